Context: an optimization exercise on an open-source flow, tuned for small area, a short achievable clock period and few clock cycles per item. The choices shown serve that exercise and are no tape-out recipe. Where RTL was checked, it was by simulation tests only, not by an equivalence proof against the original. Runs are listed by start time; runs that overlapped did not see each other's results, and the first one shown may already differ from the original design. Some runs may be left out. An edit can pass the tests and still lose a function that they never use. For runs 5 to 10, 14, 16, 17, 19 to 25, 27, 28, 30, 38, 40 and 42 to 52, only the layout was checked, not whether the RTL still works.

`run.sh`:
```
#!/bin/bash
# synth_recipe.tcl (not shown) runs the flow's synth.tcl, then flattens the netlist and writes it again
# the make line also repeats each setting of config.mk as NAME=value (left out here)
make -C /OpenROAD-flow-scripts/flow DESIGN_CONFIG=/design/flow/config.mk WORK_HOME=/design/flow/orfs CLKGATE_MAP_FILE= SYNTH_SCRIPT=/design/flow/synth_recipe.tcl finish
```
`config.mk`:
```
export PLATFORM = sky130hd
export DESIGN_NAME = mult32x32_fast
export DESIGN_NICKNAME = mult32x32_fast
export VERILOG_FILES = /design/flow/design.v
export SDC_FILE = /design/flow/constraint.sdc
export NUM_CORES = 4
export LEC_CHECK = 0
export CAP_MARGIN = 20
export CORE_MARGIN = 2
export CORE_UTILIZATION = 40
export SLEW_MARGIN = 20
```
`constraint.sdc`:
```
create_clock -name core_clock -period 10.0 [get_ports {clk}]
set_input_delay 2.0000 -clock core_clock [delete_from_list [all_inputs] [get_ports {clk}]]
set_output_delay 2.0000 -clock core_clock [all_outputs]
set_load 0.01 [all_outputs]
```
`design.v`:
```
module mult32x32_fast_fsm (
    input logic clk,               
    input logic reset,             
    input logic start,             
    input logic a_msb_is_0,        
    input logic b_msw_is_0,        
    output logic busy,             
    output logic [1:0] a_sel,      
    output logic b_sel,            
    output logic [2:0] shift_sel,  
    output logic upd_prod,         
    output logic clr_prod          
);
typedef enum { Idle, FirstByte1b, SecondByte1b, ThirdByte1b, FourthByte1b, FirstByte2b, SecondByte2b, ThirdByte2b, FourthByte2b } sm_type;
	sm_type current_state;
	sm_type next_state;
	always_ff @(posedge clk, posedge reset) begin
		if (reset == 1'b1) begin
			current_state <= Idle;  
		end
		else begin
			current_state <= next_state;
		end
	end
	always_comb begin
		next_state = current_state;
		busy = 1'b0;
		a_sel = 2'd0;
		b_sel = 1'b0;
		shift_sel = 3'd0;
		upd_prod = 1'b1;
		clr_prod = 1'b0;
		case (current_state)
			Idle: begin
				if (start == 1'b1) begin
					next_state = FirstByte1b;
					clr_prod = 1'b1;
				end
				else begin
					upd_prod = 0;
				end
			end
			FirstByte1b: begin
				next_state = SecondByte1b;
				busy = 1'b1;
			end
			SecondByte1b: begin
				next_state = ThirdByte1b;
				busy = 1'b1;
				a_sel= 2'd1;
				shift_sel = 3'd1;
			end
			ThirdByte1b: begin
				if (a_msb_is_0 == 1 && b_msw_is_0 == 1) begin
					next_state = Idle;
				end
				else if (a_msb_is_0 == 1) begin
					next_state = FirstByte2b;
				end
				else begin
					next_state = FourthByte1b;
				end
				busy = 1'b1;
				a_sel = 2'd2;
				shift_sel = 3'd2;
			end
			FourthByte1b: begin
				if (b_msw_is_0 == 1) begin
					next_state = Idle;
				end
				else begin
					next_state = FirstByte2b;
				end
				busy = 1'b1;
				a_sel = 2'd3;
				shift_sel = 3'd3;
			end
			FirstByte2b: begin
				next_state = SecondByte2b;
				busy = 1'b1;
				b_sel = 1'd1;
				shift_sel = 3'd2;
			end
			SecondByte2b: begin
				next_state = ThirdByte2b;
				busy = 1'b1;
				a_sel = 2'd1;
				b_sel = 1'b1;
				shift_sel = 3'd3;
			end
			ThirdByte2b: begin
				if (a_msb_is_0 == 1) begin
					next_state = Idle;
				end
				else begin
					next_state = FourthByte2b;
				end
				busy = 1'b1;
				a_sel = 2'd2;
				b_sel = 1'b1;
				shift_sel = 3'd4;
			end
			FourthByte2b: begin
				next_state = Idle;
				a_sel = 2'd3;
				b_sel = 1'b1;
				shift_sel = 3'd5;
				busy = 1'b1;
			end
		endcase
	end
endmodule
module mult32x32_fast_arith (
    input logic clk,              
    input logic reset,            
    input logic [31:0] a,         
    input logic [31:0] b,         
    input logic [1:0] a_sel,      
    input logic b_sel,            
    input logic [2:0] shift_sel,  
    input logic upd_prod,         
    input logic clr_prod,         
    output logic a_msb_is_0,      
    output logic b_msw_is_0,      
    output logic [63:0] product   
);
logic [7:0] mux4ToMult;
	logic [15:0] mux2ToMult;
	logic [23:0] multToShifter;
	logic [63:0] shifterToAdder;
	always_ff @(posedge clk, posedge reset) begin  
		if (reset == 1'b1) begin
			product <= 64'b0;
		end
		else begin 
			if (clr_prod == 1'b1) begin 
				product <= 64'b0;
			end
			else if (upd_prod == 1'b1) begin
				product <= product + shifterToAdder;  
			end
		end
	end
	always_comb begin  
		case (a_sel)
			2'd0: begin
				mux4ToMult = a[7:0];
			end
			2'd1: begin
				mux4ToMult = a[15:8];
			end
			2'd2: begin
				mux4ToMult = a[23:16];
			end
			2'd3: begin
				mux4ToMult = a[31:24];
			end
		endcase
	end
	always_comb begin  
		if (b_sel == 1'b0) begin
			mux2ToMult = b[15:0];
		end
		else begin
			mux2ToMult = b[31:16];
		end
	end
	assign multToShifter = mux2ToMult * mux4ToMult;  
	always_comb begin  
		case (shift_sel)
			3'd0: shifterToAdder = multToShifter << 0;
			3'd1: shifterToAdder = multToShifter << 8;
			3'd2: shifterToAdder = multToShifter << 16;
			3'd3: shifterToAdder = multToShifter << 24;
			3'd4: shifterToAdder = multToShifter << 32;
			3'd5: shifterToAdder = multToShifter << 40;
			default: shifterToAdder = 64'd0;
		endcase
	end
	always_comb begin
	a_msb_is_0 = (a[31:24] == 8'b0);
	b_msw_is_0 = (b[31:16] == 16'b0);
	end
endmodule
module mult32x32_fast (
    input logic clk,             
    input logic reset,           
    input logic start,           
    input logic [31:0] a,        
    input logic [31:0] b,        
    output logic busy,           
    output logic [63:0] product  
);
	logic [1:0] a_sel;
	logic b_sel;
	logic [2:0] shift_sel;
	logic upd_prod;
	logic clr_prod;
	logic a_msb_is_0;
	logic b_msw_is_0;
	mult32x32_fast_fsm fsm (
		.clk(clk),
		.reset(reset),
		.start(start),
		.busy(busy),
		.a_sel(a_sel),
		.b_sel(b_sel),
		.shift_sel(shift_sel),
		.upd_prod(upd_prod),
		.clr_prod(clr_prod),
		.a_msb_is_0(a_msb_is_0),
		.b_msw_is_0(b_msw_is_0)
	);
	mult32x32_fast_arith arithUnit (
		.clk(clk),
		.reset(reset),
		.a(a),
		.b(b),
		.a_sel(a_sel),
		.b_sel(b_sel),
		.shift_sel(shift_sel),
		.upd_prod(upd_prod),
		.clr_prod(clr_prod),
		.product(product),
		.a_msb_is_0(a_msb_is_0),
		.b_msw_is_0(b_msw_is_0)
	);
endmodule
```
==> impl_summary.log, run 1 <==
INFO  metric postRouteAntennaNets = 0
INFO  metric vias_in_the_first_global_route = 11400
INFO  metric synth_seq_area_share = 0.149
INFO  metric slowest_stage = sky130_fd_sc_hd__fa_1
INFO  metric hold_violations = 0
INFO  metric worstSetupStartpoint = a[22]
INFO  metric tritoncts.num_buffers = 9
INFO  metric final-seq-area = 1700 um2
INFO  metric avgRoutedWirePerCell = 17.2 um
INFO  metric maxSlewViolCount = 0
INFO  metric proportion_of_layout_cells_with_a_drive_suffix_above_1 = 0.202
INFO  metric diodes = 0
INFO  metric drc_violations_left = 0
INFO  metric synthesis.yosys.warnings = 2
INFO  metric yosys-top-cells-area = sky130_fd_sc_hd__dfrtp_1 (15%), sky130_fd_sc_hd__fa_1 (15%), sky130_fd_sc_hd__ha_1 (12%)
INFO  metric period_needed = 9.67 ns
INFO  metric maxCapViolations = 0
INFO  metric initial_core_util = 0.409
INFO  metric globalRouteMet2Util = 0.395
INFO  metric hp-start = arithUnit.product[33]
INFO  metric vias = 11502
INFO  metric globalRoute.busiestLayer = met2
INFO  metric clk_root_buffer_cell = sky130_fd_sc_hd__clkbuf_16
INFO  metric async_reset_ff_frac = 1.00
INFO  metric kind_of_path_behind_the_tightest_hold_check = reg2reg
INFO  metric synth_enable_flop_cells = 0
INFO  metric critical_path_peak_fanout = 9
INFO  metric timing.setup.tns = 0 ns
INFO  metric cts-root-to-sink-buffers = 2
INFO  metric crit_type = in2reg
INFO  metric timing.critical_path.slowest_cell_delay = 0.56 ns
INFO  metric start_kind = input port
INFO  metric antenna_found_initial = 0
INFO  metric min_period_over_period = 0.967
INFO  metric number_of_detailed_route_iterations_in_the_first_pass = 5
INFO  metric run_status = finished clean
INFO  metric fp.dieW = 173 um
INFO  metric crit-reg2reg-launch = fsm.current_state[0]
INFO  metric floorplan.rows = 61
INFO  metric worst_slew_pin_slew = 0.924 ns
INFO  metric mappedNetlistArea = 11400 um2
INFO  metric postCtsHoldBufs = 0
INFO  metric yosysTopAreaCellShare = 0.149
INFO  metric clk_sink_count = 68
INFO  metric core_region_area = 27900 um2
INFO  metric drt-vias-per-instance = 5.38
INFO  metric achievable-frequency = 103 MHz
INFO  metric cts.htree.levels = 3
INFO  metric synth_top_flop_cell = sky130_fd_sc_hd__dfrtp_1
INFO  metric worstSkewPairLatency = 0.36 ns
INFO  metric fp.dieH = 173 um
INFO  metric post_synth.cell_area_avg = 7.91 um2
INFO  metric grt_pass1_wl = 60000 um
INFO  metric critPathArrivalTime = 9.94 ns
INFO  metric post-dp-hpwl = 29500 um
INFO  metric synth_top_cell_by_area = sky130_fd_sc_hd__dfrtp_1
INFO  metric dieArea = 29900 um2
INFO  metric gr-usage-met3 = 0.0352
INFO  metric num-fill-cells = 2678
INFO  metric syn_inst = 1443
INFO  metric syn_to_final_growth = 35.2%
INFO  metric drc_marker_count_from_the_first_detailed_route_iteration = 651
INFO  metric globalRouteTotalUtil = 0.245
INFO  metric synth_seq_cells = 68
INFO  metric clk_pin_slew_worst_paths = 0.07 ns
INFO  metric grt_start_max_net_pins = 69
INFO  metric setup.worst_path.end_class = flop
INFO  metric tritoncts = yes
INFO  metric slew-limit-headroom = 0.384
INFO  metric timing.hold.ws = 0.552 ns
INFO  metric groute.layer.met1.usage = 0.349
INFO  metric setup_viol_count_final = 0
INFO  metric worst-endpoint-required = 10.27 ns
INFO  metric grt_remaining_overflow = 0
INFO  metric finalClockSkew = 0.0138 ns
INFO  metric multi_input_area = 9380 um2
INFO  metric synth_cell_types = 64
INFO  metric fin_nets = 2013
INFO  metric i_o_buffers = 131
INFO  metric wirelength = 36900 um
INFO  metric globalplace.congestion = 0.930
INFO  metric pin_count = 132
==> cells in the mapped netlist, types with 3 or more instances <==
cell                       instances
sky130_fd_sc_hd__a31oi_1          13
sky130_fd_sc_hd__o22ai_1           6
sky130_fd_sc_hd__nand4_1          13
sky130_fd_sc_hd__o21a_1            4
sky130_fd_sc_hd__o31ai_1           3
sky130_fd_sc_hd__a21oi_2           3
sky130_fd_sc_hd__mux2i_1          38
sky130_fd_sc_hd__o21bai_1         21
sky130_fd_sc_hd__clkbuf_1         58
sky130_fd_sc_hd__o211ai_1          5
sky130_fd_sc_hd__dfrtp_1          68
sky130_fd_sc_hd__nand2_1         117
sky130_fd_sc_hd__ha_1            107
sky130_fd_sc_hd__or3_1             4
sky130_fd_sc_hd__nand3b_1         61
sky130_fd_sc_hd__a21oi_1          97
sky130_fd_sc_hd__and2_1           13
sky130_fd_sc_hd__nor2_1          176
sky130_fd_sc_hd__nor3b_1           5
sky130_fd_sc_hd__o21ai_1           8
sky130_fd_sc_hd__a211oi_1         11
sky130_fd_sc_hd__nand2b_1         11
sky130_fd_sc_hd__nor4_1            7
sky130_fd_sc_hd__nor2b_1           8
sky130_fd_sc_hd__or2_2            15
sky130_fd_sc_hd__o21ai_0         127
sky130_fd_sc_hd__a21o_1           39
sky130_fd_sc_hd__xor2_1           36
sky130_fd_sc_hd__a22oi_1           8
sky130_fd_sc_hd__nor3_1           12
sky130_fd_sc_hd__buf_2             4
sky130_fd_sc_hd__and3_1           11
sky130_fd_sc_hd__buf_1             3
sky130_fd_sc_hd__fa_1             85
sky130_fd_sc_hd__and4_1            4
sky130_fd_sc_hd__o221ai_1         24
sky130_fd_sc_hd__inv_1           121
sky130_fd_sc_hd__xnor2_1          46
sky130_fd_sc_hd__nand3_1          18
==> layout make-up <==
cell class              count  area share
clock buffers              10      0.0155
clock inverters             6     0.00568
inverters                 121      0.0294
multi-input cells        1188       0.608
flip-flops and latches     68       0.110
well taps                 378      0.0306
repair buffers            366       0.201
==> metal layers <==
layer / up-vias / wire length, um
li1: 5659 / -
met1: 5524 / 17300
met2: 283 / 17300
met3: 36 / 1750
met4: 0 / 530
met5: - / 0
==> repair_timing <==
item,4_1_cts,5_1_grt
endpoints found under the hold margin,0,0
resized for setup,7,86
endpoints found under the setup margin,7,27
pin swaps,1,52
setup buffers,1,3
gates cloned,0,0
==> flip-flops by register name (all words and copies together) (netlist names) <==
name / flops
arithUnit.product: 64
fsm.current_state: 4
==> cells in the final DEF, fill, tap and decap left out, drive strengths merged, types with 5 or more instances in the layout <==
cell type,n
mux2i,38
a31oi,16
nand2,117
nand2b,11
and2,13
a211oi,11
dfrtp,68
and3,11
buf,236
xnor2,46
o221ai,24
nor3,12
inv,121
o21ai,135
or2,15
o211ai,6
fa,85
nor2b,8
nor3b,5
nor4,7
o22ai,6
ha,107
a21o,39
a221oi,5
nor2,176
a22oi,8
o21bai,22
xor2,36
nand3,19
nand3b,61
clkbuf,10
nand4,13
clkdlybuf4s50,130
a21oi,100
==> kinds of logic (layout without fill, tap and decap cells) <==
group,Yosys count,after routing,synth area share
and+or+nand+nor,478,478,0.203
DFF,68,68,0.149
buffers and inverters,187,503,0.0626
AOI/OAI and AO/OA,397,397,0.221
adders and majority gates,192,192,0.266
xor gates and xnor gates,82,82,0.0629
muxes,39,39,0.0343
==> metrics by stage <==
stage                     std cells  setup WS [ns]  cell area (um2)  utilization
after floorplan                1443          0.327            11400            -
after global placement         2116         -0.404            14700        0.526
after detailed placement       2116         -0.510            14700        0.526
after CTS                      2133        -0.0162            15000        0.539
after global routing           2137        -0.0282            15400        0.552
final                          2137          0.327            15400        0.552
==> path summary, 6_finish.rpt <==
check	to	slack, ns	depth (start not counted)
min in group asynchronous	arithUnit.product[7]	2.23	3
max in group asynchronous	arithUnit.product[44]	7.13	3
max reg2reg	arithUnit.product[61]	0.96	36
max	arithUnit.product[61]	0.33	37
min	arithUnit.product[33]	0.55	2
min reg2reg	arithUnit.product[33]	0.55	2
==> worst max-delay path: cells and delay by family <==
kind | cells | cell delay (ns)
fa+ha+maj | 6 | 2.84
simple gates | 7 | 1.41
compound gates | 13 | 2.14
xor+xnor | 1 | 0.16
buf+inv | 8 | 1.24
mux | 2 | 0.15
Testbench counts, summed over its fixed seeds: cycles 20,034, items 3,200.
Power of run 1 is not shown: the default activity estimate is doubtful for this run.
--- run 2: outline of the changes from run 1 ---
design.v: 228 -> 1192 lines; modules unchanged: 0
  mult32x32_fast: edited, 44 -> 1181 lines, shown in part
  mfa: new, 4 lines
  mha: new, 4 lines
  mbpp: new, 3 lines
  removed: mult32x32_fast_fsm, mult32x32_fast_arith
==> module mult32x32_fast, changes in run 2, first 19 of 1223 lines <==
@@ -1,44 +1,1181 @@
 module mult32x32_fast (
-    input logic clk,             
-    input logic reset,           
-    input logic start,           
-    input logic [31:0] a,        
-    input logic [31:0] b,        
-    output logic busy,           
-    output logic [63:0] product  
+    input logic clk,
+    input logic reset,
+    input logic start,
+    input logic [31:0] a,
+    input logic [31:0] b,
+    output logic busy,
+    output logic [63:0] product
 );
-	logic [1:0] a_sel;
-	logic b_sel;
==> module mfa as of run 2 <==
module mfa (input logic x, input logic y, input logic z, output logic s, output logic c);
	assign s = x ^ y ^ z;
	assign c = (x & y) | (x & z) | (y & z);
endmodule
==> module mha as of run 2 <==
module mha (input logic x, input logic y, output logic s, output logic c);
	assign s = x ^ y;
	assign c = x & y;
endmodule
==> module mbpp as of run 2 <==
module mbpp (input logic one, input logic two, input logic neg, input logic aj, input logic ajm, output logic p);
	assign p = ((one & aj) | (two & ajm)) ^ neg;
endmodule
--- a/config.mk
+++ b/config.mk
@@ -8,4 +8,7 @@
 export CAP_MARGIN = 20
 export CORE_MARGIN = 2
 export CORE_UTILIZATION = 40
+export SETUP_SLACK_MARGIN = 3
 export SLEW_MARGIN = 20
+export SYNTH_HIERARCHICAL = 1
+export SYNTH_MINIMUM_KEEP_SIZE = 0
==> run 2 against run 1 <==
Effect of this change: register-to-register slack better by 2.0 ns; cell area up 63%; first-iteration DRC count up 70%; synthesized area up 52%; clock skew up 0.0016 ns; final cell count up 17%; sequential cell count down 2; synthesized cell count up 2.8%; largest cell class unchanged; die area up 51%; worst setup slack better by 2.2 ns; sequential share of layout area down 3.1 points; via count up 30%.
==> impl_summary.log, run 2 <==
INFO  metric run_status = finished clean
INFO  metric postCtsHoldBufs = 0
INFO  metric setup_viol_count_final = 0
INFO  metric worst-endpoint-required = 10.07 ns
INFO  metric i_o_buffers = 131
INFO  metric grt_remaining_overflow = 0
INFO  metric synth_commonest_cells = sky130_fd_sc_hd__xnor2_1 (296), sky130_fd_sc_hd__a22oi_2 (264), sky130_fd_sc_hd__fa_1 (256)
INFO  metric cts-root-to-sink-buffers = 2
INFO  metric drc_violations_left = 0
INFO  metric fin_nets = 2313
INFO  metric syn_to_final_growth = 45.0%
INFO  metric drc_marker_count_from_the_first_detailed_route_iteration = 1108
INFO  metric grt_pass1_wl = 101000 um
INFO  metric vias = 14954
INFO  metric period_needed = 7.49 ns
INFO  metric synth_top_cell_by_area = sky130_fd_sc_hd__fa_1
INFO  metric yosys-top-cells-area = sky130_fd_sc_hd__fa_1 (30%), sky130_fd_sc_hd__a22oi_2 (19%), sky130_fd_sc_hd__xnor2_1 (15%)
INFO  metric largest_registers = H: 48 flops, L: 16 flops
INFO  metric dieArea = 45000 um2
INFO  metric worst_slew_pin_slew = 1.10 ns
INFO  metric finalClockSkew = 0.0154 ns
INFO  metric maxCapViolations = 0
INFO  metric clk_sink_count = 66
INFO  metric cts.htree.levels = 3
INFO  metric fp.dieH = 212 um
INFO  metric initial_core_util = 0.404
INFO  metric floorplan.rows = 76
INFO  metric synth_seq_area_share = 0.114
INFO  metric largest_register_ff_count = 48
INFO  metric tritoncts.num_buffers = 9
INFO  metric synth_cell_types = 67
INFO  metric number_of_detailed_route_iterations_in_the_first_pass = 7
INFO  metric setup.worst_path.end_class = flop
INFO  metric maxSlewViolCount = 0
INFO  metric pin_count = 132
INFO  metric critical_path_peak_fanout = 7
INFO  metric globalRouteTotalUtil = 0.304
INFO  metric timing.critical_path.slowest_cell_delay = 0.64 ns
INFO  metric kind_of_path_behind_the_tightest_hold_check = reg2reg
INFO  metric globalRoute.busiestLayer = met2
INFO  metric layout.cells.most_common = sky130_fd_sc_hd__a22oi_2
INFO  metric min_period_over_period = 0.749
INFO  metric slew-limit-headroom = 0.265
INFO  metric start_kind = input port
INFO  metric top_register = H
INFO  metric grt_setup_unrepaired = yes
INFO  metric worstSkewPairLatency = 0.34 ns
INFO  metric avgRoutedWirePerCell = 27.2 um
INFO  metric synthesis.yosys.warnings = 7
INFO  metric clk_pin_slew_worst_paths = 0.06 ns
INFO  metric grt_start_max_net_pins = 65
INFO  metric drt-vias-per-instance = 5.96
INFO  metric async_reset_ff_frac = 0.0152
INFO  metric core_region_area = 42900 um2
INFO  metric mappedNetlistArea = 17300 um2
INFO  metric achievable-frequency = 134 MHz
INFO  metric commonest_non_fill_non_tap_cells_in_the_layout = sky130_fd_sc_hd__a22oi_2 (265), sky130_fd_sc_hd__xnor2_1 (234), sky130_fd_sc_hd__fa_1 (198)
INFO  metric gr-usage-met3 = 0.0518
INFO  metric groute.layer.met1.usage = 0.376
INFO  metric clk_root_buffer_cell = sky130_fd_sc_hd__clkbuf_16
INFO  metric wirelength = 68200 um
INFO  metric yosys.cell_count.top_type = sky130_fd_sc_hd__xnor2_1
INFO  metric post-dp-hpwl = 44700 um
INFO  metric slowest_stage = sky130_fd_sc_hd__fa_2
INFO  metric post_synth.cell_area_avg = 11.7 um2
INFO  metric vias_in_the_first_global_route = 16094
INFO  metric syn_inst = 1484
INFO  metric tritoncts = yes
INFO  metric postRouteAntennaNets = 0
INFO  metric synth_top_flop_cell = sky130_fd_sc_hd__edfxtp_1
INFO  metric antenna_found_initial = 2
INFO  metric yosysTopAreaCellShare = 0.296
INFO  metric globalRouteMet2Util = 0.511
INFO  metric synth_seq_cells = 66
INFO  metric timing.setup.tns = 0 ns
INFO  metric hold_violations = 0
INFO  metric synth_enable_flop_cells = 65
INFO  metric globalplace.congestion = 0.879
INFO  metric crit_path_cell_trace = buf_6, mux2i_4, buf_4, buf_4, nand2_2, o21ai_4, buf_12, buf_4, a22oi_2, xnor2_2, fa_1, fa_2, fa_2, fa_1, ha_4, a21oi_4, o21bai_4, a211o_1, or4_4, o21ai_4, o21ai_4, buf_6, xor2_2
INFO  metric critPathArrivalTime = 7.55 ns
INFO  metric crit_type = in2reg
INFO  metric proportion_of_layout_cells_with_a_drive_suffix_above_1 = 0.488
INFO  metric fp.dieW = 212 um
[run 2: final timing paths]
path	to	slack, ns	from	cells after the start
worst min register to register	L[8]	0.48	H[8]	0
max in group asynchronous	busy	8.10	reset	2
worst max-delay path	H[36]	2.51	b[3]	23
min in group asynchronous	busy	1.80	reset	2
worst max register to register	H[36]	2.98	busy	21
worst min-delay path	L[8]	0.48	H[8]	0
[run 2: final cells by class]
| type | count | area, um2 |
|---|---|---|
| fillers | 3462 | 17800 |
| multi-input cells | 1398 | 17300 |
| repair buffers | 425 | 4660 |
| flip-flops and latches | 66 | 1980 |
| well taps | 585 | 732 |
| clock buffers | 9 | 225 |
| clock inverters | 7 | 100 |
| inverters | 19 | 97.6 |
| diodes | 1 | 2.50 |
[run 2: worst max-delay path, delay by kind of cell]
| kind | cells | cell delay (ns) |
|---|---|---|
| fa+ha+maj | 5 | 2.42 |
| compound gates | 7 | 1.25 |
| buf+inv | 6 | 0.81 |
| simple gates | 2 | 0.56 |
| xor+xnor | 2 | 0.31 |
| mux | 1 | 0.19 |
[run 2: logic make-up (layout without fill, tap and decap cells)]
logic type      after synthesis  after routing  share of synthesized area
simple gates                224            224                     0.0679
flops                        66             66                      0.114
other cells                   2             25                   0.000433
fa+ha+maj                   327            327                      0.347
buf+inv                      48            460                     0.0108
compound gates              439            443                      0.261
mux                          64             64                     0.0405
xor+xnor                    314            316                      0.159
[run 2: per-layer routing]
metal | routed length (um) | vias to the layer above
met5 | 0 | -
met4 | 4080 | 0
met3 | 4790 | 205
met2 | 33000 | 696
met1 | 26300 | 7682
li1 | - | 6371
[run 2: through the flow]
| step | util | std cells | hold slack (ns) | setup slack (ns) | area, um2 |
|---|---|---|---|---|---|
| global route | 0.586 | 2509 | 0.500 | 2.43 | 25100 |
| floorplan | - | 1506 | 0.440 | 1.55 | 18200 |
| global placement | 0.481 | 2260 | 0.456 | 0.821 | 20600 |
| finish | 0.586 | 2510 | 0.475 | 2.51 | 25100 |
| detailed placement | 0.481 | 2260 | 0.470 | 0.874 | 20600 |
| CTS | 0.571 | 2480 | 0.484 | 2.60 | 24500 |
[run 2: Yosys stat by module (local to each module, per instance)]
module / cells / flops+latches
mult32x32_fast: 677 / 66
mbpp: 2 / 0
mfa: 1 / 0
mha: 1 / 0
[run 2: timing repair]
action                     4_1_cts  5_1_grt
gates cloned                    21        1
setup buffers                  183       28
gates resized for setup        376       76
setup endpoints to repair       39       31
pin swaps                      152      104
Testbench counts for the RTL of run 2, summed over its fixed seeds: cycles 4,794, items 3,200.
Power of run 2 is left out: the tool's default activity adds up to more than one toggle a clock period on the data nets, which glitch-free logic cannot reach.
==> run 3: changes to the inputs <==
--- a/config.mk
+++ b/config.mk
@@ -8,7 +8,6 @@
 export CAP_MARGIN = 20
 export CORE_MARGIN = 2
 export CORE_UTILIZATION = 40
-export SETUP_SLACK_MARGIN = 3
 export SLEW_MARGIN = 20
 export SYNTH_HIERARCHICAL = 1
 export SYNTH_MINIMUM_KEEP_SIZE = 0
==> run 3 against run 2 <==
Effect of this change: non-clock buffer count fell by 209; cell area fell by 18%; sequential share of layout area rose by 1.7 points; wire length fell by 15%; still clean; first-iteration DRC count fell by 16%; largest cell class unchanged; clock-buffer cell count did not move; final cell count fell by 8.6%; worst setup slack got worse by 1.5 ns; critical path depth fell by 1; critical path type unchanged; hold slack got worse by 0.0040 ns; fmax fell by 16%.
==> impl_summary.log, run 3 <==
INFO  metric main_combinational_cell_family_by_area_after_synthesis = adder cells
INFO  metric critical_path_peak_fanout = 35
INFO  metric synth_cell_types = 67
INFO  metric cts-resized-gates = 0
INFO  metric crit_type = in2reg
INFO  metric synth_xor_xnor_area_share = 0.159
INFO  metric post_synth.cell_area_avg = 11.7 um2
INFO  metric wl_met2 = 29000 um
INFO  metric largest_registers = H: 48 flops, L: 16 flops
INFO  metric core_region_area = 42900 um2
INFO  metric crit_path_cell_trace = clkdlybuf4s50_1, mux2i_1, inv_2, buf_4, nand3_1, o21ai_4, buf_4, a22oi_2, xnor2_1, fa_1, fa_1, fa_1, fa_1, ha_1, a21oi_1, a21oi_1, a211o_1, or4_1, o21ai_1, o21ai_1, a41oi_1, xnor2_1
INFO  metric vias = 13387
INFO  metric synth.mux.area_fraction = 0.0405
INFO  metric globalRouteTotalUtil = 0.261
INFO  metric critPathArrivalTime = 9.03 ns
INFO  metric cts.htree.levels = 3
INFO  metric clk_root_buffer_cell = sky130_fd_sc_hd__clkbuf_16
INFO  metric synth_seq_cells = 66
INFO  metric grt_remaining_overflow = 0
INFO  metric post-dp-hpwl = 44900 um
INFO  metric globalplace.congestion = 0.891
INFO  metric syn_to_final_growth = 18.6%
INFO  metric postCtsSetupRepairBufs = 0
INFO  metric routedLengthMet1 = 23800 um
INFO  metric start_kind = input port
INFO  metric vias_in_the_first_global_route = 14363
INFO  metric pin_count = 132
INFO  metric clk_sink_count = 66
INFO  metric i_o_buffers = 131
INFO  metric diodes = 0
INFO  metric tritoncts = yes
INFO  metric synthesis.yosys.warnings = 7
INFO  metric final.setup.worst_slack = 1.05 ns
INFO  metric regToRegEndpoint = H[45]
INFO  metric crit_path_max_delay_family = adder cells
INFO  metric slew-limit-headroom = 0.232
INFO  metric drt-vias-per-instance = 5.84
INFO  metric floorplan.rows = 76
INFO  metric achievable-frequency = 112 MHz
INFO  metric commonest_non_fill_non_tap_cells_in_the_layout = sky130_fd_sc_hd__xnor2_1 (289), sky130_fd_sc_hd__a22oi_2 (264), sky130_fd_sc_hd__fa_1 (256)
INFO  metric post-place-ws = 0.763 ns
INFO  metric postRouteAntennaNets = 0
INFO  metric worst_reg2reg_setup_slack = 2.18 ns
INFO  metric synth_seq_area_share = 0.114
INFO  metric synthSimpleGateAreaFrac = 0.0679
INFO  metric final-seq-area = 1980 um2
INFO  metric synth-compound-area-share = 0.261
INFO  metric maxSlewViolCount = 0
INFO  metric placedInstanceArea = 20200 um2
INFO  metric clk_pin_slew_worst_paths = 0.06 ns
INFO  metric slowest_stage = sky130_fd_sc_hd__buf_4
INFO  metric antenna_found_initial = 2
INFO  metric synth_commonest_cells = sky130_fd_sc_hd__xnor2_1 (296), sky130_fd_sc_hd__a22oi_2 (264), sky130_fd_sc_hd__fa_1 (256)
INFO  metric fp.dieW = 212 um
INFO  metric worst-endpoint-required = 10.08 ns
INFO  metric layout.cells.most_common = sky130_fd_sc_hd__xnor2_1
INFO  metric drc_marker_count_from_the_first_detailed_route_iteration = 926
INFO  metric largest_register_ff_count = 48
INFO  metric syn_inst = 1484
INFO  metric multi_input_area = 15500 um2
INFO  metric avgRoutedWirePerCell = 25.2 um
INFO  metric setup.worst_path.end_class = flop
INFO  metric initial_core_util = 0.404
INFO  metric drc_violations_left = 0
INFO  metric maxUsedRoutingLayer = met4
INFO  metric met3_wirelength = 2740 um
INFO  metric crit-reg2reg-launch = busy
INFO  metric synth_top_flop_cell = sky130_fd_sc_hd__edfxtp_1
INFO  metric worst-path-buf-inv = 4
INFO  metric worstSkewPairLatency = 0.33 ns
INFO  metric run_status = finished clean
INFO  metric min_period_over_period = 0.895
INFO  metric tritoncts.num_buffers = 9
INFO  metric hold_violations = 0
INFO  metric postCtsHoldBufs = 0
INFO  metric yosys.cell_count.top_type = sky130_fd_sc_hd__xnor2_1
INFO  metric num-fill-cells = 3978
INFO  metric cts-root-to-sink-buffers = 2
INFO  metric finalClockSkew = 0.0114 ns
INFO  metric synth_enable_flop_cells = 65
INFO  metric maxCapViolations = 0
INFO  metric yosys-top-cells-area = sky130_fd_sc_hd__fa_1 (30%), sky130_fd_sc_hd__a22oi_2 (19%), sky130_fd_sc_hd__xnor2_1 (15%)
INFO  metric final_core_utilization = 0.479
INFO  metric grt_pass1_wl = 88400 um
INFO  metric async_reset_ff_frac = 0.0152
INFO  metric hold-path-endpoint = L[11]
INFO  metric synth_top_cell_by_area = sky130_fd_sc_hd__fa_1
INFO  metric worst_hold_path.num_cells = 0
INFO  metric kind_of_path_behind_the_tightest_hold_check = reg2reg
INFO  metric wirelength = 57700 um
INFO  metric fp.dieH = 212 um
INFO  metric timing.setup.tns = 0 ns
INFO  metric mappedNetlistArea = 17300 um2
INFO  metric timing.reg2reg.worst_path_depth = 19
INFO  metric top_register = H
INFO  metric yosys.area_share.adder = 0.347
INFO  metric worstSetupStartpoint = b[19]
INFO  metric finish.instance_area = 20600 um2
INFO  metric dieArea = 45000 um2
INFO  metric yosysTopAreaCellShare = 0.296
INFO  metric grt_setup_unrepaired = no
INFO  metric fin_nets = 2098
## run 3: logic make-up after synthesis
family | count (synthesis)
compound gates | 439
xor+xnor | 314
fa+ha+maj | 327
buf+inv | 48
flops | 66
mux | 64
other cells | 2
simple gates | 224
## run 3: layout make-up
| cell class | instances | area share |
|---|---|---|
| Multi-Input combinational cell | 1392 | 0.753 |
| Sequential cell | 66 | 0.0963 |
| Timing Repair Buffer | 216 | 0.0952 |
| Tap cell | 585 | 0.0356 |
| Clock buffer | 9 | 0.0110 |
| Clock inverter | 7 | 0.00524 |
| Inverter | 19 | 0.00347 |
## run 3: worst max path at each step
| stage | end | slack, ns | cells past startpoint |
|---|---|---|---|
| floorplan | H[42] | -0.02 | 20 |
| global placement | H[46] | 0.83 | 20 |
| detailed placement | H[42] | 0.76 | 20 |
| CTS | H[42] | 1.13 | 20 |
| global route | H[42] | 0.69 | 20 |
| finish | H[44] | 1.05 | 22 |
## run 3: modules after synthesis (local to each module, per instance)
module,copies in the design,cell area [um2],cells
mbpp,264,21.3,2
mfa,255,20.0,1
mha,24,12.5,1
mult32x32_fast,1,6310,677
## run 3: stage by stage
stage | std cells | hold WS (ns)
3_5_place_dp | 2278 | 0.460
2_1_floorplan | 1506 | 0.440
5_1_grt | 2294 | 0.485
3_3_place_gp | 2278 | 0.452
4_1_cts | 2294 | 0.477
6_report | 2294 | 0.471
## run 3: layer usage
| metal | vias to the layer above | global-route usage |
|---|---|---|
| met5 | - | 0 |
| met2 | 459 | 0.461 |
| met3 | 102 | 0.0285 |
| li1 | 5895 | - |
| met4 | 0 | 0.0884 |
| met1 | 6931 | 0.333 |
Power of run 3 is left out for the same reason.
==> run 4: changes to the inputs <==
--- a/config.mk
+++ b/config.mk
@@ -8,6 +8,8 @@
 export CAP_MARGIN = 20
 export CORE_MARGIN = 2
 export CORE_UTILIZATION = 40
+export SETUP_SLACK_MARGIN = 3
 export SLEW_MARGIN = 20
 export SYNTH_HIERARCHICAL = 1
 export SYNTH_MINIMUM_KEEP_SIZE = 0
+export TNS_END_PERCENT = 0
==> run 4 against run 3 <==
Effect of this change: still clean; sequential cell count stayed put; worst setup slack improved by 1.4 ns; synthesized area unchanged; clock-buffer cell count unchanged; critical path type unchanged; highest routed layer unchanged.
==> impl_summary.log, run 4 <==
INFO  metric post_synth.cell_area_avg = 11.7 um2
INFO  metric finish.instance_area = 24200 um2
INFO  metric drt-vias-per-instance = 5.95
INFO  metric finalClockSkew = 0.0140 ns
INFO  metric critical_path_peak_fanout = 6
INFO  metric grt_pass1_wl = 98100 um
INFO  metric crit_path_max_delay_family = adder cells
INFO  metric pin_count = 132
INFO  metric kind_of_path_behind_the_tightest_hold_check = reg2reg
INFO  metric maxCapViolations = 0
INFO  metric drc_marker_count_from_the_first_detailed_route_iteration = 1227
INFO  metric maxSlewViolCount = 0
INFO  metric number_of_detailed_route_iterations_in_the_first_pass = 5
INFO  metric commonest_non_fill_non_tap_cells_in_the_layout = sky130_fd_sc_hd__a22oi_2 (264), sky130_fd_sc_hd__xnor2_1 (258), sky130_fd_sc_hd__fa_1 (222)
INFO  metric crit_path_cell_trace = buf_2, mux2i_4, clkinvlp_4, buf_6, xnor2_4, buf_4, clkbuf_16, buf_4, a22oi_2, xnor2_1, fa_1, fa_1, fa_1, fa_1, ha_4, a21o_1, o21bai_4, a211o_1, or4_4, o21ai_4, o21ai_4, a21oi_2, xnor2_2
INFO  metric yosysTopAreaCellShare = 0.296
INFO  metric cp_common_cell = sky130_fd_sc_hd__fa_1
INFO  metric tritoncts.num_buffers = 9
INFO  metric synth_top_flop_cell = sky130_fd_sc_hd__edfxtp_1
INFO  metric critPathArrivalTime = 7.62 ns
INFO  metric worst-endpoint-required = 10.10 ns
INFO  metric antenna_found_initial = 0
INFO  metric avgRoutedWirePerCell = 27.0 um
INFO  metric globalplace.congestion = 0.883
INFO  metric core_region_area = 42900 um2
INFO  metric synth_seq_cells = 66
INFO  metric synth_top_cell_by_area = sky130_fd_sc_hd__fa_1
INFO  metric layout.cells.most_common = sky130_fd_sc_hd__a22oi_2
INFO  metric mappedNetlistArea = 17300 um2
INFO  metric vias_in_the_first_global_route = 15667
INFO  metric clk_root_buffer_cell = sky130_fd_sc_hd__clkbuf_16
INFO  metric synth_seq_area_share = 0.114
INFO  metric i_o_buffers = 131
INFO  metric timing.critical_path.slowest_cell_delay = 0.60 ns
INFO  metric postRouteAntennaNets = 0
INFO  metric worst-path-buf-inv = 6
INFO  metric tritoncts = yes
INFO  metric worst_reg2reg_setup_slack = 3.23 ns
INFO  metric min_period_over_period = 0.752
INFO  metric largest_register_ff_count = 48
INFO  metric fp.dieW = 212 um
INFO  metric proportion_of_layout_cells_with_a_drive_suffix_above_1 = 0.431
INFO  metric worst_slew_pin_slew = 1.08 ns
INFO  metric grt_remaining_overflow = 0
INFO  metric initial_core_util = 0.404
INFO  metric timing.setup.tns = 0 ns
INFO  metric period_needed = 7.52 ns
INFO  metric vias = 14826
INFO  metric synthesis.yosys.warnings = 7
INFO  metric synth_cell_types = 67
INFO  metric grt_setup_unrepaired = yes
INFO  metric synth_enable_flop_cells = 65
INFO  metric fp.dieH = 212 um
INFO  metric hold_violations = 0
INFO  metric clk_sink_count = 66
INFO  metric async_reset_ff_frac = 0.0152
INFO  metric slew-limit-headroom = 0.281
INFO  metric setup_viol_count_final = 0
INFO  metric yosys.cell_count.top_type = sky130_fd_sc_hd__xnor2_1
INFO  metric timing.hold.ws = 0.474 ns
INFO  metric start_kind = input port
INFO  metric drc_violations_left = 0
INFO  metric top_register = H
INFO  metric clk_pin_slew_worst_paths = 0.07 ns
INFO  metric run_status = finished clean
INFO  metric dieArea = 45000 um2
INFO  metric wirelength = 67100 um
INFO  metric slowest_stage = sky130_fd_sc_hd__fa_1
INFO  metric diodes = 0
INFO  metric worstSkewPairLatency = 0.35 ns
INFO  metric syn_inst = 1484
INFO  metric num-fill-cells = 3662
INFO  metric yosys-top-cells-area = sky130_fd_sc_hd__fa_1 (30%), sky130_fd_sc_hd__a22oi_2 (19%), sky130_fd_sc_hd__xnor2_1 (15%)
INFO  metric placedInstanceArea = 20400 um2
INFO  metric syn_to_final_growth = 39.7%
INFO  metric setup.worst_path.end_class = flop
INFO  metric post-dp-hpwl = 44300 um
INFO  metric achievable-frequency = 133 MHz
INFO  metric largest_registers = H: 48 flops, L: 16 flops
INFO  metric cts.htree.levels = 3
INFO  metric crit_type = in2reg
INFO  metric grt_start_max_net_pins = 65
INFO  metric globalRouteTotalUtil = 0.295
INFO  metric floorplan.rows = 76
INFO  metric synth_commonest_cells = sky130_fd_sc_hd__xnor2_1 (296), sky130_fd_sc_hd__a22oi_2 (264), sky130_fd_sc_hd__fa_1 (256)
INFO  metric cts-root-to-sink-buffers = 2
INFO  metric fin_nets = 2294
==> run 4: cell counts after synthesis <==
Identical to the previous run, type by type.
==> run 4: repair_timing <==
action	4_1_cts	5_1_grt
hold buffers	0	0
cloned	14	4
pin swaps	118	99
hold endpoints to repair	0	0
buffers inserted	159	35
resized for setup	255	105
setup endpoints to repair	40	34
==> run 4: path summary, 6_finish.rpt <==
path                            startpoint    end  depth (start not counted)
worst max register to register        busy  H[40]                         22
worst min-delay path                  H[3]   L[3]                          0
worst max-delay path                  b[1]  H[40]                         23
max in group asynchronous            reset   busy                          2
min in group asynchronous            reset   busy                          2
worst min register to register        H[3]   L[3]                          0
==> run 4: layer usage <==
layer	up-vias	global-route usage	wire length, um
li1	6310	-	-
met1	7670	0.376	27000
met2	672	0.490	32400
met3	174	0.0433	4310
met4	0	0.142	3420
met5	-	0	0
==> run 4: through the flow <==
stage / setup WS [ns] / cells / util
6_report: 2.48 / 2490 / 0.565
5_1_grt: 2.36 / 2490 / 0.565
4_1_cts: 2.55 / 2451 / 0.545
3_5_place_dp: 0.748 / 2262 / 0.476
3_3_place_gp: 0.654 / 2261 / 0.476
2_1_floorplan: 1.55 / 1506 / -
==> run 4: area by class of cell <==
class	instances	area, um2	share of cell area
multi-input cells	1396	16800	0.692
repair buffers	408	4360	0.180
flip-flops and latches	66	1980	0.0818
well taps	585	732	0.0302
clock buffers	9	225	0.00930
inverters	19	103	0.00424
clock inverters	7	53.8	0.00222
==> run 4: cells by family (layout without fill, tap and decap cells) <==
group | count (synthesis) | in the layout | share of synthesized area
flip-flops | 66 | 66 | 0.114
multiplexers | 64 | 64 | 0.0405
adder cells (fa/ha/maj) | 327 | 327 | 0.347
XOR/XNOR | 314 | 316 | 0.159
other | 2 | 24 | 0.000433
AO/OA/AOI/OAI | 439 | 441 | 0.261
AND/OR/NAND/NOR | 224 | 224 | 0.0679
buffers and inverters | 48 | 443 | 0.0108
==> run 4: modules after synthesis (local to each module, per instance) <==
module	cell area (um2)	times used
mbpp	21.3	264
mfa	20.0	255
mha	12.5	24
mult32x32_fast	6310	1
Power of run 4 is left out for the same reason.
## Run 5: large edit since run 4, in outline
design.v: 1192 -> 1597 lines; modules unchanged: 3
  mult32x32_fast: edited, 1181 -> 1586 lines, not shown
--- a/config.mk
+++ b/config.mk
@@ -8,8 +8,6 @@
 export CAP_MARGIN = 20
 export CORE_MARGIN = 2
 export CORE_UTILIZATION = 40
-export SETUP_SLACK_MARGIN = 3
 export SLEW_MARGIN = 20
 export SYNTH_HIERARCHICAL = 1
 export SYNTH_MINIMUM_KEEP_SIZE = 0
-export TNS_END_PERCENT = 0
==> run 5 against run 4 <==
Effect of this change: still clean; synthesized cell count is 2.0% lower; global-route usage is 4.0 points lower; critical path type unchanged; sequential share of layout area is 1.6 points higher; final cell count is 11% lower; critical endpoint is now H[46]; first-iteration DRC count is 26% lower; synthesized area is 0.98% lower.
==> impl_summary.log, run 5 <==
INFO  metric run_status = finished clean
INFO  metric grt_setup_unrepaired = no
INFO  metric i_o_buffers = 131
INFO  metric slew-limit-headroom = 0.224
INFO  metric synth_commonest_cells = sky130_fd_sc_hd__xnor2_1 (297), sky130_fd_sc_hd__a22oi_2 (264), sky130_fd_sc_hd__fa_1 (256)
INFO  metric synthesis.yosys.warnings = 7
INFO  metric drc_violations_left = 0
INFO  metric cp_num_cells = 22
INFO  metric num-fill-cells = 3910
INFO  metric critical_path_peak_fanout = 35
INFO  metric maxSlewViolCount = 0
INFO  metric syn_to_final_growth = 18.0%
INFO  metric clk_root_buffer_cell = sky130_fd_sc_hd__clkbuf_16
INFO  metric fp.dieH = 211 um
INFO  metric synth_top_cell_by_area = sky130_fd_sc_hd__fa_1
INFO  metric hold_violations = 0
INFO  metric nonClkBufAreaFrac = 0.0934
INFO  metric start_kind = input port
INFO  metric post_synth.cell_area_avg = 11.8 um2
INFO  metric timing.critical_path.slowest_cell_delay = 0.59 ns
INFO  metric yosys-top-cells-area = sky130_fd_sc_hd__fa_1 (30%), sky130_fd_sc_hd__a22oi_2 (19%), sky130_fd_sc_hd__xnor2_1 (15%)
INFO  metric min_period_over_period = 0.877
INFO  metric syn_inst = 1454
INFO  metric synth_seq_cells = 66
INFO  metric num-nonclk-inverters = 23
INFO  metric layout.cells.most_common = sky130_fd_sc_hd__xnor2_1
INFO  metric critPathArrivalTime = 8.85 ns
INFO  metric yosysTopAreaCellShare = 0.299
INFO  metric period_needed = 8.77 ns
INFO  metric worst_hold_path.num_cells = 0
INFO  metric slowest_stage = sky130_fd_sc_hd__buf_4
INFO  metric setup_viol_count_final = 0
INFO  metric antenna_found_initial = 2
INFO  metric async_reset_ff_frac = 0.0152
INFO  metric postCtsHoldBufs = 0
INFO  metric worst-path-buf-inv = 3
INFO  metric largest_register_ff_count = 48
INFO  metric yosys.cell_count.top_type = sky130_fd_sc_hd__xnor2_1
INFO  metric synth_top_flop_cell = sky130_fd_sc_hd__edfxtp_1
INFO  metric cts-resized-gates = 0
INFO  metric grt_remaining_overflow = 0
INFO  metric timing.hold.ws = 0.471 ns
INFO  metric crit_type = in2reg
INFO  metric cts-root-to-sink-buffers = 2
INFO  metric tritoncts = yes
INFO  metric final.setup.worst_slack = 1.23 ns
INFO  metric globalplace.congestion = 0.938
INFO  metric vias = 12959
INFO  metric commonest_non_fill_non_tap_cells_in_the_layout = sky130_fd_sc_hd__xnor2_1 (290), sky130_fd_sc_hd__a22oi_2 (264), sky130_fd_sc_hd__fa_1 (256)
INFO  metric worstSetupStartpoint = b[29]
INFO  metric final-clk-cell-share = 0.0157
INFO  metric synth_seq_area_share = 0.115
INFO  metric buffers = 209
INFO  metric crit_path_max_delay_family = adder cells
INFO  metric post-dp-hpwl = 43300 um
INFO  metric core_region_area = 42100 um2
INFO  metric cts.htree.levels = 3
INFO  metric postCtsSetupRepairBufs = 0
INFO  metric setup.worst_path.end_class = flop
INFO  metric final_core_utilization = 0.481
INFO  metric grt_start_max_net_pins = 56
INFO  metric pin_count = 132
INFO  metric number_of_detailed_route_iterations_in_the_first_pass = 5
INFO  metric tritoncts.num_buffers = 9
INFO  metric crit_path_cell_trace = clkdlybuf4s50_1, mux2i_1, inv_2, buf_4, nand3_1, o21ai_4, a22oi_2, xnor2_1, fa_1, fa_1, fa_1, fa_1, ha_1, a21oi_2, o21ai_1, a32o_1, or3_4, o2111ai_4, a21oi_2, nor3_4, o41ai_2, xor2_1
INFO  metric clk_sink_count = 66
INFO  metric maxCapViolations = 0
INFO  metric mappedNetlistArea = 17200 um2
INFO  metric postRouteAntennaNets = 0
INFO  metric fp.dieW = 211 um
INFO  metric timing.setup.tns = 0 ns
[run 5: routing by layer]
| metal | global-route usage | vias up | routed length [um] | share of wire |
|---|---|---|---|---|
| li1 | - | 5752 | - | - |
| met1 | 0.341 | 6791 | 23900 | 0.43 |
| met2 | 0.451 | 344 | 28100 | 0.51 |
| met3 | 0.0192 | 72 | 1960 | 0.036 |
| met4 | 0.0537 | 0 | 1150 | 0.021 |
| met5 | 0 | - | 0 | 0 |
[run 5: worst reg2reg max path: stages, from the launching register on]
cell and delay, ns:
sky130_fd_sc_hd__dfrtp_2 0.63, sky130_fd_sc_hd__buf_4 0.61, sky130_fd_sc_hd__mux2i_4 0.53, sky130_fd_sc_hd__nand2_1 0.16
sky130_fd_sc_hd__o21ai_4 0.60, sky130_fd_sc_hd__buf_4 0.47, sky130_fd_sc_hd__a22oi_2 0.11, sky130_fd_sc_hd__xnor2_1 0.25
sky130_fd_sc_hd__fa_1 0.47, sky130_fd_sc_hd__fa_1 0.44, sky130_fd_sc_hd__fa_1 0.49, sky130_fd_sc_hd__fa_1 0.52
sky130_fd_sc_hd__ha_1 0.41, sky130_fd_sc_hd__o21ai_0 0.25, sky130_fd_sc_hd__o211ai_1 0.12, sky130_fd_sc_hd__or3_4 0.37
sky130_fd_sc_hd__o2111ai_4 0.22, sky130_fd_sc_hd__a21oi_2 0.10, sky130_fd_sc_hd__nor3_4 0.26, sky130_fd_sc_hd__o41ai_2 0.10
sky130_fd_sc_hd__xor2_1 0.16
[run 5: per-module statistics from Yosys (local to each module, per instance)]
module,cells,flops+latches,copies in the design
mfa,1,0,255
mbpp,2,0,264
mult32x32_fast,647,66,1
mha,1,0,24
[run 5: kinds of logic after synthesis]
| kind of cell | share of synthesized area |
|---|---|
| muxes | 0.0409 |
| AOI/OAI and AO/OA | 0.252 |
| adders and majority gates | 0.350 |
| xor gates and xnor gates | 0.162 |
| and+or+nand+nor | 0.0673 |
| buffers and inverters | 0.0110 |
| DFF | 0.115 |
| other | 0.000438 |
[run 5: through the flow]
| step | area [um2] | std cells |
|---|---|---|
| after global routing | 20300 | 2215 |
| after floorplan | 17300 | 1476 |
| final | 20300 | 2215 |
| after detailed placement | 19900 | 2199 |
| after global placement | 19900 | 2199 |
| after CTS | 20300 | 2215 |
Power of run 5 is left out for the same reason.
## Run 6: large edit since run 5, in outline
design.v: 1597 -> 1450 lines; modules unchanged: 3
  mult32x32_fast: edited, 1586 -> 1439 lines, not shown
==> run 6 against run 5 <==
Effect of this change: via count down 6.5%; critical path type unchanged; synthesized area decreased by 3.4%; synthesized cell count decreased by 8.5%; first-iteration DRC count decreased by 22%; sequential cell count is the same; die area fell by 3.4%; clock skew up 0.0093 ns; critical path depth down 1.
==> impl_summary.log, run 6 <==
INFO  metric core_region_area = 40800 um2
INFO  metric post-place-ws = 0.771 ns
INFO  metric crit-reg2reg-launch = busy
INFO  metric proportion_of_layout_cells_with_a_drive_suffix_above_1 = 0.287
INFO  metric postCtsSetupRepairBufs = 0
INFO  metric worstSetupStartpoint = b[19]
INFO  metric maxSlewViolCount = 0
INFO  metric clk_pin_slew_worst_paths = 0.07 ns
INFO  metric worst_hold_path.num_cells = 0
INFO  metric yosysTopAreaCellShare = 0.315
INFO  metric async_reset_ff_frac = 0.0152
INFO  metric globalRouteMet2Util = 0.451
INFO  metric post-dp-hpwl = 40400 um
INFO  metric initial_core_util = 0.406
INFO  metric yosys.cell_count.top_type = sky130_fd_sc_hd__xnor2_1
INFO  metric final.setup.worst_slack = 1.12 ns
INFO  metric synth_top_cell_by_area = sky130_fd_sc_hd__fa_1
INFO  metric fin_nets = 1960
INFO  metric timing.setup.tns = 0 ns
INFO  metric syn_to_final_growth = 19.1%
INFO  metric hold-path-endpoint = L[2]
INFO  metric cts-root-to-sink-buffers = 2
INFO  metric kind_of_path_behind_the_tightest_hold_check = reg2reg
INFO  metric grt_pass1_wl = 82000 um
INFO  metric fp.dieW = 208 um
INFO  metric worst_slew_pin_slew = 1.17 ns
INFO  metric number_of_detailed_route_iterations_in_the_first_pass = 4
INFO  metric cell_count_post_placement = 2083
INFO  metric yosys-top-cells-area = sky130_fd_sc_hd__fa_1 (32%), sky130_fd_sc_hd__a22oi_2 (20%), sky130_fd_sc_hd__xnor2_1 (16%)
INFO  metric grt_remaining_overflow = 0
INFO  metric synth_enable_flop_cells = 65
INFO  metric i_o_buffers = 131
INFO  metric regToRegEndpoint = H[33]
INFO  metric drc_violations_left = 0
INFO  metric grt_start_max_net_pins = 62
INFO  metric fp.dieH = 208 um
INFO  metric largest_registers = H: 48 flops, L: 16 flops
INFO  metric min_period_over_period = 0.888
INFO  metric period_needed = 8.88 ns
INFO  metric mappedNetlistArea = 16600 um2
INFO  metric wirelength = 52200 um
INFO  metric pin_count = 132
INFO  metric achievable-frequency = 113 MHz
INFO  metric synthesis.yosys.warnings = 7
INFO  metric globalplace.congestion = 0.898
INFO  metric gr-usage-met3 = 0.0256
INFO  metric commonest_non_fill_non_tap_cells_in_the_layout = sky130_fd_sc_hd__xnor2_1 (288), sky130_fd_sc_hd__a22oi_2 (264), sky130_fd_sc_hd__fa_1 (261)
INFO  metric globalRouteTotalUtil = 0.247
INFO  metric post_synth.cell_area_avg = 12.5 um2
INFO  metric cts.htree.levels = 3
INFO  metric worst-endpoint-required = 10.11 ns
INFO  metric synth_cell_types = 58
INFO  metric synth_top_flop_cell = sky130_fd_sc_hd__edfxtp_1
INFO  metric worst_reg2reg_setup_slack = 2.42 ns
INFO  metric synth_commonest_cells = sky130_fd_sc_hd__xnor2_1 (295), sky130_fd_sc_hd__a22oi_2 (264), sky130_fd_sc_hd__fa_1 (261)
INFO  metric postRouteAntennaNets = 0
INFO  metric slew-limit-headroom = 0.217
INFO  metric groute.layer.met1.usage = 0.309
INFO  metric tritoncts.num_buffers = 9
INFO  metric clk_sink_count = 66
INFO  metric worstSkewPairLatency = 0.35 ns
INFO  metric largest_register_ff_count = 48
INFO  metric synth_seq_area_share = 0.119
INFO  metric cts-resized-gates = 0
INFO  metric wl_met2 = 26900 um
INFO  metric num-fill-cells = 3744
INFO  metric antenna_found_initial = 0
INFO  metric timing.reg2reg.worst_path_depth = 20
INFO  metric run_status = finished clean
INFO  metric timing.critical_path.to = H[33]
INFO  metric instances_no_fill = 2100
[run 6: stage by stage]
stage / hold WS (ns) / util / instance area (um2)
after floorplan: 0.440 / - / 16700
after global placement: 0.452 / 0.476 / 19400
after detailed placement: 0.464 / 0.476 / 19400
after CTS: 0.477 / 0.484 / 19700
after global routing: 0.492 / 0.484 / 19700
final: 0.470 / 0.484 / 19700
[run 6: area by class of cell]
cell class | instances | area [um2] | area share
Multi-Input combinational cell | 1249 | 14800 | 0.748
Tap cell | 532 | 666 | 0.0337
Clock buffer | 9 | 225 | 0.0114
Clock inverter | 7 | 92.6 | 0.00469
Timing Repair Buffer | 215 | 1940 | 0.0981
Sequential cell | 66 | 1980 | 0.100
Antenna cell | 1 | 2.50 | 0.000127
Inverter | 21 | 78.8 | 0.00399
[run 6: cell families after synthesis]
| logic type | synth area share |
|---|---|
| flip-flops | 0.119 |
| AO/OA/AOI/OAI | 0.239 |
| adder cells (fa/ha/maj) | 0.368 |
| buffers and inverters | 0.00861 |
| multiplexers | 0.0430 |
| AND/OR/NAND/NOR | 0.0592 |
| other | 0.000453 |
| XOR/XNOR | 0.163 |
[run 6: worst max-delay path: stages]
cell                              delay (ns)
sky130_fd_sc_hd__clkdlybuf4s50_1        0.48
sky130_fd_sc_hd__mux2i_1                0.24
sky130_fd_sc_hd__inv_2                  0.21
sky130_fd_sc_hd__buf_4                  0.54
sky130_fd_sc_hd__nand3_1                0.24
sky130_fd_sc_hd__o21ai_4                0.48
sky130_fd_sc_hd__buf_4                  0.38
sky130_fd_sc_hd__a22oi_2                0.09
sky130_fd_sc_hd__xnor2_1                0.18
sky130_fd_sc_hd__ha_1                   0.33
sky130_fd_sc_hd__fa_1                   0.46
sky130_fd_sc_hd__fa_1                   0.50
sky130_fd_sc_hd__fa_1                   0.51
sky130_fd_sc_hd__ha_1                   0.35
sky130_fd_sc_hd__a21oi_1                0.31
sky130_fd_sc_hd__a21oi_1                0.11
sky130_fd_sc_hd__a2111o_1               0.49
sky130_fd_sc_hd__a31oi_4                0.32
sky130_fd_sc_hd__nand2_1                0.18
sky130_fd_sc_hd__fa_1                   0.41
sky130_fd_sc_hd__xor2_1                 0.14
[run 6: per-module statistics from Yosys, one instance, submodules excluded]
module,cells,area (um2),copies in the design,flip-flops and latches
mbpp,2,21.3,264,0
mfa,1,20.0,255,0
mha,1,12.5,24,0
mult32x32_fast,524,5550,1,66
Power of run 6 is left out for the same reason.
==> run 7: too many edits to list; what changed since run 6 <==
design.v: 1450 -> 1486 lines; modules unchanged: 3
  mult32x32_fast: edited, 1439 -> 1471 lines, not shown
  menc: new, 4 lines
==> module menc as of run 7 <==
module menc (input logic b2, input logic b1, input logic b0, output logic one, output logic two);
	assign one = b1 ^ b0;
	assign two = (b2 & ~b1 & ~b0) | (~b2 & b1 & b0);
endmodule
==> run 7 against run 6 <==
Effect of this change: still clean; first-iteration DRC count grew 11%; core utilization shrank 0.24 points; wire length grew 4.2%; worst setup slack lost 0.22 ns; cell area grew 2.7%; critical path depth is the same; hold slack is essentially flat; synthesized area grew 3.6%; register-to-register slack lost 0.14 ns; fmax shrank 2.4%; final cell count grew 5.4%; sequential share of layout area shrank 0.26 points; critical path type unchanged.
==> impl_summary.log, run 7 <==
INFO  metric run_status = finished clean
INFO  metric slew-limit-headroom = 0.259
INFO  metric postRouteAntennaNets = 0
INFO  metric grt_remaining_overflow = 0
INFO  metric grt_setup_unrepaired = no
INFO  metric drt-vias-per-instance = 5.71
INFO  metric critPathArrivalTime = 9.26 ns
INFO  metric postCtsHoldBufs = 0
INFO  metric timing.reg2reg.worst_path_depth = 20
INFO  metric main_combinational_cell_family_by_area_after_synthesis = adder cells
INFO  metric achievable-frequency = 110 MHz
INFO  metric drc_violations_left = 0
INFO  metric cp_common_cell = sky130_fd_sc_hd__fa_1
INFO  metric initial_core_util = 0.407
INFO  metric pin_count = 132
INFO  metric avgRoutedWirePerCell = 24.6 um
INFO  metric synthSimpleGateAreaFrac = 0.0648
INFO  metric crit_path_cell_trace = clkdlybuf4s50_1, mux2i_1, inv_2, buf_4, o22ai_2, a22oi_2, xnor2_1, fa_1, fa_1, fa_1, fa_1, fa_1, ha_1, nand2_1, nor2_1, a211oi_1, o221ai_1, a221oi_4, o31ai_2, or4b_1, o311ai_1
INFO  metric cts.htree.levels = 3
INFO  metric tritoncts = yes
INFO  metric synth_top_cell_by_area = sky130_fd_sc_hd__fa_1
INFO  metric grt_start_max_net_pins = 65
INFO  metric synth.mux.area_fraction = 0.0426
INFO  metric floorplan.rows = 75
INFO  metric core_region_area = 42100 um2
INFO  metric vias_in_the_first_global_route = 13417
INFO  metric worstSkewPairLatency = 0.35 ns
INFO  metric min_period_over_period = 0.910
INFO  metric placedInstanceArea = 20000 um2
INFO  metric proportion_of_layout_cells_with_a_drive_suffix_above_1 = 0.288
INFO  metric fp.dieW = 211 um
INFO  metric dieArea = 44600 um2
INFO  metric layout.cells.most_common = sky130_fd_sc_hd__xnor2_1
INFO  metric maxSlewViolCount = 0
INFO  metric num-fill-cells = 3839
INFO  metric synth_commonest_cells = sky130_fd_sc_hd__xnor2_1 (287), sky130_fd_sc_hd__a22oi_2 (264), sky130_fd_sc_hd__fa_1 (261)
INFO  metric diodes = 0
INFO  metric period_needed = 9.10 ns
INFO  metric worst-endpoint-required = 10.16 ns
INFO  metric finalClockSkew = 0.00988 ns
INFO  metric vias = 12636
INFO  metric fin_nets = 2067
INFO  metric antenna_found_initial = 0
INFO  metric final-seq-area = 1980 um2
INFO  metric critical_path_peak_fanout = 17
INFO  metric yosys-top-cells-area = sky130_fd_sc_hd__fa_1 (30%), sky130_fd_sc_hd__a22oi_2 (19%), sky130_fd_sc_hd__xnor2_1 (15%)
INFO  metric start_kind = input port
INFO  metric clk_sink_count = 66
INFO  metric syn_to_final_growth = 18.1%
INFO  metric largest_registers = H: 48 flops, L: 16 flops
INFO  metric worst_hold_path.num_cells = 0
INFO  metric synth_enable_flop_cells = 65
INFO  metric post-dp-hpwl = 43500 um
INFO  metric grt_pass1_wl = 83700 um
INFO  metric cts-resized-gates = 0
INFO  metric yosys.area_share.adder = 0.355
INFO  metric drc_marker_count_from_the_first_detailed_route_iteration = 783
INFO  metric yosysTopAreaCellShare = 0.304
INFO  metric commonest_non_fill_non_tap_cells_in_the_layout = sky130_fd_sc_hd__xnor2_1 (287), sky130_fd_sc_hd__a22oi_2 (264), sky130_fd_sc_hd__fa_1 (261)
INFO  metric clk_pin_slew_worst_paths = 0.06 ns
INFO  metric multi_input_area = 15100 um2
INFO  metric syn_inst = 1412
INFO  metric crit_type = in2reg
INFO  metric number_of_detailed_route_iterations_in_the_first_pass = 5
INFO  metric fp.dieH = 211 um
INFO  metric synth-compound-area-share = 0.247
INFO  metric wirelength = 54400 um
INFO  metric worst_slew_pin_slew = 1.11 ns
INFO  metric synth_xor_xnor_area_share = 0.164
INFO  metric synth_seq_cells = 66
INFO  metric setup_viol_count_final = 0
==> run 7: final timing paths <==
check,from,slack [ns],end
worst max-delay path,b[21],0.90,H[41]
worst min-delay path,H[4],0.47,L[4]
worst max register to register,busy,2.28,H[41]
worst min register to register,H[4],0.47,L[4]
max in group asynchronous,reset,8.11,busy
min in group asynchronous,reset,1.79,busy
==> run 7: worst register-to-register path, stage by stage, from the launching register on <==
cell and delay, ns:
sky130_fd_sc_hd__dfrtp_2 0.62, sky130_fd_sc_hd__mux2i_1 0.53, sky130_fd_sc_hd__inv_2 0.33, sky130_fd_sc_hd__buf_4 0.34, sky130_fd_sc_hd__o22ai_2 0.51, sky130_fd_sc_hd__a22oi_2 0.12
sky130_fd_sc_hd__xnor2_1 0.31, sky130_fd_sc_hd__fa_1 0.47, sky130_fd_sc_hd__fa_1 0.43, sky130_fd_sc_hd__fa_1 0.43, sky130_fd_sc_hd__fa_1 0.55, sky130_fd_sc_hd__fa_1 0.45
sky130_fd_sc_hd__ha_1 0.34, sky130_fd_sc_hd__nand2_1 0.09, sky130_fd_sc_hd__nor2_1 0.04, sky130_fd_sc_hd__a211oi_1 0.38, sky130_fd_sc_hd__o221ai_1 0.28, sky130_fd_sc_hd__a221oi_4 0.50
sky130_fd_sc_hd__o31ai_2 0.19, sky130_fd_sc_hd__or4b_1 0.53, sky130_fd_sc_hd__o311ai_1 0.10
==> run 7: routing by layer <==
layer | track usage | up-vias | part of all wire
li1 | - | 5644 | -
met1 | 0.333 | 6580 | 0.43
met2 | 0.438 | 346 | 0.51
met3 | 0.0208 | 66 | 0.040
met4 | 0.0646 | 0 | 0.026
met5 | 0 | - | 0
==> run 7: cell type report <==
type / count / area share
clock inverter: 7 / 0.00376
inverter: 30 / 0.00555
tap: 539 / 0.0333
multi-input combinational: 1329 / 0.747
timing repair buffer: 233 / 0.102
clock buffer: 9 / 0.0111
sequential: 66 / 0.0976
==> run 7: stage by stage <==
step | instances | util | worst slack [ns] | hold WS [ns]
CTS | 2213 | 0.481 | 0.843 | 0.469
global placement | 2197 | 0.474 | 0.539 | 0.454
detailed placement | 2197 | 0.474 | 0.492 | 0.453
global route | 2213 | 0.481 | 0.535 | 0.493
finish | 2213 | 0.481 | 0.897 | 0.470
floorplan | 1443 | - | 0.692 | 0.440
Power of run 7 is left out for the same reason.
==> run 8: changes to the inputs <==
==> flow/run.sh (new file) <==
#!/bin/bash
set -euo pipefail
R=orfs/results/sky130hd/mult32x32_fast/base
export BUFFER_PORTS_ARGS="-buffer_cell sky130_fd_sc_hd__buf_2"
bash standard.sh synth > synth.log 2>&1
python3 flow/resize.py $R/1_2_yosys.v > resize.log 2>&1
touch $R/1_2_yosys.v
bash standard.sh > layout.log 2>&1
==> flow/resize.py (new file) <==
#!/usr/bin/env python3
"""Change the drive strength of combinational cells in the synthesized netlist.
Only cell types listed in MAP are changed; each pair has the same function and pins."""
import re, sys
MAP = {
    "sky130_fd_sc_hd__a22oi_2": "sky130_fd_sc_hd__a22oi_1",
}
path = sys.argv[1]
text = open(path).read()
for old, new in MAP.items():
    n = len(re.findall(r"\b%s\b" % old, text))
    text = re.sub(r"\b%s\b" % old, new, text)
    print(f"{old} -> {new}: {n} instances")
open(path, "w").write(text)
==> standard.sh (new file) <==
#!/bin/bash
# synth_recipe.tcl (not shown) runs the flow's synth.tcl, then flattens the netlist and writes it again
# the make line also repeats each setting of config.mk as NAME=value (left out here)
make -C /OpenROAD-flow-scripts/flow DESIGN_CONFIG=/design/flow/config.mk WORK_HOME=/design/flow/orfs CLKGATE_MAP_FILE= SYNTH_SCRIPT=/design/flow/synth_recipe.tcl "${@:-finish}"
removed: run.sh
==> run 8 against run 7 <==
Effect of this change: still clean on timing, DRC and antenna; via count shrank 1.2%; sequential share of layout area grew 1.4 points; fmax rose by 3.3%; cell area shrank 12%; first-iteration DRC count is 36% higher; non-clock buffer count shrank 68; wire length decreased by 7.7%; synthesized area down 7.7%; final cell count shrank 4.0%; hold slack better by 0.0030 ns; worst setup slack gained 0.29 ns; highest routed layer unchanged.
==> impl_summary.log, run 8 <==
INFO  metric cell_count_post_placement = 2108
INFO  metric maxSlewViolCount = 0
INFO  metric fp.dieW = 203 um
INFO  metric drt-vias-per-instance = 5.88
INFO  metric tritoncts = yes
INFO  metric cp_common_cell = sky130_fd_sc_hd__fa_1
INFO  metric globalRouteTotalUtil = 0.245
INFO  metric cts-resized-gates = 0
INFO  metric vias = 12490
INFO  metric postCtsSetupRepairBufs = 0
INFO  metric grt_setup_unrepaired = no
INFO  metric wirelength = 50200 um
INFO  metric timing.critical_path.slowest_cell_delay = 0.52 ns
INFO  metric finalClockSkew = 0.00962 ns
INFO  metric setup.worst_path.end_class = flop
INFO  metric setup_viol_count_final = 0
INFO  metric timing.setup.tns = 0 ns
INFO  metric mappedNetlistArea = 15800 um2
INFO  metric antenna_found_initial = 0
INFO  metric cts-root-to-sink-buffers = 2
INFO  metric crit_path_cell_trace = buf_2, mux2i_1, inv_2, buf_4, o22ai_2, a22oi_1, xnor2_1, fa_1, fa_1, fa_1, fa_1, fa_1, ha_1, a21oi_1, nor2_1, a211oi_1, o221ai_1, a221oi_4, o31ai_2, or4_1, o211a_1
INFO  metric grt_start_max_net_pins = 52
INFO  metric clk_sink_count = 66
INFO  metric kind_of_path_behind_the_tightest_hold_check = reg2reg
INFO  metric largest_register_ff_count = 48
INFO  metric final-seq-area = 1980 um2
INFO  metric achievable-frequency = 113 MHz
INFO  metric min_period_over_period = 0.881
INFO  metric num-fill-cells = 3709
INFO  metric synthesis.yosys.warnings = 7
INFO  metric run_status = finished clean
INFO  metric floorplan.rows = 72
INFO  metric core_region_area = 38900 um2
INFO  metric critPathArrivalTime = 8.91 ns
INFO  metric period_needed = 8.81 ns
INFO  metric top_register = H
INFO  metric worst-endpoint-required = 10.10 ns
INFO  metric postRouteAntennaNets = 0
INFO  metric worstSkewPairLatency = 0.35 ns
INFO  metric fp.dieH = 203 um
INFO  metric multi_input_area = 13800 um2
INFO  metric grt_pass1_wl = 77200 um
INFO  metric postCtsHoldBufs = 0
INFO  metric syn_to_final_growth = 12.3%
INFO  metric crit_path_max_delay_family = adder cells
INFO  metric clk_pin_slew_worst_paths = 0.06 ns
INFO  metric avgRoutedWirePerCell = 23.6 um
INFO  metric number_of_detailed_route_iterations_in_the_first_pass = 8
INFO  metric pin_count = 132
INFO  metric vias_in_the_first_global_route = 13084
INFO  metric finish.instance_area = 17800 um2
INFO  metric fin_nets = 1999
INFO  metric start_kind = input port
INFO  metric cts.htree.levels = 3
INFO  metric critical_path_peak_fanout = 20
INFO  metric worst-path-buf-inv = 3
INFO  metric hold_violations = 0
INFO  metric crit_type = in2reg
INFO  metric slew-limit-headroom = 0.327
INFO  metric tritoncts.num_buffers = 9
INFO  metric worst_slew_pin_slew = 1.01 ns
INFO  metric proportion_of_layout_cells_with_a_drive_suffix_above_1 = 0.173
INFO  metric instances_no_fill = 2125
INFO  metric drc_marker_count_from_the_first_detailed_route_iteration = 1066
INFO  metric maxCapViolations = 0
INFO  metric clk_root_buffer_cell = sky130_fd_sc_hd__clkbuf_16
INFO  metric post_synth.cell_area_avg = 11.2 um2
INFO  metric globalplace.congestion = 0.892
INFO  metric post-dp-hpwl = 39800 um
INFO  metric syn_inst = 1412
INFO  metric placedInstanceArea = 17500 um2
INFO  metric layout.cells.most_common = sky130_fd_sc_hd__xnor2_1
INFO  metric commonest_non_fill_non_tap_cells_in_the_layout = sky130_fd_sc_hd__xnor2_1 (287), sky130_fd_sc_hd__a22oi_1 (264), sky130_fd_sc_hd__fa_1 (261)
INFO  metric i_o_buffers = 131
INFO  metric drc_violations_left = 0
INFO  metric initial_core_util = 0.407
INFO  metric grt_remaining_overflow = 0
INFO  metric dieArea = 41200 um2
INFO  metric largest_registers = H: 48 flops, L: 16 flops
INFO  metric worst_reg2reg_setup_slack = 2.11 ns
INFO  metric slowest_stage = sky130_fd_sc_hd__fa_1
-- run 8: worst register-to-register path, stage by stage (launching register included) --
cell and delay (ns):
sky130_fd_sc_hd__dfrtp_2 0.69, sky130_fd_sc_hd__mux2i_1 0.49, sky130_fd_sc_hd__inv_2 0.29, sky130_fd_sc_hd__buf_4 0.35
sky130_fd_sc_hd__o22ai_2 0.51, sky130_fd_sc_hd__a22oi_1 0.18, sky130_fd_sc_hd__xnor2_1 0.27, sky130_fd_sc_hd__fa_1 0.49
sky130_fd_sc_hd__fa_1 0.48, sky130_fd_sc_hd__fa_1 0.52, sky130_fd_sc_hd__fa_1 0.43, sky130_fd_sc_hd__fa_1 0.43
sky130_fd_sc_hd__ha_1 0.36, sky130_fd_sc_hd__a21oi_1 0.17, sky130_fd_sc_hd__nor2_1 0.07, sky130_fd_sc_hd__a211oi_1 0.34
sky130_fd_sc_hd__o221ai_1 0.29, sky130_fd_sc_hd__a221oi_4 0.51, sky130_fd_sc_hd__o31ai_2 0.20, sky130_fd_sc_hd__or4_1 0.44
sky130_fd_sc_hd__o211a_1 0.14
-- run 8: metal layers --
layer | GRT usage | vias to the layer above | share of wire
met5 | 0 | - | 0
met4 | 0.0952 | 0 | 0.038
met3 | 0.0228 | 90 | 0.049
met2 | 0.436 | 474 | 0.51
met1 | 0.308 | 6423 | 0.40
li1 | - | 5503 | -
-- run 8: stage by stage --
| stage | hold WS [ns] | worst slack (ns) | util |
|---|---|---|---|
| detailed placement | 0.463 | 0.854 | 0.449 |
| floorplan | 0.440 | 0.954 | - |
| CTS | 0.477 | 1.21 | 0.457 |
| global placement | 0.454 | 0.963 | 0.449 |
| global route | 0.485 | 0.667 | 0.457 |
| finish | 0.473 | 1.19 | 0.457 |
-- run 8: layout make-up --
| class | count | share of cell area |
|---|---|---|
| clock buffers | 9 | 0.0127 |
| clock inverters | 7 | 0.00520 |
| repair buffers | 165 | 0.0519 |
| diodes | 1 | 0.000141 |
| flip-flops and latches | 66 | 0.111 |
| well taps | 518 | 0.0364 |
| inverters | 30 | 0.00633 |
| multi-input cells | 1329 | 0.776 |
-- run 8: worst paths after layout --
| kind | start | endpoint | cells past startpoint |
|---|---|---|---|
| max in group asynchronous | reset | busy | 2 |
| worst max register to register | busy | H[42] | 20 |
| min in group asynchronous | reset | busy | 2 |
| worst min-delay path | H[3] | L[3] | 0 |
| worst max-delay path | b[17] | H[42] | 21 |
| worst min register to register | H[3] | L[3] | 0 |
Power of run 8 is left out for the same reason.
## Run 9: large edit since run 8, in outline
design.v: 1486 -> 1924 lines; modules unchanged: 4
  mult32x32_fast: edited, 1471 -> 1878 lines, shown in part
  mpg: new, 4 lines
  mgpa: new, 4 lines, not shown
  mgpb: new, 4 lines, not shown
  mga: new, 3 lines
  mgb: new, 3 lines
  mencm: new, 10 lines, not shown
  mmx: new, 3 lines
==> module mult32x32_fast, changes in run 9, first 12 of 1915 lines <==
@@ -13,630 +13,638 @@
 wire go = start & ~busy;
 wire [15:0] m = busy ? b[31:16] : b[15:0];
 wire [31:0] acc = busy ? H[47:16] : 32'd0;
-wire one0_0, two0_0;
-menc ue0_0 (.b2(m[1]), .b1(m[0]), .b0(1'b0), .one(one0_0), .two(two0_0));
-wire one0_1, two0_1;
-menc ue0_1 (.b2(m[1]), .b1(m[0]), .b0(1'b0), .one(one0_1), .two(two0_1));
-wire one0_2, two0_2;
-menc ue0_2 (.b2(m[1]), .b1(m[0]), .b0(1'b0), .one(one0_2), .two(two0_2));
-wire neg0 = m[1];
+wire one0_0, two0_0, neg0_0;
==> module mpg as of run 9 <==
module mpg (input logic x, input logic y, output logic g, output logic p);
	assign g = x & y;
	assign p = x ^ y;
endmodule
==> module mga as of run 9 <==
module mga (input logic gi, input logic pi, input logic gj, output logic g);
	assign g = ~(gi | (pi & gj));
endmodule
==> module mgb as of run 9 <==
module mgb (input logic gi, input logic pi, input logic gj, output logic g);
	assign g = ~(gi & (pi | gj));
endmodule
==> module mmx as of run 9 <==
module mmx (input logic s, input logic x, input logic y, output logic o);
	assign o = s ? y : x;
endmodule
==> run 9 against run 8 <==
Effect of this change: still clean; first-iteration DRC count grew 19%; largest cell class unchanged; critical path depth shrank 1; worst setup slack gained 0.61 ns; core utilization shrank 1.2 points; global-route usage is essentially flat; synthesized cell count grew 20%; via count grew 14%; synthesized area grew 12%; sequential share of layout area shrank 1.0 points; register-to-register slack gained 0.20 ns; final cell count grew 18%; clock-buffer cell count grew 1.
==> impl_summary.log, run 9 <==
INFO  metric largest_register_ff_count = 48
INFO  metric cts.htree.levels = 3
INFO  metric proportion_of_layout_cells_with_a_drive_suffix_above_1 = 0.184
INFO  metric critical_path_peak_fanout = 19
INFO  metric globalplace.congestion = 0.878
INFO  metric worst_hold_path.num_cells = 0
INFO  metric critPathArrivalTime = 8.29 ns
INFO  metric setup.worst_path.end_class = flop
INFO  metric finalClockSkew = 0.0148 ns
INFO  metric regToRegEndpoint = H[44]
INFO  metric worst-endpoint-required = 10.09 ns
INFO  metric worst_slew_pin_slew = 1.18 ns
INFO  metric number_of_detailed_route_iterations_in_the_first_pass = 6
INFO  metric postCtsHoldBufs = 0
INFO  metric syn_inst = 1700
INFO  metric crit-reg2reg-launch = busy
INFO  metric initial_core_util = 0.402
INFO  metric clk_sink_count = 66
INFO  metric post_synth.cell_area_avg = 10.4 um2
INFO  metric setup_viol_count_final = 0
INFO  metric grt_setup_unrepaired = no
INFO  metric period_needed = 8.20 ns
INFO  metric antenna_found_initial = 2
INFO  metric drc_marker_count_from_the_first_detailed_route_iteration = 1270
INFO  metric num-fill-cells = 4284
INFO  metric hold_violations = 0
INFO  metric tritoncts.num_buffers = 9
INFO  metric floorplan.rows = 77
INFO  metric worst_reg2reg_setup_slack = 2.31 ns
INFO  metric i_o_buffers = 131
INFO  metric tritoncts = yes
INFO  metric maxCapViolations = 0
INFO  metric postRouteAntennaNets = 0
INFO  metric layout.cells.most_common = sky130_fd_sc_hd__xnor2_1
INFO  metric core_region_area = 43900 um2
INFO  metric post-dp-hpwl = 43800 um
INFO  metric commonest_non_fill_non_tap_cells_in_the_layout = sky130_fd_sc_hd__xnor2_1 (309), sky130_fd_sc_hd__a22oi_1 (264), sky130_fd_sc_hd__fa_1 (255)
INFO  metric dieArea = 45900 um2
INFO  metric globalRouteMet2Util = 0.422
INFO  metric timing.setup.tns = 0 ns
INFO  metric fp.dieW = 214 um
INFO  metric start_kind = input port
INFO  metric avgRoutedWirePerCell = 22.7 um
INFO  metric clk_pin_slew_worst_paths = 0.06 ns
INFO  metric postCtsSetupRepairBufs = 0
INFO  metric slew-limit-headroom = 0.210
INFO  metric min_period_over_period = 0.820
INFO  metric vias_in_the_first_global_route = 14435
INFO  metric globalRoute.busiestLayer = met2
INFO  metric run_status = finished clean
INFO  metric groute.layer.met1.usage = 0.318
INFO  metric clk_root_buffer_cell = sky130_fd_sc_hd__clkbuf_16
INFO  metric drt-vias-per-instance = 5.69
INFO  metric fin_nets = 2292
INFO  metric kind_of_path_behind_the_tightest_hold_check = reg2reg
INFO  metric cts-resized-gates = 0
INFO  metric maxSlewViolCount = 0
INFO  metric gr-usage-met3 = 0.0265
INFO  metric finish.instance_area = 19600 um2
INFO  metric drc_violations_left = 0
INFO  metric largest_registers = H: 48 flops, L: 16 flops
INFO  metric worstSkewPairLatency = 0.35 ns
INFO  metric cts-root-to-sink-buffers = 2
INFO  metric synthesis.yosys.warnings = 7
INFO  metric mappedNetlistArea = 17700 um2
INFO  metric grt_start_max_net_pins = 88
INFO  metric achievable-frequency = 122 MHz
INFO  metric pin_count = 132
INFO  metric placedInstanceArea = 19300 um2
INFO  metric fp.dieH = 214 um
INFO  metric hp-start = H[15]
INFO  metric top_register = H
INFO  metric syn_to_final_growth = 10.8%
INFO  metric globalRouteTotalUtil = 0.245
INFO  metric vias = 14214
INFO  metric crit_type = in2reg
INFO  metric grt_pass1_wl = 87000 um
INFO  metric wirelength = 56600 um
INFO  metric hold-path-endpoint = L[15]
INFO  metric timing.reg2reg.worst_path_depth = 19
INFO  metric grt_remaining_overflow = 0
-- run 9: layout make-up --
class                      count  area (um2)  share of cell area
sequential                    66        1980               0.101
tap                          592         741              0.0378
timing repair buffer         157         851              0.0434
inverter                      93         349              0.0178
clock buffer                  10         229              0.0117
multi-input combinational   1571       15400               0.786
antenna                        2        5.00            0.000256
clock inverter                 6        33.8             0.00172
-- run 9: worst max path at each step --
stage | depth (start not counted) | start | slack [ns] | to
CTS | 19 | b[7] | 1.80 | H[36]
global route | 19 | b[5] | 1.38 | H[33]
finish | 20 | b[19] | 1.80 | H[44]
global placement | 20 | b[19] | 1.54 | H[36]
floorplan | 16 | busy | 0.88 | H[36]
detailed placement | 19 | b[7] | 1.43 | H[36]
-- run 9: per-layer routing --
layer	vias up	part of all wire
met4	0	0.036
li1	6424	-
met3	94	0.057
met5	-	0
met1	7126	0.42
met2	570	0.49
-- run 9: critical path: stages --
cell and delay [ns]:
sky130_fd_sc_hd__buf_2 0.22, sky130_fd_sc_hd__nor2_1 0.14, sky130_fd_sc_hd__nand2_1 0.06, sky130_fd_sc_hd__a31oi_1 0.94
sky130_fd_sc_hd__a22oi_1 0.20, sky130_fd_sc_hd__xnor2_1 0.21, sky130_fd_sc_hd__fa_1 0.55, sky130_fd_sc_hd__fa_1 0.46
sky130_fd_sc_hd__fa_1 0.45, sky130_fd_sc_hd__fa_1 0.44, sky130_fd_sc_hd__fa_1 0.49, sky130_fd_sc_hd__ha_1 0.36
sky130_fd_sc_hd__a21oi_2 0.24, sky130_fd_sc_hd__o21ai_2 0.16, sky130_fd_sc_hd__a21oi_2 0.14, sky130_fd_sc_hd__buf_4 0.20
sky130_fd_sc_hd__o21ai_2 0.08, sky130_fd_sc_hd__a21oi_2 0.56, sky130_fd_sc_hd__o21ai_1 0.19, sky130_fd_sc_hd__xor2_1 0.19
-- run 9: stage by stage --
| stage | util | hold slack, ns | setup WS (ns) | cells |
|---|---|---|---|---|
| finish | 0.446 | 0.482 | 1.80 | 2497 |
| global route | 0.446 | 0.497 | 1.38 | 2496 |
| CTS | 0.445 | 0.482 | 1.80 | 2494 |
| detailed placement | 0.439 | 0.469 | 1.43 | 2478 |
| global placement | 0.439 | 0.465 | 1.54 | 2478 |
| floorplan | - | 0.446 | 0.878 | 1740 |
Power of run 9 is left out for the same reason.
## Run 10: large edit since run 9, in outline
design.v: 1924 -> 1924 lines; modules unchanged: 11
  mult32x32_fast: edited, 1878 -> 1878 lines, not shown
==> run 10 against run 9 <==
Effect of this change: cell area rose by 5.2%; global-route usage rose by 2.2 points; worst setup slack improved by 0.21 ns; synthesized area rose by 5.3%; wire length rose by 14%; sequential share of layout area fell by 0.50 points; still clean on timing, DRC and antenna; core utilization barely moved; first-iteration DRC count rose by 31%.
==> impl_summary.log, run 10 <==
INFO  metric run_status = finished clean
INFO  metric worst_hold_path.num_cells = 0
INFO  metric clk_sink_count = 66
INFO  metric drt-vias-per-instance = 5.98
INFO  metric drc_violations_left = 0
INFO  metric critical_path_peak_fanout = 18
INFO  metric proportion_of_layout_cells_with_a_drive_suffix_above_1 = 0.224
INFO  metric crit-reg2reg-launch = busy
INFO  metric post-dp-hpwl = 51100 um
INFO  metric period_needed = 7.99 ns
INFO  metric avgRoutedWirePerCell = 24.6 um
INFO  metric globalRoute.busiestLayer = met2
INFO  metric fp.dieH = 220 um
INFO  metric vias = 15702
INFO  metric vias_in_the_first_global_route = 15672
INFO  metric gr-usage-met3 = 0.0413
INFO  metric regToRegEndpoint = H[47]
INFO  metric commonest_non_fill_non_tap_cells_in_the_layout = sky130_fd_sc_hd__xnor2_1 (309), sky130_fd_sc_hd__a22oi_1 (264), sky130_fd_sc_hd__fa_1 (255)
INFO  metric number_of_detailed_route_iterations_in_the_first_pass = 7
INFO  metric cts-root-to-sink-buffers = 2
INFO  metric syn_inst = 1823
INFO  metric setup_viol_count_final = 0
INFO  metric postCtsSetupRepairBufs = 0
INFO  metric finalClockSkew = 0.0194 ns
INFO  metric grt_remaining_overflow = 0
INFO  metric worstSkewPairLatency = 0.36 ns
INFO  metric maxCapViolations = 0
INFO  metric hold-path-endpoint = L[0]
INFO  metric timing.reg2reg.worst_path_depth = 16
INFO  metric pin_count = 132
INFO  metric cts.htree.levels = 3
INFO  metric i_o_buffers = 131
INFO  metric clk_pin_slew_worst_paths = 0.06 ns
INFO  metric antenna_found_initial = 1
INFO  metric worst-endpoint-required = 10.10 ns
INFO  metric largest_registers = H: 48 flops, L: 16 flops
INFO  metric maxSlewViolCount = 0
INFO  metric start_kind = input port
INFO  metric kind_of_path_behind_the_tightest_hold_check = reg2reg
INFO  metric worst_reg2reg_setup_slack = 2.39 ns
INFO  metric core_region_area = 46300 um2
INFO  metric synthesis.yosys.warnings = 7
INFO  metric syn_to_final_growth = 10.7%
INFO  metric mappedNetlistArea = 18600 um2
INFO  metric hp-start = H[0]
INFO  metric postCtsHoldBufs = 0
INFO  metric worst_slew_pin_slew = 1.22 ns
INFO  metric slew-limit-headroom = 0.185
INFO  metric timing.setup.tns = 0 ns
INFO  metric min_period_over_period = 0.799
INFO  metric clk_root_buffer_cell = sky130_fd_sc_hd__clkbuf_16
INFO  metric timing.hold.ws = 0.481 ns
INFO  metric achievable-frequency = 125 MHz
INFO  metric grt_pass1_wl = 96900 um
INFO  metric hold_violations = 0
INFO  metric dieArea = 48300 um2
INFO  metric crit_type = in2reg
INFO  metric top_register = H
INFO  metric layout.cells.most_common = sky130_fd_sc_hd__xnor2_1
INFO  metric globalRouteMet2Util = 0.438
INFO  metric wirelength = 64700 um
INFO  metric cts-resized-gates = 0
INFO  metric fin_nets = 2406
INFO  metric critPathArrivalTime = 8.09 ns
INFO  metric diodes = 0
INFO  metric num-fill-cells = 4489
INFO  metric grt_start_max_net_pins = 85
INFO  metric drc_marker_count_from_the_first_detailed_route_iteration = 1667
INFO  metric groute.layer.met1.usage = 0.360
INFO  metric largest_register_ff_count = 48
INFO  metric tritoncts.num_buffers = 9
INFO  metric floorplan.rows = 79
INFO  metric setup.worst_path.end_class = flop
INFO  metric globalRouteTotalUtil = 0.266
INFO  metric grt_setup_unrepaired = no
INFO  metric fp.dieW = 220 um
INFO  metric post_synth.cell_area_avg = 10.2 um2
INFO  metric tritoncts = yes
INFO  metric postRouteAntennaNets = 0
INFO  metric initial_core_util = 0.402
INFO  metric globalplace.congestion = 0.940
[run 10: area by class of cell]
cell class	count	area (um2)	area share
clock buffers	10	229	0.0111
clock inverters	6	90.1	0.00437
inverters	24	90.1	0.00437
multi-input cells	1763	16700	0.809
flip-flops and latches	66	1980	0.0961
well taps	607	759	0.0369
repair buffers	148	783	0.0380
[run 10: per-layer routing]
layer / vias to the layer above / wire (um)
li1: 6954 / -
met1: 7962 / 27500
met2: 659 / 30900
met3: 127 / 4160
met4: 0 / 2160
met5: - / 0
[run 10: metrics by stage]
| step | util | cells | worst slack (ns) | cell area (um2) |
|---|---|---|---|---|
| 2_1_floorplan | - | 1863 | 1.93 | 18800 |
| 3_3_place_gp | 0.437 | 2608 | 1.58 | 20200 |
| 3_5_place_dp | 0.437 | 2608 | 1.63 | 20200 |
| 4_1_cts | 0.444 | 2624 | 1.99 | 20600 |
| 5_1_grt | 0.445 | 2624 | 1.73 | 20600 |
| 6_report | 0.445 | 2624 | 2.01 | 20600 |
[run 10: worst max-delay path by stage]
stage,end,slack [ns],start
finish,H[47],2.01,b[1]
global route,H[26],1.73,b[7]
CTS,H[47],1.99,b[7]
detailed placement,H[47],1.63,b[7]
global placement,H[46],1.58,b[1]
floorplan,H[39],1.93,busy
[run 10: worst max-delay path, stage by stage]
cell and delay [ns]:
sky130_fd_sc_hd__buf_2 0.30, sky130_fd_sc_hd__a221oi_1 0.15, sky130_fd_sc_hd__a31oi_1 0.75, sky130_fd_sc_hd__a22oi_1 0.23
sky130_fd_sc_hd__xnor2_1 0.34, sky130_fd_sc_hd__fa_1 0.49, sky130_fd_sc_hd__fa_1 0.43, sky130_fd_sc_hd__fa_1 0.58
sky130_fd_sc_hd__fa_1 0.50, sky130_fd_sc_hd__ha_1 0.33, sky130_fd_sc_hd__ha_1 0.40, sky130_fd_sc_hd__nand2_1 0.14
sky130_fd_sc_hd__nor2_1 0.27, sky130_fd_sc_hd__nand2_1 0.16, sky130_fd_sc_hd__o21ai_1 0.55, sky130_fd_sc_hd__inv_1 0.11
sky130_fd_sc_hd__o21ai_1 0.27, sky130_fd_sc_hd__xor2_1 0.10
Power of run 10 is left out for the same reason.
--- run 11: outline of the changes from run 10 ---
design.v: 1924 -> 1917 lines; modules unchanged: 11
  mult32x32_fast: edited, 1878 -> 1862 lines, shown in part
  mencm0: new, 9 lines, not shown
==> module mult32x32_fast, changes in run 11, first 5 of 257 lines <==
@@ -14,14 +14,13 @@
 wire [15:0] m = busy ? b[31:16] : b[15:0];
 wire [31:0] acc = busy ? H[47:16] : 32'd0;
 wire one0_0, two0_0, neg0_0;
-mencm ue0_0 (.s(busy), .l2(b[1]), .l1(b[0]), .l0(1'b0), .h2(b[17]), .h1(b[16]), .h0(1'b0), .one(one0_0), .two(two0_0), .neg(neg0_0));
changed, not shown: flow/resize.py
==> flow/run.sh (replaced) <==
#!/bin/bash
# Own layout flow: the standard synthesis and layout (standard.sh), with two changes:
#  - before floorplanning, every combinational cell of the synthesized netlist is set to
#    the smallest drive strength of its footprint (flow/resize.py); registers are untouched,
#    and the layout's repair steps size cells up again where needed;
#  - ports are buffered with buf_2 instead of the default port buffer.
# Each tool's output goes to a log file in this folder.
set -euo pipefail
R=orfs/results/sky130hd/mult32x32_fast/base
export BUFFER_PORTS_ARGS="-buffer_cell sky130_fd_sc_hd__buf_2"
bash standard.sh synth > synth.log 2>&1
python3 flow/resize.py "$FLOW_HOME/platforms/sky130hd/lib/sky130_fd_sc_hd__tt_025C_1v80.lib" $R/1_2_yosys.v > resize.log 2>&1
touch $R/1_2_yosys.v
bash standard.sh > layout.log 2>&1
--- a/config.mk
+++ b/config.mk
@@ -8,6 +8,7 @@
 export CAP_MARGIN = 20
 export CORE_MARGIN = 2
 export CORE_UTILIZATION = 40
+export SETUP_SLACK_MARGIN = 2
 export SLEW_MARGIN = 20
 export SYNTH_HIERARCHICAL = 1
 export SYNTH_MINIMUM_KEEP_SIZE = 0
==> run 11 against run 10 <==
Effect of this change: still clean on timing, DRC and antenna; fmax is 2.6% higher; sequential share of layout area rose by 0.66 points; first-iteration DRC count is 7.7% lower; cell area decreased by 6.4%; synthesized cell count hardly changed; final cell count shrank 2.6%.
==> impl_summary.log, run 11 <==
INFO  metric clk_root_buffer_cell = sky130_fd_sc_hd__clkbuf_16
INFO  metric placedInstanceArea = 18800 um2
INFO  metric min_period_over_period = 0.779
INFO  metric number_of_detailed_route_iterations_in_the_first_pass = 8
INFO  metric timing.hold.ws = 0.468 ns
INFO  metric maxSlewViolCount = 0
INFO  metric mappedNetlistArea = 17400 um2
INFO  metric drt-vias-per-instance = 6.07
INFO  metric diodes = 0
INFO  metric worst_slew_pin_slew = 1.12 ns
INFO  metric post_synth.cell_area_avg = 9.53 um2
INFO  metric cts.htree.levels = 3
INFO  metric fin_nets = 2361
INFO  metric worst-endpoint-required = 10.09 ns
INFO  metric layout.cells.most_common = sky130_fd_sc_hd__xnor2_1
INFO  metric postCtsHoldBufs = 0
INFO  metric setup.worst_path.end_class = flop
INFO  metric pin_count = 132
INFO  metric globalplace.congestion = 0.980
INFO  metric worstSkewPairLatency = 0.35 ns
INFO  metric vias = 15510
INFO  metric critical_path_peak_fanout = 12
INFO  metric setup_viol_count_final = 0
INFO  metric timing.setup.tns = 0 ns
INFO  metric finish.instance_area = 19300 um2
INFO  metric crit_type = in2reg
INFO  metric syn_to_final_growth = 10.9%
INFO  metric finalClockSkew = 0.0132 ns
INFO  metric postCtsSetupRepairBufs = 0
INFO  metric i_o_buffers = 131
INFO  metric grt_setup_unrepaired = yes
INFO  metric grt_start_max_net_pins = 71
INFO  metric largest_registers = H: 48 flops, L: 16 flops
INFO  metric vias_in_the_first_global_route = 15646
INFO  metric cts-root-to-sink-buffers = 2
INFO  metric top_register = H
INFO  metric dieArea = 45100 um2
INFO  metric post-dp-hpwl = 49900 um
INFO  metric start_kind = input port
INFO  metric run_status = finished clean
INFO  metric tritoncts = yes
INFO  metric hold_violations = 0
INFO  metric critPathArrivalTime = 7.88 ns
INFO  metric num-fill-cells = 4248
INFO  metric commonest_non_fill_non_tap_cells_in_the_layout = sky130_fd_sc_hd__xnor2_1 (306), sky130_fd_sc_hd__a22oi_1 (248), sky130_fd_sc_hd__fa_1 (247)
INFO  metric core_region_area = 43000 um2
INFO  metric clk_sink_count = 66
INFO  metric floorplan.rows = 76
INFO  metric slew-limit-headroom = 0.255
INFO  metric post-place-ws = 1.66 ns
INFO  metric globalRouteTotalUtil = 0.285
INFO  metric grt_remaining_overflow = 0
INFO  metric synthesis.yosys.warnings = 7
INFO  metric initial_core_util = 0.404
INFO  metric grt_pass1_wl = 96000 um
INFO  metric wirelength = 63300 um
INFO  metric drc_violations_left = 0
INFO  metric postRouteAntennaNets = 0
INFO  metric drc_marker_count_from_the_first_detailed_route_iteration = 1538
INFO  metric kind_of_path_behind_the_tightest_hold_check = reg2reg
INFO  metric avgRoutedWirePerCell = 24.8 um
INFO  metric tritoncts.num_buffers = 9
INFO  metric clk_pin_slew_worst_paths = 0.06 ns
INFO  metric proportion_of_layout_cells_with_a_drive_suffix_above_1 = 0.0979
INFO  metric final.setup.worst_slack = 2.21 ns
INFO  metric largest_register_ff_count = 48
INFO  metric syn_inst = 1824
INFO  metric period_needed = 7.79 ns
INFO  metric fp.dieH = 212 um
INFO  metric achievable-frequency = 128 MHz
INFO  metric maxCapViolations = 0
INFO  metric cts-resized-gates = 0
INFO  metric fp.dieW = 212 um
INFO  metric antenna_found_initial = 3
run 11: path summary, 6_finish.rpt:
| kind | from | end | slack [ns] | cells past startpoint |
|---|---|---|---|---|
| worst max-delay path | b[1] | H[34] | 2.21 | 18 |
| min in group asynchronous | reset | busy | 1.48 | 2 |
| worst min register to register | H[10] | L[10] | 0.47 | 0 |
| max in group asynchronous | reset | busy | 8.41 | 2 |
| worst min-delay path | H[10] | L[10] | 0.47 | 0 |
| worst max register to register | busy | H[39] | 2.57 | 16 |
run 11: layer usage:
layer,GRT usage,share of wire,vias to the layer above
li1,-,-,6835
met1,0.376,0.41,7762
met2,0.475,0.47,786
met3,0.0346,0.073,127
met4,0.118,0.041,0
met5,0,0,-
run 11: area by class of cell:
class / count / area (um2) / area share
flip-flops and latches: 66 / 1980 / 0.103
well taps: 585 / 732 / 0.0380
inverters: 46 / 173 / 0.00896
clock buffers: 9 / 225 / 0.0117
clock inverters: 7 / 70.1 / 0.00363
multi-input cells: 1700 / 15300 / 0.795
repair buffers: 144 / 771 / 0.0400
run 11: worst max-delay path, cell delays in order:
cell                      delay (ns)
sky130_fd_sc_hd__buf_2          0.22
sky130_fd_sc_hd__xnor2_1        0.12
sky130_fd_sc_hd__o21ai_1        0.80
sky130_fd_sc_hd__a22oi_1        0.26
sky130_fd_sc_hd__xnor2_1        0.32
sky130_fd_sc_hd__fa_1           0.49
sky130_fd_sc_hd__fa_1           0.46
sky130_fd_sc_hd__fa_1           0.46
sky130_fd_sc_hd__fa_1           0.56
sky130_fd_sc_hd__fa_1           0.44
sky130_fd_sc_hd__ha_1           0.43
sky130_fd_sc_hd__a21oi_1        0.21
sky130_fd_sc_hd__o21ai_0        0.17
sky130_fd_sc_hd__a21oi_1        0.28
sky130_fd_sc_hd__o21ai_0        0.22
sky130_fd_sc_hd__a21oi_1        0.14
sky130_fd_sc_hd__o21ai_1        0.10
sky130_fd_sc_hd__xor2_1         0.18
run 11: stage by stage:
| step | utilization | instances |
|---|---|---|
| after floorplan | - | 1824 |
| after CTS | 0.445 | 2556 |
| after global placement | 0.438 | 2540 |
| after global routing | 0.449 | 2557 |
| final | 0.449 | 2557 |
| after detailed placement | 0.438 | 2540 |
Testbench counts for the RTL of run 11, summed over its fixed seeds: cycles 4,794, items 3,200.
Power of run 11 is left out for the same reason.
==> run 12: changes to the inputs <==
--- a/config.mk
+++ b/config.mk
@@ -8,7 +8,6 @@
 export CAP_MARGIN = 20
 export CORE_MARGIN = 2
 export CORE_UTILIZATION = 40
-export SETUP_SLACK_MARGIN = 2
 export SLEW_MARGIN = 20
 export SYNTH_HIERARCHICAL = 1
 export SYNTH_MINIMUM_KEEP_SIZE = 0
==> run 12 against run 11 <==
Effect of this change: register-to-register slack worse by 0.08 ns; synthesized cell count stayed put; hold slack is essentially flat; clock skew about the same; first-iteration DRC count shrank 0.72%; sequential cell count is the same; highest routed layer unchanged; non-clock buffer count unchanged; die area unchanged; worst setup slack worse by 0.19 ns; synthesized area unchanged.
==> impl_summary.log, run 12 <==
INFO  metric postRouteAntennaNets = 0
INFO  metric slowest_stage = sky130_fd_sc_hd__o21ai_1
INFO  metric postCtsSetupRepairBufs = 0
INFO  metric postCtsHoldBufs = 0
INFO  metric avgRoutedWirePerCell = 24.8 um
INFO  metric hold_violations = 0
INFO  metric worst-endpoint-required = 10.08 ns
INFO  metric cell_count_post_placement = 2540
INFO  metric tritoncts.num_buffers = 9
INFO  metric worst_slew_pin_slew = 1.23 ns
INFO  metric timing.hold.ws = 0.468 ns
INFO  metric instances_no_fill = 2557
INFO  metric timing.critical_path.slowest_cell_delay = 0.92 ns
INFO  metric setup.worst_path.end_class = flop
INFO  metric cts-resized-gates = 0
INFO  metric finalClockSkew = 0.0130 ns
INFO  metric achievable-frequency = 125 MHz
INFO  metric period_needed = 7.98 ns
INFO  metric crit_path_max_delay_family = adder cells
INFO  metric drc_marker_count_from_the_first_detailed_route_iteration = 1527
INFO  metric vias_in_the_first_global_route = 15646
INFO  metric kind_of_path_behind_the_tightest_hold_check = reg2reg
INFO  metric floorplan.rows = 76
INFO  metric fin_nets = 2361
INFO  metric antenna_found_initial = 3
INFO  metric maxCapViolations = 0
INFO  metric run_status = finished clean
INFO  metric worstSkewPairLatency = 0.35 ns
INFO  metric worst-path-buf-inv = 1
INFO  metric number_of_detailed_route_iterations_in_the_first_pass = 6
INFO  metric proportion_of_layout_cells_with_a_drive_suffix_above_1 = 0.0892
INFO  metric dieArea = 45100 um2
INFO  metric fp.dieW = 212 um
INFO  metric core_region_area = 43000 um2
INFO  metric largest_register_ff_count = 48
INFO  metric drt-vias-per-instance = 6.02
INFO  metric maxSlewViolCount = 0
INFO  metric layout.cells.most_common = sky130_fd_sc_hd__xnor2_1
INFO  metric crit_path_cell_trace = buf_2, xnor2_1, o21ai_1, a22oi_1, xnor2_1, fa_1, fa_1, fa_1, fa_1, fa_1, ha_1, a21oi_1, o21ai_0, a21oi_1, o21ai_0, a21oi_1, o21ai_1, xor2_1
INFO  metric grt_setup_unrepaired = no
INFO  metric drc_violations_left = 0
INFO  metric grt_start_max_net_pins = 71
INFO  metric cts-root-to-sink-buffers = 2
INFO  metric commonest_non_fill_non_tap_cells_in_the_layout = sky130_fd_sc_hd__xnor2_1 (306), sky130_fd_sc_hd__a22oi_1 (248), sky130_fd_sc_hd__fa_1 (247)
INFO  metric worst_reg2reg_setup_slack = 2.49 ns
INFO  metric clk_root_buffer_cell = sky130_fd_sc_hd__clkbuf_16
INFO  metric globalplace.congestion = 0.980
INFO  metric grt_remaining_overflow = 0
INFO  metric grt_pass1_wl = 96000 um
INFO  metric post_synth.cell_area_avg = 9.53 um2
INFO  metric min_period_over_period = 0.798
INFO  metric initial_core_util = 0.404
INFO  metric setup_viol_count_final = 0
INFO  metric fp.dieH = 212 um
INFO  metric post-dp-hpwl = 49900 um
INFO  metric largest_registers = H: 48 flops, L: 16 flops
INFO  metric critPathArrivalTime = 8.07 ns
INFO  metric cp_common_cell = sky130_fd_sc_hd__fa_1
INFO  metric tritoncts = yes
INFO  metric slew-limit-headroom = 0.177
INFO  metric clk_pin_slew_worst_paths = 0.06 ns
INFO  metric clk_sink_count = 66
INFO  metric vias = 15392
INFO  metric i_o_buffers = 131
INFO  metric start_kind = input port
INFO  metric syn_inst = 1824
INFO  metric placedInstanceArea = 18800 um2
INFO  metric critical_path_peak_fanout = 18
INFO  metric finish.instance_area = 19200 um2
INFO  metric wirelength = 63400 um
INFO  metric pin_count = 132
INFO  metric synthesis.yosys.warnings = 7
INFO  metric timing.setup.tns = 0 ns
INFO  metric cts.htree.levels = 3
INFO  metric crit_type = in2reg
INFO  metric diodes = 0
INFO  metric globalRouteTotalUtil = 0.285
INFO  metric top_register = H
INFO  metric syn_to_final_growth = 10.4%
INFO  metric mappedNetlistArea = 17400 um2
[run 12: routing by layer]
layer	share of wire	global-route usage
met3	0.071	0.0346
met1	0.41	0.376
met4	0.041	0.118
met2	0.47	0.475
met5	0	0
[run 12: stage by stage]
stage	util	setup slack, ns
CTS	0.445	2.02
detailed placement	0.438	1.66
floorplan	-	2.15
global placement	0.438	1.70
finish	0.447	2.02
global route	0.447	1.74
[run 12: worst reg2reg max path, stage by stage (launching register included)]
cell	delay, ns
sky130_fd_sc_hd__dfrtp_4	0.94
sky130_fd_sc_hd__buf_4	0.62
sky130_fd_sc_hd__a221oi_1	0.13
sky130_fd_sc_hd__a31oi_1	0.73
sky130_fd_sc_hd__a22oi_1	0.22
sky130_fd_sc_hd__xnor2_1	0.38
sky130_fd_sc_hd__fa_1	0.52
sky130_fd_sc_hd__fa_1	0.47
sky130_fd_sc_hd__fa_1	0.52
sky130_fd_sc_hd__fa_1	0.43
sky130_fd_sc_hd__fa_1	0.52
sky130_fd_sc_hd__ha_1	0.37
sky130_fd_sc_hd__a21oi_1	0.27
sky130_fd_sc_hd__o21ai_0	0.25
sky130_fd_sc_hd__a21oi_1	0.29
sky130_fd_sc_hd__o21ai_0	0.18
sky130_fd_sc_hd__a21oi_1	0.15
sky130_fd_sc_hd__o21ai_1	0.09
sky130_fd_sc_hd__xor2_1	0.17
[run 12: layout make-up]
class | count | area [um2]
Clock buffer | 9 | 225
Clock inverter | 7 | 70.1
Fill cell | 4259 | 23800
Inverter | 46 | 173
Multi-Input combinational cell | 1700 | 15200
Sequential cell | 66 | 1980
Tap cell | 585 | 732
Timing Repair Buffer | 144 | 771
[run 12: final timing paths]
path	start	end	depth (start not counted)
worst max-delay path	b[5]	H[43]	18
max in group asynchronous	reset	busy	2
min in group asynchronous	reset	busy	2
worst min register to register	H[10]	L[10]	0
worst max register to register	busy	H[43]	18
worst min-delay path	H[10]	L[10]	0
Power of run 12 is left out for the same reason.
==> run 13: changes to the inputs <==
--- a/config.mk
+++ b/config.mk
@@ -8,6 +8,7 @@
 export CAP_MARGIN = 20
 export CORE_MARGIN = 2
 export CORE_UTILIZATION = 40
+export SETUP_SLACK_MARGIN = 3.5
 export SLEW_MARGIN = 20
 export SYNTH_HIERARCHICAL = 1
 export SYNTH_MINIMUM_KEEP_SIZE = 0
==> run 13 against run 12 <==
Effect of this change: register-to-register slack better by 1.1 ns; critical path type unchanged; still clean on timing, DRC and antenna; worst setup slack gained 1.1 ns; largest cell class unchanged; fmax grew 16%; highest routed layer is now met5; final cell count is 5.0% higher.
==> impl_summary.log, run 13 <==
INFO  metric wirelength = 70700 um
INFO  metric maxCapViolations = 0
INFO  metric timing.setup.tns = 0 ns
INFO  metric dieArea = 45100 um2
INFO  metric postRouteAntennaNets = 0
INFO  metric worst_slew_pin_slew = 1.03 ns
INFO  metric worst-endpoint-required = 10.10 ns
INFO  metric worst-path-buf-inv = 3
INFO  metric avgRoutedWirePerCell = 26.3 um
INFO  metric crit_type = in2reg
INFO  metric antenna_found_initial = 2
INFO  metric tritoncts.num_buffers = 9
INFO  metric proportion_of_layout_cells_with_a_drive_suffix_above_1 = 0.450
INFO  metric slew-limit-headroom = 0.316
INFO  metric number_of_detailed_route_iterations_in_the_first_pass = 6
INFO  metric i_o_buffers = 131
INFO  metric tritoncts = yes
INFO  metric fp.dieW = 212 um
INFO  metric top_register = H
INFO  metric crit_path_max_delay_family = adder cells
INFO  metric hold_violations = 0
INFO  metric timing.reg2reg.worst_path_depth = 16
INFO  metric floorplan.rows = 76
INFO  metric crit_path_cell_trace = buf_4, nor2_1, nand2_1, a31oi_4, buf_12, buf_16, a22oi_1, xnor2_1, fa_2, fa_2, fa_2, fa_2, fa_1, ha_4, nand2_2, nor2_4, nand2_2, nor2_2, nand2_1, o21ai_2, xor2_1
INFO  metric vias = 16554
INFO  metric fin_nets = 2489
INFO  metric clk_pin_slew_worst_paths = 0.07 ns
INFO  metric timing.critical_path.slowest_cell_delay = 0.55 ns
INFO  metric post-dp-hpwl = 51300 um
INFO  metric setup_viol_count_final = 0
INFO  metric globalplace.congestion = 0.986
INFO  metric cts.htree.levels = 3
INFO  metric finalClockSkew = 0.0251 ns
INFO  metric cp_common_cell = sky130_fd_sc_hd__fa_2
INFO  metric min_period_over_period = 0.686
INFO  metric clk_root_buffer_cell = sky130_fd_sc_hd__clkbuf_16
INFO  metric drc_violations_left = 0
INFO  metric post_synth.cell_area_avg = 9.53 um2
INFO  metric syn_to_final_growth = 43.1%
INFO  metric synthesis.yosys.warnings = 7
INFO  metric run_status = finished clean
INFO  metric critical_path_peak_fanout = 10
INFO  metric clk_sink_count = 66
INFO  metric fp.dieH = 212 um
INFO  metric grt_pass1_wl = 106000 um
INFO  metric achievable-frequency = 146 MHz
INFO  metric period_needed = 6.86 ns
INFO  metric kind_of_path_behind_the_tightest_hold_check = reg2reg
INFO  metric vias_in_the_first_global_route = 17152
INFO  metric syn_inst = 1824
INFO  metric placedInstanceArea = 19700 um2
INFO  metric setup.worst_path.end_class = flop
INFO  metric grt_setup_unrepaired = yes
INFO  metric layout.cells.most_common = sky130_fd_sc_hd__xnor2_1
INFO  metric cp_num_cells = 21
INFO  metric worstSkewPairLatency = 0.37 ns
INFO  metric slowest_stage = sky130_fd_sc_hd__fa_2
INFO  metric mappedNetlistArea = 17400 um2
INFO  metric critPathArrivalTime = 6.96 ns
INFO  metric drt-vias-per-instance = 6.16
INFO  metric worst_hold_path.num_cells = 0
INFO  metric largest_register_ff_count = 48
INFO  metric grt_start_max_net_pins = 56
INFO  metric finish.instance_area = 24900 um2
INFO  metric start_kind = input port
INFO  metric core_region_area = 43000 um2
INFO  metric cts-root-to-sink-buffers = 2
INFO  metric pin_count = 132
INFO  metric drc_marker_count_from_the_first_detailed_route_iteration = 1447
INFO  metric globalRouteTotalUtil = 0.313
INFO  metric maxSlewViolCount = 0
INFO  metric largest_registers = H: 48 flops, L: 16 flops
INFO  metric grt_remaining_overflow = 0
INFO  metric num-fill-cells = 3654
INFO  metric commonest_non_fill_non_tap_cells_in_the_layout = sky130_fd_sc_hd__xnor2_1 (265), sky130_fd_sc_hd__a22oi_1 (162), sky130_fd_sc_hd__fa_2 (135)
INFO  metric initial_core_util = 0.404
run 13: worst paths after layout:
| path | to | from | slack [ns] |
|---|---|---|---|
| setup / recovery | H[42] | b[22] | 3.14 |
| hold / removal | L[7] | H[7] | 0.47 |
| setup reg to reg | H[42] | busy | 3.55 |
| min in group asynchronous | busy | reset | 1.44 |
| max in group asynchronous | busy | reset | 8.46 |
| hold reg to reg | L[7] | H[7] | 0.47 |
run 13: what timing repair did:
item                       CTS  global route
setup endpoints to repair   40            39
pin swaps                  183           136
resized for setup          579           241
gates cloned                12             1
buffers inserted            80            27
hold buffers                 0             0
run 13: cell type report:
type / instances / area (um2) / area share
inverters: 46 / 173 / 0.00694
well taps: 585 / 732 / 0.0294
clock buffers: 9 / 225 / 0.00906
diodes: 1 / 2.50 / 0.000101
flip-flops and latches: 66 / 1980 / 0.0796
multi-input cells: 1701 / 19200 / 0.772
repair buffers: 271 / 2460 / 0.0991
clock inverters: 7 / 101 / 0.00408
run 13: worst reg2reg max path, delay by kind of cell (launching register included):
family | cells | cell delay [ns]
simple gates | 5 | 0.72
buf+inv | 1 | 0.63
mux | 1 | 0.73
xor+xnor | 2 | 0.48
fa+ha+maj | 6 | 2.61
flops | 1 | 0.80
compound gates | 1 | 0.22
run 13: layer usage:
| metal | wire length [um] | global-route usage | vias to the layer above |
|---|---|---|---|
| met5 | 12 | 0 | - |
| li1 | - | - | 7119 |
| met4 | 3190 | 0.120 | 2 |
| met2 | 34300 | 0.525 | 785 |
| met1 | 28900 | 0.406 | 8453 |
| met3 | 4330 | 0.0474 | 195 |
run 13: stage by stage:
step	instances	util	hold WS, ns	setup slack, ns
floorplan	1824	-	0.438	3.28
global placement	2549	0.458	0.454	1.97
detailed placement	2549	0.458	0.462	1.95
CTS	2657	0.544	0.476	3.30
global route	2685	0.579	0.494	3.10
finish	2686	0.579	0.472	3.14
Power of run 13 is left out for the same reason.
--- run 14: outline of the changes from run 13 ---
design.v: 1917 -> 1917 lines; modules unchanged: 12
  mult32x32_fast: edited, 1862 -> 1862 lines, not shown
--- a/config.mk
+++ b/config.mk
@@ -8,7 +8,6 @@
 export CAP_MARGIN = 20
 export CORE_MARGIN = 2
 export CORE_UTILIZATION = 40
-export SETUP_SLACK_MARGIN = 3.5
 export SLEW_MARGIN = 20
 export SYNTH_HIERARCHICAL = 1
 export SYNTH_MINIMUM_KEEP_SIZE = 0
==> run 14 against run 13 <==
Effect of this change: sequential cell count unchanged; core utilization is 13 points lower; largest cell class unchanged; synthesized area shrank 3.3%.
==> impl_summary.log, run 14 <==
INFO  metric fp.dieH = 209 um
INFO  metric globalRouteTotalUtil = 0.252
INFO  metric synthesis.yosys.warnings = 7
INFO  metric min_period_over_period = 0.842
INFO  metric initial_core_util = 0.403
INFO  metric crit_path_cell_trace = buf_2, nor2_1, nand2_1, a31oi_1, a22oi_1, xnor2_1, fa_1, fa_1, fa_1, fa_1, fa_1, ha_1, a21oi_1, o21ai_0, a21oi_1, o21ai_0, a21oi_1, buf_4, o21ai_1, xor2_1
INFO  metric post-dp-hpwl = 42400 um
INFO  metric timing.critical_path.slowest_cell_delay = 0.93 ns
INFO  metric achievable-frequency = 119 MHz
INFO  metric cts.htree.levels = 3
INFO  metric grt_pass1_wl = 84500 um
INFO  metric worst_reg2reg_setup_slack = 2.50 ns
INFO  metric start_kind = input port
INFO  metric timing.setup.tns = 0 ns
INFO  metric maxSlewViolCount = 0
INFO  metric cts-root-to-sink-buffers = 2
INFO  metric worstSkewPairLatency = 0.36 ns
INFO  metric setup_viol_count_final = 0
INFO  metric wirelength = 54600 um
INFO  metric tritoncts.num_buffers = 9
INFO  metric maxCapViolations = 0
INFO  metric clk_pin_slew_worst_paths = 0.06 ns
INFO  metric antenna_found_initial = 1
INFO  metric floorplan.rows = 75
INFO  metric run_status = finished clean
INFO  metric i_o_buffers = 131
INFO  metric worst-path-buf-inv = 2
INFO  metric drc_marker_count_from_the_first_detailed_route_iteration = 1365
INFO  metric postCtsSetupRepairBufs = 0
INFO  metric grt_remaining_overflow = 0
INFO  metric globalplace.congestion = 0.892
INFO  metric vias = 13849
INFO  metric largest_register_ff_count = 48
INFO  metric grt_setup_unrepaired = no
INFO  metric kind_of_path_behind_the_tightest_hold_check = reg2reg
INFO  metric fp.dieW = 209 um
INFO  metric post_synth.cell_area_avg = 9.88 um2
INFO  metric crit_path_max_delay_family = adder cells
INFO  metric setup.worst_path.end_class = flop
INFO  metric postRouteAntennaNets = 0
INFO  metric slew-limit-headroom = 0.209
INFO  metric syn_to_final_growth = 10.6%
INFO  metric slowest_stage = sky130_fd_sc_hd__a31oi_1
INFO  metric timing.reg2reg.worst_path_depth = 17
INFO  metric cts-resized-gates = 0
INFO  metric clk_sink_count = 66
INFO  metric tritoncts = yes
INFO  metric critical_path_peak_fanout = 19
INFO  metric top_register = H
INFO  metric worst_slew_pin_slew = 1.18 ns
INFO  metric postCtsHoldBufs = 0
INFO  metric drt-vias-per-instance = 5.78
INFO  metric proportion_of_layout_cells_with_a_drive_suffix_above_1 = 0.0948
INFO  metric hold_violations = 0
INFO  metric pin_count = 132
INFO  metric clk_root_buffer_cell = sky130_fd_sc_hd__clkbuf_16
INFO  metric crit_type = in2reg
INFO  metric cp_num_cells = 20
INFO  metric dieArea = 43700 um2
INFO  metric syn_inst = 1701
INFO  metric largest_registers = H: 48 flops, L: 16 flops
INFO  metric critPathArrivalTime = 8.51 ns
INFO  metric timing.critical_path.to = H[36]
INFO  metric drc_violations_left = 0
INFO  metric cp_common_cell = sky130_fd_sc_hd__fa_1
INFO  metric layout.cells.most_common = sky130_fd_sc_hd__xnor2_1
INFO  metric worstSetupStartpoint = b[19]
INFO  metric core_region_area = 41700 um2
INFO  metric fin_nets = 2246
INFO  metric regToRegEndpoint = H[36]
INFO  metric period_needed = 8.42 ns
INFO  metric number_of_detailed_route_iterations_in_the_first_pass = 5
INFO  metric mappedNetlistArea = 16800 um2
INFO  metric vias_in_the_first_global_route = 14149
INFO  metric grt_start_max_net_pins = 67
INFO  metric finalClockSkew = 0.0224 ns
INFO  metric commonest_non_fill_non_tap_cells_in_the_layout = sky130_fd_sc_hd__xnor2_1 (306), sky130_fd_sc_hd__a22oi_1 (248), sky130_fd_sc_hd__fa_1 (247)
INFO  metric worst-endpoint-required = 10.09 ns
INFO  metric avgRoutedWirePerCell = 22.8 um
INFO  metric crit-reg2reg-launch = busy
## run 14: changes by cell type in the layout (fill, tap and decap cells not counted), sizes merged
cell / before / now
clkinvlp: 2 / 1
inv: 48 / 115
nand2: 164 / 106
a31oi: 22 / 21
clkbuf: 13 / 10
buf: 267 / 152
clkinv: 1 / 3
a21oi: 120 / 62
o21ai: 120 / 82
nor2: 116 / 78
## run 14: worst min-delay path by stage
stage / from / endpoint / slack [ns] / cells after the start
global placement: H[12] / L[12] / 0.45 / 0
floorplan: H[10] / L[10] / 0.44 / 0
detailed placement: H[3] / L[3] / 0.46 / 0
CTS: H[4] / L[4] / 0.47 / 0
global route: H[8] / L[8] / 0.49 / 0
finish: H[13] / L[13] / 0.47 / 0
## run 14: per-stage QoR
stage	hold slack (ns)	std cells	area, um2	utilization	setup WS (ns)
after floorplan	0.438	1701	16800	-	1.17
after global placement	0.455	2380	18200	0.438	1.43
after detailed placement	0.457	2380	18200	0.438	1.22
after CTS	0.473	2396	18600	0.445	1.59
after global routing	0.493	2396	18600	0.446	1.16
final	0.469	2397	18600	0.446	1.58
## run 14: final cells by class
type,instances,area [um2]
multi-input combinational,1508,14400
fill,4121,23100
timing repair buffer,152,813
clock buffer,10,229
sequential,66,1980
clock inverter,6,81.3
antenna,1,2.50
inverter,115,432
tap,539,674
## run 14: metal layers
| metal | vias up | part of all wire | global-route usage | wire [um] |
|---|---|---|---|---|
| li1 | 6309 | - | - | - |
| met4 | 0 | 0.035 | 0.0877 | 1890 |
| met5 | - | 0 | 0 | 0 |
| met2 | 542 | 0.49 | 0.431 | 26600 |
| met3 | 88 | 0.054 | 0.0274 | 2970 |
| met1 | 6910 | 0.42 | 0.331 | 23100 |
Power of run 14 is left out for the same reason.
==> run 15: changes to the inputs <==
==> design.v: back to that of run 11 <==
--- a/flow/run.sh
+++ b/flow/run.sh
@@ -8,6 +8,7 @@
 set -euo pipefail
 R=orfs/results/sky130hd/mult32x32_fast/base
 export BUFFER_PORTS_ARGS="-buffer_cell sky130_fd_sc_hd__buf_2"
+export SETUP_MOVE_SEQUENCE="sizeup,swap"
 bash standard.sh synth > synth.log 2>&1
 python3 flow/resize.py "$FLOW_HOME/platforms/sky130hd/lib/sky130_fd_sc_hd__tt_025C_1v80.lib" $R/1_2_yosys.v > resize.log 2>&1
 touch $R/1_2_yosys.v
--- a/config.mk
+++ b/config.mk
@@ -8,6 +8,8 @@
 export CAP_MARGIN = 20
 export CORE_MARGIN = 2
 export CORE_UTILIZATION = 40
+export SETUP_SLACK_MARGIN = 3.5
 export SLEW_MARGIN = 20
 export SYNTH_HIERARCHICAL = 1
 export SYNTH_MINIMUM_KEEP_SIZE = 0
+export TNS_END_PERCENT = 0
==> run 15 against run 14 <==
Effect of this change: still clean; fmax increased by 23%; first-iteration DRC count up 6.2%; non-clock buffer count is the same; cell area up 20%; synthesized cell count increased by 7.2%; critical path type unchanged.
==> impl_summary.log, run 15 <==
INFO  metric run_status = finished clean
INFO  metric top_register = H
INFO  metric num-fill-cells = 3902
INFO  metric critical_path_peak_fanout = 18
INFO  metric final-seq-area = 1980 um2
INFO  metric globalRouteTotalUtil = 0.295
INFO  metric largest_registers = H: 48 flops, L: 16 flops
INFO  metric drc_marker_count_from_the_first_detailed_route_iteration = 1449
INFO  metric fin_nets = 2369
INFO  metric crit_type = in2reg
INFO  metric finalClockSkew = 0.0129 ns
INFO  metric i_o_buffers = 131
INFO  metric vias = 15666
INFO  metric tritoncts.num_buffers = 9
INFO  metric proportion_of_layout_cells_with_a_drive_suffix_above_1 = 0.353
INFO  metric fp.dieW = 212 um
INFO  metric period_needed = 6.83 ns
INFO  metric postRouteAntennaNets = 0
INFO  metric maxSlewViolCount = 0
INFO  metric postCtsSetupRepairBufs = 0
INFO  metric drt-vias-per-instance = 6.11
INFO  metric worst-path-buf-inv = 3
INFO  metric worst_slew_pin_slew = 1.05 ns
INFO  metric achievable-frequency = 146 MHz
INFO  metric avgRoutedWirePerCell = 25.7 um
INFO  metric dieArea = 45100 um2
INFO  metric post_synth.cell_area_avg = 9.53 um2
INFO  metric setup_viol_count_final = 0
INFO  metric wirelength = 65900 um
INFO  metric cts.htree.levels = 3
INFO  metric min_period_over_period = 0.683
INFO  metric vias_in_the_first_global_route = 16146
INFO  metric slowest_stage = sky130_fd_sc_hd__fa_1
INFO  metric worstSkewPairLatency = 0.34 ns
INFO  metric largest_register_ff_count = 48
INFO  metric crit_path_max_delay_family = adder cells
INFO  metric worst-endpoint-required = 10.09 ns
INFO  metric synthesis.yosys.warnings = 7
INFO  metric number_of_detailed_route_iterations_in_the_first_pass = 6
INFO  metric clk_pin_slew_worst_paths = 0.06 ns
INFO  metric slew-limit-headroom = 0.302
INFO  metric antenna_found_initial = 5
INFO  metric grt_start_max_net_pins = 64
INFO  metric timing.setup.tns = 0 ns
INFO  metric maxCapViolations = 0
INFO  metric diodes = 0
INFO  metric layout.cells.most_common = sky130_fd_sc_hd__xnor2_1
INFO  metric syn_inst = 1824
INFO  metric clk_sink_count = 66
INFO  metric grt_pass1_wl = 99800 um
INFO  metric globalplace.congestion = 0.980
INFO  metric timing.critical_path.slowest_cell_delay = 0.58 ns
INFO  metric pin_count = 132
INFO  metric hold_violations = 0
INFO  metric postCtsHoldBufs = 0
INFO  metric core_region_area = 43000 um2
INFO  metric syn_to_final_growth = 28.4%
INFO  metric setup.worst_path.end_class = flop
INFO  metric drc_violations_left = 0
INFO  metric floorplan.rows = 76
INFO  metric crit_path_cell_trace = buf_12, nor2_1, a221oi_1, a31oi_1, buf_4, a22oi_1, xnor2_1, fa_1, fa_1, fa_1, fa_1, ha_1, ha_4, nand2_1, nor2_4, nand2_2, o21ai_4, inv_1, o21ai_2, xor2_1
INFO  metric start_kind = input port
INFO  metric commonest_non_fill_non_tap_cells_in_the_layout = sky130_fd_sc_hd__xnor2_1 (273), sky130_fd_sc_hd__a22oi_1 (178), sky130_fd_sc_hd__fa_1 (138)
INFO  metric initial_core_util = 0.404
INFO  metric clk_root_buffer_cell = sky130_fd_sc_hd__clkbuf_16
INFO  metric cp_common_cell = sky130_fd_sc_hd__fa_1
INFO  metric grt_setup_unrepaired = yes
INFO  metric cts-root-to-sink-buffers = 2
INFO  metric grt_remaining_overflow = 0
INFO  metric tritoncts = yes
INFO  metric kind_of_path_behind_the_tightest_hold_check = reg2reg
INFO  metric multi_input_area = 18100 um2
INFO  metric critPathArrivalTime = 6.92 ns
INFO  metric post-dp-hpwl = 50600 um
INFO  metric mappedNetlistArea = 17400 um2
INFO  metric fp.dieH = 212 um
run 15: routing by layer:
| layer | vias to the layer above | share of wire | GRT usage |
|---|---|---|---|
| met4 | 0 | 0.049 | 0.121 |
| met2 | 703 | 0.48 | 0.498 |
| met1 | 7929 | 0.41 | 0.388 |
| met3 | 156 | 0.057 | 0.0269 |
| li1 | 6878 | - | - |
| met5 | - | 0 | 0 |
run 15: metrics by stage:
stage / worst slack [ns] / hold slack (ns) / utilization / cells / cell area, um2
6_report: 3.17 / 0.470 / 0.519 / 2565 / 22300
3_3_place_gp: 1.98 / 0.460 / 0.452 / 2549 / 19400
4_1_cts: 3.26 / 0.475 / 0.497 / 2565 / 21300
3_5_place_dp: 1.98 / 0.467 / 0.453 / 2549 / 19400
2_1_floorplan: 3.28 / 0.438 / - / 1824 / 17900
5_1_grt: 3.01 / 0.489 / 0.519 / 2565 / 22300
run 15: repair_timing:
| item | CTS | global route |
|---|---|---|
| cloned | 0 | 0 |
| gates resized for setup | 392 | 220 |
| setup endpoints to repair | 40 | 39 |
| pin swaps | 141 | 154 |
run 15: area by class of cell:
class | instances | share of cell area
inverters | 46 | 0.00773
repair buffers | 152 | 0.0439
multi-input cells | 1700 | 0.812
flip-flops and latches | 66 | 0.0887
clock buffers | 9 | 0.0101
well taps | 585 | 0.0328
clock inverters | 7 | 0.00448
run 15: final timing paths:
| path | from | endpoint | slack (ns) | cells after the start |
|---|---|---|---|---|
| worst max register to register | busy | H[38] | 3.31 | 17 |
| min in group asynchronous | reset | busy | 1.50 | 2 |
| max in group asynchronous | reset | busy | 8.37 | 2 |
| worst max-delay path | b[3] | H[46] | 3.17 | 20 |
| worst min-delay path | H[6] | L[6] | 0.47 | 0 |
| worst min register to register | H[6] | L[6] | 0.47 | 0 |
Testbench counts for the RTL of run 15, summed over its fixed seeds: cycles 4,794, items 3,200.
Power of run 15 is left out for the same reason.
--- run 16: outline of the changes from run 15 ---
design.v: 1917 -> 1917 lines; modules unchanged: 12
  mult32x32_fast: edited, 1862 -> 1862 lines, not shown
changed, not shown: flow/resize.py
--- a/flow/run.sh
+++ b/flow/run.sh
@@ -8,7 +8,6 @@
 set -euo pipefail
 R=orfs/results/sky130hd/mult32x32_fast/base
 export BUFFER_PORTS_ARGS="-buffer_cell sky130_fd_sc_hd__buf_2"
-export SETUP_MOVE_SEQUENCE="sizeup,swap"
 bash standard.sh synth > synth.log 2>&1
 python3 flow/resize.py "$FLOW_HOME/platforms/sky130hd/lib/sky130_fd_sc_hd__tt_025C_1v80.lib" $R/1_2_yosys.v > resize.log 2>&1
 touch $R/1_2_yosys.v
--- a/config.mk
+++ b/config.mk
@@ -8,7 +8,7 @@
 export CAP_MARGIN = 20
 export CORE_MARGIN = 2
 export CORE_UTILIZATION = 40
-export SETUP_SLACK_MARGIN = 3.5
+export SETUP_SLACK_MARGIN = 2.5
 export SLEW_MARGIN = 20
 export SYNTH_HIERARCHICAL = 1
 export SYNTH_MINIMUM_KEEP_SIZE = 0
==> run 16 against run 15 <==
Effect of this change: still clean on timing, DRC and antenna; die area increased by 1.3%; global-route usage decreased by 0.93 points; sequential share of layout area increased by 1.0 points; register-to-register slack got worse by 0.37 ns; synthesized cell count decreased by 0.44%; via count increased by 1.2%; clock-buffer cell count unchanged; cell area decreased by 10%; sequential cell count unchanged; non-clock buffer count increased by 3; wire length increased by 0.34%; synthesized area increased by 1.4%.
==> impl_summary.log, run 16 <==
INFO  metric crit_path_max_delay_family = adder cells
INFO  metric routedLengthMet1 = 27200 um
INFO  metric timing.setup.tns = 0 ns
INFO  metric syn_to_final_growth = 13.8%
INFO  metric cts.htree.levels = 3
INFO  metric globalRouteTotalUtil = 0.285
INFO  metric worst-path-buf-inv = 1
INFO  metric wirelength = 66100 um
INFO  metric period_needed = 7.42 ns
INFO  metric grt_remaining_overflow = 0
INFO  metric setup_viol_count_final = 0
INFO  metric worst_slew_pin_slew = 0.796 ns
INFO  metric globalRoute.busiestLayer = met2
INFO  metric cp_common_cell = sky130_fd_sc_hd__fa_1
INFO  metric antenna_found_initial = 4
INFO  metric tritoncts.num_buffers = 9
INFO  metric pin_count = 132
INFO  metric grt_start_max_net_pins = 108
INFO  metric syn_inst = 1816
INFO  metric drc_violations_left = 0
INFO  metric synthesis.yosys.warnings = 7
INFO  metric drc_marker_count_from_the_first_detailed_route_iteration = 1759
INFO  metric finalClockSkew = 0.0179 ns
INFO  metric largest_registers = H: 48 flops, L: 16 flops
INFO  metric diodes = 0
INFO  metric avgRoutedWirePerCell = 25.8 um
INFO  metric worstSkewPairLatency = 0.35 ns
INFO  metric gr-usage-met3 = 0.0231
INFO  metric met3_wirelength = 5040 um
INFO  metric hold_violations = 0
INFO  metric drt-vias-per-instance = 6.19
INFO  metric clk_pin_slew_worst_paths = 0.07 ns
INFO  metric maxCapViolations = 0
INFO  metric tritoncts = yes
INFO  metric crit_path_cell_trace = buf_2, nand3b_1, a31oi_4, a22oi_1, xnor2_1, fa_1, fa_1, fa_1, fa_1, fa_1, ha_1, a21oi_1, o21ai_0, a21oi_1, o21ai_1, a21oi_1, o21ai_0, xor2_1
INFO  metric postCtsHoldBufs = 0
INFO  metric mappedNetlistArea = 17600 um2
INFO  metric vias = 15859
INFO  metric layout.cells.most_common = sky130_fd_sc_hd__xnor2_1
INFO  metric min_period_over_period = 0.742
INFO  metric clk_root_buffer_cell = sky130_fd_sc_hd__clkbuf_16
INFO  metric commonest_non_fill_non_tap_cells_in_the_layout = sky130_fd_sc_hd__xnor2_1 (305), sky130_fd_sc_hd__fa_1 (247), sky130_fd_sc_hd__a22oi_1 (240)
INFO  metric clk_sink_count = 66
INFO  metric post_synth.cell_area_avg = 9.70 um2
INFO  metric postRouteAntennaNets = 0
INFO  metric timing.reg2reg.worst_path_depth = 18
INFO  metric dieArea = 45700 um2
INFO  metric achievable-frequency = 135 MHz
INFO  metric fin_nets = 2367
INFO  metric floorplan.rows = 76
INFO  metric grt_setup_unrepaired = yes
INFO  metric maxUsedRoutingLayer = met4
INFO  metric grt_pass1_wl = 97600 um
INFO  metric initial_core_util = 0.407
INFO  metric slew-limit-headroom = 0.469
INFO  metric number_of_detailed_route_iterations_in_the_first_pass = 6
INFO  metric groute.layer.met1.usage = 0.383
INFO  metric crit_type = in2reg
INFO  metric worst-endpoint-required = 10.09 ns
INFO  metric worst_hold_path.num_cells = 0
INFO  metric vias_in_the_first_global_route = 16002
INFO  metric kind_of_path_behind_the_tightest_hold_check = reg2reg
INFO  metric largest_register_ff_count = 48
INFO  metric critical_path_peak_fanout = 19
INFO  metric setup.worst_path.end_class = flop
INFO  metric core_region_area = 43300 um2
INFO  metric slowest_stage = sky130_fd_sc_hd__fa_1
INFO  metric fp.dieH = 214 um
INFO  metric run_status = finished clean
INFO  metric timing.critical_path.slowest_cell_delay = 0.51 ns
INFO  metric wl_met2 = 31500 um
INFO  metric critPathArrivalTime = 7.51 ns
INFO  metric start_kind = input port
INFO  metric cp_num_cells = 18
INFO  metric post-dp-hpwl = 50400 um
INFO  metric globalRouteMet2Util = 0.482
INFO  metric proportion_of_layout_cells_with_a_drive_suffix_above_1 = 0.148
INFO  metric globalplace.congestion = 0.951
INFO  metric i_o_buffers = 131
INFO  metric fp.dieW = 214 um
INFO  metric cts-root-to-sink-buffers = 2
INFO  metric maxSlewViolCount = 0
INFO  metric top_register = H
run 16: cell type report:
class                   instances  area (um2)
repair buffers                155         938
well taps                     585         732
multi-input cells            1703       16000
clock buffers                   9         225
fillers                      4178       23200
clock inverters                 7        77.6
inverters                      38         143
flip-flops and latches         66        1980
run 16: stage by stage:
| stage | area, um2 | setup slack [ns] | util | instances | hold slack [ns] |
|---|---|---|---|---|---|
| final | 20100 | 2.58 | 0.464 | 2563 | 0.474 |
| after floorplan | 17600 | 3.10 | - | 1816 | 0.438 |
| after detailed placement | 19000 | 1.84 | 0.439 | 2523 | 0.462 |
| after CTS | 19400 | 2.42 | 0.448 | 2539 | 0.478 |
| after global placement | 19000 | 1.78 | 0.439 | 2523 | 0.451 |
| after global routing | 20100 | 2.40 | 0.464 | 2563 | 0.485 |
run 16: repair_timing:
action / CTS / global route
setup endpoints to repair: 24 / 32
pin swaps: 0 / 13
setup buffers: 0 / 20
cloned: 0 / 3
gates resized for setup: 17 / 80
run 16: final timing paths:
check,from,end,slack [ns]
min reg2reg,H[0],L[0],0.47
max reg2reg,busy,H[45],2.94
max,b[19],H[46],2.58
min,H[0],L[0],0.47
min in group asynchronous,reset,busy,1.49
max in group asynchronous,reset,busy,8.38
run 16: worst register-to-register path, stage by stage (launching register included):
cell,delay [ns]
sky130_fd_sc_hd__dfrtp_4,0.90
sky130_fd_sc_hd__buf_12,0.60
sky130_fd_sc_hd__nand2_1,0.31
sky130_fd_sc_hd__o22ai_4,0.43
sky130_fd_sc_hd__a22oi_1,0.15
sky130_fd_sc_hd__xnor2_1,0.18
sky130_fd_sc_hd__fa_1,0.46
sky130_fd_sc_hd__fa_1,0.51
sky130_fd_sc_hd__fa_1,0.44
sky130_fd_sc_hd__fa_1,0.55
sky130_fd_sc_hd__fa_1,0.44
sky130_fd_sc_hd__ha_1,0.40
sky130_fd_sc_hd__a21oi_1,0.34
sky130_fd_sc_hd__o21ai_0,0.20
sky130_fd_sc_hd__a21oi_1,0.22
sky130_fd_sc_hd__o21ai_0,0.16
sky130_fd_sc_hd__a21oi_1,0.14
sky130_fd_sc_hd__o21ai_0,0.15
sky130_fd_sc_hd__xor2_1,0.19
Power of run 16 is left out for the same reason.
==> run 17: changes to the inputs <==
--- a/flow/run.sh
+++ b/flow/run.sh
@@ -8,6 +8,7 @@
 set -euo pipefail
 R=orfs/results/sky130hd/mult32x32_fast/base
 export BUFFER_PORTS_ARGS="-buffer_cell sky130_fd_sc_hd__buf_2"
+export SETUP_MOVE_SEQUENCE="sizeup,swap"
 bash standard.sh synth > synth.log 2>&1
 python3 flow/resize.py "$FLOW_HOME/platforms/sky130hd/lib/sky130_fd_sc_hd__tt_025C_1v80.lib" $R/1_2_yosys.v > resize.log 2>&1
 touch $R/1_2_yosys.v
--- a/config.mk
+++ b/config.mk
@@ -8,7 +8,7 @@
 export CAP_MARGIN = 20
 export CORE_MARGIN = 2
 export CORE_UTILIZATION = 40
-export SETUP_SLACK_MARGIN = 2.5
+export SETUP_SLACK_MARGIN = 3.0
 export SLEW_MARGIN = 20
 export SYNTH_HIERARCHICAL = 1
 export SYNTH_MINIMUM_KEEP_SIZE = 0
==> run 17 against run 16 <==
Effect of this change: non-clock buffer count fell by 19; clock-buffer cell count did not move; worst setup slack improved by 0.45 ns; final cell count fell by 0.78%; global-route usage rose by 0.39 points; synthesized area did not move; wire length fell by 0.78%; sequential cell count did not move; critical endpoint is now H[36]; core utilization rose by 3.2 points; cell area rose by 7.0%.
==> impl_summary.log, run 17 <==
INFO  metric final_core_utilization = 0.496
INFO  metric start_kind = input port
INFO  metric proportion_of_layout_cells_with_a_drive_suffix_above_1 = 0.285
INFO  metric syn_inst = 1816
INFO  metric setup_viol_count_final = 0
INFO  metric kind_of_path_behind_the_tightest_hold_check = reg2reg
INFO  metric floorplan.rows = 76
INFO  metric mappedNetlistArea = 17600 um2
INFO  metric synthesis.yosys.warnings = 7
INFO  metric achievable-frequency = 143 MHz
INFO  metric run_status = finished clean
INFO  metric hold_violations = 0
INFO  metric grt_remaining_overflow = 0
INFO  metric initial_core_util = 0.407
INFO  metric postCtsHoldBufs = 0
INFO  metric number_of_detailed_route_iterations_in_the_first_pass = 6
INFO  metric post-place-ws = 1.84 ns
INFO  metric maxSlewViolCount = 0
INFO  metric critical_path_peak_fanout = 19
INFO  metric period_needed = 6.97 ns
INFO  metric drc_marker_count_from_the_first_detailed_route_iteration = 1415
INFO  metric postRouteAntennaNets = 0
INFO  metric tritoncts = yes
INFO  metric instances_no_fill = 2543
INFO  metric worst_slew_pin_slew = 0.789 ns
INFO  metric clk_root_buffer_cell = sky130_fd_sc_hd__clkbuf_16
INFO  metric antenna_found_initial = 3
INFO  metric post_synth.cell_area_avg = 9.70 um2
INFO  metric commonest_non_fill_non_tap_cells_in_the_layout = sky130_fd_sc_hd__xnor2_1 (293), sky130_fd_sc_hd__fa_1 (198), sky130_fd_sc_hd__a22oi_1 (197)
INFO  metric core_region_area = 43300 um2
INFO  metric final.setup.worst_slack = 3.03 ns
INFO  metric dieArea = 45700 um2
INFO  metric avgRoutedWirePerCell = 25.8 um
INFO  metric cts.htree.levels = 3
INFO  metric worst-endpoint-required = 10.09 ns
INFO  metric largest_registers = H: 48 flops, L: 16 flops
INFO  metric clk_pin_slew_worst_paths = 0.07 ns
INFO  metric top_register = H
INFO  metric grt_pass1_wl = 99000 um
INFO  metric drt-vias-per-instance = 6.16
INFO  metric wirelength = 65600 um
INFO  metric maxCapViolations = 0
INFO  metric vias = 15663
INFO  metric setup.worst_path.end_class = flop
INFO  metric crit_type = in2reg
INFO  metric fp.dieH = 214 um
INFO  metric clk_sink_count = 66
INFO  metric grt_start_max_net_pins = 108
INFO  metric vias_in_the_first_global_route = 16273
INFO  metric syn_to_final_growth = 21.8%
INFO  metric tritoncts.num_buffers = 9
INFO  metric worstSkewPairLatency = 0.35 ns
INFO  metric slew-limit-headroom = 0.474
INFO  metric globalRouteTotalUtil = 0.289
INFO  metric i_o_buffers = 131
INFO  metric grt_setup_unrepaired = yes
INFO  metric pin_count = 132
INFO  metric cts-root-to-sink-buffers = 2
INFO  metric layout.cells.most_common = sky130_fd_sc_hd__xnor2_1
INFO  metric post-dp-hpwl = 50400 um
INFO  metric min_period_over_period = 0.697
INFO  metric globalplace.congestion = 0.951
INFO  metric drc_violations_left = 0
INFO  metric fp.dieW = 214 um
INFO  metric cell_count_post_placement = 2523
INFO  metric critPathArrivalTime = 7.06 ns
INFO  metric largest_register_ff_count = 48
INFO  metric finalClockSkew = 0.0171 ns
INFO  metric fin_nets = 2345
INFO  metric timing.setup.tns = 0 ns
[run 17: layout make-up]
type	count	area, um2
tap	585	732
clock buffer	9	225
multi-input combinational	1700	17500
fill	4014	21800
timing repair buffer	136	803
clock inverter	7	77.6
antenna	2	5.00
inverter	38	143
sequential	66	1980
[run 17: final timing paths]
path | cells after the start | to | from | slack [ns]
min reg2reg | 0 | L[0] | H[0] | 0.47
max | 18 | H[36] | b[23] | 3.03
min in group asynchronous | 2 | busy | reset | 1.49
max in group asynchronous | 2 | busy | reset | 8.38
min | 0 | L[0] | H[0] | 0.47
max reg2reg | 18 | H[46] | busy | 3.62
[run 17: what timing repair did]
item                                   CTS  global route
endpoints found under the hold margin    0             0
pin swaps                               49            71
gates cloned                             0             0
setup endpoints to repair               36            34
setup buffers                            0             0
gates resized for setup                236           291
[run 17: per-layer routing]
layer,GRT usage,share of wire,vias to the layer above
met3,0.0272,0.067,155
met2,0.491,0.48,747
li1,-,-,6823
met5,0,0.00041,-
met4,0.108,0.043,4
met1,0.384,0.41,7934
[run 17: worst max-delay path: stages]
cell                       delay (ns)
sky130_fd_sc_hd__buf_4           0.18
sky130_fd_sc_hd__nand3b_1        0.22
sky130_fd_sc_hd__a31oi_4         0.54
sky130_fd_sc_hd__a22oi_2         0.14
sky130_fd_sc_hd__xnor2_2         0.21
sky130_fd_sc_hd__fa_2            0.48
sky130_fd_sc_hd__fa_2            0.41
sky130_fd_sc_hd__fa_2            0.57
sky130_fd_sc_hd__fa_2            0.45
sky130_fd_sc_hd__ha_1            0.32
sky130_fd_sc_hd__ha_2            0.36
sky130_fd_sc_hd__a21oi_2         0.26
sky130_fd_sc_hd__o21ai_2         0.13
sky130_fd_sc_hd__a21oi_2         0.19
sky130_fd_sc_hd__o21ai_1         0.11
sky130_fd_sc_hd__a21oi_1         0.18
sky130_fd_sc_hd__o21ai_2         0.11
sky130_fd_sc_hd__xor2_1          0.19
[run 17: metrics by stage]
| stage | hold WS (ns) | cell area (um2) |
|---|---|---|
| 2_1_floorplan | 0.438 | 17600 |
| 3_3_place_gp | 0.451 | 19000 |
| 3_5_place_dp | 0.462 | 19000 |
| 4_1_cts | 0.478 | 20200 |
| 5_1_grt | 0.485 | 21500 |
| 6_report | 0.474 | 21500 |
Power of run 17 is left out for the same reason.
==> run 18: changes to the inputs <==
==> design.v: back to that of run 11 <==
--- a/flow/run.sh
+++ b/flow/run.sh
@@ -8,7 +8,6 @@
 set -euo pipefail
 R=orfs/results/sky130hd/mult32x32_fast/base
 export BUFFER_PORTS_ARGS="-buffer_cell sky130_fd_sc_hd__buf_2"
-export SETUP_MOVE_SEQUENCE="sizeup,swap"
 bash standard.sh synth > synth.log 2>&1
 python3 flow/resize.py "$FLOW_HOME/platforms/sky130hd/lib/sky130_fd_sc_hd__tt_025C_1v80.lib" $R/1_2_yosys.v > resize.log 2>&1
 touch $R/1_2_yosys.v
==> flow/resize.py (replaced) <==
#!/usr/bin/env python3
"""Set every combinational cell of the synthesized netlist to the smallest cell of its
footprint (the same function and pins, the lowest drive strength). Flip-flops, latches and
tie cells are left as synthesis made them. The layout's own repair steps size cells up
again where slew, capacitance or timing need it.
usage: resize.py LIBERTY NETLIST"""
import re, sys, collections
lib, path = sys.argv[1], sys.argv[2]
area, foot, seq = {}, {}, set()
cur = None
for line in open(lib):
    m = re.search(r'^\s*cell\s*\(\s*"?(sky130_fd_sc_hd__\w+)"?\s*\)', line)
    if m:
        cur = m.group(1); continue
    if cur is None:
        continue
    m = re.search(r'^\s*area\s*:\s*([\d.]+)', line)
    if m: area[cur] = float(m.group(1))
    m = re.search(r'cell_footprint\s*:\s*"([^"]+)"', line)
    if m: foot[cur] = m.group(1)
    if re.search(r'^\s*(ff|latch|statetable)\s*\(', line): seq.add(cur)
best = {}
for c, f in foot.items():
    if c in seq or "lpflow" in c or "probe" in c or c not in area:
        continue
    if f not in best or area[c] < area[best[f]]:
        best[f] = c
text = open(path).read()
used = collections.Counter(re.findall(r'^\s*(sky130_fd_sc_hd__\w+)\s', text, re.M))
for c, n in sorted(used.items()):
    if c in seq or c not in foot or "conb" in c:
        continue
    b = best.get(foot[c])
    if b and b != c and area[b] < area[c]:
        text = re.sub(r'(^\s*)%s(\s)' % c, r'\g<1>%s\g<2>' % b, text, flags=re.M)
        print(f"{c} -> {b}: {n}")
open(path, "w").write(text)
--- a/config.mk
+++ b/config.mk
@@ -8,7 +8,7 @@
 export CAP_MARGIN = 20
 export CORE_MARGIN = 2
 export CORE_UTILIZATION = 40
-export SETUP_SLACK_MARGIN = 3.0
+export SETUP_SLACK_MARGIN = 2.5
 export SLEW_MARGIN = 20
 export SYNTH_HIERARCHICAL = 1
 export SYNTH_MINIMUM_KEEP_SIZE = 0
==> run 18 against run 17 <==
Effect of this change: cell area decreased by 7.0%; sequential share of layout area increased by 0.70 points; wire length decreased by 0.86%; register-to-register slack got worse by 0.64 ns; via count decreased by 1.1%; non-clock buffer count increased by 25; die area decreased by 1.3%; clock skew increased by 0.0044 ns; critical path type unchanged.
==> impl_summary.log, run 18 <==
INFO  metric drc_violations_left = 0
INFO  metric mappedNetlistArea = 17400 um2
INFO  metric clk_pin_slew_worst_paths = 0.06 ns
INFO  metric globalRoute.busiestLayer = met2
INFO  metric timing.setup.tns = 0 ns
INFO  metric start_kind = input port
INFO  metric setup_viol_count_final = 0
INFO  metric cts-resized-gates = 49
INFO  metric cts.htree.levels = 3
INFO  metric tritoncts.num_buffers = 9
INFO  metric postCtsSetupRepairBufs = 0
INFO  metric post-place-ws = 1.60 ns
INFO  metric final.setup.worst_slack = 2.66 ns
INFO  metric gr-usage-met3 = 0.0285
INFO  metric worst-path-buf-inv = 2
INFO  metric hold_violations = 0
INFO  metric worst-endpoint-required = 10.09 ns
INFO  metric grt_setup_unrepaired = yes
INFO  metric fin_nets = 2378
INFO  metric pin_count = 132
INFO  metric cts-root-to-sink-buffers = 2
INFO  metric achievable-frequency = 136 MHz
INFO  metric wirelength = 65000 um
INFO  metric proportion_of_layout_cells_with_a_drive_suffix_above_1 = 0.132
INFO  metric globalRouteMet2Util = 0.500
INFO  metric drt-vias-per-instance = 6.02
INFO  metric critPathArrivalTime = 7.43 ns
INFO  metric groute.layer.met1.usage = 0.385
INFO  metric i_o_buffers = 131
INFO  metric maxSlewViolCount = 0
INFO  metric initial_core_util = 0.404
INFO  metric drc_marker_count_from_the_first_detailed_route_iteration = 1421
INFO  metric top_register = H
INFO  metric number_of_detailed_route_iterations_in_the_first_pass = 6
INFO  metric timing.critical_path.slowest_cell_delay = 0.61 ns
INFO  metric period_needed = 7.34 ns
INFO  metric crit_type = in2reg
INFO  metric kind_of_path_behind_the_tightest_hold_check = reg2reg
INFO  metric run_status = finished clean
INFO  metric vias = 15498
INFO  metric largest_registers = H: 48 flops, L: 16 flops
INFO  metric post_synth.cell_area_avg = 9.53 um2
INFO  metric crit_path_cell_trace = clkbuf_4, nand3b_1, a31oi_4, buf_4, a22oi_1, xnor2_1, fa_1, fa_1, fa_1, fa_1, fa_1, ha_2, a21oi_1, o21ai_0, a21oi_1, o21ai_1, a21oi_1, o21ai_1, xor2_1
INFO  metric setup.worst_path.end_class = flop
INFO  metric cp_common_cell = sky130_fd_sc_hd__fa_1
INFO  metric slowest_stage = sky130_fd_sc_hd__fa_1
INFO  metric worst_slew_pin_slew = 0.977 ns
INFO  metric synthesis.yosys.warnings = 7
INFO  metric post-dp-hpwl = 50900 um
INFO  metric commonest_non_fill_non_tap_cells_in_the_layout = sky130_fd_sc_hd__xnor2_1 (303), sky130_fd_sc_hd__fa_1 (247), sky130_fd_sc_hd__a22oi_1 (245)
INFO  metric cell_count_post_placement = 2541
INFO  metric fp.dieW = 212 um
INFO  metric instances_no_fill = 2575
INFO  metric slew-limit-headroom = 0.345
INFO  metric dieArea = 45100 um2
INFO  metric grt_start_max_net_pins = 76
INFO  metric largest_register_ff_count = 48
INFO  metric clk_sink_count = 66
INFO  metric globalRouteTotalUtil = 0.292
INFO  metric tritoncts = yes
INFO  metric syn_inst = 1824
INFO  metric fp.dieH = 212 um
INFO  metric finalClockSkew = 0.0214 ns
INFO  metric globalplace.congestion = 0.934
INFO  metric critical_path_peak_fanout = 19
INFO  metric min_period_over_period = 0.734
INFO  metric syn_to_final_growth = 14.7%
INFO  metric antenna_found_initial = 0
INFO  metric floorplan.rows = 76
INFO  metric grt_remaining_overflow = 0
INFO  metric avgRoutedWirePerCell = 25.2 um
INFO  metric layout.cells.most_common = sky130_fd_sc_hd__xnor2_1
INFO  metric worstSkewPairLatency = 0.36 ns
INFO  metric postCtsHoldBufs = 0
INFO  metric postRouteAntennaNets = 0
INFO  metric vias_in_the_first_global_route = 15882
INFO  metric final_core_utilization = 0.464
INFO  metric core_region_area = 43000 um2
INFO  metric grt_pass1_wl = 98100 um
INFO  metric maxCapViolations = 0
INFO  metric crit_path_max_delay_family = adder cells
INFO  metric clk_root_buffer_cell = sky130_fd_sc_hd__clkbuf_16
[run 18: cell count changes in the layout (fill, tap and decap cells not counted), sizes merged]
cell / before / now
and2: 72 / 79
buf: 133 / 157
bufinv: 1 / 0
clkbuf: 12 / 13
clkinvlp: 1 / 2
diode: 2 / 1
inv: 40 / 48
nand2: 171 / 164
[run 18: routing by layer]
metal	share of wire	vias to the layer above
met4	0.035	0
met2	0.48	741
met3	0.067	116
met1	0.41	7769
met5	0	-
li1	-	6872
[run 18: cell type report]
| type | instances | area [um2] |
|---|---|---|
| flip-flops and latches | 66 | 1980 |
| clock inverters | 7 | 53.8 |
| well taps | 585 | 732 |
| multi-input cells | 1700 | 15800 |
| repair buffers | 161 | 1000 |
| diodes | 1 | 2.50 |
| inverters | 46 | 173 |
| fillers | 4205 | 23000 |
| clock buffers | 9 | 225 |
[run 18: metrics by stage]
step	instance area, um2	hold WS, ns
6_report	19900	0.463
5_1_grt	19900	0.478
4_1_cts	19400	0.468
3_5_place_dp	18800	0.462
3_3_place_gp	18800	0.452
2_1_floorplan	17400	0.438
[run 18: worst paths after layout]
path / startpoint / depth (start not counted) / slack (ns) / to
max in group asynchronous: reset / 2 / 8.40 / busy
setup / recovery: b[19] / 19 / 2.66 / H[36]
min in group asynchronous: reset / 2 / 1.47 / busy
hold reg to reg: H[7] / 0 / 0.46 / L[7]
hold / removal: H[7] / 0 / 0.46 / L[7]
setup reg to reg: busy / 16 / 2.98 / H[46]
[run 18: worst register-to-register path, stage by stage, from the launching register on]
cell                      delay [ns]
sky130_fd_sc_hd__dfrtp_4        0.84
sky130_fd_sc_hd__buf_4          0.73
sky130_fd_sc_hd__mux2_1         0.68
sky130_fd_sc_hd__xnor2_2        0.38
sky130_fd_sc_hd__fa_1           0.54
sky130_fd_sc_hd__fa_1           0.46
sky130_fd_sc_hd__fa_1           0.44
sky130_fd_sc_hd__fa_1           0.54
sky130_fd_sc_hd__fa_1           0.43
sky130_fd_sc_hd__ha_1           0.40
sky130_fd_sc_hd__a21oi_1        0.25
sky130_fd_sc_hd__o21ai_0        0.19
sky130_fd_sc_hd__a21oi_2        0.25
sky130_fd_sc_hd__o21ai_0        0.20
sky130_fd_sc_hd__a21oi_1        0.16
sky130_fd_sc_hd__o21ai_1        0.11
sky130_fd_sc_hd__xor2_1         0.17
Testbench counts for the RTL of run 18, summed over its fixed seeds: cycles 4,794, items 3,200.
Power of run 18 is left out for the same reason.
--- run 19: outline of the changes from run 18 ---
design.v: 1917 -> 1917 lines; modules unchanged: 12
  mult32x32_fast: edited, 1862 -> 1862 lines, not shown
==> run 19 against run 18 <==
Effect of this change: cell area down 2.5%; synthesized area down 0.27%; critical endpoint is now H[37]; first-iteration DRC count increased by 19%; final cell count decreased by 0.62%; via count is 0.72% higher; synthesized cell count decreased by 0.44%; clock-buffer cell count increased by 1.
==> impl_summary.log, run 19 <==
INFO  metric run_status = finished clean
INFO  metric setup_viol_count_final = 0
INFO  metric vias_in_the_first_global_route = 16132
INFO  metric syn_to_final_growth = 12.2%
INFO  metric tritoncts = yes
INFO  metric cts-root-to-sink-buffers = 2
INFO  metric timing.setup.tns = 0 ns
INFO  metric hold_violations = 0
INFO  metric postCtsHoldBufs = 0
INFO  metric critical_path_peak_fanout = 18
INFO  metric initial_core_util = 0.404
INFO  metric maxCapViolations = 0
INFO  metric worstSetupStartpoint = b[7]
INFO  metric largest_register_ff_count = 48
INFO  metric synthesis.yosys.warnings = 7
INFO  metric antenna_found_initial = 1
INFO  metric number_of_detailed_route_iterations_in_the_first_pass = 6
INFO  metric top_register = H
INFO  metric fp.dieW = 212 um
INFO  metric regToRegEndpoint = H[22]
INFO  metric fin_nets = 2362
INFO  metric clk_pin_slew_worst_paths = 0.06 ns
INFO  metric drc_violations_left = 0
INFO  metric i_o_buffers = 131
INFO  metric period_needed = 7.34 ns
INFO  metric grt_remaining_overflow = 0
INFO  metric crit-reg2reg-launch = busy
INFO  metric dieArea = 45000 um2
INFO  metric worst_slew_pin_slew = 0.947 ns
INFO  metric grt_start_max_net_pins = 79
INFO  metric fp.dieH = 212 um
INFO  metric globalplace.congestion = 0.988
INFO  metric min_period_over_period = 0.734
INFO  metric vias = 15610
INFO  metric slew-limit-headroom = 0.364
INFO  metric setup.worst_path.end_class = flop
INFO  metric timing.critical_path.slowest_cell_delay = 0.58 ns
INFO  metric postCtsSetupRepairBufs = 0
INFO  metric cts.htree.levels = 3
INFO  metric worstSkewPairLatency = 0.35 ns
INFO  metric globalRouteTotalUtil = 0.291
INFO  metric maxSlewViolCount = 0
INFO  metric drc_marker_count_from_the_first_detailed_route_iteration = 1688
INFO  metric slowest_stage = sky130_fd_sc_hd__o21ai_2
INFO  metric layout.cells.most_common = sky130_fd_sc_hd__xnor2_1
INFO  metric num-fill-cells = 4175
INFO  metric tritoncts.num_buffers = 9
INFO  metric avgRoutedWirePerCell = 25.1 um
INFO  metric crit_path_cell_trace = clkbuf_4, xnor2_1, o21ai_2, a22oi_1, xnor2_1, fa_1, fa_1, fa_1, fa_1, ha_1, ha_1, a21oi_1, o21ai_1, a21oi_1, o21ai_0, a21oi_1, o21ai_1, xor2_1
INFO  metric clk_root_buffer_cell = sky130_fd_sc_hd__clkbuf_16
INFO  metric start_kind = input port
INFO  metric finalClockSkew = 0.0209 ns
INFO  metric largest_registers = H: 48 flops, L: 16 flops
INFO  metric worst_reg2reg_setup_slack = 2.91 ns
INFO  metric achievable-frequency = 136 MHz
INFO  metric kind_of_path_behind_the_tightest_hold_check = reg2reg
INFO  metric critPathArrivalTime = 7.42 ns
INFO  metric worst-endpoint-required = 10.08 ns
INFO  metric hp-start = H[7]
INFO  metric syn_inst = 1816
INFO  metric floorplan.rows = 76
INFO  metric cp_common_cell = sky130_fd_sc_hd__fa_1
INFO  metric post_synth.cell_area_avg = 9.55 um2
INFO  metric crit_type = in2reg
INFO  metric timing.reg2reg.worst_path_depth = 15
INFO  metric grt_setup_unrepaired = yes
INFO  metric post-dp-hpwl = 50200 um
INFO  metric worst_hold_path.num_cells = 0
INFO  metric mappedNetlistArea = 17300 um2
INFO  metric proportion_of_layout_cells_with_a_drive_suffix_above_1 = 0.112
INFO  metric hold-path-endpoint = L[7]
INFO  metric drt-vias-per-instance = 6.10
INFO  metric clk_sink_count = 66
INFO  metric commonest_non_fill_non_tap_cells_in_the_layout = sky130_fd_sc_hd__xnor2_1 (306), sky130_fd_sc_hd__a22oi_1 (247), sky130_fd_sc_hd__fa_1 (247)
INFO  metric pin_count = 132
INFO  metric core_region_area = 42900 um2
INFO  metric wirelength = 64300 um
INFO  metric grt_pass1_wl = 98200 um
INFO  metric postRouteAntennaNets = 0
[run 19: worst max path at each step]
stage / endpoint / depth (start not counted)
6_report: H[37] / 18
5_1_grt: H[38] / 20
4_1_cts: H[37] / 18
3_5_place_dp: H[37] / 19
3_3_place_gp: H[37] / 19
2_1_floorplan: H[39] / 18
[run 19: final cells by class]
type	count	area [um2]	area share
Antenna cell	1	2.50	0.000129
Clock buffer	10	229	0.0118
Clock inverter	6	88.8	0.00457
Inverter	38	143	0.00734
Multi-Input combinational cell	1700	15400	0.794
Sequential cell	66	1980	0.102
Tap cell	585	732	0.0376
Timing Repair Buffer	153	836	0.0430
[run 19: repair_timing]
action,CTS,global route
pin swaps,0,1
gates resized for setup,15,44
hold endpoints to repair,0,0
endpoints found under the setup margin,27,30
[run 19: metal layers]
metal,vias up,GRT usage,part of all wire
met5,-,0,0
met4,0,0.153,0.057
met3,173,0.0319,0.065
met2,806,0.473,0.46
met1,7784,0.384,0.41
li1,6847,-,-
[run 19: critical path: cells and delay by family]
kind	cells	cell delay (ns)
fa+ha+maj	6	2.66
compound gates	8	1.98
xor+xnor	3	0.54
buf+inv	1	0.21
[run 19: through the flow]
| step | cell area, um2 | cells | hold slack, ns | util | setup slack [ns] |
|---|---|---|---|---|---|
| after detailed placement | 18900 | 2542 | 0.466 | 0.440 | 1.87 |
| after global placement | 18900 | 2542 | 0.459 | 0.440 | 1.91 |
| after CTS | 19200 | 2558 | 0.474 | 0.449 | 2.50 |
| after floorplan | 17300 | 1816 | 0.438 | - | 3.08 |
| after global routing | 19400 | 2558 | 0.493 | 0.453 | 2.42 |
| final | 19400 | 2559 | 0.474 | 0.453 | 2.66 |
Power of run 19 is left out for the same reason.
## Run 20: large edit since run 19, in outline
design.v: 1917 -> 2014 lines; modules unchanged: 12
  mult32x32_fast: edited, 1862 -> 1959 lines, not shown
==> run 20 against run 19 <==
Effect of this change: still clean; cell area shrank 3.9%; die area fell by 4.4%; via count is 9.7% lower; first-iteration DRC count shrank 27%; sequential cell count unchanged.
==> impl_summary.log, run 20 <==
INFO  metric postCtsHoldBufs = 0
INFO  metric syn_to_final_growth = 12.9%
INFO  metric drt-vias-per-instance = 6.05
INFO  metric syn_inst = 1638
INFO  metric critical_path_peak_fanout = 18
INFO  metric floorplan.rows = 74
INFO  metric fp.dieH = 207 um
INFO  metric core_region_area = 40800 um2
INFO  metric fin_nets = 2188
INFO  metric slew-limit-headroom = 0.249
INFO  metric start_kind = input port
INFO  metric synthesis.yosys.warnings = 7
INFO  metric setup.worst_path.end_class = flop
INFO  metric clk_pin_slew_worst_paths = 0.07 ns
INFO  metric worst_hold_path.num_cells = 0
INFO  metric worst_reg2reg_setup_slack = 2.85 ns
INFO  metric largest_registers = H: 48 flops, L: 16 flops
INFO  metric min_period_over_period = 0.736
INFO  metric period_needed = 7.36 ns
INFO  metric antenna_found_initial = 1
INFO  metric avgRoutedWirePerCell = 24.8 um
INFO  metric clk_root_buffer_cell = sky130_fd_sc_hd__clkbuf_16
INFO  metric timing.setup.tns = 0 ns
INFO  metric instances_no_fill = 2331
INFO  metric run_status = finished clean
INFO  metric i_o_buffers = 131
INFO  metric fp.dieW = 207 um
INFO  metric grt_start_max_net_pins = 78
INFO  metric initial_core_util = 0.405
INFO  metric finalClockSkew = 0.0102 ns
INFO  metric drc_marker_count_from_the_first_detailed_route_iteration = 1224
INFO  metric worst-endpoint-required = 10.10 ns
INFO  metric maxSlewViolCount = 0
INFO  metric postRouteAntennaNets = 0
INFO  metric worst_slew_pin_slew = 1.12 ns
INFO  metric pin_count = 132
INFO  metric top_register = H
INFO  metric largest_register_ff_count = 48
INFO  metric post-dp-hpwl = 44200 um
INFO  metric tritoncts.num_buffers = 9
INFO  metric vias = 14093
INFO  metric kind_of_path_behind_the_tightest_hold_check = reg2reg
INFO  metric dieArea = 43000 um2
INFO  metric grt_pass1_wl = 88000 um
INFO  metric crit_type = in2reg
INFO  metric hold-path-endpoint = L[1]
INFO  metric globalRouteTotalUtil = 0.265
INFO  metric mappedNetlistArea = 16600 um2
INFO  metric grt_remaining_overflow = 0
INFO  metric setup_viol_count_final = 0
INFO  metric post_synth.cell_area_avg = 10.1 um2
INFO  metric worstSkewPairLatency = 0.34 ns
INFO  metric commonest_non_fill_non_tap_cells_in_the_layout = sky130_fd_sc_hd__xnor2_1 (318), sky130_fd_sc_hd__a22oi_1 (247), sky130_fd_sc_hd__fa_1 (246)
INFO  metric globalplace.congestion = 0.946
INFO  metric timing.reg2reg.worst_path_depth = 17
INFO  metric regToRegEndpoint = H[41]
INFO  metric grt_setup_unrepaired = yes
INFO  metric cell_count_post_placement = 2313
INFO  metric drc_violations_left = 0
INFO  metric critPathArrivalTime = 7.45 ns
INFO  metric hp-start = H[1]
INFO  metric maxCapViolations = 0
INFO  metric cts.htree.levels = 3
INFO  metric clk_sink_count = 66
INFO  metric cts-root-to-sink-buffers = 2
INFO  metric proportion_of_layout_cells_with_a_drive_suffix_above_1 = 0.132
INFO  metric tritoncts = yes
INFO  metric wirelength = 57700 um
INFO  metric achievable-frequency = 136 MHz
INFO  metric num-fill-cells = 3975
INFO  metric number_of_detailed_route_iterations_in_the_first_pass = 8
INFO  metric vias_in_the_first_global_route = 14514
INFO  metric crit-reg2reg-launch = busy
INFO  metric diodes = 0
INFO  metric hold_violations = 0
INFO  metric layout.cells.most_common = sky130_fd_sc_hd__xnor2_1
==> run 20: final cells by class <==
cell class,count,area (um2),share of cell area
repair buffers,157,877,0.0469
flip-flops and latches,66,1980,0.106
clock buffers,9,225,0.0121
clock inverters,7,100,0.00536
inverters,38,143,0.00763
well taps,532,666,0.0356
multi-input cells,1522,14700,0.786
==> run 20: through the flow <==
step | area [um2] | utilization | hold slack (ns) | setup WS, ns
6_report | 18700 | 0.458 | 0.476 | 2.64
5_1_grt | 18700 | 0.458 | 0.493 | 2.46
4_1_cts | 18400 | 0.451 | 0.476 | 2.47
3_5_place_dp | 18000 | 0.441 | 0.463 | 1.86
3_3_place_gp | 18000 | 0.441 | 0.458 | 1.84
2_1_floorplan | 16600 | - | 0.438 | 3.01
==> run 20: how the worst max path moves through the flow <==
stage,from,endpoint,slack [ns],cells past startpoint
detailed placement,b[3],H[19],1.86,19
global route,b[1],H[33],2.46,21
floorplan,b[2],H[47],3.01,19
CTS,b[27],H[39],2.47,20
finish,b[13],H[41],2.64,19
global placement,b[3],H[19],1.84,19
==> run 20: per-layer routing <==
metal  track usage  part of all wire  vias to the layer above
met1         0.333              0.40                     7125
li1              -                 -                     6210
met5             0                 0                        -
met2         0.464              0.50                      635
met4         0.106             0.045                        0
met3        0.0330             0.060                      123
==> run 20: critical path: stages <==
cell	delay, ns
sky130_fd_sc_hd__buf_2	0.30
sky130_fd_sc_hd__xnor2_1	0.12
sky130_fd_sc_hd__o21ai_1	0.66
sky130_fd_sc_hd__a22oi_1	0.22
sky130_fd_sc_hd__xnor2_1	0.18
sky130_fd_sc_hd__fa_1	0.43
sky130_fd_sc_hd__fa_1	0.46
sky130_fd_sc_hd__fa_1	0.51
sky130_fd_sc_hd__fa_1	0.40
sky130_fd_sc_hd__fa_1	0.50
sky130_fd_sc_hd__ha_1	0.38
sky130_fd_sc_hd__a21oi_1	0.21
sky130_fd_sc_hd__o21ai_0	0.18
sky130_fd_sc_hd__a21oi_1	0.25
sky130_fd_sc_hd__o21ai_0	0.13
sky130_fd_sc_hd__a21oi_1	0.16
sky130_fd_sc_hd__o21ai_2	0.13
sky130_fd_sc_hd__a21oi_2	0.17
sky130_fd_sc_hd__xnor2_1	0.07
==> run 20: what timing repair did <==
action / in CTS / in global routing
endpoints found under the setup margin: 26 / 32
gates cloned: 0 / 1
resized for setup: 14 / 71
pin swaps: 0 / 2
setup buffers: 0 / 1
Power of run 20 is left out for the same reason.
==> run 21: changes to the inputs <==
==> design.v: back to that of run 19 <==
--- a/config.mk
+++ b/config.mk
@@ -7,7 +7,8 @@
 export LEC_CHECK = 0
 export CAP_MARGIN = 20
 export CORE_MARGIN = 2
-export CORE_UTILIZATION = 40
+export CORE_UTILIZATION = 60
+export PLACE_DENSITY = 0.75
 export SETUP_SLACK_MARGIN = 2.5
 export SLEW_MARGIN = 20
 export SYNTH_HIERARCHICAL = 1
==> run 21 against run 20 <==
Effect of this change: still clean; core utilization rose by 22 points; sequential cell count did not move; critical path depth fell by 1; hold slack got worse by 0.0062 ns; final cell count rose by 0.82%; register-to-register slack got worse by 0.10 ns; worst setup slack got worse by 0.031 ns; via count rose by 13%; first-iteration DRC count rose by 71%; clock skew rose by 0.0020 ns.
==> impl_summary.log, run 21 <==
INFO  metric slew-limit-headroom = 0.318
INFO  metric pin_count = 132
INFO  metric antenna_found_initial = 1
INFO  metric groute.layer.met1.usage = 0.501
INFO  metric vias_in_the_first_global_route = 15932
INFO  metric vias = 15927
INFO  metric start_kind = input port
INFO  metric fin_nets = 2355
INFO  metric proportion_of_layout_cells_with_a_drive_suffix_above_1 = 0.113
INFO  metric avgRoutedWirePerCell = 25.3 um
INFO  metric worst_slew_pin_slew = 1.02 ns
INFO  metric globalplace.congestion = 1.02
INFO  metric dieArea = 30300 um2
INFO  metric floorplan.rows = 62
INFO  metric globalRouteTotalUtil = 0.391
INFO  metric critPathArrivalTime = 7.47 ns
INFO  metric setup_viol_count_final = 0
INFO  metric finalClockSkew = 0.0122 ns
INFO  metric met3_wirelength = 5290 um
INFO  metric gr-usage-met3 = 0.0577
INFO  metric routedLengthMet1 = 22300 um
INFO  metric grt_pass1_wl = 90700 um
INFO  metric maxCapViolations = 0
INFO  metric maxUsedRoutingLayer = met4
INFO  metric commonest_non_fill_non_tap_cells_in_the_layout = sky130_fd_sc_hd__xnor2_1 (306), sky130_fd_sc_hd__fa_1 (246), sky130_fd_sc_hd__a22oi_1 (241)
INFO  metric drc_marker_count_from_the_first_detailed_route_iteration = 2095
INFO  metric grt_start_max_net_pins = 71
INFO  metric timing.setup.tns = 0 ns
INFO  metric fp.dieH = 174 um
INFO  metric kind_of_path_behind_the_tightest_hold_check = reg2reg
INFO  metric wirelength = 59500 um
INFO  metric drc_violations_left = 0
INFO  metric finish.instance_area = 19200 um2
INFO  metric syn_to_final_growth = 11.0%
INFO  metric initial_core_util = 0.607
INFO  metric grt_setup_unrepaired = yes
INFO  metric cts-root-to-sink-buffers = 2
INFO  metric core_region_area = 28500 um2
INFO  metric hold_violations = 0
INFO  metric post_synth.cell_area_avg = 9.55 um2
INFO  metric timing.reg2reg.worst_path_depth = 16
INFO  metric post-dp-hpwl = 45800 um
INFO  metric critical_path_peak_fanout = 18
INFO  metric cts.htree.levels = 3
INFO  metric clk_pin_slew_worst_paths = 0.06 ns
INFO  metric fp.dieW = 174 um
INFO  metric wl_met2 = 28100 um
INFO  metric largest_registers = H: 48 flops, L: 16 flops
INFO  metric crit_type = in2reg
INFO  metric clk_sink_count = 66
INFO  metric top_register = H
INFO  metric postRouteAntennaNets = 0
INFO  metric layout.cells.most_common = sky130_fd_sc_hd__xnor2_1
INFO  metric achievable-frequency = 135 MHz
INFO  metric worst_hold_path.num_cells = 0
INFO  metric worst-endpoint-required = 10.08 ns
INFO  metric mappedNetlistArea = 17300 um2
INFO  metric i_o_buffers = 131
INFO  metric worstSkewPairLatency = 0.35 ns
INFO  metric num-fill-cells = 2386
INFO  metric largest_register_ff_count = 48
INFO  metric maxSlewViolCount = 0
INFO  metric drt-vias-per-instance = 6.78
INFO  metric min_period_over_period = 0.739
INFO  metric clk_root_buffer_cell = sky130_fd_sc_hd__clkbuf_16
INFO  metric synthesis.yosys.warnings = 7
INFO  metric tritoncts = yes
INFO  metric run_status = finished clean
INFO  metric timing.hold.ws = 0.470 ns
INFO  metric placedInstanceArea = 18500 um2
INFO  metric setup.worst_path.end_class = flop
INFO  metric grt_remaining_overflow = 0
INFO  metric globalRouteMet2Util = 0.636
INFO  metric globalRoute.busiestLayer = met2
INFO  metric number_of_detailed_route_iterations_in_the_first_pass = 6
INFO  metric period_needed = 7.39 ns
INFO  metric tritoncts.num_buffers = 9
INFO  metric diodes = 0
INFO  metric syn_inst = 1816
==> run 21: area by class of cell <==
type | count | area (um2) | area share
well taps | 384 | 480 | 0.0250
clock buffers | 9 | 225 | 0.0117
flip-flops and latches | 66 | 1980 | 0.103
clock inverters | 7 | 77.6 | 0.00403
repair buffers | 146 | 781 | 0.0406
inverters | 38 | 143 | 0.00741
multi-input cells | 1700 | 15600 | 0.808
==> run 21: repair_timing <==
item | 4_1_cts | 5_1_grt
resized for setup | 14 | 61
pin swaps | 0 | 2
buffers inserted | 0 | 0
hold buffers | 0 | 0
setup endpoints to repair | 19 | 32
endpoints found under the hold margin | 0 | 0
cloned | 0 | 0
==> run 21: path summary, 6_finish.rpt <==
| check | start | endpoint | slack, ns |
|---|---|---|---|
| setup reg to reg | busy | H[45] | 2.75 |
| setup / recovery | b[7] | H[45] | 2.61 |
| max in group asynchronous | reset | busy | 8.41 |
| hold / removal | H[1] | L[1] | 0.47 |
| min in group asynchronous | reset | busy | 1.49 |
| hold reg to reg | H[1] | L[1] | 0.47 |
==> run 21: stage by stage <==
stage | utilization | setup slack (ns) | cells
after floorplan | - | 3.08 | 1816
after global placement | 0.649 | 1.86 | 2333
after detailed placement | 0.650 | 1.93 | 2333
after CTS | 0.663 | 2.47 | 2349
after global routing | 0.674 | 2.42 | 2350
final | 0.674 | 2.61 | 2350
==> run 21: critical path: stages <==
cell and delay [ns]:
sky130_fd_sc_hd__clkbuf_4 0.21, sky130_fd_sc_hd__xnor2_1 0.17, sky130_fd_sc_hd__o21ai_2 0.57, sky130_fd_sc_hd__a22oi_1 0.21, sky130_fd_sc_hd__xnor2_1 0.19, sky130_fd_sc_hd__fa_1 0.44
sky130_fd_sc_hd__fa_1 0.48, sky130_fd_sc_hd__fa_1 0.46, sky130_fd_sc_hd__fa_1 0.46, sky130_fd_sc_hd__fa_1 0.50, sky130_fd_sc_hd__ha_1 0.39, sky130_fd_sc_hd__a21oi_1 0.24
sky130_fd_sc_hd__o21ai_0 0.17, sky130_fd_sc_hd__a21oi_1 0.26, sky130_fd_sc_hd__o21ai_0 0.21, sky130_fd_sc_hd__a21oi_1 0.20, sky130_fd_sc_hd__o21ai_1 0.12, sky130_fd_sc_hd__xor2_1 0.18
Power of run 21 is left out for the same reason.
==> run 22: changes to the inputs <==
--- a/design.v
+++ b/design.v
@@ -7,12 +7,14 @@
     output logic busy,
     output logic [63:0] product
 );
-logic [47:0] H;
+wire [47:0] sum;
 logic [15:0] L;
 logic two;
 wire go = start & ~busy;
 wire [15:0] m = busy ? b[31:16] : b[15:0];
-wire [31:0] acc = busy ? H[47:16] : 32'd0;
+wire [31:0] acc = busy ? sum[47:16] : 32'd0;
+logic [47:0] hsr;
+logic [47:0] hcr;
 wire one0_0, two0_0, neg0_0;
 mencm0 ue0_0 (.s(busy), .l2(b[1]), .l1(b[0]), .h2(b[17]), .h1(b[16]), .one(one0_0), .two(two0_0), .neg(neg0_0));
 wire one0_1, two0_1, neg0_1;
@@ -1190,101 +1192,101 @@
 wire [47:0] ra = {c556, s555, c548, s547, c536, s535, c520, s519, c500, s499, c476, s475, c448, s447, c416, s415, c384, c368, c352, c336, c320, c304, c288, c272, c256, c240, c224, c208, c192, c176, c160, c144, c128, c112, c98, c84, s81, c60, c50, s47, s37, c24, s21, s17, s9, pp1_0, s3, s1};
 wire [47:0] rb = {s557, c552, s551, c542, s541, c528, s527, c510, s509, c488, s487, c462, s461, c432, s431, c400, s399, s383, s367, s351, s335, s319, s303, s287, s271, s255, s239, s223, s207, s191, s175, s159, s143, s127, s111, s97, s83, s71, s59, s49, s39, s31, s23, s15, s11, s7, pp0_1, pp0_0};
 wire ag0, ap0;
-mpg upg0 (.x(ra[0]), .y(rb[0]), .g(ag0), .p(ap0));
+mpg upg0 (.x(hsr[0]), .y(hcr[0]), .g(ag0), .p(ap0));
 wire ag1, ap1;
-mpg upg1 (.x(ra[1]), .y(rb[1]), .g(ag1), .p(ap1));
+mpg upg1 (.x(hsr[1]), .y(hcr[1]), .g(ag1), .p(ap1));
 wire ag2, ap2;
-mpg upg2 (.x(ra[2]), .y(rb[2]), .g(ag2), .p(ap2));
+mpg upg2 (.x(hsr[2]), .y(hcr[2]), .g(ag2), .p(ap2));
 wire ag3, ap3;
-mpg upg3 (.x(ra[3]), .y(rb[3]), .g(ag3), .p(ap3));
+mpg upg3 (.x(hsr[3]), .y(hcr[3]), .g(ag3), .p(ap3));
 wire ag4, ap4;
-mpg upg4 (.x(ra[4]), .y(rb[4]), .g(ag4), .p(ap4));
+mpg upg4 (.x(hsr[4]), .y(hcr[4]), .g(ag4), .p(ap4));
 wire ag5, ap5;
-mpg upg5 (.x(ra[5]), .y(rb[5]), .g(ag5), .p(ap5));
+mpg upg5 (.x(hsr[5]), .y(hcr[5]), .g(ag5), .p(ap5));
 wire ag6, ap6;
-mpg upg6 (.x(ra[6]), .y(rb[6]), .g(ag6), .p(ap6));
+mpg upg6 (.x(hsr[6]), .y(hcr[6]), .g(ag6), .p(ap6));
 wire ag7, ap7;
-mpg upg7 (.x(ra[7]), .y(rb[7]), .g(ag7), .p(ap7));
+mpg upg7 (.x(hsr[7]), .y(hcr[7]), .g(ag7), .p(ap7));
 wire ag8, ap8;
-mpg upg8 (.x(ra[8]), .y(rb[8]), .g(ag8), .p(ap8));
+mpg upg8 (.x(hsr[8]), .y(hcr[8]), .g(ag8), .p(ap8));
 wire ag9, ap9;
-mpg upg9 (.x(ra[9]), .y(rb[9]), .g(ag9), .p(ap9));
+mpg upg9 (.x(hsr[9]), .y(hcr[9]), .g(ag9), .p(ap9));
 wire ag10, ap10;
-mpg upg10 (.x(ra[10]), .y(rb[10]), .g(ag10), .p(ap10));
+mpg upg10 (.x(hsr[10]), .y(hcr[10]), .g(ag10), .p(ap10));
 wire ag11, ap11;
-mpg upg11 (.x(ra[11]), .y(rb[11]), .g(ag11), .p(ap11));
+mpg upg11 (.x(hsr[11]), .y(hcr[11]), .g(ag11), .p(ap11));
 wire ag12, ap12;
-mpg upg12 (.x(ra[12]), .y(rb[12]), .g(ag12), .p(ap12));
+mpg upg12 (.x(hsr[12]), .y(hcr[12]), .g(ag12), .p(ap12));
 wire ag13, ap13;
-mpg upg13 (.x(ra[13]), .y(rb[13]), .g(ag13), .p(ap13));
+mpg upg13 (.x(hsr[13]), .y(hcr[13]), .g(ag13), .p(ap13));
 wire ag14, ap14;
-mpg upg14 (.x(ra[14]), .y(rb[14]), .g(ag14), .p(ap14));
+mpg upg14 (.x(hsr[14]), .y(hcr[14]), .g(ag14), .p(ap14));
 wire ag15, ap15;
-mpg upg15 (.x(ra[15]), .y(rb[15]), .g(ag15), .p(ap15));
+mpg upg15 (.x(hsr[15]), .y(hcr[15]), .g(ag15), .p(ap15));
 wire ag16, ap16;
-mpg upg16 (.x(ra[16]), .y(rb[16]), .g(ag16), .p(ap16));
+mpg upg16 (.x(hsr[16]), .y(hcr[16]), .g(ag16), .p(ap16));
 wire ag17, ap17;
-mpg upg17 (.x(ra[17]), .y(rb[17]), .g(ag17), .p(ap17));
+mpg upg17 (.x(hsr[17]), .y(hcr[17]), .g(ag17), .p(ap17));
 wire ag18, ap18;
-mpg upg18 (.x(ra[18]), .y(rb[18]), .g(ag18), .p(ap18));
+mpg upg18 (.x(hsr[18]), .y(hcr[18]), .g(ag18), .p(ap18));
 wire ag19, ap19;
-mpg upg19 (.x(ra[19]), .y(rb[19]), .g(ag19), .p(ap19));
+mpg upg19 (.x(hsr[19]), .y(hcr[19]), .g(ag19), .p(ap19));
 wire ag20, ap20;
-mpg upg20 (.x(ra[20]), .y(rb[20]), .g(ag20), .p(ap20));
+mpg upg20 (.x(hsr[20]), .y(hcr[20]), .g(ag20), .p(ap20));
 wire ag21, ap21;
-mpg upg21 (.x(ra[21]), .y(rb[21]), .g(ag21), .p(ap21));
+mpg upg21 (.x(hsr[21]), .y(hcr[21]), .g(ag21), .p(ap21));
 wire ag22, ap22;
-mpg upg22 (.x(ra[22]), .y(rb[22]), .g(ag22), .p(ap22));
+mpg upg22 (.x(hsr[22]), .y(hcr[22]), .g(ag22), .p(ap22));
 wire ag23, ap23;
-mpg upg23 (.x(ra[23]), .y(rb[23]), .g(ag23), .p(ap23));
+mpg upg23 (.x(hsr[23]), .y(hcr[23]), .g(ag23), .p(ap23));
 wire ag24, ap24;
-mpg upg24 (.x(ra[24]), .y(rb[24]), .g(ag24), .p(ap24));
+mpg upg24 (.x(hsr[24]), .y(hcr[24]), .g(ag24), .p(ap24));
 wire ag25, ap25;
-mpg upg25 (.x(ra[25]), .y(rb[25]), .g(ag25), .p(ap25));
+mpg upg25 (.x(hsr[25]), .y(hcr[25]), .g(ag25), .p(ap25));
 wire ag26, ap26;
-mpg upg26 (.x(ra[26]), .y(rb[26]), .g(ag26), .p(ap26));
+mpg upg26 (.x(hsr[26]), .y(hcr[26]), .g(ag26), .p(ap26));
 wire ag27, ap27;
-mpg upg27 (.x(ra[27]), .y(rb[27]), .g(ag27), .p(ap27));
+mpg upg27 (.x(hsr[27]), .y(hcr[27]), .g(ag27), .p(ap27));
 wire ag28, ap28;
-mpg upg28 (.x(ra[28]), .y(rb[28]), .g(ag28), .p(ap28));
+mpg upg28 (.x(hsr[28]), .y(hcr[28]), .g(ag28), .p(ap28));
 wire ag29, ap29;
-mpg upg29 (.x(ra[29]), .y(rb[29]), .g(ag29), .p(ap29));
+mpg upg29 (.x(hsr[29]), .y(hcr[29]), .g(ag29), .p(ap29));
 wire ag30, ap30;
-mpg upg30 (.x(ra[30]), .y(rb[30]), .g(ag30), .p(ap30));
+mpg upg30 (.x(hsr[30]), .y(hcr[30]), .g(ag30), .p(ap30));
 wire ag31, ap31;
-mpg upg31 (.x(ra[31]), .y(rb[31]), .g(ag31), .p(ap31));
+mpg upg31 (.x(hsr[31]), .y(hcr[31]), .g(ag31), .p(ap31));
 wire ag32, ap32;
-mpg upg32 (.x(ra[32]), .y(rb[32]), .g(ag32), .p(ap32));
+mpg upg32 (.x(hsr[32]), .y(hcr[32]), .g(ag32), .p(ap32));
 wire ag33, ap33;
-mpg upg33 (.x(ra[33]), .y(rb[33]), .g(ag33), .p(ap33));
+mpg upg33 (.x(hsr[33]), .y(hcr[33]), .g(ag33), .p(ap33));
 wire ag34, ap34;
-mpg upg34 (.x(ra[34]), .y(rb[34]), .g(ag34), .p(ap34));
+mpg upg34 (.x(hsr[34]), .y(hcr[34]), .g(ag34), .p(ap34));
 wire ag35, ap35;
-mpg upg35 (.x(ra[35]), .y(rb[35]), .g(ag35), .p(ap35));
+mpg upg35 (.x(hsr[35]), .y(hcr[35]), .g(ag35), .p(ap35));
 wire ag36, ap36;
-mpg upg36 (.x(ra[36]), .y(rb[36]), .g(ag36), .p(ap36));
+mpg upg36 (.x(hsr[36]), .y(hcr[36]), .g(ag36), .p(ap36));
 wire ag37, ap37;
-mpg upg37 (.x(ra[37]), .y(rb[37]), .g(ag37), .p(ap37));
+mpg upg37 (.x(hsr[37]), .y(hcr[37]), .g(ag37), .p(ap37));
 wire ag38, ap38;
-mpg upg38 (.x(ra[38]), .y(rb[38]), .g(ag38), .p(ap38));
+mpg upg38 (.x(hsr[38]), .y(hcr[38]), .g(ag38), .p(ap38));
 wire ag39, ap39;
-mpg upg39 (.x(ra[39]), .y(rb[39]), .g(ag39), .p(ap39));
+mpg upg39 (.x(hsr[39]), .y(hcr[39]), .g(ag39), .p(ap39));
 wire ag40, ap40;
-mpg upg40 (.x(ra[40]), .y(rb[40]), .g(ag40), .p(ap40));
+mpg upg40 (.x(hsr[40]), .y(hcr[40]), .g(ag40), .p(ap40));
 wire ag41, ap41;
-mpg upg41 (.x(ra[41]), .y(rb[41]), .g(ag41), .p(ap41));
+mpg upg41 (.x(hsr[41]), .y(hcr[41]), .g(ag41), .p(ap41));
 wire ag42, ap42;
-mpg upg42 (.x(ra[42]), .y(rb[42]), .g(ag42), .p(ap42));
+mpg upg42 (.x(hsr[42]), .y(hcr[42]), .g(ag42), .p(ap42));
 wire ag43, ap43;
-mpg upg43 (.x(ra[43]), .y(rb[43]), .g(ag43), .p(ap43));
+mpg upg43 (.x(hsr[43]), .y(hcr[43]), .g(ag43), .p(ap43));
 wire ag44, ap44;
-mpg upg44 (.x(ra[44]), .y(rb[44]), .g(ag44), .p(ap44));
+mpg upg44 (.x(hsr[44]), .y(hcr[44]), .g(ag44), .p(ap44));
 wire ag45, ap45;
-mpg upg45 (.x(ra[45]), .y(rb[45]), .g(ag45), .p(ap45));
+mpg upg45 (.x(hsr[45]), .y(hcr[45]), .g(ag45), .p(ap45));
 wire ag46, ap46;
-mpg upg46 (.x(ra[46]), .y(rb[46]), .g(ag46), .p(ap46));
+mpg upg46 (.x(hsr[46]), .y(hcr[46]), .g(ag46), .p(ap46));
 wire ag47, ap47;
-mpg upg47 (.x(ra[47]), .y(rb[47]), .g(ag47), .p(ap47));
+mpg upg47 (.x(hsr[47]), .y(hcr[47]), .g(ag47), .p(ap47));
 wire g1_0 = ~ag0;
 wire g1_1;
 mga ug1_1 (.gi(ag1), .pi(ap1), .gj(ag0), .g(g1_1));
@@ -1798,7 +1800,6 @@
 mgb ug6_46 (.gi(g5_46), .pi(p5_46), .gj(g5_14), .g(g6_46));
 wire g6_47;
 mgb ug6_47 (.gi(g5_47), .pi(p5_47), .gj(g5_15), .g(g6_47));
-wire [47:0] sum;
 assign sum[0] = ap0 ^ 1'b0;
 assign sum[1] = ap1 ^ g6_0;
 assign sum[2] = ap2 ^ g6_1;
@@ -1853,12 +1854,13 @@
 end
 always_ff @(posedge clk) begin
 	if (go | busy) begin
-		H <= sum;
+		hsr <= {c556, s555, c548, s547, c536, s535, c520, s519, c500, s499, c476, s475, c448, s447, c416, s415, c384, c368, c352, c336, c320, c304, c288, c272, c256, c240, c224, c208, c192, c176, c160, c144, c128, c112, c98, c84, s81, c60, c50, s47, s37, c24, s21, s17, s9, pp1_0, s3, s1};
+		hcr <= {s557, c552, s551, c542, s541, c528, s527, c510, s509, c488, s487, c462, s461, c432, s431, c400, s399, s383, s367, s351, s335, s319, s303, s287, s271, s255, s239, s223, s207, s191, s175, s159, s143, s127, s111, s97, s83, s71, s59, s49, s39, s31, s23, s15, s11, s7, pp0_1, pp0_0};
 		two <= busy;
 	end
-	if (busy) L <= H[15:0];
+	if (busy) L <= sum[15:0];
 end
-assign product = two ? {H, L} : {16'd0, H};
+assign product = two ? {sum, L} : {16'd0, sum};
 endmodule
 module mfa (input logic x, input logic y, input logic z, output logic s, output logic c);
 	assign s = x ^ y ^ z;
==> flow/resize.py: back to that of run 16 <==
--- a/config.mk
+++ b/config.mk
@@ -7,9 +7,8 @@
 export LEC_CHECK = 0
 export CAP_MARGIN = 20
 export CORE_MARGIN = 2
-export CORE_UTILIZATION = 60
-export PLACE_DENSITY = 0.75
-export SETUP_SLACK_MARGIN = 2.5
+export CORE_UTILIZATION = 40
+export SETUP_SLACK_MARGIN = 4.0
 export SLEW_MARGIN = 20
 export SYNTH_HIERARCHICAL = 1
 export SYNTH_MINIMUM_KEEP_SIZE = 0
==> run 22 against run 21 <==
Effect of this change: still clean; synthesized cell count up 3.9%; register-to-register slack better by 1.4 ns; clock skew up 0.0093 ns; worst setup slack better by 1.5 ns; final cell count up 13%; cell area up 9.3%; clock-buffer cell count up 8; synthesized area up 9.6%; fmax up 27%; wire length up 9.3%.
==> impl_summary.log, run 22 <==
INFO  metric timing.setup.tns = 0 ns
INFO  metric final_core_utilization = 0.450
INFO  metric grt_remaining_overflow = 0
INFO  metric drc_violations_left = 0
INFO  metric run_status = finished clean
INFO  metric clk_root_buffer_cell = sky130_fd_sc_hd__clkbuf_16
INFO  metric layout.cells.most_common = sky130_fd_sc_hd__xnor2_1
INFO  metric syn_to_final_growth = 10.7%
INFO  metric final.setup.worst_slack = 4.16 ns
INFO  metric min_period_over_period = 0.584
INFO  metric syn_inst = 1886
INFO  metric critPathArrivalTime = 6.00 ns
INFO  metric globalplace.congestion = 0.943
INFO  metric proportion_of_layout_cells_with_a_drive_suffix_above_1 = 0.121
INFO  metric crit_type = reg2reg
INFO  metric maxSlewViolCount = 0
INFO  metric postCtsSetupRepairBufs = 0
INFO  metric grt_pass1_wl = 99500 um
INFO  metric largest_registers = hcr: 48 flops, hsr: 48 flops, L: 16 flops
INFO  metric vias = 15966
INFO  metric i_o_buffers = 131
INFO  metric cts-root-to-sink-buffers = 2
INFO  metric post_synth.cell_area_avg = 10.1 um2
INFO  metric synthesis.yosys.warnings = 7
INFO  metric grt_setup_unrepaired = yes
INFO  metric globalRouteTotalUtil = 0.264
INFO  metric fp.dieH = 222 um
INFO  metric vias_in_the_first_global_route = 16124
INFO  metric finalClockSkew = 0.0214 ns
INFO  metric worstSkewPairLatency = 0.44 ns
INFO  metric worst-endpoint-required = 10.16 ns
INFO  metric wirelength = 65100 um
INFO  metric commonest_non_fill_non_tap_cells_in_the_layout = sky130_fd_sc_hd__xnor2_1 (311), sky130_fd_sc_hd__a22oi_1 (248), sky130_fd_sc_hd__fa_1 (247)
INFO  metric fin_nets = 2423
INFO  metric start_kind = flop
INFO  metric floorplan.rows = 79
INFO  metric mappedNetlistArea = 19000 um2
INFO  metric grt_start_max_net_pins = 78
INFO  metric avgRoutedWirePerCell = 24.6 um
INFO  metric dieArea = 49300 um2
INFO  metric num-fill-cells = 4477
INFO  metric post-place-ws = 3.84 ns
INFO  metric slew-limit-headroom = 0.288
INFO  metric number_of_detailed_route_iterations_in_the_first_pass = 6
INFO  metric drc_marker_count_from_the_first_detailed_route_iteration = 1637
INFO  metric cts.htree.levels = 4
INFO  metric pin_count = 132
INFO  metric setup.worst_path.end_class = flop
INFO  metric period_needed = 5.84 ns
INFO  metric critical_path_peak_fanout = 4
INFO  metric crit-reg2reg-launch = hcr[16]
INFO  metric core_region_area = 46800 um2
INFO  metric postCtsHoldBufs = 0
INFO  metric kind_of_path_behind_the_tightest_hold_check = reg2reg
INFO  metric maxCapViolations = 0
INFO  metric worst_slew_pin_slew = 1.07 ns
INFO  metric antenna_found_initial = 1
INFO  metric clk_pin_slew_worst_paths = 0.07 ns
INFO  metric drt-vias-per-instance = 6.02
INFO  metric postRouteAntennaNets = 0
INFO  metric tritoncts = yes
INFO  metric tritoncts.num_buffers = 17
INFO  metric setup_viol_count_final = 0
INFO  metric hold_violations = 0
INFO  metric cts-resized-gates = 0
INFO  metric post-dp-hpwl = 51500 um
INFO  metric worstSetupStartpoint = hcr[16]
INFO  metric fp.dieW = 222 um
INFO  metric clk_sink_count = 114
INFO  metric hp-start = hsr[0]
INFO  metric initial_core_util = 0.406
INFO  metric achievable-frequency = 171 MHz
[run 22: worst max-delay path, stage by stage (launching register included)]
cell,delay [ns]
sky130_fd_sc_hd__edfxtp_1,0.42
sky130_fd_sc_hd__ha_1,0.41
sky130_fd_sc_hd__a21oi_1,0.36
sky130_fd_sc_hd__o21ai_0,0.24
sky130_fd_sc_hd__a21oi_1,0.28
sky130_fd_sc_hd__o21ai_0,0.16
sky130_fd_sc_hd__a21oi_1,0.13
sky130_fd_sc_hd__o21ai_0,0.16
sky130_fd_sc_hd__xnor2_1,0.80
sky130_fd_sc_hd__nor2_1,0.20
sky130_fd_sc_hd__fa_1,0.49
sky130_fd_sc_hd__fa_1,0.48
sky130_fd_sc_hd__fa_1,0.46
sky130_fd_sc_hd__fa_1,0.51
sky130_fd_sc_hd__fa_1,0.42
[run 22: final timing paths]
check / to / slack [ns] / cells after the start
worst min register to register: L[0] / 0.60 / 1
max in group asynchronous: busy / 8.48 / 2
worst max-delay path: hcr[24] / 4.16 / 14
worst min-delay path: L[0] / 0.60 / 1
worst max register to register: hcr[24] / 4.16 / 14
min in group asynchronous: busy / 1.39 / 2
[run 22: layout make-up]
cell class / instances / area, um2 / share of cell area
diodes: 1 / 2.50 / 0.000119
clock buffers: 17 / 425 / 0.0202
clock inverters: 15 / 206 / 0.00981
inverters: 54 / 203 / 0.00963
multi-input cells: 1705 / 15300 / 0.728
flip-flops and latches: 114 / 3420 / 0.163
well taps: 607 / 759 / 0.0361
repair buffers: 137 / 701 / 0.0333
[run 22: through the flow]
| step | instances | hold slack, ns | cell area (um2) |
|---|---|---|---|
| after floorplan | 1886 | 0.545 | 19000 |
| after global placement | 2617 | 0.582 | 20400 |
| after detailed placement | 2617 | 0.599 | 20400 |
| after CTS | 2649 | 0.619 | 21000 |
| after global routing | 2649 | 0.662 | 21000 |
| final | 2650 | 0.603 | 21000 |
[run 22: layer usage]
layer  share of wire  vias up  wire [um]  global-route usage
li1                -     7073          -                   -
met1            0.43     7972      28100               0.365
met2            0.46      841      30100               0.428
met3           0.081       80       5250              0.0435
met4           0.025        0       1640              0.0741
met5               0        -          0                   0
Power of run 22 is not shown: the default activity estimate is doubtful for this run.
==> run 23: changes to the inputs <==
--- a/config.mk
+++ b/config.mk
@@ -8,7 +8,7 @@
 export CAP_MARGIN = 20
 export CORE_MARGIN = 2
 export CORE_UTILIZATION = 40
-export SETUP_SLACK_MARGIN = 4.0
+export SETUP_SLACK_MARGIN = 4.8
 export SLEW_MARGIN = 20
 export SYNTH_HIERARCHICAL = 1
 export SYNTH_MINIMUM_KEEP_SIZE = 0
==> run 23 against run 22 <==
Effect of this change: still clean on timing, DRC and antenna; synthesized area unchanged; global-route usage up 0.35 points; register-to-register slack better by 0.64 ns; critical endpoint is now hcr[35]; largest cell class unchanged.
==> impl_summary.log, run 23 <==
INFO  metric grt_pass1_wl = 101000 um
INFO  metric fp.dieH = 222 um
INFO  metric commonest_non_fill_non_tap_cells_in_the_layout = sky130_fd_sc_hd__xnor2_1 (294), sky130_fd_sc_hd__a22oi_1 (231), sky130_fd_sc_hd__fa_1 (200)
INFO  metric largest_registers = hcr: 48 flops, hsr: 48 flops, L: 16 flops
INFO  metric worstSkewPairLatency = 0.44 ns
INFO  metric hold-path-endpoint = L[0]
INFO  metric setup_viol_count_final = 0
INFO  metric period_needed = 5.35 ns
INFO  metric worst_hold_path.num_cells = 1
INFO  metric core_region_area = 46800 um2
INFO  metric i_o_buffers = 131
INFO  metric synthesis.yosys.warnings = 7
INFO  metric antenna_found_initial = 0
INFO  metric grt_start_max_net_pins = 66
INFO  metric finalClockSkew = 0.0196 ns
INFO  metric timing.setup.tns = 0 ns
INFO  metric grt_remaining_overflow = 0
INFO  metric syn_inst = 1886
INFO  metric worst_reg2reg_setup_slack = 4.80 ns
INFO  metric vias_in_the_first_global_route = 16337
INFO  metric regToRegEndpoint = hcr[31]
INFO  metric clk_root_buffer_cell = sky130_fd_sc_hd__clkbuf_16
INFO  metric wirelength = 67200 um
INFO  metric postRouteAntennaNets = 0
INFO  metric clk_pin_slew_worst_paths = 0.06 ns
INFO  metric min_period_over_period = 0.535
INFO  metric tritoncts.num_buffers = 17
INFO  metric crit_type = in2reg
INFO  metric hp-start = hsr[0]
INFO  metric layout.cells.most_common = sky130_fd_sc_hd__xnor2_1
INFO  metric globalRouteTotalUtil = 0.268
INFO  metric start_kind = input port
INFO  metric slew-limit-headroom = 0.457
INFO  metric maxUsedRoutingLayer = met4
INFO  metric wl_met2 = 31300 um
INFO  metric vias = 16270
INFO  metric maxSlewViolCount = 0
INFO  metric setup.worst_path.end_class = flop
INFO  metric avgRoutedWirePerCell = 24.9 um
INFO  metric run_status = finished clean
INFO  metric fp.dieW = 222 um
INFO  metric hold_violations = 0
INFO  metric syn_to_final_growth = 18.4%
INFO  metric floorplan.rows = 79
INFO  metric timing.reg2reg.worst_path_depth = 14
INFO  metric met3_wirelength = 5500 um
INFO  metric cts-root-to-sink-buffers = 2
INFO  metric post_synth.cell_area_avg = 10.1 um2
INFO  metric post-dp-hpwl = 51600 um
INFO  metric critical_path_peak_fanout = 10
INFO  metric cts.htree.levels = 4
INFO  metric drc_violations_left = 0
INFO  metric maxCapViolations = 0
INFO  metric fin_nets = 2474
INFO  metric dieArea = 49300 um2
INFO  metric kind_of_path_behind_the_tightest_hold_check = reg2reg
INFO  metric crit-reg2reg-launch = hsr[5]
INFO  metric tritoncts = yes
INFO  metric initial_core_util = 0.406
INFO  metric diodes = 0
INFO  metric pin_count = 132
INFO  metric achievable-frequency = 187 MHz
INFO  metric drt-vias-per-instance = 6.03
INFO  metric mappedNetlistArea = 19000 um2
INFO  metric worst-endpoint-required = 10.17 ns
INFO  metric postCtsHoldBufs = 0
INFO  metric critPathArrivalTime = 5.52 ns
INFO  metric proportion_of_layout_cells_with_a_drive_suffix_above_1 = 0.195
INFO  metric drc_marker_count_from_the_first_detailed_route_iteration = 1523
INFO  metric number_of_detailed_route_iterations_in_the_first_pass = 6
INFO  metric grt_setup_unrepaired = yes
INFO  metric clk_sink_count = 114
INFO  metric globalplace.congestion = 0.920
INFO  metric routedLengthMet1 = 28300 um
INFO  metric worst_slew_pin_slew = 0.814 ns
run 23: metrics by stage:
| step | cells | area, um2 | hold WS (ns) | setup WS [ns] | utilization |
|---|---|---|---|---|---|
| finish | 2700 | 22500 | 0.598 | 4.65 | 0.481 |
| global route | 2700 | 22500 | 0.642 | 4.63 | 0.481 |
| floorplan | 1886 | 19100 | 0.545 | 4.62 | - |
| global placement | 2618 | 20500 | 0.576 | 3.91 | 0.439 |
| detailed placement | 2618 | 20500 | 0.593 | 3.83 | 0.439 |
| CTS | 2667 | 21700 | 0.603 | 4.66 | 0.463 |
run 23: layer usage:
layer	track usage	vias to the layer above
met4	0.0782	0
met2	0.437	840
met5	0	-
met3	0.0445	99
met1	0.366	8153
li1	-	7178
run 23: timing repair:
item / in CTS / in global routing
cloned: 0 / 4
gates resized for setup: 64 / 110
buffers inserted: 17 / 29
pin swaps: 12 / 44
endpoints found under the setup margin: 94 / 109
run 23: final cells by class:
class	instances	area, um2
fill	4392	24200
multi-input combinational	1707	16200
sequential	114	3420
timing repair buffer	186	1350
tap	607	759
clock buffer	18	429
inverter	54	203
clock inverter	14	155
run 23: how the worst max path moves through the flow:
stage	start	to	slack, ns
floorplan	b[4]	hcr[33]	4.62
global placement	b[7]	hcr[16]	3.91
detailed placement	b[23]	hcr[16]	3.83
CTS	hcr[18]	hcr[27]	4.66
global route	b[28]	hcr[16]	4.63
finish	b[4]	hcr[35]	4.65
run 23: critical path: stages:
cell,delay (ns)
sky130_fd_sc_hd__clkbuf_4,0.17
sky130_fd_sc_hd__nor2b_1,0.15
sky130_fd_sc_hd__a221oi_2,0.30
sky130_fd_sc_hd__a31oi_4,0.07
sky130_fd_sc_hd__buf_12,0.17
sky130_fd_sc_hd__a22oi_1,0.18
sky130_fd_sc_hd__xnor2_1,0.17
sky130_fd_sc_hd__fa_2,0.50
sky130_fd_sc_hd__fa_2,0.36
sky130_fd_sc_hd__fa_1,0.56
sky130_fd_sc_hd__fa_2,0.39
sky130_fd_sc_hd__fa_1,0.50
Power of run 23 is not shown: the default activity estimate is doubtful for this run.
==> run 24: changes to the inputs <==
--- a/flow/resize.py
+++ b/flow/resize.py
@@ -56,10 +56,9 @@
         fo = max([fanout[n] for n in o] + [0])
         want = 0 if fo <= FO1 else (2 if fo <= FO2 else 4)
         vs = fam[foot[cell]]
-        ok = [v for v in vs if strength(v) >= want]
-        new = ok[0] if ok else vs[-1]
-        if want == 0:
-            new = min(vs, key=lambda v: area[v])
+        ok = [v for v in vs if strength(v) >= want] or [vs[-1]]
+        # the smallest area that gives the drive; among equal areas the strongest
+        new = min(ok, key=lambda v: (area[v], -strength(v)))
     out.append(text[last:s]); out.append(new); last = e
     if new != cell: changes[(cell, new)] += 1
 out.append(text[last:])
--- a/config.mk
+++ b/config.mk
@@ -8,7 +8,7 @@
 export CAP_MARGIN = 20
 export CORE_MARGIN = 2
 export CORE_UTILIZATION = 40
-export SETUP_SLACK_MARGIN = 4.8
+export SETUP_SLACK_MARGIN = 4.0
 export SLEW_MARGIN = 20
 export SYNTH_HIERARCHICAL = 1
 export SYNTH_MINIMUM_KEEP_SIZE = 0
==> run 24 against run 23 <==
Effect of this change: wire length decreased by 2.8%; still clean; core utilization fell by 3.2 points; clock-buffer cell count stayed put; critical path depth fell by 2; fmax fell by 8.1%; worst setup slack got worse by 0.47 ns; clock skew down 0.0027 ns; final cell count fell by 1.9%; cell area shrank 6.6%; sequential share of layout area is 1.1 points higher; die area stayed put; via count decreased by 1.4%; critical path type unchanged.
==> impl_summary.log, run 24 <==
INFO  metric vias = 16043
INFO  metric cts.htree.levels = 4
INFO  metric i_o_buffers = 131
INFO  metric instances_no_fill = 2650
INFO  metric grt_pass1_wl = 100000 um
INFO  metric vias_in_the_first_global_route = 16268
INFO  metric maxCapViolations = 0
INFO  metric worst_slew_pin_slew = 1.03 ns
INFO  metric clk_root_buffer_cell = sky130_fd_sc_hd__clkbuf_16
INFO  metric critPathArrivalTime = 6.00 ns
INFO  metric tritoncts = yes
INFO  metric pin_count = 132
INFO  metric post-dp-hpwl = 51500 um
INFO  metric globalplace.congestion = 0.938
INFO  metric commonest_non_fill_non_tap_cells_in_the_layout = sky130_fd_sc_hd__xnor2_1 (311), sky130_fd_sc_hd__a22oi_1 (248), sky130_fd_sc_hd__fa_1 (247)
INFO  metric period_needed = 5.83 ns
INFO  metric fin_nets = 2424
INFO  metric number_of_detailed_route_iterations_in_the_first_pass = 9
INFO  metric globalRouteTotalUtil = 0.266
INFO  metric wirelength = 65400 um
INFO  metric clk_pin_slew_worst_paths = 0.06 ns
INFO  metric cts-root-to-sink-buffers = 2
INFO  metric antenna_found_initial = 0
INFO  metric drt-vias-per-instance = 6.05
INFO  metric cell_count_post_placement = 2618
INFO  metric proportion_of_layout_cells_with_a_drive_suffix_above_1 = 0.153
INFO  metric diodes = 0
INFO  metric core_region_area = 46800 um2
INFO  metric layout.cells.most_common = sky130_fd_sc_hd__xnor2_1
INFO  metric worst-endpoint-required = 10.18 ns
INFO  metric post_synth.cell_area_avg = 10.1 um2
INFO  metric setup_viol_count_final = 0
INFO  metric drc_marker_count_from_the_first_detailed_route_iteration = 1745
INFO  metric hold_violations = 0
INFO  metric clk_sink_count = 114
INFO  metric critical_path_peak_fanout = 18
INFO  metric finalClockSkew = 0.0170 ns
INFO  metric crit_type = in2reg
INFO  metric slew-limit-headroom = 0.316
INFO  metric grt_start_max_net_pins = 74
INFO  metric drc_violations_left = 0
INFO  metric mappedNetlistArea = 19000 um2
INFO  metric fp.dieH = 222 um
INFO  metric avgRoutedWirePerCell = 24.7 um
INFO  metric grt_setup_unrepaired = yes
INFO  metric dieArea = 49300 um2
INFO  metric maxSlewViolCount = 0
INFO  metric floorplan.rows = 79
INFO  metric syn_inst = 1886
INFO  metric syn_to_final_growth = 10.6%
INFO  metric run_status = finished clean
INFO  metric synthesis.yosys.warnings = 7
INFO  metric achievable-frequency = 172 MHz
INFO  metric initial_core_util = 0.406
INFO  metric start_kind = input port
INFO  metric setup.worst_path.end_class = flop
INFO  metric tritoncts.num_buffers = 17
INFO  metric kind_of_path_behind_the_tightest_hold_check = reg2reg
INFO  metric min_period_over_period = 0.583
INFO  metric timing.setup.tns = 0 ns
INFO  metric postRouteAntennaNets = 0
INFO  metric postCtsSetupRepairBufs = 0
INFO  metric largest_registers = hcr: 48 flops, hsr: 48 flops, L: 16 flops
INFO  metric worstSkewPairLatency = 0.43 ns
INFO  metric postCtsHoldBufs = 0
INFO  metric grt_remaining_overflow = 0
INFO  metric fp.dieW = 222 um
==> run 24: worst max-delay path, cell delays in order <==
cell                       delay, ns
sky130_fd_sc_hd__buf_2          0.29
sky130_fd_sc_hd__a221oi_1       0.17
sky130_fd_sc_hd__a31oi_2        0.73
sky130_fd_sc_hd__a22oi_1        0.21
sky130_fd_sc_hd__xnor2_1        0.20
sky130_fd_sc_hd__fa_1           0.48
sky130_fd_sc_hd__fa_1           0.52
sky130_fd_sc_hd__fa_1           0.50
sky130_fd_sc_hd__fa_1           0.40
sky130_fd_sc_hd__fa_1           0.47
==> run 24: final timing paths <==
kind	start	slack, ns	to	cells after the start
worst max register to register	hcr[6]	4.18	hcr[18]	13
min in group asynchronous	reset	1.40	busy	2
worst max-delay path	b[5]	4.17	hcr[16]	10
worst min-delay path	hsr[0]	0.60	L[0]	1
max in group asynchronous	reset	8.49	busy	2
worst min register to register	hsr[0]	0.60	L[0]	1
==> run 24: layer usage <==
metal,wire length [um],vias up,GRT usage,part of all wire
li1,-,7082,-,-
met1,28400,8113,0.365,0.43
met2,30300,777,0.432,0.46
met3,4920,71,0.0444,0.075
met4,1780,0,0.0782,0.027
met5,0,-,0,0
==> run 24: timing repair <==
item	4_1_cts	5_1_grt
resized for setup	0	2
endpoints found under the hold margin	0	0
endpoints found under the setup margin	0	2
==> run 24: area by class of cell <==
cell class	instances	area, um2
clock buffer	18	429
clock inverter	14	165
fill	4499	25700
inverter	54	203
multi-input combinational	1705	15300
sequential	114	3420
tap	607	759
timing repair buffer	138	712
==> run 24: per-stage QoR <==
stage	setup slack, ns	hold WS, ns	area, um2	utilization
after CTS	4.21	0.604	21000	0.449
final	4.17	0.599	21000	0.449
after detailed placement	3.83	0.587	20400	0.437
after global placement	3.92	0.579	20400	0.437
after global routing	4.00	0.629	21000	0.449
after floorplan	4.40	0.547	19000	-
Power of run 24 is not shown: the default activity estimate is doubtful for this run.
==> run 25: too many edits to list; what changed since run 24 <==
design.v: 1919 -> 2122 lines; modules unchanged: 12
  mult32x32_fast: edited, 1864 -> 2067 lines, shown in part
==> module mult32x32_fast, changes in run 25, first 9 of 1920 lines <==
@@ -12,9 +12,14 @@
 logic two;
 wire go = start & ~busy;
 wire [15:0] m = busy ? b[31:16] : b[15:0];
-wire [31:0] acc = busy ? sum[47:16] : 32'd0;
-logic [47:0] hsr;
-logic [47:0] hcr;
+wire cy16;
+wire [48:0] HS = {hsr[48], hsr[47], hsr[46], hsr[45], hsr[44], hsr[43], hsr[42], hsr[41], hsr[40], hsr[39], hsr[38], hsr[37], hsr[36], hsr[35], hsr[34], hsr[33], hsr[32], hsr[31], hsr[30], hsr[29], hsr[28], hsr[27], hsr[26], hsr[25], hsr[24], hsr[23], hsr[22], hsr[21], hsr[20], hsr[19], hsr[18], hsr[17], hsr[16], hsr[15], hsr[14], hsr[13], hsr[12], hsr[11], hsr[10], hsr[9], hsr[8], hsr[7], hsr[6], hsr[5], hsr[4], hsr[3], hsr[2], hsr[1], hsr[0]};
--- a/config.mk
+++ b/config.mk
@@ -8,7 +8,7 @@
 export CAP_MARGIN = 20
 export CORE_MARGIN = 2
 export CORE_UTILIZATION = 40
-export SETUP_SLACK_MARGIN = 4.0
+export SETUP_SLACK_MARGIN = 4.8
 export SLEW_MARGIN = 20
 export SYNTH_HIERARCHICAL = 1
 export SYNTH_MINIMUM_KEEP_SIZE = 0
==> run 25 against run 24 <==
Effect of this change: worst setup slack improved by 0.34 ns; sequential cell count rose by 2; first-iteration DRC count fell by 16%; global-route usage fell by 0.068 points; clock-buffer cell count fell by 1; via count fell by 3.2%; synthesized area rose by 2.9%; fmax rose by 6.1%; final cell count fell by 1.4%; non-clock buffer count rose by 28; core utilization rose by 1.1 points; die area rose by 2.9%; critical endpoint is now hcr[21].
==> impl_summary.log, run 25 <==
INFO  metric run_status = finished clean
INFO  metric wirelength = 66400 um
INFO  metric cts-root-to-sink-buffers = 2
INFO  metric vias_in_the_first_global_route = 15904
INFO  metric maxCapViolations = 0
INFO  metric grt_start_max_net_pins = 93
INFO  metric vias = 15534
INFO  metric worstSetupStartpoint = b[4]
INFO  metric timing.reg2reg.worst_path_depth = 13
INFO  metric crit-reg2reg-launch = busy
INFO  metric grt_remaining_overflow = 0
INFO  metric timing.critical_path.to = hcr[21]
INFO  metric maxUsedRoutingLayer = met4
INFO  metric syn_to_final_growth = 14.4%
INFO  metric number_of_detailed_route_iterations_in_the_first_pass = 6
INFO  metric finalClockSkew = 0.0202 ns
INFO  metric tritoncts = yes
INFO  metric syn_inst = 1808
INFO  metric drc_marker_count_from_the_first_detailed_route_iteration = 1470
INFO  metric globalplace.congestion = 0.937
INFO  metric fp.dieH = 225 um
INFO  metric worst-endpoint-required = 10.14 ns
INFO  metric dieArea = 50700 um2
INFO  metric crit_type = in2reg
INFO  metric met3_wirelength = 4600 um
INFO  metric diodes = 0
INFO  metric start_kind = input port
INFO  metric post-dp-hpwl = 51300 um
INFO  metric slew-limit-headroom = 0.306
INFO  metric period_needed = 5.49 ns
INFO  metric globalRouteTotalUtil = 0.265
INFO  metric maxSlewViolCount = 0
INFO  metric hold_violations = 0
INFO  metric placedInstanceArea = 21000 um2
INFO  metric critPathArrivalTime = 5.63 ns
INFO  metric mappedNetlistArea = 19600 um2
INFO  metric setup.worst_path.end_class = flop
INFO  metric floorplan.rows = 81
INFO  metric post_synth.cell_area_avg = 10.8 um2
INFO  metric min_period_over_period = 0.549
INFO  metric fin_nets = 2421
INFO  metric antenna_found_initial = 2
INFO  metric routedLengthMet1 = 27300 um
INFO  metric clk_pin_slew_worst_paths = 0.06 ns
INFO  metric commonest_non_fill_non_tap_cells_in_the_layout = sky130_fd_sc_hd__xnor2_1 (298), sky130_fd_sc_hd__fa_1 (282), sky130_fd_sc_hd__a22oi_1 (233)
INFO  metric worst_hold_path.num_cells = 1
INFO  metric instances_no_fill = 2612
INFO  metric cell_count_post_placement = 2549
INFO  metric worst_slew_pin_slew = 1.04 ns
INFO  metric fp.dieW = 225 um
INFO  metric proportion_of_layout_cells_with_a_drive_suffix_above_1 = 0.199
INFO  metric i_o_buffers = 131
INFO  metric layout.cells.most_common = sky130_fd_sc_hd__xnor2_1
INFO  metric pin_count = 132
INFO  metric postCtsHoldBufs = 0
INFO  metric drt-vias-per-instance = 5.95
INFO  metric avgRoutedWirePerCell = 25.4 um
INFO  metric synthesis.yosys.warnings = 7
INFO  metric grt_setup_unrepaired = yes
INFO  metric cts.htree.levels = 4
INFO  metric regToRegEndpoint = hcr[37]
INFO  metric postRouteAntennaNets = 0
INFO  metric core_region_area = 48600 um2
INFO  metric achievable-frequency = 182 MHz
INFO  metric worst_reg2reg_setup_slack = 4.80 ns
INFO  metric finish.instance_area = 22400 um2
INFO  metric wl_met2 = 32700 um
INFO  metric largest_registers = hcr: 49 flops, hsr: 49 flops, L: 16 flops
INFO  metric kind_of_path_behind_the_tightest_hold_check = reg2reg
INFO  metric clk_root_buffer_cell = sky130_fd_sc_hd__clkbuf_16
INFO  metric clk_sink_count = 116
INFO  metric critical_path_peak_fanout = 9
INFO  metric final.setup.worst_slack = 4.51 ns
INFO  metric tritoncts.num_buffers = 17
INFO  metric initial_core_util = 0.402
INFO  metric grt_pass1_wl = 100000 um
INFO  metric num-fill-cells = 4559
INFO  metric post-place-ws = 3.79 ns
INFO  metric worstSkewPairLatency = 0.43 ns
INFO  metric setup_viol_count_final = 0
INFO  metric timing.setup.tns = 0 ns
INFO  metric drc_violations_left = 0
==> run 25: per-stage QoR <==
| stage | utilization | hold slack (ns) |
|---|---|---|
| 4_1_cts | 0.452 | 0.702 |
| 3_5_place_dp | 0.431 | 0.695 |
| 3_3_place_gp | 0.431 | 0.692 |
| 6_report | 0.460 | 0.671 |
| 2_1_floorplan | - | 0.553 |
| 5_1_grt | 0.460 | 0.715 |
==> run 25: cell type report <==
type                            count  area [um2]  area share
Inverter                           57         214     0.00956
Sequential cell                   116        3480       0.156
Clock buffer                       17         425      0.0190
Clock inverter                     15         135     0.00604
Timing Repair Buffer              166        1040      0.0463
Multi-Input combinational cell   1619       16300       0.729
Tap cell                          622         778      0.0348
==> run 25: critical path, stage by stage <==
cell	delay, ns
sky130_fd_sc_hd__buf_2	0.20
sky130_fd_sc_hd__nor2b_4	0.20
sky130_fd_sc_hd__a221oi_4	0.07
sky130_fd_sc_hd__buf_4	0.19
sky130_fd_sc_hd__a31oi_4	0.29
sky130_fd_sc_hd__a22oi_2	0.10
sky130_fd_sc_hd__xnor2_1	0.17
sky130_fd_sc_hd__fa_1	0.52
sky130_fd_sc_hd__fa_1	0.49
sky130_fd_sc_hd__fa_1	0.39
sky130_fd_sc_hd__fa_1	0.53
sky130_fd_sc_hd__fa_1	0.48
==> run 25: how the worst min path moves through the flow <==
stage / from / endpoint / slack (ns)
global route: hsr[0] / L[0] / 0.72
CTS: hsr[0] / L[0] / 0.70
finish: hsr[0] / L[0] / 0.67
floorplan: hsr[0] / L[0] / 0.55
global placement: hsr[0] / L[0] / 0.69
detailed placement: hsr[0] / L[0] / 0.70
==> run 25: metal layers <==
layer | vias to the layer above | global-route usage
met1 | 7951 | 0.355
li1 | 6799 | -
met4 | 0 | 0.0681
met2 | 700 | 0.458
met3 | 84 | 0.0300
met5 | - | 0
==> run 25: timing repair <==
item	4_1_cts	5_1_grt
hold endpoints to repair	0	0
pin swaps	12	11
gates resized for setup	59	42
setup endpoints to repair	98	97
setup buffers	14	16
gates cloned	0	1
Power of run 25 is not shown: the default activity estimate is doubtful for this run.
==> run 26: too many edits to list; what changed since run 25 <==
design.v: 2122 -> 2016 lines; modules unchanged: 12
  mult32x32_fast: edited, 2067 -> 1961 lines, shown in part
==> module mult32x32_fast, changes in run 26, first 6 of 995 lines <==
@@ -12,14 +12,9 @@
 logic two;
 wire go = start & ~busy;
 wire [15:0] m = busy ? b[31:16] : b[15:0];
-wire cy16;
-wire [48:0] HS = {hsr[48], hsr[47], hsr[46], hsr[45], hsr[44], hsr[43], hsr[42], hsr[41], hsr[40], hsr[39], hsr[38], hsr[37], hsr[36], hsr[35], hsr[34], hsr[33], hsr[32], hsr[31], hsr[30], hsr[29], hsr[28], hsr[27], hsr[26], hsr[25], hsr[24], hsr[23], hsr[22], hsr[21], hsr[20], hsr[19], hsr[18], hsr[17], hsr[16], hsr[15], hsr[14], hsr[13], hsr[12], hsr[11], hsr[10], hsr[9], hsr[8], hsr[7], hsr[6], hsr[5], hsr[4], hsr[3], hsr[2], hsr[1], hsr[0]};
--- a/config.mk
+++ b/config.mk
@@ -8,7 +8,7 @@
 export CAP_MARGIN = 20
 export CORE_MARGIN = 2
 export CORE_UTILIZATION = 40
-export SETUP_SLACK_MARGIN = 4.8
+export SETUP_SLACK_MARGIN = 4.0
 export SLEW_MARGIN = 20
 export SYNTH_HIERARCHICAL = 1
 export SYNTH_MINIMUM_KEEP_SIZE = 0
==> run 26 against run 25 <==
Effect of this change: still clean on timing, DRC and antenna; wire length fell by 9.1%; register-to-register slack got worse by 0.69 ns; global-route usage fell by 0.94 points; cell area fell by 9.9%; synthesized area fell by 7.1%; non-clock buffer count fell by 30; critical path type is now reg2reg; critical endpoint is now hcr[27]; largest cell class unchanged; highest routed layer unchanged.
==> impl_summary.log, run 26 <==
INFO  metric timing.setup.tns = 0 ns
INFO  metric largest_registers = hcr: 48 flops, hsr: 48 flops, L: 16 flops
INFO  metric fp.dieH = 217 um
INFO  metric worst_slew_pin_slew = 0.933 ns
INFO  metric vias_in_the_first_global_route = 14626
INFO  metric cts-resized-gates = 0
INFO  metric start_kind = flop
INFO  metric synthesis.yosys.warnings = 7
INFO  metric cp_common_cell = sky130_fd_sc_hd__fa_1
INFO  metric diodes = 0
INFO  metric globalRouteTotalUtil = 0.256
INFO  metric period_needed = 5.89 ns
INFO  metric final-seq-area = 3420 um2
INFO  metric cts.htree.levels = 4
INFO  metric worst-endpoint-required = 10.15 ns
INFO  metric multi_input_area = 14500 um2
INFO  metric drt-vias-per-instance = 5.87
INFO  metric setup_viol_count_final = 0
INFO  metric crit_path_cell_trace = ha_1, a21oi_1, o21ai_1, a21oi_1, o21ai_1, a21oi_1, xor2_1, nor2_1, fa_1, fa_1, fa_1, fa_1, fa_1
INFO  metric grt_remaining_overflow = 0
INFO  metric critPathArrivalTime = 6.04 ns
INFO  metric tritoncts = yes
INFO  metric grt_start_max_net_pins = 76
INFO  metric worst-path-buf-inv = 0
INFO  metric hold_violations = 0
INFO  metric wl_met2 = 27900 um
INFO  metric pin_count = 132
INFO  metric syn_to_final_growth = 10.9%
INFO  metric grt_setup_unrepaired = yes
INFO  metric routedLengthMet1 = 25800 um
INFO  metric i_o_buffers = 131
INFO  metric maxSlewViolCount = 0
INFO  metric slew-limit-headroom = 0.376
INFO  metric postRouteAntennaNets = 0
INFO  metric number_of_detailed_route_iterations_in_the_first_pass = 6
INFO  metric proportion_of_layout_cells_with_a_drive_suffix_above_1 = 0.165
INFO  metric post_synth.cell_area_avg = 10.6 um2
INFO  metric clk_root_buffer_cell = sky130_fd_sc_hd__clkbuf_16
INFO  metric clk_pin_slew_worst_paths = 0.06 ns
INFO  metric post-dp-hpwl = 47200 um
INFO  metric timing.critical_path.slowest_cell_delay = 0.60 ns
INFO  metric mappedNetlistArea = 18200 um2
INFO  metric cp_num_cells = 13
INFO  metric postCtsHoldBufs = 0
INFO  metric core_region_area = 45100 um2
INFO  metric crit_path_max_delay_family = adder cells
INFO  metric num-fill-cells = 4290
INFO  metric layout.cells.most_common = sky130_fd_sc_hd__xnor2_1
INFO  metric floorplan.rows = 78
INFO  metric met3_wirelength = 5230 um
INFO  metric tritoncts.num_buffers = 17
INFO  metric cts-root-to-sink-buffers = 2
INFO  metric clk_sink_count = 114
INFO  metric maxCapViolations = 0
INFO  metric kind_of_path_behind_the_tightest_hold_check = reg2reg
INFO  metric fin_nets = 2250
INFO  metric antenna_found_initial = 0
INFO  metric maxUsedRoutingLayer = met4
INFO  metric slowest_stage = sky130_fd_sc_hd__xor2_1
INFO  metric timing.reg2reg.worst_path_depth = 13
INFO  metric achievable-frequency = 170 MHz
INFO  metric min_period_over_period = 0.589
INFO  metric vias = 14497
INFO  metric syn_inst = 1714
INFO  metric commonest_non_fill_non_tap_cells_in_the_layout = sky130_fd_sc_hd__xnor2_1 (298), sky130_fd_sc_hd__a22oi_1 (248), sky130_fd_sc_hd__fa_1 (247)
INFO  metric drc_violations_left = 0
INFO  metric critical_path_peak_fanout = 5
INFO  metric drc_marker_count_from_the_first_detailed_route_iteration = 1392
INFO  metric fp.dieW = 217 um
INFO  metric initial_core_util = 0.403
INFO  metric run_status = finished clean
INFO  metric grt_pass1_wl = 91500 um
INFO  metric crit_type = reg2reg
INFO  metric dieArea = 47200 um2
INFO  metric globalplace.congestion = 0.963
INFO  metric postCtsSetupRepairBufs = 0
INFO  metric wirelength = 60300 um
INFO  metric finalClockSkew = 0.0248 ns
INFO  metric setup.worst_path.end_class = flop
INFO  metric worst_hold_path.num_cells = 2
INFO  metric avgRoutedWirePerCell = 24.4 um
INFO  metric worstSkewPairLatency = 0.43 ns
run 26: cell count changes in the layout (fill, tap and decap cells not counted), sizes merged, moves of 4 or more:
cell / previous run / this run
and2: 93 / 27
buf: 164 / 136
fa: 297 / 247
inv: 59 / 55
nor2: 94 / 123
run 26: path summary, 6_finish.rpt:
| kind | start | endpoint | slack [ns] |
|---|---|---|---|
| max in group asynchronous | reset | busy | 8.48 |
| worst min register to register | busy | busy | 0.69 |
| min in group asynchronous | reset | busy | 1.41 |
| worst max-delay path | hcr[1] | hcr[27] | 4.11 |
| worst max register to register | hcr[1] | hcr[27] | 4.11 |
| worst min-delay path | busy | busy | 0.69 |
run 26: worst register-to-register path, delay by kind of cell, from the launching register on:
kind,cells,cell delay (ns)
XOR/XNOR,1,0.60
flip-flops,1,0.38
AND/OR/NAND/NOR,1,0.24
AO/OA/AOI/OAI,5,1.69
adder cells (fa/ha/maj),6,2.70
run 26: per-layer routing:
metal / vias to the layer above / track usage
met5: - / 0
met4: 0 / 0.0671
met3: 76 / 0.0500
met2: 733 / 0.411
met1: 7225 / 0.354
li1: 6463 / -
run 26: final cells by class:
type / instances / area share
inverters: 55 / 0.0102
well taps: 600 / 0.0372
clock inverters: 14 / 0.00825
flip-flops and latches: 114 / 0.170
clock buffers: 17 / 0.0211
repair buffers: 136 / 0.0344
multi-input cells: 1532 / 0.719
run 26: stage by stage:
| stage | instances | area [um2] | setup slack [ns] | util | hold WS, ns |
|---|---|---|---|---|---|
| CTS | 2468 | 20200 | 4.19 | 0.447 | 0.688 |
| finish | 2468 | 20200 | 4.11 | 0.447 | 0.686 |
| global placement | 2437 | 19600 | 3.91 | 0.434 | 0.665 |
| detailed placement | 2437 | 19600 | 3.79 | 0.434 | 0.673 |
| global route | 2468 | 20200 | 3.96 | 0.447 | 0.720 |
| floorplan | 1714 | 18200 | 4.40 | - | 0.548 |
Testbench counts for the RTL of run 26, summed over its fixed seeds: cycles 4,794, items 3,200.
Power of run 26 is not shown: the default activity estimate is doubtful for this run.
==> run 27: changes to the inputs <==
==> design.v: back to that of run 25 <==
--- a/config.mk
+++ b/config.mk
@@ -8,7 +8,8 @@
 export CAP_MARGIN = 20
 export CORE_MARGIN = 2
 export CORE_UTILIZATION = 40
-export SETUP_SLACK_MARGIN = 4.0
+export CTS_BUF_LIST = sky130_fd_sc_hd__clkbuf_4 sky130_fd_sc_hd__clkbuf_8
+export SETUP_SLACK_MARGIN = 4.8
 export SLEW_MARGIN = 20
 export SYNTH_HIERARCHICAL = 1
 export SYNTH_MINIMUM_KEEP_SIZE = 0
==> run 27 against run 26 <==
Effect of this change: die area increased by 7.5%; fmax increased by 9.4%; first-iteration DRC count increased by 4.8%; sequential cell count increased by 2; core utilization increased by 1.2 points; hold slack got worse by 0.013 ns; synthesized area increased by 7.6%; critical endpoint is now hcr[24].
==> impl_summary.log, run 27 <==
INFO  metric worst_slew_pin_slew = 1.04 ns
INFO  metric tritoncts = yes
INFO  metric instances_no_fill = 2616
INFO  metric maxUsedRoutingLayer = met4
INFO  metric cp_common_cell = sky130_fd_sc_hd__fa_1
INFO  metric timing.setup.tns = 0 ns
INFO  metric wirelength = 66300 um
INFO  metric post_synth.cell_area_avg = 10.8 um2
INFO  metric syn_to_final_growth = 14.1%
INFO  metric pin_count = 132
INFO  metric tritoncts.num_buffers = 17
INFO  metric run_status = finished clean
INFO  metric maxCapViolations = 0
INFO  metric dieArea = 50700 um2
INFO  metric hold_violations = 0
INFO  metric i_o_buffers = 131
INFO  metric grt_start_max_net_pins = 94
INFO  metric layout.cells.most_common = sky130_fd_sc_hd__xnor2_1
INFO  metric final.setup.worst_slack = 4.62 ns
INFO  metric postCtsHoldBufs = 0
INFO  metric num-fill-cells = 4561
INFO  metric fin_nets = 2425
INFO  metric post-place-ws = 3.79 ns
INFO  metric slew-limit-headroom = 0.303
INFO  metric initial_core_util = 0.402
INFO  metric wl_met2 = 32500 um
INFO  metric cts.htree.levels = 4
INFO  metric period_needed = 5.38 ns
INFO  metric number_of_detailed_route_iterations_in_the_first_pass = 6
INFO  metric grt_remaining_overflow = 0
INFO  metric drc_marker_count_from_the_first_detailed_route_iteration = 1459
INFO  metric achievable-frequency = 186 MHz
INFO  metric cell_count_post_placement = 2549
INFO  metric postRouteAntennaNets = 0
INFO  metric setup_viol_count_final = 0
INFO  metric hp-start = hsr[0]
INFO  metric drt-vias-per-instance = 5.93
INFO  metric crit_path_cell_trace = buf_6, nor2_1, a221oi_2, a31oi_4, a22oi_2, xnor2_1, fa_1, fa_1, fa_1, fa_1, fa_1
INFO  metric cts-root-to-sink-buffers = 2
INFO  metric core_region_area = 48600 um2
INFO  metric crit-reg2reg-launch = busy
INFO  metric fp.dieW = 225 um
INFO  metric globalRouteTotalUtil = 0.268
INFO  metric synthesis.yosys.warnings = 7
INFO  metric vias_in_the_first_global_route = 16105
INFO  metric finalClockSkew = 0.0261 ns
INFO  metric setup.worst_path.end_class = flop
INFO  metric drc_violations_left = 0
INFO  metric start_kind = input port
INFO  metric syn_inst = 1808
INFO  metric maxSlewViolCount = 0
INFO  metric worstSkewPairLatency = 0.46 ns
INFO  metric fp.dieH = 225 um
INFO  metric met3_wirelength = 4310 um
INFO  metric min_period_over_period = 0.538
INFO  metric post-dp-hpwl = 51300 um
INFO  metric worst-endpoint-required = 10.16 ns
INFO  metric commonest_non_fill_non_tap_cells_in_the_layout = sky130_fd_sc_hd__xnor2_1 (298), sky130_fd_sc_hd__fa_1 (262), sky130_fd_sc_hd__a22oi_1 (240)
INFO  metric mappedNetlistArea = 19600 um2
INFO  metric clk_pin_slew_worst_paths = 0.08 ns
INFO  metric clk_sink_count = 116
INFO  metric vias = 15503
INFO  metric floorplan.rows = 81
INFO  metric worstSetupStartpoint = b[5]
INFO  metric avgRoutedWirePerCell = 25.4 um
INFO  metric grt_setup_unrepaired = yes
INFO  metric antenna_found_initial = 1
INFO  metric critPathArrivalTime = 5.55 ns
INFO  metric diodes = 0
INFO  metric grt_pass1_wl = 101000 um
INFO  metric routedLengthMet1 = 27400 um
INFO  metric slowest_stage = sky130_fd_sc_hd__fa_1
INFO  metric critical_path_peak_fanout = 18
INFO  metric timing.hold.ws = 0.673 ns
INFO  metric proportion_of_layout_cells_with_a_drive_suffix_above_1 = 0.211
INFO  metric timing.critical_path.slowest_cell_delay = 0.55 ns
INFO  metric globalplace.congestion = 0.937
INFO  metric kind_of_path_behind_the_tightest_hold_check = reg2reg
INFO  metric crit_type = in2reg
INFO  metric largest_registers = hcr: 49 flops, hsr: 49 flops, L: 16 flops
INFO  metric clk_root_buffer_cell = sky130_fd_sc_hd__clkbuf_8
[run 27: per-stage QoR]
step            util  instance area [um2]
3_3_place_gp   0.431                21000
6_report       0.459                22300
5_1_grt        0.459                22300
2_1_floorplan      -                19600
3_5_place_dp   0.431                21000
4_1_cts        0.456                22200
[run 27: area by class of cell]
cell class / count / area, um2 / area share
clock buffer: 17 / 234 / 0.0105
clock inverter: 15 / 135 / 0.00605
inverter: 57 / 214 / 0.00959
multi-input combinational: 1619 / 16400 / 0.734
sequential: 116 / 3480 / 0.156
tap: 622 / 778 / 0.0349
timing repair buffer: 170 / 1090 / 0.0489
[run 27: final timing paths]
kind / to / slack [ns] / cells after the start
min: L[0] / 0.67 / 1
min reg2reg: L[0] / 0.67 / 1
min in group asynchronous: busy / 1.35 / 2
max in group asynchronous: busy / 8.56 / 2
max: hcr[24] / 4.62 / 11
max reg2reg: hcr[37] / 4.80 / 11
[run 27: critical path, delay by kind of cell]
family,cells,cell delay [ns]
buf+inv,1,0.19
compound gates,3,0.77
simple gates,1,0.09
fa+ha+maj,5,2.36
xor+xnor,1,0.11
[run 27: layer usage]
layer / global-route usage / up-vias
met2: 0.461 / 682
met1: 0.354 / 7918
met3: 0.0335 / 96
li1: - / 6807
met4: 0.0771 / 0
met5: 0 / -
[run 27: repair_timing]
item                                    CTS  global route
buffers inserted                         28             6
endpoints found under the setup margin   98            97
pin swaps                                22            13
cloned                                    1             0
resized for setup                       107            21
Power of run 27 is not shown: the default activity estimate is doubtful for this run.
==> run 28: changes to the inputs <==
--- a/config.mk
+++ b/config.mk
@@ -9,7 +9,7 @@
 export CORE_MARGIN = 2
 export CORE_UTILIZATION = 40
 export CTS_BUF_LIST = sky130_fd_sc_hd__clkbuf_4 sky130_fd_sc_hd__clkbuf_8
-export SETUP_SLACK_MARGIN = 4.8
+export SETUP_SLACK_MARGIN = 5.0
 export SLEW_MARGIN = 20
 export SYNTH_HIERARCHICAL = 1
 export SYNTH_MINIMUM_KEEP_SIZE = 0
==> run 28 against run 27 <==
Effect of this change: fmax is the same; register-to-register slack about the same; hold slack stayed put; largest cell class unchanged; critical path type unchanged.
==> impl_summary.log, run 28 <==
INFO  metric avgRoutedWirePerCell = 25.4 um
INFO  metric num-fill-cells = 4561
INFO  metric wirelength = 66300 um
INFO  metric synthesis.yosys.warnings = 7
INFO  metric drt-vias-per-instance = 5.93
INFO  metric clk_sink_count = 116
INFO  metric run_status = finished clean
INFO  metric pin_count = 132
INFO  metric critPathArrivalTime = 5.55 ns
INFO  metric mappedNetlistArea = 19600 um2
INFO  metric clk_root_buffer_cell = sky130_fd_sc_hd__clkbuf_8
INFO  metric worst_slew_pin_slew = 1.04 ns
INFO  metric floorplan.rows = 81
INFO  metric timing.hold.ws = 0.673 ns
INFO  metric clk_pin_slew_worst_paths = 0.08 ns
INFO  metric min_period_over_period = 0.538
INFO  metric core_region_area = 48600 um2
INFO  metric start_kind = input port
INFO  metric grt_pass1_wl = 101000 um
INFO  metric diodes = 0
INFO  metric globalplace.congestion = 0.937
INFO  metric crit_type = in2reg
INFO  metric fp.dieH = 225 um
INFO  metric groute.layer.met1.usage = 0.354
INFO  metric hold_violations = 0
INFO  metric antenna_found_initial = 1
INFO  metric fin_nets = 2425
INFO  metric globalRouteTotalUtil = 0.268
INFO  metric achievable-frequency = 186 MHz
INFO  metric final-seq-area = 3480 um2
INFO  metric slew-limit-headroom = 0.303
INFO  metric period_needed = 5.38 ns
INFO  metric finalClockSkew = 0.0261 ns
INFO  metric setup.worst_path.end_class = flop
INFO  metric grt_remaining_overflow = 0
INFO  metric worst-endpoint-required = 10.16 ns
INFO  metric finish.instance_area = 22300 um2
INFO  metric cts-root-to-sink-buffers = 2
INFO  metric largest_registers = hcr: 49 flops, hsr: 49 flops, L: 16 flops
INFO  metric tritoncts = yes
INFO  metric setup_viol_count_final = 0
INFO  metric tritoncts.num_buffers = 17
INFO  metric fp.dieW = 225 um
INFO  metric commonest_non_fill_non_tap_cells_in_the_layout = sky130_fd_sc_hd__xnor2_1 (298), sky130_fd_sc_hd__fa_1 (262), sky130_fd_sc_hd__a22oi_1 (240)
INFO  metric worstSkewPairLatency = 0.46 ns
INFO  metric maxSlewViolCount = 0
INFO  metric critical_path_peak_fanout = 18
INFO  metric drc_violations_left = 0
INFO  metric gr-usage-met3 = 0.0335
INFO  metric post-dp-hpwl = 51300 um
INFO  metric timing.setup.tns = 0 ns
INFO  metric layout.cells.most_common = sky130_fd_sc_hd__xnor2_1
INFO  metric number_of_detailed_route_iterations_in_the_first_pass = 6
INFO  metric kind_of_path_behind_the_tightest_hold_check = reg2reg
INFO  metric maxCapViolations = 0
INFO  metric postCtsHoldBufs = 0
INFO  metric dieArea = 50700 um2
INFO  metric multi_input_area = 16400 um2
INFO  metric i_o_buffers = 131
INFO  metric grt_start_max_net_pins = 94
INFO  metric syn_to_final_growth = 14.1%
INFO  metric vias = 15503
INFO  metric postRouteAntennaNets = 0
INFO  metric drc_marker_count_from_the_first_detailed_route_iteration = 1459
INFO  metric globalRouteMet2Util = 0.461
INFO  metric proportion_of_layout_cells_with_a_drive_suffix_above_1 = 0.211
INFO  metric globalRoute.busiestLayer = met2
INFO  metric vias_in_the_first_global_route = 16105
INFO  metric initial_core_util = 0.402
INFO  metric cts.htree.levels = 4
INFO  metric placedInstanceArea = 21000 um2
INFO  metric syn_inst = 1808
INFO  metric post_synth.cell_area_avg = 10.8 um2
INFO  metric grt_setup_unrepaired = yes
run 28: cell type report:
type / count / area share
Inverter: 57 / 0.00959
Clock buffer: 17 / 0.0105
Sequential cell: 116 / 0.156
Multi-Input combinational cell: 1619 / 0.734
Clock inverter: 15 / 0.00605
Tap cell: 622 / 0.0349
Timing Repair Buffer: 170 / 0.0489
run 28: timing repair:
item	in CTS	in global routing
cloned	1	0
pin swaps	22	13
gates resized for setup	107	21
setup endpoints to repair	125	127
setup buffers	28	6
run 28: worst paths after layout:
check / endpoint / slack [ns] / start / cells past startpoint
min in group asynchronous: busy / 1.35 / reset / 2
worst min register to register: L[0] / 0.67 / hsr[0] / 1
worst max register to register: hcr[37] / 4.80 / busy / 11
worst min-delay path: L[0] / 0.67 / hsr[0] / 1
worst max-delay path: hcr[24] / 4.62 / b[5] / 11
max in group asynchronous: busy / 8.56 / reset / 2
run 28: worst max-delay path: stages:
cell	delay, ns
sky130_fd_sc_hd__buf_6	0.19
sky130_fd_sc_hd__nor2_1	0.09
sky130_fd_sc_hd__a221oi_2	0.36
sky130_fd_sc_hd__a31oi_4	0.14
sky130_fd_sc_hd__a22oi_2	0.27
sky130_fd_sc_hd__xnor2_1	0.11
sky130_fd_sc_hd__fa_1	0.46
sky130_fd_sc_hd__fa_1	0.48
sky130_fd_sc_hd__fa_1	0.40
sky130_fd_sc_hd__fa_1	0.47
sky130_fd_sc_hd__fa_1	0.55
run 28: through the flow:
step / worst slack (ns) / instances / utilization
final: 4.62 / 2616 / 0.459
after global routing: 4.53 / 2616 / 0.459
after CTS: 4.65 / 2610 / 0.456
after detailed placement: 3.79 / 2549 / 0.431
after global placement: 3.81 / 2549 / 0.431
after floorplan: 4.32 / 1808 / -
run 28: routing by layer:
layer | routed length, um | share of wire | vias to the layer above
met4 | 2080 | 0.031 | 0
met1 | 27400 | 0.41 | 7918
met2 | 32500 | 0.49 | 682
met3 | 4310 | 0.065 | 96
li1 | - | - | 6807
met5 | 0 | 0 | -
Power of run 28 is not shown: the default activity estimate is doubtful for this run.
==> run 29: too many edits to list; what changed since run 28 <==
design.v: 2122 -> 2016 lines; modules unchanged: 12
  mult32x32_fast: edited, 2067 -> 1961 lines, shown in part
==> module mult32x32_fast, changes in run 29, first 6 of 995 lines <==
@@ -12,14 +12,9 @@
 logic two;
 wire go = start & ~busy;
 wire [15:0] m = busy ? b[31:16] : b[15:0];
-wire cy16;
-wire [48:0] HS = {hsr[48], hsr[47], hsr[46], hsr[45], hsr[44], hsr[43], hsr[42], hsr[41], hsr[40], hsr[39], hsr[38], hsr[37], hsr[36], hsr[35], hsr[34], hsr[33], hsr[32], hsr[31], hsr[30], hsr[29], hsr[28], hsr[27], hsr[26], hsr[25], hsr[24], hsr[23], hsr[22], hsr[21], hsr[20], hsr[19], hsr[18], hsr[17], hsr[16], hsr[15], hsr[14], hsr[13], hsr[12], hsr[11], hsr[10], hsr[9], hsr[8], hsr[7], hsr[6], hsr[5], hsr[4], hsr[3], hsr[2], hsr[1], hsr[0]};
--- a/config.mk
+++ b/config.mk
@@ -9,7 +9,7 @@
 export CORE_MARGIN = 2
 export CORE_UTILIZATION = 40
 export CTS_BUF_LIST = sky130_fd_sc_hd__clkbuf_4 sky130_fd_sc_hd__clkbuf_8
-export SETUP_SLACK_MARGIN = 5.0
+export SETUP_SLACK_MARGIN = 4.8
 export SLEW_MARGIN = 20
 export SYNTH_HIERARCHICAL = 1
 export SYNTH_MINIMUM_KEEP_SIZE = 0
==> run 29 against run 28 <==
Effect of this change: worst setup slack improved by 0.061 ns; critical path depth stayed put; fmax rose by 1.1%; synthesized area shrank 7.1%; hold slack got worse by 0.058 ns; first-iteration DRC count decreased by 2.5%; synthesized cell count shrank 5.2%; wire length decreased by 4.2%; via count shrank 3.0%; critical path type unchanged; largest cell class unchanged.
==> impl_summary.log, run 29 <==
INFO  metric wirelength = 63500 um
INFO  metric tritoncts = yes
INFO  metric maxCapViolations = 0
INFO  metric post_synth.cell_area_avg = 10.6 um2
INFO  metric globalplace.congestion = 0.941
INFO  metric clk_root_buffer_cell = sky130_fd_sc_hd__clkbuf_8
INFO  metric dieArea = 47200 um2
INFO  metric floorplan.rows = 78
INFO  metric synthesis.yosys.warnings = 7
INFO  metric slowest_stage = sky130_fd_sc_hd__fa_2
INFO  metric grt_remaining_overflow = 0
INFO  metric largest_registers = hcr: 48 flops, hsr: 48 flops, L: 16 flops
INFO  metric drc_marker_count_from_the_first_detailed_route_iteration = 1422
INFO  metric hold_violations = 0
INFO  metric cp_common_cell = sky130_fd_sc_hd__fa_2
INFO  metric critPathArrivalTime = 5.50 ns
INFO  metric cts.htree.levels = 4
INFO  metric i_o_buffers = 131
INFO  metric grt_start_max_net_pins = 86
INFO  metric vias = 15035
INFO  metric num-fill-cells = 4197
INFO  metric critical_path_peak_fanout = 13
INFO  metric fin_nets = 2321
INFO  metric drt-vias-per-instance = 5.92
INFO  metric tritoncts.num_buffers = 17
INFO  metric diodes = 0
INFO  metric number_of_detailed_route_iterations_in_the_first_pass = 6
INFO  metric crit_path_cell_trace = buf_4, nor2_2, nand2_2, a31oi_4, a22oi_1, xnor2_1, fa_2, fa_2, fa_2, fa_1, fa_2
INFO  metric kind_of_path_behind_the_tightest_hold_check = reg2reg
INFO  metric finalClockSkew = 0.0318 ns
INFO  metric worstSkewPairLatency = 0.47 ns
INFO  metric syn_to_final_growth = 21.1%
INFO  metric run_status = finished clean
INFO  metric worst_slew_pin_slew = 0.810 ns
INFO  metric slew-limit-headroom = 0.460
INFO  metric worst_hold_path.num_cells = 1
INFO  metric postCtsHoldBufs = 0
INFO  metric timing.critical_path.slowest_cell_delay = 0.53 ns
INFO  metric mappedNetlistArea = 18200 um2
INFO  metric timing.reg2reg.worst_path_depth = 16
INFO  metric grt_setup_unrepaired = yes
INFO  metric globalRouteTotalUtil = 0.263
INFO  metric cts-root-to-sink-buffers = 2
INFO  metric commonest_non_fill_non_tap_cells_in_the_layout = sky130_fd_sc_hd__xnor2_1 (287), sky130_fd_sc_hd__a22oi_1 (220), sky130_fd_sc_hd__fa_1 (194)
INFO  metric avgRoutedWirePerCell = 25.0 um
INFO  metric layout.cells.most_common = sky130_fd_sc_hd__xnor2_1
INFO  metric clk_pin_slew_worst_paths = 0.07 ns
INFO  metric fp.dieH = 217 um
INFO  metric period_needed = 5.32 ns
INFO  metric antenna_found_initial = 1
INFO  metric core_region_area = 45100 um2
INFO  metric post-dp-hpwl = 47300 um
INFO  metric timing.setup.tns = 0 ns
INFO  metric setup.worst_path.end_class = flop
INFO  metric initial_core_util = 0.403
INFO  metric min_period_over_period = 0.532
INFO  metric grt_pass1_wl = 93100 um
INFO  metric drc_violations_left = 0
INFO  metric final_core_utilization = 0.488
INFO  metric maxSlewViolCount = 0
INFO  metric start_kind = input port
INFO  metric setup_viol_count_final = 0
INFO  metric crit_type = in2reg
INFO  metric syn_inst = 1714
INFO  metric proportion_of_layout_cells_with_a_drive_suffix_above_1 = 0.287
INFO  metric postRouteAntennaNets = 0
INFO  metric clk_sink_count = 114
INFO  metric vias_in_the_first_global_route = 14733
INFO  metric pin_count = 132
INFO  metric worst-endpoint-required = 10.18 ns
INFO  metric achievable-frequency = 188 MHz
INFO  metric fp.dieW = 217 um
-- run 29: cell types whose count changed in the layout (fill, tap and decap cells not counted), sizes merged, moves of 3 or more --
cell / delta
buf: +27
and2: -66
clkbuf: +7
fa: -50
nor2: +29
clkinv: -3
-- run 29: metal layers --
layer,track usage,vias up,share of wire
li1,-,6607,-
met1,0.362,7623,0.42
met2,0.427,701,0.47
met3,0.0442,104,0.076
met4,0.0749,0,0.033
met5,0,-,0
-- run 29: worst max-delay path: cells and delay by family --
| kind | cells | cell delay [ns] |
|---|---|---|
| simple gates | 2 | 0.29 |
| fa+ha+maj | 5 | 2.20 |
| compound gates | 2 | 0.52 |
| buf+inv | 1 | 0.17 |
| xor+xnor | 1 | 0.29 |
-- run 29: final timing paths --
kind                       startpoint  endpoint  slack (ns)
max                             b[17]   hcr[33]        4.68
min                            hsr[0]      L[0]        0.62
max reg2reg                    hsr[3]   hcr[22]        4.85
min reg2reg                    hsr[0]      L[0]        0.62
max in group asynchronous       reset      busy        8.55
min in group asynchronous       reset      busy        1.35
-- run 29: per-stage QoR --
stage	area, um2	hold slack, ns	worst slack (ns)	std cells
after floorplan	18300	0.548	4.62	1714
after global placement	19700	0.607	3.85	2437
after detailed placement	19700	0.593	3.82	2437
after CTS	20500	0.617	4.61	2485
after global routing	22000	0.653	4.64	2540
final	22000	0.615	4.68	2540
-- run 29: area by class of cell --
type	instances	area [um2]	area share
Clock buffer	17	234	0.0106
Timing Repair Buffer	204	1570	0.0711
Tap cell	600	751	0.0341
Multi-Input combinational cell	1535	15700	0.712
Sequential cell	114	3420	0.155
Inverter	55	206	0.00938
Clock inverter	15	159	0.00722
-- run 29: what timing repair did --
action | in CTS | in global routing
gates resized for setup | 50 | 202
pin swaps | 7 | 60
endpoints found under the setup margin | 116 | 103
gates cloned | 1 | 4
buffers inserted | 15 | 50
Testbench counts for the RTL of run 29, summed over its fixed seeds: cycles 4,794, items 3,200.
Power of run 29 is not shown: the default activity estimate is doubtful for this run.
==> run 30: too many edits to list; what changed since run 29 <==
design.v: 2016 -> 2032 lines; modules unchanged: 12
  mult32x32_fast: edited, 1961 -> 1977 lines, not shown
==> run 30 against run 29 <==
Effect of this change: highest routed layer unchanged; final cell count up 2.2%; critical path depth is 1 lower; non-clock buffer count down 37.
==> impl_summary.log, run 30 <==
INFO  metric run_status = finished clean
INFO  metric postRouteAntennaNets = 0
INFO  metric maxCapViolations = 0
INFO  metric globalplace.congestion = 0.982
INFO  metric setup.worst_path.end_class = flop
INFO  metric commonest_non_fill_non_tap_cells_in_the_layout = sky130_fd_sc_hd__xnor2_1 (298), sky130_fd_sc_hd__fa_1 (223), sky130_fd_sc_hd__a22oi_1 (214)
INFO  metric tritoncts.num_buffers = 17
INFO  metric critical_path_peak_fanout = 25
INFO  metric diodes = 0
INFO  metric antenna_found_initial = 0
INFO  metric tritoncts = yes
INFO  metric cts.htree.levels = 4
INFO  metric drc_violations_left = 0
INFO  metric mappedNetlistArea = 18800 um2
INFO  metric vias_in_the_first_global_route = 15067
INFO  metric worst-endpoint-required = 10.20 ns
INFO  metric grt_setup_unrepaired = yes
INFO  metric achievable-frequency = 189 MHz
INFO  metric fp.dieW = 221 um
INFO  metric initial_core_util = 0.405
INFO  metric min_period_over_period = 0.528
INFO  metric start_kind = input port
INFO  metric timing.setup.tns = 0 ns
INFO  metric syn_to_final_growth = 17.5%
INFO  metric grt_remaining_overflow = 0
INFO  metric vias = 15358
INFO  metric crit_type = in2reg
INFO  metric synthesis.yosys.warnings = 7
INFO  metric proportion_of_layout_cells_with_a_drive_suffix_above_1 = 0.267
INFO  metric grt_start_max_net_pins = 82
INFO  metric worstSkewPairLatency = 0.50 ns
INFO  metric layout.cells.most_common = sky130_fd_sc_hd__xnor2_1
INFO  metric grt_pass1_wl = 95300 um
INFO  metric cts-root-to-sink-buffers = 2
INFO  metric maxSlewViolCount = 0
INFO  metric clk_root_buffer_cell = sky130_fd_sc_hd__clkbuf_8
INFO  metric clk_pin_slew_worst_paths = 0.06 ns
INFO  metric wirelength = 65100 um
INFO  metric fp.dieH = 221 um
INFO  metric pin_count = 132
INFO  metric drc_marker_count_from_the_first_detailed_route_iteration = 1439
INFO  metric number_of_detailed_route_iterations_in_the_first_pass = 6
INFO  metric post_synth.cell_area_avg = 10.4 um2
INFO  metric avgRoutedWirePerCell = 25.1 um
INFO  metric largest_registers = hcr: 48 flops, hsr: 48 flops, L: 16 flops
INFO  metric setup_viol_count_final = 0
INFO  metric worst_slew_pin_slew = 0.803 ns
INFO  metric critPathArrivalTime = 5.48 ns
INFO  metric globalRouteTotalUtil = 0.265
INFO  metric post-dp-hpwl = 50300 um
INFO  metric dieArea = 48700 um2
INFO  metric period_needed = 5.28 ns
INFO  metric core_region_area = 46500 um2
INFO  metric finalClockSkew = 0.0377 ns
INFO  metric fin_nets = 2370
INFO  metric drt-vias-per-instance = 5.92
INFO  metric floorplan.rows = 79
INFO  metric kind_of_path_behind_the_tightest_hold_check = reg2reg
INFO  metric slew-limit-headroom = 0.464
INFO  metric clk_sink_count = 114
INFO  metric i_o_buffers = 131
INFO  metric hold_violations = 0
INFO  metric syn_inst = 1803
-- run 30: final cells by class --
class,instances,area [um2]
Inverter,55,206
Timing Repair Buffer,167,1100
Clock inverter,14,140
Clock buffer,18,241
Fill cell,4361,24400
Sequential cell,114,3420
Tap cell,607,759
Multi-Input combinational cell,1621,16200
-- run 30: final timing paths --
path	start	endpoint	slack [ns]	cells past startpoint
worst max-delay path	b[25]	hcr[33]	4.72	10
worst min-delay path	hsr[0]	L[0]	0.63	1
min in group asynchronous	reset	busy	1.32	2
worst min register to register	hsr[0]	L[0]	0.63	1
max in group asynchronous	reset	busy	8.59	2
worst max register to register	hsr[9]	hcr[27]	4.83	16
-- run 30: metrics by stage --
stage / worst slack (ns) / instance area, um2 / hold WS, ns / cells / util
detailed placement: 3.88 / 20200 / 0.619 / 2532 / 0.435
CTS: 4.55 / 20800 / 0.638 / 2570 / 0.448
global placement: 3.94 / 20200 / 0.613 / 2532 / 0.435
global route: 4.58 / 22100 / 0.679 / 2596 / 0.475
finish: 4.72 / 22100 / 0.628 / 2596 / 0.475
floorplan: 4.60 / 18800 / 0.548 / 1803 / -
-- run 30: repair_timing --
action	CTS	global route
hold buffers	0	0
gates resized for setup	32	214
pin swaps	2	43
endpoints found under the setup margin	108	109
endpoints found under the hold margin	0	0
setup buffers	6	26
-- run 30: per-layer routing --
layer  vias up  global-route usage  part of all wire
li1       6836                   -                 -
met1      7857               0.364              0.43
met2       587               0.429              0.47
met3        78              0.0448             0.068
met4         0              0.0822             0.032
met5         -                   0                 0
-- run 30: critical path, stage by stage --
cell and delay [ns]:
sky130_fd_sc_hd__clkbuf_4 0.23, sky130_fd_sc_hd__nand3b_1 0.26, sky130_fd_sc_hd__a31oi_4 0.39, sky130_fd_sc_hd__a22oi_2 0.09
sky130_fd_sc_hd__xnor2_1 0.18, sky130_fd_sc_hd__fa_2 0.42, sky130_fd_sc_hd__fa_1 0.60, sky130_fd_sc_hd__fa_2 0.45
sky130_fd_sc_hd__fa_2 0.36, sky130_fd_sc_hd__fa_1 0.48
Power of run 30 is not shown: the default activity estimate is doubtful for this run.
==> run 31: changes to the inputs <==
==> design.v: back to that of run 29 <==
--- a/flow/run.sh
+++ b/flow/run.sh
@@ -8,6 +8,7 @@
 set -euo pipefail
 R=orfs/results/sky130hd/mult32x32_fast/base
 export BUFFER_PORTS_ARGS="-buffer_cell sky130_fd_sc_hd__buf_2"
+export SKIP_INCREMENTAL_REPAIR=1
 bash standard.sh synth > synth.log 2>&1
 python3 flow/resize.py "$FLOW_HOME/platforms/sky130hd/lib/sky130_fd_sc_hd__tt_025C_1v80.lib" $R/1_2_yosys.v > resize.log 2>&1
 touch $R/1_2_yosys.v
==> run 31 against run 30 <==
Effect of this change: sequential share of layout area grew 1.2 points; worst setup slack worse by 0.20 ns; via count shrank 4.3%; wire length down 5.1%; synthesized cell count down 4.9%; clock skew shrank 0.0087 ns; core utilization down 2.0 points; clock-buffer cell count is 1 lower; first-iteration DRC count grew 0.56%; cell area fell by 7.0%; non-clock buffer count fell by 16.
==> impl_summary.log, run 31 <==
INFO  metric run_status = finished clean
INFO  metric syn_inst = 1714
INFO  metric avgRoutedWirePerCell = 24.9 um
INFO  metric critPathArrivalTime = 5.67 ns
INFO  metric placedInstanceArea = 19700 um2
INFO  metric worst_slew_pin_slew = 1.08 ns
INFO  metric post_synth.cell_area_avg = 10.6 um2
INFO  metric timing.hold.ws = 0.615 ns
INFO  metric crit_path_cell_trace = buf_4, xnor2_1, o21ai_2, a22oi_1, xnor2_1, fa_2, fa_1, fa_1, fa_1, fa_1
INFO  metric setup_viol_count_final = 0
INFO  metric worst-endpoint-required = 10.19 ns
INFO  metric postCtsSetupRepairBufs = 15
INFO  metric pin_count = 132
INFO  metric globalRouteTotalUtil = 0.263
INFO  metric grt_pass1_wl = 93100 um
INFO  metric slowest_stage = sky130_fd_sc_hd__o21ai_2
INFO  metric hold_violations = 0
INFO  metric clk_pin_slew_worst_paths = 0.07 ns
INFO  metric crit_type = in2reg
INFO  metric drc_marker_count_from_the_first_detailed_route_iteration = 1447
INFO  metric clk_sink_count = 114
INFO  metric min_period_over_period = 0.548
INFO  metric cts-root-to-sink-buffers = 2
INFO  metric clk_root_buffer_cell = sky130_fd_sc_hd__clkbuf_8
INFO  metric initial_core_util = 0.403
INFO  metric syn_to_final_growth = 13.0%
INFO  metric layout.cells.most_common = sky130_fd_sc_hd__xnor2_1
INFO  metric tritoncts = yes
INFO  metric commonest_non_fill_non_tap_cells_in_the_layout = sky130_fd_sc_hd__xnor2_1 (296), sky130_fd_sc_hd__a22oi_1 (248), sky130_fd_sc_hd__fa_1 (237)
INFO  metric cp_common_cell = sky130_fd_sc_hd__fa_1
INFO  metric timing.critical_path.slowest_cell_delay = 0.65 ns
INFO  metric antenna_found_initial = 0
INFO  metric fin_nets = 2266
INFO  metric number_of_detailed_route_iterations_in_the_first_pass = 6
INFO  metric mappedNetlistArea = 18200 um2
INFO  metric vias = 14700
INFO  metric fp.dieH = 217 um
INFO  metric drt-vias-per-instance = 5.92
INFO  metric globalplace.congestion = 0.941
INFO  metric achievable-frequency = 183 MHz
INFO  metric vias_in_the_first_global_route = 14733
INFO  metric critical_path_peak_fanout = 18
INFO  metric worst_reg2reg_setup_slack = 4.56 ns
INFO  metric setup.worst_path.end_class = flop
INFO  metric cell_count_post_placement = 2437
INFO  metric floorplan.rows = 78
INFO  metric regToRegEndpoint = hcr[29]
INFO  metric period_needed = 5.48 ns
INFO  metric cts-resized-gates = 50
INFO  metric drc_violations_left = 0
INFO  metric worst_hold_path.num_cells = 1
INFO  metric diodes = 0
INFO  metric post-dp-hpwl = 47300 um
INFO  metric synthesis.yosys.warnings = 7
INFO  metric proportion_of_layout_cells_with_a_drive_suffix_above_1 = 0.194
INFO  metric hp-start = hsr[0]
INFO  metric grt_remaining_overflow = 0
INFO  metric finalClockSkew = 0.0290 ns
INFO  metric grt_start_max_net_pins = 86
INFO  metric core_region_area = 45100 um2
INFO  metric timing.reg2reg.worst_path_depth = 14
INFO  metric timing.setup.tns = 0 ns
INFO  metric largest_registers = hcr: 48 flops, hsr: 48 flops, L: 16 flops
INFO  metric cts.htree.levels = 4
INFO  metric wirelength = 61800 um
INFO  metric hold-path-endpoint = L[0]
INFO  metric start_kind = input port
INFO  metric i_o_buffers = 131
INFO  metric fp.dieW = 217 um
INFO  metric finish.instance_area = 20500 um2
INFO  metric crit-reg2reg-launch = hcr[21]
INFO  metric slew-limit-headroom = 0.280
INFO  metric postCtsHoldBufs = 0
INFO  metric tritoncts.num_buffers = 17
INFO  metric dieArea = 47200 um2
INFO  metric maxSlewViolCount = 0
INFO  metric instances_no_fill = 2485
INFO  metric kind_of_path_behind_the_tightest_hold_check = reg2reg
INFO  metric worstSkewPairLatency = 0.47 ns
INFO  metric maxCapViolations = 0
INFO  metric postRouteAntennaNets = 0
run 31: routing by layer:
metal,share of wire,vias to the layer above,global-route usage
met2,0.47,657,0.427
met4,0.026,0,0.0749
li1,-,6497,-
met5,0,-,0
met1,0.42,7472,0.362
met3,0.081,74,0.0442
run 31: critical path, delay by kind of cell:
family	cells	cell delay, ns
compound gates	2	0.87
xor+xnor	2	0.34
fa+ha+maj	5	2.24
buf+inv	1	0.18
run 31: worst max-delay path by stage:
stage | startpoint | endpoint | slack, ns | depth (start not counted)
after floorplan | b[4] | hcr[33] | 4.62 | 10
after global placement | b[5] | hcr[35] | 3.85 | 10
after detailed placement | b[11] | hcr[35] | 3.82 | 10
after CTS | hcr[21] | product[42] | 4.61 | 10
after global routing | hsr[5] | hcr[33] | 4.30 | 15
final | b[7] | hcr[17] | 4.52 | 10
run 31: stage by stage:
stage                     worst slack [ns]  utilization
final                                 4.52        0.456
after global routing                  4.30        0.456
after CTS                             4.61        0.456
after detailed placement              3.82        0.436
after global placement                3.85        0.436
after floorplan                       4.62            -
run 31: final cells by class:
class | instances | area (um2)
inverters | 55 | 206
clock buffers | 17 | 234
clock inverters | 15 | 159
flip-flops and latches | 114 | 3420
well taps | 600 | 751
fillers | 4346 | 24500
multi-input cells | 1533 | 14900
repair buffers | 151 | 891
Testbench counts for the RTL of run 31, summed over its fixed seeds: cycles 4,794, items 3,200.
Power of run 31 is not shown: the default activity estimate is doubtful for this run.
==> run 32: changes to the inputs <==
--- a/flow/run.sh
+++ b/flow/run.sh
@@ -8,7 +8,7 @@
 set -euo pipefail
 R=orfs/results/sky130hd/mult32x32_fast/base
 export BUFFER_PORTS_ARGS="-buffer_cell sky130_fd_sc_hd__buf_2"
-export SKIP_INCREMENTAL_REPAIR=1
+export RECOVER_POWER=100
 bash standard.sh synth > synth.log 2>&1
 python3 flow/resize.py "$FLOW_HOME/platforms/sky130hd/lib/sky130_fd_sc_hd__tt_025C_1v80.lib" $R/1_2_yosys.v > resize.log 2>&1
 touch $R/1_2_yosys.v
==> run 32 against run 31 <==
Effect of this change: the layout now fails its checks (capacitance limit, slew limit); via count grew 1.8%; worst setup slack lost 1.5 ns; clock-buffer cell count is the same; sequential cell count is the same; largest cell class unchanged; clock skew grew 0.0036 ns; critical path depth shrank 6; critical path type is now reg2out; register-to-register slack lost 1.4 ns; fmax shrank 21%; core utilization grew 2.7 points; wire length grew 2.9%.
==> impl_summary.log, run 32 <==
INFO  metric run_status = complete, but fails checks
INFO  metric violatedChecks = capacitance limit, slew limit
INFO  metric maxSlewViolCount = 105
INFO  metric crit_type = reg2out
INFO  metric drc_violations_left = 0
INFO  metric grt_remaining_overflow = 0
INFO  metric i_o_buffers = 131
INFO  metric start_kind = flop
INFO  metric kind_of_path_behind_the_tightest_hold_check = reg2reg
INFO  metric tritoncts.num_buffers = 17
INFO  metric hold_violations = 0
INFO  metric syn_inst = 1714
INFO  metric tritoncts = yes
INFO  metric globalplace.congestion = 0.941
INFO  metric grt_pass1_wl = 93100 um
INFO  metric critical_path_peak_fanout = 53
INFO  metric finalClockSkew = 0.0326 ns
INFO  metric floorplan.rows = 78
INFO  metric globalRouteTotalUtil = 0.263
INFO  metric pin_count = 132
INFO  metric clk_sink_count = 114
INFO  metric number_of_detailed_route_iterations_in_the_first_pass = 5
INFO  metric antenna_found_initial = 1
INFO  metric worst-endpoint-required = 8.00 ns
INFO  metric fp.dieW = 217 um
INFO  metric fin_nets = 2321
INFO  metric fp.dieH = 217 um
INFO  metric min_period_over_period = 0.698
INFO  metric achievable-frequency = 143 MHz
INFO  metric period_needed = 6.98 ns
INFO  metric commonest_non_fill_non_tap_cells_in_the_layout = sky130_fd_sc_hd__xnor2_1 (287), sky130_fd_sc_hd__a22oi_1 (220), sky130_fd_sc_hd__fa_1 (209)
INFO  metric worst_slew_pin_slew = 3.00 ns
INFO  metric cts-root-to-sink-buffers = 2
INFO  metric core_region_area = 45100 um2
INFO  metric critPathArrivalTime = 4.98 ns
INFO  metric timing.setup.tns = 0 ns
INFO  metric setup.worst_path.end_class = primary output
INFO  metric grt_setup_unrepaired = yes
INFO  metric clk_pin_slew_worst_paths = 0.07 ns
INFO  metric layout.cells.most_common = sky130_fd_sc_hd__xnor2_1
INFO  metric post-dp-hpwl = 47300 um
INFO  metric wirelength = 63500 um
INFO  metric worstSkewPairLatency = 0.47 ns
INFO  metric synthesis.yosys.warnings = 7
INFO  metric drt-vias-per-instance = 5.89
INFO  metric grt_start_max_net_pins = 86
INFO  metric postRouteAntennaNets = 0
INFO  metric avgRoutedWirePerCell = 25.0 um
INFO  metric syn_to_final_growth = 19.7%
INFO  metric vias = 14971
INFO  metric dieArea = 47200 um2
INFO  metric cts.htree.levels = 4
INFO  metric post_synth.cell_area_avg = 10.6 um2
INFO  metric vias_in_the_first_global_route = 14733
INFO  metric slew-limit-headroom = -0.999
INFO  metric initial_core_util = 0.403
INFO  metric maxCapViolations = 4
INFO  metric mappedNetlistArea = 18200 um2
INFO  metric drc_marker_count_from_the_first_detailed_route_iteration = 1455
INFO  metric largest_registers = hcr: 48 flops, hsr: 48 flops, L: 16 flops
INFO  metric clk_root_buffer_cell = sky130_fd_sc_hd__clkbuf_8
INFO  metric postCtsHoldBufs = 0
INFO  metric setup_viol_count_final = 0
INFO  metric proportion_of_layout_cells_with_a_drive_suffix_above_1 = 0.236
-- run 32: worst paths after layout --
path	start	end	slack, ns	depth (start not counted)
setup / recovery	two	product[49]	3.02	4
hold / removal	hsr[0]	L[0]	0.61	1
setup reg to reg	busy	hcr[16]	3.19	9
hold reg to reg	hsr[0]	L[0]	0.61	1
max in group asynchronous	reset	busy	8.54	2
min in group asynchronous	reset	busy	1.35	2
-- run 32: per-stage QoR --
stage | hold WS [ns] | cell area, um2 | instances | util | setup WS, ns
global placement | 0.607 | 19700 | 2437 | 0.436 | 3.85
CTS | 0.617 | 20500 | 2485 | 0.456 | 4.61
global route | 0.653 | 21800 | 2541 | 0.483 | 2.70
floorplan | 0.548 | 18300 | 1714 | - | 4.62
finish | 0.609 | 21800 | 2541 | 0.483 | 3.02
detailed placement | 0.593 | 19700 | 2437 | 0.436 | 3.82
-- run 32: area by class of cell --
cell class                 instances  area (um2)
inverter                          55         206
multi-input combinational       1535       15500
timing repair buffer             204        1500
clock inverter                    15         159
tap                              600         751
sequential                       114        3420
antenna                            1        2.50
clock buffer                      17         234
fill                            4249       23300
-- run 32: what timing repair did --
| item | in CTS | in global routing |
|---|---|---|
| cloned | 1 | 4 |
| gates resized for setup | 50 | 202 |
| buffers inserted | 15 | 50 |
| setup endpoints to repair | 116 | 103 |
| pin swaps | 7 | 60 |
-- run 32: critical path: stages (launching register included) --
cell and delay [ns]:
sky130_fd_sc_hd__edfxtp_1 0.33, sky130_fd_sc_hd__clkbuf_1 2.11, sky130_fd_sc_hd__inv_1 1.29, sky130_fd_sc_hd__nor2_1 0.61
sky130_fd_sc_hd__clkbuf_1 0.20
-- run 32: routing by layer --
metal  GRT usage  routed length, um  vias up
met3      0.0442               4800       93
met5           0                  0        -
met1       0.362              27100     7576
met4      0.0749               1980        0
met2       0.427              29700      691
li1            -                  -     6611
Power of run 32 is not shown: the default activity estimate is doubtful for this run.
==> run 33: changes to the inputs <==
--- a/flow/run.sh
+++ b/flow/run.sh
@@ -8,7 +8,8 @@
 set -euo pipefail
 R=orfs/results/sky130hd/mult32x32_fast/base
 export BUFFER_PORTS_ARGS="-buffer_cell sky130_fd_sc_hd__buf_2"
-export RECOVER_POWER=100
+export SKIP_INCREMENTAL_REPAIR=1
+export SETUP_MOVE_SEQUENCE="sizeup,swap"
 bash standard.sh synth > synth.log 2>&1
 python3 flow/resize.py "$FLOW_HOME/platforms/sky130hd/lib/sky130_fd_sc_hd__tt_025C_1v80.lib" $R/1_2_yosys.v > resize.log 2>&1
 touch $R/1_2_yosys.v
==> run 33 against run 32 <==
Effect of this change: now clean on timing, DRC and antenna; wire length fell by 3.7%; clock skew fell by 0.0075 ns; core utilization fell by 2.9 points; non-clock buffer count fell by 68; register-to-register slack improved by 1.4 ns; sequential share of layout area rose by 1.0 points; worst setup slack improved by 1.5 ns; cell area fell by 6.0%; final cell count fell by 2.8%; hold slack improved by 0.0080 ns; clock-buffer cell count did not move; global-route usage fell by 0.27 points.
==> impl_summary.log, run 33 <==
INFO  metric layout.cells.most_common = sky130_fd_sc_hd__xnor2_1
INFO  metric syn_to_final_growth = 12.6%
INFO  metric clk_root_buffer_cell = sky130_fd_sc_hd__clkbuf_8
INFO  metric grt_start_max_net_pins = 86
INFO  metric globalplace.congestion = 0.941
INFO  metric clk_sink_count = 114
INFO  metric vias_in_the_first_global_route = 14671
INFO  metric synthesis.yosys.warnings = 7
INFO  metric kind_of_path_behind_the_tightest_hold_check = reg2reg
INFO  metric crit_type = in2reg
INFO  metric number_of_detailed_route_iterations_in_the_first_pass = 5
INFO  metric start_kind = input port
INFO  metric largest_registers = hcr: 48 flops, hsr: 48 flops, L: 16 flops
INFO  metric setup_viol_count_final = 0
INFO  metric pin_count = 132
INFO  metric critical_path_peak_fanout = 18
INFO  metric cts-resized-gates = 76
INFO  metric crit_path_max_delay_family = adder cells
INFO  metric critPathArrivalTime = 5.68 ns
INFO  metric postCtsSetupRepairBufs = 0
INFO  metric post-dp-hpwl = 47300 um
INFO  metric timing.setup.tns = 0 ns
INFO  metric setup.worst_path.end_class = flop
INFO  metric hp-start = hsr[0]
INFO  metric worstSkewPairLatency = 0.46 ns
INFO  metric initial_core_util = 0.403
INFO  metric dieArea = 47200 um2
INFO  metric crit_path_cell_trace = buf_4, xnor2_1, o21ai_2, a22oi_1, xnor2_1, fa_2, fa_1, fa_1, fa_1, fa_1
INFO  metric wirelength = 61200 um
INFO  metric postRouteAntennaNets = 0
INFO  metric vias = 14572
INFO  metric cts-root-to-sink-buffers = 2
INFO  metric postCtsHoldBufs = 0
INFO  metric worst-path-buf-inv = 1
INFO  metric commonest_non_fill_non_tap_cells_in_the_layout = sky130_fd_sc_hd__xnor2_1 (295), sky130_fd_sc_hd__a22oi_1 (243), sky130_fd_sc_hd__fa_1 (237)
INFO  metric maxCapViolations = 0
INFO  metric drt-vias-per-instance = 5.90
INFO  metric post_synth.cell_area_avg = 10.6 um2
INFO  metric worstSetupStartpoint = b[7]
INFO  metric syn_inst = 1714
INFO  metric globalRouteTotalUtil = 0.260
INFO  metric worst_slew_pin_slew = 1.17 ns
INFO  metric diodes = 0
INFO  metric min_period_over_period = 0.549
INFO  metric mappedNetlistArea = 18200 um2
INFO  metric cp_common_cell = sky130_fd_sc_hd__fa_1
INFO  metric slew-limit-headroom = 0.220
INFO  metric worst-endpoint-required = 10.19 ns
INFO  metric grt_remaining_overflow = 0
INFO  metric floorplan.rows = 78
INFO  metric drc_marker_count_from_the_first_detailed_route_iteration = 1383
INFO  metric tritoncts = yes
INFO  metric run_status = finished clean
INFO  metric antenna_found_initial = 0
INFO  metric achievable-frequency = 182 MHz
INFO  metric post-place-ws = 3.82 ns
INFO  metric clk_pin_slew_worst_paths = 0.07 ns
INFO  metric fp.dieH = 217 um
INFO  metric fp.dieW = 217 um
INFO  metric cts.htree.levels = 4
INFO  metric drc_violations_left = 0
INFO  metric slowest_stage = sky130_fd_sc_hd__o21ai_2
INFO  metric proportion_of_layout_cells_with_a_drive_suffix_above_1 = 0.193
INFO  metric fin_nets = 2250
INFO  metric crit-reg2reg-launch = hcr[16]
INFO  metric i_o_buffers = 131
INFO  metric hold_violations = 0
INFO  metric grt_pass1_wl = 92500 um
INFO  metric maxSlewViolCount = 0
INFO  metric avgRoutedWirePerCell = 24.8 um
INFO  metric tritoncts.num_buffers = 17
INFO  metric period_needed = 5.49 ns
INFO  metric core_region_area = 45100 um2
INFO  metric timing.critical_path.slowest_cell_delay = 0.66 ns
INFO  metric final.setup.worst_slack = 4.51 ns
INFO  metric finalClockSkew = 0.0250 ns
run 33: path summary, 6_finish.rpt:
path / to / slack [ns] / cells past startpoint
worst max-delay path: hcr[17] / 4.51 / 10
worst min-delay path: L[0] / 0.62 / 1
worst max register to register: hcr[23] / 4.59 / 15
worst min register to register: L[0] / 0.62 / 1
max in group asynchronous: busy / 8.54 / 2
min in group asynchronous: busy / 1.36 / 2
run 33: final cells by class:
cell class / instances / area [um2]
fill: 4358 / 24600
multi-input combinational: 1532 / 14900
sequential: 114 / 3420
tap: 600 / 751
timing repair buffer: 136 / 748
clock buffer: 17 / 234
inverter: 55 / 206
clock inverter: 15 / 159
run 33: through the flow:
| stage | utilization | instances | cell area [um2] | hold WS (ns) |
|---|---|---|---|---|
| 2_1_floorplan | - | 1714 | 18300 | 0.548 |
| 3_3_place_gp | 0.436 | 2437 | 19700 | 0.607 |
| 3_5_place_dp | 0.436 | 2437 | 19700 | 0.593 |
| 4_1_cts | 0.454 | 2469 | 20500 | 0.617 |
| 5_1_grt | 0.454 | 2469 | 20500 | 0.653 |
| 6_report | 0.454 | 2469 | 20500 | 0.617 |
run 33: layer usage:
metal	vias up	wire [um]	global-route usage
met3	71	4730	0.0428
met1	7384	26400	0.360
met4	0	1440	0.0685
met5	-	0	0
li1	6465	-	-
met2	652	28600	0.425
Power of run 33 is not shown: the default activity estimate is doubtful for this run.
==> run 34: changes to the inputs <==
--- a/flow/run.sh
+++ b/flow/run.sh
@@ -9,7 +9,6 @@
 R=orfs/results/sky130hd/mult32x32_fast/base
 export BUFFER_PORTS_ARGS="-buffer_cell sky130_fd_sc_hd__buf_2"
 export SKIP_INCREMENTAL_REPAIR=1
-export SETUP_MOVE_SEQUENCE="sizeup,swap"
 bash standard.sh synth > synth.log 2>&1
 python3 flow/resize.py "$FLOW_HOME/platforms/sky130hd/lib/sky130_fd_sc_hd__tt_025C_1v80.lib" $R/1_2_yosys.v > resize.log 2>&1
 touch $R/1_2_yosys.v
--- a/config.mk
+++ b/config.mk
@@ -9,7 +9,7 @@
 export CORE_MARGIN = 2
 export CORE_UTILIZATION = 40
 export CTS_BUF_LIST = sky130_fd_sc_hd__clkbuf_4 sky130_fd_sc_hd__clkbuf_8
-export SETUP_SLACK_MARGIN = 4.8
+export SETUP_SLACK_MARGIN = 5.0
 export SLEW_MARGIN = 20
 export SYNTH_HIERARCHICAL = 1
 export SYNTH_MINIMUM_KEEP_SIZE = 0
==> run 34 against run 33 <==
Effect of this change: cell area up 4.7%; via count up 2.4%; critical endpoint is now hcr[28]; sequential cell count unchanged; clock skew up 0.0031 ns; first-iteration DRC count up 6.1%; core utilization up 2.1 points; fmax up 3.0%; critical path depth up 2; global-route usage up 0.75 points; non-clock buffer count up 57; sequential share of layout area down 0.74 points; highest routed layer unchanged.
==> impl_summary.log, run 34 <==
INFO  metric period_needed = 5.33 ns
INFO  metric avgRoutedWirePerCell = 24.9 um
INFO  metric core_region_area = 45100 um2
INFO  metric setup.worst_path.end_class = flop
INFO  metric cts-root-to-sink-buffers = 2
INFO  metric fp.dieH = 217 um
INFO  metric critPathArrivalTime = 5.52 ns
INFO  metric postRouteAntennaNets = 0
INFO  metric tritoncts.num_buffers = 17
INFO  metric grt_start_max_net_pins = 86
INFO  metric cell_count_post_placement = 2437
INFO  metric dieArea = 47200 um2
INFO  metric vias = 14925
INFO  metric cts.htree.levels = 4
INFO  metric worst_slew_pin_slew = 1.09 ns
INFO  metric timing.setup.tns = 0 ns
INFO  metric drt-vias-per-instance = 5.91
INFO  metric globalplace.congestion = 0.941
INFO  metric slew-limit-headroom = 0.271
INFO  metric start_kind = input port
INFO  metric hold_violations = 0
INFO  metric run_status = finished clean
INFO  metric floorplan.rows = 78
INFO  metric largest_registers = hcr: 48 flops, hsr: 48 flops, L: 16 flops
INFO  metric number_of_detailed_route_iterations_in_the_first_pass = 5
INFO  metric critical_path_peak_fanout = 12
INFO  metric diodes = 0
INFO  metric worst-endpoint-required = 10.19 ns
INFO  metric fin_nets = 2308
INFO  metric syn_inst = 1714
INFO  metric tritoncts = yes
INFO  metric final-seq-area = 3420 um2
INFO  metric postCtsHoldBufs = 0
INFO  metric initial_core_util = 0.403
INFO  metric slowest_stage = sky130_fd_sc_hd__fa_1
INFO  metric clk_sink_count = 114
INFO  metric grt_remaining_overflow = 0
INFO  metric layout.cells.most_common = sky130_fd_sc_hd__xnor2_1
INFO  metric post-dp-hpwl = 47300 um
INFO  metric finalClockSkew = 0.0281 ns
INFO  metric worstSkewPairLatency = 0.47 ns
INFO  metric vias_in_the_first_global_route = 15136
INFO  metric clk_pin_slew_worst_paths = 0.07 ns
INFO  metric num-fill-cells = 4266
INFO  metric commonest_non_fill_non_tap_cells_in_the_layout = sky130_fd_sc_hd__xnor2_1 (292), sky130_fd_sc_hd__a22oi_1 (240), sky130_fd_sc_hd__fa_1 (214)
INFO  metric postCtsSetupRepairBufs = 56
INFO  metric achievable-frequency = 188 MHz
INFO  metric antenna_found_initial = 1
INFO  metric proportion_of_layout_cells_with_a_drive_suffix_above_1 = 0.243
INFO  metric min_period_over_period = 0.533
INFO  metric instances_no_fill = 2527
INFO  metric timing.critical_path.slowest_cell_delay = 0.52 ns
INFO  metric syn_to_final_growth = 17.9%
INFO  metric wirelength = 62900 um
INFO  metric clk_root_buffer_cell = sky130_fd_sc_hd__clkbuf_8
INFO  metric drc_marker_count_from_the_first_detailed_route_iteration = 1468
INFO  metric crit_path_cell_trace = buf_4, nor2_2, a221oi_4, buf_4, a31oi_4, a22oi_2, xnor2_1, fa_1, fa_1, fa_1, fa_1, fa_1
INFO  metric kind_of_path_behind_the_tightest_hold_check = reg2reg
INFO  metric crit_type = in2reg
INFO  metric i_o_buffers = 131
INFO  metric maxSlewViolCount = 0
INFO  metric mappedNetlistArea = 18200 um2
INFO  metric fp.dieW = 217 um
INFO  metric multi_input_area = 15300 um2
INFO  metric setup_viol_count_final = 0
INFO  metric globalRouteTotalUtil = 0.268
INFO  metric cts-resized-gates = 150
INFO  metric cp_common_cell = sky130_fd_sc_hd__fa_1
INFO  metric maxCapViolations = 0
INFO  metric pin_count = 132
INFO  metric grt_pass1_wl = 95000 um
INFO  metric post_synth.cell_area_avg = 10.6 um2
INFO  metric synthesis.yosys.warnings = 7
INFO  metric drc_violations_left = 0
## run 34: path summary, 6_finish.rpt
path	start	end	slack, ns	cells after the start
worst max-delay path	b[1]	hcr[28]	4.67	12
worst min-delay path	hsr[0]	L[0]	0.61	1
worst max register to register	hcr[21]	hcr[28]	4.71	16
worst min register to register	hsr[0]	L[0]	0.61	1
max in group asynchronous	reset	busy	8.55	2
min in group asynchronous	reset	busy	1.35	2
## run 34: routing by layer
| metal | routed length [um] | global-route usage |
|---|---|---|
| met5 | 0 | 0 |
| met4 | 2060 | 0.0888 |
| met3 | 4640 | 0.0412 |
| met2 | 29500 | 0.435 |
| met1 | 26800 | 0.366 |
## run 34: area by class of cell
class                      count  share of cell area
multi-input combinational   1533               0.712
tap                          600              0.0350
timing repair buffer         193              0.0649
inverter                      55             0.00964
clock buffer                  17              0.0109
clock inverter                15             0.00742
sequential                   114               0.160
## run 34: metrics by stage
step           hold WS [ns]  instance area [um2]  worst slack, ns  utilization
4_1_cts               0.617                21400             4.78        0.475
3_5_place_dp          0.593                19700             3.82        0.436
3_3_place_gp          0.607                19700             3.85        0.436
5_1_grt               0.653                21400             4.53        0.475
6_report              0.610                21400             4.67        0.475
2_1_floorplan         0.548                18300             4.62            -
## run 34: critical path: cells and delay by family
family / cells / cell delay (ns)
compound gates: 3 / 0.48
xor+xnor: 1 / 0.17
fa+ha+maj: 5 / 2.31
buf+inv: 2 / 0.38
simple gates: 1 / 0.18
Power of run 34 is not shown: the default activity estimate is doubtful for this run.
==> run 35: changes to the inputs <==
--- a/flow/run.sh
+++ b/flow/run.sh
@@ -9,6 +9,8 @@
 R=orfs/results/sky130hd/mult32x32_fast/base
 export BUFFER_PORTS_ARGS="-buffer_cell sky130_fd_sc_hd__buf_2"
 export SKIP_INCREMENTAL_REPAIR=1
+export SKIP_CTS_REPAIR_TIMING=1
+export SETUP_MOVE_SEQUENCE="sizeup,swap"
 bash standard.sh synth > synth.log 2>&1
 python3 flow/resize.py "$FLOW_HOME/platforms/sky130hd/lib/sky130_fd_sc_hd__tt_025C_1v80.lib" $R/1_2_yosys.v > resize.log 2>&1
 touch $R/1_2_yosys.v
--- a/config.mk
+++ b/config.mk
@@ -9,7 +9,7 @@
 export CORE_MARGIN = 2
 export CORE_UTILIZATION = 40
 export CTS_BUF_LIST = sky130_fd_sc_hd__clkbuf_4 sky130_fd_sc_hd__clkbuf_8
-export SETUP_SLACK_MARGIN = 5.0
+export SETUP_SLACK_MARGIN = 4.8
 export SLEW_MARGIN = 20
 export SYNTH_HIERARCHICAL = 1
 export SYNTH_MINIMUM_KEEP_SIZE = 0
==> run 35 against run 34 <==
Effect of this change: wire length down 3.4%; global-route usage is 0.89 points lower; largest cell class unchanged; still clean on timing, DRC and antenna; via count decreased by 2.7%; critical path depth down 2; sequential cell count stayed put; register-to-register slack worse by 0.66 ns; hold slack improved by 0.0085 ns; clock-buffer cell count unchanged; synthesized cell count did not move.
==> impl_summary.log, run 35 <==
INFO  metric dieArea = 47200 um2
INFO  metric kind_of_path_behind_the_tightest_hold_check = reg2reg
INFO  metric i_o_buffers = 131
INFO  metric start_kind = flop
INFO  metric syn_inst = 1714
INFO  metric tritoncts = yes
INFO  metric worst_slew_pin_slew = 1.09 ns
INFO  metric cts.htree.levels = 4
INFO  metric min_period_over_period = 0.595
INFO  metric layout.cells.most_common = sky130_fd_sc_hd__xnor2_1
INFO  metric number_of_detailed_route_iterations_in_the_first_pass = 5
INFO  metric largest_registers = hcr: 48 flops, hsr: 48 flops, L: 16 flops
INFO  metric critPathArrivalTime = 6.11 ns
INFO  metric period_needed = 5.95 ns
INFO  metric cp_common_cell = sky130_fd_sc_hd__fa_1
INFO  metric worstSkewPairLatency = 0.47 ns
INFO  metric drc_violations_left = 0
INFO  metric avgRoutedWirePerCell = 24.6 um
INFO  metric proportion_of_layout_cells_with_a_drive_suffix_above_1 = 0.174
INFO  metric fp.dieH = 217 um
INFO  metric drt-vias-per-instance = 5.88
INFO  metric fp.dieW = 217 um
INFO  metric post-place-ws = 3.82 ns
INFO  metric wirelength = 60800 um
INFO  metric vias = 14527
INFO  metric crit_type = reg2reg
INFO  metric timing.hold.ws = 0.618 ns
INFO  metric final.setup.worst_slack = 4.05 ns
INFO  metric worst-endpoint-required = 10.16 ns
INFO  metric slowest_stage = sky130_fd_sc_hd__dfrtp_4
INFO  metric commonest_non_fill_non_tap_cells_in_the_layout = sky130_fd_sc_hd__xnor2_1 (298), sky130_fd_sc_hd__a22oi_1 (248), sky130_fd_sc_hd__fa_1 (237)
INFO  metric critical_path_peak_fanout = 71
INFO  metric hold_violations = 0
INFO  metric pin_count = 132
INFO  metric synthesis.yosys.warnings = 7
INFO  metric slew-limit-headroom = 0.273
INFO  metric worst_reg2reg_setup_slack = 4.05 ns
INFO  metric timing.critical_path.slowest_cell_delay = 1.14 ns
INFO  metric cell_count_post_placement = 2437
INFO  metric globalplace.congestion = 0.941
INFO  metric vias_in_the_first_global_route = 14513
INFO  metric crit_path_max_delay_family = adder cells
INFO  metric antenna_found_initial = 0
INFO  metric crit_path_cell_trace = buf_4, a221oi_1, a31oi_2, a22oi_1, xnor2_1, fa_1, fa_1, fa_1, fa_1, fa_1
INFO  metric syn_to_final_growth = 10.3%
INFO  metric clk_pin_slew_worst_paths = 0.10 ns
INFO  metric grt_start_max_net_pins = 86
INFO  metric grt_remaining_overflow = 0
INFO  metric worst-path-buf-inv = 1
INFO  metric achievable-frequency = 168 MHz
INFO  metric maxCapViolations = 0
INFO  metric clk_sink_count = 114
INFO  metric fin_nets = 2250
INFO  metric globalRouteTotalUtil = 0.259
INFO  metric post-dp-hpwl = 47300 um
INFO  metric floorplan.rows = 78
INFO  metric postRouteAntennaNets = 0
INFO  metric drc_marker_count_from_the_first_detailed_route_iteration = 1458
INFO  metric finalClockSkew = 0.0258 ns
INFO  metric core_region_area = 45100 um2
INFO  metric tritoncts.num_buffers = 17
INFO  metric setup.worst_path.end_class = flop
INFO  metric grt_pass1_wl = 91900 um
INFO  metric initial_core_util = 0.403
INFO  metric clk_root_buffer_cell = sky130_fd_sc_hd__clkbuf_8
INFO  metric setup_viol_count_final = 0
INFO  metric post_synth.cell_area_avg = 10.6 um2
INFO  metric diodes = 0
INFO  metric instances_no_fill = 2469
INFO  metric timing.setup.tns = 0 ns
INFO  metric run_status = finished clean
INFO  metric maxSlewViolCount = 0
INFO  metric cts-root-to-sink-buffers = 2
INFO  metric mappedNetlistArea = 18200 um2
==> run 35: path summary, 6_finish.rpt <==
| check | endpoint | from | cells past startpoint |
|---|---|---|---|
| setup / recovery | hcr[35] | busy | 10 |
| hold / removal | L[0] | hsr[0] | 1 |
| setup reg to reg | hcr[35] | busy | 10 |
| hold reg to reg | L[0] | hsr[0] | 1 |
| max in group asynchronous | busy | reset | 2 |
| min in group asynchronous | busy | reset | 2 |
==> run 35: layer usage <==
layer / track usage / part of all wire / vias up
li1: - / - / 6461
met1: 0.361 / 0.43 / 7329
met2: 0.417 / 0.46 / 663
met3: 0.0435 / 0.083 / 74
met4: 0.0717 / 0.026 / 0
met5: 0 / 0 / -
==> run 35: worst register-to-register path: stages, from the launching register on <==
cell and delay [ns]:
sky130_fd_sc_hd__dfrtp_4 1.14, sky130_fd_sc_hd__buf_4 0.89, sky130_fd_sc_hd__a221oi_1 0.15, sky130_fd_sc_hd__a31oi_2 0.78
sky130_fd_sc_hd__a22oi_1 0.19, sky130_fd_sc_hd__xnor2_1 0.19, sky130_fd_sc_hd__fa_1 0.45, sky130_fd_sc_hd__fa_1 0.45
sky130_fd_sc_hd__fa_1 0.47, sky130_fd_sc_hd__fa_1 0.40, sky130_fd_sc_hd__fa_1 0.54
==> run 35: area by class of cell <==
type / count / area (um2)
Fill cell: 4379 / 25000
Clock inverter: 15 / 159
Timing Repair Buffer: 136 / 693
Inverter: 55 / 206
Sequential cell: 114 / 3420
Tap cell: 600 / 751
Multi-Input combinational cell: 1532 / 14600
Clock buffer: 17 / 234
==> run 35: metrics by stage <==
step           utilization  cell area [um2]
2_1_floorplan            -            18300
3_3_place_gp         0.436            19700
3_5_place_dp         0.436            19700
4_1_cts              0.445            20100
5_1_grt              0.445            20100
6_report             0.445            20100
Power of run 35 is not shown: the default activity estimate is doubtful for this run.
==> run 36: changes to the inputs <==
--- a/flow/run.sh
+++ b/flow/run.sh
@@ -9,7 +9,6 @@
 R=orfs/results/sky130hd/mult32x32_fast/base
 export BUFFER_PORTS_ARGS="-buffer_cell sky130_fd_sc_hd__buf_2"
 export SKIP_INCREMENTAL_REPAIR=1
-export SKIP_CTS_REPAIR_TIMING=1
 export SETUP_MOVE_SEQUENCE="sizeup,swap"
 bash standard.sh synth > synth.log 2>&1
 python3 flow/resize.py "$FLOW_HOME/platforms/sky130hd/lib/sky130_fd_sc_hd__tt_025C_1v80.lib" $R/1_2_yosys.v > resize.log 2>&1
--- a/config.mk
+++ b/config.mk
@@ -9,7 +9,7 @@
 export CORE_MARGIN = 2
 export CORE_UTILIZATION = 40
 export CTS_BUF_LIST = sky130_fd_sc_hd__clkbuf_4 sky130_fd_sc_hd__clkbuf_8
-export SETUP_SLACK_MARGIN = 4.8
+export SETUP_SLACK_MARGIN = 4.4
 export SLEW_MARGIN = 20
 export SYNTH_HIERARCHICAL = 1
 export SYNTH_MINIMUM_KEEP_SIZE = 0
==> run 36 against run 35 <==
Effect of this change: still clean; cell area is 0.27% lower; first-iteration DRC count rose by 12%; sequential cell count stayed put; fmax rose by 3.9%; global-route usage hardly changed; final cell count about the same; non-clock buffer count grew 1; wire length grew 0.28%; register-to-register slack improved by 0.23 ns; sequential share of layout area about the same; largest cell class unchanged.
==> impl_summary.log, run 36 <==
INFO  metric regToRegEndpoint = hcr[22]
INFO  metric crit-reg2reg-launch = hsr[21]
INFO  metric floorplan.rows = 78
INFO  metric worst_slew_pin_slew = 0.932 ns
INFO  metric drc_violations_left = 0
INFO  metric fp.dieH = 217 um
INFO  metric largest_registers = hcr: 48 flops, hsr: 48 flops, L: 16 flops
INFO  metric vias_in_the_first_global_route = 14454
INFO  metric achievable-frequency = 175 MHz
INFO  metric vias = 14590
INFO  metric grt_start_max_net_pins = 75
INFO  metric clk_sink_count = 114
INFO  metric drc_marker_count_from_the_first_detailed_route_iteration = 1628
INFO  metric timing.reg2reg.worst_path_depth = 15
INFO  metric hp-start = hcr[0]
INFO  metric critical_path_peak_fanout = 18
INFO  metric post_synth.cell_area_avg = 10.6 um2
INFO  metric grt_remaining_overflow = 0
INFO  metric cts-root-to-sink-buffers = 2
INFO  metric pin_count = 132
INFO  metric wirelength = 61000 um
INFO  metric clk_pin_slew_worst_paths = 0.08 ns
INFO  metric clk_root_buffer_cell = sky130_fd_sc_hd__clkbuf_8
INFO  metric syn_inst = 1714
INFO  metric crit_path_cell_trace = buf_2, a221oi_1, a31oi_2, a22oi_1, xnor2_1, fa_1, fa_1, fa_1, fa_1, fa_1
INFO  metric synthesis.yosys.warnings = 7
INFO  metric maxSlewViolCount = 0
INFO  metric cp_common_cell = sky130_fd_sc_hd__fa_1
INFO  metric cts.htree.levels = 4
INFO  metric antenna_found_initial = 0
INFO  metric postCtsSetupRepairBufs = 0
INFO  metric number_of_detailed_route_iterations_in_the_first_pass = 6
INFO  metric finalClockSkew = 0.0191 ns
INFO  metric slowest_stage = sky130_fd_sc_hd__a31oi_2
INFO  metric i_o_buffers = 131
INFO  metric layout.cells.most_common = sky130_fd_sc_hd__xnor2_1
INFO  metric postCtsHoldBufs = 0
INFO  metric start_kind = input port
INFO  metric initial_core_util = 0.403
INFO  metric drt-vias-per-instance = 5.91
INFO  metric core_region_area = 45100 um2
INFO  metric fp.dieW = 217 um
INFO  metric diodes = 0
INFO  metric tritoncts.num_buffers = 17
INFO  metric maxCapViolations = 0
INFO  metric run_status = finished clean
INFO  metric crit_type = in2reg
INFO  metric tritoncts = yes
INFO  metric grt_pass1_wl = 91500 um
INFO  metric setup_viol_count_final = 0
INFO  metric period_needed = 5.73 ns
INFO  metric post-dp-hpwl = 47600 um
INFO  metric worst_hold_path.num_cells = 1
INFO  metric hold-path-endpoint = L[0]
INFO  metric cp_num_cells = 10
INFO  metric hold_violations = 0
INFO  metric dieArea = 47200 um2
INFO  metric timing.setup.tns = 0 ns
INFO  metric globalRouteTotalUtil = 0.259
INFO  metric postRouteAntennaNets = 0
INFO  metric cts-resized-gates = 6
INFO  metric slew-limit-headroom = 0.374
INFO  metric syn_to_final_growth = 10.0%
INFO  metric critPathArrivalTime = 5.92 ns
INFO  metric avgRoutedWirePerCell = 24.7 um
INFO  metric mappedNetlistArea = 18200 um2
INFO  metric globalplace.congestion = 0.962
INFO  metric crit_path_max_delay_family = adder cells
INFO  metric min_period_over_period = 0.573
INFO  metric proportion_of_layout_cells_with_a_drive_suffix_above_1 = 0.168
INFO  metric kind_of_path_behind_the_tightest_hold_check = reg2reg
INFO  metric num-fill-cells = 4330
INFO  metric worst_reg2reg_setup_slack = 4.28 ns
INFO  metric worstSkewPairLatency = 0.46 ns
INFO  metric commonest_non_fill_non_tap_cells_in_the_layout = sky130_fd_sc_hd__xnor2_1 (298), sky130_fd_sc_hd__a22oi_1 (248), sky130_fd_sc_hd__fa_1 (247)
INFO  metric setup.worst_path.end_class = flop
INFO  metric fin_nets = 2251
INFO  metric timing.critical_path.slowest_cell_delay = 0.75 ns
INFO  metric worst-endpoint-required = 10.19 ns
INFO  metric worst-path-buf-inv = 1
[run 36: worst max path at each step]
stage | slack [ns] | start | end
after floorplan | 4.41 | b[4] | hcr[16]
after global placement | 3.89 | b[11] | hcr[35]
after global routing | 4.09 | hsr[11] | hcr[22]
after detailed placement | 3.86 | b[3] | hcr[35]
after CTS | 4.35 | hcr[21] | hcr[22]
final | 4.27 | b[9] | hcr[16]
[run 36: metrics by stage]
step	hold slack, ns	util	setup WS, ns	cells	area, um2
detailed placement	0.698	0.434	3.86	2438	19600
CTS	0.725	0.444	4.35	2470	20000
finish	0.738	0.444	4.27	2470	20000
global placement	0.692	0.434	3.89	2438	19600
floorplan	0.548	-	4.41	1714	18200
global route	0.743	0.444	4.09	2470	20000
[run 36: area by class of cell]
cell class              instances  area, um2  share of cell area
clock buffers                  18        241              0.0121
inverters                      55        206              0.0103
repair buffers                137        704              0.0352
multi-input cells            1532      14500               0.726
clock inverters                14        149             0.00745
well taps                     600        751              0.0375
flip-flops and latches        114       3420               0.171
[run 36: per-layer routing]
layer,track usage,up-vias,wire (um),share of wire
li1,-,6470,-,-
met1,0.357,7351,26300,0.43
met2,0.422,696,28500,0.47
met3,0.0412,73,4740,0.078
met4,0.0689,0,1360,0.022
met5,0,-,0,0
[run 36: worst reg2reg max path: cells and delay by family (launching register included)]
family,cells,cell delay [ns]
adders and majority gates,6,2.80
AOI/OAI and AO/OA,2,0.49
DFF,1,0.42
xor gates and xnor gates,1,0.66
and+or+nand+nor,6,1.08
Power of run 36 is not shown: the default activity estimate is doubtful for this run.
==> run 37: changes to the inputs <==
==> flow/run.sh (replaced) <==
#!/bin/bash
# Own layout flow: the standard synthesis and layout (standard.sh), with these changes:
#  - before floorplanning, each combinational cell of the synthesized netlist gets the drive
#    strength its fanout calls for (flow/resize.py): the smallest variant of its footprint for
#    a small fanout, larger ones for large fanouts. Registers are untouched; the layout's repair
#    steps size cells again where slew, capacitance or timing need it;
#  - ports are buffered with buf_2 instead of the default port buffer;
#  - timing repair only sizes cells up and swaps pins (no buffering or cloning), and the
#    repair after global routing is skipped (the repair after clock tree synthesis remains).
# Each tool's output goes to a log file in this folder.
set -euo pipefail
R=orfs/results/sky130hd/mult32x32_fast/base
export BUFFER_PORTS_ARGS="-buffer_cell sky130_fd_sc_hd__buf_2"
export SKIP_INCREMENTAL_REPAIR=1
export SETUP_MOVE_SEQUENCE="sizeup,swap"
bash standard.sh synth > synth.log 2>&1
python3 flow/resize.py "$FLOW_HOME/platforms/sky130hd/lib/sky130_fd_sc_hd__tt_025C_1v80.lib" $R/1_2_yosys.v > resize.log 2>&1
touch $R/1_2_yosys.v
bash standard.sh > layout.log 2>&1
--- a/config.mk
+++ b/config.mk
@@ -9,7 +9,7 @@
 export CORE_MARGIN = 2
 export CORE_UTILIZATION = 40
 export CTS_BUF_LIST = sky130_fd_sc_hd__clkbuf_4 sky130_fd_sc_hd__clkbuf_8
-export SETUP_SLACK_MARGIN = 4.4
+export SETUP_SLACK_MARGIN = 4.8
 export SLEW_MARGIN = 20
 export SYNTH_HIERARCHICAL = 1
 export SYNTH_MINIMUM_KEEP_SIZE = 0
==> run 37 against run 36 <==
Effect of this change: global-route usage increased by 0.18 points; largest cell class unchanged; fmax up 4.3%; critical endpoint is now hcr[17]; first-iteration DRC count fell by 15%; final cell count about the same; wire length grew 0.36%; synthesized area did not move; via count down 0.12%; highest routed layer unchanged; still clean on timing, DRC and antenna; clock-buffer cell count fell by 1; sequential share of layout area down 0.40 points; die area stayed put; worst setup slack improved by 0.23 ns.
==> impl_summary.log, run 37 <==
INFO  metric post-dp-hpwl = 47300 um
INFO  metric achievable-frequency = 182 MHz
INFO  metric setup_viol_count_final = 0
INFO  metric dieArea = 47200 um2
INFO  metric syn_inst = 1714
INFO  metric wl_met2 = 28600 um
INFO  metric grt_remaining_overflow = 0
INFO  metric regToRegEndpoint = hcr[23]
INFO  metric hold_violations = 0
INFO  metric antenna_found_initial = 0
INFO  metric min_period_over_period = 0.549
INFO  metric drt-vias-per-instance = 5.90
INFO  metric floorplan.rows = 78
INFO  metric layout.cells.most_common = sky130_fd_sc_hd__xnor2_1
INFO  metric routedLengthMet1 = 26400 um
INFO  metric clk_pin_slew_worst_paths = 0.07 ns
INFO  metric worst_reg2reg_setup_slack = 4.59 ns
INFO  metric met3_wirelength = 4730 um
INFO  metric commonest_non_fill_non_tap_cells_in_the_layout = sky130_fd_sc_hd__xnor2_1 (295), sky130_fd_sc_hd__a22oi_1 (243), sky130_fd_sc_hd__fa_1 (237)
INFO  metric synthesis.yosys.warnings = 7
INFO  metric postRouteAntennaNets = 0
INFO  metric kind_of_path_behind_the_tightest_hold_check = reg2reg
INFO  metric worstSetupStartpoint = b[7]
INFO  metric fin_nets = 2250
INFO  metric crit_type = in2reg
INFO  metric fp.dieH = 217 um
INFO  metric i_o_buffers = 131
INFO  metric critical_path_peak_fanout = 18
INFO  metric proportion_of_layout_cells_with_a_drive_suffix_above_1 = 0.193
INFO  metric period_needed = 5.49 ns
INFO  metric clk_root_buffer_cell = sky130_fd_sc_hd__clkbuf_8
INFO  metric worst_slew_pin_slew = 1.17 ns
INFO  metric post_synth.cell_area_avg = 10.6 um2
INFO  metric initial_core_util = 0.403
INFO  metric grt_start_max_net_pins = 86
INFO  metric slew-limit-headroom = 0.220
INFO  metric tritoncts = yes
INFO  metric run_status = finished clean
INFO  metric worstSkewPairLatency = 0.46 ns
INFO  metric timing.reg2reg.worst_path_depth = 15
INFO  metric critPathArrivalTime = 5.68 ns
INFO  metric mappedNetlistArea = 18200 um2
INFO  metric drc_violations_left = 0
INFO  metric postCtsHoldBufs = 0
INFO  metric core_region_area = 45100 um2
INFO  metric wirelength = 61200 um
INFO  metric start_kind = input port
INFO  metric cts-resized-gates = 76
INFO  metric num-fill-cells = 4358
INFO  metric largest_registers = hcr: 48 flops, hsr: 48 flops, L: 16 flops
INFO  metric cts-root-to-sink-buffers = 2
INFO  metric hp-start = hsr[0]
INFO  metric fp.dieW = 217 um
INFO  metric diodes = 0
INFO  metric number_of_detailed_route_iterations_in_the_first_pass = 5
INFO  metric globalRouteTotalUtil = 0.260
INFO  metric finalClockSkew = 0.0250 ns
INFO  metric clk_sink_count = 114
INFO  metric syn_to_final_growth = 12.6%
INFO  metric final_core_utilization = 0.454
INFO  metric globalplace.congestion = 0.941
INFO  metric vias = 14572
INFO  metric timing.critical_path.to = hcr[17]
INFO  metric setup.worst_path.end_class = flop
INFO  metric drc_marker_count_from_the_first_detailed_route_iteration = 1383
INFO  metric postCtsSetupRepairBufs = 0
INFO  metric avgRoutedWirePerCell = 24.8 um
INFO  metric tritoncts.num_buffers = 17
INFO  metric vias_in_the_first_global_route = 14671
INFO  metric maxSlewViolCount = 0
INFO  metric pin_count = 132
INFO  metric crit-reg2reg-launch = hcr[16]
INFO  metric cts.htree.levels = 4
INFO  metric maxCapViolations = 0
INFO  metric maxUsedRoutingLayer = met4
INFO  metric grt_pass1_wl = 92500 um
INFO  metric worst-endpoint-required = 10.19 ns
INFO  metric timing.setup.tns = 0 ns
## run 37: stage by stage
step	cell area, um2	setup slack (ns)	std cells	hold WS [ns]
global placement	19700	3.85	2437	0.607
finish	20500	4.51	2469	0.617
floorplan	18300	4.62	1714	0.548
global route	20500	4.40	2469	0.653
detailed placement	19700	3.82	2437	0.593
CTS	20500	4.63	2469	0.617
## run 37: layout make-up
type | count | area, um2 | share of cell area
clock buffers | 17 | 234 | 0.0114
clock inverters | 15 | 159 | 0.00776
inverters | 55 | 206 | 0.0101
multi-input cells | 1532 | 14900 | 0.730
flip-flops and latches | 114 | 3420 | 0.167
well taps | 600 | 751 | 0.0367
repair buffers | 136 | 748 | 0.0366
## run 37: how the worst min path moves through the flow
stage               cells after the start  slack [ns]    to
global route                            1        0.65  L[0]
floorplan                               1        0.55  L[0]
detailed placement                      1        0.59  L[0]
global placement                        1        0.61  L[0]
CTS                                     1        0.62  L[0]
finish                                  1        0.62  L[0]
## run 37: critical path: stages
cell and delay (ns):
sky130_fd_sc_hd__buf_4 0.18, sky130_fd_sc_hd__xnor2_1 0.15, sky130_fd_sc_hd__o21ai_2 0.66, sky130_fd_sc_hd__a22oi_1 0.22
sky130_fd_sc_hd__xnor2_1 0.19, sky130_fd_sc_hd__fa_2 0.39, sky130_fd_sc_hd__fa_1 0.49, sky130_fd_sc_hd__fa_1 0.46
sky130_fd_sc_hd__fa_1 0.51, sky130_fd_sc_hd__fa_1 0.40
## run 37: layer usage
layer	GRT usage	up-vias
met5	0	-
met4	0.0685	0
met3	0.0428	71
met2	0.425	652
met1	0.360	7384
li1	-	6465
Power of run 37 is not shown: the default activity estimate is doubtful for this run.
==> run 38: changes to the inputs <==
==> design.v: back to that of run 25 <==
==> run 38 against run 37 <==
Effect of this change: fmax decreased by 1.1%; via count grew 4.5%; sequential cell count up 2; first-iteration DRC count up 3.0%; final cell count increased by 4.5%; wire length up 5.3%; synthesized cell count is 5.5% higher; critical endpoint is now hcr[21].
==> impl_summary.log, run 38 <==
INFO  metric clk_root_buffer_cell = sky130_fd_sc_hd__clkbuf_8
INFO  metric hold_violations = 0
INFO  metric avgRoutedWirePerCell = 25.0 um
INFO  metric wirelength = 64400 um
INFO  metric drc_marker_count_from_the_first_detailed_route_iteration = 1424
INFO  metric layout.cells.most_common = sky130_fd_sc_hd__xnor2_1
INFO  metric cts.htree.levels = 4
INFO  metric drc_violations_left = 0
INFO  metric timing.setup.tns = 0 ns
INFO  metric post_synth.cell_area_avg = 10.8 um2
INFO  metric core_region_area = 48600 um2
INFO  metric globalRouteTotalUtil = 0.260
INFO  metric synthesis.yosys.warnings = 7
INFO  metric pin_count = 132
INFO  metric drt-vias-per-instance = 5.90
INFO  metric fp.dieW = 225 um
INFO  metric commonest_non_fill_non_tap_cells_in_the_layout = sky130_fd_sc_hd__xnor2_1 (298), sky130_fd_sc_hd__fa_1 (275), sky130_fd_sc_hd__a22oi_1 (248)
INFO  metric number_of_detailed_route_iterations_in_the_first_pass = 6
INFO  metric grt_pass1_wl = 98500 um
INFO  metric floorplan.rows = 81
INFO  metric tritoncts.num_buffers = 17
INFO  metric vias = 15231
INFO  metric grt_start_max_net_pins = 93
INFO  metric vias_in_the_first_global_route = 15835
INFO  metric finalClockSkew = 0.0309 ns
INFO  metric initial_core_util = 0.402
INFO  metric cts-root-to-sink-buffers = 2
INFO  metric kind_of_path_behind_the_tightest_hold_check = reg2reg
INFO  metric maxSlewViolCount = 0
INFO  metric critical_path_peak_fanout = 18
INFO  metric worstSkewPairLatency = 0.46 ns
INFO  metric clk_pin_slew_worst_paths = 0.08 ns
INFO  metric maxCapViolations = 0
INFO  metric fp.dieH = 225 um
INFO  metric clk_sink_count = 116
INFO  metric start_kind = input port
INFO  metric worst_slew_pin_slew = 1.03 ns
INFO  metric largest_registers = hcr: 49 flops, hsr: 49 flops, L: 16 flops
INFO  metric worst-endpoint-required = 10.17 ns
INFO  metric mappedNetlistArea = 19600 um2
INFO  metric setup_viol_count_final = 0
INFO  metric grt_remaining_overflow = 0
INFO  metric fin_nets = 2390
INFO  metric setup.worst_path.end_class = flop
INFO  metric achievable-frequency = 180 MHz
INFO  metric i_o_buffers = 131
INFO  metric diodes = 0
INFO  metric slew-limit-headroom = 0.312
INFO  metric postCtsSetupRepairBufs = 0
INFO  metric crit_type = in2reg
INFO  metric postRouteAntennaNets = 0
INFO  metric tritoncts = yes
INFO  metric syn_inst = 1808
INFO  metric post-dp-hpwl = 51300 um
INFO  metric cts-resized-gates = 59
INFO  metric critPathArrivalTime = 5.72 ns
INFO  metric run_status = finished clean
INFO  metric postCtsHoldBufs = 0
INFO  metric antenna_found_initial = 1
INFO  metric globalplace.congestion = 0.937
INFO  metric min_period_over_period = 0.555
INFO  metric proportion_of_layout_cells_with_a_drive_suffix_above_1 = 0.174
INFO  metric syn_to_final_growth = 10.6%
INFO  metric dieArea = 50700 um2
INFO  metric period_needed = 5.55 ns
run 38: critical path: stages:
cell and delay (ns):
sky130_fd_sc_hd__buf_2 0.29, sky130_fd_sc_hd__a221oi_1 0.17, sky130_fd_sc_hd__a31oi_2 0.54, sky130_fd_sc_hd__a22oi_1 0.17, sky130_fd_sc_hd__xnor2_1 0.18, sky130_fd_sc_hd__fa_1 0.48
sky130_fd_sc_hd__fa_1 0.49, sky130_fd_sc_hd__fa_1 0.39, sky130_fd_sc_hd__fa_1 0.53, sky130_fd_sc_hd__fa_1 0.47
run 38: final cells by class:
class	count	area (um2)
Multi-Input combinational cell	1618	16000
Clock buffer	17	234
Sequential cell	116	3480
Inverter	57	214
Clock inverter	15	135
Fill cell	4619	27000
Timing Repair Buffer	136	758
Tap cell	622	778
run 38: final timing paths:
kind	start	endpoint	slack [ns]	cells past startpoint
worst max-delay path	b[7]	hcr[21]	4.45	10
worst min-delay path	hsr[0]	L[0]	0.69	1
worst max register to register	busy	hcr[37]	4.52	13
worst min register to register	hsr[0]	L[0]	0.69	1
max in group asynchronous	reset	busy	8.56	2
min in group asynchronous	reset	busy	1.35	2
run 38: routing by layer:
layer / track usage / routed length, um / vias to the layer above
li1: - / - / 6724
met1: 0.344 / 26500 / 7736
met2: 0.449 / 31900 / 690
met3: 0.0332 / 4310 / 81
met4: 0.0681 / 1710 / 0
met5: 0 / 0 / -
run 38: metrics by stage:
stage,worst slack (ns),hold slack [ns],cell area (um2),cells,util
after floorplan,4.32,0.553,19600,1808,-
after global placement,3.81,0.692,21000,2549,0.431
after detailed placement,3.79,0.695,21000,2549,0.431
after CTS,4.50,0.701,21600,2581,0.445
after global routing,4.26,0.716,21600,2581,0.445
final,4.45,0.687,21600,2581,0.445
Power of run 38 is not shown: the default activity estimate is doubtful for this run.
==> run 39: changes to the inputs <==
==> design.v: back to that of run 29 <==
--- a/flow/run.sh
+++ b/flow/run.sh
@@ -14,6 +14,6 @@
 export SKIP_INCREMENTAL_REPAIR=1
 export SETUP_MOVE_SEQUENCE="sizeup,swap"
 bash standard.sh synth > synth.log 2>&1
-python3 flow/resize.py "$FLOW_HOME/platforms/sky130hd/lib/sky130_fd_sc_hd__tt_025C_1v80.lib" $R/1_2_yosys.v > resize.log 2>&1
+python3 flow/resize.py "$FLOW_HOME/platforms/sky130hd/lib/sky130_fd_sc_hd__tt_025C_1v80.lib" $R/1_2_yosys.v 4 8 > resize.log 2>&1
 touch $R/1_2_yosys.v
 bash standard.sh > layout.log 2>&1
==> run 39 against run 38 <==
Effect of this change: synthesized area is 4.6% lower; cell area is 4.5% lower; highest routed layer unchanged; synthesized cell count is 5.2% lower; first-iteration DRC count is 5.2% lower; sequential cell count is 2 lower; wire length is 3.2% lower; via count is 3.1% lower; register-to-register slack worse by 0.05 ns; core utilization is 0.21 points higher; fmax is 0.26% lower.
==> impl_summary.log, run 39 <==
INFO  metric achievable-frequency = 180 MHz
INFO  metric grt_remaining_overflow = 0
INFO  metric postCtsSetupRepairBufs = 0
INFO  metric floorplan.rows = 79
INFO  metric setup.worst_path.end_class = flop
INFO  metric i_o_buffers = 131
INFO  metric cts.htree.levels = 4
INFO  metric crit_type = in2reg
INFO  metric largest_registers = hcr: 48 flops, hsr: 48 flops, L: 16 flops
INFO  metric fp.dieW = 220 um
INFO  metric grt_start_max_net_pins = 88
INFO  metric period_needed = 5.57 ns
INFO  metric crit-reg2reg-launch = hsr[20]
INFO  metric multi_input_area = 15200 um2
INFO  metric slew-limit-headroom = 0.265
INFO  metric layout.cells.most_common = sky130_fd_sc_hd__xnor2_1
INFO  metric final-seq-area = 3420 um2
INFO  metric synthesis.yosys.warnings = 7
INFO  metric antenna_found_initial = 0
INFO  metric clk_pin_slew_worst_paths = 0.07 ns
INFO  metric hold-path-endpoint = L[0]
INFO  metric cts-root-to-sink-buffers = 2
INFO  metric finalClockSkew = 0.0285 ns
INFO  metric wirelength = 62400 um
INFO  metric fp.dieH = 220 um
INFO  metric mappedNetlistArea = 18700 um2
INFO  metric worst_hold_path.num_cells = 1
INFO  metric kind_of_path_behind_the_tightest_hold_check = reg2reg
INFO  metric run_status = finished clean
INFO  metric critPathArrivalTime = 5.73 ns
INFO  metric number_of_detailed_route_iterations_in_the_first_pass = 5
INFO  metric grt_pass1_wl = 93200 um
INFO  metric pin_count = 132
INFO  metric avgRoutedWirePerCell = 25.2 um
INFO  metric postCtsHoldBufs = 0
INFO  metric hold_violations = 0
INFO  metric drc_violations_left = 0
INFO  metric maxSlewViolCount = 0
INFO  metric maxCapViolations = 0
INFO  metric start_kind = input port
INFO  metric dieArea = 48400 um2
INFO  metric regToRegEndpoint = hcr[26]
INFO  metric tritoncts = yes
INFO  metric worst_reg2reg_setup_slack = 4.47 ns
INFO  metric critical_path_peak_fanout = 19
INFO  metric globalplace.congestion = 0.928
INFO  metric initial_core_util = 0.403
INFO  metric commonest_non_fill_non_tap_cells_in_the_layout = sky130_fd_sc_hd__xnor2_1 (294), sky130_fd_sc_hd__fa_1 (239), sky130_fd_sc_hd__a22oi_1 (224)
INFO  metric globalRouteTotalUtil = 0.259
INFO  metric hp-start = hcr[0]
INFO  metric proportion_of_layout_cells_with_a_drive_suffix_above_1 = 0.189
INFO  metric vias_in_the_first_global_route = 14803
INFO  metric cts-resized-gates = 12
INFO  metric worst_slew_pin_slew = 1.10 ns
INFO  metric syn_inst = 1714
INFO  metric min_period_over_period = 0.557
INFO  metric num-fill-cells = 4448
INFO  metric clk_sink_count = 114
INFO  metric diodes = 0
INFO  metric fin_nets = 2249
INFO  metric drt-vias-per-instance = 5.97
INFO  metric setup_viol_count_final = 0
INFO  metric tritoncts.num_buffers = 17
INFO  metric vias = 14765
INFO  metric worstSkewPairLatency = 0.46 ns
INFO  metric post_synth.cell_area_avg = 10.9 um2
INFO  metric core_region_area = 46300 um2
INFO  metric syn_to_final_growth = 10.8%
INFO  metric drc_marker_count_from_the_first_detailed_route_iteration = 1350
INFO  metric postRouteAntennaNets = 0
INFO  metric timing.reg2reg.worst_path_depth = 15
INFO  metric timing.setup.tns = 0 ns
INFO  metric worst-endpoint-required = 10.16 ns
INFO  metric post-dp-hpwl = 48700 um
INFO  metric clk_root_buffer_cell = sky130_fd_sc_hd__clkbuf_8
run 39: worst max path at each step:
stage          slack (ns)  cells past startpoint           to     from
2_1_floorplan        4.55                     10      hcr[16]    b[10]
3_3_place_gp         4.02                     11      hcr[35]     b[3]
3_5_place_dp         3.97                     11      hcr[35]     b[9]
4_1_cts              4.52                     10  product[36]  hcr[13]
5_1_grt              4.30                     11      hcr[19]     b[5]
6_report             4.43                     10      hcr[30]    b[19]
run 39: through the flow:
step                       util  setup slack, ns  hold slack (ns)  cells  area [um2]
after global placement    0.436             4.02            0.700   2443       20200
after floorplan               -             4.55            0.548   1714       18800
after global routing      0.447             4.30            0.758   2475       20700
after detailed placement  0.436             3.97            0.703   2443       20200
final                     0.447             4.43            0.715   2475       20700
after CTS                 0.447             4.52            0.728   2475       20700
run 39: metal layers:
metal	GRT usage	routed length, um	up-vias
met1	0.359	26500	7452
met4	0.0738	1560	0
met2	0.418	29100	774
met5	0	0	-
met3	0.0424	5210	89
li1	-	-	6450
run 39: cell type report:
cell class,instances,area share
Clock inverter,12,0.00793
Multi-Input combinational cell,1532,0.734
Inverter,55,0.00999
Tap cell,607,0.0368
Clock buffer,20,0.0124
Timing Repair Buffer,135,0.0333
Sequential cell,114,0.166
run 39: worst max-delay path, cell delays in order:
cell,delay (ns)
sky130_fd_sc_hd__buf_2,0.31
sky130_fd_sc_hd__nand3b_1,0.18
sky130_fd_sc_hd__a31oi_4,0.60
sky130_fd_sc_hd__a22oi_2,0.11
sky130_fd_sc_hd__xnor2_1,0.19
sky130_fd_sc_hd__fa_1,0.46
sky130_fd_sc_hd__fa_1,0.43
sky130_fd_sc_hd__fa_1,0.47
sky130_fd_sc_hd__fa_1,0.51
sky130_fd_sc_hd__fa_1,0.46
Testbench counts for the RTL of run 39, summed over its fixed seeds: cycles 4,794, items 3,200.
Power of run 39 is not shown: the default activity estimate is doubtful for this run.
==> run 40: changes to the inputs <==
--- a/design.v
+++ b/design.v
@@ -636,25 +636,25 @@
 wire s3, c4;
 mha us3 (.x(acc[1]), .y(c2), .s(s3), .c(c4));
 wire s5, c6;
-mfa us5 (.x(pp0_2), .y(acc[2]), .z(neg1), .s(s5), .c(c6));
+mfa us5 (.x(c4), .y(acc[2]), .z(neg1), .s(s5), .c(c6));
 wire s7, c8;
-mha us7 (.x(pp1_0), .y(c4), .s(s7), .c(c8));
+mha us7 (.x(pp0_2), .y(pp1_0), .s(s7), .c(c8));
 wire s9, c10;
-mfa us9 (.x(pp1_1), .y(pp0_3), .z(acc[3]), .s(s9), .c(c10));
+mfa us9 (.x(pp0_3), .y(c6), .z(acc[3]), .s(s9), .c(c10));
 wire s11, c12;
-mha us11 (.x(c8), .y(c6), .s(s11), .c(c12));
+mha us11 (.x(pp1_1), .y(c8), .s(s11), .c(c12));
 wire s13, c14;
 mfa us13 (.x(pp0_4), .y(acc[4]), .z(neg2), .s(s13), .c(c14));
 wire s15, c16;
 mfa us15 (.x(c10), .y(pp2_0), .z(pp1_2), .s(s15), .c(c16));
 wire s17, c18;
-mha us17 (.x(s13), .y(c12), .s(s17), .c(c18));
+mha us17 (.x(c12), .y(s13), .s(s17), .c(c18));
 wire s19, c20;
 mfa us19 (.x(pp1_3), .y(pp0_5), .z(acc[5]), .s(s19), .c(c20));
 wire s21, c22;
 mfa us21 (.x(s19), .y(c14), .z(pp2_1), .s(s21), .c(c22));
 wire s23, c24;
-mha us23 (.x(c16), .y(c18), .s(s23), .c(c24));
+mha us23 (.x(c18), .y(c16), .s(s23), .c(c24));
 wire s25, c26;
 mfa us25 (.x(pp0_6), .y(acc[6]), .z(neg3), .s(s25), .c(c26));
 wire s27, c28;
@@ -776,7 +776,7 @@
 wire s143, c144;
 mha us143 (.x(c126), .y(s141), .s(s143), .c(c144));
 wire s145, c146;
-mfa us145 (.x(pp0_16), .y(acc[16]), .z(pt0), .s(s145), .c(c146));
+mfa us145 (.x(pp0_16), .y(pt0), .z(acc[16]), .s(s145), .c(c146));
 wire s147, c148;
 mfa us147 (.x(pp3_10), .y(pp2_12), .z(pp1_14), .s(s147), .c(c148));
 wire s149, c150;
@@ -792,7 +792,7 @@
 wire s159, c160;
 mfa us159 (.x(s157), .y(c142), .z(s155), .s(s159), .c(c160));
 wire s161, c162;
-mfa us161 (.x(pp0_17), .y(acc[17]), .z(pt1), .s(s161), .c(c162));
+mfa us161 (.x(pp0_17), .y(pt1), .z(acc[17]), .s(s161), .c(c162));
 wire s163, c164;
 mfa us163 (.x(pp3_11), .y(pp2_13), .z(pp1_15), .s(s163), .c(c164));
 wire s165, c166;
@@ -808,7 +808,7 @@
 wire s175, c176;
 mfa us175 (.x(s173), .y(c158), .z(s171), .s(s175), .c(c176));
 wire s177, c178;
-mfa us177 (.x(pp0_18), .y(acc[18]), .z(pt2), .s(s177), .c(c178));
+mfa us177 (.x(pp0_18), .y(pt2), .z(acc[18]), .s(s177), .c(c178));
 wire s179, c180;
 mfa us179 (.x(pp3_12), .y(pp2_14), .z(pp1_16), .s(s179), .c(c180));
 wire s181, c182;
@@ -824,7 +824,7 @@
 wire s191, c192;
 mfa us191 (.x(s189), .y(c174), .z(s187), .s(s191), .c(c192));
 wire s193, c194;
-mfa us193 (.x(pp0_19), .y(acc[19]), .z(pt3), .s(s193), .c(c194));
+mfa us193 (.x(pp0_19), .y(pt3), .z(acc[19]), .s(s193), .c(c194));
 wire s195, c196;
 mfa us195 (.x(pp3_13), .y(pp2_15), .z(pp1_17), .s(s195), .c(c196));
 wire s197, c198;
@@ -840,7 +840,7 @@
 wire s207, c208;
 mfa us207 (.x(s205), .y(c190), .z(s203), .s(s207), .c(c208));
 wire s209, c210;
-mfa us209 (.x(pp0_20), .y(acc[20]), .z(pt4), .s(s209), .c(c210));
+mfa us209 (.x(pp0_20), .y(pt4), .z(acc[20]), .s(s209), .c(c210));
 wire s211, c212;
 mfa us211 (.x(pp3_14), .y(pp2_16), .z(pp1_18), .s(s211), .c(c212));
 wire s213, c214;
@@ -856,7 +856,7 @@
 wire s223, c224;
 mfa us223 (.x(s221), .y(c206), .z(s219), .s(s223), .c(c224));
 wire s225, c226;
-mfa us225 (.x(pp0_21), .y(acc[21]), .z(pt5), .s(s225), .c(c226));
+mfa us225 (.x(pp0_21), .y(pt5), .z(acc[21]), .s(s225), .c(c226));
 wire s227, c228;
 mfa us227 (.x(pp3_15), .y(pp2_17), .z(pp1_19), .s(s227), .c(c228));
 wire s229, c230;
@@ -872,7 +872,7 @@
 wire s239, c240;
 mfa us239 (.x(s237), .y(c222), .z(s235), .s(s239), .c(c240));
 wire s241, c242;
-mfa us241 (.x(pp0_22), .y(acc[22]), .z(pt6), .s(s241), .c(c242));
+mfa us241 (.x(pp0_22), .y(pt6), .z(acc[22]), .s(s241), .c(c242));
 wire s243, c244;
 mfa us243 (.x(pp3_16), .y(pp2_18), .z(pp1_20), .s(s243), .c(c244));
 wire s245, c246;
@@ -888,7 +888,7 @@
 wire s255, c256;
 mfa us255 (.x(s253), .y(c238), .z(s251), .s(s255), .c(c256));
 wire s257, c258;
-mfa us257 (.x(pp0_23), .y(acc[23]), .z(pt7), .s(s257), .c(c258));
+mfa us257 (.x(pp0_23), .y(pt7), .z(acc[23]), .s(s257), .c(c258));
 wire s259, c260;
 mfa us259 (.x(pp3_17), .y(pp2_19), .z(pp1_21), .s(s259), .c(c260));
 wire s261, c262;
@@ -904,7 +904,7 @@
 wire s271, c272;
 mfa us271 (.x(s269), .y(c254), .z(s267), .s(s271), .c(c272));
 wire s273, c274;
-mfa us273 (.x(pp0_24), .y(acc[24]), .z(pt8), .s(s273), .c(c274));
+mfa us273 (.x(pp0_24), .y(pt8), .z(acc[24]), .s(s273), .c(c274));
 wire s275, c276;
 mfa us275 (.x(pp3_18), .y(pp2_20), .z(pp1_22), .s(s275), .c(c276));
 wire s277, c278;
@@ -920,7 +920,7 @@
 wire s287, c288;
 mfa us287 (.x(s285), .y(c270), .z(s283), .s(s287), .c(c288));
 wire s289, c290;
-mfa us289 (.x(pp0_25), .y(acc[25]), .z(pt9), .s(s289), .c(c290));
+mfa us289 (.x(pp0_25), .y(pt9), .z(acc[25]), .s(s289), .c(c290));
 wire s291, c292;
 mfa us291 (.x(pp3_19), .y(pp2_21), .z(pp1_23), .s(s291), .c(c292));
 wire s293, c294;
@@ -936,7 +936,7 @@
 wire s303, c304;
 mfa us303 (.x(s301), .y(c286), .z(s299), .s(s303), .c(c304));
 wire s305, c306;
-mfa us305 (.x(pp0_26), .y(acc[26]), .z(pt10), .s(s305), .c(c306));
+mfa us305 (.x(pp0_26), .y(pt10), .z(acc[26]), .s(s305), .c(c306));
 wire s307, c308;
 mfa us307 (.x(pp3_20), .y(pp2_22), .z(pp1_24), .s(s307), .c(c308));
 wire s309, c310;
@@ -952,7 +952,7 @@
 wire s319, c320;
 mfa us319 (.x(s317), .y(c302), .z(s315), .s(s319), .c(c320));
 wire s321, c322;
-mfa us321 (.x(pp0_27), .y(acc[27]), .z(pt11), .s(s321), .c(c322));
+mfa us321 (.x(pp0_27), .y(pt11), .z(acc[27]), .s(s321), .c(c322));
 wire s323, c324;
 mfa us323 (.x(pp3_21), .y(pp2_23), .z(pp1_25), .s(s323), .c(c324));
 wire s325, c326;
@@ -968,7 +968,7 @@
 wire s335, c336;
 mfa us335 (.x(s333), .y(c318), .z(s331), .s(s335), .c(c336));
 wire s337, c338;
-mfa us337 (.x(pp0_28), .y(acc[28]), .z(pt12), .s(s337), .c(c338));
+mfa us337 (.x(pp0_28), .y(pt12), .z(acc[28]), .s(s337), .c(c338));
 wire s339, c340;
 mfa us339 (.x(pp3_22), .y(pp2_24), .z(pp1_26), .s(s339), .c(c340));
 wire s341, c342;
@@ -984,7 +984,7 @@
 wire s351, c352;
 mfa us351 (.x(s349), .y(c334), .z(s347), .s(s351), .c(c352));
 wire s353, c354;
-mfa us353 (.x(pp0_29), .y(acc[29]), .z(pt13), .s(s353), .c(c354));
+mfa us353 (.x(pp0_29), .y(pt13), .z(acc[29]), .s(s353), .c(c354));
 wire s355, c356;
 mfa us355 (.x(pp3_23), .y(pp2_25), .z(pp1_27), .s(s355), .c(c356));
 wire s357, c358;
@@ -1000,7 +1000,7 @@
 wire s367, c368;
 mfa us367 (.x(s365), .y(c350), .z(s363), .s(s367), .c(c368));
 wire s369, c370;
-mfa us369 (.x(pp0_30), .y(acc[30]), .z(pt14), .s(s369), .c(c370));
+mfa us369 (.x(pp0_30), .y(pt14), .z(acc[30]), .s(s369), .c(c370));
 wire s371, c372;
 mfa us371 (.x(pp3_24), .y(pp2_26), .z(pp1_28), .s(s371), .c(c372));
 wire s373, c374;
@@ -1016,7 +1016,7 @@
 wire s383, c384;
 mfa us383 (.x(s381), .y(c366), .z(s379), .s(s383), .c(c384));
 wire s385, c386;
-mfa us385 (.x(pp0_31), .y(acc[31]), .z(pt15), .s(s385), .c(c386));
+mfa us385 (.x(pp0_31), .y(pt15), .z(acc[31]), .s(s385), .c(c386));
 wire s387, c388;
 mfa us387 (.x(pp3_25), .y(pp2_27), .z(pp1_29), .s(s387), .c(c388));
 wire s389, c390;
@@ -1189,8 +1189,8 @@
 mha us555 (.x(c550), .y(s553), .s(s555), .c(c556));
 wire s557, c558;
 mfa us557 (.x(c554), .y(pt31), .z(sn7), .s(s557), .c(c558));
-wire [47:0] ra = {c556, s555, c548, s547, c536, s535, c520, s519, c500, s499, c476, s475, c448, s447, c416, s415, c384, c368, c352, c336, c320, c304, c288, c272, c256, c240, c224, c208, c192, c176, c160, c144, c128, c112, c98, c84, s81, c60, c50, s47, s37, c24, s21, s15, s9, s7, pp0_1, s1};
-wire [47:0] rb = {s557, c552, s551, c542, s541, c528, s527, c510, s509, c488, s487, c462, s461, c432, s431, c400, s399, s383, s367, s351, s335, s319, s303, s287, s271, s255, s239, s223, s207, s191, s175, s159, s143, s127, s111, s97, s83, s71, s59, s49, s39, s31, s23, s17, s11, s5, s3, pp0_0};
+wire [47:0] ra = {c556, s555, c548, s547, c536, s535, c520, s519, c500, s499, c476, s475, c448, s447, c416, s415, c384, c368, c352, c336, c320, c304, c288, c272, c256, c240, c224, c208, c192, c176, c160, c144, c128, c112, c98, c84, s81, c60, c50, s47, s37, c24, s21, s17, s9, s5, s3, s1};
+wire [47:0] rb = {s557, c552, s551, c542, s541, c528, s527, c510, s509, c488, s487, c462, s461, c432, s431, c400, s399, s383, s367, s351, s335, s319, s303, s287, s271, s255, s239, s223, s207, s191, s175, s159, s143, s127, s111, s97, s83, s71, s59, s49, s39, s31, s23, s15, s11, s7, pp0_1, pp0_0};
 wire ag0, ap0;
 mpg upg0 (.x(hsr[0]), .y(hcr[0]), .g(ag0), .p(ap0));
 wire ag1, ap1;
@@ -1951,8 +1951,8 @@
 end
 always_ff @(posedge clk) begin
 	if (go | busy) begin
-		hsr <= {c556, s555, c548, s547, c536, s535, c520, s519, c500, s499, c476, s475, c448, s447, c416, s415, c384, c368, c352, c336, c320, c304, c288, c272, c256, c240, c224, c208, c192, c176, c160, c144, c128, c112, c98, c84, s81, c60, c50, s47, s37, c24, s21, s15, s9, s7, pp0_1, s1};
-		hcr <= {s557, c552, s551, c542, s541, c528, s527, c510, s509, c488, s487, c462, s461, c432, s431, c400, s399, s383, s367, s351, s335, s319, s303, s287, s271, s255, s239, s223, s207, s191, s175, s159, s143, s127, s111, s97, s83, s71, s59, s49, s39, s31, s23, s17, s11, s5, s3, pp0_0};
+		hsr <= {c556, s555, c548, s547, c536, s535, c520, s519, c500, s499, c476, s475, c448, s447, c416, s415, c384, c368, c352, c336, c320, c304, c288, c272, c256, c240, c224, c208, c192, c176, c160, c144, c128, c112, c98, c84, s81, c60, c50, s47, s37, c24, s21, s17, s9, s5, s3, s1};
+		hcr <= {s557, c552, s551, c542, s541, c528, s527, c510, s509, c488, s487, c462, s461, c432, s431, c400, s399, s383, s367, s351, s335, s319, s303, s287, s271, s255, s239, s223, s207, s191, s175, s159, s143, s127, s111, s97, s83, s71, s59, s49, s39, s31, s23, s15, s11, s7, pp0_1, pp0_0};
 		two <= busy;
 	end
 	if (busy) L <= sum[15:0];
--- a/flow/run.sh
+++ b/flow/run.sh
@@ -14,6 +14,6 @@
 export SKIP_INCREMENTAL_REPAIR=1
 export SETUP_MOVE_SEQUENCE="sizeup,swap"
 bash standard.sh synth > synth.log 2>&1
-python3 flow/resize.py "$FLOW_HOME/platforms/sky130hd/lib/sky130_fd_sc_hd__tt_025C_1v80.lib" $R/1_2_yosys.v 4 8 > resize.log 2>&1
+python3 flow/resize.py "$FLOW_HOME/platforms/sky130hd/lib/sky130_fd_sc_hd__tt_025C_1v80.lib" $R/1_2_yosys.v > resize.log 2>&1
 touch $R/1_2_yosys.v
 bash standard.sh > layout.log 2>&1
==> run 40 against run 39 <==
Effect of this change: core utilization is 0.48 points higher; global-route usage is 0.24 points higher; register-to-register slack improved by 0.09 ns; highest routed layer is now met5.
==> impl_summary.log, run 40 <==
INFO  metric hold_violations = 0
INFO  metric layout.cells.most_common = sky130_fd_sc_hd__xnor2_1
INFO  metric postCtsSetupRepairBufs = 0
INFO  metric clk_pin_slew_worst_paths = 0.08 ns
INFO  metric run_status = finished clean
INFO  metric syn_inst = 1714
INFO  metric globalRouteTotalUtil = 0.262
INFO  metric timing.critical_path.to = hcr[33]
INFO  metric tritoncts = yes
INFO  metric timing.reg2reg.worst_path_depth = 14
INFO  metric slew-limit-headroom = 0.331
INFO  metric postRouteAntennaNets = 0
INFO  metric period_needed = 5.52 ns
INFO  metric vias = 14668
INFO  metric critical_path_peak_fanout = 19
INFO  metric globalRoute.busiestLayer = met2
INFO  metric hold-path-endpoint = L[0]
INFO  metric cts.htree.levels = 4
INFO  metric number_of_detailed_route_iterations_in_the_first_pass = 6
INFO  metric grt_pass1_wl = 93400 um
INFO  metric floorplan.rows = 78
INFO  metric min_period_over_period = 0.552
INFO  metric placedInstanceArea = 19700 um2
INFO  metric syn_to_final_growth = 12.0%
INFO  metric worst_hold_path.num_cells = 1
INFO  metric setup.worst_path.end_class = flop
INFO  metric dieArea = 47200 um2
INFO  metric cp_common_cell = sky130_fd_sc_hd__fa_1
INFO  metric regToRegEndpoint = hcr[27]
INFO  metric gr-usage-met3 = 0.0482
INFO  metric fp.dieW = 217 um
INFO  metric worst-endpoint-required = 10.17 ns
INFO  metric post_synth.cell_area_avg = 10.6 um2
INFO  metric mappedNetlistArea = 18200 um2
INFO  metric drt-vias-per-instance = 5.94
INFO  metric pin_count = 132
INFO  metric i_o_buffers = 131
INFO  metric cts-resized-gates = 43
INFO  metric cp_num_cells = 10
INFO  metric clk_root_buffer_cell = sky130_fd_sc_hd__clkbuf_8
INFO  metric crit_type = in2reg
INFO  metric maxCapViolations = 0
INFO  metric drc_violations_left = 0
INFO  metric globalRouteMet2Util = 0.423
INFO  metric grt_start_max_net_pins = 72
INFO  metric setup_viol_count_final = 0
INFO  metric clk_sink_count = 114
INFO  metric critPathArrivalTime = 5.69 ns
INFO  metric drc_marker_count_from_the_first_detailed_route_iteration = 1225
INFO  metric antenna_found_initial = 1
INFO  metric finish.instance_area = 20400 um2
INFO  metric worst_slew_pin_slew = 1.00 ns
INFO  metric diodes = 0
INFO  metric groute.layer.met1.usage = 0.361
INFO  metric cts-root-to-sink-buffers = 2
INFO  metric wirelength = 61000 um
INFO  metric initial_core_util = 0.403
INFO  metric achievable-frequency = 181 MHz
INFO  metric hp-start = hcr[0]
INFO  metric commonest_non_fill_non_tap_cells_in_the_layout = sky130_fd_sc_hd__xnor2_1 (296), sky130_fd_sc_hd__a22oi_1 (248), sky130_fd_sc_hd__fa_1 (237)
INFO  metric finalClockSkew = 0.0269 ns
INFO  metric worstSkewPairLatency = 0.47 ns
INFO  metric fin_nets = 2251
INFO  metric core_region_area = 45100 um2
INFO  metric worst-path-buf-inv = 1
INFO  metric post-dp-hpwl = 47700 um
INFO  metric timing.critical_path.slowest_cell_delay = 0.57 ns
INFO  metric worst_reg2reg_setup_slack = 4.56 ns
INFO  metric postCtsHoldBufs = 0
INFO  metric grt_remaining_overflow = 0
INFO  metric fp.dieH = 217 um
INFO  metric worstSetupStartpoint = b[19]
INFO  metric start_kind = input port
INFO  metric crit-reg2reg-launch = hcr[35]
INFO  metric kind_of_path_behind_the_tightest_hold_check = reg2reg
INFO  metric globalplace.congestion = 0.920
INFO  metric crit_path_max_delay_family = adder cells
INFO  metric avgRoutedWirePerCell = 24.7 um
INFO  metric tritoncts.num_buffers = 17
INFO  metric timing.setup.tns = 0 ns
INFO  metric slowest_stage = sky130_fd_sc_hd__fa_1
INFO  metric synthesis.yosys.warnings = 7
INFO  metric largest_registers = hcr: 48 flops, hsr: 48 flops, L: 16 flops
INFO  metric vias_in_the_first_global_route = 14835
INFO  metric proportion_of_layout_cells_with_a_drive_suffix_above_1 = 0.188
INFO  metric crit_path_cell_trace = buf_2, nand3b_1, a31oi_4, a22oi_1, xnor2_1, fa_1, fa_1, fa_1, fa_2, fa_1
INFO  metric maxSlewViolCount = 0
-- run 40: changes by cell type in the layout (fill, tap and decap cells not counted), moves of 6 or more --
cell                      delta
sky130_fd_sc_hd__a22oi_1    +24
sky130_fd_sc_hd__buf_4       +6
sky130_fd_sc_hd__xor2_2      +6
sky130_fd_sc_hd__o21ai_4    -20
sky130_fd_sc_hd__mux2_2     +17
sky130_fd_sc_hd__a22oi_2    -24
sky130_fd_sc_hd__xor2_1      -7
sky130_fd_sc_hd__a31oi_4     -8
sky130_fd_sc_hd__a31oi_2     +8
sky130_fd_sc_hd__o21ai_2    +22
sky130_fd_sc_hd__mux2_4     -17
-- run 40: per-stage QoR --
| stage | instances | setup WS [ns] | hold slack [ns] | util |
|---|---|---|---|---|
| floorplan | 1714 | 4.62 | 0.548 | - |
| global placement | 2438 | 3.91 | 0.654 | 0.436 |
| detailed placement | 2438 | 3.84 | 0.675 | 0.436 |
| CTS | 2470 | 4.56 | 0.696 | 0.451 |
| global route | 2470 | 4.36 | 0.711 | 0.451 |
| finish | 2470 | 4.48 | 0.698 | 0.451 |
-- run 40: area by class of cell --
class | instances | area (um2)
tap | 600 | 751
inverter | 55 | 206
multi-input combinational | 1532 | 14800
fill | 4337 | 24700
clock inverter | 15 | 184
clock buffer | 17 | 234
timing repair buffer | 137 | 713
sequential | 114 | 3420
-- run 40: worst register-to-register path: stages, from the launching register on --
cell                       delay, ns
sky130_fd_sc_hd__edfxtp_1       0.37
sky130_fd_sc_hd__ha_1           0.41
sky130_fd_sc_hd__a21oi_1        0.34
sky130_fd_sc_hd__o21ai_1        0.15
sky130_fd_sc_hd__a21oi_1        0.21
sky130_fd_sc_hd__o21ai_1        0.10
sky130_fd_sc_hd__a21oi_1        0.13
sky130_fd_sc_hd__o21ai_1        0.17
sky130_fd_sc_hd__xnor2_1        0.71
sky130_fd_sc_hd__nor2_1         0.19
sky130_fd_sc_hd__fa_1           0.50
sky130_fd_sc_hd__fa_1           0.47
sky130_fd_sc_hd__fa_1           0.46
sky130_fd_sc_hd__fa_1           0.51
sky130_fd_sc_hd__fa_1           0.44
-- run 40: layer usage --
metal	part of all wire	up-vias	wire [um]
li1	-	6454	-
met1	0.43	7411	26200
met2	0.47	721	28500
met3	0.079	80	4800
met4	0.024	2	1470
met5	0.00029	-	18
Power of run 40 is not shown: the default activity estimate is doubtful for this run.
==> run 41: changes to the inputs <==
==> design.v: back to that of run 29 <==
--- a/config.mk
+++ b/config.mk
@@ -13,4 +13,4 @@
 export SLEW_MARGIN = 20
 export SYNTH_HIERARCHICAL = 1
 export SYNTH_MINIMUM_KEEP_SIZE = 0
-export TNS_END_PERCENT = 0
+export TNS_END_PERCENT = 10
==> run 41 against run 40 <==
Effect of this change: wire length increased by 0.80%; worst setup slack improved by 0.12 ns; register-to-register slack improved by 0.11 ns; core utilization increased by 0.85 points.
==> impl_summary.log, run 41 <==
INFO  metric run_status = finished clean
INFO  metric final-seq-area = 3420 um2
INFO  metric antenna_found_initial = 0
INFO  metric met3_wirelength = 5020 um
INFO  metric grt_start_max_net_pins = 73
INFO  metric vias = 14723
INFO  metric min_period_over_period = 0.540
INFO  metric wl_met2 = 29300 um
INFO  metric globalplace.congestion = 0.943
INFO  metric drc_marker_count_from_the_first_detailed_route_iteration = 1504
INFO  metric setup_viol_count_final = 0
INFO  metric postRouteAntennaNets = 0
INFO  metric timing.reg2reg.worst_path_depth = 15
INFO  metric slowest_stage = sky130_fd_sc_hd__fa_1
INFO  metric fp.dieH = 217 um
INFO  metric commonest_non_fill_non_tap_cells_in_the_layout = sky130_fd_sc_hd__xnor2_1 (292), sky130_fd_sc_hd__a22oi_1 (235), sky130_fd_sc_hd__fa_1 (232)
INFO  metric crit_path_cell_trace = buf_6, nor2b_4, a221oi_2, a31oi_4, a22oi_2, xnor2_1, fa_2, fa_2, fa_2, fa_1, fa_1
INFO  metric hold-path-endpoint = L[0]
INFO  metric floorplan.rows = 78
INFO  metric dieArea = 47200 um2
INFO  metric pin_count = 132
INFO  metric proportion_of_layout_cells_with_a_drive_suffix_above_1 = 0.209
INFO  metric cts-root-to-sink-buffers = 2
INFO  metric worst_hold_path.num_cells = 1
INFO  metric i_o_buffers = 131
INFO  metric worstSkewPairLatency = 0.46 ns
INFO  metric drc_violations_left = 0
INFO  metric slew-limit-headroom = 0.237
INFO  metric kind_of_path_behind_the_tightest_hold_check = reg2reg
INFO  metric diodes = 0
INFO  metric clk_sink_count = 114
INFO  metric syn_to_final_growth = 14.1%
INFO  metric clk_root_buffer_cell = sky130_fd_sc_hd__clkbuf_8
INFO  metric drt-vias-per-instance = 5.97
INFO  metric timing.critical_path.slowest_cell_delay = 0.57 ns
INFO  metric crit_path_max_delay_family = adder cells
INFO  metric wirelength = 61500 um
INFO  metric timing.setup.tns = 0 ns
INFO  metric postCtsSetupRepairBufs = 0
INFO  metric worst_reg2reg_setup_slack = 4.67 ns
INFO  metric cp_common_cell = sky130_fd_sc_hd__fa_2
INFO  metric worst-path-buf-inv = 1
INFO  metric num-fill-cells = 4340
INFO  metric crit_type = in2reg
INFO  metric worst-endpoint-required = 10.16 ns
INFO  metric fp.dieW = 217 um
INFO  metric layout.cells.most_common = sky130_fd_sc_hd__xnor2_1
INFO  metric regToRegEndpoint = hcr[24]
INFO  metric syn_inst = 1714
INFO  metric routedLengthMet1 = 26100 um
INFO  metric mappedNetlistArea = 18200 um2
INFO  metric setup.worst_path.end_class = flop
INFO  metric maxUsedRoutingLayer = met4
INFO  metric critical_path_peak_fanout = 18
INFO  metric postCtsHoldBufs = 0
INFO  metric globalRouteTotalUtil = 0.263
INFO  metric vias_in_the_first_global_route = 15034
INFO  metric multi_input_area = 15200 um2
INFO  metric maxCapViolations = 0
INFO  metric tritoncts = yes
INFO  metric maxSlewViolCount = 0
INFO  metric largest_registers = hcr: 48 flops, hsr: 48 flops, L: 16 flops
INFO  metric initial_core_util = 0.403
INFO  metric clk_pin_slew_worst_paths = 0.06 ns
INFO  metric grt_remaining_overflow = 0
INFO  metric worst_slew_pin_slew = 1.14 ns
INFO  metric cts.htree.levels = 4
INFO  metric hp-start = hsr[0]
INFO  metric crit-reg2reg-launch = hcr[5]
INFO  metric core_region_area = 45100 um2
INFO  metric hold_violations = 0
INFO  metric fin_nets = 2251
INFO  metric start_kind = input port
INFO  metric critPathArrivalTime = 5.56 ns
INFO  metric post_synth.cell_area_avg = 10.6 um2
INFO  metric synthesis.yosys.warnings = 7
INFO  metric achievable-frequency = 185 MHz
INFO  metric tritoncts.num_buffers = 17
INFO  metric cts-resized-gates = 148
INFO  metric post-dp-hpwl = 47500 um
INFO  metric period_needed = 5.40 ns
INFO  metric finalClockSkew = 0.0284 ns
INFO  metric grt_pass1_wl = 93700 um
INFO  metric avgRoutedWirePerCell = 24.9 um
INFO  metric number_of_detailed_route_iterations_in_the_first_pass = 6
## run 41: layout make-up
class / count / area share
multi-input combinational: 1532 / 0.731
sequential: 114 / 0.165
timing repair buffer: 137 / 0.0413
tap: 600 / 0.0362
clock buffer: 20 / 0.0124
inverter: 55 / 0.00995
clock inverter: 10 / 0.00452
## run 41: worst max path at each step
stage          startpoint     endpoint  slack, ns  depth (start not counted)
2_1_floorplan        b[4]      hcr[33]       4.62                         10
3_3_place_gp         b[5]      hcr[33]       3.87                         10
3_5_place_dp         b[9]      hcr[17]       3.76                         11
4_1_cts            hsr[3]  product[39]       4.66                         11
5_1_grt            hcr[1]  product[33]       4.42                         11
6_report             b[7]      hcr[33]       4.60                         11
## run 41: layer usage
metal | vias to the layer above | global-route usage
li1 | 6461 | -
met3 | 68 | 0.0458
met1 | 7474 | 0.364
met5 | - | 0
met2 | 720 | 0.433
met4 | 0 | 0.0566
## run 41: through the flow
| step | setup WS (ns) | hold WS, ns | cell area, um2 | cells | util |
|---|---|---|---|---|---|
| final | 4.60 | 0.607 | 20700 | 2468 | 0.460 |
| after global routing | 4.42 | 0.648 | 20700 | 2468 | 0.460 |
| after CTS | 4.66 | 0.606 | 20700 | 2468 | 0.460 |
| after detailed placement | 3.76 | 0.584 | 19700 | 2438 | 0.436 |
| after global placement | 3.87 | 0.593 | 19700 | 2438 | 0.436 |
| after floorplan | 4.62 | 0.548 | 18300 | 1714 | - |
Testbench counts for the RTL of run 41, summed over its fixed seeds: cycles 4,794, items 3,200.
Power of run 41 is not shown: the default activity estimate is doubtful for this run.
==> run 42: changes to the inputs <==
==> design.v: back to that of run 40 <==
--- a/config.mk
+++ b/config.mk
@@ -7,10 +7,10 @@
 export LEC_CHECK = 0
 export CAP_MARGIN = 20
 export CORE_MARGIN = 2
-export CORE_UTILIZATION = 40
+export CORE_UTILIZATION = 50
 export CTS_BUF_LIST = sky130_fd_sc_hd__clkbuf_4 sky130_fd_sc_hd__clkbuf_8
 export SETUP_SLACK_MARGIN = 4.8
 export SLEW_MARGIN = 20
 export SYNTH_HIERARCHICAL = 1
 export SYNTH_MINIMUM_KEEP_SIZE = 0
-export TNS_END_PERCENT = 10
+export TNS_END_PERCENT = 0
==> run 42 against run 41 <==
Effect of this change: global-route usage is 5.8 points higher; die area shrank 20%; core utilization rose by 11 points; wire length shrank 2.8%; worst setup slack worse by 0.068 ns; critical path depth is the same; synthesized cell count is the same; critical path type unchanged; highest routed layer unchanged.
==> impl_summary.log, run 42 <==
INFO  metric postCtsHoldBufs = 0
INFO  metric drc_marker_count_from_the_first_detailed_route_iteration = 1653
INFO  metric clk_root_buffer_cell = sky130_fd_sc_hd__clkbuf_8
INFO  metric finalClockSkew = 0.0231 ns
INFO  metric maxCapViolations = 0
INFO  metric commonest_non_fill_non_tap_cells_in_the_layout = sky130_fd_sc_hd__xnor2_1 (293), sky130_fd_sc_hd__a22oi_1 (240), sky130_fd_sc_hd__fa_1 (236)
INFO  metric syn_to_final_growth = 11.9%
INFO  metric achievable-frequency = 183 MHz
INFO  metric min_period_over_period = 0.547
INFO  metric maxSlewViolCount = 0
INFO  metric clk_pin_slew_worst_paths = 0.07 ns
INFO  metric synthesis.yosys.warnings = 7
INFO  metric antenna_found_initial = 0
INFO  metric pin_count = 132
INFO  metric cts-root-to-sink-buffers = 2
INFO  metric fin_nets = 2250
INFO  metric grt_start_max_net_pins = 78
INFO  metric tritoncts = yes
INFO  metric number_of_detailed_route_iterations_in_the_first_pass = 8
INFO  metric timing.critical_path.slowest_cell_delay = 0.67 ns
INFO  metric timing.setup.tns = 0 ns
INFO  metric drc_violations_left = 0
INFO  metric syn_inst = 1714
INFO  metric grt_remaining_overflow = 0
INFO  metric wirelength = 59800 um
INFO  metric mappedNetlistArea = 18200 um2
INFO  metric postRouteAntennaNets = 0
INFO  metric crit_path_max_delay_family = adder cells
INFO  metric period_needed = 5.47 ns
INFO  metric clk_sink_count = 114
INFO  metric slew-limit-headroom = 0.326
INFO  metric slowest_stage = sky130_fd_sc_hd__a31oi_2
INFO  metric largest_registers = hcr: 48 flops, hsr: 48 flops, L: 16 flops
INFO  metric hold_violations = 0
INFO  metric worstSkewPairLatency = 0.46 ns
INFO  metric globalplace.congestion = 0.927
INFO  metric num-fill-cells = 3157
INFO  metric proportion_of_layout_cells_with_a_drive_suffix_above_1 = 0.196
INFO  metric timing.hold.ws = 0.734 ns
INFO  metric run_status = finished clean
INFO  metric drt-vias-per-instance = 6.27
INFO  metric worst_slew_pin_slew = 1.01 ns
INFO  metric grt_pass1_wl = 92300 um
INFO  metric critPathArrivalTime = 5.66 ns
INFO  metric core_region_area = 35700 um2
INFO  metric worst-endpoint-required = 10.20 ns
INFO  metric fp.dieH = 195 um
INFO  metric cp_common_cell = sky130_fd_sc_hd__fa_2
INFO  metric tritoncts.num_buffers = 17
INFO  metric fp.dieW = 195 um
INFO  metric worst-path-buf-inv = 1
INFO  metric cts.htree.levels = 4
INFO  metric diodes = 0
INFO  metric start_kind = input port
INFO  metric cts-resized-gates = 83
INFO  metric i_o_buffers = 131
INFO  metric post-dp-hpwl = 46600 um
INFO  metric initial_core_util = 0.510
INFO  metric crit_path_cell_trace = buf_4, nor2b_1, a221oi_1, a31oi_2, a22oi_1, xnor2_1, fa_2, fa_2, fa_2, fa_2, ha_1
INFO  metric avgRoutedWirePerCell = 25.7 um
INFO  metric post_synth.cell_area_avg = 10.6 um2
INFO  metric final-seq-area = 3420 um2
INFO  metric layout.cells.most_common = sky130_fd_sc_hd__xnor2_1
INFO  metric dieArea = 37900 um2
INFO  metric setup_viol_count_final = 0
INFO  metric crit_type = in2reg
INFO  metric critical_path_peak_fanout = 10
INFO  metric setup.worst_path.end_class = flop
INFO  metric floorplan.rows = 69
INFO  metric globalRouteTotalUtil = 0.322
INFO  metric vias_in_the_first_global_route = 14930
INFO  metric multi_input_area = 15000 um2
INFO  metric postCtsSetupRepairBufs = 0
INFO  metric vias = 14604
INFO  metric worst_reg2reg_setup_slack = 4.62 ns
INFO  metric kind_of_path_behind_the_tightest_hold_check = reg2reg
-- run 42: layout make-up --
type / instances / share of cell area
clock inverters: 14 / 0.00806
multi-input cells: 1532 / 0.736
inverters: 55 / 0.0102
flip-flops and latches: 114 / 0.168
well taps: 461 / 0.0284
clock buffers: 18 / 0.0119
repair buffers: 136 / 0.0370
-- run 42: final timing paths --
kind / startpoint / to / cells after the start
max in group asynchronous: reset / busy / 2
min: hcr[0] / L[0] / 1
min reg2reg: hcr[0] / L[0] / 1
min in group asynchronous: reset / busy / 2
max: b[4] / hcr[15] / 11
max reg2reg: hsr[5] / hcr[31] / 15
-- run 42: through the flow --
stage          std cells  cell area, um2  setup slack, ns   util
2_1_floorplan       1714           18300             4.62      -
5_1_grt             2330           20300             4.36  0.570
3_3_place_gp        2298           19500             3.80  0.546
6_report            2330           20300             4.53  0.570
3_5_place_dp        2298           19500             3.78  0.546
4_1_cts             2330           20300             4.64  0.570
-- run 42: layer usage --
metal,part of all wire,track usage,up-vias
li1,-,-,6449
met1,0.43,0.450,7374
met2,0.46,0.515,701
met3,0.080,0.0533,80
met4,0.028,0.0960,0
met5,0,0,-
Power of run 42 is not shown: the default activity estimate is doubtful for this run.
==> run 43: changes to the inputs <==
--- a/config.mk
+++ b/config.mk
@@ -7,8 +7,9 @@
 export LEC_CHECK = 0
 export CAP_MARGIN = 20
 export CORE_MARGIN = 2
-export CORE_UTILIZATION = 50
+export CORE_UTILIZATION = 40
 export CTS_BUF_LIST = sky130_fd_sc_hd__clkbuf_4 sky130_fd_sc_hd__clkbuf_8
+export GPL_ROUTABILITY_DRIVEN = 0
 export SETUP_SLACK_MARGIN = 4.8
 export SLEW_MARGIN = 20
 export SYNTH_HIERARCHICAL = 1
==> run 43 against run 42 <==
Effect of this change: cell area is 1.4% higher; still clean; hold slack worse by 0.11 ns; clock skew is 0.00062 ns higher; via count is 0.94% higher; sequential cell count stayed put; core utilization is 11 points lower; non-clock buffer count is 1 higher; register-to-register slack worse by 0.03 ns; critical path type is now reg2out; synthesized cell count stayed put; highest routed layer unchanged; first-iteration DRC count is 6.8% lower.
==> impl_summary.log, run 43 <==
INFO  metric run_status = finished clean
INFO  metric post_synth.cell_area_avg = 10.6 um2
INFO  metric timing.hold.ws = 0.625 ns
INFO  metric hold_violations = 0
INFO  metric clk_pin_slew_worst_paths = 0.07 ns
INFO  metric vias = 14742
INFO  metric clk_sink_count = 114
INFO  metric cts-resized-gates = 102
INFO  metric crit_path_cell_trace = ha_1, a21oi_1, o21ai_1, a21oi_1, o21ai_1, a21oi_1, o21ai_1, xnor2_1, mux2i_1, buf_2
INFO  metric grt_start_max_net_pins = 84
INFO  metric grt_remaining_overflow = 0
INFO  metric multi_input_area = 15000 um2
INFO  metric setup.worst_path.end_class = primary output
INFO  metric kind_of_path_behind_the_tightest_hold_check = reg2reg
INFO  metric timing.setup.tns = 0 ns
INFO  metric wirelength = 60600 um
INFO  metric drt-vias-per-instance = 5.97
INFO  metric slowest_stage = sky130_fd_sc_hd__xnor2_1
INFO  metric finish.instance_area = 20600 um2
INFO  metric tritoncts = yes
INFO  metric worst_slew_pin_slew = 1.14 ns
INFO  metric crit_type = reg2out
INFO  metric postRouteAntennaNets = 0
INFO  metric layout.cells.most_common = sky130_fd_sc_hd__xnor2_1
INFO  metric maxSlewViolCount = 0
INFO  metric period_needed = 5.42 ns
INFO  metric floorplan.rows = 78
INFO  metric synthesis.yosys.warnings = 7
INFO  metric clk_root_buffer_cell = sky130_fd_sc_hd__clkbuf_8
INFO  metric setup_viol_count_final = 0
INFO  metric mappedNetlistArea = 18200 um2
INFO  metric slew-limit-headroom = 0.237
INFO  metric finalClockSkew = 0.0237 ns
INFO  metric tritoncts.num_buffers = 17
INFO  metric worstSkewPairLatency = 0.45 ns
INFO  metric largest_registers = hcr: 48 flops, hsr: 48 flops, L: 16 flops
INFO  metric num-fill-cells = 4236
INFO  metric final-seq-area = 3420 um2
INFO  metric initial_core_util = 0.403
INFO  metric proportion_of_layout_cells_with_a_drive_suffix_above_1 = 0.204
INFO  metric postCtsSetupRepairBufs = 0
INFO  metric worst-endpoint-required = 8.00 ns
INFO  metric drc_violations_left = 0
INFO  metric vias_in_the_first_global_route = 14757
INFO  metric diodes = 0
INFO  metric post-dp-hpwl = 46800 um
INFO  metric placedInstanceArea = 19700 um2
INFO  metric cts.htree.levels = 4
INFO  metric commonest_non_fill_non_tap_cells_in_the_layout = sky130_fd_sc_hd__xnor2_1 (294), sky130_fd_sc_hd__a22oi_1 (233), sky130_fd_sc_hd__fa_1 (232)
INFO  metric postCtsHoldBufs = 0
INFO  metric start_kind = flop
INFO  metric pin_count = 132
INFO  metric syn_to_final_growth = 13.5%
INFO  metric fp.dieH = 217 um
INFO  metric avgRoutedWirePerCell = 24.5 um
INFO  metric globalRouteTotalUtil = 0.259
INFO  metric cts-root-to-sink-buffers = 2
INFO  metric achievable-frequency = 184 MHz
INFO  metric maxCapViolations = 0
INFO  metric core_region_area = 45100 um2
INFO  metric critical_path_peak_fanout = 3
INFO  metric fin_nets = 2251
INFO  metric critPathArrivalTime = 3.42 ns
INFO  metric min_period_over_period = 0.542
INFO  metric final.setup.worst_slack = 4.58 ns
INFO  metric syn_inst = 1714
INFO  metric number_of_detailed_route_iterations_in_the_first_pass = 7
INFO  metric i_o_buffers = 131
INFO  metric antenna_found_initial = 0
INFO  metric timing.critical_path.slowest_cell_delay = 0.70 ns
INFO  metric dieArea = 47200 um2
INFO  metric post-place-ws = 3.83 ns
INFO  metric drc_marker_count_from_the_first_detailed_route_iteration = 1541
INFO  metric fp.dieW = 217 um
INFO  metric grt_pass1_wl = 92700 um
[run 43: layout make-up]
cell class              instances  area share
clock buffers                  19      0.0121
flip-flops and latches        114       0.166
well taps                     600      0.0364
clock inverters                13     0.00898
repair buffers                137      0.0374
inverters                      55      0.0100
multi-input cells            1532       0.729
[run 43: per-layer routing]
layer / up-vias / track usage / wire length (um)
met5: - / 0 / 0
met2: 742 / 0.422 / 28300
li1: 6452 / - / -
met4: 0 / 0.0669 / 1630
met3: 77 / 0.0348 / 4800
met1: 7471 / 0.365 / 25900
[run 43: worst max-delay path: cells and delay by family, from the launching register on]
family | cells | cell delay [ns]
AOI/OAI and AO/OA | 6 | 1.15
xor gates and xnor gates | 1 | 0.70
buffers and inverters | 1 | 0.20
muxes | 1 | 0.20
DFF | 1 | 0.37
adders and majority gates | 1 | 0.37
[run 43: path summary, 6_finish.rpt]
kind	startpoint	endpoint	slack [ns]	depth (start not counted)
setup / recovery	hcr[7]	product[36]	4.58	10
hold / removal	hsr[0]	L[0]	0.63	1
setup reg to reg	hcr[7]	hcr[23]	4.59	14
hold reg to reg	hsr[0]	L[0]	0.63	1
max in group asynchronous	reset	busy	8.52	2
min in group asynchronous	reset	busy	1.38	2
[run 43: stage by stage]
step | util | std cells
6_report | 0.457 | 2470
5_1_grt | 0.457 | 2470
4_1_cts | 0.457 | 2470
3_5_place_dp | 0.436 | 2438
3_3_place_gp | 0.436 | 2438
2_1_floorplan | - | 1714
Power of run 43 is not shown: the default activity estimate is doubtful for this run.
## Run 44: large edit since run 43, in outline
design.v: 2016 -> 2069 lines; modules unchanged: 12
  mult32x32_fast: edited, 1961 -> 1992 lines, not shown
  mencmg: new, 10 lines, not shown
  mencm0g: new, 9 lines
  mmxg: new, 3 lines
==> module mencm0g as of run 44 <==
module mencm0g (input logic s, input logic g, input logic l2, input logic l1, input logic h2, input logic h1,
                output logic one, output logic two, output logic neg);
	logic b2, b1;
	assign b2 = (s & h2) | (g & l2);
	assign b1 = (s & h1) | (g & l1);
	assign one = b1;
	assign two = b2 & ~b1;
	assign neg = b2;
endmodule
==> module mmxg as of run 44 <==
module mmxg (input logic s, input logic g, input logic x, input logic y, output logic o);
	assign o = (s & y) | (g & x);
endmodule
--- a/config.mk
+++ b/config.mk
@@ -9,7 +9,6 @@
 export CORE_MARGIN = 2
 export CORE_UTILIZATION = 40
 export CTS_BUF_LIST = sky130_fd_sc_hd__clkbuf_4 sky130_fd_sc_hd__clkbuf_8
-export GPL_ROUTABILITY_DRIVEN = 0
 export SETUP_SLACK_MARGIN = 4.8
 export SLEW_MARGIN = 20
 export SYNTH_HIERARCHICAL = 1
==> run 44 against run 43 <==
Effect of this change: synthesized cell count shrank 3.2%; via count shrank 2.4%; critical path depth is the same; final cell count shrank 3.2%; largest cell class unchanged; still clean; highest routed layer unchanged; sequential share of layout area shrank 4.1 points; critical endpoint is now product[38].
==> impl_summary.log, run 44 <==
INFO  metric drt-vias-per-instance = 6.02
INFO  metric core_region_area = 43100 um2
INFO  metric maxCapViolations = 0
INFO  metric vias = 14388
INFO  metric run_status = finished clean
INFO  metric post_synth.cell_area_avg = 10.5 um2
INFO  metric period_needed = 5.69 ns
INFO  metric num-fill-cells = 4083
INFO  metric clk_root_buffer_cell = sky130_fd_sc_hd__clkbuf_8
INFO  metric post-dp-hpwl = 49100 um
INFO  metric postRouteAntennaNets = 0
INFO  metric final_core_utilization = 0.459
INFO  metric drc_marker_count_from_the_first_detailed_route_iteration = 1514
INFO  metric worstSkewPairLatency = 0.48 ns
INFO  metric drc_violations_left = 0
INFO  metric critPathArrivalTime = 3.69 ns
INFO  metric crit_type = reg2out
INFO  metric timing.critical_path.slowest_cell_delay = 0.76 ns
INFO  metric setup_viol_count_final = 0
INFO  metric synthesis.yosys.warnings = 7
INFO  metric pin_count = 132
INFO  metric tritoncts = yes
INFO  metric commonest_non_fill_non_tap_cells_in_the_layout = sky130_fd_sc_hd__xnor2_1 (286), sky130_fd_sc_hd__a22oi_1 (258), sky130_fd_sc_hd__fa_1 (246)
INFO  metric start_kind = flop
INFO  metric clk_pin_slew_worst_paths = 0.10 ns
INFO  metric worst-endpoint-required = 8.00 ns
INFO  metric avgRoutedWirePerCell = 26.2 um
INFO  metric floorplan.rows = 76
INFO  metric crit_path_max_delay_family = simple AND/OR/NAND/NOR gates
INFO  metric tritoncts.num_buffers = 17
INFO  metric diodes = 0
INFO  metric cp_common_cell = sky130_fd_sc_hd__nand2_1
INFO  metric wirelength = 62700 um
INFO  metric hold_violations = 0
INFO  metric globalRouteTotalUtil = 0.279
INFO  metric worst_slew_pin_slew = 0.992 ns
INFO  metric cts.htree.levels = 4
INFO  metric globalplace.congestion = 0.942
INFO  metric postCtsHoldBufs = 0
INFO  metric fp.dieW = 213 um
INFO  metric initial_core_util = 0.405
INFO  metric worst-path-buf-inv = 1
INFO  metric syn_to_final_growth = 13.4%
INFO  metric grt_remaining_overflow = 0
INFO  metric timing.setup.tns = 0 ns
INFO  metric slowest_stage = sky130_fd_sc_hd__xor2_1
INFO  metric cell_count_post_placement = 2360
INFO  metric setup.worst_path.end_class = primary output
INFO  metric min_period_over_period = 0.569
INFO  metric cts-root-to-sink-buffers = 2
INFO  metric i_o_buffers = 131
INFO  metric critical_path_peak_fanout = 4
INFO  metric achievable-frequency = 176 MHz
INFO  metric maxSlewViolCount = 0
INFO  metric postCtsSetupRepairBufs = 0
INFO  metric grt_pass1_wl = 92600 um
INFO  metric fin_nets = 2203
INFO  metric slew-limit-headroom = 0.339
INFO  metric cts-resized-gates = 88
INFO  metric largest_registers = hcr: 48 flops, hsr: 48 flops, L: 16 flops
INFO  metric proportion_of_layout_cells_with_a_drive_suffix_above_1 = 0.212
INFO  metric finalClockSkew = 0.0300 ns
INFO  metric number_of_detailed_route_iterations_in_the_first_pass = 6
INFO  metric clk_sink_count = 114
INFO  metric layout.cells.most_common = sky130_fd_sc_hd__xnor2_1
INFO  metric grt_start_max_net_pins = 77
INFO  metric dieArea = 45300 um2
INFO  metric fp.dieH = 213 um
INFO  metric vias_in_the_first_global_route = 14510
INFO  metric mappedNetlistArea = 17400 um2
INFO  metric crit_path_cell_trace = ha_1, nand2_1, nor2_1, nand2_1, nor2_1, nand2_1, o21ai_1, xor2_1, mux2_2, buf_2
INFO  metric syn_inst = 1659
INFO  metric kind_of_path_behind_the_tightest_hold_check = reg2reg
INFO  metric antenna_found_initial = 1
INFO  metric instances_no_fill = 2392
-- run 44: cell count changes in the layout (fill, tap and decap cells not counted), sizes merged, moves of 15 or more --
cell    previous run  this run
nor2             123        45
o21ai             79        56
nand3b            21         0
a221oi            21         0
nor2b             21         0
dfxtp              0        96
or3                0        21
and2              27        42
edfxtp           113        17
fa               247       262
a31oi             21         3
nand3              0        21
a22oi            248       290
a22o               0        59
-- run 44: stage by stage --
step	worst slack [ns]	hold slack [ns]	cell area [um2]
after floorplan	4.30	0.543	17600
after global placement	3.60	0.585	18900
after detailed placement	3.62	0.594	18900
after CTS	4.40	0.614	19800
after global routing	4.18	0.633	19800
final	4.31	0.606	19800
-- run 44: cell type report --
cell class	instances	area [um2]	area share
repair buffers	134	693	0.0351
inverters	48	196	0.00994
well taps	585	732	0.0370
clock inverters	15	133	0.00671
flip-flops and latches	114	2460	0.125
multi-input cells	1479	15300	0.775
clock buffers	17	234	0.0118
-- run 44: worst paths after layout --
kind / from / end / slack (ns) / depth (start not counted)
max reg2reg: busy / hcr[16] / 4.45 / 11
min reg2reg: hsr[0] / L[0] / 0.61 / 1
max in group asynchronous: reset / busy / 8.56 / 2
min in group asynchronous: reset / busy / 1.34 / 2
max: hsr[18] / product[38] / 4.31 / 10
min: hsr[0] / L[0] / 0.61 / 1
-- run 44: routing by layer --
metal,vias up,global-route usage,part of all wire
li1,6248,-,-
met1,7336,0.391,0.44
met2,729,0.448,0.46
met3,75,0.0457,0.081
met4,0,0.0772,0.024
met5,-,0,0
Power of run 44 is not shown: the default activity estimate is doubtful for this run.
## Run 45: large edit since run 44, in outline
design.v: 2069 -> 2048 lines; modules unchanged: 12
  mult32x32_fast: edited, 1992 -> 1993 lines, not shown
  removed: mencmg, mencm0g, mmxg
--- a/flow/run.sh
+++ b/flow/run.sh
@@ -14,6 +14,6 @@
 export SKIP_INCREMENTAL_REPAIR=1
 export SETUP_MOVE_SEQUENCE="sizeup,swap"
 bash standard.sh synth > synth.log 2>&1
-python3 flow/resize.py "$FLOW_HOME/platforms/sky130hd/lib/sky130_fd_sc_hd__tt_025C_1v80.lib" $R/1_2_yosys.v > resize.log 2>&1
+python3 flow/resize.py "$FLOW_HOME/platforms/sky130hd/lib/sky130_fd_sc_hd__tt_025C_1v80.lib" $R/1_2_yosys.v 3 12 > resize.log 2>&1
 touch $R/1_2_yosys.v
 bash standard.sh > layout.log 2>&1
==> run 45 against run 44 <==
Effect of this change: die area up 6.4%; wire length up 6.2%; global-route usage about the same; sequential cell count unchanged; cell area up 5.1%; critical path depth unchanged; clock skew down 0.0026 ns; via count up 6.5%; synthesized area up 6.6%; non-clock buffer count up 4; register-to-register slack better by 0.18 ns; critical path type is now in2reg.
==> impl_summary.log, run 45 <==
INFO  metric diodes = 0
INFO  metric postRouteAntennaNets = 0
INFO  metric fp.dieH = 220 um
INFO  metric worst-endpoint-required = 10.33 ns
INFO  metric fin_nets = 2337
INFO  metric timing.setup.tns = 0 ns
INFO  metric core_region_area = 45600 um2
INFO  metric drc_violations_left = 0
INFO  metric antenna_found_initial = 0
INFO  metric clk_root_buffer_cell = sky130_fd_sc_hd__clkbuf_8
INFO  metric setup.worst_path.end_class = flop
INFO  metric finalClockSkew = 0.0274 ns
INFO  metric postCtsSetupRepairBufs = 0
INFO  metric floorplan.rows = 78
INFO  metric dieArea = 48200 um2
INFO  metric kind_of_path_behind_the_tightest_hold_check = reg2reg
INFO  metric grt_remaining_overflow = 0
INFO  metric globalRouteTotalUtil = 0.279
INFO  metric run_status = finished clean
INFO  metric start_kind = input port
INFO  metric clk_sink_count = 114
INFO  metric layout.cells.most_common = sky130_fd_sc_hd__xnor2_1
INFO  metric worstSkewPairLatency = 0.48 ns
INFO  metric vias_in_the_first_global_route = 15328
INFO  metric vias = 15318
INFO  metric crit_type = in2reg
INFO  metric critical_path_peak_fanout = 18
INFO  metric post_synth.cell_area_avg = 10.3 um2
INFO  metric min_period_over_period = 0.553
INFO  metric clk_pin_slew_worst_paths = 0.09 ns
INFO  metric drc_marker_count_from_the_first_detailed_route_iteration = 1628
INFO  metric fp.dieW = 220 um
INFO  metric maxCapViolations = 0
INFO  metric hold_violations = 0
INFO  metric grt_pass1_wl = 99000 um
INFO  metric post-dp-hpwl = 53600 um
INFO  metric tritoncts = yes
INFO  metric worst_reg2reg_setup_slack = 4.63 ns
INFO  metric largest_registers = hcr: 48 flops, hsr: 48 flops, L: 16 flops
INFO  metric period_needed = 5.53 ns
INFO  metric cts-resized-gates = 56
INFO  metric synthesis.yosys.warnings = 7
INFO  metric syn_to_final_growth = 11.8%
INFO  metric tritoncts.num_buffers = 17
INFO  metric initial_core_util = 0.408
INFO  metric setup_viol_count_final = 0
INFO  metric avgRoutedWirePerCell = 26.2 um
INFO  metric cts-root-to-sink-buffers = 2
INFO  metric number_of_detailed_route_iterations_in_the_first_pass = 8
INFO  metric critPathArrivalTime = 5.87 ns
INFO  metric postCtsHoldBufs = 0
INFO  metric mappedNetlistArea = 18600 um2
INFO  metric drt-vias-per-instance = 6.03
INFO  metric proportion_of_layout_cells_with_a_drive_suffix_above_1 = 0.236
INFO  metric pin_count = 132
INFO  metric wirelength = 66600 um
INFO  metric slew-limit-headroom = 0.343
INFO  metric achievable-frequency = 181 MHz
INFO  metric worst_slew_pin_slew = 0.977 ns
INFO  metric i_o_buffers = 131
INFO  metric cts.htree.levels = 4
INFO  metric commonest_non_fill_non_tap_cells_in_the_layout = sky130_fd_sc_hd__xnor2_1 (295), sky130_fd_sc_hd__fa_1 (243), sky130_fd_sc_hd__a22oi_1 (229)
INFO  metric maxSlewViolCount = 0
INFO  metric grt_start_max_net_pins = 71
INFO  metric globalplace.congestion = 0.976
INFO  metric syn_inst = 1800
==> run 45: path summary, 6_finish.rpt <==
| kind | start | to | cells past startpoint |
|---|---|---|---|
| setup / recovery | b[3] | hcr[25] | 10 |
| hold / removal | hsr[0] | L[0] | 1 |
| setup reg to reg | hcr[7] | hcr[24] | 15 |
| hold reg to reg | hsr[0] | L[0] | 1 |
| max in group asynchronous | reset | busy | 2 |
| min in group asynchronous | reset | busy | 2 |
==> run 45: layout make-up <==
cell class | count | area, um2
Fill cell | 4355 | 24800
Multi-Input combinational cell | 1610 | 16200
Sequential cell | 114 | 2460
Timing Repair Buffer | 138 | 763
Tap cell | 600 | 751
Clock buffer | 17 | 234
Inverter | 47 | 181
Clock inverter | 15 | 158
==> run 45: per-stage QoR <==
stage	setup WS [ns]	std cells	utilization	hold WS, ns	area (um2)
2_1_floorplan	4.72	1800	-	0.553	18800
3_3_place_gp	3.34	2509	0.440	0.620	20100
3_5_place_dp	3.28	2509	0.440	0.621	20100
4_1_cts	4.58	2541	0.456	0.624	20800
5_1_grt	4.39	2541	0.456	0.650	20800
6_report	4.47	2541	0.456	0.624	20800
==> run 45: per-layer routing <==
layer,global-route usage,wire length [um]
met2,0.432,29600
met5,0,0
met4,0.0840,2000
met3,0.0497,5770
met1,0.398,29300
==> run 45: worst max-delay path, cell delays in order <==
cell and delay (ns):
sky130_fd_sc_hd__buf_2 0.31, sky130_fd_sc_hd__a221oi_1 0.17, sky130_fd_sc_hd__a31oi_2 0.68, sky130_fd_sc_hd__a22oi_1 0.18, sky130_fd_sc_hd__xnor2_1 0.19, sky130_fd_sc_hd__fa_1 0.49
sky130_fd_sc_hd__fa_1 0.44, sky130_fd_sc_hd__fa_1 0.46, sky130_fd_sc_hd__fa_1 0.52, sky130_fd_sc_hd__fa_1 0.41
Power of run 45 is not shown: the default activity estimate is doubtful for this run.
==> run 46: changes to the inputs <==
--- a/flow/run.sh
+++ b/flow/run.sh
@@ -14,6 +14,6 @@
 export SKIP_INCREMENTAL_REPAIR=1
 export SETUP_MOVE_SEQUENCE="sizeup,swap"
 bash standard.sh synth > synth.log 2>&1
-python3 flow/resize.py "$FLOW_HOME/platforms/sky130hd/lib/sky130_fd_sc_hd__tt_025C_1v80.lib" $R/1_2_yosys.v 3 12 > resize.log 2>&1
+python3 flow/resize.py "$FLOW_HOME/platforms/sky130hd/lib/sky130_fd_sc_hd__tt_025C_1v80.lib" $R/1_2_yosys.v > resize.log 2>&1
 touch $R/1_2_yosys.v
 bash standard.sh > layout.log 2>&1
==> run 46 against run 45 <==
Effect of this change: final cell count about the same; non-clock buffer count is 1 higher; die area shrank 1.3%; still clean.
==> impl_summary.log, run 46 <==
INFO  metric setup.worst_path.end_class = flop
INFO  metric synthesis.yosys.warnings = 7
INFO  metric wirelength = 68800 um
INFO  metric run_status = finished clean
INFO  metric grt_remaining_overflow = 0
INFO  metric min_period_over_period = 0.555
INFO  metric core_region_area = 45300 um2
INFO  metric commonest_non_fill_non_tap_cells_in_the_layout = sky130_fd_sc_hd__xnor2_1 (301), sky130_fd_sc_hd__a22oi_1 (222), sky130_fd_sc_hd__fa_1 (220)
INFO  metric cts-resized-gates = 81
INFO  metric post-dp-hpwl = 54200 um
INFO  metric num-fill-cells = 4404
INFO  metric crit_path_cell_trace = buf_2, xnor2_1, o21ai_2, a22oi_2, xnor2_1, fa_2, fa_2, fa_2, fa_1, fa_1
INFO  metric critical_path_peak_fanout = 18
INFO  metric worst_slew_pin_slew = 0.936 ns
INFO  metric period_needed = 5.55 ns
INFO  metric cts-root-to-sink-buffers = 2
INFO  metric cp_common_cell = sky130_fd_sc_hd__fa_2
INFO  metric clk_root_buffer_cell = sky130_fd_sc_hd__clkbuf_8
INFO  metric initial_core_util = 0.405
INFO  metric mappedNetlistArea = 18300 um2
INFO  metric largest_registers = hcr: 48 flops, hsr: 48 flops, L: 16 flops
INFO  metric achievable-frequency = 180 MHz
INFO  metric slowest_stage = sky130_fd_sc_hd__o21ai_2
INFO  metric postRouteAntennaNets = 0
INFO  metric drc_marker_count_from_the_first_detailed_route_iteration = 1767
INFO  metric i_o_buffers = 131
INFO  metric clk_sink_count = 114
INFO  metric fin_nets = 2338
INFO  metric antenna_found_initial = 0
INFO  metric finalClockSkew = 0.0180 ns
INFO  metric slew-limit-headroom = 0.374
INFO  metric diodes = 0
INFO  metric worst-endpoint-required = 10.35 ns
INFO  metric crit_type = in2reg
INFO  metric syn_to_final_growth = 12.4%
INFO  metric timing.hold.ws = 0.666 ns
INFO  metric grt_pass1_wl = 102000 um
INFO  metric drc_violations_left = 0
INFO  metric critPathArrivalTime = 5.89 ns
INFO  metric hold_violations = 0
INFO  metric clk_pin_slew_worst_paths = 0.08 ns
INFO  metric timing.setup.tns = 0 ns
INFO  metric vias_in_the_first_global_route = 15485
INFO  metric proportion_of_layout_cells_with_a_drive_suffix_above_1 = 0.228
INFO  metric drt-vias-per-instance = 6.06
INFO  metric kind_of_path_behind_the_tightest_hold_check = reg2reg
INFO  metric dieArea = 47600 um2
INFO  metric tritoncts.num_buffers = 17
INFO  metric maxSlewViolCount = 0
INFO  metric floorplan.rows = 78
INFO  metric timing.critical_path.slowest_cell_delay = 0.66 ns
INFO  metric cts.htree.levels = 4
INFO  metric post_synth.cell_area_avg = 10.2 um2
INFO  metric maxCapViolations = 0
INFO  metric number_of_detailed_route_iterations_in_the_first_pass = 6
INFO  metric grt_start_max_net_pins = 57
INFO  metric start_kind = input port
INFO  metric globalRouteTotalUtil = 0.291
INFO  metric fp.dieH = 218 um
INFO  metric pin_count = 132
INFO  metric setup_viol_count_final = 0
INFO  metric layout.cells.most_common = sky130_fd_sc_hd__xnor2_1
INFO  metric tritoncts = yes
INFO  metric postCtsHoldBufs = 0
INFO  metric postCtsSetupRepairBufs = 0
INFO  metric vias = 15411
INFO  metric avgRoutedWirePerCell = 27.1 um
INFO  metric fp.dieW = 218 um
INFO  metric globalplace.congestion = 0.967
INFO  metric worstSkewPairLatency = 0.48 ns
INFO  metric syn_inst = 1800
-- run 46: final timing paths --
kind / from / end / slack, ns / cells past startpoint
worst max-delay path: b[5] / hcr[35] / 4.45 / 10
worst min-delay path: hcr[0] / L[0] / 0.67 / 1
min in group asynchronous: reset / busy / 1.34 / 2
worst min register to register: hcr[0] / L[0] / 0.67 / 1
max in group asynchronous: reset / busy / 8.57 / 2
worst max register to register: hsr[11] / hcr[39] / 4.66 / 16
-- run 46: through the flow --
| step | instance area (um2) | instances | util | worst slack (ns) |
|---|---|---|---|---|
| after floorplan | 18500 | 1800 | - | 4.72 |
| after global placement | 19800 | 2510 | 0.438 | 3.23 |
| after detailed placement | 19800 | 2510 | 0.438 | 3.16 |
| after CTS | 20600 | 2542 | 0.455 | 4.54 |
| after global routing | 20600 | 2542 | 0.455 | 4.34 |
| final | 20600 | 2542 | 0.455 | 4.45 |
-- run 46: area by class of cell --
class | count | area [um2] | share of cell area
Multi-Input combinational cell | 1610 | 16000 | 0.778
Sequential cell | 114 | 2460 | 0.119
Timing Repair Buffer | 139 | 767 | 0.0372
Tap cell | 600 | 751 | 0.0364
Clock buffer | 17 | 234 | 0.0114
Inverter | 47 | 193 | 0.00935
Clock inverter | 15 | 180 | 0.00874
-- run 46: metal layers --
layer  vias to the layer above  global-route usage  share of wire
met2                       812               0.455           0.45
li1                       6710                   -              -
met3                       116              0.0473          0.086
met5                         -                   0              0
met1                      7773               0.410           0.43
met4                         0              0.0930          0.032
-- run 46: worst max-delay path, delay by kind of cell --
kind	cells	cell delay (ns)
fa+ha+maj	5	2.22
buf+inv	1	0.29
xor+xnor	2	0.51
compound gates	2	0.84
Power of run 46 is not shown: the default activity estimate is doubtful for this run.
==> run 47: changes to the inputs <==
==> design.v: back to that of run 40 <==
--- a/flow/run.sh
+++ b/flow/run.sh
@@ -14,6 +14,6 @@
 export SKIP_INCREMENTAL_REPAIR=1
 export SETUP_MOVE_SEQUENCE="sizeup,swap"
 bash standard.sh synth > synth.log 2>&1
-python3 flow/resize.py "$FLOW_HOME/platforms/sky130hd/lib/sky130_fd_sc_hd__tt_025C_1v80.lib" $R/1_2_yosys.v > resize.log 2>&1
+python3 flow/resize.py "$FLOW_HOME/platforms/sky130hd/lib/sky130_fd_sc_hd__tt_025C_1v80.lib" $R/1_2_yosys.v 5 12 '(one|two|neg)[0-9]+_[0-9]+' > resize.log 2>&1
 touch $R/1_2_yosys.v
 bash standard.sh > layout.log 2>&1
--- a/flow/resize.py
+++ b/flow/resize.py
@@ -4,11 +4,13 @@
 fanout: the smallest for a fanout up to FO1, drive 2 up to FO2, else drive 4.
 Flip-flops, latches and tie cells are left as synthesis made them. The layout's own repair
 steps size cells again where slew, capacitance or timing need it.
-usage: resize.py LIBERTY NETLIST [FO1 FO2]"""
+Cells driving a net whose name matches STRONG (a regular expression) get drive 4.
+usage: resize.py LIBERTY NETLIST [FO1 FO2 [STRONG]]"""
 import re, sys, collections
 lib, path = sys.argv[1], sys.argv[2]
 FO1 = int(sys.argv[3]) if len(sys.argv) > 3 else 5
 FO2 = int(sys.argv[4]) if len(sys.argv) > 4 else 12
+STRONG = re.compile(sys.argv[5]) if len(sys.argv) > 5 else None
 area, foot, seq, outs = {}, {}, set(), collections.defaultdict(set)
 cur = None; pin = None
 for line in open(lib):
@@ -55,6 +57,8 @@
     if cell not in seq and cell in foot and "conb" not in cell and foot[cell] in fam:
         fo = max([fanout[n] for n in o] + [0])
         want = 0 if fo <= FO1 else (2 if fo <= FO2 else 4)
+        if STRONG and any(STRONG.fullmatch(n) for n in o):
+            want = 4
         vs = fam[foot[cell]]
         ok = [v for v in vs if strength(v) >= want] or [vs[-1]]
         # the smallest area that gives the drive; among equal areas the strongest
--- a/config.mk
+++ b/config.mk
@@ -9,6 +9,7 @@
 export CORE_MARGIN = 2
 export CORE_UTILIZATION = 40
 export CTS_BUF_LIST = sky130_fd_sc_hd__clkbuf_4 sky130_fd_sc_hd__clkbuf_8
+export GPL_ROUTABILITY_DRIVEN = 0
 export SETUP_SLACK_MARGIN = 4.8
 export SLEW_MARGIN = 20
 export SYNTH_HIERARCHICAL = 1
==> run 47 against run 46 <==
Effect of this change: largest cell class unchanged; fmax rose by 2.1%; synthesized area up 1.5%; core utilization fell by 0.51 points; register-to-register slack lost 0.04 ns; worst setup slack better by 0.11 ns; sequential cell count did not move; wire length down 12%; still clean; sequential share of layout area grew 4.5 points; highest routed layer unchanged.
==> impl_summary.log, run 47 <==
INFO  metric grt_remaining_overflow = 0
INFO  metric commonest_non_fill_non_tap_cells_in_the_layout = sky130_fd_sc_hd__xnor2_1 (293), sky130_fd_sc_hd__fa_1 (239), sky130_fd_sc_hd__a22oi_1 (224)
INFO  metric maxSlewViolCount = 0
INFO  metric regToRegEndpoint = hcr[27]
INFO  metric mappedNetlistArea = 18600 um2
INFO  metric cts-root-to-sink-buffers = 2
INFO  metric crit-reg2reg-launch = hcr[9]
INFO  metric clk_sink_count = 114
INFO  metric syn_to_final_growth = 11.8%
INFO  metric worst-endpoint-required = 10.19 ns
INFO  metric post_synth.cell_area_avg = 10.9 um2
INFO  metric diodes = 0
INFO  metric core_region_area = 46300 um2
INFO  metric slowest_stage = sky130_fd_sc_hd__fa_1
INFO  metric timing.critical_path.slowest_cell_delay = 0.51 ns
INFO  metric worst_reg2reg_setup_slack = 4.62 ns
INFO  metric period_needed = 5.43 ns
INFO  metric postCtsHoldBufs = 0
INFO  metric finish.instance_area = 20800 um2
INFO  metric crit_path_cell_trace = buf_2, nor2_1, a221oi_1, a31oi_4, a22oi_1, xnor2_1, fa_1, fa_1, fa_1, fa_1, fa_1
INFO  metric start_kind = input port
INFO  metric grt_pass1_wl = 91900 um
INFO  metric critical_path_peak_fanout = 12
INFO  metric hold_violations = 0
INFO  metric slew-limit-headroom = 0.355
INFO  metric pin_count = 132
INFO  metric i_o_buffers = 131
INFO  metric worst-path-buf-inv = 1
INFO  metric initial_core_util = 0.402
INFO  metric grt_start_max_net_pins = 121
INFO  metric drt-vias-per-instance = 5.92
INFO  metric avgRoutedWirePerCell = 24.5 um
INFO  metric antenna_found_initial = 0
INFO  metric vias_in_the_first_global_route = 14910
INFO  metric cp_common_cell = sky130_fd_sc_hd__fa_1
INFO  metric num-fill-cells = 4372
INFO  metric postRouteAntennaNets = 0
INFO  metric floorplan.rows = 79
INFO  metric proportion_of_layout_cells_with_a_drive_suffix_above_1 = 0.199
INFO  metric drc_violations_left = 0
INFO  metric worstSkewPairLatency = 0.46 ns
INFO  metric timing.reg2reg.worst_path_depth = 14
INFO  metric run_status = finished clean
INFO  metric syn_inst = 1714
INFO  metric layout.cells.most_common = sky130_fd_sc_hd__xnor2_1
INFO  metric tritoncts = yes
INFO  metric timing.critical_path.to = hcr[23]
INFO  metric dieArea = 48300 um2
INFO  metric tritoncts.num_buffers = 17
INFO  metric timing.setup.tns = 0 ns
INFO  metric number_of_detailed_route_iterations_in_the_first_pass = 7
INFO  metric min_period_over_period = 0.543
INFO  metric post-place-ws = 3.98 ns
INFO  metric cts.htree.levels = 4
INFO  metric fp.dieH = 220 um
INFO  metric cts-resized-gates = 40
INFO  metric setup_viol_count_final = 0
INFO  metric worstSetupStartpoint = b[1]
INFO  metric achievable-frequency = 184 MHz
INFO  metric crit_path_max_delay_family = adder cells
INFO  metric clk_root_buffer_cell = sky130_fd_sc_hd__clkbuf_8
INFO  metric placedInstanceArea = 20200 um2
INFO  metric vias = 14638
INFO  metric largest_registers = hcr: 48 flops, hsr: 48 flops, L: 16 flops
INFO  metric post-dp-hpwl = 46900 um
INFO  metric clk_pin_slew_worst_paths = 0.07 ns
INFO  metric maxCapViolations = 0
INFO  metric fin_nets = 2248
INFO  metric kind_of_path_behind_the_tightest_hold_check = reg2reg
INFO  metric worst_slew_pin_slew = 0.968 ns
INFO  metric wirelength = 60500 um
INFO  metric critPathArrivalTime = 5.62 ns
INFO  metric fp.dieW = 220 um
INFO  metric final.setup.worst_slack = 4.57 ns
INFO  metric postCtsSetupRepairBufs = 0
INFO  metric finalClockSkew = 0.0234 ns
INFO  metric crit_type = in2reg
INFO  metric synthesis.yosys.warnings = 7
INFO  metric timing.hold.ws = 0.636 ns
INFO  metric cp_num_cells = 11
INFO  metric drc_marker_count_from_the_first_detailed_route_iteration = 1439
INFO  metric setup.worst_path.end_class = flop
INFO  metric globalRouteTotalUtil = 0.254
-- run 47: stage by stage --
stage          utilization  std cells
5_1_grt              0.450       2474
2_1_floorplan            -       1714
3_5_place_dp         0.436       2442
6_report             0.450       2474
4_1_cts              0.450       2474
3_3_place_gp         0.436       2442
-- run 47: layer usage --
metal | up-vias | wire [um] | GRT usage
met2 | 710 | 28000 | 0.403
met3 | 106 | 4890 | 0.0422
met5 | - | 0 | 0
met4 | 0 | 2060 | 0.0966
met1 | 7375 | 25600 | 0.347
li1 | 6447 | - | -
-- run 47: layout make-up --
type	instances	area [um2]	share of cell area
Clock buffer	17	234	0.0112
Clock inverter	15	209	0.0100
Inverter	55	206	0.00992
Multi-Input combinational cell	1532	15300	0.734
Sequential cell	114	3420	0.164
Tap cell	607	759	0.0365
Timing Repair Buffer	134	713	0.0343
-- run 47: how the worst min path moves through the flow --
stage,to,cells past startpoint,start
final,L[0],1,hcr[0]
after detailed placement,L[0],1,hcr[0]
after floorplan,L[0],1,hsr[0]
after CTS,L[0],1,hcr[0]
after global placement,L[0],1,hsr[0]
after global routing,L[0],1,hcr[0]
-- run 47: worst register-to-register path, stage by stage (launching register included) --
cell                       delay [ns]
sky130_fd_sc_hd__edfxtp_1        0.39
sky130_fd_sc_hd__ha_1            0.39
sky130_fd_sc_hd__a21oi_2         0.26
sky130_fd_sc_hd__o21ai_1         0.14
sky130_fd_sc_hd__a21oi_1         0.20
sky130_fd_sc_hd__o21ai_1         0.11
sky130_fd_sc_hd__a21oi_1         0.13
sky130_fd_sc_hd__o21ai_1         0.19
sky130_fd_sc_hd__xnor2_1         0.74
sky130_fd_sc_hd__nor2_1          0.17
sky130_fd_sc_hd__fa_1            0.49
sky130_fd_sc_hd__fa_1            0.47
sky130_fd_sc_hd__fa_1            0.45
sky130_fd_sc_hd__fa_1            0.52
sky130_fd_sc_hd__fa_1            0.46
Power of run 47 is not shown: the default activity estimate is doubtful for this run.
==> run 48: changes to the inputs <==
==> design.v: back to that of run 45 <==
==> run 48 against run 47 <==
Effect of this change: non-clock buffer count is 2 higher; global-route usage increased by 1.1 points; wire length is 6.7% higher; register-to-register slack worse by 0.56 ns; final cell count increased by 3.0%; clock skew rose by 0.0054 ns; die area grew 0.84%; worst setup slack got worse by 0.65 ns; sequential cell count did not move; fmax shrank 11%; hold slack improved by 0.078 ns.
==> impl_summary.log, run 48 <==
INFO  metric floorplan.rows = 79
INFO  metric final-seq-area = 2460 um2
INFO  metric postCtsHoldBufs = 0
INFO  metric layout.cells.most_common = sky130_fd_sc_hd__xnor2_1
INFO  metric critPathArrivalTime = 6.42 ns
INFO  metric vias_in_the_first_global_route = 15213
INFO  metric fin_nets = 2335
INFO  metric postCtsSetupRepairBufs = 0
INFO  metric timing.critical_path.slowest_cell_delay = 0.83 ns
INFO  metric min_period_over_period = 0.608
INFO  metric clk_sink_count = 114
INFO  metric tritoncts = yes
INFO  metric regToRegEndpoint = hcr[39]
INFO  metric cp_common_cell = sky130_fd_sc_hd__fa_2
INFO  metric cts.htree.levels = 4
INFO  metric worstSkewPairLatency = 0.47 ns
INFO  metric hold-path-endpoint = L[0]
INFO  metric grt_pass1_wl = 96000 um
INFO  metric run_status = finished clean
INFO  metric syn_inst = 1800
INFO  metric dieArea = 48700 um2
INFO  metric fp.dieW = 221 um
INFO  metric hp-start = hsr[0]
INFO  metric mappedNetlistArea = 18800 um2
INFO  metric commonest_non_fill_non_tap_cells_in_the_layout = sky130_fd_sc_hd__xnor2_1 (311), sky130_fd_sc_hd__fa_1 (243), sky130_fd_sc_hd__a22oi_1 (218)
INFO  metric setup_viol_count_final = 0
INFO  metric final_core_utilization = 0.446
INFO  metric core_region_area = 46500 um2
INFO  metric start_kind = input port
INFO  metric tritoncts.num_buffers = 17
INFO  metric drc_marker_count_from_the_first_detailed_route_iteration = 1777
INFO  metric period_needed = 6.08 ns
INFO  metric slew-limit-headroom = 0.299
INFO  metric fp.dieH = 221 um
INFO  metric crit_path_cell_trace = buf_6, nor2_4, inv_8, buf_16, and2_4, a22oi_2, xnor2_2, fa_2, fa_1, fa_2, fa_2, ha_1
INFO  metric hold_violations = 0
INFO  metric instances_no_fill = 2547
INFO  metric synthesis.yosys.warnings = 7
INFO  metric grt_remaining_overflow = 0
INFO  metric pin_count = 132
INFO  metric critical_path_peak_fanout = 40
INFO  metric syn_to_final_growth = 10.4%
INFO  metric drc_violations_left = 0
INFO  metric post-dp-hpwl = 51600 um
INFO  metric avgRoutedWirePerCell = 25.3 um
INFO  metric vias = 15385
INFO  metric cts-resized-gates = 20
INFO  metric multi_input_area = 16200 um2
INFO  metric drt-vias-per-instance = 6.04
INFO  metric slowest_stage = sky130_fd_sc_hd__nor2_4
INFO  metric achievable-frequency = 164 MHz
INFO  metric worst_hold_path.num_cells = 1
INFO  metric cp_num_cells = 12
INFO  metric worst_slew_pin_slew = 1.05 ns
INFO  metric worst-path-buf-inv = 3
INFO  metric antenna_found_initial = 1
INFO  metric wirelength = 64600 um
INFO  metric proportion_of_layout_cells_with_a_drive_suffix_above_1 = 0.206
INFO  metric maxSlewViolCount = 0
INFO  metric setup.worst_path.end_class = flop
INFO  metric timing.hold.ws = 0.715 ns
INFO  metric i_o_buffers = 131
INFO  metric number_of_detailed_route_iterations_in_the_first_pass = 6
INFO  metric worst-endpoint-required = 10.34 ns
INFO  metric cell_count_post_placement = 2514
INFO  metric timing.reg2reg.worst_path_depth = 11
INFO  metric postRouteAntennaNets = 0
INFO  metric clk_root_buffer_cell = sky130_fd_sc_hd__clkbuf_8
INFO  metric crit-reg2reg-launch = busy
INFO  metric timing.setup.tns = 0 ns
INFO  metric largest_registers = hcr: 48 flops, hsr: 48 flops, L: 16 flops
INFO  metric clk_pin_slew_worst_paths = 0.07 ns
INFO  metric finalClockSkew = 0.0289 ns
INFO  metric grt_start_max_net_pins = 58
INFO  metric post_synth.cell_area_avg = 10.4 um2
INFO  metric cts-root-to-sink-buffers = 2
INFO  metric num-fill-cells = 4456
INFO  metric initial_core_util = 0.404
INFO  metric crit_path_max_delay_family = adder cells
INFO  metric crit_type = in2reg
INFO  metric globalRouteTotalUtil = 0.264
INFO  metric worst_reg2reg_setup_slack = 4.06 ns
INFO  metric kind_of_path_behind_the_tightest_hold_check = reg2reg
INFO  metric maxCapViolations = 0
[run 48: per-layer routing]
layer,share of wire,vias up,GRT usage
li1,-,6714,-
met1,0.44,7780,0.375
met2,0.44,803,0.409
met3,0.088,86,0.0496
met4,0.031,2,0.0798
met5,0.00020,-,0
[run 48: metrics by stage]
step	worst slack, ns	area (um2)
finish	3.92	20700
global route	3.78	20700
CTS	3.99	20700
detailed placement	2.94	20300
global placement	3.04	20300
floorplan	4.69	19000
[run 48: final cells by class]
cell class | count | area share
clock inverters | 14 | 0.00742
diodes | 1 | 0.000121
well taps | 607 | 0.0366
clock buffers | 18 | 0.0116
repair buffers | 136 | 0.0347
flip-flops and latches | 114 | 0.119
multi-input cells | 1610 | 0.782
inverters | 47 | 0.00887
[run 48: how the worst max path moves through the flow]
stage	endpoint	start	slack, ns
finish	hcr[34]	start	3.92
global route	hcr[35]	start	3.78
CTS	hcr[35]	start	3.99
detailed placement	hcr[35]	start	2.94
global placement	hcr[29]	start	3.04
floorplan	hcr[35]	b[14]	4.69
Power of run 48 is not shown: the default activity estimate is doubtful for this run.
==> run 49: too many edits to list; what changed since run 48 <==
design.v: 2048 -> 2000 lines; modules unchanged: 12
  mult32x32_fast: edited, 1993 -> 1945 lines, not shown
--- a/flow/run.sh
+++ b/flow/run.sh
@@ -14,6 +14,6 @@
 export SKIP_INCREMENTAL_REPAIR=1
 export SETUP_MOVE_SEQUENCE="sizeup,swap"
 bash standard.sh synth > synth.log 2>&1
-python3 flow/resize.py "$FLOW_HOME/platforms/sky130hd/lib/sky130_fd_sc_hd__tt_025C_1v80.lib" $R/1_2_yosys.v 5 12 '(one|two|neg)[0-9]+_[0-9]+' > resize.log 2>&1
+python3 flow/resize.py "$FLOW_HOME/platforms/sky130hd/lib/sky130_fd_sc_hd__tt_025C_1v80.lib" $R/1_2_yosys.v > resize.log 2>&1
 touch $R/1_2_yosys.v
 bash standard.sh > layout.log 2>&1
--- a/flow/resize.py
+++ b/flow/resize.py
@@ -4,13 +4,11 @@
 fanout: the smallest for a fanout up to FO1, drive 2 up to FO2, else drive 4.
 Flip-flops, latches and tie cells are left as synthesis made them. The layout's own repair
 steps size cells again where slew, capacitance or timing need it.
-Cells driving a net whose name matches STRONG (a regular expression) get drive 4.
-usage: resize.py LIBERTY NETLIST [FO1 FO2 [STRONG]]"""
+usage: resize.py LIBERTY NETLIST [FO1 FO2]"""
 import re, sys, collections
 lib, path = sys.argv[1], sys.argv[2]
 FO1 = int(sys.argv[3]) if len(sys.argv) > 3 else 5
 FO2 = int(sys.argv[4]) if len(sys.argv) > 4 else 12
-STRONG = re.compile(sys.argv[5]) if len(sys.argv) > 5 else None
 area, foot, seq, outs = {}, {}, set(), collections.defaultdict(set)
 cur = None; pin = None
 for line in open(lib):
@@ -57,8 +55,6 @@
     if cell not in seq and cell in foot and "conb" not in cell and foot[cell] in fam:
         fo = max([fanout[n] for n in o] + [0])
         want = 0 if fo <= FO1 else (2 if fo <= FO2 else 4)
-        if STRONG and any(STRONG.fullmatch(n) for n in o):
-            want = 4
         vs = fam[foot[cell]]
         ok = [v for v in vs if strength(v) >= want] or [vs[-1]]
         # the smallest area that gives the drive; among equal areas the strongest
==> run 49 against run 48 <==
Effect of this change: largest cell class unchanged; sequential share of layout area grew 5.0 points; first-iteration DRC count decreased by 23%; critical endpoint is now hcr[33]; clock skew fell by 0.0041 ns; die area decreased by 5.1%; critical path type unchanged.
==> impl_summary.log, run 49 <==
INFO  metric min_period_over_period = 0.553
INFO  metric fp.dieW = 215 um
INFO  metric syn_to_final_growth = 13.7%
INFO  metric clk_root_buffer_cell = sky130_fd_sc_hd__clkbuf_8
INFO  metric initial_core_util = 0.404
INFO  metric slew-limit-headroom = 0.375
INFO  metric drt-vias-per-instance = 5.99
INFO  metric grt_pass1_wl = 89800 um
INFO  metric num-fill-cells = 4193
INFO  metric period_needed = 5.53 ns
INFO  metric worst_slew_pin_slew = 0.930 ns
INFO  metric core_region_area = 44100 um2
INFO  metric maxCapViolations = 0
INFO  metric drc_violations_left = 0
INFO  metric diodes = 0
INFO  metric synthesis.yosys.warnings = 7
INFO  metric timing.reg2reg.worst_path_depth = 14
INFO  metric globalRouteTotalUtil = 0.254
INFO  metric run_status = finished clean
INFO  metric placedInstanceArea = 19400 um2
INFO  metric postCtsHoldBufs = 0
INFO  metric avgRoutedWirePerCell = 24.8 um
INFO  metric antenna_found_initial = 0
INFO  metric setup_viol_count_final = 0
INFO  metric start_kind = input port
INFO  metric post-dp-hpwl = 44100 um
INFO  metric achievable-frequency = 181 MHz
INFO  metric vias_in_the_first_global_route = 14564
INFO  metric crit_type = in2reg
INFO  metric largest_registers = hcr: 48 flops, hsr: 48 flops, L: 16 flops
INFO  metric worst-endpoint-required = 10.17 ns
INFO  metric critPathArrivalTime = 5.70 ns
INFO  metric cts-root-to-sink-buffers = 2
INFO  metric crit-reg2reg-launch = hcr[19]
INFO  metric post_synth.cell_area_avg = 11.0 um2
INFO  metric proportion_of_layout_cells_with_a_drive_suffix_above_1 = 0.223
INFO  metric pin_count = 132
INFO  metric commonest_non_fill_non_tap_cells_in_the_layout = sky130_fd_sc_hd__xnor2_1 (280), sky130_fd_sc_hd__fa_1 (223), sky130_fd_sc_hd__a22oi_1 (218)
INFO  metric postRouteAntennaNets = 0
INFO  metric grt_start_max_net_pins = 59
INFO  metric syn_inst = 1625
INFO  metric regToRegEndpoint = hcr[27]
INFO  metric floorplan.rows = 77
INFO  metric worstSetupStartpoint = b[29]
INFO  metric wirelength = 58800 um
INFO  metric clk_pin_slew_worst_paths = 0.07 ns
INFO  metric kind_of_path_behind_the_tightest_hold_check = reg2reg
INFO  metric final_core_utilization = 0.459
INFO  metric number_of_detailed_route_iterations_in_the_first_pass = 8
INFO  metric critical_path_peak_fanout = 16
INFO  metric tritoncts.num_buffers = 17
INFO  metric cts.htree.levels = 4
INFO  metric grt_remaining_overflow = 0
INFO  metric dieArea = 46200 um2
INFO  metric fin_nets = 2160
INFO  metric maxSlewViolCount = 0
INFO  metric cts-resized-gates = 106
INFO  metric vias = 14192
INFO  metric timing.setup.tns = 0 ns
INFO  metric mappedNetlistArea = 17800 um2
INFO  metric worst_reg2reg_setup_slack = 4.58 ns
INFO  metric postCtsSetupRepairBufs = 0
INFO  metric finalClockSkew = 0.0248 ns
INFO  metric drc_marker_count_from_the_first_detailed_route_iteration = 1369
INFO  metric finish.instance_area = 20200 um2
INFO  metric fp.dieH = 215 um
INFO  metric worstSkewPairLatency = 0.47 ns
INFO  metric i_o_buffers = 131
INFO  metric timing.critical_path.to = hcr[33]
INFO  metric hold_violations = 0
INFO  metric setup.worst_path.end_class = flop
INFO  metric tritoncts = yes
INFO  metric layout.cells.most_common = sky130_fd_sc_hd__xnor2_1
INFO  metric clk_sink_count = 114
## run 49: cell types whose count changed in the layout (fill, tap and decap cells not counted), sizes merged, moves of 8 or more
cell    before  now
dfxtp       96    0
and2        50   27
xnor2      312  291
mux2i       16   30
nand3        8    0
nor2        87  109
xor2        57   48
mux2        52   28
o211ai      16    0
and3        24    0
fa         262  247
edfxtp      17  113
a22o        31    0
## run 49: worst min path at each step
stage / startpoint / to / slack (ns) / depth (start not counted)
global placement: hsr[0] / L[0] / 0.60 / 1
CTS: hsr[0] / L[0] / 0.63 / 1
finish: hsr[0] / L[0] / 0.62 / 1
global route: hsr[0] / L[0] / 0.66 / 1
detailed placement: hsr[0] / L[0] / 0.61 / 1
floorplan: hsr[0] / L[0] / 0.55 / 1
## run 49: metrics by stage
stage / std cells / hold WS (ns) / setup slack (ns)
after floorplan: 1625 / 0.548 / 4.62
after global placement: 2339 / 0.603 / 4.03
after CTS: 2371 / 0.630 / 4.63
after global routing: 2371 / 0.656 / 4.36
after detailed placement: 2339 / 0.607 / 3.99
final: 2371 / 0.622 / 4.47
## run 49: critical path, stage by stage
cell	delay, ns
sky130_fd_sc_hd__buf_2	0.18
sky130_fd_sc_hd__nand3b_1	0.22
sky130_fd_sc_hd__a31oi_4	0.64
sky130_fd_sc_hd__a22oi_2	0.15
sky130_fd_sc_hd__xnor2_2	0.20
sky130_fd_sc_hd__fa_2	0.41
sky130_fd_sc_hd__fa_1	0.47
sky130_fd_sc_hd__fa_2	0.36
sky130_fd_sc_hd__fa_1	0.49
sky130_fd_sc_hd__fa_1	0.58
## run 49: routing by layer
metal  part of all wire  global-route usage  wire length [um]
met1               0.43               0.355             25400
met2               0.45               0.401             26500
met3              0.091              0.0488              5330
met4              0.027              0.0740              1570
met5                  0                   0                 0
## run 49: area by class of cell
type	count	area, um2	area share
Multi-Input combinational cell	1443	14700	0.726
Sequential cell	114	3420	0.169
Inverter	55	206	0.0102
Tap cell	592	741	0.0366
Timing Repair Buffer	135	783	0.0387
Clock inverter	12	140	0.00692
Clock buffer	20	256	0.0127
Power of run 49 is not shown: the default activity estimate is doubtful for this run.
==> run 50: changes to the inputs <==
==> design.v: back to that of run 40 <==
--- a/flow/run.sh
+++ b/flow/run.sh
@@ -10,7 +10,7 @@
 # Each tool's output goes to a log file in this folder.
 set -euo pipefail
 R=orfs/results/sky130hd/mult32x32_fast/base
-export BUFFER_PORTS_ARGS="-buffer_cell sky130_fd_sc_hd__buf_2"
+export BUFFER_PORTS_ARGS="-buffer_cell sky130_fd_sc_hd__buf_4"
 export SKIP_INCREMENTAL_REPAIR=1
 export SETUP_MOVE_SEQUENCE="sizeup,swap"
 bash standard.sh synth > synth.log 2>&1
==> run 50 against run 49 <==
Effect of this change: first-iteration DRC count grew 8.9%; die area grew 2.0%; final cell count grew 4.2%; global-route usage grew 0.24 points; synthesized cell count grew 5.5%; via count grew 3.1%; non-clock buffer count grew 2; synthesized area grew 2.1%; sequential cell count is the same; largest cell class unchanged.
==> impl_summary.log, run 50 <==
INFO  metric cell_count_post_placement = 2438
INFO  metric dieArea = 47200 um2
INFO  metric wirelength = 60000 um
INFO  metric drc_violations_left = 0
INFO  metric syn_to_final_growth = 12.9%
INFO  metric core_region_area = 45100 um2
INFO  metric run_status = finished clean
INFO  metric timing.reg2reg.worst_path_depth = 14
INFO  metric crit_path_max_delay_family = adder cells
INFO  metric final.setup.worst_slack = 4.50 ns
INFO  metric antenna_found_initial = 0
INFO  metric drt-vias-per-instance = 5.92
INFO  metric grt_pass1_wl = 91300 um
INFO  metric layout.cells.most_common = sky130_fd_sc_hd__xnor2_1
INFO  metric cts.htree.levels = 4
INFO  metric period_needed = 5.50 ns
INFO  metric setup.worst_path.end_class = flop
INFO  metric kind_of_path_behind_the_tightest_hold_check = reg2reg
INFO  metric i_o_buffers = 131
INFO  metric fin_nets = 2251
INFO  metric postCtsSetupRepairBufs = 0
INFO  metric synthesis.yosys.warnings = 7
INFO  metric grt_start_max_net_pins = 84
INFO  metric final_core_utilization = 0.455
INFO  metric crit-reg2reg-launch = hcr[21]
INFO  metric worst-endpoint-required = 10.17 ns
INFO  metric clk_sink_count = 114
INFO  metric placedInstanceArea = 20000 um2
INFO  metric tritoncts.num_buffers = 17
INFO  metric cts-resized-gates = 23
INFO  metric worst-path-buf-inv = 1
INFO  metric largest_registers = hcr: 48 flops, hsr: 48 flops, L: 16 flops
INFO  metric worstSkewPairLatency = 0.46 ns
INFO  metric mappedNetlistArea = 18200 um2
INFO  metric grt_remaining_overflow = 0
INFO  metric postCtsHoldBufs = 0
INFO  metric worstSetupStartpoint = b[3]
INFO  metric timing.critical_path.to = hcr[35]
INFO  metric tritoncts = yes
INFO  metric slew-limit-headroom = 0.255
INFO  metric drc_marker_count_from_the_first_detailed_route_iteration = 1491
INFO  metric worst_slew_pin_slew = 1.12 ns
INFO  metric crit_type = in2reg
INFO  metric cp_common_cell = sky130_fd_sc_hd__fa_1
INFO  metric regToRegEndpoint = hcr[25]
INFO  metric timing.setup.tns = 0 ns
INFO  metric cp_num_cells = 11
INFO  metric vias = 14625
INFO  metric initial_core_util = 0.403
INFO  metric syn_inst = 1714
INFO  metric min_period_over_period = 0.550
INFO  metric clk_root_buffer_cell = sky130_fd_sc_hd__clkbuf_8
INFO  metric maxSlewViolCount = 0
INFO  metric proportion_of_layout_cells_with_a_drive_suffix_above_1 = 0.182
INFO  metric globalRouteTotalUtil = 0.256
INFO  metric instances_no_fill = 2470
INFO  metric pin_count = 132
INFO  metric timing.critical_path.slowest_cell_delay = 0.54 ns
INFO  metric finalClockSkew = 0.0254 ns
INFO  metric achievable-frequency = 182 MHz
INFO  metric finish.instance_area = 20500 um2
INFO  metric hold_violations = 0
INFO  metric worst_reg2reg_setup_slack = 4.53 ns
INFO  metric start_kind = input port
INFO  metric critical_path_peak_fanout = 18
INFO  metric slowest_stage = sky130_fd_sc_hd__fa_1
INFO  metric post_synth.cell_area_avg = 10.6 um2
INFO  metric post-dp-hpwl = 46800 um
INFO  metric diodes = 0
INFO  metric vias_in_the_first_global_route = 14862
INFO  metric maxCapViolations = 0
INFO  metric cts-root-to-sink-buffers = 2
INFO  metric fp.dieH = 217 um
INFO  metric crit_path_cell_trace = buf_4, nor2_1, a221oi_1, a31oi_4, a22oi_1, xnor2_1, fa_1, fa_1, fa_1, fa_1, fa_1
INFO  metric clk_pin_slew_worst_paths = 0.07 ns
INFO  metric fp.dieW = 217 um
INFO  metric setup_viol_count_final = 0
INFO  metric number_of_detailed_route_iterations_in_the_first_pass = 5
INFO  metric post-place-ws = 3.88 ns
INFO  metric postRouteAntennaNets = 0
INFO  metric timing.hold.ws = 0.635 ns
INFO  metric floorplan.rows = 78
INFO  metric avgRoutedWirePerCell = 24.3 um
INFO  metric commonest_non_fill_non_tap_cells_in_the_layout = sky130_fd_sc_hd__xnor2_1 (297), sky130_fd_sc_hd__a22oi_1 (248), sky130_fd_sc_hd__fa_1 (237)
INFO  metric critPathArrivalTime = 5.67 ns
==> run 50: cell count changes in the layout (fill, tap and decap cells not counted), moves of 14 or more <==
| cell | change |
|---|---|
| sky130_fd_sc_hd__a22oi_1 | +30 |
| sky130_fd_sc_hd__nor2b_1 | +15 |
| sky130_fd_sc_hd__a22oi_2 | -30 |
| sky130_fd_sc_hd__fa_1 | +14 |
| sky130_fd_sc_hd__xnor2_1 | +17 |
| sky130_fd_sc_hd__nand2_1 | +16 |
| sky130_fd_sc_hd__buf_2 | -112 |
| sky130_fd_sc_hd__mux2_2 | +17 |
| sky130_fd_sc_hd__o21ai_4 | -14 |
| sky130_fd_sc_hd__buf_4 | +123 |
| sky130_fd_sc_hd__fa_2 | -14 |
| sky130_fd_sc_hd__nor2_1 | +20 |
| sky130_fd_sc_hd__o21ai_2 | +21 |
==> run 50: layer usage <==
metal,GRT usage,share of wire,wire (um)
met5,0,0,0
met4,0.0872,0.031,1840
met3,0.0379,0.081,4830
met2,0.408,0.46,27500
met1,0.357,0.43,25800
==> run 50: worst register-to-register path: stages (launching register included) <==
cell	delay, ns
sky130_fd_sc_hd__edfxtp_1	0.38
sky130_fd_sc_hd__ha_1	0.36
sky130_fd_sc_hd__a21oi_1	0.28
sky130_fd_sc_hd__o21ai_1	0.17
sky130_fd_sc_hd__a21oi_1	0.22
sky130_fd_sc_hd__o21ai_1	0.14
sky130_fd_sc_hd__a21oi_1	0.15
sky130_fd_sc_hd__o21ai_1	0.13
sky130_fd_sc_hd__xnor2_1	0.78
sky130_fd_sc_hd__nor2_1	0.25
sky130_fd_sc_hd__fa_1	0.48
sky130_fd_sc_hd__fa_1	0.50
sky130_fd_sc_hd__fa_1	0.46
sky130_fd_sc_hd__fa_1	0.51
sky130_fd_sc_hd__fa_1	0.40
==> run 50: worst min-delay path by stage <==
stage,slack [ns],from,cells past startpoint,endpoint
after global routing,0.68,hsr[0],1,L[0]
after global placement,0.60,hsr[0],1,L[0]
after CTS,0.66,hsr[0],1,L[0]
after floorplan,0.55,hsr[0],1,L[0]
after detailed placement,0.63,hsr[0],1,L[0]
final,0.64,hsr[0],1,L[0]
==> run 50: layout make-up <==
type,instances,area (um2)
fill,4289,24600
clock buffer,17,234
inverter,55,206
sequential,114,3420
clock inverter,15,143
multi-input combinational,1532,14700
tap,600,751
timing repair buffer,137,1030
Power of run 50 is not shown: the default activity estimate is doubtful for this run.
--- run 51: outline of the changes from run 50 ---
design.v: 2016 -> 1951 lines; modules unchanged: 12
  mult32x32_fast: edited, 1961 -> 1896 lines, shown in part
==> module mult32x32_fast, changes in run 51, first 19 of 2325 lines <==
@@ -12,7 +12,9 @@
 logic two;
 wire go = start & ~busy;
 wire [15:0] m = busy ? b[31:16] : b[15:0];
-wire [31:0] acc = busy ? sum[47:16] : 32'd0;
+wire idle = ~busy & ~start;
+wire [31:0] ag = a & {32{~idle}};
+wire [47:0] acc = ({48{busy}} & {16'd0, sum[47:16]}) | ({48{idle}} & sum[47:0]);
 logic [47:0] hsr;
 logic [47:0] hcr;
 wire one0_0, two0_0, neg0_0;
@@ -22,70 +24,70 @@
 wire one0_2, two0_2, neg0_2;
 mencm0 ue0_2 (.s(busy), .l2(b[1]), .l1(b[0]), .h2(b[17]), .h1(b[16]), .one(one0_2), .two(two0_2), .neg(neg0_2));
 wire neg0 = neg0_0;
-wire pp0_0 = ((one0_0 & a[0]) | (two0_0 & 1'b0)) ^ neg0;
+wire pp0_0 = ((one0_0 & ag[0]) | (two0_0 & 1'b0)) ^ neg0;
 wire pp0_1;
-mbpp upp0_1 (.one(one0_0), .two(two0_0), .neg(neg0_0), .aj(a[1]), .ajm(a[0]), .p(pp0_1));
--- a/flow/run.sh
+++ b/flow/run.sh
@@ -10,7 +10,7 @@
 # Each tool's output goes to a log file in this folder.
 set -euo pipefail
 R=orfs/results/sky130hd/mult32x32_fast/base
-export BUFFER_PORTS_ARGS="-buffer_cell sky130_fd_sc_hd__buf_4"
+export BUFFER_PORTS_ARGS="-buffer_cell sky130_fd_sc_hd__buf_2"
 export SKIP_INCREMENTAL_REPAIR=1
 export SETUP_MOVE_SEQUENCE="sizeup,swap"
 bash standard.sh synth > synth.log 2>&1
==> run 51 against run 50 <==
Effect of this change: via count grew 15%; largest cell class unchanged; critical endpoint is now hcr[35]; sequential cell count is the same; global-route usage grew 2.2 points; fmax shrank 0.19%; hold slack lost 0.029 ns; sequential share of layout area shrank 5.0 points.
==> impl_summary.log, run 51 <==
INFO  metric timing.setup.tns = 0 ns
INFO  metric run_status = finished clean
INFO  metric floorplan.rows = 79
INFO  metric worst_reg2reg_setup_slack = 4.70 ns
INFO  metric postCtsHoldBufs = 0
INFO  metric hold_violations = 0
INFO  metric clk_pin_slew_worst_paths = 0.07 ns
INFO  metric wirelength = 69800 um
INFO  metric commonest_non_fill_non_tap_cells_in_the_layout = sky130_fd_sc_hd__xnor2_1 (303), sky130_fd_sc_hd__fa_1 (249), sky130_fd_sc_hd__a22oi_1 (220)
INFO  metric syn_inst = 1957
INFO  metric maxSlewViolCount = 0
INFO  metric maxCapViolations = 0
INFO  metric postRouteAntennaNets = 0
INFO  metric start_kind = input port
INFO  metric tritoncts = yes
INFO  metric post-dp-hpwl = 55700 um
INFO  metric crit_type = in2reg
INFO  metric worst_slew_pin_slew = 1.00 ns
INFO  metric proportion_of_layout_cells_with_a_drive_suffix_above_1 = 0.195
INFO  metric cts-resized-gates = 37
INFO  metric largest_registers = hcr: 48 flops, hsr: 48 flops, L: 16 flops
INFO  metric clk_root_buffer_cell = sky130_fd_sc_hd__clkbuf_8
INFO  metric i_o_buffers = 131
INFO  metric avgRoutedWirePerCell = 25.8 um
INFO  metric worst-endpoint-required = 10.32 ns
INFO  metric min_period_over_period = 0.552
INFO  metric diodes = 0
INFO  metric grt_pass1_wl = 104000 um
INFO  metric cts.htree.levels = 4
INFO  metric mappedNetlistArea = 19000 um2
INFO  metric setup.worst_path.end_class = flop
INFO  metric antenna_found_initial = 0
INFO  metric fp.dieH = 222 um
INFO  metric critical_path_peak_fanout = 45
INFO  metric final.setup.worst_slack = 4.48 ns
INFO  metric finalClockSkew = 0.0246 ns
INFO  metric vias = 16875
INFO  metric fp.dieW = 222 um
INFO  metric vias_in_the_first_global_route = 16697
INFO  metric drt-vias-per-instance = 6.23
INFO  metric drc_marker_count_from_the_first_detailed_route_iteration = 1929
INFO  metric clk_sink_count = 114
INFO  metric post-place-ws = 3.15 ns
INFO  metric num-fill-cells = 4504
INFO  metric syn_to_final_growth = 11.1%
INFO  metric kind_of_path_behind_the_tightest_hold_check = reg2reg
INFO  metric globalRouteTotalUtil = 0.278
INFO  metric setup_viol_count_final = 0
INFO  metric achievable-frequency = 181 MHz
INFO  metric number_of_detailed_route_iterations_in_the_first_pass = 6
INFO  metric placedInstanceArea = 20600 um2
INFO  metric critPathArrivalTime = 5.84 ns
INFO  metric initial_core_util = 0.407
INFO  metric drc_violations_left = 0
INFO  metric pin_count = 132
INFO  metric dieArea = 49400 um2
INFO  metric tritoncts.num_buffers = 17
INFO  metric synthesis.yosys.warnings = 7
INFO  metric slew-limit-headroom = 0.326
INFO  metric grt_remaining_overflow = 0
INFO  metric grt_start_max_net_pins = 67
INFO  metric post_synth.cell_area_avg = 9.73 um2
INFO  metric core_region_area = 46800 um2
INFO  metric cts-root-to-sink-buffers = 2
INFO  metric finish.instance_area = 21200 um2
INFO  metric layout.cells.most_common = sky130_fd_sc_hd__xnor2_1
INFO  metric fin_nets = 2498
INFO  metric period_needed = 5.52 ns
INFO  metric postCtsSetupRepairBufs = 0
INFO  metric worstSkewPairLatency = 0.46 ns
[run 51: layout make-up]
class / instances / area (um2) / area share
clock buffers: 24 / 318 / 0.0150
clock inverters: 6 / 80.1 / 0.00379
inverters: 42 / 174 / 0.00822
multi-input cells: 1773 / 16600 / 0.784
flip-flops and latches: 114 / 2460 / 0.116
well taps: 607 / 759 / 0.0359
repair buffers: 141 / 773 / 0.0366
[run 51: per-layer routing]
layer  track usage  vias to the layer above  share of wire
li1              -                     7317              -
met1         0.389                     8436           0.42
met2         0.422                     1001           0.44
met3        0.0530                      121          0.099
met4         0.112                        0          0.041
met5             0                        -              0
[run 51: final timing paths]
kind / endpoint / depth (start not counted) / start
max: hcr[35] / 13 / start
min: L[0] / 1 / hsr[0]
max reg2reg: hcr[20] / 13 / hcr[0]
min reg2reg: L[0] / 1 / hsr[0]
max in group asynchronous: busy / 2 / reset
min in group asynchronous: busy / 2 / reset
[run 51: worst max-delay path, stage by stage]
cell,delay [ns]
sky130_fd_sc_hd__buf_8,0.14
sky130_fd_sc_hd__nor2_4,0.12
sky130_fd_sc_hd__buf_12,0.26
sky130_fd_sc_hd__inv_16,0.11
sky130_fd_sc_hd__buf_12,0.19
sky130_fd_sc_hd__and2_4,0.24
sky130_fd_sc_hd__a22oi_2,0.20
sky130_fd_sc_hd__xnor2_1,0.14
sky130_fd_sc_hd__fa_1,0.48
sky130_fd_sc_hd__fa_1,0.58
sky130_fd_sc_hd__fa_2,0.45
sky130_fd_sc_hd__fa_2,0.41
sky130_fd_sc_hd__fa_1,0.43
[run 51: through the flow]
step | hold slack, ns | cells | utilization
after global routing | 0.625 | 2707 | 0.452
after CTS | 0.614 | 2707 | 0.452
after floorplan | 0.543 | 1957 | -
after global placement | 0.602 | 2677 | 0.440
after detailed placement | 0.599 | 2677 | 0.440
final | 0.606 | 2707 | 0.452
Power of run 51 is not shown: the default activity estimate is doubtful for this run.
## Run 52: large edit since run 51, in outline
design.v: 1951 -> 1919 lines; modules unchanged: 12
  mult32x32_fast: edited, 1896 -> 1864 lines, not shown
==> run 52 against run 51 <==
Effect of this change: still clean; global-route usage is 1.8 points lower; clock-buffer cell count is 7 lower; critical path type unchanged; critical endpoint is now hcr[33]; die area is 0.21% lower; core utilization is 0.92 points higher.
==> impl_summary.log, run 52 <==
INFO  metric crit_type = in2reg
INFO  metric regToRegEndpoint = hcr[33]
INFO  metric placedInstanceArea = 20500 um2
INFO  metric vias_in_the_first_global_route = 16406
INFO  metric clk_sink_count = 114
INFO  metric start_kind = input port
INFO  metric postRouteAntennaNets = 0
INFO  metric finish.instance_area = 21600 um2
INFO  metric commonest_non_fill_non_tap_cells_in_the_layout = sky130_fd_sc_hd__xnor2_1 (299), sky130_fd_sc_hd__fa_1 (225), sky130_fd_sc_hd__a22oi_1 (220)
INFO  metric syn_to_final_growth = 13.6%
INFO  metric clk_pin_slew_worst_paths = 0.08 ns
INFO  metric slew-limit-headroom = 0.391
INFO  metric dieArea = 49300 um2
INFO  metric cts.htree.levels = 4
INFO  metric cts-root-to-sink-buffers = 2
INFO  metric critPathArrivalTime = 5.54 ns
INFO  metric final-seq-area = 3420 um2
INFO  metric layout.cells.most_common = sky130_fd_sc_hd__xnor2_1
INFO  metric drc_marker_count_from_the_first_detailed_route_iteration = 1792
INFO  metric drc_violations_left = 0
INFO  metric fp.dieH = 222 um
INFO  metric pin_count = 132
INFO  metric critical_path_peak_fanout = 18
INFO  metric kind_of_path_behind_the_tightest_hold_check = reg2reg
INFO  metric worst_slew_pin_slew = 0.913 ns
INFO  metric achievable-frequency = 187 MHz
INFO  metric run_status = finished clean
INFO  metric worstSkewPairLatency = 0.47 ns
INFO  metric hp-start = hsr[0]
INFO  metric largest_registers = hcr: 48 flops, hsr: 48 flops, L: 16 flops
INFO  metric min_period_over_period = 0.535
INFO  metric setup_viol_count_final = 0
INFO  metric antenna_found_initial = 1
INFO  metric maxSlewViolCount = 0
INFO  metric hold-path-endpoint = L[0]
INFO  metric timing.reg2reg.worst_path_depth = 14
INFO  metric vias = 16069
INFO  metric avgRoutedWirePerCell = 24.2 um
INFO  metric number_of_detailed_route_iterations_in_the_first_pass = 6
INFO  metric setup.worst_path.end_class = flop
INFO  metric maxCapViolations = 0
INFO  metric core_region_area = 46800 um2
INFO  metric fin_nets = 2421
INFO  metric grt_remaining_overflow = 0
INFO  metric timing.hold.ws = 0.618 ns
INFO  metric grt_start_max_net_pins = 62
INFO  metric worst_hold_path.num_cells = 1
INFO  metric period_needed = 5.35 ns
INFO  metric finalClockSkew = 0.0289 ns
INFO  metric tritoncts.num_buffers = 17
INFO  metric num-fill-cells = 4411
INFO  metric post_synth.cell_area_avg = 10.1 um2
INFO  metric globalRouteTotalUtil = 0.260
INFO  metric initial_core_util = 0.406
INFO  metric floorplan.rows = 79
INFO  metric cts-resized-gates = 132
INFO  metric post-dp-hpwl = 50000 um
INFO  metric drt-vias-per-instance = 6.07
INFO  metric multi_input_area = 16000 um2
INFO  metric clk_root_buffer_cell = sky130_fd_sc_hd__clkbuf_8
INFO  metric postCtsSetupRepairBufs = 0
INFO  metric proportion_of_layout_cells_with_a_drive_suffix_above_1 = 0.198
INFO  metric grt_pass1_wl = 98900 um
INFO  metric syn_inst = 1886
INFO  metric i_o_buffers = 131
INFO  metric synthesis.yosys.warnings = 7
INFO  metric postCtsHoldBufs = 0
INFO  metric crit-reg2reg-launch = hcr[3]
INFO  metric hold_violations = 0
INFO  metric timing.setup.tns = 0 ns
INFO  metric worst-endpoint-required = 10.19 ns
INFO  metric wirelength = 64100 um
INFO  metric tritoncts = yes
INFO  metric worst_reg2reg_setup_slack = 4.68 ns
INFO  metric fp.dieW = 222 um
INFO  metric mappedNetlistArea = 19000 um2
==> run 52: layout make-up <==
type	instances	share of cell area
flip-flops and latches	114	0.159
well taps	607	0.0352
clock inverters	15	0.00841
multi-input cells	1705	0.742
diodes	1	0.000116
repair buffers	135	0.0355
clock buffers	17	0.0108
inverters	54	0.00939
==> run 52: worst max path at each step <==
stage / slack, ns / cells after the start / endpoint / from
after floorplan: 4.62 / 10 / hcr[33] / b[4]
after global placement: 3.92 / 10 / hcr[16] / b[9]
after detailed placement: 3.84 / 10 / hcr[16] / b[7]
after CTS: 4.74 / 11 / hcr[33] / b[1]
after global routing: 4.46 / 14 / hcr[33] / hsr[5]
final: 4.65 / 11 / hcr[33] / b[3]
==> run 52: worst max-delay path, cell delays in order <==
cell,delay [ns]
sky130_fd_sc_hd__buf_6,0.18
sky130_fd_sc_hd__nor2_2,0.07
sky130_fd_sc_hd__a221oi_2,0.33
sky130_fd_sc_hd__a31oi_4,0.16
sky130_fd_sc_hd__a22oi_2,0.33
sky130_fd_sc_hd__xnor2_2,0.15
sky130_fd_sc_hd__fa_2,0.47
sky130_fd_sc_hd__fa_1,0.41
sky130_fd_sc_hd__fa_2,0.40
sky130_fd_sc_hd__fa_1,0.48
sky130_fd_sc_hd__fa_1,0.55
==> run 52: stage by stage <==
step	setup WS (ns)	util	instances
finish	4.65	0.462	2648
global route	4.46	0.462	2648
CTS	4.74	0.462	2647
detailed placement	3.84	0.438	2615
global placement	3.92	0.438	2615
floorplan	4.62	-	1886
==> run 52: metal layers <==
| metal | global-route usage | routed length [um] | vias up |
|---|---|---|---|
| met5 | 0 | 0 | - |
| met2 | 0.414 | 28700 | 891 |
| met3 | 0.0600 | 6140 | 109 |
| met1 | 0.353 | 27300 | 7999 |
| met4 | 0.0791 | 1980 | 0 |
| li1 | - | - | 7070 |
Power of run 52 is not shown: the default activity estimate is doubtful for this run.
==> run 53: too many edits to list; what changed since run 52 <==
design.v: 1919 -> 2016 lines; modules unchanged: 12
  mult32x32_fast: edited, 1864 -> 1961 lines, not shown
==> run 53 against run 52 <==
Effect of this change: still clean; cell area decreased by 6.8%; final cell count decreased by 7.1%; critical path depth decreased by 2; worst setup slack got worse by 0.15 ns; first-iteration DRC count decreased by 14%; fmax decreased by 2.7%; hold slack got worse by 0.020 ns; core utilization decreased by 1.5 points; sequential cell count unchanged; critical endpoint is now hcr[16]; highest routed layer unchanged.
==> impl_summary.log, run 53 <==
INFO  metric run_status = finished clean
INFO  metric syn_inst = 1707
INFO  metric commonest_non_fill_non_tap_cells_in_the_layout = sky130_fd_sc_hd__xnor2_1 (297), sky130_fd_sc_hd__fa_1 (243), sky130_fd_sc_hd__a22oi_1 (242)
INFO  metric maxCapViolations = 0
INFO  metric cell_count_post_placement = 2429
INFO  metric avgRoutedWirePerCell = 24.1 um
INFO  metric initial_core_util = 0.402
INFO  metric cts-resized-gates = 22
INFO  metric grt_start_max_net_pins = 78
INFO  metric grt_remaining_overflow = 0
INFO  metric timing.setup.tns = 0 ns
INFO  metric worst_reg2reg_setup_slack = 4.57 ns
INFO  metric pin_count = 132
INFO  metric tritoncts.num_buffers = 17
INFO  metric i_o_buffers = 131
INFO  metric setup_viol_count_final = 0
INFO  metric grt_pass1_wl = 90900 um
INFO  metric drc_violations_left = 0
INFO  metric maxSlewViolCount = 0
INFO  metric timing.critical_path.slowest_cell_delay = 0.80 ns
INFO  metric clk_sink_count = 114
INFO  metric final-seq-area = 3420 um2
INFO  metric slew-limit-headroom = 0.339
INFO  metric post_synth.cell_area_avg = 10.6 um2
INFO  metric worst_slew_pin_slew = 0.992 ns
INFO  metric slowest_stage = sky130_fd_sc_hd__a31oi_2
INFO  metric proportion_of_layout_cells_with_a_drive_suffix_above_1 = 0.183
INFO  metric globalRouteTotalUtil = 0.254
INFO  metric finalClockSkew = 0.0209 ns
INFO  metric critPathArrivalTime = 5.73 ns
INFO  metric kind_of_path_behind_the_tightest_hold_check = reg2reg
INFO  metric fin_nets = 2238
INFO  metric synthesis.yosys.warnings = 7
INFO  metric mappedNetlistArea = 18100 um2
INFO  metric multi_input_area = 14700 um2
INFO  metric syn_to_final_growth = 10.9%
INFO  metric vias = 14487
INFO  metric vias_in_the_first_global_route = 14907
INFO  metric min_period_over_period = 0.550
INFO  metric worst-endpoint-required = 10.23 ns
INFO  metric setup.worst_path.end_class = flop
INFO  metric post-dp-hpwl = 46300 um
INFO  metric start_kind = input port
INFO  metric postRouteAntennaNets = 0
INFO  metric instances_no_fill = 2461
INFO  metric number_of_detailed_route_iterations_in_the_first_pass = 6
INFO  metric largest_registers = hcr: 48 flops, hsr: 48 flops, L: 16 flops
INFO  metric hold_violations = 0
INFO  metric drc_marker_count_from_the_first_detailed_route_iteration = 1546
INFO  metric antenna_found_initial = 1
INFO  metric diodes = 0
INFO  metric floorplan.rows = 78
INFO  metric period_needed = 5.50 ns
INFO  metric core_region_area = 45100 um2
INFO  metric dieArea = 47100 um2
INFO  metric layout.cells.most_common = sky130_fd_sc_hd__xnor2_1
INFO  metric clk_root_buffer_cell = sky130_fd_sc_hd__clkbuf_8
INFO  metric drt-vias-per-instance = 5.89
INFO  metric crit_type = in2reg
INFO  metric critical_path_peak_fanout = 18
INFO  metric num-fill-cells = 4304
INFO  metric postCtsHoldBufs = 0
INFO  metric cts.htree.levels = 4
INFO  metric tritoncts = yes
INFO  metric fp.dieW = 217 um
INFO  metric crit_path_cell_trace = buf_2, a221oi_1, a31oi_2, a22oi_1, xnor2_1, fa_1, fa_1, fa_1, fa_1
INFO  metric wirelength = 59300 um
INFO  metric cts-root-to-sink-buffers = 2
INFO  metric postCtsSetupRepairBufs = 0
INFO  metric cp_common_cell = sky130_fd_sc_hd__fa_1
INFO  metric worstSkewPairLatency = 0.48 ns
INFO  metric clk_pin_slew_worst_paths = 0.09 ns
INFO  metric fp.dieH = 217 um
INFO  metric achievable-frequency = 182 MHz
==> run 53: worst max-delay path, delay by kind of cell <==
kind	cells	cell delay, ns
adders and majority gates	4	2.03
AOI/OAI and AO/OA	3	1.17
buffers and inverters	1	0.31
xor gates and xnor gates	1	0.20
==> run 53: through the flow <==
| step | cell area [um2] | setup slack [ns] | utilization | hold WS (ns) |
|---|---|---|---|---|
| 6_report | 20100 | 4.50 | 0.446 | 0.598 |
| 5_1_grt | 20100 | 4.29 | 0.446 | 0.621 |
| 4_1_cts | 20100 | 4.58 | 0.446 | 0.607 |
| 3_5_place_dp | 19600 | 4.06 | 0.434 | 0.590 |
| 3_3_place_gp | 19600 | 4.14 | 0.434 | 0.593 |
| 2_1_floorplan | 18200 | 4.70 | - | 0.548 |
==> run 53: layout make-up <==
cell class,instances,area share
inverter,52,0.00970
clock inverter,15,0.00908
tap,600,0.0373
multi-input combinational,1528,0.728
timing repair buffer,135,0.0342
clock buffer,17,0.0116
sequential,114,0.170
==> run 53: path summary, 6_finish.rpt <==
path | from | endpoint | depth (start not counted)
max in group asynchronous | reset | busy | 2
max | b[9] | hcr[16] | 9
min in group asynchronous | reset | busy | 2
max reg2reg | hcr[16] | hcr[26] | 15
min | hsr[0] | L[0] | 1
min reg2reg | hsr[0] | L[0] | 1
==> run 53: per-layer routing <==
layer  up-vias  wire [um]  track usage
met5         -          0            0
li1       6427          -            -
met3       106       4420       0.0393
met2       669      27700        0.411
met1      7285      25100        0.345
met4         0       2140       0.0936
Testbench counts for the RTL of run 53, summed over its fixed seeds: cycles 4,794, items 3,200.
Power of run 53 is not shown: the default activity estimate is doubtful for this run.

## port drivers added, routing unchanged
In the flow no input, the clock included, has a driving cell. The finished layouts below were timed again as built, in two steps. Step 1 assumes that a clkbuf_16 drives the clock port and a buf_2 every other input. Step 2 moves the port delays by t, midway between the first and last clock arrival at a register: inputs arrive t later, outputs are due t later. That takes back most of the time a late clock gives input paths. a / b / c = ideal / step 1 / step 2; a / b = the first two.
| run | t (ns) | setup WS [ns] | hold slack, ns | worst setup path after step 2 | worst slew at a driven data input, ns |
|---|---|---|---|---|---|
| run 1 | 0.399 | 0.327 / 0.339 / -0.060 | 0.552 / 0.552 / 0.552 | input to register | 0.04 |
| run 2 | 0.383 | 2.514 / 2.528 / 2.145 | 0.475 / 0.475 / 0.475 | input to register | 0.06 |
| run 3 | 0.367 | 1.054 / 1.068 / 0.700 | 0.471 / 0.471 / 0.471 | input to register | 0.04 |
| run 4 | 0.389 | 2.476 / 2.493 / 2.104 | 0.474 / 0.474 / 0.474 | input to register | 0.04 |
| run 5 | 0.372 | 1.232 / 1.244 / 0.872 | 0.471 / 0.471 / 0.471 | input to register | 0.04 |
| run 6 | 0.395 | 1.118 / 1.136 / 0.741 | 0.470 / 0.470 / 0.470 | input to register | 0.05 |
| run 7 | 0.378 | 0.897 / 0.914 / 0.536 | 0.470 / 0.470 / 0.470 | input to register | 0.06 |
| run 8 | 0.378 | 1.187 / 1.205 / 0.827 | 0.473 / 0.473 / 0.473 | input to register | 0.05 |
| run 9 | 0.388 | 1.797 / 1.824 / 1.436 | 0.482 / 0.482 / 0.482 | input to register | 0.06 |
| run 10 | 0.407 | 2.007 / 2.039 / 1.632 | 0.481 / 0.481 / 0.481 | input to register | 0.04 |
| run 11 | 0.400 | 2.211 / 2.243 / 1.844 | 0.468 / 0.468 / 0.468 | input to register | 0.04 |
| run 12 | 0.399 | 2.016 / 2.051 / 1.652 | 0.468 / 0.468 / 0.468 | input to register | 0.04 |
| run 13 | 0.404 | 3.140 / 3.047 / 2.643 | 0.472 / 0.472 / 0.472 | input to register | 0.18 |
| run 14 | 0.393 | 1.583 / 1.612 / 1.219 | 0.469 / 0.469 / 0.469 | input to register | 0.05 |
| run 15 | 0.382 | 3.172 / 3.152 / 2.771 | 0.470 / 0.470 / 0.470 | input to register | 0.06 |
| run 16 | 0.388 | 2.576 / 2.602 / 2.214 | 0.474 / 0.474 / 0.474 | input to register | 0.04 |
| run 17 | 0.389 | 3.031 / 3.058 / 2.670 | 0.474 / 0.474 / 0.474 | input to register | 0.04 |
| run 18 | 0.404 | 2.659 / 2.693 / 2.289 | 0.463 / 0.463 / 0.463 | input to register | 0.05 |
| run 19 | 0.391 | 2.658 / 2.681 / 2.291 | 0.474 / 0.474 / 0.474 | input to register | 0.04 |
| run 20 | 0.382 | 2.642 / 2.665 / 2.283 | 0.476 / 0.476 / 0.476 | input to register | 0.04 |
| run 21 | 0.388 | 2.611 / 2.636 / 2.248 | 0.470 / 0.470 / 0.470 | input to register | 0.03 |
| run 22 | 0.478 | 4.160 / 4.132 / 3.774 | 0.603 / 0.603 / 0.603 | input to register | 0.04 |
| run 23 | 0.485 | 4.649 / 4.677 / 4.192 | 0.598 / 0.598 / 0.598 | input to register | 0.05 |
| run 24 | 0.476 | 4.175 / 4.183 / 3.716 | 0.599 / 0.599 / 0.599 | input to register | 0.04 |
| run 25 | 0.475 | 4.511 / 4.537 / 4.062 | 0.671 / 0.671 / 0.671 | input to register | 0.06 |
| run 26 | 0.462 | 4.113 / 4.113 / 3.704 | 0.686 / 0.686 / 0.686 | input to register | 0.05 |
| run 27 | 0.496 | 4.616 / 4.621 / 4.125 | 0.673 / 0.673 / 0.673 | input to register | 0.05 |
| run 28 | 0.496 | 4.616 / 4.621 / 4.125 | 0.673 / 0.673 / 0.673 | input to register | 0.05 |
| run 29 | 0.502 | 4.677 / 4.629 / 4.127 | 0.615 / 0.615 / 0.615 | input to register | 0.15 |
| run 30 | 0.524 | 4.723 / 4.694 / 4.220 | 0.628 / 0.628 / 0.628 | input to register | 0.06 |
| run 31 | 0.504 | 4.521 / 4.531 / 4.039 | 0.615 / 0.615 / 0.615 | input to register | 0.05 |
| run 32 | 0.504 | 3.021 / 2.973 / 3.056 | 0.609 / 0.609 / 0.609 | input to register | 0.15 |
| run 33 | 0.494 | 4.507 / 4.529 / 4.035 | 0.617 / 0.617 / 0.617 | input to register | 0.05 |
| run 34 | 0.499 | 4.667 / 4.645 / 4.176 | 0.610 / 0.610 / 0.610 | input to register | 0.07 |
| run 35 | 0.501 | 4.050 / 4.050 / 3.731 | 0.618 / 0.618 / 0.618 | input to register | 0.05 |
| run 36 | 0.492 | 4.272 / 4.284 / 3.800 | 0.738 / 0.738 / 0.738 | input to register | 0.06 |
| run 37 | 0.494 | 4.507 / 4.529 / 4.035 | 0.617 / 0.617 / 0.617 | input to register | 0.05 |
| run 38 | 0.495 | 4.446 / 4.475 / 3.980 | 0.687 / 0.687 / 0.687 | input to register | 0.04 |
| run 39 | 0.493 | 4.431 / 4.432 / 3.957 | 0.715 / 0.715 / 0.715 | input to register | 0.05 |
| run 40 | 0.497 | 4.483 / 4.498 / 4.000 | 0.698 / 0.698 / 0.698 | input to register | 0.05 |
| run 41 | 0.481 | 4.600 / 4.581 / 4.113 | 0.607 / 0.607 / 0.607 | input to register | 0.07 |
| run 42 | 0.493 | 4.532 / 4.550 / 4.057 | 0.734 / 0.734 / 0.734 | input to register | 0.04 |
| run 43 | 0.478 | 4.580 / 4.536 / 4.133 | 0.625 / 0.625 / 0.625 | input to register | 0.06 |
| run 44 | 0.508 | 4.308 / 4.263 / 3.820 | 0.606 / 0.606 / 0.606 | input to register | 0.09 |
| run 45 | 0.510 | 4.467 / 4.430 / 3.920 | 0.624 / 0.624 / 0.624 | input to register | 0.10 |
| run 46 | 0.520 | 4.451 / 4.465 / 3.945 | 0.666 / 0.666 / 0.666 | input to register | 0.07 |
| run 47 | 0.499 | 4.565 / 4.531 / 4.092 | 0.636 / 0.636 / 0.636 | input to register | 0.06 |
| run 48 | 0.504 | 3.919 / 3.935 / 3.431 | 0.715 / 0.715 / 0.715 | input to register | 0.08 |
| run 49 | 0.504 | 4.471 / 4.478 / 3.995 | 0.622 / 0.622 / 0.622 | input to register | 0.06 |
| run 50 | 0.497 | 4.495 / 4.494 / 4.004 | 0.635 / 0.635 / 0.635 | input to register | 0.04 |
| run 51 | 0.486 | 4.485 / 4.489 / 4.003 | 0.606 / 0.606 / 0.606 | input to register | 0.05 |
| run 52 | 0.504 | 4.647 / 4.620 / 4.151 | 0.618 / 0.618 / 0.618 | input to register | 0.07 |
| run 53 | 0.510 | 4.500 / 4.473 / 4.011 | 0.598 / 0.598 / 0.598 | input to register | 0.06 |
Met with ideal ports but missed after step 2: setup timing in run 1. For run 29, which loses most, drivers alone change the setup slack by -0.048 ns; drivers and shift together by -0.550 ns.
